Source: an optimization exercise on an open RTL-to-GDS flow (aim: small area and a short achievable clock period). Production flows keep margins and buffers that such runs may drop. Where RTL was checked, it was by simulation tests only, not by an equivalence proof against the original. Runs are listed by start time; runs that overlapped did not see each other's results, and the first one shown may already differ from the original design. Some runs may be left out. An edit can pass the tests and still lose a function that they never use. Only the layout flow was run in runs 2 to 4; the RTL was not checked for function there.

--- flow/design.v ---
`timescale 1ns / 1ps
module ALU32Bit(ALUControl, A, B, ALUResult, Zero, Hi_in, Lo_in, Hi_out, Lo_out);
    input [5:0] ALUControl;
    input [31:0] A;
    input [31:0] B;
    input [31:0] Hi_in;
    input [31:0] Lo_in;
    output reg [31:0] ALUResult;
    output reg Zero;
    output reg [31:0] Hi_out;
    output reg [31:0] Lo_out;
    reg [63:0] Result64bit;
    always @(*) begin
        ALUResult = 32'h00000000;
        Hi_out = Hi_in;
        Lo_out = Lo_in;
        Result64bit = {Hi_in, Lo_in};
        case (ALUControl)
            6'b000000 : ALUResult = A + B;                  
            6'b000001 : ALUResult = A + B;                  
            6'b000010 : ALUResult = A + B;                  
            6'b000011 : ALUResult = A + B;                  
            6'b000100 : ALUResult = A - B;                  
            6'b000101 : ALUResult = A * B;                  
            6'b000110 : begin                               
                Result64bit = A * B;
                Hi_out = Result64bit[63:32];
                Lo_out = Result64bit[31:0];
            end
            6'b000111 : begin                               
                Result64bit = A * B;
                Hi_out = Result64bit[63:32];
                Lo_out = Result64bit[31:0];
            end
            6'b001000 : begin                               
                Result64bit = {Hi_in, Lo_in} + (A * B);
                Hi_out = Result64bit[63:32];
                Lo_out = Result64bit[31:0];
            end
            6'b001001 : begin                               
                Result64bit = {Hi_in, Lo_in} - (A * B);
                Hi_out = Result64bit[63:32];
                Lo_out = Result64bit[31:0];
            end
            6'b001010 : ALUResult = A & B;                  
            6'b001011 : ALUResult = A & B;                  
            6'b001100 : ALUResult = A | B;                  
            6'b001101 : ALUResult = ~(A | B);               
            6'b001110 : ALUResult = A ^ B;                  
            6'b001111 : ALUResult = A | {16'h0000, B[15:0]};  
            6'b010000 : ALUResult = A ^ B;                  
            6'b010001 : ALUResult = {{16{B[15]}}, B[15:0]};  
            6'b010010 : ALUResult = B << A;                 
            6'b010011 : ALUResult = B >> A;                 
            6'b010100 : ALUResult = B << A;                 
            6'b010101 : ALUResult = B >> A;                 
            6'b010110 : ALUResult = (A < B) ? 32'd1 : 32'd0;  
            6'b010111 : ALUResult = (A < B) ? 32'd1 : 32'd0;  
            6'b011000 : if (B != 0) ALUResult = A;          
            6'b011001 : if (B == 0) ALUResult = A;          
            6'b011010 : ALUResult = (B << (32 - A)) | (B >> A);  
            6'b011011 : ALUResult = (B << (32 - A)) | (B >> A);  
            6'b011100 : ALUResult = A >>> B;                
            6'b011101 : ALUResult = B >>> A;                
            6'b011110 : ALUResult = {{24{B[7]}}, B[7:0]};   
            6'b011111 : ALUResult = (A < B) ? 32'd1 : 32'd0;  
            6'b100000 : ALUResult = (A < B) ? 32'd1 : 32'd0;  
            6'b100001 : Hi_out = A;                         
            6'b100010 : Lo_out = A;                         
            6'b100011 : ALUResult = Hi_in;                  
            6'b100100 : ALUResult = Lo_in;                  
            6'b100101 : ALUResult = A + B;                  
            6'b100110 : ALUResult = {B[15:0], 16'h0000};    
            6'b100111 : ALUResult = ($signed(A) >= 0) ? 32'd0 : 32'd1;  
            6'b101000 : ALUResult = (A == B) ? 32'd0 : 32'd1;           
            6'b101001 : ALUResult = (A != B) ? 32'd0 : 32'd1;           
            6'b101010 : ALUResult = ($signed(A) > 0) ? 32'd0 : 32'd1;   
            6'b101011 : ALUResult = ($signed(A) <= 0) ? 32'd0 : 32'd1;  
            6'b101100 : ALUResult = ($signed(A) < 0) ? 32'd0 : 32'd1;   
            default   : ALUResult = 32'h00000000;           
        endcase
        Zero = (ALUResult == 32'h00000000);
    end
endmodule
`timescale 1ns / 1ps
module ALUTop(Clk, ALUControl, A, B, Hi_in, Lo_in, ALUResult, Zero, Hi_out, Lo_out);
    input Clk;
    input [5:0] ALUControl;
    input [31:0] A, B, Hi_in, Lo_in;
    output reg [31:0] ALUResult;
    output reg Zero;
    output reg [31:0] Hi_out, Lo_out;
    reg [5:0] ctl_q;
    reg [31:0] a_q, b_q, hi_q, lo_q;
    wire [31:0] res_d, hi_d, lo_d;
    wire zero_d;
    ALU32Bit alu(.ALUControl(ctl_q), .A(a_q), .B(b_q), .ALUResult(res_d), .Zero(zero_d),
                 .Hi_in(hi_q), .Lo_in(lo_q), .Hi_out(hi_d), .Lo_out(lo_d));
    always @(posedge Clk) begin
        ctl_q <= ALUControl;
        a_q <= A;
        b_q <= B;
        hi_q <= Hi_in;
        lo_q <= Lo_in;
        ALUResult <= res_d;
        Zero <= zero_d;
        Hi_out <= hi_d;
        Lo_out <= lo_d;
    end
endmodule
--- flow/run.sh ---
#!/bin/bash
# synth_recipe.tcl (not shown) runs the flow's synth.tcl, then flattens the netlist and writes it again
# the make line also repeats each setting of config.mk as NAME=value (left out here)
make -C /OpenROAD-flow-scripts/flow DESIGN_CONFIG=/design/flow/config.mk WORK_HOME=/design/flow/orfs CLKGATE_MAP_FILE= SYNTH_SCRIPT=/design/flow/synth_recipe.tcl finish
--- flow/config.mk ---
export PLATFORM = sky130hd
export DESIGN_NAME = ALUTop
export DESIGN_NICKNAME = ALUTop
export VERILOG_FILES = /design/flow/design.v
export SDC_FILE = /design/flow/constraint.sdc
export NUM_CORES = 4
export LEC_CHECK = 0
export CAP_MARGIN = 20
export CORE_MARGIN = 2
export CORE_UTILIZATION = 40
export SLEW_MARGIN = 20
--- flow/constraint.sdc ---
create_clock -name core_clock -period 14.0 [get_ports {Clk}]
set_input_delay 2.8000 -clock core_clock [delete_from_list [all_inputs] [get_ports {Clk}]]
set_output_delay 2.8000 -clock core_clock [all_outputs]
set_load 0.01 [all_outputs]
==> impl_metrics.toml, run 1 <==
[setup_path]
rr_startpoint = "b_q[14]"
path_common_cell = "fa_1"
cp.required_ns = 14.55
cp_slowest_stage_delay_ns = 0.86
arrival_ns = 13.22
cp-startpoint = "b_q[14]"
end_kind = "flop"
critical_path_class = "reg2reg"
crit_fanout = 23
cp_slowest_cell = "ha_1"
start_kind = "flop"

[sta]
fmax_ghz = 0.0789
finalSetupViolCount = 0
finalCriticalPeriod_ns = 12.68
min_period_over_period_pct = 90.5
hold_viol_final = 0
tightest_slew_ns = 1.37
setup_slack_ns = 1.32
rsz0062_at_grt = "false"
setup_tns_ns = 0
fin_skew_ns = 0.0277
slew_headroom_pct = 8.68
drv_slew = 0

[grt]
grt_pass1_vias = 59600
grt_pass1_wl_mm = 456
grt_max_degree = 61
antenna_found_initial = 35
overflow = 0
grtUsageTotal_pct = 42.4

[logic_synthesis]
ys_warn_count = 2
synth.cell_area_sq_um = 59600
yosys_register_bits = 231
synthCells = 7385
synth-async-reset-ratio_pct = 0
synth_top_flop_cell = "dfxtp_1"
syn_avg_cell_area_sq_um = 8.07
seq_area_frac_synth_pct = 7.76
synth_edf_count = 0
yosysUniqueCellTypes = 92

[clock_network]
cts_max_level = 2
ctsHoldBuffers = 0
cts_sinks = 231
clk_pin_slew_worst_paths_ns = 0.06
cts_buffer_depth = 3
cts_root_buf = "clkbuf_16"
cts_buffers = 35
cts_resized = 0
tritoncts = "built"
post_cts_buffers = 0
clk_latency_ns = 0.64

[floorplan]
core_area_sq_um = 148000
fp.dieH_um = 390
die-area_sq_um = 152000
ios = 232
start_util_pct = 40.3
rows = 141
die_w_um = 390

[placed_design]
place_inst = 9296
hpwl_mm = 254
portBuffers = 231
post-place-ws_ns = 1.66
dpl-instance-area_sq_um = 64600
globalplace.congestion = 1.06

[cells_and_area]
drive_gt1_share_pct = 7.54
fin_nets = 8934
syn_to_final_growth_pct = 10.6
final_cells = 9381
fin_area_sq_um = 65900

[routing]
wl_per_cell_um = 34.7
remaining_drc_errors = 0
vias = 59900
ant_nets = 0
viasPerCell = 6.38
wirelength_mm = 325
drt_pass1_iterations = 10
drt-initial-drc-count = 8212

[min_path]
worstHoldPathType = "reg2reg"
min_from = "lo_q[8]"

[run_status]
status = "timing/DRC/antenna clean"

[run]
cap_violations = 0
-- kinds of logic (layout without fill, tap and decap cells) --
kind of cell               after synthesis  count (layout)  share of synthesized area (%)
other                                    0              22                              0
and+or+nand+nor                       2269            2269                           16.6
adders and majority gates             1396            1396                           40.7
xor gates and xnor gates               106             106                           1.56
AOI/OAI and AO/OA                     1497            1497                           17.2
muxes                                  221             221                           5.72
buffers and inverters                 1665            1709                           10.6
DFF                                    231             231                           7.76
-- placed cells by master (no fill, tap or decap), drive strengths merged, types with 36 or more instances in the layout --
master	n
clkbuf	42
mux4	93
fa	900
a31oi	62
clkdlybuf4s50	231
buf	278
o221ai	40
inv	1125
a21o	74
mux2i	102
a21oi	368
a222oi	45
nand4	48
nor2b	37
nand3	104
a211oi	61
a221oi	67
ha	496
o21bai	71
o21ai	263
nand2b	53
nand2	797
dfxtp	231
a221o	47
o211ai	47
and3	36
a22oi	63
nor2	904
nor3	102
xnor2	71
nor4	50
-- worst max-delay path, delay by kind of cell (launching register included) --
kind | cells | cell delay, ns
compound gates | 13 | 3.63
xor+xnor | 1 | 0.71
fa+ha+maj | 11 | 5.56
buf+inv | 7 | 1.04
flops | 1 | 0.32
simple gates | 5 | 1.31
-- flip-flops by register name, indices dropped and copies added, names as in the netlist --
register   flops
lo_q          32
Hi_out        32
a_q           32
Lo_out        32
Zero           1
ALUResult     32
ctl_q          6
b_q           32
hi_q          32
-- synthesized netlist by cell type (61+ instances only) --
cell         n  share of area (%)
inv_1     1112                7.0
nor2_1     904                5.7
fa_1       900                 30
nand2_1    797                5.0
ha_1       496                 10
clkbuf_1   370                2.3
a21oi_1    368                3.1
o21ai_0    262                2.2
dfxtp_1    231                7.8
buf_1      124               0.78
nand3_1    104               0.87
mux2i_1    102                1.7
nor3_1     102               0.86
mux4_2      93                3.5
a21o_1      74               0.93
o21bai_1    71               0.89
xnor2_1     71                1.0
a221oi_1    67               0.98
a22oi_1     63               0.79
a31oi_1     62               0.65
a211oi_1    61               0.77
-- final timing paths --
path / to / slack, ns / cells after the start
max: Hi_out[28] / 1.32 / 37
min: Lo_out[8] / 0.58 / 2
max reg2reg: Hi_out[28] / 1.32 / 37
min reg2reg: Lo_out[8] / 0.58 / 2
-- metal layers --
metal  up-vias  track usage, %  routed length [um]  share of wire (%)
met5         -           0.191                 113              0.035
met4        12            26.1               24700                7.6
met3       917            11.3               36300                 11
met2      3994            63.5              140000                 43
met1     30300            54.3              124000                 38
li1      24700               -                   -                  -
-- metrics by stage --
stage	hold slack (ns)	utilization [%]
CTS	0.588	44.5
floorplan	0.471	-
finish	0.584	44.6
global placement	0.572	43.7
global route	0.590	44.5
detailed placement	0.576	43.7
-- area by class of cell --
cell class / instances / area [sq um]
Sequential cell: 231 / 4670
Inverter: 1137 / 4270
Tap cell: 1930 / 2410
Fill cell: 14900 / 82000
Multi-Input combinational cell: 5489 / 48900
Timing Repair Buffer: 509 / 4420
Clock buffer: 42 / 932
Antenna cell: 22 / 55.1
Clock inverter: 21 / 238
Power of run 1 is left out: the tool's default activity adds up to more than one toggle a clock period on the data nets, which glitch-free logic cannot reach.
==> run 2: changes to the inputs <==
==> flow/design.v (replaced) <==
`timescale 1ns / 1ps
module ALU32Bit(ALUControl, A, B, ALUResult, Zero, Hi_in, Lo_in, Hi_out, Lo_out);
    input [5:0] ALUControl;
    input [31:0] A;
    input [31:0] B;
    input [31:0] Hi_in;
    input [31:0] Lo_in;
    output reg [31:0] ALUResult;
    output Zero;
    output [31:0] Hi_out;
    output [31:0] Lo_out;
    wire op_mul  = (ALUControl == 6'h05);
    wire op_mult = (ALUControl == 6'h06) | (ALUControl == 6'h07);
    wire op_madd = (ALUControl == 6'h08);
    wire op_msub = (ALUControl == 6'h09);
    wire op_mthi = (ALUControl == 6'h21);
    wire op_mtlo = (ALUControl == 6'h22);
    wire op_hilo = op_mult | op_madd | op_msub;
    wire [33:0] bx = {1'b0, B, 1'b0};      
    wire [33:0] ax = {1'b0, A, 1'b0};      
    wire [15:0] neg, one, two;
    wire [32:0] pp0, pp1, pp2, pp3, pp4, pp5, pp6, pp7;
    wire [32:0] pp8, pp9, pp10, pp11, pp12, pp13, pp14, pp15;
    wire [31:0] pp16 = A & {32{B[31]}};
    wire [32:0] ppr [0:15];
    genvar j, i;
    generate
        for (j = 0; j < 16; j = j + 1) begin : benc
            wire b0 = bx[2*j];
            wire b1 = bx[2*j+1];
            wire b2 = bx[2*j+2];
            assign neg[j] = b2;
            assign one[j] = b1 ^ b0;
            assign two[j] = (b2 & ~b1 & ~b0) | (~b2 & b1 & b0);
            for (i = 0; i < 33; i = i + 1) begin : bsel
                assign ppr[j][i] = ((one[j] & ax[i+1]) | (two[j] & ax[i])) ^ neg[j];
            end
        end
    endgenerate
    assign pp0 = ppr[0];   assign pp1 = ppr[1];   assign pp2 = ppr[2];   assign pp3 = ppr[3];
    assign pp4 = ppr[4];   assign pp5 = ppr[5];   assign pp6 = ppr[6];   assign pp7 = ppr[7];
    assign pp8 = ppr[8];   assign pp9 = ppr[9];   assign pp10 = ppr[10]; assign pp11 = ppr[11];
    assign pp12 = ppr[12]; assign pp13 = ppr[13]; assign pp14 = ppr[14]; assign pp15 = ppr[15];
    wire [63:0] cadd = ({Hi_in, Lo_in} ^ {64{op_msub}}) & {64{op_madd | op_msub}};
    wire [63:0] px, py;
    wire hs0, hc0;
    HA uhs0 (.a(neg[11]), .b(cadd[22]), .s(hs0), .co(hc0));
    wire hs1, hc1;
    HA uhs1 (.a(cadd[23]), .b(pp0[23]), .s(hs1), .co(hc1));
    wire fs2, fc2;
    FA ufs2 (.a(neg[12]), .b(cadd[24]), .c(pp0[24]), .s(fs2), .co(fc2));
    wire hs3, hc3;
    HA uhs3 (.a(pp1[22]), .b(pp2[20]), .s(hs3), .co(hc3));
    wire fs4, fc4;
    FA ufs4 (.a(cadd[25]), .b(pp0[25]), .c(pp1[23]), .s(fs4), .co(fc4));
    wire hs5, hc5;
    HA uhs5 (.a(pp2[21]), .b(pp3[19]), .s(hs5), .co(hc5));
    wire fs6, fc6;
    FA ufs6 (.a(neg[13]), .b(cadd[26]), .c(pp0[26]), .s(fs6), .co(fc6));
    wire fs7, fc7;
    FA ufs7 (.a(pp1[24]), .b(pp2[22]), .c(pp3[20]), .s(fs7), .co(fc7));
    wire hs8, hc8;
    HA uhs8 (.a(pp4[18]), .b(pp5[16]), .s(hs8), .co(hc8));
    wire fs9, fc9;
    FA ufs9 (.a(cadd[27]), .b(pp0[27]), .c(pp1[25]), .s(fs9), .co(fc9));
    wire fs10, fc10;
    FA ufs10 (.a(pp2[23]), .b(pp3[21]), .c(pp4[19]), .s(fs10), .co(fc10));
    wire hs11, hc11;
    HA uhs11 (.a(pp5[17]), .b(pp6[15]), .s(hs11), .co(hc11));
    wire fs12, fc12;
    FA ufs12 (.a(neg[14]), .b(cadd[28]), .c(pp0[28]), .s(fs12), .co(fc12));
    wire fs13, fc13;
    FA ufs13 (.a(pp1[26]), .b(pp2[24]), .c(pp3[22]), .s(fs13), .co(fc13));
    wire fs14, fc14;
    FA ufs14 (.a(pp4[20]), .b(pp5[18]), .c(pp6[16]), .s(fs14), .co(fc14));
    wire hs15, hc15;
    HA uhs15 (.a(pp7[14]), .b(pp8[12]), .s(hs15), .co(hc15));
    wire fs16, fc16;
    FA ufs16 (.a(cadd[29]), .b(pp0[29]), .c(pp1[27]), .s(fs16), .co(fc16));
    wire fs17, fc17;
    FA ufs17 (.a(pp2[25]), .b(pp3[23]), .c(pp4[21]), .s(fs17), .co(fc17));
    wire fs18, fc18;
    FA ufs18 (.a(pp5[19]), .b(pp6[17]), .c(pp7[15]), .s(fs18), .co(fc18));
    wire hs19, hc19;
    HA uhs19 (.a(pp8[13]), .b(pp9[11]), .s(hs19), .co(hc19));
    wire fs20, fc20;
    FA ufs20 (.a(neg[15]), .b(cadd[30]), .c(pp0[30]), .s(fs20), .co(fc20));
    wire fs21, fc21;
    FA ufs21 (.a(pp1[28]), .b(pp2[26]), .c(pp3[24]), .s(fs21), .co(fc21));
    wire fs22, fc22;
    FA ufs22 (.a(pp4[22]), .b(pp5[20]), .c(pp6[18]), .s(fs22), .co(fc22));
    wire fs23, fc23;
    FA ufs23 (.a(pp7[16]), .b(pp8[14]), .c(pp9[12]), .s(fs23), .co(fc23));
    wire hs24, hc24;
    HA uhs24 (.a(pp10[10]), .b(pp11[8]), .s(hs24), .co(hc24));
    wire fs25, fc25;
    FA ufs25 (.a(cadd[31]), .b(pp0[31]), .c(pp1[29]), .s(fs25), .co(fc25));
    wire fs26, fc26;
    FA ufs26 (.a(pp2[27]), .b(pp3[25]), .c(pp4[23]), .s(fs26), .co(fc26));
    wire fs27, fc27;
    FA ufs27 (.a(pp5[21]), .b(pp6[19]), .c(pp7[17]), .s(fs27), .co(fc27));
    wire fs28, fc28;
    FA ufs28 (.a(pp8[15]), .b(pp9[13]), .c(pp10[11]), .s(fs28), .co(fc28));
    wire hs29, hc29;
    HA uhs29 (.a(pp11[9]), .b(pp12[7]), .s(hs29), .co(hc29));
    wire fs30, fc30;
    FA ufs30 (.a(cadd[32]), .b(pp16[0]), .c(pp0[32]), .s(fs30), .co(fc30));
    wire fs31, fc31;
    FA ufs31 (.a(pp1[30]), .b(pp2[28]), .c(pp3[26]), .s(fs31), .co(fc31));
    wire fs32, fc32;
    FA ufs32 (.a(pp4[24]), .b(pp5[22]), .c(pp6[20]), .s(fs32), .co(fc32));
    wire fs33, fc33;
    FA ufs33 (.a(pp7[18]), .b(pp8[16]), .c(pp9[14]), .s(fs33), .co(fc33));
    wire fs34, fc34;
    FA ufs34 (.a(pp10[12]), .b(pp11[10]), .c(pp12[8]), .s(fs34), .co(fc34));
    wire fs35, fc35;
    FA ufs35 (.a(1'b1), .b(~neg[0]), .c(cadd[33]), .s(fs35), .co(fc35));
    wire fs36, fc36;
    FA ufs36 (.a(pp16[1]), .b(pp1[31]), .c(pp2[29]), .s(fs36), .co(fc36));
    wire fs37, fc37;
    FA ufs37 (.a(pp3[27]), .b(pp4[25]), .c(pp5[23]), .s(fs37), .co(fc37));
    wire fs38, fc38;
    FA ufs38 (.a(pp6[21]), .b(pp7[19]), .c(pp8[17]), .s(fs38), .co(fc38));
    wire fs39, fc39;
    FA ufs39 (.a(pp9[15]), .b(pp10[13]), .c(pp11[11]), .s(fs39), .co(fc39));
    wire hs40, hc40;
    HA uhs40 (.a(pp12[9]), .b(pp13[7]), .s(hs40), .co(hc40));
    wire fs41, fc41;
    FA ufs41 (.a(1'b1), .b(cadd[34]), .c(pp16[2]), .s(fs41), .co(fc41));
    wire fs42, fc42;
    FA ufs42 (.a(pp1[32]), .b(pp2[30]), .c(pp3[28]), .s(fs42), .co(fc42));
    wire fs43, fc43;
    FA ufs43 (.a(pp4[26]), .b(pp5[24]), .c(pp6[22]), .s(fs43), .co(fc43));
    wire fs44, fc44;
    FA ufs44 (.a(pp7[20]), .b(pp8[18]), .c(pp9[16]), .s(fs44), .co(fc44));
    wire fs45, fc45;
    FA ufs45 (.a(pp10[14]), .b(pp11[12]), .c(pp12[10]), .s(fs45), .co(fc45));
    wire hs46, hc46;
    HA uhs46 (.a(pp13[8]), .b(pp14[6]), .s(hs46), .co(hc46));
    wire fs47, fc47;
    FA ufs47 (.a(~neg[1]), .b(cadd[35]), .c(pp16[3]), .s(fs47), .co(fc47));
    wire fs48, fc48;
    FA ufs48 (.a(pp2[31]), .b(pp3[29]), .c(pp4[27]), .s(fs48), .co(fc48));
    wire fs49, fc49;
    FA ufs49 (.a(pp5[25]), .b(pp6[23]), .c(pp7[21]), .s(fs49), .co(fc49));
    wire fs50, fc50;
    FA ufs50 (.a(pp8[19]), .b(pp9[17]), .c(pp10[15]), .s(fs50), .co(fc50));
    wire fs51, fc51;
    FA ufs51 (.a(pp11[13]), .b(pp12[11]), .c(pp13[9]), .s(fs51), .co(fc51));
    wire fs52, fc52;
    FA ufs52 (.a(1'b1), .b(cadd[36]), .c(pp16[4]), .s(fs52), .co(fc52));
    wire fs53, fc53;
    FA ufs53 (.a(pp2[32]), .b(pp3[30]), .c(pp4[28]), .s(fs53), .co(fc53));
    wire fs54, fc54;
    FA ufs54 (.a(pp5[26]), .b(pp6[24]), .c(pp7[22]), .s(fs54), .co(fc54));
    wire fs55, fc55;
    FA ufs55 (.a(pp8[20]), .b(pp9[18]), .c(pp10[16]), .s(fs55), .co(fc55));
    wire hs56, hc56;
    HA uhs56 (.a(pp11[14]), .b(pp12[12]), .s(hs56), .co(hc56));
    wire fs57, fc57;
    FA ufs57 (.a(~neg[2]), .b(cadd[37]), .c(pp16[5]), .s(fs57), .co(fc57));
    wire fs58, fc58;
    FA ufs58 (.a(pp3[31]), .b(pp4[29]), .c(pp5[27]), .s(fs58), .co(fc58));
    wire fs59, fc59;
    FA ufs59 (.a(pp6[25]), .b(pp7[23]), .c(pp8[21]), .s(fs59), .co(fc59));
    wire fs60, fc60;
    FA ufs60 (.a(pp9[19]), .b(pp10[17]), .c(pp11[15]), .s(fs60), .co(fc60));
    wire fs61, fc61;
    FA ufs61 (.a(1'b1), .b(cadd[38]), .c(pp16[6]), .s(fs61), .co(fc61));
    wire fs62, fc62;
    FA ufs62 (.a(pp3[32]), .b(pp4[30]), .c(pp5[28]), .s(fs62), .co(fc62));
    wire fs63, fc63;
    FA ufs63 (.a(pp6[26]), .b(pp7[24]), .c(pp8[22]), .s(fs63), .co(fc63));
    wire hs64, hc64;
    HA uhs64 (.a(pp9[20]), .b(pp10[18]), .s(hs64), .co(hc64));
    wire fs65, fc65;
    FA ufs65 (.a(~neg[3]), .b(cadd[39]), .c(pp16[7]), .s(fs65), .co(fc65));
    wire fs66, fc66;
    FA ufs66 (.a(pp4[31]), .b(pp5[29]), .c(pp6[27]), .s(fs66), .co(fc66));
    wire fs67, fc67;
    FA ufs67 (.a(pp7[25]), .b(pp8[23]), .c(pp9[21]), .s(fs67), .co(fc67));
    wire fs68, fc68;
    FA ufs68 (.a(1'b1), .b(cadd[40]), .c(pp16[8]), .s(fs68), .co(fc68));
    wire fs69, fc69;
    FA ufs69 (.a(pp4[32]), .b(pp5[30]), .c(pp6[28]), .s(fs69), .co(fc69));
    wire hs70, hc70;
    HA uhs70 (.a(pp7[26]), .b(pp8[24]), .s(hs70), .co(hc70));
    wire fs71, fc71;
    FA ufs71 (.a(~neg[4]), .b(cadd[41]), .c(pp16[9]), .s(fs71), .co(fc71));
    wire fs72, fc72;
    FA ufs72 (.a(pp5[31]), .b(pp6[29]), .c(pp7[27]), .s(fs72), .co(fc72));
    wire fs73, fc73;
    FA ufs73 (.a(1'b1), .b(cadd[42]), .c(pp16[10]), .s(fs73), .co(fc73));
    wire hs74, hc74;
    HA uhs74 (.a(pp5[32]), .b(pp6[30]), .s(hs74), .co(hc74));
    wire fs75, fc75;
    FA ufs75 (.a(~neg[5]), .b(cadd[43]), .c(pp16[11]), .s(fs75), .co(fc75));
    wire hs76, hc76;
    HA uhs76 (.a(1'b1), .b(cadd[44]), .s(hs76), .co(hc76));
    wire hs77, hc77;
    HA uhs77 (.a(neg[7]), .b(cadd[14]), .s(hs77), .co(hc77));
    wire hs78, hc78;
    HA uhs78 (.a(cadd[15]), .b(pp0[15]), .s(hs78), .co(hc78));
    wire fs79, fc79;
    FA ufs79 (.a(neg[8]), .b(cadd[16]), .c(pp0[16]), .s(fs79), .co(fc79));
    wire hs80, hc80;
    HA uhs80 (.a(pp1[14]), .b(pp2[12]), .s(hs80), .co(hc80));
    wire fs81, fc81;
    FA ufs81 (.a(cadd[17]), .b(pp0[17]), .c(pp1[15]), .s(fs81), .co(fc81));
    wire hs82, hc82;
    HA uhs82 (.a(pp2[13]), .b(pp3[11]), .s(hs82), .co(hc82));
    wire fs83, fc83;
    FA ufs83 (.a(neg[9]), .b(cadd[18]), .c(pp0[18]), .s(fs83), .co(fc83));
    wire fs84, fc84;
    FA ufs84 (.a(pp1[16]), .b(pp2[14]), .c(pp3[12]), .s(fs84), .co(fc84));
    wire hs85, hc85;
    HA uhs85 (.a(pp4[10]), .b(pp5[8]), .s(hs85), .co(hc85));
    wire fs86, fc86;
    FA ufs86 (.a(cadd[19]), .b(pp0[19]), .c(pp1[17]), .s(fs86), .co(fc86));
    wire fs87, fc87;
    FA ufs87 (.a(pp2[15]), .b(pp3[13]), .c(pp4[11]), .s(fs87), .co(fc87));
    wire hs88, hc88;
    HA uhs88 (.a(pp5[9]), .b(pp6[7]), .s(hs88), .co(hc88));
    wire fs89, fc89;
    FA ufs89 (.a(neg[10]), .b(cadd[20]), .c(pp0[20]), .s(fs89), .co(fc89));
    wire fs90, fc90;
    FA ufs90 (.a(pp1[18]), .b(pp2[16]), .c(pp3[14]), .s(fs90), .co(fc90));
    wire fs91, fc91;
    FA ufs91 (.a(pp4[12]), .b(pp5[10]), .c(pp6[8]), .s(fs91), .co(fc91));
    wire hs92, hc92;
    HA uhs92 (.a(pp7[6]), .b(pp8[4]), .s(hs92), .co(hc92));
    wire fs93, fc93;
    FA ufs93 (.a(cadd[21]), .b(pp0[21]), .c(pp1[19]), .s(fs93), .co(fc93));
    wire fs94, fc94;
    FA ufs94 (.a(pp2[17]), .b(pp3[15]), .c(pp4[13]), .s(fs94), .co(fc94));
    wire fs95, fc95;
    FA ufs95 (.a(pp5[11]), .b(pp6[9]), .c(pp7[7]), .s(fs95), .co(fc95));
    wire hs96, hc96;
    HA uhs96 (.a(pp8[5]), .b(pp9[3]), .s(hs96), .co(hc96));
    wire fs97, fc97;
    FA ufs97 (.a(hs0), .b(pp0[22]), .c(pp1[20]), .s(fs97), .co(fc97));
    wire fs98, fc98;
    FA ufs98 (.a(pp2[18]), .b(pp3[16]), .c(pp4[14]), .s(fs98), .co(fc98));
    wire fs99, fc99;
    FA ufs99 (.a(pp5[12]), .b(pp6[10]), .c(pp7[8]), .s(fs99), .co(fc99));
    wire fs100, fc100;
    FA ufs100 (.a(pp8[6]), .b(pp9[4]), .c(pp10[2]), .s(fs100), .co(fc100));
    wire fs101, fc101;
    FA ufs101 (.a(hc0), .b(pp1[21]), .c(pp2[19]), .s(fs101), .co(fc101));
    wire fs102, fc102;
    FA ufs102 (.a(pp3[17]), .b(pp4[15]), .c(pp5[13]), .s(fs102), .co(fc102));
    wire fs103, fc103;
    FA ufs103 (.a(pp6[11]), .b(pp7[9]), .c(pp8[7]), .s(fs103), .co(fc103));
    wire fs104, fc104;
    FA ufs104 (.a(pp9[5]), .b(pp10[3]), .c(pp11[1]), .s(fs104), .co(fc104));
    wire fs105, fc105;
    FA ufs105 (.a(pp3[18]), .b(pp4[16]), .c(pp5[14]), .s(fs105), .co(fc105));
    wire fs106, fc106;
    FA ufs106 (.a(pp6[12]), .b(pp7[10]), .c(pp8[8]), .s(fs106), .co(fc106));
    wire fs107, fc107;
    FA ufs107 (.a(pp9[6]), .b(pp10[4]), .c(pp11[2]), .s(fs107), .co(fc107));
    wire fs108, fc108;
    FA ufs108 (.a(pp12[0]), .b(hc1), .c(hs3), .s(fs108), .co(fc108));
    wire fs109, fc109;
    FA ufs109 (.a(pp4[17]), .b(pp5[15]), .c(pp6[13]), .s(fs109), .co(fc109));
    wire fs110, fc110;
    FA ufs110 (.a(pp7[11]), .b(pp8[9]), .c(pp9[7]), .s(fs110), .co(fc110));
    wire fs111, fc111;
    FA ufs111 (.a(pp10[5]), .b(pp11[3]), .c(pp12[1]), .s(fs111), .co(fc111));
    wire fs112, fc112;
    FA ufs112 (.a(hc3), .b(hs5), .c(fc2), .s(fs112), .co(fc112));
    wire fs113, fc113;
    FA ufs113 (.a(pp6[14]), .b(pp7[12]), .c(pp8[10]), .s(fs113), .co(fc113));
    wire fs114, fc114;
    FA ufs114 (.a(pp9[8]), .b(pp10[6]), .c(pp11[4]), .s(fs114), .co(fc114));
    wire fs115, fc115;
    FA ufs115 (.a(pp12[2]), .b(pp13[0]), .c(hc5), .s(fs115), .co(fc115));
    wire fs116, fc116;
    FA ufs116 (.a(hs8), .b(fc4), .c(fs6), .s(fs116), .co(fc116));
    wire fs117, fc117;
    FA ufs117 (.a(pp7[13]), .b(pp8[11]), .c(pp9[9]), .s(fs117), .co(fc117));
    wire fs118, fc118;
    FA ufs118 (.a(pp10[7]), .b(pp11[5]), .c(pp12[3]), .s(fs118), .co(fc118));
    wire fs119, fc119;
    FA ufs119 (.a(pp13[1]), .b(hc8), .c(hs11), .s(fs119), .co(fc119));
    wire fs120, fc120;
    FA ufs120 (.a(fc6), .b(fc7), .c(fs9), .s(fs120), .co(fc120));
    wire fs121, fc121;
    FA ufs121 (.a(pp9[10]), .b(pp10[8]), .c(pp11[6]), .s(fs121), .co(fc121));
    wire fs122, fc122;
    FA ufs122 (.a(pp12[4]), .b(pp13[2]), .c(pp14[0]), .s(fs122), .co(fc122));
    wire fs123, fc123;
    FA ufs123 (.a(hc11), .b(hs15), .c(fc9), .s(fs123), .co(fc123));
    wire fs124, fc124;
    FA ufs124 (.a(fc10), .b(fs12), .c(fs13), .s(fs124), .co(fc124));
    wire fs125, fc125;
    FA ufs125 (.a(pp10[9]), .b(pp11[7]), .c(pp12[5]), .s(fs125), .co(fc125));
    wire fs126, fc126;
    FA ufs126 (.a(pp13[3]), .b(pp14[1]), .c(hc15), .s(fs126), .co(fc126));
    wire fs127, fc127;
    FA ufs127 (.a(hs19), .b(fc12), .c(fc13), .s(fs127), .co(fc127));
    wire fs128, fc128;
    FA ufs128 (.a(fc14), .b(fs16), .c(fs17), .s(fs128), .co(fc128));
    wire fs129, fc129;
    FA ufs129 (.a(pp12[6]), .b(pp13[4]), .c(pp14[2]), .s(fs129), .co(fc129));
    wire fs130, fc130;
    FA ufs130 (.a(pp15[0]), .b(hc19), .c(hs24), .s(fs130), .co(fc130));
    wire fs131, fc131;
    FA ufs131 (.a(fc16), .b(fc17), .c(fc18), .s(fs131), .co(fc131));
    wire fs132, fc132;
    FA ufs132 (.a(fs20), .b(fs21), .c(fs22), .s(fs132), .co(fc132));
    wire fs133, fc133;
    FA ufs133 (.a(pp13[5]), .b(pp14[3]), .c(pp15[1]), .s(fs133), .co(fc133));
    wire fs134, fc134;
    FA ufs134 (.a(hc24), .b(hs29), .c(fc20), .s(fs134), .co(fc134));
    wire fs135, fc135;
    FA ufs135 (.a(fc21), .b(fc22), .c(fc23), .s(fs135), .co(fc135));
    wire fs136, fc136;
    FA ufs136 (.a(fs25), .b(fs26), .c(fs27), .s(fs136), .co(fc136));
    wire fs137, fc137;
    FA ufs137 (.a(pp13[6]), .b(pp14[4]), .c(pp15[2]), .s(fs137), .co(fc137));
    wire fs138, fc138;
    FA ufs138 (.a(hc29), .b(fc25), .c(fc26), .s(fs138), .co(fc138));
    wire fs139, fc139;
    FA ufs139 (.a(fc27), .b(fc28), .c(fs30), .s(fs139), .co(fc139));
    wire fs140, fc140;
    FA ufs140 (.a(fs31), .b(fs32), .c(fs33), .s(fs140), .co(fc140));
    wire fs141, fc141;
    FA ufs141 (.a(pp14[5]), .b(pp15[3]), .c(fs35), .s(fs141), .co(fc141));
    wire fs142, fc142;
    FA ufs142 (.a(hs40), .b(fc30), .c(fc31), .s(fs142), .co(fc142));
    wire fs143, fc143;
    FA ufs143 (.a(fc32), .b(fc33), .c(fc34), .s(fs143), .co(fc143));
    wire fs144, fc144;
    FA ufs144 (.a(fs36), .b(fs37), .c(fs38), .s(fs144), .co(fc144));
    wire fs145, fc145;
    FA ufs145 (.a(fc35), .b(pp15[4]), .c(hc40), .s(fs145), .co(fc145));
    wire fs146, fc146;
    FA ufs146 (.a(fs41), .b(hs46), .c(fc36), .s(fs146), .co(fc146));
    wire fs147, fc147;
    FA ufs147 (.a(fc37), .b(fc38), .c(fc39), .s(fs147), .co(fc147));
    wire fs148, fc148;
    FA ufs148 (.a(fs42), .b(fs43), .c(fs44), .s(fs148), .co(fc148));
    wire fs149, fc149;
    FA ufs149 (.a(pp14[7]), .b(pp15[5]), .c(fc41), .s(fs149), .co(fc149));
    wire fs150, fc150;
    FA ufs150 (.a(hc46), .b(fs47), .c(fc42), .s(fs150), .co(fc150));
    wire fs151, fc151;
    FA ufs151 (.a(fc43), .b(fc44), .c(fc45), .s(fs151), .co(fc151));
    wire fs152, fc152;
    FA ufs152 (.a(fs48), .b(fs49), .c(fs50), .s(fs152), .co(fc152));
    wire fs153, fc153;
    FA ufs153 (.a(pp13[10]), .b(pp14[8]), .c(pp15[6]), .s(fs153), .co(fc153));
    wire fs154, fc154;
    FA ufs154 (.a(fc47), .b(fs52), .c(hs56), .s(fs154), .co(fc154));
    wire fs155, fc155;
    FA ufs155 (.a(fc48), .b(fc49), .c(fc50), .s(fs155), .co(fc155));
    wire fs156, fc156;
    FA ufs156 (.a(fc51), .b(fs53), .c(fs54), .s(fs156), .co(fc156));
    wire fs157, fc157;
    FA ufs157 (.a(pp12[13]), .b(pp13[11]), .c(pp14[9]), .s(fs157), .co(fc157));
    wire fs158, fc158;
    FA ufs158 (.a(pp15[7]), .b(fc52), .c(hc56), .s(fs158), .co(fc158));
    wire fs159, fc159;
    FA ufs159 (.a(fs57), .b(fc53), .c(fc54), .s(fs159), .co(fc159));
    wire fs160, fc160;
    FA ufs160 (.a(fc55), .b(fs58), .c(fs59), .s(fs160), .co(fc160));
    wire fs161, fc161;
    FA ufs161 (.a(pp11[16]), .b(pp12[14]), .c(pp13[12]), .s(fs161), .co(fc161));
    wire fs162, fc162;
    FA ufs162 (.a(pp14[10]), .b(pp15[8]), .c(fc57), .s(fs162), .co(fc162));
    wire fs163, fc163;
    FA ufs163 (.a(fs61), .b(hs64), .c(fc58), .s(fs163), .co(fc163));
    wire fs164, fc164;
    FA ufs164 (.a(fc59), .b(fc60), .c(fs62), .s(fs164), .co(fc164));
    wire fs165, fc165;
    FA ufs165 (.a(pp10[19]), .b(pp11[17]), .c(pp12[15]), .s(fs165), .co(fc165));
    wire fs166, fc166;
    FA ufs166 (.a(pp13[13]), .b(pp14[11]), .c(pp15[9]), .s(fs166), .co(fc166));
    wire fs167, fc167;
    FA ufs167 (.a(fc61), .b(hc64), .c(fs65), .s(fs167), .co(fc167));
    wire fs168, fc168;
    FA ufs168 (.a(fc62), .b(fc63), .c(fs66), .s(fs168), .co(fc168));
    wire fs169, fc169;
    FA ufs169 (.a(pp9[22]), .b(pp10[20]), .c(pp11[18]), .s(fs169), .co(fc169));
    wire fs170, fc170;
    FA ufs170 (.a(pp12[16]), .b(pp13[14]), .c(pp14[12]), .s(fs170), .co(fc170));
    wire fs171, fc171;
    FA ufs171 (.a(pp15[10]), .b(fc65), .c(fs68), .s(fs171), .co(fc171));
    wire fs172, fc172;
    FA ufs172 (.a(hs70), .b(fc66), .c(fc67), .s(fs172), .co(fc172));
    wire fs173, fc173;
    FA ufs173 (.a(pp8[25]), .b(pp9[23]), .c(pp10[21]), .s(fs173), .co(fc173));
    wire fs174, fc174;
    FA ufs174 (.a(pp11[19]), .b(pp12[17]), .c(pp13[15]), .s(fs174), .co(fc174));
    wire fs175, fc175;
    FA ufs175 (.a(pp14[13]), .b(pp15[11]), .c(fc68), .s(fs175), .co(fc175));
    wire fs176, fc176;
    FA ufs176 (.a(hc70), .b(fs71), .c(fc69), .s(fs176), .co(fc176));
    wire fs177, fc177;
    FA ufs177 (.a(pp7[28]), .b(pp8[26]), .c(pp9[24]), .s(fs177), .co(fc177));
    wire fs178, fc178;
    FA ufs178 (.a(pp10[22]), .b(pp11[20]), .c(pp12[18]), .s(fs178), .co(fc178));
    wire fs179, fc179;
    FA ufs179 (.a(pp13[16]), .b(pp14[14]), .c(pp15[12]), .s(fs179), .co(fc179));
    wire fs180, fc180;
    FA ufs180 (.a(fc71), .b(fs73), .c(hs74), .s(fs180), .co(fc180));
    wire fs181, fc181;
    FA ufs181 (.a(pp6[31]), .b(pp7[29]), .c(pp8[27]), .s(fs181), .co(fc181));
    wire fs182, fc182;
    FA ufs182 (.a(pp9[25]), .b(pp10[23]), .c(pp11[21]), .s(fs182), .co(fc182));
    wire fs183, fc183;
    FA ufs183 (.a(pp12[19]), .b(pp13[17]), .c(pp14[15]), .s(fs183), .co(fc183));
    wire fs184, fc184;
    FA ufs184 (.a(pp15[13]), .b(fc73), .c(hc74), .s(fs184), .co(fc184));
    wire fs185, fc185;
    FA ufs185 (.a(pp16[12]), .b(hs76), .c(pp6[32]), .s(fs185), .co(fc185));
    wire fs186, fc186;
    FA ufs186 (.a(pp7[30]), .b(pp8[28]), .c(pp9[26]), .s(fs186), .co(fc186));
    wire fs187, fc187;
    FA ufs187 (.a(pp10[24]), .b(pp11[22]), .c(pp12[20]), .s(fs187), .co(fc187));
    wire fs188, fc188;
    FA ufs188 (.a(pp13[18]), .b(pp14[16]), .c(pp15[14]), .s(fs188), .co(fc188));
    wire fs189, fc189;
    FA ufs189 (.a(~neg[6]), .b(cadd[45]), .c(hc76), .s(fs189), .co(fc189));
    wire fs190, fc190;
    FA ufs190 (.a(pp16[13]), .b(pp7[31]), .c(pp8[29]), .s(fs190), .co(fc190));
    wire fs191, fc191;
    FA ufs191 (.a(pp9[27]), .b(pp10[25]), .c(pp11[23]), .s(fs191), .co(fc191));
    wire fs192, fc192;
    FA ufs192 (.a(pp12[21]), .b(pp13[19]), .c(pp14[17]), .s(fs192), .co(fc192));
    wire fs193, fc193;
    FA ufs193 (.a(1'b1), .b(cadd[46]), .c(pp16[14]), .s(fs193), .co(fc193));
    wire fs194, fc194;
    FA ufs194 (.a(pp7[32]), .b(pp8[30]), .c(pp9[28]), .s(fs194), .co(fc194));
    wire fs195, fc195;
    FA ufs195 (.a(pp10[26]), .b(pp11[24]), .c(pp12[22]), .s(fs195), .co(fc195));
    wire hs196, hc196;
    HA uhs196 (.a(pp13[20]), .b(pp14[18]), .s(hs196), .co(hc196));
    wire fs197, fc197;
    FA ufs197 (.a(~neg[7]), .b(cadd[47]), .c(pp16[15]), .s(fs197), .co(fc197));
    wire fs198, fc198;
    FA ufs198 (.a(pp8[31]), .b(pp9[29]), .c(pp10[27]), .s(fs198), .co(fc198));
    wire fs199, fc199;
    FA ufs199 (.a(pp11[25]), .b(pp12[23]), .c(pp13[21]), .s(fs199), .co(fc199));
    wire fs200, fc200;
    FA ufs200 (.a(1'b1), .b(cadd[48]), .c(pp16[16]), .s(fs200), .co(fc200));
    wire fs201, fc201;
    FA ufs201 (.a(pp8[32]), .b(pp9[30]), .c(pp10[28]), .s(fs201), .co(fc201));
    wire hs202, hc202;
    HA uhs202 (.a(pp11[26]), .b(pp12[24]), .s(hs202), .co(hc202));
    wire fs203, fc203;
    FA ufs203 (.a(~neg[8]), .b(cadd[49]), .c(pp16[17]), .s(fs203), .co(fc203));
    wire fs204, fc204;
    FA ufs204 (.a(pp9[31]), .b(pp10[29]), .c(pp11[27]), .s(fs204), .co(fc204));
    wire fs205, fc205;
    FA ufs205 (.a(1'b1), .b(cadd[50]), .c(pp16[18]), .s(fs205), .co(fc205));
    wire hs206, hc206;
    HA uhs206 (.a(pp9[32]), .b(pp10[30]), .s(hs206), .co(hc206));
    wire fs207, fc207;
    FA ufs207 (.a(~neg[9]), .b(cadd[51]), .c(pp16[19]), .s(fs207), .co(fc207));
    wire hs208, hc208;
    HA uhs208 (.a(1'b1), .b(cadd[52]), .s(hs208), .co(hc208));
    wire hs209, hc209;
    HA uhs209 (.a(neg[4]), .b(cadd[8]), .s(hs209), .co(hc209));
    wire hs210, hc210;
    HA uhs210 (.a(cadd[9]), .b(pp0[9]), .s(hs210), .co(hc210));
    wire fs211, fc211;
    FA ufs211 (.a(neg[5]), .b(cadd[10]), .c(pp0[10]), .s(fs211), .co(fc211));
    wire hs212, hc212;
    HA uhs212 (.a(pp1[8]), .b(pp2[6]), .s(hs212), .co(hc212));
    wire fs213, fc213;
    FA ufs213 (.a(cadd[11]), .b(pp0[11]), .c(pp1[9]), .s(fs213), .co(fc213));
    wire hs214, hc214;
    HA uhs214 (.a(pp2[7]), .b(pp3[5]), .s(hs214), .co(hc214));
    wire fs215, fc215;
    FA ufs215 (.a(neg[6]), .b(cadd[12]), .c(pp0[12]), .s(fs215), .co(fc215));
    wire fs216, fc216;
    FA ufs216 (.a(pp1[10]), .b(pp2[8]), .c(pp3[6]), .s(fs216), .co(fc216));
    wire hs217, hc217;
    HA uhs217 (.a(pp4[4]), .b(pp5[2]), .s(hs217), .co(hc217));
    wire fs218, fc218;
    FA ufs218 (.a(cadd[13]), .b(pp0[13]), .c(pp1[11]), .s(fs218), .co(fc218));
    wire fs219, fc219;
    FA ufs219 (.a(pp2[9]), .b(pp3[7]), .c(pp4[5]), .s(fs219), .co(fc219));
    wire hs220, hc220;
    HA uhs220 (.a(pp5[3]), .b(pp6[1]), .s(hs220), .co(hc220));
    wire fs221, fc221;
    FA ufs221 (.a(hs77), .b(pp0[14]), .c(pp1[12]), .s(fs221), .co(fc221));
    wire fs222, fc222;
    FA ufs222 (.a(pp2[10]), .b(pp3[8]), .c(pp4[6]), .s(fs222), .co(fc222));
    wire fs223, fc223;
    FA ufs223 (.a(pp5[4]), .b(pp6[2]), .c(pp7[0]), .s(fs223), .co(fc223));
    wire fs224, fc224;
    FA ufs224 (.a(hc77), .b(pp1[13]), .c(pp2[11]), .s(fs224), .co(fc224));
    wire fs225, fc225;
    FA ufs225 (.a(pp3[9]), .b(pp4[7]), .c(pp5[5]), .s(fs225), .co(fc225));
    wire fs226, fc226;
    FA ufs226 (.a(pp6[3]), .b(pp7[1]), .c(hs78), .s(fs226), .co(fc226));
    wire fs227, fc227;
    FA ufs227 (.a(pp3[10]), .b(pp4[8]), .c(pp5[6]), .s(fs227), .co(fc227));
    wire fs228, fc228;
    FA ufs228 (.a(pp6[4]), .b(pp7[2]), .c(pp8[0]), .s(fs228), .co(fc228));
    wire fs229, fc229;
    FA ufs229 (.a(hc78), .b(hs80), .c(fs79), .s(fs229), .co(fc229));
    wire fs230, fc230;
    FA ufs230 (.a(pp4[9]), .b(pp5[7]), .c(pp6[5]), .s(fs230), .co(fc230));
    wire fs231, fc231;
    FA ufs231 (.a(pp7[3]), .b(pp8[1]), .c(hc80), .s(fs231), .co(fc231));
    wire fs232, fc232;
    FA ufs232 (.a(hs82), .b(fc79), .c(fs81), .s(fs232), .co(fc232));
    wire fs233, fc233;
    FA ufs233 (.a(pp6[6]), .b(pp7[4]), .c(pp8[2]), .s(fs233), .co(fc233));
    wire fs234, fc234;
    FA ufs234 (.a(pp9[0]), .b(hc82), .c(hs85), .s(fs234), .co(fc234));
    wire fs235, fc235;
    FA ufs235 (.a(fc81), .b(fs83), .c(fs84), .s(fs235), .co(fc235));
    wire fs236, fc236;
    FA ufs236 (.a(pp7[5]), .b(pp8[3]), .c(pp9[1]), .s(fs236), .co(fc236));
    wire fs237, fc237;
    FA ufs237 (.a(hc85), .b(hs88), .c(fc83), .s(fs237), .co(fc237));
    wire fs238, fc238;
    FA ufs238 (.a(fc84), .b(fs86), .c(fs87), .s(fs238), .co(fc238));
    wire fs239, fc239;
    FA ufs239 (.a(pp9[2]), .b(pp10[0]), .c(hc88), .s(fs239), .co(fc239));
    wire fs240, fc240;
    FA ufs240 (.a(hs92), .b(fc86), .c(fc87), .s(fs240), .co(fc240));
    wire fs241, fc241;
    FA ufs241 (.a(fs89), .b(fs90), .c(fs91), .s(fs241), .co(fc241));
    wire fs242, fc242;
    FA ufs242 (.a(pp10[1]), .b(hc92), .c(hs96), .s(fs242), .co(fc242));
    wire fs243, fc243;
    FA ufs243 (.a(fc89), .b(fc90), .c(fc91), .s(fs243), .co(fc243));
    wire fs244, fc244;
    FA ufs244 (.a(fs93), .b(fs94), .c(fs95), .s(fs244), .co(fc244));
    wire fs245, fc245;
    FA ufs245 (.a(pp11[0]), .b(hc96), .c(fc93), .s(fs245), .co(fc245));
    wire fs246, fc246;
    FA ufs246 (.a(fc94), .b(fc95), .c(fs97), .s(fs246), .co(fc246));
    wire fs247, fc247;
    FA ufs247 (.a(fs98), .b(fs99), .c(fs100), .s(fs247), .co(fc247));
    wire fs248, fc248;
    FA ufs248 (.a(hs1), .b(fc97), .c(fc98), .s(fs248), .co(fc248));
    wire fs249, fc249;
    FA ufs249 (.a(fc99), .b(fc100), .c(fs101), .s(fs249), .co(fc249));
    wire fs250, fc250;
    FA ufs250 (.a(fs102), .b(fs103), .c(fs104), .s(fs250), .co(fc250));
    wire fs251, fc251;
    FA ufs251 (.a(fc101), .b(fc102), .c(fc103), .s(fs251), .co(fc251));
    wire fs252, fc252;
    FA ufs252 (.a(fc104), .b(fs105), .c(fs106), .s(fs252), .co(fc252));
    wire fs253, fc253;
    FA ufs253 (.a(fs107), .b(fs2), .c(fs108), .s(fs253), .co(fc253));
    wire fs254, fc254;
    FA ufs254 (.a(fc105), .b(fc106), .c(fc107), .s(fs254), .co(fc254));
    wire fs255, fc255;
    FA ufs255 (.a(fs109), .b(fs110), .c(fs111), .s(fs255), .co(fc255));
    wire fs256, fc256;
    FA ufs256 (.a(fs4), .b(fc108), .c(fs112), .s(fs256), .co(fc256));
    wire fs257, fc257;
    FA ufs257 (.a(fc109), .b(fc110), .c(fc111), .s(fs257), .co(fc257));
    wire fs258, fc258;
    FA ufs258 (.a(fs113), .b(fs114), .c(fs7), .s(fs258), .co(fc258));
    wire fs259, fc259;
    FA ufs259 (.a(fs115), .b(fc112), .c(fs116), .s(fs259), .co(fc259));
    wire fs260, fc260;
    FA ufs260 (.a(fc113), .b(fc114), .c(fs117), .s(fs260), .co(fc260));
    wire fs261, fc261;
    FA ufs261 (.a(fs118), .b(fs10), .c(fc115), .s(fs261), .co(fc261));
    wire fs262, fc262;
    FA ufs262 (.a(fs119), .b(fc116), .c(fs120), .s(fs262), .co(fc262));
    wire fs263, fc263;
    FA ufs263 (.a(fc117), .b(fc118), .c(fs121), .s(fs263), .co(fc263));
    wire fs264, fc264;
    FA ufs264 (.a(fs122), .b(fs14), .c(fc119), .s(fs264), .co(fc264));
    wire fs265, fc265;
    FA ufs265 (.a(fs123), .b(fc120), .c(fs124), .s(fs265), .co(fc265));
    wire fs266, fc266;
    FA ufs266 (.a(fc121), .b(fc122), .c(fs125), .s(fs266), .co(fc266));
    wire fs267, fc267;
    FA ufs267 (.a(fs18), .b(fs126), .c(fc123), .s(fs267), .co(fc267));
    wire fs268, fc268;
    FA ufs268 (.a(fs127), .b(fc124), .c(fs128), .s(fs268), .co(fc268));
    wire fs269, fc269;
    FA ufs269 (.a(fc125), .b(fs129), .c(fs23), .s(fs269), .co(fc269));
    wire fs270, fc270;
    FA ufs270 (.a(fc126), .b(fc127), .c(fs130), .s(fs270), .co(fc270));
    wire fs271, fc271;
    FA ufs271 (.a(fs131), .b(fc128), .c(fs132), .s(fs271), .co(fc271));
    wire fs272, fc272;
    FA ufs272 (.a(fc129), .b(fs133), .c(fs28), .s(fs272), .co(fc272));
    wire fs273, fc273;
    FA ufs273 (.a(fc130), .b(fc131), .c(fs134), .s(fs273), .co(fc273));
    wire fs274, fc274;
    FA ufs274 (.a(fs135), .b(fc132), .c(fs136), .s(fs274), .co(fc274));
    wire fs275, fc275;
    FA ufs275 (.a(fc133), .b(fs137), .c(fs34), .s(fs275), .co(fc275));
    wire fs276, fc276;
    FA ufs276 (.a(fc134), .b(fc135), .c(fs138), .s(fs276), .co(fc276));
    wire fs277, fc277;
    FA ufs277 (.a(fc136), .b(fs139), .c(fs140), .s(fs277), .co(fc277));
    wire fs278, fc278;
    FA ufs278 (.a(fc137), .b(fs39), .c(fs141), .s(fs278), .co(fc278));
    wire fs279, fc279;
    FA ufs279 (.a(fc138), .b(fs142), .c(fs143), .s(fs279), .co(fc279));
    wire fs280, fc280;
    FA ufs280 (.a(fc139), .b(fc140), .c(fs144), .s(fs280), .co(fc280));
    wire fs281, fc281;
    FA ufs281 (.a(fc141), .b(fs45), .c(fs145), .s(fs281), .co(fc281));
    wire fs282, fc282;
    FA ufs282 (.a(fc142), .b(fc143), .c(fs146), .s(fs282), .co(fc282));
    wire fs283, fc283;
    FA ufs283 (.a(fs147), .b(fc144), .c(fs148), .s(fs283), .co(fc283));
    wire fs284, fc284;
    FA ufs284 (.a(fs51), .b(fc145), .c(fs149), .s(fs284), .co(fc284));
    wire fs285, fc285;
    FA ufs285 (.a(fc146), .b(fc147), .c(fs150), .s(fs285), .co(fc285));
    wire fs286, fc286;
    FA ufs286 (.a(fs151), .b(fc148), .c(fs152), .s(fs286), .co(fc286));
    wire fs287, fc287;
    FA ufs287 (.a(fs153), .b(fs55), .c(fc149), .s(fs287), .co(fc287));
    wire fs288, fc288;
    FA ufs288 (.a(fc150), .b(fc151), .c(fs154), .s(fs288), .co(fc288));
    wire fs289, fc289;
    FA ufs289 (.a(fs155), .b(fc152), .c(fs156), .s(fs289), .co(fc289));
    wire fs290, fc290;
    FA ufs290 (.a(fc153), .b(fs157), .c(fs60), .s(fs290), .co(fc290));
    wire fs291, fc291;
    FA ufs291 (.a(fc154), .b(fs158), .c(fc155), .s(fs291), .co(fc291));
    wire fs292, fc292;
    FA ufs292 (.a(fs159), .b(fc156), .c(fs160), .s(fs292), .co(fc292));
    wire fs293, fc293;
    FA ufs293 (.a(fc157), .b(fs161), .c(fs63), .s(fs293), .co(fc293));
    wire fs294, fc294;
    FA ufs294 (.a(fc158), .b(fs162), .c(fc159), .s(fs294), .co(fc294));
    wire fs295, fc295;
    FA ufs295 (.a(fs163), .b(fc160), .c(fs164), .s(fs295), .co(fc295));
    wire fs296, fc296;
    FA ufs296 (.a(fc161), .b(fs165), .c(fs166), .s(fs296), .co(fc296));
    wire fs297, fc297;
    FA ufs297 (.a(fs67), .b(fc162), .c(fs167), .s(fs297), .co(fc297));
    wire fs298, fc298;
    FA ufs298 (.a(fc163), .b(fc164), .c(fs168), .s(fs298), .co(fc298));
    wire fs299, fc299;
    FA ufs299 (.a(fc165), .b(fc166), .c(fs169), .s(fs299), .co(fc299));
    wire fs300, fc300;
    FA ufs300 (.a(fs170), .b(fs69), .c(fc167), .s(fs300), .co(fc300));
    wire fs301, fc301;
    FA ufs301 (.a(fs171), .b(fs172), .c(fc168), .s(fs301), .co(fc301));
    wire fs302, fc302;
    FA ufs302 (.a(fc169), .b(fc170), .c(fs173), .s(fs302), .co(fc302));
    wire fs303, fc303;
    FA ufs303 (.a(fs174), .b(fs72), .c(fs175), .s(fs303), .co(fc303));
    wire fs304, fc304;
    FA ufs304 (.a(fc171), .b(fc172), .c(fs176), .s(fs304), .co(fc304));
    wire fs305, fc305;
    FA ufs305 (.a(fc173), .b(fc174), .c(fc72), .s(fs305), .co(fc305));
    wire fs306, fc306;
    FA ufs306 (.a(fs177), .b(fs178), .c(fs179), .s(fs306), .co(fc306));
    wire fs307, fc307;
    FA ufs307 (.a(fc175), .b(fc176), .c(fs180), .s(fs307), .co(fc307));
    wire fs308, fc308;
    FA ufs308 (.a(fs75), .b(fc177), .c(fc178), .s(fs308), .co(fc308));
    wire fs309, fc309;
    FA ufs309 (.a(fc179), .b(fs181), .c(fs182), .s(fs309), .co(fc309));
    wire fs310, fc310;
    FA ufs310 (.a(fs183), .b(fc180), .c(fs184), .s(fs310), .co(fc310));
    wire fs311, fc311;
    FA ufs311 (.a(fc75), .b(fc181), .c(fc182), .s(fs311), .co(fc311));
    wire fs312, fc312;
    FA ufs312 (.a(fc183), .b(fs185), .c(fs186), .s(fs312), .co(fc312));
    wire fs313, fc313;
    FA ufs313 (.a(fs187), .b(fs188), .c(fc184), .s(fs313), .co(fc313));
    wire fs314, fc314;
    FA ufs314 (.a(pp15[15]), .b(fs189), .c(fc185), .s(fs314), .co(fc314));
    wire fs315, fc315;
    FA ufs315 (.a(fc186), .b(fc187), .c(fc188), .s(fs315), .co(fc315));
    wire fs316, fc316;
    FA ufs316 (.a(fs190), .b(fs191), .c(fs192), .s(fs316), .co(fc316));
    wire fs317, fc317;
    FA ufs317 (.a(pp15[16]), .b(fc189), .c(fs193), .s(fs317), .co(fc317));
    wire fs318, fc318;
    FA ufs318 (.a(hs196), .b(fc190), .c(fc191), .s(fs318), .co(fc318));
    wire fs319, fc319;
    FA ufs319 (.a(fc192), .b(fs194), .c(fs195), .s(fs319), .co(fc319));
    wire fs320, fc320;
    FA ufs320 (.a(pp14[19]), .b(pp15[17]), .c(fc193), .s(fs320), .co(fc320));
    wire fs321, fc321;
    FA ufs321 (.a(hc196), .b(fs197), .c(fc194), .s(fs321), .co(fc321));
    wire fs322, fc322;
    FA ufs322 (.a(fc195), .b(fs198), .c(fs199), .s(fs322), .co(fc322));
    wire fs323, fc323;
    FA ufs323 (.a(pp13[22]), .b(pp14[20]), .c(pp15[18]), .s(fs323), .co(fc323));
    wire fs324, fc324;
    FA ufs324 (.a(fc197), .b(fs200), .c(hs202), .s(fs324), .co(fc324));
    wire fs325, fc325;
    FA ufs325 (.a(fc198), .b(fc199), .c(fs201), .s(fs325), .co(fc325));
    wire fs326, fc326;
    FA ufs326 (.a(pp12[25]), .b(pp13[23]), .c(pp14[21]), .s(fs326), .co(fc326));
    wire fs327, fc327;
    FA ufs327 (.a(pp15[19]), .b(fc200), .c(hc202), .s(fs327), .co(fc327));
    wire fs328, fc328;
    FA ufs328 (.a(fs203), .b(fc201), .c(fs204), .s(fs328), .co(fc328));
    wire fs329, fc329;
    FA ufs329 (.a(pp11[28]), .b(pp12[26]), .c(pp13[24]), .s(fs329), .co(fc329));
    wire fs330, fc330;
    FA ufs330 (.a(pp14[22]), .b(pp15[20]), .c(fc203), .s(fs330), .co(fc330));
    wire fs331, fc331;
    FA ufs331 (.a(fs205), .b(hs206), .c(fc204), .s(fs331), .co(fc331));
    wire fs332, fc332;
    FA ufs332 (.a(pp10[31]), .b(pp11[29]), .c(pp12[27]), .s(fs332), .co(fc332));
    wire fs333, fc333;
    FA ufs333 (.a(pp13[25]), .b(pp14[23]), .c(pp15[21]), .s(fs333), .co(fc333));
    wire fs334, fc334;
    FA ufs334 (.a(fc205), .b(hc206), .c(fs207), .s(fs334), .co(fc334));
    wire fs335, fc335;
    FA ufs335 (.a(pp16[20]), .b(hs208), .c(pp10[32]), .s(fs335), .co(fc335));
    wire fs336, fc336;
    FA ufs336 (.a(pp11[30]), .b(pp12[28]), .c(pp13[26]), .s(fs336), .co(fc336));
    wire fs337, fc337;
    FA ufs337 (.a(pp14[24]), .b(pp15[22]), .c(fc207), .s(fs337), .co(fc337));
    wire fs338, fc338;
    FA ufs338 (.a(~neg[10]), .b(cadd[53]), .c(hc208), .s(fs338), .co(fc338));
    wire fs339, fc339;
    FA ufs339 (.a(pp16[21]), .b(pp11[31]), .c(pp12[29]), .s(fs339), .co(fc339));
    wire fs340, fc340;
    FA ufs340 (.a(pp13[27]), .b(pp14[25]), .c(pp15[23]), .s(fs340), .co(fc340));
    wire fs341, fc341;
    FA ufs341 (.a(1'b1), .b(cadd[54]), .c(pp16[22]), .s(fs341), .co(fc341));
    wire fs342, fc342;
    FA ufs342 (.a(pp11[32]), .b(pp12[30]), .c(pp13[28]), .s(fs342), .co(fc342));
    wire hs343, hc343;
    HA uhs343 (.a(pp14[26]), .b(pp15[24]), .s(hs343), .co(hc343));
    wire fs344, fc344;
    FA ufs344 (.a(~neg[11]), .b(cadd[55]), .c(pp16[23]), .s(fs344), .co(fc344));
    wire fs345, fc345;
    FA ufs345 (.a(pp12[31]), .b(pp13[29]), .c(pp14[27]), .s(fs345), .co(fc345));
    wire fs346, fc346;
    FA ufs346 (.a(1'b1), .b(cadd[56]), .c(pp16[24]), .s(fs346), .co(fc346));
    wire hs347, hc347;
    HA uhs347 (.a(pp12[32]), .b(pp13[30]), .s(hs347), .co(hc347));
    wire fs348, fc348;
    FA ufs348 (.a(~neg[12]), .b(cadd[57]), .c(pp16[25]), .s(fs348), .co(fc348));
    wire hs349, hc349;
    HA uhs349 (.a(1'b1), .b(cadd[58]), .s(hs349), .co(hc349));
    wire hs350, hc350;
    HA uhs350 (.a(neg[2]), .b(cadd[4]), .s(hs350), .co(hc350));
    wire hs351, hc351;
    HA uhs351 (.a(cadd[5]), .b(pp0[5]), .s(hs351), .co(hc351));
    wire fs352, fc352;
    FA ufs352 (.a(neg[3]), .b(cadd[6]), .c(pp0[6]), .s(fs352), .co(fc352));
    wire hs353, hc353;
    HA uhs353 (.a(pp1[4]), .b(pp2[2]), .s(hs353), .co(hc353));
    wire fs354, fc354;
    FA ufs354 (.a(cadd[7]), .b(pp0[7]), .c(pp1[5]), .s(fs354), .co(fc354));
    wire hs355, hc355;
    HA uhs355 (.a(pp2[3]), .b(pp3[1]), .s(hs355), .co(hc355));
    wire fs356, fc356;
    FA ufs356 (.a(hs209), .b(pp0[8]), .c(pp1[6]), .s(fs356), .co(fc356));
    wire fs357, fc357;
    FA ufs357 (.a(pp2[4]), .b(pp3[2]), .c(pp4[0]), .s(fs357), .co(fc357));
    wire fs358, fc358;
    FA ufs358 (.a(hc209), .b(pp1[7]), .c(pp2[5]), .s(fs358), .co(fc358));
    wire fs359, fc359;
    FA ufs359 (.a(pp3[3]), .b(pp4[1]), .c(hs210), .s(fs359), .co(fc359));
    wire fs360, fc360;
    FA ufs360 (.a(pp3[4]), .b(pp4[2]), .c(pp5[0]), .s(fs360), .co(fc360));
    wire fs361, fc361;
    FA ufs361 (.a(hc210), .b(hs212), .c(fs211), .s(fs361), .co(fc361));
    wire fs362, fc362;
    FA ufs362 (.a(pp4[3]), .b(pp5[1]), .c(hc212), .s(fs362), .co(fc362));
    wire fs363, fc363;
    FA ufs363 (.a(hs214), .b(fc211), .c(fs213), .s(fs363), .co(fc363));
    wire fs364, fc364;
    FA ufs364 (.a(pp6[0]), .b(hc214), .c(hs217), .s(fs364), .co(fc364));
    wire fs365, fc365;
    FA ufs365 (.a(fc213), .b(fs215), .c(fs216), .s(fs365), .co(fc365));
    wire fs366, fc366;
    FA ufs366 (.a(hc217), .b(hs220), .c(fc215), .s(fs366), .co(fc366));
    wire fs367, fc367;
    FA ufs367 (.a(fc216), .b(fs218), .c(fs219), .s(fs367), .co(fc367));
    wire fs368, fc368;
    FA ufs368 (.a(hc220), .b(fc218), .c(fc219), .s(fs368), .co(fc368));
    wire fs369, fc369;
    FA ufs369 (.a(fs221), .b(fs222), .c(fs223), .s(fs369), .co(fc369));
    wire fs370, fc370;
    FA ufs370 (.a(fc221), .b(fc222), .c(fc223), .s(fs370), .co(fc370));
    wire fs371, fc371;
    FA ufs371 (.a(fs224), .b(fs225), .c(fs226), .s(fs371), .co(fc371));
    wire fs372, fc372;
    FA ufs372 (.a(fc224), .b(fc225), .c(fs227), .s(fs372), .co(fc372));
    wire fs373, fc373;
    FA ufs373 (.a(fs228), .b(fc226), .c(fs229), .s(fs373), .co(fc373));
    wire fs374, fc374;
    FA ufs374 (.a(fc227), .b(fc228), .c(fs230), .s(fs374), .co(fc374));
    wire fs375, fc375;
    FA ufs375 (.a(fs231), .b(fc229), .c(fs232), .s(fs375), .co(fc375));
    wire fs376, fc376;
    FA ufs376 (.a(fc230), .b(fs233), .c(fc231), .s(fs376), .co(fc376));
    wire fs377, fc377;
    FA ufs377 (.a(fs234), .b(fc232), .c(fs235), .s(fs377), .co(fc377));
    wire fs378, fc378;
    FA ufs378 (.a(fc233), .b(fs236), .c(fc234), .s(fs378), .co(fc378));
    wire fs379, fc379;
    FA ufs379 (.a(fs237), .b(fc235), .c(fs238), .s(fs379), .co(fc379));
    wire fs380, fc380;
    FA ufs380 (.a(fc236), .b(fs239), .c(fc237), .s(fs380), .co(fc380));
    wire fs381, fc381;
    FA ufs381 (.a(fs240), .b(fc238), .c(fs241), .s(fs381), .co(fc381));
    wire fs382, fc382;
    FA ufs382 (.a(fc239), .b(fc240), .c(fs242), .s(fs382), .co(fc382));
    wire fs383, fc383;
    FA ufs383 (.a(fs243), .b(fc241), .c(fs244), .s(fs383), .co(fc383));
    wire fs384, fc384;
    FA ufs384 (.a(fc242), .b(fc243), .c(fs245), .s(fs384), .co(fc384));
    wire fs385, fc385;
    FA ufs385 (.a(fc244), .b(fs246), .c(fs247), .s(fs385), .co(fc385));
    wire fs386, fc386;
    FA ufs386 (.a(fc245), .b(fs248), .c(fc246), .s(fs386), .co(fc386));
    wire fs387, fc387;
    FA ufs387 (.a(fc247), .b(fs249), .c(fs250), .s(fs387), .co(fc387));
    wire fs388, fc388;
    FA ufs388 (.a(fc248), .b(fs251), .c(fc249), .s(fs388), .co(fc388));
    wire fs389, fc389;
    FA ufs389 (.a(fc250), .b(fs252), .c(fs253), .s(fs389), .co(fc389));
    wire fs390, fc390;
    FA ufs390 (.a(fc251), .b(fs254), .c(fc252), .s(fs390), .co(fc390));
    wire fs391, fc391;
    FA ufs391 (.a(fs255), .b(fc253), .c(fs256), .s(fs391), .co(fc391));
    wire fs392, fc392;
    FA ufs392 (.a(fc254), .b(fs257), .c(fc255), .s(fs392), .co(fc392));
    wire fs393, fc393;
    FA ufs393 (.a(fs258), .b(fc256), .c(fs259), .s(fs393), .co(fc393));
    wire fs394, fc394;
    FA ufs394 (.a(fc257), .b(fc258), .c(fs260), .s(fs394), .co(fc394));
    wire fs395, fc395;
    FA ufs395 (.a(fs261), .b(fc259), .c(fs262), .s(fs395), .co(fc395));
    wire fs396, fc396;
    FA ufs396 (.a(fc260), .b(fs263), .c(fc261), .s(fs396), .co(fc396));
    wire fs397, fc397;
    FA ufs397 (.a(fs264), .b(fc262), .c(fs265), .s(fs397), .co(fc397));
    wire fs398, fc398;
    FA ufs398 (.a(fc263), .b(fs266), .c(fc264), .s(fs398), .co(fc398));
    wire fs399, fc399;
    FA ufs399 (.a(fs267), .b(fc265), .c(fs268), .s(fs399), .co(fc399));
    wire fs400, fc400;
    FA ufs400 (.a(fc266), .b(fs269), .c(fc267), .s(fs400), .co(fc400));
    wire fs401, fc401;
    FA ufs401 (.a(fs270), .b(fc268), .c(fs271), .s(fs401), .co(fc401));
    wire fs402, fc402;
    FA ufs402 (.a(fc269), .b(fs272), .c(fc270), .s(fs402), .co(fc402));
    wire fs403, fc403;
    FA ufs403 (.a(fc271), .b(fs273), .c(fs274), .s(fs403), .co(fc403));
    wire fs404, fc404;
    FA ufs404 (.a(fc272), .b(fs275), .c(fc273), .s(fs404), .co(fc404));
    wire fs405, fc405;
    FA ufs405 (.a(fc274), .b(fs276), .c(fs277), .s(fs405), .co(fc405));
    wire fs406, fc406;
    FA ufs406 (.a(fc275), .b(fs278), .c(fc276), .s(fs406), .co(fc406));
    wire fs407, fc407;
    FA ufs407 (.a(fc277), .b(fs279), .c(fs280), .s(fs407), .co(fc407));
    wire fs408, fc408;
    FA ufs408 (.a(fc278), .b(fs281), .c(fc279), .s(fs408), .co(fc408));
    wire fs409, fc409;
    FA ufs409 (.a(fc280), .b(fs282), .c(fs283), .s(fs409), .co(fc409));
    wire fs410, fc410;
    FA ufs410 (.a(fc281), .b(fs284), .c(fc282), .s(fs410), .co(fc410));
    wire fs411, fc411;
    FA ufs411 (.a(fc283), .b(fs285), .c(fs286), .s(fs411), .co(fc411));
    wire fs412, fc412;
    FA ufs412 (.a(fc284), .b(fs287), .c(fc285), .s(fs412), .co(fc412));
    wire fs413, fc413;
    FA ufs413 (.a(fs288), .b(fc286), .c(fs289), .s(fs413), .co(fc413));
    wire fs414, fc414;
    FA ufs414 (.a(fc287), .b(fs290), .c(fc288), .s(fs414), .co(fc414));
    wire fs415, fc415;
    FA ufs415 (.a(fs291), .b(fc289), .c(fs292), .s(fs415), .co(fc415));
    wire fs416, fc416;
    FA ufs416 (.a(fc290), .b(fs293), .c(fc291), .s(fs416), .co(fc416));
    wire fs417, fc417;
    FA ufs417 (.a(fs294), .b(fc292), .c(fs295), .s(fs417), .co(fc417));
    wire fs418, fc418;
    FA ufs418 (.a(fc293), .b(fs296), .c(fc294), .s(fs418), .co(fc418));
    wire fs419, fc419;
    FA ufs419 (.a(fs297), .b(fc295), .c(fs298), .s(fs419), .co(fc419));
    wire fs420, fc420;
    FA ufs420 (.a(fc296), .b(fs299), .c(fc297), .s(fs420), .co(fc420));
    wire fs421, fc421;
    FA ufs421 (.a(fs300), .b(fc298), .c(fs301), .s(fs421), .co(fc421));
    wire fs422, fc422;
    FA ufs422 (.a(fc299), .b(fs302), .c(fc300), .s(fs422), .co(fc422));
    wire fs423, fc423;
    FA ufs423 (.a(fs303), .b(fc301), .c(fs304), .s(fs423), .co(fc423));
    wire fs424, fc424;
    FA ufs424 (.a(fs305), .b(fc302), .c(fs306), .s(fs424), .co(fc424));
    wire fs425, fc425;
    FA ufs425 (.a(fc303), .b(fc304), .c(fs307), .s(fs425), .co(fc425));
    wire fs426, fc426;
    FA ufs426 (.a(fc305), .b(fs308), .c(fc306), .s(fs426), .co(fc426));
    wire fs427, fc427;
    FA ufs427 (.a(fs309), .b(fc307), .c(fs310), .s(fs427), .co(fc427));
    wire fs428, fc428;
    FA ufs428 (.a(fc308), .b(fs311), .c(fc309), .s(fs428), .co(fc428));
    wire fs429, fc429;
    FA ufs429 (.a(fs312), .b(fc310), .c(fs313), .s(fs429), .co(fc429));
    wire fs430, fc430;
    FA ufs430 (.a(fc311), .b(fs314), .c(fs315), .s(fs430), .co(fc430));
    wire fs431, fc431;
    FA ufs431 (.a(fc312), .b(fs316), .c(fc313), .s(fs431), .co(fc431));
    wire fs432, fc432;
    FA ufs432 (.a(fs317), .b(fc314), .c(fc315), .s(fs432), .co(fc432));
    wire fs433, fc433;
    FA ufs433 (.a(fs318), .b(fc316), .c(fs319), .s(fs433), .co(fc433));
    wire fs434, fc434;
    FA ufs434 (.a(fs320), .b(fc317), .c(fc318), .s(fs434), .co(fc434));
    wire fs435, fc435;
    FA ufs435 (.a(fs321), .b(fc319), .c(fs322), .s(fs435), .co(fc435));
    wire fs436, fc436;
    FA ufs436 (.a(fs323), .b(fc320), .c(fc321), .s(fs436), .co(fc436));
    wire fs437, fc437;
    FA ufs437 (.a(fs324), .b(fc322), .c(fs325), .s(fs437), .co(fc437));
    wire fs438, fc438;
    FA ufs438 (.a(fc323), .b(fs326), .c(fc324), .s(fs438), .co(fc438));
    wire fs439, fc439;
    FA ufs439 (.a(fs327), .b(fc325), .c(fs328), .s(fs439), .co(fc439));
    wire fs440, fc440;
    FA ufs440 (.a(fc326), .b(fs329), .c(fc327), .s(fs440), .co(fc440));
    wire fs441, fc441;
    FA ufs441 (.a(fs330), .b(fs331), .c(fc328), .s(fs441), .co(fc441));
    wire fs442, fc442;
    FA ufs442 (.a(fc329), .b(fs332), .c(fs333), .s(fs442), .co(fc442));
    wire fs443, fc443;
    FA ufs443 (.a(fc330), .b(fs334), .c(fc331), .s(fs443), .co(fc443));
    wire fs444, fc444;
    FA ufs444 (.a(fc332), .b(fc333), .c(fs335), .s(fs444), .co(fc444));
    wire fs445, fc445;
    FA ufs445 (.a(fs336), .b(fs337), .c(fc334), .s(fs445), .co(fc445));
    wire fs446, fc446;
    FA ufs446 (.a(fs338), .b(fc335), .c(fc336), .s(fs446), .co(fc446));
    wire fs447, fc447;
    FA ufs447 (.a(fs339), .b(fs340), .c(fc337), .s(fs447), .co(fc447));
    wire fs448, fc448;
    FA ufs448 (.a(fc338), .b(fs341), .c(hs343), .s(fs448), .co(fc448));
    wire fs449, fc449;
    FA ufs449 (.a(fc339), .b(fc340), .c(fs342), .s(fs449), .co(fc449));
    wire fs450, fc450;
    FA ufs450 (.a(pp15[25]), .b(fc341), .c(hc343), .s(fs450), .co(fc450));
    wire fs451, fc451;
    FA ufs451 (.a(fs344), .b(fc342), .c(fs345), .s(fs451), .co(fc451));
    wire fs452, fc452;
    FA ufs452 (.a(pp14[28]), .b(pp15[26]), .c(fc344), .s(fs452), .co(fc452));
    wire fs453, fc453;
    FA ufs453 (.a(fs346), .b(hs347), .c(fc345), .s(fs453), .co(fc453));
    wire fs454, fc454;
    FA ufs454 (.a(pp13[31]), .b(pp14[29]), .c(pp15[27]), .s(fs454), .co(fc454));
    wire fs455, fc455;
    FA ufs455 (.a(fc346), .b(hc347), .c(fs348), .s(fs455), .co(fc455));
    wire fs456, fc456;
    FA ufs456 (.a(pp16[26]), .b(hs349), .c(pp13[32]), .s(fs456), .co(fc456));
    wire fs457, fc457;
    FA ufs457 (.a(pp14[30]), .b(pp15[28]), .c(fc348), .s(fs457), .co(fc457));
    wire fs458, fc458;
    FA ufs458 (.a(~neg[13]), .b(cadd[59]), .c(hc349), .s(fs458), .co(fc458));
    wire fs459, fc459;
    FA ufs459 (.a(pp16[27]), .b(pp14[31]), .c(pp15[29]), .s(fs459), .co(fc459));
    wire fs460, fc460;
    FA ufs460 (.a(1'b1), .b(cadd[60]), .c(pp16[28]), .s(fs460), .co(fc460));
    wire hs461, hc461;
    HA uhs461 (.a(pp14[32]), .b(pp15[30]), .s(hs461), .co(hc461));
    wire fs462, fc462;
    FA ufs462 (.a(~neg[14]), .b(cadd[61]), .c(pp16[29]), .s(fs462), .co(fc462));
    wire hs463, hc463;
    HA uhs463 (.a(1'b1), .b(cadd[62]), .s(hs463), .co(hc463));
    wire hs464, hc464;
    HA uhs464 (.a(neg[1]), .b(cadd[2]), .s(hs464), .co(hc464));
    wire hs465, hc465;
    HA uhs465 (.a(cadd[3]), .b(pp0[3]), .s(hs465), .co(hc465));
    wire fs466, fc466;
    FA ufs466 (.a(hs350), .b(pp0[4]), .c(pp1[2]), .s(fs466), .co(fc466));
    wire fs467, fc467;
    FA ufs467 (.a(hc350), .b(pp1[3]), .c(pp2[1]), .s(fs467), .co(fc467));
    wire fs468, fc468;
    FA ufs468 (.a(pp3[0]), .b(hc351), .c(hs353), .s(fs468), .co(fc468));
    wire fs469, fc469;
    FA ufs469 (.a(hc353), .b(hs355), .c(fc352), .s(fs469), .co(fc469));
    wire fs470, fc470;
    FA ufs470 (.a(hc355), .b(fc354), .c(fs356), .s(fs470), .co(fc470));
    wire fs471, fc471;
    FA ufs471 (.a(fc356), .b(fc357), .c(fs358), .s(fs471), .co(fc471));
    wire fs472, fc472;
    FA ufs472 (.a(fc358), .b(fs360), .c(fc359), .s(fs472), .co(fc472));
    wire fs473, fc473;
    FA ufs473 (.a(fc360), .b(fs362), .c(fc361), .s(fs473), .co(fc473));
    wire fs474, fc474;
    FA ufs474 (.a(fc362), .b(fs364), .c(fc363), .s(fs474), .co(fc474));
    wire fs475, fc475;
    FA ufs475 (.a(fc364), .b(fs366), .c(fc365), .s(fs475), .co(fc475));
    wire fs476, fc476;
    FA ufs476 (.a(fc366), .b(fs368), .c(fc367), .s(fs476), .co(fc476));
    wire fs477, fc477;
    FA ufs477 (.a(fc368), .b(fs370), .c(fc369), .s(fs477), .co(fc477));
    wire fs478, fc478;
    FA ufs478 (.a(fc370), .b(fs372), .c(fc371), .s(fs478), .co(fc478));
    wire fs479, fc479;
    FA ufs479 (.a(fc372), .b(fs374), .c(fc373), .s(fs479), .co(fc479));
    wire fs480, fc480;
    FA ufs480 (.a(fc374), .b(fs376), .c(fc375), .s(fs480), .co(fc480));
    wire fs481, fc481;
    FA ufs481 (.a(fc376), .b(fs378), .c(fc377), .s(fs481), .co(fc481));
    wire fs482, fc482;
    FA ufs482 (.a(fc378), .b(fs380), .c(fc379), .s(fs482), .co(fc482));
    wire fs483, fc483;
    FA ufs483 (.a(fc380), .b(fs382), .c(fc381), .s(fs483), .co(fc483));
    wire fs484, fc484;
    FA ufs484 (.a(fc382), .b(fc383), .c(fs384), .s(fs484), .co(fc484));
    wire fs485, fc485;
    FA ufs485 (.a(fc384), .b(fc385), .c(fs386), .s(fs485), .co(fc485));
    wire fs486, fc486;
    FA ufs486 (.a(fc386), .b(fc387), .c(fs388), .s(fs486), .co(fc486));
    wire fs487, fc487;
    FA ufs487 (.a(fc388), .b(fs390), .c(fc389), .s(fs487), .co(fc487));
    wire fs488, fc488;
    FA ufs488 (.a(fc390), .b(fs392), .c(fc391), .s(fs488), .co(fc488));
    wire fs489, fc489;
    FA ufs489 (.a(fc392), .b(fs394), .c(fc393), .s(fs489), .co(fc489));
    wire fs490, fc490;
    FA ufs490 (.a(fc394), .b(fs396), .c(fc395), .s(fs490), .co(fc490));
    wire fs491, fc491;
    FA ufs491 (.a(fc396), .b(fs398), .c(fc397), .s(fs491), .co(fc491));
    wire fs492, fc492;
    FA ufs492 (.a(fc398), .b(fs400), .c(fc399), .s(fs492), .co(fc492));
    wire fs493, fc493;
    FA ufs493 (.a(fc400), .b(fs402), .c(fc401), .s(fs493), .co(fc493));
    wire fs494, fc494;
    FA ufs494 (.a(fc402), .b(fs404), .c(fc403), .s(fs494), .co(fc494));
    wire fs495, fc495;
    FA ufs495 (.a(fc404), .b(fs406), .c(fc405), .s(fs495), .co(fc495));
    wire fs496, fc496;
    FA ufs496 (.a(fc406), .b(fs408), .c(fc407), .s(fs496), .co(fc496));
    wire fs497, fc497;
    FA ufs497 (.a(fc408), .b(fs410), .c(fc409), .s(fs497), .co(fc497));
    wire fs498, fc498;
    FA ufs498 (.a(fc410), .b(fs412), .c(fc411), .s(fs498), .co(fc498));
    wire fs499, fc499;
    FA ufs499 (.a(fc412), .b(fs414), .c(fc413), .s(fs499), .co(fc499));
    wire fs500, fc500;
    FA ufs500 (.a(fc414), .b(fs416), .c(fc415), .s(fs500), .co(fc500));
    wire fs501, fc501;
    FA ufs501 (.a(fc416), .b(fs418), .c(fc417), .s(fs501), .co(fc501));
    wire fs502, fc502;
    FA ufs502 (.a(fc418), .b(fs420), .c(fc419), .s(fs502), .co(fc502));
    wire fs503, fc503;
    FA ufs503 (.a(fc420), .b(fs422), .c(fc421), .s(fs503), .co(fc503));
    wire fs504, fc504;
    FA ufs504 (.a(fc422), .b(fs424), .c(fc423), .s(fs504), .co(fc504));
    wire fs505, fc505;
    FA ufs505 (.a(fc424), .b(fs426), .c(fc425), .s(fs505), .co(fc505));
    wire fs506, fc506;
    FA ufs506 (.a(fc426), .b(fs428), .c(fc427), .s(fs506), .co(fc506));
    wire fs507, fc507;
    FA ufs507 (.a(fc428), .b(fs430), .c(fc429), .s(fs507), .co(fc507));
    wire fs508, fc508;
    FA ufs508 (.a(fc430), .b(fs432), .c(fc431), .s(fs508), .co(fc508));
    wire fs509, fc509;
    FA ufs509 (.a(fc432), .b(fs434), .c(fc433), .s(fs509), .co(fc509));
    wire fs510, fc510;
    FA ufs510 (.a(fc434), .b(fs436), .c(fc435), .s(fs510), .co(fc510));
    wire fs511, fc511;
    FA ufs511 (.a(fc436), .b(fs438), .c(fc437), .s(fs511), .co(fc511));
    wire fs512, fc512;
    FA ufs512 (.a(fc438), .b(fs440), .c(fc439), .s(fs512), .co(fc512));
    wire fs513, fc513;
    FA ufs513 (.a(fs442), .b(fc440), .c(fc441), .s(fs513), .co(fc513));
    wire fs514, fc514;
    FA ufs514 (.a(fc442), .b(fs444), .c(fs445), .s(fs514), .co(fc514));
    wire fs515, fc515;
    FA ufs515 (.a(fs446), .b(fc444), .c(fs447), .s(fs515), .co(fc515));
    wire fs516, fc516;
    FA ufs516 (.a(fc446), .b(fs448), .c(fc447), .s(fs516), .co(fc516));
    wire fs517, fc517;
    FA ufs517 (.a(fc448), .b(fs450), .c(fc449), .s(fs517), .co(fc517));
    wire fs518, fc518;
    FA ufs518 (.a(fc450), .b(fs452), .c(fs453), .s(fs518), .co(fc518));
    wire fs519, fc519;
    FA ufs519 (.a(fs454), .b(fc452), .c(fs455), .s(fs519), .co(fc519));
    wire fs520, fc520;
    FA ufs520 (.a(fc454), .b(fs456), .c(fs457), .s(fs520), .co(fc520));
    wire fs521, fc521;
    FA ufs521 (.a(fs458), .b(fc456), .c(fs459), .s(fs521), .co(fc521));
    wire fs522, fc522;
    FA ufs522 (.a(fc458), .b(fs460), .c(hs461), .s(fs522), .co(fc522));
    wire fs523, fc523;
    FA ufs523 (.a(pp15[31]), .b(fc460), .c(hc461), .s(fs523), .co(fc523));
    wire fs524, fc524;
    FA ufs524 (.a(pp16[30]), .b(hs463), .c(pp15[32]), .s(fs524), .co(fc524));
    wire fs525, fc525;
    FA ufs525 (.a(~neg[15]), .b(cadd[63]), .c(hc463), .s(fs525), .co(fc525));
    wire hs526, hc526;
    HA uhs526 (.a(neg[0]), .b(cadd[0]), .s(hs526), .co(hc526));
    wire hs527, hc527;
    HA uhs527 (.a(cadd[1]), .b(pp0[1]), .s(hs527), .co(hc527));
    wire fs528, fc528;
    FA ufs528 (.a(hs464), .b(pp0[2]), .c(pp1[0]), .s(fs528), .co(fc528));
    wire fs529, fc529;
    FA ufs529 (.a(hc464), .b(pp1[1]), .c(hs465), .s(fs529), .co(fc529));
    wire fs530, fc530;
    FA ufs530 (.a(pp2[0]), .b(hc465), .c(fs466), .s(fs530), .co(fc530));
    wire fs531, fc531;
    FA ufs531 (.a(hs351), .b(fc466), .c(fs467), .s(fs531), .co(fc531));
    wire fs532, fc532;
    FA ufs532 (.a(fc467), .b(fs352), .c(fs468), .s(fs532), .co(fc532));
    wire fs533, fc533;
    FA ufs533 (.a(fs354), .b(fc468), .c(fs469), .s(fs533), .co(fc533));
    wire fs534, fc534;
    FA ufs534 (.a(fs357), .b(fc469), .c(fs470), .s(fs534), .co(fc534));
    wire fs535, fc535;
    FA ufs535 (.a(fs359), .b(fc470), .c(fs471), .s(fs535), .co(fc535));
    wire fs536, fc536;
    FA ufs536 (.a(fc471), .b(fs361), .c(fs472), .s(fs536), .co(fc536));
    wire fs537, fc537;
    FA ufs537 (.a(fs363), .b(fc472), .c(fs473), .s(fs537), .co(fc537));
    wire fs538, fc538;
    FA ufs538 (.a(fs365), .b(fc473), .c(fs474), .s(fs538), .co(fc538));
    wire fs539, fc539;
    FA ufs539 (.a(fs367), .b(fc474), .c(fs475), .s(fs539), .co(fc539));
    wire fs540, fc540;
    FA ufs540 (.a(fs369), .b(fc475), .c(fs476), .s(fs540), .co(fc540));
    wire fs541, fc541;
    FA ufs541 (.a(fc476), .b(fs371), .c(fs477), .s(fs541), .co(fc541));
    wire fs542, fc542;
    FA ufs542 (.a(fc477), .b(fs373), .c(fs478), .s(fs542), .co(fc542));
    wire fs543, fc543;
    FA ufs543 (.a(fs375), .b(fc478), .c(fs479), .s(fs543), .co(fc543));
    wire fs544, fc544;
    FA ufs544 (.a(fs377), .b(fc479), .c(fs480), .s(fs544), .co(fc544));
    wire fs545, fc545;
    FA ufs545 (.a(fs379), .b(fc480), .c(fs481), .s(fs545), .co(fc545));
    wire fs546, fc546;
    FA ufs546 (.a(fs381), .b(fc481), .c(fs482), .s(fs546), .co(fc546));
    wire fs547, fc547;
    FA ufs547 (.a(fs383), .b(fc482), .c(fs483), .s(fs547), .co(fc547));
    wire fs548, fc548;
    FA ufs548 (.a(fs385), .b(fc483), .c(fs484), .s(fs548), .co(fc548));
    wire fs549, fc549;
    FA ufs549 (.a(fs387), .b(fc484), .c(fs485), .s(fs549), .co(fc549));
    wire fs550, fc550;
    FA ufs550 (.a(fc485), .b(fs389), .c(fs486), .s(fs550), .co(fc550));
    wire fs551, fc551;
    FA ufs551 (.a(fc486), .b(fs391), .c(fs487), .s(fs551), .co(fc551));
    wire fs552, fc552;
    FA ufs552 (.a(fs393), .b(fc487), .c(fs488), .s(fs552), .co(fc552));
    wire fs553, fc553;
    FA ufs553 (.a(fs395), .b(fc488), .c(fs489), .s(fs553), .co(fc553));
    wire fs554, fc554;
    FA ufs554 (.a(fs397), .b(fc489), .c(fs490), .s(fs554), .co(fc554));
    wire fs555, fc555;
    FA ufs555 (.a(fs399), .b(fc490), .c(fs491), .s(fs555), .co(fc555));
    wire fs556, fc556;
    FA ufs556 (.a(fs401), .b(fc491), .c(fs492), .s(fs556), .co(fc556));
    wire fs557, fc557;
    FA ufs557 (.a(fs403), .b(fc492), .c(fs493), .s(fs557), .co(fc557));
    wire fs558, fc558;
    FA ufs558 (.a(fs405), .b(fc493), .c(fs494), .s(fs558), .co(fc558));
    wire fs559, fc559;
    FA ufs559 (.a(fs407), .b(fc494), .c(fs495), .s(fs559), .co(fc559));
    wire fs560, fc560;
    FA ufs560 (.a(fs409), .b(fc495), .c(fs496), .s(fs560), .co(fc560));
    wire fs561, fc561;
    FA ufs561 (.a(fs411), .b(fc496), .c(fs497), .s(fs561), .co(fc561));
    wire fs562, fc562;
    FA ufs562 (.a(fs413), .b(fc497), .c(fs498), .s(fs562), .co(fc562));
    wire fs563, fc563;
    FA ufs563 (.a(fs415), .b(fc498), .c(fs499), .s(fs563), .co(fc563));
    wire fs564, fc564;
    FA ufs564 (.a(fs417), .b(fc499), .c(fs500), .s(fs564), .co(fc564));
    wire fs565, fc565;
    FA ufs565 (.a(fs419), .b(fc500), .c(fs501), .s(fs565), .co(fc565));
    wire fs566, fc566;
    FA ufs566 (.a(fs421), .b(fc501), .c(fs502), .s(fs566), .co(fc566));
    wire fs567, fc567;
    FA ufs567 (.a(fs423), .b(fc502), .c(fs503), .s(fs567), .co(fc567));
    wire fs568, fc568;
    FA ufs568 (.a(fs425), .b(fc503), .c(fs504), .s(fs568), .co(fc568));
    wire fs569, fc569;
    FA ufs569 (.a(fs427), .b(fc504), .c(fs505), .s(fs569), .co(fc569));
    wire fs570, fc570;
    FA ufs570 (.a(fs429), .b(fc505), .c(fs506), .s(fs570), .co(fc570));
    wire fs571, fc571;
    FA ufs571 (.a(fs431), .b(fc506), .c(fs507), .s(fs571), .co(fc571));
    wire fs572, fc572;
    FA ufs572 (.a(fs433), .b(fc507), .c(fs508), .s(fs572), .co(fc572));
    wire fs573, fc573;
    FA ufs573 (.a(fs435), .b(fc508), .c(fs509), .s(fs573), .co(fc573));
    wire fs574, fc574;
    FA ufs574 (.a(fs437), .b(fc509), .c(fs510), .s(fs574), .co(fc574));
    wire fs575, fc575;
    FA ufs575 (.a(fs439), .b(fc510), .c(fs511), .s(fs575), .co(fc575));
    wire fs576, fc576;
    FA ufs576 (.a(fs441), .b(fc511), .c(fs512), .s(fs576), .co(fc576));
    wire fs577, fc577;
    FA ufs577 (.a(fs443), .b(fc512), .c(fs513), .s(fs577), .co(fc577));
    wire fs578, fc578;
    FA ufs578 (.a(fc443), .b(fs514), .c(fc513), .s(fs578), .co(fc578));
    wire fs579, fc579;
    FA ufs579 (.a(fc445), .b(fc514), .c(fs515), .s(fs579), .co(fc579));
    wire fs580, fc580;
    FA ufs580 (.a(fs449), .b(fc515), .c(fs516), .s(fs580), .co(fc580));
    wire fs581, fc581;
    FA ufs581 (.a(fs451), .b(fc516), .c(fs517), .s(fs581), .co(fc581));
    wire fs582, fc582;
    FA ufs582 (.a(fc451), .b(fc517), .c(fs518), .s(fs582), .co(fc582));
    wire fs583, fc583;
    FA ufs583 (.a(fc453), .b(fc518), .c(fs519), .s(fs583), .co(fc583));
    wire fs584, fc584;
    FA ufs584 (.a(fc455), .b(fc519), .c(fs520), .s(fs584), .co(fc584));
    wire fs585, fc585;
    FA ufs585 (.a(fc457), .b(fs521), .c(fc520), .s(fs585), .co(fc585));
    wire fs586, fc586;
    FA ufs586 (.a(fc459), .b(fs522), .c(fc521), .s(fs586), .co(fc586));
    wire fs587, fc587;
    FA ufs587 (.a(fs462), .b(fc522), .c(fs523), .s(fs587), .co(fc587));
    wire fs588, fc588;
    FA ufs588 (.a(fc462), .b(fs524), .c(fc523), .s(fs588), .co(fc588));
    wire fs589, fc589;
    FA ufs589 (.a(pp16[31]), .b(fs525), .c(fc524), .s(fs589), .co(fc589));
    assign px = {fs589, fc587, fs587, fs586, fc584, fc583, fc582, fc581, fc580, fc579, fs579, fc577, fc576, fc575, fc574, fc573, fc572, fc571, fc570, fc569, fc568, fc567, fc566, fc565, fc564, fc563, fc562, fc561, fc560, fc559, fc558, fc557, fc556, fc555, fc554, fc553, fc552, fc551, fc550, fc549, fc548, fc547, fc546, fc545, fc544, fc543, fc542, fc541, fc540, fc539, fc538, fc537, fc536, fc535, fc534, fc533, fc532, fc531, fc530, fc529, fc528, hc527, hc526, hs526};
    assign py = {fc588, fs588, fc586, fc585, fs585, fs584, fs583, fs582, fs581, fs580, fc578, fs578, fs577, fs576, fs575, fs574, fs573, fs572, fs571, fs570, fs569, fs568, fs567, fs566, fs565, fs564, fs563, fs562, fs561, fs560, fs559, fs558, fs557, fs556, fs555, fs554, fs553, fs552, fs551, fs550, fs549, fs548, fs547, fs546, fs545, fs544, fs543, fs542, fs541, fs540, fs539, fs538, fs537, fs536, fs535, fs534, fs533, fs532, fs531, fs530, fs529, fs528, hs527, pp0[0]};
    wire [63:0] prod = px + py;
    wire [63:0] mres = prod ^ {64{op_msub}};
    assign Hi_out = op_hilo ? mres[63:32] : (op_mthi ? A : Hi_in);
    assign Lo_out = op_hilo ? mres[31:0]  : (op_mtlo ? A : Lo_in);
    wire is_sub = ~((ALUControl[5:2] == 4'b0000) | (ALUControl == 6'h25));
    wire [32:0] as = {1'b0, A} + {1'b0, B ^ {32{is_sub}}} + {32'b0, is_sub};
    wire ltu = ~as[32];
    wire eq = (A == B);
    wire a_nz = |A;
    wire sra_op = (ALUControl == 6'h1C);
    wire rot = (ALUControl == 6'h1A) | (ALUControl == 6'h1B);
    wire [31:0] shd = sra_op ? A : B;
    wire [31:0] sha = sra_op ? B : A;
    wire [63:0] fun = {rot ? B : 32'b0, shd} >> sha[4:0];
    wire sh_small = ~|sha[31:5];
    wire [31:0] srres = sh_small ? fun[31:0] : 32'b0;
    wire [31:0] rotres = sh_small ? fun[31:0] : ((A == 32'd32) ? B : 32'b0);
    wire [31:0] slres = (~|A[31:5]) ? (B << A[4:0]) : 32'b0;
    reg [31:0] r;
    always @(*) begin
        case (ALUControl)
            6'h00, 6'h01, 6'h02, 6'h03, 6'h25, 6'h04 : r = as[31:0];
            6'h0A, 6'h0B : r = A & B;
            6'h0C : r = A | B;
            6'h0D : r = ~(A | B);
            6'h0E, 6'h10 : r = A ^ B;
            6'h0F : r = A | {16'h0000, B[15:0]};
            6'h11 : r = {{16{B[15]}}, B[15:0]};
            6'h12, 6'h14 : r = slres;
            6'h13, 6'h15, 6'h1D, 6'h1C : r = srres;
            6'h16, 6'h17, 6'h1F, 6'h20 : r = {31'b0, ltu};
            6'h18 : r = (B != 0) ? A : 32'b0;
            6'h19 : r = (B == 0) ? A : 32'b0;
            6'h1A, 6'h1B : r = rotres;
            6'h1E : r = {{24{B[7]}}, B[7:0]};
            6'h23 : r = Hi_in;
            6'h24 : r = Lo_in;
            6'h26 : r = {B[15:0], 16'h0000};
            6'h27 : r = {31'b0, A[31]};
            6'h28 : r = {31'b0, ~eq};
            6'h29 : r = {31'b0, eq};
            6'h2A : r = {31'b0, A[31] | ~a_nz};
            6'h2B : r = {31'b0, ~A[31] & a_nz};
            6'h2C : r = {31'b0, ~A[31]};
            default : r = 32'b0;
        endcase
        ALUResult = op_mul ? prod[31:0] : r;
    end
    assign Zero = (ALUResult == 32'h00000000);
endmodule
module FA(input a, input b, input c, output s, output co);
    assign s = a ^ b ^ c;
    assign co = (a & b) | (a & c) | (b & c);
endmodule
module HA(input a, input b, output s, output co);
    assign s = a ^ b;
    assign co = a & b;
endmodule
`timescale 1ns / 1ps
module ALUTop(Clk, ALUControl, A, B, Hi_in, Lo_in, ALUResult, Zero, Hi_out, Lo_out);
    input Clk;
    input [5:0] ALUControl;
    input [31:0] A, B, Hi_in, Lo_in;
    output reg [31:0] ALUResult;
    output reg Zero;
    output reg [31:0] Hi_out, Lo_out;
    reg [5:0] ctl_q;
    reg [31:0] a_q, b_q, hi_q, lo_q;
    wire [31:0] res_d, hi_d, lo_d;
    wire zero_d;
    ALU32Bit alu(.ALUControl(ctl_q), .A(a_q), .B(b_q), .ALUResult(res_d), .Zero(zero_d),
                 .Hi_in(hi_q), .Lo_in(lo_q), .Hi_out(hi_d), .Lo_out(lo_d));
    always @(posedge Clk) begin
        ctl_q <= ALUControl;
        a_q <= A;
        b_q <= B;
        hi_q <= Hi_in;
        lo_q <= Lo_in;
        ALUResult <= res_d;
        Zero <= zero_d;
        Hi_out <= hi_d;
        Lo_out <= lo_d;
    end
endmodule
--- a/flow/config.mk
+++ b/flow/config.mk
@@ -6,6 +6,9 @@
 export NUM_CORES = 4
 export LEC_CHECK = 0
+export ABC_AREA = 1
 export CAP_MARGIN = 20
 export CORE_MARGIN = 2
 export CORE_UTILIZATION = 40
 export SLEW_MARGIN = 20
+export SYNTH_HIERARCHICAL = 1
+export SYNTH_MINIMUM_KEEP_SIZE = 0
==> impl_metrics.toml, run 2 <==
[logic_synthesis]
synth_area_leaders = "fa_1 25%, xor2_1 12%, nand2_1 11%"
synthAdderAreaFrac_pct = 30.4
synthCells = 6073
synthXorXnorAreaFrac_pct = 12.5
synth_top_area_share_pct = 24.5
synth_top_family_by_area = "adder cells"
ys_warn_count = 8
synth_compound_area_share_pct = 16.5
synth_edf_count = 0
synth_top_flop_cell = "dfxtp_1"
synth.cell_area_sq_um = 44400
ys_top_cells_by_count = "1275 x nand2_1, 616 x xor2_1, 545 x nand3_1"
yosys_register_bits = 231
synth_top_area_cell = "fa_1"
synth-async-reset-ratio_pct = 0
seq_area_frac_synth_pct = 10.4
syn_avg_cell_area_sq_um = 7.31
yosysMostFrequentCell = "nand2_1"
synth-simple-area-share_pct = 22.3
synthMuxAreaShare_pct = 0.270
yosysUniqueCellTypes = 56

[sta]
hold_viol_final = 0
min_period_over_period_pct = 63.1
tightest_slew_ns = 1.25
finalSetupViolCount = 0
slew_headroom_pct = 15.9
fin_skew_ns = 0.0421
fmax_ghz = 0.113
setup_tns_ns = 0
finalCriticalPeriod_ns = 8.83
rsz0062_at_grt = "false"
drv_slew = 0

[routing]
ant_nets = 0
wl_per_cell_um = 36.7
drt_pass1_iterations = 6
drt-initial-drc-count = 8176
vias = 49900
viasPerCell = 6.56
remaining_drc_errors = 0
wirelength_mm = 279

[placed_design]
globalplace.congestion = 1.09
portBuffers = 231
hpwl_mm = 208

[floorplan]
rows = 122
die_w_um = 337
die-area_sq_um = 114000
core_area_sq_um = 110000
fp.dieH_um = 337
start_util_pct = 40.2
ios = 232

[clock_network]
cts_max_level = 1
post_cts_buffers = 0
ctsHoldBuffers = 0
cts_sinks = 231
cts_buffers = 28
cts_resized = 0
cts_buffer_depth = 3
cts_root_buf = "clkbuf_16"
tritoncts = "built"
clk_latency_ns = 0.63
clk_pin_slew_worst_paths_ns = 0.07

[cells_and_area]
fin_nets = 6972
final_common_cell = "nand2_1"
syn_to_final_growth_pct = 11.2
final_cell_mix = "1273 x nand2_1, 616 x xor2_1, 544 x nand3_1, 544 x fa_1, 519 x o22ai_1"
drive_gt1_share_pct = 5.47
n_fill_cell = 11500

[run_status]
status = "timing/DRC/antenna clean"

[setup_path]
arrival_ns = 9.37
cp_slowest_cell = "a31oi_1"
cp.required_ns = 14.54
path_common_cell = "nand2_1"
critical_path_class = "reg2reg"
crit_family = "adder cells"
crit_fanout = 33
cp_num_buf_inv = 4
cp_slowest_stage_delay_ns = 0.65
end_kind = "flop"
crit_cells = 29
start_kind = "flop"
reg2regPathDepth = 29

[grt]
grt_max_degree = 74
antenna_found_initial = 28
grt_pass1_vias = 47400
grtUsageTotal_pct = 48.4
grt_pass1_wl_mm = 382
overflow = 0

[min_path]
worstHoldPathType = "reg2reg"
min_path_cells = 2

[run]
cap_violations = 0
-- run 2: changes by cell type after synthesis, sizes merged, moves of 93 or more --
cell	change
inv	-731
ha	-289
o22ai	+486
nand3	+444
mux4	-93
nand2	+483
a21oi	-123
fa	-356
xor2	+581
nor2	-532
-- run 2: Yosys stat by module, one instance, submodules excluded --
module / flops+latches / area, sq um
ALU32Bit: 0 / 28300
ALUTop: 231 / 4620
FA: 0 / 20.0
HA: 0 / 12.5
-- run 2: cell type report --
type | count | area (sq um) | share of cell area [%]
inverter | 428 | 1610 | 3.26
multi-input combinational | 4986 | 36600 | 74.1
clock inverter | 17 | 228 | 0.461
antenna | 13 | 32.5 | 0.0659
clock buffer | 34 | 764 | 1.55
timing repair buffer | 411 | 3660 | 7.42
tap | 1488 | 1860 | 3.77
sequential | 231 | 4650 | 9.42
-- run 2: tightest hold or removal path: stages, from the launching register on --
cell and delay (ns):
dfxtp_1 0.34, a21oi_1 0.14, a31oi_1 0.07
-- run 2: logic make-up after synthesis --
logic type | after synthesis
compound gates | 1231
xor+xnor | 632
fa+ha+maj | 751
buf+inv | 871
flops | 231
mux | 12
other cells | 1
simple gates | 2344
-- run 2: per-layer routing --
metal  share of wire [%]  track usage [%]  vias up
met5                0.11            0.851        -
met4                 7.6             28.1       30
met3                  14             17.0      983
met2                  40             67.8     4206
met1                  39             63.9    24300
li1                    -                -    20400
-- run 2: worst paths after layout --
kind	start	endpoint	slack [ns]
max	ctl_q[3]	Hi_out[17]	5.17
min	lo_q[7]	Lo_out[7]	0.63
max reg2reg	ctl_q[3]	Hi_out[17]	5.17
min reg2reg	lo_q[7]	Lo_out[7]	0.63
-- run 2: per-stage QoR --
stage          area, sq um  utilization (%)  setup WS [ns]  std cells  hold slack, ns
6_report             49400             44.7           5.17       7608           0.626
5_1_grt              49300             44.7           4.99       7595           0.655
4_1_cts              49300             44.7           5.49       7594           0.616
3_5_place_dp         48300             43.8           5.51       7543           0.586
3_3_place_gp         48300             43.8           5.48       7543           0.582
2_1_floorplan        44500                -           7.51       6088           0.448
Power of run 2 is left out for the same reason.
==> run 3: changes to the inputs <==
--- a/flow/design.v
+++ b/flow/design.v
@@ -1,10 +1,14 @@
 `timescale 1ns / 1ps
-module ALU32Bit(ALUControl, A, B, ALUResult, Zero, Hi_in, Lo_in, Hi_out, Lo_out);
+module ALU32Bit(ALUControl, op_ar, op_neg, op_hl, op_msub, A, B, ALUResult, Zero, Hi_in, Lo_in, Hi_out, Lo_out);
     input [5:0] ALUControl;
+    input op_ar;                        
+    input op_neg;                       
+    input op_hl;                        
+    input op_msub;                      
     input [31:0] A;
     input [31:0] B;
     input [31:0] Hi_in;
     input [31:0] Lo_in;
-    output reg [31:0] ALUResult;
+    output [31:0] ALUResult;
     output Zero;
     output [31:0] Hi_out;
@@ -13,8 +17,12 @@
     wire op_mult = (ALUControl == 6'h06) | (ALUControl == 6'h07);
     wire op_madd = (ALUControl == 6'h08);
-    wire op_msub = (ALUControl == 6'h09);
     wire op_mthi = (ALUControl == 6'h21);
     wire op_mtlo = (ALUControl == 6'h22);
+    wire op_add  = (ALUControl[5:2] == 4'b0000) | (ALUControl == 6'h25);
+    wire op_sub  = (ALUControl == 6'h04);
+    wire op_slt  = (ALUControl == 6'h16) | (ALUControl == 6'h17) |
+                   (ALUControl == 6'h1F) | (ALUControl == 6'h20);
     wire op_hilo = op_mult | op_madd | op_msub;
+    wire op_low  = op_mul | op_add | op_sub;  
     wire [33:0] bx = {1'b0, B, 1'b0};      
     wire [33:0] ax = {1'b0, A, 1'b0};      
@@ -22,5 +30,5 @@
     wire [32:0] pp0, pp1, pp2, pp3, pp4, pp5, pp6, pp7;
     wire [32:0] pp8, pp9, pp10, pp11, pp12, pp13, pp14, pp15;
-    wire [31:0] pp16 = A & {32{B[31]}};
+    wire [31:0] pp16 = A & {32{B[31] & ~op_ar}};
     wire [32:0] ppr [0:15];
     genvar j, i;
@@ -30,7 +38,13 @@
             wire b1 = bx[2*j+1];
             wire b2 = bx[2*j+2];
-            assign neg[j] = b2;
-            assign one[j] = b1 ^ b0;
-            assign two[j] = (b2 & ~b1 & ~b0) | (~b2 & b1 & b0);
+            if (j == 0) begin : r0
+                assign neg[j] = b2 & ~op_ar;
+                assign one[j] = (b1 ^ b0) | op_ar;
+                assign two[j] = ((b2 & ~b1 & ~b0) | (~b2 & b1 & b0)) & ~op_ar;
+            end else begin : rj
+                assign neg[j] = b2 & ~op_ar;
+                assign one[j] = (b1 ^ b0) & ~op_ar;
+                assign two[j] = ((b2 & ~b1 & ~b0) | (~b2 & b1 & b0)) & ~op_ar;
+            end
             for (i = 0; i < 33; i = i + 1) begin : bsel
                 assign ppr[j][i] = ((one[j] & ax[i+1]) | (two[j] & ax[i])) ^ neg[j];
@@ -42,5 +56,9 @@
     assign pp8 = ppr[8];   assign pp9 = ppr[9];   assign pp10 = ppr[10]; assign pp11 = ppr[11];
     assign pp12 = ppr[12]; assign pp13 = ppr[13]; assign pp14 = ppr[14]; assign pp15 = ppr[15];
-    wire [63:0] cadd = ({Hi_in, Lo_in} ^ {64{op_msub}}) & {64{op_madd | op_msub}};
+    wire [63:0] cadd;
+    assign cadd[31:0]  = ((Lo_in ^ {32{op_msub}}) & {32{op_hl}}) |
+                         ((B ^ {32{op_neg}}) & {32{op_ar}});
+    assign cadd[63:32] = ((Hi_in ^ {32{op_msub}}) & {32{op_hl}}) | {32{op_neg}};
+    wire cin = op_neg;
     wire [63:0] px, py;
     wire hs0, hc0;
@@ -239,11 +257,11 @@
     HA uhs96 (.a(pp8[5]), .b(pp9[3]), .s(hs96), .co(hc96));
     wire fs97, fc97;
-    FA ufs97 (.a(hs0), .b(pp0[22]), .c(pp1[20]), .s(fs97), .co(fc97));
+    FA ufs97 (.a(pp0[22]), .b(pp1[20]), .c(pp2[18]), .s(fs97), .co(fc97));
     wire fs98, fc98;
-    FA ufs98 (.a(pp2[18]), .b(pp3[16]), .c(pp4[14]), .s(fs98), .co(fc98));
+    FA ufs98 (.a(pp3[16]), .b(pp4[14]), .c(pp5[12]), .s(fs98), .co(fc98));
     wire fs99, fc99;
-    FA ufs99 (.a(pp5[12]), .b(pp6[10]), .c(pp7[8]), .s(fs99), .co(fc99));
+    FA ufs99 (.a(pp6[10]), .b(pp7[8]), .c(pp8[6]), .s(fs99), .co(fc99));
     wire fs100, fc100;
-    FA ufs100 (.a(pp8[6]), .b(pp9[4]), .c(pp10[2]), .s(fs100), .co(fc100));
+    FA ufs100 (.a(pp9[4]), .b(pp10[2]), .c(pp11[0]), .s(fs100), .co(fc100));
     wire fs101, fc101;
     FA ufs101 (.a(hc0), .b(pp1[21]), .c(pp2[19]), .s(fs101), .co(fc101));
@@ -335,5 +353,5 @@
     FA ufs144 (.a(fs36), .b(fs37), .c(fs38), .s(fs144), .co(fc144));
     wire fs145, fc145;
-    FA ufs145 (.a(fc35), .b(pp15[4]), .c(hc40), .s(fs145), .co(fc145));
+    FA ufs145 (.a(pp15[4]), .b(fc35), .c(hc40), .s(fs145), .co(fc145));
     wire fs146, fc146;
     FA ufs146 (.a(fs41), .b(hs46), .c(fc36), .s(fs146), .co(fc146));
@@ -415,15 +433,15 @@
     FA ufs184 (.a(pp15[13]), .b(fc73), .c(hc74), .s(fs184), .co(fc184));
     wire fs185, fc185;
-    FA ufs185 (.a(pp16[12]), .b(hs76), .c(pp6[32]), .s(fs185), .co(fc185));
+    FA ufs185 (.a(pp16[12]), .b(pp6[32]), .c(pp7[30]), .s(fs185), .co(fc185));
     wire fs186, fc186;
-    FA ufs186 (.a(pp7[30]), .b(pp8[28]), .c(pp9[26]), .s(fs186), .co(fc186));
+    FA ufs186 (.a(pp8[28]), .b(pp9[26]), .c(pp10[24]), .s(fs186), .co(fc186));
     wire fs187, fc187;
-    FA ufs187 (.a(pp10[24]), .b(pp11[22]), .c(pp12[20]), .s(fs187), .co(fc187));
+    FA ufs187 (.a(pp11[22]), .b(pp12[20]), .c(pp13[18]), .s(fs187), .co(fc187));
     wire fs188, fc188;
-    FA ufs188 (.a(pp13[18]), .b(pp14[16]), .c(pp15[14]), .s(fs188), .co(fc188));
+    FA ufs188 (.a(pp14[16]), .b(pp15[14]), .c(hs76), .s(fs188), .co(fc188));
     wire fs189, fc189;
-    FA ufs189 (.a(~neg[6]), .b(cadd[45]), .c(hc76), .s(fs189), .co(fc189));
+    FA ufs189 (.a(~neg[6]), .b(cadd[45]), .c(pp16[13]), .s(fs189), .co(fc189));
     wire fs190, fc190;
-    FA ufs190 (.a(pp16[13]), .b(pp7[31]), .c(pp8[29]), .s(fs190), .co(fc190));
+    FA ufs190 (.a(hc76), .b(pp7[31]), .c(pp8[29]), .s(fs190), .co(fc190));
     wire fs191, fc191;
     FA ufs191 (.a(pp9[27]), .b(pp10[25]), .c(pp11[23]), .s(fs191), .co(fc191));
@@ -487,9 +505,9 @@
     HA uhs220 (.a(pp5[3]), .b(pp6[1]), .s(hs220), .co(hc220));
     wire fs221, fc221;
-    FA ufs221 (.a(hs77), .b(pp0[14]), .c(pp1[12]), .s(fs221), .co(fc221));
+    FA ufs221 (.a(pp0[14]), .b(pp1[12]), .c(pp2[10]), .s(fs221), .co(fc221));
     wire fs222, fc222;
-    FA ufs222 (.a(pp2[10]), .b(pp3[8]), .c(pp4[6]), .s(fs222), .co(fc222));
+    FA ufs222 (.a(pp3[8]), .b(pp4[6]), .c(pp5[4]), .s(fs222), .co(fc222));
     wire fs223, fc223;
-    FA ufs223 (.a(pp5[4]), .b(pp6[2]), .c(pp7[0]), .s(fs223), .co(fc223));
+    FA ufs223 (.a(pp6[2]), .b(pp7[0]), .c(hs77), .s(fs223), .co(fc223));
     wire fs224, fc224;
     FA ufs224 (.a(hc77), .b(pp1[13]), .c(pp2[11]), .s(fs224), .co(fc224));
@@ -535,5 +553,5 @@
     FA ufs244 (.a(fs93), .b(fs94), .c(fs95), .s(fs244), .co(fc244));
     wire fs245, fc245;
-    FA ufs245 (.a(pp11[0]), .b(hc96), .c(fc93), .s(fs245), .co(fc245));
+    FA ufs245 (.a(hs0), .b(hc96), .c(fc93), .s(fs245), .co(fc245));
     wire fs246, fc246;
     FA ufs246 (.a(fc94), .b(fc95), .c(fs97), .s(fs246), .co(fc246));
@@ -575,5 +593,5 @@
     FA ufs264 (.a(fs122), .b(fs14), .c(fc119), .s(fs264), .co(fc264));
     wire fs265, fc265;
-    FA ufs265 (.a(fs123), .b(fc120), .c(fs124), .s(fs265), .co(fc265));
+    FA ufs265 (.a(fc120), .b(fs123), .c(fs124), .s(fs265), .co(fc265));
     wire fs266, fc266;
     FA ufs266 (.a(fc121), .b(fc122), .c(fs125), .s(fs266), .co(fc266));
@@ -581,5 +599,5 @@
     FA ufs267 (.a(fs18), .b(fs126), .c(fc123), .s(fs267), .co(fc267));
     wire fs268, fc268;
-    FA ufs268 (.a(fs127), .b(fc124), .c(fs128), .s(fs268), .co(fc268));
+    FA ufs268 (.a(fc124), .b(fs127), .c(fs128), .s(fs268), .co(fc268));
     wire fs269, fc269;
     FA ufs269 (.a(fc125), .b(fs129), .c(fs23), .s(fs269), .co(fc269));
@@ -587,35 +605,35 @@
     FA ufs270 (.a(fc126), .b(fc127), .c(fs130), .s(fs270), .co(fc270));
     wire fs271, fc271;
-    FA ufs271 (.a(fs131), .b(fc128), .c(fs132), .s(fs271), .co(fc271));
+    FA ufs271 (.a(fc128), .b(fs131), .c(fs132), .s(fs271), .co(fc271));
     wire fs272, fc272;
     FA ufs272 (.a(fc129), .b(fs133), .c(fs28), .s(fs272), .co(fc272));
     wire fs273, fc273;
-    FA ufs273 (.a(fc130), .b(fc131), .c(fs134), .s(fs273), .co(fc273));
+    FA ufs273 (.a(fc130), .b(fc131), .c(fc132), .s(fs273), .co(fc273));
     wire fs274, fc274;
-    FA ufs274 (.a(fs135), .b(fc132), .c(fs136), .s(fs274), .co(fc274));
+    FA ufs274 (.a(fs134), .b(fs135), .c(fs136), .s(fs274), .co(fc274));
     wire fs275, fc275;
     FA ufs275 (.a(fc133), .b(fs137), .c(fs34), .s(fs275), .co(fc275));
     wire fs276, fc276;
-    FA ufs276 (.a(fc134), .b(fc135), .c(fs138), .s(fs276), .co(fc276));
+    FA ufs276 (.a(fc134), .b(fc135), .c(fc136), .s(fs276), .co(fc276));
     wire fs277, fc277;
-    FA ufs277 (.a(fc136), .b(fs139), .c(fs140), .s(fs277), .co(fc277));
+    FA ufs277 (.a(fs138), .b(fs139), .c(fs140), .s(fs277), .co(fc277));
     wire fs278, fc278;
     FA ufs278 (.a(fc137), .b(fs39), .c(fs141), .s(fs278), .co(fc278));
     wire fs279, fc279;
-    FA ufs279 (.a(fc138), .b(fs142), .c(fs143), .s(fs279), .co(fc279));
+    FA ufs279 (.a(fc138), .b(fc139), .c(fc140), .s(fs279), .co(fc279));
     wire fs280, fc280;
-    FA ufs280 (.a(fc139), .b(fc140), .c(fs144), .s(fs280), .co(fc280));
+    FA ufs280 (.a(fs142), .b(fs143), .c(fs144), .s(fs280), .co(fc280));
     wire fs281, fc281;
-    FA ufs281 (.a(fc141), .b(fs45), .c(fs145), .s(fs281), .co(fc281));
+    FA ufs281 (.a(fs45), .b(fc141), .c(fs145), .s(fs281), .co(fc281));
     wire fs282, fc282;
-    FA ufs282 (.a(fc142), .b(fc143), .c(fs146), .s(fs282), .co(fc282));
+    FA ufs282 (.a(fc142), .b(fc143), .c(fc144), .s(fs282), .co(fc282));
     wire fs283, fc283;
-    FA ufs283 (.a(fs147), .b(fc144), .c(fs148), .s(fs283), .co(fc283));
+    FA ufs283 (.a(fs146), .b(fs147), .c(fs148), .s(fs283), .co(fc283));
     wire fs284, fc284;
     FA ufs284 (.a(fs51), .b(fc145), .c(fs149), .s(fs284), .co(fc284));
     wire fs285, fc285;
-    FA ufs285 (.a(fc146), .b(fc147), .c(fs150), .s(fs285), .co(fc285));
+    FA ufs285 (.a(fc146), .b(fc147), .c(fc148), .s(fs285), .co(fc285));
     wire fs286, fc286;
-    FA ufs286 (.a(fs151), .b(fc148), .c(fs152), .s(fs286), .co(fc286));
+    FA ufs286 (.a(fs150), .b(fs151), .c(fs152), .s(fs286), .co(fc286));
     wire fs287, fc287;
     FA ufs287 (.a(fs153), .b(fs55), .c(fc149), .s(fs287), .co(fc287));
@@ -623,5 +641,5 @@
     FA ufs288 (.a(fc150), .b(fc151), .c(fs154), .s(fs288), .co(fc288));
     wire fs289, fc289;
-    FA ufs289 (.a(fs155), .b(fc152), .c(fs156), .s(fs289), .co(fc289));
+    FA ufs289 (.a(fc152), .b(fs155), .c(fs156), .s(fs289), .co(fc289));
     wire fs290, fc290;
     FA ufs290 (.a(fc153), .b(fs157), .c(fs60), .s(fs290), .co(fc290));
@@ -629,5 +647,5 @@
     FA ufs291 (.a(fc154), .b(fs158), .c(fc155), .s(fs291), .co(fc291));
     wire fs292, fc292;
-    FA ufs292 (.a(fs159), .b(fc156), .c(fs160), .s(fs292), .co(fc292));
+    FA ufs292 (.a(fc156), .b(fs159), .c(fs160), .s(fs292), .co(fc292));
     wire fs293, fc293;
     FA ufs293 (.a(fc157), .b(fs161), .c(fs63), .s(fs293), .co(fc293));
@@ -635,5 +653,5 @@
     FA ufs294 (.a(fc158), .b(fs162), .c(fc159), .s(fs294), .co(fc294));
     wire fs295, fc295;
-    FA ufs295 (.a(fs163), .b(fc160), .c(fs164), .s(fs295), .co(fc295));
+    FA ufs295 (.a(fc160), .b(fs163), .c(fs164), .s(fs295), .co(fc295));
     wire fs296, fc296;
     FA ufs296 (.a(fc161), .b(fs165), .c(fs166), .s(fs296), .co(fc296));
@@ -647,5 +665,5 @@
     FA ufs300 (.a(fs170), .b(fs69), .c(fc167), .s(fs300), .co(fc300));
     wire fs301, fc301;
-    FA ufs301 (.a(fs171), .b(fs172), .c(fc168), .s(fs301), .co(fc301));
+    FA ufs301 (.a(fs171), .b(fc168), .c(fs172), .s(fs301), .co(fc301));
     wire fs302, fc302;
     FA ufs302 (.a(fc169), .b(fc170), .c(fs173), .s(fs302), .co(fc302));
@@ -671,5 +689,5 @@
     FA ufs312 (.a(fc183), .b(fs185), .c(fs186), .s(fs312), .co(fc312));
     wire fs313, fc313;
-    FA ufs313 (.a(fs187), .b(fs188), .c(fc184), .s(fs313), .co(fc313));
+    FA ufs313 (.a(fs187), .b(fc184), .c(fs188), .s(fs313), .co(fc313));
     wire fs314, fc314;
     FA ufs314 (.a(pp15[15]), .b(fs189), .c(fc185), .s(fs314), .co(fc314));
@@ -715,13 +733,13 @@
     FA ufs334 (.a(fc205), .b(hc206), .c(fs207), .s(fs334), .co(fc334));
     wire fs335, fc335;
-    FA ufs335 (.a(pp16[20]), .b(hs208), .c(pp10[32]), .s(fs335), .co(fc335));
+    FA ufs335 (.a(pp16[20]), .b(pp10[32]), .c(pp11[30]), .s(fs335), .co(fc335));
     wire fs336, fc336;
-    FA ufs336 (.a(pp11[30]), .b(pp12[28]), .c(pp13[26]), .s(fs336), .co(fc336));
+    FA ufs336 (.a(pp12[28]), .b(pp13[26]), .c(pp14[24]), .s(fs336), .co(fc336));
     wire fs337, fc337;
-    FA ufs337 (.a(pp14[24]), .b(pp15[22]), .c(fc207), .s(fs337), .co(fc337));
+    FA ufs337 (.a(pp15[22]), .b(hs208), .c(fc207), .s(fs337), .co(fc337));
     wire fs338, fc338;
-    FA ufs338 (.a(~neg[10]), .b(cadd[53]), .c(hc208), .s(fs338), .co(fc338));
+    FA ufs338 (.a(~neg[10]), .b(cadd[53]), .c(pp16[21]), .s(fs338), .co(fc338));
     wire fs339, fc339;
-    FA ufs339 (.a(pp16[21]), .b(pp11[31]), .c(pp12[29]), .s(fs339), .co(fc339));
+    FA ufs339 (.a(hc208), .b(pp11[31]), .c(pp12[29]), .s(fs339), .co(fc339));
     wire fs340, fc340;
     FA ufs340 (.a(pp13[27]), .b(pp14[25]), .c(pp15[23]), .s(fs340), .co(fc340));
@@ -757,7 +775,7 @@
     HA uhs355 (.a(pp2[3]), .b(pp3[1]), .s(hs355), .co(hc355));
     wire fs356, fc356;
-    FA ufs356 (.a(hs209), .b(pp0[8]), .c(pp1[6]), .s(fs356), .co(fc356));
+    FA ufs356 (.a(pp0[8]), .b(pp1[6]), .c(pp2[4]), .s(fs356), .co(fc356));
     wire fs357, fc357;
-    FA ufs357 (.a(pp2[4]), .b(pp3[2]), .c(pp4[0]), .s(fs357), .co(fc357));
+    FA ufs357 (.a(pp3[2]), .b(pp4[0]), .c(hs209), .s(fs357), .co(fc357));
     wire fs358, fc358;
     FA ufs358 (.a(hc209), .b(pp1[7]), .c(pp2[5]), .s(fs358), .co(fc358));
@@ -803,31 +821,31 @@
     FA ufs378 (.a(fc233), .b(fs236), .c(fc234), .s(fs378), .co(fc378));
     wire fs379, fc379;
-    FA ufs379 (.a(fs237), .b(fc235), .c(fs238), .s(fs379), .co(fc379));
+    FA ufs379 (.a(fc235), .b(fs237), .c(fs238), .s(fs379), .co(fc379));
     wire fs380, fc380;
     FA ufs380 (.a(fc236), .b(fs239), .c(fc237), .s(fs380), .co(fc380));
     wire fs381, fc381;
-    FA ufs381 (.a(fs240), .b(fc238), .c(fs241), .s(fs381), .co(fc381));
+    FA ufs381 (.a(fc238), .b(fs240), .c(fs241), .s(fs381), .co(fc381));
     wire fs382, fc382;
     FA ufs382 (.a(fc239), .b(fc240), .c(fs242), .s(fs382), .co(fc382));
     wire fs383, fc383;
-    FA ufs383 (.a(fs243), .b(fc241), .c(fs244), .s(fs383), .co(fc383));
+    FA ufs383 (.a(fc241), .b(fs243), .c(fs244), .s(fs383), .co(fc383));
     wire fs384, fc384;
-    FA ufs384 (.a(fc242), .b(fc243), .c(fs245), .s(fs384), .co(fc384));
+    FA ufs384 (.a(fc242), .b(fc243), .c(fc244), .s(fs384), .co(fc384));
     wire fs385, fc385;
-    FA ufs385 (.a(fc244), .b(fs246), .c(fs247), .s(fs385), .co(fc385));
+    FA ufs385 (.a(fs245), .b(fs246), .c(fs247), .s(fs385), .co(fc385));
     wire fs386, fc386;
-    FA ufs386 (.a(fc245), .b(fs248), .c(fc246), .s(fs386), .co(fc386));
+    FA ufs386 (.a(fc245), .b(fc246), .c(fc247), .s(fs386), .co(fc386));
     wire fs387, fc387;
-    FA ufs387 (.a(fc247), .b(fs249), .c(fs250), .s(fs387), .co(fc387));
+    FA ufs387 (.a(fs248), .b(fs249), .c(fs250), .s(fs387), .co(fc387));
     wire fs388, fc388;
-    FA ufs388 (.a(fc248), .b(fs251), .c(fc249), .s(fs388), .co(fc388));
+    FA ufs388 (.a(fc248), .b(fc249), .c(fc250), .s(fs388), .co(fc388));
     wire fs389, fc389;
-    FA ufs389 (.a(fc250), .b(fs252), .c(fs253), .s(fs389), .co(fc389));
+    FA ufs389 (.a(fs251), .b(fs252), .c(fs253), .s(fs389), .co(fc389));
     wire fs390, fc390;
-    FA ufs390 (.a(fc251), .b(fs254), .c(fc252), .s(fs390), .co(fc390));
+    FA ufs390 (.a(fc251), .b(fc252), .c(fs254), .s(fs390), .co(fc390));
     wire fs391, fc391;
     FA ufs391 (.a(fs255), .b(fc253), .c(fs256), .s(fs391), .co(fc391));
     wire fs392, fc392;
-    FA ufs392 (.a(fc254), .b(fs257), .c(fc255), .s(fs392), .co(fc392));
+    FA ufs392 (.a(fc254), .b(fc255), .c(fs257), .s(fs392), .co(fc392));
     wire fs393, fc393;
     FA ufs393 (.a(fs258), .b(fc256), .c(fs259), .s(fs393), .co(fc393));
@@ -837,5 +855,5 @@
     FA ufs395 (.a(fs261), .b(fc259), .c(fs262), .s(fs395), .co(fc395));
     wire fs396, fc396;
-    FA ufs396 (.a(fc260), .b(fs263), .c(fc261), .s(fs396), .co(fc396));
+    FA ufs396 (.a(fc260), .b(fc261), .c(fs263), .s(fs396), .co(fc396));
     wire fs397, fc397;
     FA ufs397 (.a(fs264), .b(fc262), .c(fs265), .s(fs397), .co(fc397));
@@ -857,5 +875,5 @@
     FA ufs405 (.a(fc274), .b(fs276), .c(fs277), .s(fs405), .co(fc405));
     wire fs406, fc406;
-    FA ufs406 (.a(fc275), .b(fs278), .c(fc276), .s(fs406), .co(fc406));
+    FA ufs406 (.a(fc275), .b(fc276), .c(fs278), .s(fs406), .co(fc406));
     wire fs407, fc407;
     FA ufs407 (.a(fc277), .b(fs279), .c(fs280), .s(fs407), .co(fc407));
@@ -893,27 +911,27 @@
     FA ufs423 (.a(fs303), .b(fc301), .c(fs304), .s(fs423), .co(fc423));
     wire fs424, fc424;
-    FA ufs424 (.a(fs305), .b(fc302), .c(fs306), .s(fs424), .co(fc424));
+    FA ufs424 (.a(fc302), .b(fs305), .c(fs306), .s(fs424), .co(fc424));
     wire fs425, fc425;
     FA ufs425 (.a(fc303), .b(fc304), .c(fs307), .s(fs425), .co(fc425));
     wire fs426, fc426;
-    FA ufs426 (.a(fc305), .b(fs308), .c(fc306), .s(fs426), .co(fc426));
+    FA ufs426 (.a(fc305), .b(fc306), .c(fs308), .s(fs426), .co(fc426));
     wire fs427, fc427;
     FA ufs427 (.a(fs309), .b(fc307), .c(fs310), .s(fs427), .co(fc427));
     wire fs428, fc428;
-    FA ufs428 (.a(fc308), .b(fs311), .c(fc309), .s(fs428), .co(fc428));
+    FA ufs428 (.a(fc308), .b(fc309), .c(fs311), .s(fs428), .co(fc428));
     wire fs429, fc429;
     FA ufs429 (.a(fs312), .b(fc310), .c(fs313), .s(fs429), .co(fc429));
     wire fs430, fc430;
-    FA ufs430 (.a(fc311), .b(fs314), .c(fs315), .s(fs430), .co(fc430));
+    FA ufs430 (.a(fc311), .b(fc312), .c(fs314), .s(fs430), .co(fc430));
     wire fs431, fc431;
-    FA ufs431 (.a(fc312), .b(fs316), .c(fc313), .s(fs431), .co(fc431));
+    FA ufs431 (.a(fs315), .b(fc313), .c(fs316), .s(fs431), .co(fc431));
     wire fs432, fc432;
     FA ufs432 (.a(fs317), .b(fc314), .c(fc315), .s(fs432), .co(fc432));
     wire fs433, fc433;
-    FA ufs433 (.a(fs318), .b(fc316), .c(fs319), .s(fs433), .co(fc433));
+    FA ufs433 (.a(fc316), .b(fs318), .c(fs319), .s(fs433), .co(fc433));
     wire fs434, fc434;
     FA ufs434 (.a(fs320), .b(fc317), .c(fc318), .s(fs434), .co(fc434));
     wire fs435, fc435;
-    FA ufs435 (.a(fs321), .b(fc319), .c(fs322), .s(fs435), .co(fc435));
+    FA ufs435 (.a(fc319), .b(fs321), .c(fs322), .s(fs435), .co(fc435));
     wire fs436, fc436;
     FA ufs436 (.a(fs323), .b(fc320), .c(fc321), .s(fs436), .co(fc436));
@@ -927,5 +945,5 @@
     FA ufs440 (.a(fc326), .b(fs329), .c(fc327), .s(fs440), .co(fc440));
     wire fs441, fc441;
-    FA ufs441 (.a(fs330), .b(fs331), .c(fc328), .s(fs441), .co(fc441));
+    FA ufs441 (.a(fs330), .b(fc328), .c(fs331), .s(fs441), .co(fc441));
     wire fs442, fc442;
     FA ufs442 (.a(fc329), .b(fs332), .c(fs333), .s(fs442), .co(fc442));
@@ -957,11 +975,11 @@
     FA ufs455 (.a(fc346), .b(hc347), .c(fs348), .s(fs455), .co(fc455));
     wire fs456, fc456;
-    FA ufs456 (.a(pp16[26]), .b(hs349), .c(pp13[32]), .s(fs456), .co(fc456));
+    FA ufs456 (.a(pp16[26]), .b(pp13[32]), .c(pp14[30]), .s(fs456), .co(fc456));
     wire fs457, fc457;
-    FA ufs457 (.a(pp14[30]), .b(pp15[28]), .c(fc348), .s(fs457), .co(fc457));
+    FA ufs457 (.a(pp15[28]), .b(hs349), .c(fc348), .s(fs457), .co(fc457));
     wire fs458, fc458;
-    FA ufs458 (.a(~neg[13]), .b(cadd[59]), .c(hc349), .s(fs458), .co(fc458));
+    FA ufs458 (.a(~neg[13]), .b(cadd[59]), .c(pp16[27]), .s(fs458), .co(fc458));
     wire fs459, fc459;
-    FA ufs459 (.a(pp16[27]), .b(pp14[31]), .c(pp15[29]), .s(fs459), .co(fc459));
+    FA ufs459 (.a(hc349), .b(pp14[31]), .c(pp15[29]), .s(fs459), .co(fc459));
     wire fs460, fc460;
     FA ufs460 (.a(1'b1), .b(cadd[60]), .c(pp16[28]), .s(fs460), .co(fc460));
@@ -973,279 +991,282 @@
     HA uhs463 (.a(1'b1), .b(cadd[62]), .s(hs463), .co(hc463));
     wire hs464, hc464;
-    HA uhs464 (.a(neg[1]), .b(cadd[2]), .s(hs464), .co(hc464));
+    HA uhs464 (.a(neg[0]), .b(cadd[0]), .s(hs464), .co(hc464));
     wire hs465, hc465;
-    HA uhs465 (.a(cadd[3]), .b(pp0[3]), .s(hs465), .co(hc465));
-    wire fs466, fc466;
-    FA ufs466 (.a(hs350), .b(pp0[4]), .c(pp1[2]), .s(fs466), .co(fc466));
+    HA uhs465 (.a(neg[1]), .b(cadd[2]), .s(hs465), .co(hc465));
+    wire hs466, hc466;
+    HA uhs466 (.a(cadd[3]), .b(pp0[3]), .s(hs466), .co(hc466));
     wire fs467, fc467;
-    FA ufs467 (.a(hc350), .b(pp1[3]), .c(pp2[1]), .s(fs467), .co(fc467));
+    FA ufs467 (.a(pp0[4]), .b(pp1[2]), .c(pp2[0]), .s(fs467), .co(fc467));
     wire fs468, fc468;
-    FA ufs468 (.a(pp3[0]), .b(hc351), .c(hs353), .s(fs468), .co(fc468));
+    FA ufs468 (.a(hc350), .b(pp1[3]), .c(pp2[1]), .s(fs468), .co(fc468));
     wire fs469, fc469;
-    FA ufs469 (.a(hc353), .b(hs355), .c(fc352), .s(fs469), .co(fc469));
+    FA ufs469 (.a(pp3[0]), .b(hc351), .c(hs353), .s(fs469), .co(fc469));
     wire fs470, fc470;
-    FA ufs470 (.a(hc355), .b(fc354), .c(fs356), .s(fs470), .co(fc470));
+    FA ufs470 (.a(hc353), .b(hs355), .c(fc352), .s(fs470), .co(fc470));
     wire fs471, fc471;
-    FA ufs471 (.a(fc356), .b(fc357), .c(fs358), .s(fs471), .co(fc471));
+    FA ufs471 (.a(hc355), .b(fc354), .c(fs356), .s(fs471), .co(fc471));
     wire fs472, fc472;
-    FA ufs472 (.a(fc358), .b(fs360), .c(fc359), .s(fs472), .co(fc472));
+    FA ufs472 (.a(fc356), .b(fc357), .c(fs358), .s(fs472), .co(fc472));
     wire fs473, fc473;
-    FA ufs473 (.a(fc360), .b(fs362), .c(fc361), .s(fs473), .co(fc473));
+    FA ufs473 (.a(fc358), .b(fs360), .c(fc359), .s(fs473), .co(fc473));
     wire fs474, fc474;
-    FA ufs474 (.a(fc362), .b(fs364), .c(fc363), .s(fs474), .co(fc474));
+    FA ufs474 (.a(fc360), .b(fs362), .c(fc361), .s(fs474), .co(fc474));
     wire fs475, fc475;
-    FA ufs475 (.a(fc364), .b(fs366), .c(fc365), .s(fs475), .co(fc475));
+    FA ufs475 (.a(fc362), .b(fs364), .c(fc363), .s(fs475), .co(fc475));
     wire fs476, fc476;
-    FA ufs476 (.a(fc366), .b(fs368), .c(fc367), .s(fs476), .co(fc476));
+    FA ufs476 (.a(fc364), .b(fc365), .c(fs366), .s(fs476), .co(fc476));
     wire fs477, fc477;
-    FA ufs477 (.a(fc368), .b(fs370), .c(fc369), .s(fs477), .co(fc477));
+    FA ufs477 (.a(fc366), .b(fc367), .c(fs368), .s(fs477), .co(fc477));
     wire fs478, fc478;
-    FA ufs478 (.a(fc370), .b(fs372), .c(fc371), .s(fs478), .co(fc478));
+    FA ufs478 (.a(fc368), .b(fs370), .c(fc369), .s(fs478), .co(fc478));
     wire fs479, fc479;
-    FA ufs479 (.a(fc372), .b(fs374), .c(fc373), .s(fs479), .co(fc479));
+    FA ufs479 (.a(fc370), .b(fs372), .c(fc371), .s(fs479), .co(fc479));
     wire fs480, fc480;
-    FA ufs480 (.a(fc374), .b(fs376), .c(fc375), .s(fs480), .co(fc480));
+    FA ufs480 (.a(fc372), .b(fs374), .c(fc373), .s(fs480), .co(fc480));
     wire fs481, fc481;
-    FA ufs481 (.a(fc376), .b(fs378), .c(fc377), .s(fs481), .co(fc481));
+    FA ufs481 (.a(fc374), .b(fs376), .c(fc375), .s(fs481), .co(fc481));
     wire fs482, fc482;
-    FA ufs482 (.a(fc378), .b(fs380), .c(fc379), .s(fs482), .co(fc482));
+    FA ufs482 (.a(fc376), .b(fs378), .c(fc377), .s(fs482), .co(fc482));
     wire fs483, fc483;
-    FA ufs483 (.a(fc380), .b(fs382), .c(fc381), .s(fs483), .co(fc483));
+    FA ufs483 (.a(fc378), .b(fs380), .c(fc379), .s(fs483), .co(fc483));
     wire fs484, fc484;
-    FA ufs484 (.a(fc382), .b(fc383), .c(fs384), .s(fs484), .co(fc484));
+    FA ufs484 (.a(fc380), .b(fs382), .c(fc381), .s(fs484), .co(fc484));
     wire fs485, fc485;
-    FA ufs485 (.a(fc384), .b(fc385), .c(fs386), .s(fs485), .co(fc485));
+    FA ufs485 (.a(fc382), .b(fc383), .c(fs384), .s(fs485), .co(fc485));
     wire fs486, fc486;
-    FA ufs486 (.a(fc386), .b(fc387), .c(fs388), .s(fs486), .co(fc486));
+    FA ufs486 (.a(fc384), .b(fc385), .c(fs386), .s(fs486), .co(fc486));
     wire fs487, fc487;
-    FA ufs487 (.a(fc388), .b(fs390), .c(fc389), .s(fs487), .co(fc487));
+    FA ufs487 (.a(fc386), .b(fc387), .c(fs388), .s(fs487), .co(fc487));
     wire fs488, fc488;
-    FA ufs488 (.a(fc390), .b(fs392), .c(fc391), .s(fs488), .co(fc488));
+    FA ufs488 (.a(fc388), .b(fs390), .c(fc389), .s(fs488), .co(fc488));
     wire fs489, fc489;
-    FA ufs489 (.a(fc392), .b(fs394), .c(fc393), .s(fs489), .co(fc489));
+    FA ufs489 (.a(fc390), .b(fs392), .c(fc391), .s(fs489), .co(fc489));
     wire fs490, fc490;
-    FA ufs490 (.a(fc394), .b(fs396), .c(fc395), .s(fs490), .co(fc490));
+    FA ufs490 (.a(fc392), .b(fs394), .c(fc393), .s(fs490), .co(fc490));
     wire fs491, fc491;
-    FA ufs491 (.a(fc396), .b(fs398), .c(fc397), .s(fs491), .co(fc491));
+    FA ufs491 (.a(fc394), .b(fs396), .c(fc395), .s(fs491), .co(fc491));
     wire fs492, fc492;
-    FA ufs492 (.a(fc398), .b(fs400), .c(fc399), .s(fs492), .co(fc492));
+    FA ufs492 (.a(fc396), .b(fs398), .c(fc397), .s(fs492), .co(fc492));
     wire fs493, fc493;
-    FA ufs493 (.a(fc400), .b(fs402), .c(fc401), .s(fs493), .co(fc493));
+    FA ufs493 (.a(fc398), .b(fs400), .c(fc399), .s(fs493), .co(fc493));
     wire fs494, fc494;
-    FA ufs494 (.a(fc402), .b(fs404), .c(fc403), .s(fs494), .co(fc494));
+    FA ufs494 (.a(fc400), .b(fs402), .c(fc401), .s(fs494), .co(fc494));
     wire fs495, fc495;
-    FA ufs495 (.a(fc404), .b(fs406), .c(fc405), .s(fs495), .co(fc495));
+    FA ufs495 (.a(fc402), .b(fs404), .c(fc403), .s(fs495), .co(fc495));
     wire fs496, fc496;
-    FA ufs496 (.a(fc406), .b(fs408), .c(fc407), .s(fs496), .co(fc496));
+    FA ufs496 (.a(fc404), .b(fs406), .c(fc405), .s(fs496), .co(fc496));
     wire fs497, fc497;
-    FA ufs497 (.a(fc408), .b(fs410), .c(fc409), .s(fs497), .co(fc497));
+    FA ufs497 (.a(fc406), .b(fs408), .c(fc407), .s(fs497), .co(fc497));
     wire fs498, fc498;
-    FA ufs498 (.a(fc410), .b(fs412), .c(fc411), .s(fs498), .co(fc498));
+    FA ufs498 (.a(fc408), .b(fs410), .c(fc409), .s(fs498), .co(fc498));
     wire fs499, fc499;
-    FA ufs499 (.a(fc412), .b(fs414), .c(fc413), .s(fs499), .co(fc499));
+    FA ufs499 (.a(fc410), .b(fs412), .c(fc411), .s(fs499), .co(fc499));
     wire fs500, fc500;
-    FA ufs500 (.a(fc414), .b(fs416), .c(fc415), .s(fs500), .co(fc500));
+    FA ufs500 (.a(fc412), .b(fs414), .c(fc413), .s(fs500), .co(fc500));
     wire fs501, fc501;
-    FA ufs501 (.a(fc416), .b(fs418), .c(fc417), .s(fs501), .co(fc501));
+    FA ufs501 (.a(fc414), .b(fs416), .c(fc415), .s(fs501), .co(fc501));
     wire fs502, fc502;
-    FA ufs502 (.a(fc418), .b(fs420), .c(fc419), .s(fs502), .co(fc502));
+    FA ufs502 (.a(fc416), .b(fs418), .c(fc417), .s(fs502), .co(fc502));
     wire fs503, fc503;
-    FA ufs503 (.a(fc420), .b(fs422), .c(fc421), .s(fs503), .co(fc503));
+    FA ufs503 (.a(fc418), .b(fs420), .c(fc419), .s(fs503), .co(fc503));
     wire fs504, fc504;
-    FA ufs504 (.a(fc422), .b(fs424), .c(fc423), .s(fs504), .co(fc504));
+    FA ufs504 (.a(fc420), .b(fs422), .c(fc421), .s(fs504), .co(fc504));
     wire fs505, fc505;
-    FA ufs505 (.a(fc424), .b(fs426), .c(fc425), .s(fs505), .co(fc505));
+    FA ufs505 (.a(fc422), .b(fs424), .c(fc423), .s(fs505), .co(fc505));
     wire fs506, fc506;
-    FA ufs506 (.a(fc426), .b(fs428), .c(fc427), .s(fs506), .co(fc506));
+    FA ufs506 (.a(fc424), .b(fs426), .c(fc425), .s(fs506), .co(fc506));
     wire fs507, fc507;
-    FA ufs507 (.a(fc428), .b(fs430), .c(fc429), .s(fs507), .co(fc507));
+    FA ufs507 (.a(fc426), .b(fs428), .c(fc427), .s(fs507), .co(fc507));
     wire fs508, fc508;
-    FA ufs508 (.a(fc430), .b(fs432), .c(fc431), .s(fs508), .co(fc508));
+    FA ufs508 (.a(fc428), .b(fs430), .c(fc429), .s(fs508), .co(fc508));
     wire fs509, fc509;
-    FA ufs509 (.a(fc432), .b(fs434), .c(fc433), .s(fs509), .co(fc509));
+    FA ufs509 (.a(fc430), .b(fc431), .c(fs432), .s(fs509), .co(fc509));
     wire fs510, fc510;
-    FA ufs510 (.a(fc434), .b(fs436), .c(fc435), .s(fs510), .co(fc510));
+    FA ufs510 (.a(fc432), .b(fs434), .c(fc433), .s(fs510), .co(fc510));
     wire fs511, fc511;
-    FA ufs511 (.a(fc436), .b(fs438), .c(fc437), .s(fs511), .co(fc511));
+    FA ufs511 (.a(fc434), .b(fs436), .c(fc435), .s(fs511), .co(fc511));
     wire fs512, fc512;
-    FA ufs512 (.a(fc438), .b(fs440), .c(fc439), .s(fs512), .co(fc512));
+    FA ufs512 (.a(fc436), .b(fs438), .c(fc437), .s(fs512), .co(fc512));
     wire fs513, fc513;
-    FA ufs513 (.a(fs442), .b(fc440), .c(fc441), .s(fs513), .co(fc513));
+    FA ufs513 (.a(fc438), .b(fs440), .c(fc439), .s(fs513), .co(fc513));
     wire fs514, fc514;
-    FA ufs514 (.a(fc442), .b(fs444), .c(fs445), .s(fs514), .co(fc514));
+    FA ufs514 (.a(fc440), .b(fs442), .c(fc441), .s(fs514), .co(fc514));
     wire fs515, fc515;
-    FA ufs515 (.a(fs446), .b(fc444), .c(fs447), .s(fs515), .co(fc515));
+    FA ufs515 (.a(fc442), .b(fs444), .c(fc443), .s(fs515), .co(fc515));
     wire fs516, fc516;
-    FA ufs516 (.a(fc446), .b(fs448), .c(fc447), .s(fs516), .co(fc516));
+    FA ufs516 (.a(fc444), .b(fs446), .c(fc445), .s(fs516), .co(fc516));
     wire fs517, fc517;
-    FA ufs517 (.a(fc448), .b(fs450), .c(fc449), .s(fs517), .co(fc517));
+    FA ufs517 (.a(fc446), .b(fs448), .c(fc447), .s(fs517), .co(fc517));
     wire fs518, fc518;
-    FA ufs518 (.a(fc450), .b(fs452), .c(fs453), .s(fs518), .co(fc518));
+    FA ufs518 (.a(fc448), .b(fs450), .c(fc449), .s(fs518), .co(fc518));
     wire fs519, fc519;
-    FA ufs519 (.a(fs454), .b(fc452), .c(fs455), .s(fs519), .co(fc519));
+    FA ufs519 (.a(fc450), .b(fs452), .c(fc451), .s(fs519), .co(fc519));
     wire fs520, fc520;
-    FA ufs520 (.a(fc454), .b(fs456), .c(fs457), .s(fs520), .co(fc520));
+    FA ufs520 (.a(fs454), .b(fc452), .c(fs455), .s(fs520), .co(fc520));
     wire fs521, fc521;
-    FA ufs521 (.a(fs458), .b(fc456), .c(fs459), .s(fs521), .co(fc521));
+    FA ufs521 (.a(fc454), .b(fs456), .c(fs457), .s(fs521), .co(fc521));
     wire fs522, fc522;
-    FA ufs522 (.a(fc458), .b(fs460), .c(hs461), .s(fs522), .co(fc522));
+    FA ufs522 (.a(fs458), .b(fc456), .c(fs459), .s(fs522), .co(fc522));
     wire fs523, fc523;
-    FA ufs523 (.a(pp15[31]), .b(fc460), .c(hc461), .s(fs523), .co(fc523));
+    FA ufs523 (.a(fc458), .b(fs460), .c(hs461), .s(fs523), .co(fc523));
     wire fs524, fc524;
-    FA ufs524 (.a(pp16[30]), .b(hs463), .c(pp15[32]), .s(fs524), .co(fc524));
+    FA ufs524 (.a(pp15[31]), .b(fc460), .c(hc461), .s(fs524), .co(fc524));
     wire fs525, fc525;
-    FA ufs525 (.a(~neg[15]), .b(cadd[63]), .c(hc463), .s(fs525), .co(fc525));
-    wire hs526, hc526;
-    HA uhs526 (.a(neg[0]), .b(cadd[0]), .s(hs526), .co(hc526));
+    FA ufs525 (.a(pp16[30]), .b(pp15[32]), .c(hs463), .s(fs525), .co(fc525));
+    wire fs526, fc526;
+    FA ufs526 (.a(~neg[15]), .b(cadd[63]), .c(pp16[31]), .s(fs526), .co(fc526));
     wire hs527, hc527;
-    HA uhs527 (.a(cadd[1]), .b(pp0[1]), .s(hs527), .co(hc527));
+    HA uhs527 (.a(cin), .b(pp0[0]), .s(hs527), .co(hc527));
     wire fs528, fc528;
-    FA ufs528 (.a(hs464), .b(pp0[2]), .c(pp1[0]), .s(fs528), .co(fc528));
+    FA ufs528 (.a(cadd[1]), .b(hc464), .c(pp0[1]), .s(fs528), .co(fc528));
     wire fs529, fc529;
-    FA ufs529 (.a(hc464), .b(pp1[1]), .c(hs465), .s(fs529), .co(fc529));
+    FA ufs529 (.a(pp0[2]), .b(pp1[0]), .c(hs465), .s(fs529), .co(fc529));
     wire fs530, fc530;
-    FA ufs530 (.a(pp2[0]), .b(hc465), .c(fs466), .s(fs530), .co(fc530));
+    FA ufs530 (.a(hc465), .b(pp1[1]), .c(hs466), .s(fs530), .co(fc530));
     wire fs531, fc531;
-    FA ufs531 (.a(hs351), .b(fc466), .c(fs467), .s(fs531), .co(fc531));
+    FA ufs531 (.a(hs350), .b(hc466), .c(fs467), .s(fs531), .co(fc531));
     wire fs532, fc532;
-    FA ufs532 (.a(fc467), .b(fs352), .c(fs468), .s(fs532), .co(fc532));
+    FA ufs532 (.a(hs351), .b(fc467), .c(fs468), .s(fs532), .co(fc532));
     wire fs533, fc533;
-    FA ufs533 (.a(fs354), .b(fc468), .c(fs469), .s(fs533), .co(fc533));
+    FA ufs533 (.a(fc468), .b(fs352), .c(fs469), .s(fs533), .co(fc533));
     wire fs534, fc534;
-    FA ufs534 (.a(fs357), .b(fc469), .c(fs470), .s(fs534), .co(fc534));
+    FA ufs534 (.a(fs354), .b(fc469), .c(fs470), .s(fs534), .co(fc534));
     wire fs535, fc535;
-    FA ufs535 (.a(fs359), .b(fc470), .c(fs471), .s(fs535), .co(fc535));
+    FA ufs535 (.a(fs357), .b(fc470), .c(fs471), .s(fs535), .co(fc535));
     wire fs536, fc536;
-    FA ufs536 (.a(fc471), .b(fs361), .c(fs472), .s(fs536), .co(fc536));
+    FA ufs536 (.a(fs359), .b(fc471), .c(fs472), .s(fs536), .co(fc536));
     wire fs537, fc537;
-    FA ufs537 (.a(fs363), .b(fc472), .c(fs473), .s(fs537), .co(fc537));
+    FA ufs537 (.a(fc472), .b(fs361), .c(fs473), .s(fs537), .co(fc537));
     wire fs538, fc538;
-    FA ufs538 (.a(fs365), .b(fc473), .c(fs474), .s(fs538), .co(fc538));
+    FA ufs538 (.a(fs363), .b(fc473), .c(fs474), .s(fs538), .co(fc538));
     wire fs539, fc539;
-    FA ufs539 (.a(fs367), .b(fc474), .c(fs475), .s(fs539), .co(fc539));
+    FA ufs539 (.a(fs365), .b(fc474), .c(fs475), .s(fs539), .co(fc539));
     wire fs540, fc540;
-    FA ufs540 (.a(fs369), .b(fc475), .c(fs476), .s(fs540), .co(fc540));
+    FA ufs540 (.a(fs367), .b(fc475), .c(fs476), .s(fs540), .co(fc540));
     wire fs541, fc541;
-    FA ufs541 (.a(fc476), .b(fs371), .c(fs477), .s(fs541), .co(fc541));
+    FA ufs541 (.a(fs369), .b(fc476), .c(fs477), .s(fs541), .co(fc541));
     wire fs542, fc542;
-    FA ufs542 (.a(fc477), .b(fs373), .c(fs478), .s(fs542), .co(fc542));
+    FA ufs542 (.a(fc477), .b(fs371), .c(fs478), .s(fs542), .co(fc542));
     wire fs543, fc543;
-    FA ufs543 (.a(fs375), .b(fc478), .c(fs479), .s(fs543), .co(fc543));
+    FA ufs543 (.a(fc478), .b(fs373), .c(fs479), .s(fs543), .co(fc543));
     wire fs544, fc544;
-    FA ufs544 (.a(fs377), .b(fc479), .c(fs480), .s(fs544), .co(fc544));
+    FA ufs544 (.a(fs375), .b(fc479), .c(fs480), .s(fs544), .co(fc544));
     wire fs545, fc545;
-    FA ufs545 (.a(fs379), .b(fc480), .c(fs481), .s(fs545), .co(fc545));
+    FA ufs545 (.a(fs377), .b(fc480), .c(fs481), .s(fs545), .co(fc545));
     wire fs546, fc546;
-    FA ufs546 (.a(fs381), .b(fc481), .c(fs482), .s(fs546), .co(fc546));
+    FA ufs546 (.a(fs379), .b(fc481), .c(fs482), .s(fs546), .co(fc546));
     wire fs547, fc547;
-    FA ufs547 (.a(fs383), .b(fc482), .c(fs483), .s(fs547), .co(fc547));
+    FA ufs547 (.a(fs381), .b(fc482), .c(fs483), .s(fs547), .co(fc547));
     wire fs548, fc548;
-    FA ufs548 (.a(fs385), .b(fc483), .c(fs484), .s(fs548), .co(fc548));
+    FA ufs548 (.a(fs383), .b(fc483), .c(fs484), .s(fs548), .co(fc548));
     wire fs549, fc549;
-    FA ufs549 (.a(fs387), .b(fc484), .c(fs485), .s(fs549), .co(fc549));
+    FA ufs549 (.a(fs385), .b(fc484), .c(fs485), .s(fs549), .co(fc549));
     wire fs550, fc550;
-    FA ufs550 (.a(fc485), .b(fs389), .c(fs486), .s(fs550), .co(fc550));
+    FA ufs550 (.a(fs387), .b(fc485), .c(fs486), .s(fs550), .co(fc550));
     wire fs551, fc551;
-    FA ufs551 (.a(fc486), .b(fs391), .c(fs487), .s(fs551), .co(fc551));
+    FA ufs551 (.a(fc486), .b(fs389), .c(fs487), .s(fs551), .co(fc551));
     wire fs552, fc552;
-    FA ufs552 (.a(fs393), .b(fc487), .c(fs488), .s(fs552), .co(fc552));
+    FA ufs552 (.a(fc487), .b(fs391), .c(fs488), .s(fs552), .co(fc552));
     wire fs553, fc553;
-    FA ufs553 (.a(fs395), .b(fc488), .c(fs489), .s(fs553), .co(fc553));
+    FA ufs553 (.a(fs393), .b(fc488), .c(fs489), .s(fs553), .co(fc553));
     wire fs554, fc554;
-    FA ufs554 (.a(fs397), .b(fc489), .c(fs490), .s(fs554), .co(fc554));
+    FA ufs554 (.a(fs395), .b(fc489), .c(fs490), .s(fs554), .co(fc554));
     wire fs555, fc555;
-    FA ufs555 (.a(fs399), .b(fc490), .c(fs491), .s(fs555), .co(fc555));
+    FA ufs555 (.a(fs397), .b(fc490), .c(fs491), .s(fs555), .co(fc555));
     wire fs556, fc556;
-    FA ufs556 (.a(fs401), .b(fc491), .c(fs492), .s(fs556), .co(fc556));
+    FA ufs556 (.a(fs399), .b(fc491), .c(fs492), .s(fs556), .co(fc556));
     wire fs557, fc557;
-    FA ufs557 (.a(fs403), .b(fc492), .c(fs493), .s(fs557), .co(fc557));
+    FA ufs557 (.a(fs401), .b(fc492), .c(fs493), .s(fs557), .co(fc557));
     wire fs558, fc558;
-    FA ufs558 (.a(fs405), .b(fc493), .c(fs494), .s(fs558), .co(fc558));
+    FA ufs558 (.a(fs403), .b(fc493), .c(fs494), .s(fs558), .co(fc558));
     wire fs559, fc559;
-    FA ufs559 (.a(fs407), .b(fc494), .c(fs495), .s(fs559), .co(fc559));
+    FA ufs559 (.a(fs405), .b(fc494), .c(fs495), .s(fs559), .co(fc559));
     wire fs560, fc560;
-    FA ufs560 (.a(fs409), .b(fc495), .c(fs496), .s(fs560), .co(fc560));
+    FA ufs560 (.a(fs407), .b(fc495), .c(fs496), .s(fs560), .co(fc560));
     wire fs561, fc561;
-    FA ufs561 (.a(fs411), .b(fc496), .c(fs497), .s(fs561), .co(fc561));
+    FA ufs561 (.a(fs409), .b(fc496), .c(fs497), .s(fs561), .co(fc561));
     wire fs562, fc562;
-    FA ufs562 (.a(fs413), .b(fc497), .c(fs498), .s(fs562), .co(fc562));
+    FA ufs562 (.a(fs411), .b(fc497), .c(fs498), .s(fs562), .co(fc562));
     wire fs563, fc563;
-    FA ufs563 (.a(fs415), .b(fc498), .c(fs499), .s(fs563), .co(fc563));
+    FA ufs563 (.a(fs413), .b(fc498), .c(fs499), .s(fs563), .co(fc563));
     wire fs564, fc564;
-    FA ufs564 (.a(fs417), .b(fc499), .c(fs500), .s(fs564), .co(fc564));
+    FA ufs564 (.a(fs415), .b(fc499), .c(fs500), .s(fs564), .co(fc564));
     wire fs565, fc565;
-    FA ufs565 (.a(fs419), .b(fc500), .c(fs501), .s(fs565), .co(fc565));
+    FA ufs565 (.a(fs417), .b(fc500), .c(fs501), .s(fs565), .co(fc565));
     wire fs566, fc566;
-    FA ufs566 (.a(fs421), .b(fc501), .c(fs502), .s(fs566), .co(fc566));
+    FA ufs566 (.a(fs419), .b(fc501), .c(fs502), .s(fs566), .co(fc566));
     wire fs567, fc567;
-    FA ufs567 (.a(fs423), .b(fc502), .c(fs503), .s(fs567), .co(fc567));
+    FA ufs567 (.a(fs421), .b(fc502), .c(fs503), .s(fs567), .co(fc567));
     wire fs568, fc568;
-    FA ufs568 (.a(fs425), .b(fc503), .c(fs504), .s(fs568), .co(fc568));
+    FA ufs568 (.a(fs423), .b(fc503), .c(fs504), .s(fs568), .co(fc568));
     wire fs569, fc569;
-    FA ufs569 (.a(fs427), .b(fc504), .c(fs505), .s(fs569), .co(fc569));
+    FA ufs569 (.a(fs425), .b(fc504), .c(fs505), .s(fs569), .co(fc569));
     wire fs570, fc570;
-    FA ufs570 (.a(fs429), .b(fc505), .c(fs506), .s(fs570), .co(fc570));
+    FA ufs570 (.a(fs427), .b(fc505), .c(fs506), .s(fs570), .co(fc570));
     wire fs571, fc571;
-    FA ufs571 (.a(fs431), .b(fc506), .c(fs507), .s(fs571), .co(fc571));
+    FA ufs571 (.a(fs429), .b(fc506), .c(fs507), .s(fs571), .co(fc571));
     wire fs572, fc572;
-    FA ufs572 (.a(fs433), .b(fc507), .c(fs508), .s(fs572), .co(fc572));
+    FA ufs572 (.a(fs431), .b(fc507), .c(fs508), .s(fs572), .co(fc572));
     wire fs573, fc573;
-    FA ufs573 (.a(fs435), .b(fc508), .c(fs509), .s(fs573), .co(fc573));
+    FA ufs573 (.a(fs433), .b(fc508), .c(fs509), .s(fs573), .co(fc573));
     wire fs574, fc574;
-    FA ufs574 (.a(fs437), .b(fc509), .c(fs510), .s(fs574), .co(fc574));
+    FA ufs574 (.a(fs435), .b(fc509), .c(fs510), .s(fs574), .co(fc574));
     wire fs575, fc575;
-    FA ufs575 (.a(fs439), .b(fc510), .c(fs511), .s(fs575), .co(fc575));
+    FA ufs575 (.a(fs437), .b(fc510), .c(fs511), .s(fs575), .co(fc575));
     wire fs576, fc576;
-    FA ufs576 (.a(fs441), .b(fc511), .c(fs512), .s(fs576), .co(fc576));
+    FA ufs576 (.a(fs439), .b(fc511), .c(fs512), .s(fs576), .co(fc576));
     wire fs577, fc577;
-    FA ufs577 (.a(fs443), .b(fc512), .c(fs513), .s(fs577), .co(fc577));
+    FA ufs577 (.a(fs441), .b(fc512), .c(fs513), .s(fs577), .co(fc577));
     wire fs578, fc578;
-    FA ufs578 (.a(fc443), .b(fs514), .c(fc513), .s(fs578), .co(fc578));
+    FA ufs578 (.a(fs443), .b(fc513), .c(fs514), .s(fs578), .co(fc578));
     wire fs579, fc579;
-    FA ufs579 (.a(fc445), .b(fc514), .c(fs515), .s(fs579), .co(fc579));
+    FA ufs579 (.a(fs445), .b(fc514), .c(fs515), .s(fs579), .co(fc579));
     wire fs580, fc580;
-    FA ufs580 (.a(fs449), .b(fc515), .c(fs516), .s(fs580), .co(fc580));
+    FA ufs580 (.a(fs447), .b(fc515), .c(fs516), .s(fs580), .co(fc580));
     wire fs581, fc581;
-    FA ufs581 (.a(fs451), .b(fc516), .c(fs517), .s(fs581), .co(fc581));
+    FA ufs581 (.a(fs449), .b(fc516), .c(fs517), .s(fs581), .co(fc581));
     wire fs582, fc582;
-    FA ufs582 (.a(fc451), .b(fc517), .c(fs518), .s(fs582), .co(fc582));
+    FA ufs582 (.a(fs451), .b(fc517), .c(fs518), .s(fs582), .co(fc582));
     wire fs583, fc583;
-    FA ufs583 (.a(fc453), .b(fc518), .c(fs519), .s(fs583), .co(fc583));
+    FA ufs583 (.a(fs453), .b(fc518), .c(fs519), .s(fs583), .co(fc583));
     wire fs584, fc584;
-    FA ufs584 (.a(fc455), .b(fc519), .c(fs520), .s(fs584), .co(fc584));
+    FA ufs584 (.a(fc453), .b(fc519), .c(fs520), .s(fs584), .co(fc584));
     wire fs585, fc585;
-    FA ufs585 (.a(fc457), .b(fs521), .c(fc520), .s(fs585), .co(fc585));
+    FA ufs585 (.a(fc455), .b(fc520), .c(fs521), .s(fs585), .co(fc585));
     wire fs586, fc586;
-    FA ufs586 (.a(fc459), .b(fs522), .c(fc521), .s(fs586), .co(fc586));
+    FA ufs586 (.a(fc457), .b(fs522), .c(fc521), .s(fs586), .co(fc586));
     wire fs587, fc587;
-    FA ufs587 (.a(fs462), .b(fc522), .c(fs523), .s(fs587), .co(fc587));
+    FA ufs587 (.a(fc459), .b(fs523), .c(fc522), .s(fs587), .co(fc587));
     wire fs588, fc588;
-    FA ufs588 (.a(fc462), .b(fs524), .c(fc523), .s(fs588), .co(fc588));
+    FA ufs588 (.a(fs462), .b(fc523), .c(fs524), .s(fs588), .co(fc588));
     wire fs589, fc589;
-    FA ufs589 (.a(pp16[31]), .b(fs525), .c(fc524), .s(fs589), .co(fc589));
-    assign px = {fs589, fc587, fs587, fs586, fc584, fc583, fc582, fc581, fc580, fc579, fs579, fc577, fc576, fc575, fc574, fc573, fc572, fc571, fc570, fc569, fc568, fc567, fc566, fc565, fc564, fc563, fc562, fc561, fc560, fc559, fc558, fc557, fc556, fc555, fc554, fc553, fc552, fc551, fc550, fc549, fc548, fc547, fc546, fc545, fc544, fc543, fc542, fc541, fc540, fc539, fc538, fc537, fc536, fc535, fc534, fc533, fc532, fc531, fc530, fc529, fc528, hc527, hc526, hs526};
-    assign py = {fc588, fs588, fc586, fc585, fs585, fs584, fs583, fs582, fs581, fs580, fc578, fs578, fs577, fs576, fs575, fs574, fs573, fs572, fs571, fs570, fs569, fs568, fs567, fs566, fs565, fs564, fs563, fs562, fs561, fs560, fs559, fs558, fs557, fs556, fs555, fs554, fs553, fs552, fs551, fs550, fs549, fs548, fs547, fs546, fs545, fs544, fs543, fs542, fs541, fs540, fs539, fs538, fs537, fs536, fs535, fs534, fs533, fs532, fs531, fs530, fs529, fs528, hs527, pp0[0]};
+    FA ufs589 (.a(fc462), .b(fc524), .c(fs525), .s(fs589), .co(fc589));
+    wire fs590, fc590;
+    FA ufs590 (.a(hc463), .b(fs526), .c(fc525), .s(fs590), .co(fc590));
+    assign px = {fs590, fc588, fs588, fs587, fc585, fc584, fc583, fc582, fc581, fc580, fc579, fc578, fc577, fc576, fc575, fc574, fc573, fc572, fc571, fc570, fc569, fc568, fc567, fc566, fc565, fc564, fc563, fc562, fc561, fc560, fc559, fc558, fc557, fc556, fc555, fc554, fc553, fc552, fc551, fc550, fc549, fc548, fc547, fc546, fc545, fc544, fc543, fc542, fc541, fc540, fc539, fc538, fc537, fc536, fc535, fc534, fc533, fc532, fc531, fc530, fc529, fc528, hc527, hs464};
+    assign py = {fc589, fs589, fc587, fc586, fs586, fs585, fs584, fs583, fs582, fs581, fs580, fs579, fs578, fs577, fs576, fs575, fs574, fs573, fs572, fs571, fs570, fs569, fs568, fs567, fs566, fs565, fs564, fs563, fs562, fs561, fs560, fs559, fs558, fs557, fs556, fs555, fs554, fs553, fs552, fs551, fs550, fs549, fs548, fs547, fs546, fs545, fs544, fs543, fs542, fs541, fs540, fs539, fs538, fs537, fs536, fs535, fs534, fs533, fs532, fs531, fs530, fs529, fs528, hs527};
     wire [63:0] prod = px + py;
     wire [63:0] mres = prod ^ {64{op_msub}};
+    wire [31:0] zc = {px[30:0] | py[30:0], 1'b0};
+    wire zsum = &(~(px[31:0] ^ py[31:0] ^ zc));
     assign Hi_out = op_hilo ? mres[63:32] : (op_mthi ? A : Hi_in);
     assign Lo_out = op_hilo ? mres[31:0]  : (op_mtlo ? A : Lo_in);
-    wire is_sub = ~((ALUControl[5:2] == 4'b0000) | (ALUControl == 6'h25));
-    wire [32:0] as = {1'b0, A} + {1'b0, B ^ {32{is_sub}}} + {32'b0, is_sub};
-    wire ltu = ~as[32];
+    wire op_sll = (ALUControl == 6'h12) | (ALUControl == 6'h14);
+    wire op_sra = (ALUControl == 6'h1C);
+    wire op_rot = (ALUControl == 6'h1A) | (ALUControl == 6'h1B);
+    wire [31:0] shd = op_sra ? A : B;
+    wire [31:0] sha = op_sra ? B : A;
+    wire [31:0] fx = op_rot ? B : (op_sll ? {1'b0, B[31:1]} : 32'b0);
+    wire [31:0] fy = op_sll ? {B[0], 31'b0} : shd;
+    wire [4:0] fk = sha[4:0] ^ {5{op_sll}};
+    wire [63:0] fun = {fx, fy} >> fk;
+    wire sh_small = ~|sha[31:5];
+    wire [31:0] shres = sh_small ? fun[31:0] : ((op_rot & (A == 32'd32)) ? B : 32'b0);
     wire eq = (A == B);
     wire a_nz = |A;
-    wire sra_op = (ALUControl == 6'h1C);
-    wire rot = (ALUControl == 6'h1A) | (ALUControl == 6'h1B);
-    wire [31:0] shd = sra_op ? A : B;
-    wire [31:0] sha = sra_op ? B : A;
-    wire [63:0] fun = {rot ? B : 32'b0, shd} >> sha[4:0];
-    wire sh_small = ~|sha[31:5];
-    wire [31:0] srres = sh_small ? fun[31:0] : 32'b0;
-    wire [31:0] rotres = sh_small ? fun[31:0] : ((A == 32'd32) ? B : 32'b0);
-    wire [31:0] slres = (~|A[31:5]) ? (B << A[4:0]) : 32'b0;
+    wire ltu = prod[32];
     reg [31:0] r;
     always @(*) begin
         case (ALUControl)
-            6'h00, 6'h01, 6'h02, 6'h03, 6'h25, 6'h04 : r = as[31:0];
             6'h0A, 6'h0B : r = A & B;
             6'h0C : r = A | B;
@@ -1254,10 +1275,7 @@
             6'h0F : r = A | {16'h0000, B[15:0]};
             6'h11 : r = {{16{B[15]}}, B[15:0]};
-            6'h12, 6'h14 : r = slres;
-            6'h13, 6'h15, 6'h1D, 6'h1C : r = srres;
-            6'h16, 6'h17, 6'h1F, 6'h20 : r = {31'b0, ltu};
+            6'h12, 6'h14, 6'h13, 6'h15, 6'h1D, 6'h1C, 6'h1A, 6'h1B : r = shres;
             6'h18 : r = (B != 0) ? A : 32'b0;
             6'h19 : r = (B == 0) ? A : 32'b0;
-            6'h1A, 6'h1B : r = rotres;
             6'h1E : r = {{24{B[7]}}, B[7:0]};
             6'h23 : r = Hi_in;
@@ -1272,7 +1290,7 @@
             default : r = 32'b0;
         endcase
-        ALUResult = op_mul ? prod[31:0] : r;
     end
-    assign Zero = (ALUResult == 32'h00000000);
+    assign ALUResult = op_low ? prod[31:0] : (op_slt ? {31'b0, ltu} : r);
+    assign Zero = op_low ? zsum : (op_slt ? ~ltu : ~|r);
 endmodule
 module FA(input a, input b, input c, output s, output co);
@@ -1293,11 +1311,21 @@
     output reg [31:0] Hi_out, Lo_out;
     reg [5:0] ctl_q;
+    reg ar_q;       
+    reg neg_q;      
+    reg hl_q;       
+    reg msub_q;     
     reg [31:0] a_q, b_q, hi_q, lo_q;
     wire [31:0] res_d, hi_d, lo_d;
     wire zero_d;
-    ALU32Bit alu(.ALUControl(ctl_q), .A(a_q), .B(b_q), .ALUResult(res_d), .Zero(zero_d),
+    ALU32Bit alu(.ALUControl(ctl_q), .op_ar(ar_q), .op_neg(neg_q), .op_hl(hl_q), .op_msub(msub_q), .A(a_q), .B(b_q), .ALUResult(res_d), .Zero(zero_d),
                  .Hi_in(hi_q), .Lo_in(lo_q), .Hi_out(hi_d), .Lo_out(lo_d));
     always @(posedge Clk) begin
         ctl_q <= ALUControl;
+        ar_q <= (ALUControl[5:2] == 4'b0000) | (ALUControl == 6'h25) | (ALUControl == 6'h04) |
+                (ALUControl == 6'h16) | (ALUControl == 6'h17) | (ALUControl == 6'h1F) | (ALUControl == 6'h20);
+        neg_q <= (ALUControl == 6'h04) | (ALUControl == 6'h16) | (ALUControl == 6'h17) |
+                 (ALUControl == 6'h1F) | (ALUControl == 6'h20);
+        hl_q <= (ALUControl == 6'h08) | (ALUControl == 6'h09);
+        msub_q <= (ALUControl == 6'h09);
         a_q <= A;
         b_q <= B;
==> flow/flow/run.sh (new file) <==
#!/bin/bash
set -euo pipefail
export SETUP_SLACK_MARGIN=${SETUP_MARGIN:-8}
bash standard.sh > standard.log 2>&1
==> flow/standard.sh (new file) <==
#!/bin/bash
# synth_recipe.tcl (not shown) runs the flow's synth.tcl, then flattens the netlist and writes it again
# the make line also repeats each setting of config.mk as NAME=value (left out here)
make -C /OpenROAD-flow-scripts/flow DESIGN_CONFIG=/design/flow/config.mk WORK_HOME=/design/flow/orfs CLKGATE_MAP_FILE= SYNTH_SCRIPT=/design/flow/synth_recipe.tcl "${@:-finish}"
removed: flow/run.sh
==> impl_metrics.toml, run 3 <==
[routing]
drt-met1-wl_mm = 83.0
wl_met2_mm = 95.5
top_layer = "met5"
vias = 48200
drt_pass1_iterations = 7
remaining_drc_errors = 0
ant_nets = 0
wirelength_mm = 239
met3_length_mm = 37.9
viasPerCell = 6.53
drt-initial-drc-count = 7988
wl_per_cell_um = 32.3

[setup_path]
crit_fanout = 9
critical_path_class = "reg2reg"
end_kind = "flop"
cp.required_ns = 14.50
arrival_ns = 7.43
start_kind = "flop"
reg2regPathDepth = 21

[cells_and_area]
drive_gt1_share_pct = 20.4
final_common_cell = "nand2_1"
syn_to_final_growth_pct = 30.1
fin_nets = 6844
final_cell_mix = "1061 x nand2_1, 517 x xor2_1, 461 x fa_1, 438 x o22ai_1, 428 x nand3_1"
n_fill_cell = 9950
multiInputGateArea_sq_um = 38800
fin_area_sq_um = 55700
regArea_sq_um = 4800

[logic_synthesis]
synth_compound_area_share_pct = 17.1
synth_area_leaders = "fa_1 25%, xor2_1 11%, dfxtp_1 11%"
synth-simple-area-share_pct = 19.7
yosysUniqueCellTypes = 59
synth-async-reset-ratio_pct = 0
synthMuxAreaShare_pct = 0
synth_edf_count = 0
ys_top_cells_by_count = "1128 x nand2_1, 556 x xor2_1, 544 x fa_1"
synth_top_flop_cell = "dfxtp_1"
synthCells = 5713
syn_avg_cell_area_sq_um = 7.50
yosysMostFrequentCell = "nand2_1"
yosys_register_bits = 235
synth_top_area_cell = "fa_1"
synthXorXnorAreaFrac_pct = 12.6
ys_warn_count = 8
synthAdderAreaFrac_pct = 31.5
synth_top_family_by_area = "adder cells"
seq_area_frac_synth_pct = 11.0
synth.cell_area_sq_um = 42800
synth_top_area_share_pct = 25.4

[clock_network]
cts_buffer_depth = 3
cts_buffers = 28
tritoncts = "built"
cts_max_level = 1
cts_root_buf = "clkbuf_16"
clk_pin_slew_worst_paths_ns = 0.06
clk_latency_ns = 0.66
cts_sinks = 235

[grt]
overflow = 0
grt_max_degree = 68
antenna_found_initial = 14
grtUsageTotal_pct = 42.1
grt_pass1_vias = 46000
grt_pass1_wl_mm = 331

[sta]
fmax_ghz = 0.144
min_period_over_period_pct = 49.5
rsz0062_at_grt = "true"
finalCriticalPeriod_ns = 6.93
setup_tns_ns = 0
finalSetupViolCount = 0
slew_headroom_pct = 14.8
drv_slew = 0
fin_skew_ns = 0.0187
hold_viol_final = 0
tightest_slew_ns = 1.27

[min_path]
worstHoldPathType = "reg2reg"
min_path_cells = 2

[run]
cap_violations = 0

[floorplan]
core_area_sq_um = 107000
die_w_um = 331
rows = 120
ios = 232
fp.dieH_um = 331
start_util_pct = 40.2
die-area_sq_um = 110000

[run_status]
status = "timing/DRC/antenna clean"

[placed_design]
dpl-instance-area_sq_um = 46400
portBuffers = 231
globalplace.congestion = 1.05
hpwl_mm = 160
## run 3: cell count changes in the layout (fill, tap and decap cells not counted), moves of 55 or more
| cell | change |
|---|---|
| nand2_1 | -212 |
| nor2_1 | -164 |
| nand3_1 | -116 |
| xor2_1 | -99 |
| fa_1 | -83 |
| fa_2 | +83 |
| buf_4 | +81 |
| o22ai_1 | -81 |
| buf_12 | +72 |
| o22ai_2 | +58 |
| a21oi_1 | -56 |
| o21ai_0 | -56 |
| buf_6 | +55 |
## run 3: timing repair
action | 4_1_cts | 5_1_grt
hold buffers | 0 | 0
cloned | 38 | 1
pin swaps | 178 | 130
buffers inserted | 206 | 65
setup endpoints to repair | 77 | 64
resized for setup | 890 | 244
## run 3: cells by family (layout without fill, tap and decap cells)
kind of cell | Yosys count | count (layout)
buffers and inverters | 899 | 1151
AND/OR/NAND/NOR | 1994 | 1994
AO/OA/AOI/OAI | 1217 | 1217
other | 1 | 20
XOR/XNOR | 617 | 617
adder cells (fa/ha/maj) | 750 | 750
flip-flops | 235 | 235
## run 3: per-module statistics from Yosys, one instance, submodules excluded
module	flops+latches	cell area [sq um]	cells	copies in the design
ALUTop	235	4810	258	1
FA	0	20.0	1	543
ALU32Bit	0	26500	4864	1
HA	0	12.5	1	48
## run 3: critical path, stage by stage, from the launching register on
cell and delay (ns):
dfxtp_1 0.31, buf_4 0.25, clkinv_1 0.64, a21oi_1 0.63
fa_1 0.52, fa_1 0.53, fa_1 0.45, fa_2 0.37
fa_1 0.47, fa_2 0.61, ha_4 0.25, a21oi_1 0.16
inv_1 0.10, a21oi_2 0.23, o21ai_1 0.13, inv_1 0.11
o21ai_0 0.13, a211oi_2 0.24, o21ai_2 0.16, or2_2 0.30
nand2_1 0.08, o211ai_1 0.10
## run 3: layout make-up
class	instances	share of cell area (%)
Clock inverter	16	0.436
Sequential cell	235	8.61
Clock buffer	35	1.38
Multi-Input combinational cell	4594	69.6
Tap cell	1403	3.15
Timing Repair Buffer	664	13.7
Inverter	436	3.11
Antenna cell	4	0.0180
## run 3: final timing paths
check             slack (ns)     start          to
hold reg to reg         0.64  lo_q[29]  Lo_out[29]
setup reg to reg        7.07    b_q[0]  Hi_out[24]
setup / recovery        7.07    b_q[0]  Hi_out[24]
hold / removal          0.64  lo_q[29]  Lo_out[29]
## run 3: layer usage
metal / up-vias / GRT usage [%]
met2: 4337 / 59.0
met4: 26 / 29.0
met3: 1263 / 17.3
met1: 23000 / 52.2
met5: - / 1.61
li1: 19600 / -
## run 3: through the flow
stage	instances	hold slack [ns]	util, %	setup slack, ns
floorplan	5728	0.518	-	7.98
global placement	7022	0.602	43.5	5.03
detailed placement	7022	0.616	43.5	4.93
CTS	7317	0.646	50.7	7.40
global route	7383	0.661	52.3	7.04
finish	7387	0.643	52.3	7.07
Power of run 3 is left out for the same reason.
==> run 4: changes to the inputs <==
==> flow/flow/run.sh (replaced) <==
#!/bin/bash
set -euo pipefail
export SETUP_SLACK_MARGIN=${SETUP_MARGIN:-10}
bash standard.sh > standard.log 2>&1
--- a/flow/config.mk
+++ b/flow/config.mk
@@ -9,5 +9,5 @@
 export CAP_MARGIN = 20
 export CORE_MARGIN = 2
-export CORE_UTILIZATION = 40
+export CORE_UTILIZATION = 60
 export SLEW_MARGIN = 20
 export SYNTH_HIERARCHICAL = 1
==> impl_metrics.toml, run 4 <==
[logic_synthesis]
yosysMostFrequentCell = "nand2_1"
synth_top_area_share_pct = 25.4
ys_top_cells_by_count = "1128 x nand2_1, 556 x xor2_1, 544 x fa_1"
ys_warn_count = 8
synth-async-reset-ratio_pct = 0
synthCells = 5713
synth.cell_area_sq_um = 42800
yosys_register_bits = 235
synth_area_leaders = "fa_1 25%, xor2_1 11%, dfxtp_1 11%"
synth_top_area_cell = "fa_1"
syn_avg_cell_area_sq_um = 7.50
seq_area_frac_synth_pct = 11.0
yosysUniqueCellTypes = 59
synth_edf_count = 0
synth_top_flop_cell = "dfxtp_1"

[clock_network]
cts_root_buf = "clkbuf_16"
cts_buffers = 28
cts_sinks = 235
cts_max_level = 1
cts_buffer_depth = 3

[grt]
grtUsageTotal_pct = 76.9
overflow = 14
grt_max_degree = 68

[placed_design]
globalplace.congestion = 1.14
hpwl_mm = 155
portBuffers = 231

[floorplan]
ios = 232
start_util_pct = 60.8
fp.dieH_um = 271
die_w_um = 271
rows = 97

[run_status]
status = "did not finish"
stop_stage = "global routing (5_1_grt)"
firstError = "[ERROR GRT-0232] Routing congestion too high. Check the congestion heatmap in the GUI."
-- run 4: cell counts after synthesis --
Identical to the previous run, type by type.
-- run 4: how the worst max path moves through the flow --
stage,to,slack (ns),cells after the start
after floorplan,Hi_out[27],8.02,28
after CTS,Hi_out[30],7.52,26
after detailed placement,ALUResult[0],5.65,24
after global placement,ALUResult[0],5.68,24
-- run 4: kinds of logic after synthesis --
| family | Yosys count | share of synthesized area [%] |
|---|---|---|
| adder cells (fa/ha/maj) | 750 | 31.5 |
| buffers and inverters | 899 | 8.17 |
| other | 1 | 0.00876 |
| AND/OR/NAND/NOR | 1994 | 19.7 |
| XOR/XNOR | 617 | 12.6 |
| AO/OA/AOI/OAI | 1217 | 17.1 |
| flip-flops | 235 | 11.0 |
-- run 4: per-module statistics from Yosys, one instance, submodules excluded --
module | area, sq um | copies in the design | cells | flip-flops and latches
ALU32Bit | 26500 | 1 | 4864 | 0
ALUTop | 4810 | 1 | 258 | 235
FA | 20.0 | 543 | 1 | 0
HA | 12.5 | 48 | 1 | 0
-- run 4: metrics by stage --
| stage | worst slack (ns) | cell area (sq um) | hold slack, ns | instances |
|---|---|---|---|---|
| floorplan | 8.02 | 44300 | 0.518 | 5728 |
| global placement | 5.68 | 46600 | 0.598 | 6562 |
| detailed placement | 5.65 | 46600 | 0.614 | 6562 |
| CTS | 7.52 | 53600 | 0.644 | 6843 |
-- run 4: metal layers --
layer	overflow	global-route usage (%)
met5	0	56.2
met4	4	65.4
met3	6	67.2
met2	1	87.2
met1	3	80.9
-- run 4: timing repair --
| action | CTS |
|---|---|
| endpoints found under the setup margin | 192 |
| buffers inserted | 192 |
| gates resized for setup | 992 |
| gates cloned | 37 |
| pin swaps | 135 |
| hold endpoints to repair | 0 |
| hold buffers | 0 |
==> run 5: changes to the inputs <==
--- a/flow/design.v
+++ b/flow/design.v
@@ -1246,6 +1246,19 @@
     assign px = {fs590, fc588, fs588, fs587, fc585, fc584, fc583, fc582, fc581, fc580, fc579, fc578, fc577, fc576, fc575, fc574, fc573, fc572, fc571, fc570, fc569, fc568, fc567, fc566, fc565, fc564, fc563, fc562, fc561, fc560, fc559, fc558, fc557, fc556, fc555, fc554, fc553, fc552, fc551, fc550, fc549, fc548, fc547, fc546, fc545, fc544, fc543, fc542, fc541, fc540, fc539, fc538, fc537, fc536, fc535, fc534, fc533, fc532, fc531, fc530, fc529, fc528, hc527, hs464};
     assign py = {fc589, fs589, fc587, fc586, fs586, fs585, fs584, fs583, fs582, fs581, fs580, fs579, fs578, fs577, fs576, fs575, fs574, fs573, fs572, fs571, fs570, fs569, fs568, fs567, fs566, fs565, fs564, fs563, fs562, fs561, fs560, fs559, fs558, fs557, fs556, fs555, fs554, fs553, fs552, fs551, fs550, fs549, fs548, fs547, fs546, fs545, fs544, fs543, fs542, fs541, fs540, fs539, fs538, fs537, fs536, fs535, fs534, fs533, fs532, fs531, fs530, fs529, fs528, hs527};
-    wire [63:0] prod = px + py;
-    wire [63:0] mres = prod ^ {64{op_msub}};
+    wire [63:0] hp = px ^ py;
+    wire [63:0] gk [0:6];
+    wire [63:0] pk [0:6];
+    assign gk[0] = px & py;
+    assign pk[0] = hp;
+    genvar k;
+    generate
+        for (k = 0; k < 6; k = k + 1) begin : ks
+            assign gk[k+1] = gk[k] | (pk[k] & {gk[k][63-(1<<k):0], {(1<<k){1'b0}}});
+            assign pk[k+1] = pk[k] & {pk[k][63-(1<<k):0], {(1<<k){1'b1}}};
+        end
+    endgenerate
+    wire [63:0] cy = {gk[6][62:0], 1'b0};
+    wire [63:0] prod = hp ^ cy;
+    wire [63:0] mres = (hp ^ {64{op_msub}}) ^ cy;
     wire [31:0] zc = {px[30:0] | py[30:0], 1'b0};
     wire zsum = &(~(px[31:0] ^ py[31:0] ^ zc));
==> flow/flow/run.sh (replaced) <==
#!/bin/bash
set -euo pipefail
export SETUP_SLACK_MARGIN=8
bash standard.sh > standard.log 2>&1
--- a/flow/config.mk
+++ b/flow/config.mk
@@ -9,5 +9,5 @@
 export CAP_MARGIN = 20
 export CORE_MARGIN = 2
-export CORE_UTILIZATION = 60
+export CORE_UTILIZATION = 40
 export SLEW_MARGIN = 20
 export SYNTH_HIERARCHICAL = 1
==> impl_metrics.toml, run 5 <==
[grt]
grt_max_degree = 65
antenna_found_initial = 23
grt_pass1_wl_mm = 354
grtUsageTotal_pct = 46.2
overflow = 0
grt_pass1_vias = 45600

[logic_synthesis]
syn_avg_cell_area_sq_um = 7.60
synth_top_flop_cell = "dfxtp_1"
seq_area_frac_synth_pct = 11.1
yosys_register_bits = 235
synth_top_area_cell = "fa_1"
synth_top_area_share_pct = 25.7
ys_warn_count = 8
yosysUniqueCellTypes = 64
ys_top_cells_by_count = "1085 x nand2_1, 559 x xor2_1, 544 x fa_1"
synth_edf_count = 0
synth-async-reset-ratio_pct = 0
yosysMostFrequentCell = "nand2_1"
synthCells = 5578
synth.cell_area_sq_um = 42400
synth_area_leaders = "fa_1 26%, xor2_1 12%, dfxtp_1 11%"

[sta]
finalSetupViolCount = 0
min_period_over_period_pct = 49.7
fin_skew_ns = 0.0325
tightest_slew_ns = 1.55
setup_tns_ns = 0
finalCriticalPeriod_ns = 6.96
slew_headroom_pct = -4.46
rsz0062_at_grt = "true"
hold_viol_final = 0
fmax_ghz = 0.144
drv_slew = 3

[routing]
remaining_drc_errors = 0
wl_met2_mm = 99.3
drt-initial-drc-count = 8461
wl_per_cell_um = 35.8
ant_nets = 0
wirelength_mm = 260
vias = 48700
viasPerCell = 6.71
top_layer = "met5"
met3_length_mm = 44.3
drt-met1-wl_mm = 92.7
drt_pass1_iterations = 14

[run_status]
status = "finished with violations"
violations = "capacitance limit, slew limit"

[placed_design]
portBuffers = 231
hpwl_mm = 174
globalplace.congestion = 1.10

[clock_network]
cts_sinks = 235
cts_buffer_depth = 3
cts_buffers = 26
clk_latency_ns = 0.62
tritoncts = "built"
cts_max_level = 1
cts_root_buf = "clkbuf_16"
clk_pin_slew_worst_paths_ns = 0.07

[setup_path]
start_kind = "flop"
endpoint = "Hi_out[27]"
cp_slowest_stage_delay_ns = 0.62
crit_fanout = 7
rrSetupSlack_ns = 7.04
cp.required_ns = 14.44
reg2reg_to = "Hi_out[27]"
arrival_ns = 7.40
cp_slowest_cell = "fa_1"
cp-startpoint = "b_q[10]"
end_kind = "flop"
rr_startpoint = "b_q[10]"
critical_path_class = "reg2reg"
reg2regPathDepth = 29

[floorplan]
fp.dieH_um = 330
die-area_sq_um = 109000
ios = 232
core_area_sq_um = 105000
die_w_um = 330
rows = 119
start_util_pct = 40.3

[cells_and_area]
n_fill_cell = 9912
syn_to_final_growth_pct = 29.5
final_cell_mix = "1042 x nand2_1, 511 x xor2_1, 470 x fa_1, 439 x o22ai_1, 356 x nand3_1"
final_common_cell = "nand2_1"
fin_nets = 6716
drive_gt1_share_pct = 20.4

[run]
cap_violations = 1

[min_path]
worstHoldPathType = "reg2reg"
run 5: cell count changes after synthesis, moves of 12 or more:
cell / before / now
a211oi_1: 47 / 13
a21oi_1: 262 / 232
buf_2: 42 / 59
clkbuf_1: 352 / 340
inv_1: 399 / 381
nand2_1: 1128 / 1085
nand3_1: 436 / 367
nand4_1: 41 / 25
nor2_1: 273 / 251
o211ai_1: 39 / 72
o21ai_0: 229 / 260
or2_2: 21 / 3
run 5: worst max-delay path, delay by kind of cell (launching register included):
| kind | cells | cell delay, ns |
|---|---|---|
| adder cells (fa/ha/maj) | 7 | 3.29 |
| AO/OA/AOI/OAI | 9 | 1.31 |
| buffers and inverters | 7 | 0.88 |
| AND/OR/NAND/NOR | 4 | 0.54 |
| XOR/XNOR | 2 | 0.39 |
| flip-flops | 1 | 0.34 |
run 5: layer usage:
layer,vias up,track usage [%]
li1,19200,-
met1,23400,57.9
met2,4774,62.5
met3,1354,22.9
met4,26,28.9
met5,-,1.52
run 5: modules after synthesis (local to each module, per instance):
module / cells / copies in the design
ALU32Bit: 4729 / 1
ALUTop: 258 / 1
FA: 1 / 543
HA: 1 / 48
run 5: cell type report:
cell class                 count  area (sq um)  area share, %
antenna                       20          50.0         0.0912
clock buffer                  30           717           1.31
clock inverter                18           189          0.344
inverter                     425          1740           3.16
multi-input combinational   4470         38200           69.6
sequential                   235          4760           8.68
tap                         1391          1740           3.17
timing repair buffer         672          7490           13.6
timing repair inverter         1          7.51         0.0137
run 5: worst min path at each step:
stage	start	endpoint	slack, ns	depth (start not counted)
3_5_place_dp	hi_q[31]	Hi_out[31]	0.68	2
2_1_floorplan	a_q[27]	ALUResult[27]	0.50	2
5_1_grt	hi_q[31]	Hi_out[31]	0.71	2
4_1_cts	hi_q[31]	Hi_out[31]	0.68	2
6_report	hi_q[31]	Hi_out[31]	0.70	2
3_3_place_gp	hi_q[31]	Hi_out[31]	0.66	2
run 5: cell families after synthesis:
logic type | count (synthesis) | synth area share, %
adder cells (fa/ha/maj) | 750 | 31.8
flip-flops | 235 | 11.1
AO/OA/AOI/OAI | 1243 | 17.7
XOR/XNOR | 630 | 13.1
other | 1 | 0.00885
AND/OR/NAND/NOR | 1831 | 18.1
buffers and inverters | 888 | 8.23
run 5: repair_timing:
action | CTS | global route
setup buffers | 193 | 75
hold buffers | 0 | 0
cloned | 30 | 3
resized for setup | 750 | 348
pin swaps | 134 | 131
setup endpoints to repair | 78 | 67
run 5: per-stage QoR:
stage	instance area, sq um	instances	hold WS [ns]	util [%]	setup slack (ns)
floorplan	42800	5593	0.496	-	7.98
global placement	46000	6893	0.664	43.7	5.23
detailed placement	46000	6893	0.683	43.7	5.32
CTS	52600	7164	0.681	49.9	7.21
global route	54800	7242	0.706	52.1	6.91
finish	54900	7262	0.697	52.1	7.04
Power of run 5 is left out for the same reason.
==> run 6: changes to the inputs <==
--- a/flow/design.v
+++ b/flow/design.v
@@ -1,4 +1,4 @@
 `timescale 1ns / 1ps
-module ALU32Bit(ALUControl, op_ar, op_neg, op_hl, op_msub, A, B, ALUResult, Zero, Hi_in, Lo_in, Hi_out, Lo_out);
+module ALU32Bit(ALUControl, op_ar, op_neg, op_hl, op_msub, bone, btwo, bneg, bhi, A, B, ALUResult, Zero, Hi_in, Lo_in, Hi_out, Lo_out);
     input [5:0] ALUControl;
     input op_ar;                        
@@ -6,4 +6,6 @@
     input op_hl;                        
     input op_msub;                      
+    input [15:0] bone, btwo, bneg;
+    input bhi;                          
     input [31:0] A;
     input [31:0] B;
@@ -25,28 +27,15 @@
     wire op_hilo = op_mult | op_madd | op_msub;
     wire op_low  = op_mul | op_add | op_sub;  
-    wire [33:0] bx = {1'b0, B, 1'b0};      
     wire [33:0] ax = {1'b0, A, 1'b0};      
-    wire [15:0] neg, one, two;
     wire [32:0] pp0, pp1, pp2, pp3, pp4, pp5, pp6, pp7;
     wire [32:0] pp8, pp9, pp10, pp11, pp12, pp13, pp14, pp15;
-    wire [31:0] pp16 = A & {32{B[31] & ~op_ar}};
+    wire [31:0] pp16 = A & {32{bhi}};
+    wire [15:0] neg = bneg;
     wire [32:0] ppr [0:15];
     genvar j, i;
     generate
-        for (j = 0; j < 16; j = j + 1) begin : benc
-            wire b0 = bx[2*j];
-            wire b1 = bx[2*j+1];
-            wire b2 = bx[2*j+2];
-            if (j == 0) begin : r0
-                assign neg[j] = b2 & ~op_ar;
-                assign one[j] = (b1 ^ b0) | op_ar;
-                assign two[j] = ((b2 & ~b1 & ~b0) | (~b2 & b1 & b0)) & ~op_ar;
-            end else begin : rj
-                assign neg[j] = b2 & ~op_ar;
-                assign one[j] = (b1 ^ b0) & ~op_ar;
-                assign two[j] = ((b2 & ~b1 & ~b0) | (~b2 & b1 & b0)) & ~op_ar;
-            end
-            for (i = 0; i < 33; i = i + 1) begin : bsel
-                assign ppr[j][i] = ((one[j] & ax[i+1]) | (two[j] & ax[i])) ^ neg[j];
+        for (j = 0; j < 16; j = j + 1) begin : bsel
+            for (i = 0; i < 33; i = i + 1) begin : bb
+                assign ppr[j][i] = ((bone[j] & ax[i+1]) | (btwo[j] & ax[i])) ^ bneg[j];
             end
         end
@@ -1246,23 +1235,9 @@
     assign px = {fs590, fc588, fs588, fs587, fc585, fc584, fc583, fc582, fc581, fc580, fc579, fc578, fc577, fc576, fc575, fc574, fc573, fc572, fc571, fc570, fc569, fc568, fc567, fc566, fc565, fc564, fc563, fc562, fc561, fc560, fc559, fc558, fc557, fc556, fc555, fc554, fc553, fc552, fc551, fc550, fc549, fc548, fc547, fc546, fc545, fc544, fc543, fc542, fc541, fc540, fc539, fc538, fc537, fc536, fc535, fc534, fc533, fc532, fc531, fc530, fc529, fc528, hc527, hs464};
     assign py = {fc589, fs589, fc587, fc586, fs586, fs585, fs584, fs583, fs582, fs581, fs580, fs579, fs578, fs577, fs576, fs575, fs574, fs573, fs572, fs571, fs570, fs569, fs568, fs567, fs566, fs565, fs564, fs563, fs562, fs561, fs560, fs559, fs558, fs557, fs556, fs555, fs554, fs553, fs552, fs551, fs550, fs549, fs548, fs547, fs546, fs545, fs544, fs543, fs542, fs541, fs540, fs539, fs538, fs537, fs536, fs535, fs534, fs533, fs532, fs531, fs530, fs529, fs528, hs527};
-    wire [63:0] hp = px ^ py;
-    wire [63:0] gk [0:6];
-    wire [63:0] pk [0:6];
-    assign gk[0] = px & py;
-    assign pk[0] = hp;
-    genvar k;
-    generate
-        for (k = 0; k < 6; k = k + 1) begin : ks
-            assign gk[k+1] = gk[k] | (pk[k] & {gk[k][63-(1<<k):0], {(1<<k){1'b0}}});
-            assign pk[k+1] = pk[k] & {pk[k][63-(1<<k):0], {(1<<k){1'b1}}};
-        end
-    endgenerate
-    wire [63:0] cy = {gk[6][62:0], 1'b0};
-    wire [63:0] prod = hp ^ cy;
-    wire [63:0] mres = (hp ^ {64{op_msub}}) ^ cy;
-    wire [31:0] zc = {px[30:0] | py[30:0], 1'b0};
-    wire zsum = &(~(px[31:0] ^ py[31:0] ^ zc));
-    assign Hi_out = op_hilo ? mres[63:32] : (op_mthi ? A : Hi_in);
-    assign Lo_out = op_hilo ? mres[31:0]  : (op_mtlo ? A : Lo_in);
+    wire ltu;
+    reg [31:0] r;                       
+    ALUOut fin(.px(px), .py(py), .op_msub(op_msub), .op_hilo(op_hilo), .op_low(op_low),
+               .op_slt(op_slt), .hi_o(op_mthi ? A : Hi_in), .lo_o(op_mtlo ? A : Lo_in), .r(r),
+               .ALUResult(ALUResult), .Zero(Zero), .Hi_out(Hi_out), .Lo_out(Lo_out), .ltu(ltu));
     wire op_sll = (ALUControl == 6'h12) | (ALUControl == 6'h14);
     wire op_sra = (ALUControl == 6'h1C);
@@ -1278,6 +1253,4 @@
     wire eq = (A == B);
     wire a_nz = |A;
-    wire ltu = prod[32];
-    reg [31:0] r;
     always @(*) begin
         case (ALUControl)
@@ -1304,4 +1277,40 @@
         endcase
     end
+endmodule
+module ALUOut(px, py, op_msub, op_hilo, op_low, op_slt, hi_o, lo_o, r, ALUResult, Zero, Hi_out, Lo_out, ltu);
+    input [63:0] px, py;
+    input op_msub, op_hilo, op_low, op_slt;
+    input [31:0] hi_o, lo_o, r;
+    output [31:0] ALUResult;
+    output Zero;
+    output [31:0] Hi_out, Lo_out;
+    output ltu;
+    wire [63:0] hp = px ^ py;
+    wire [63:0] gk [0:6];
+    wire [63:0] pk [0:6];
+    assign gk[0] = px & py;
+    assign pk[0] = hp;
+    genvar k, i;
+    generate
+        for (k = 0; k < 6; k = k + 1) begin : sk
+            for (i = 0; i < 64; i = i + 1) begin : b
+                if ((i >> k) & 1) begin : c
+                    assign gk[k+1][i] = gk[k][i] | (pk[k][i] & gk[k][((i >> k) << k) - 1]);
+                    assign pk[k+1][i] = pk[k][i] & pk[k][((i >> k) << k) - 1];
+                end else begin : p
+                    assign gk[k+1][i] = gk[k][i];
+                    assign pk[k+1][i] = pk[k][i];
+                end
+            end
+        end
+    endgenerate
+    wire [63:0] cy = {gk[6][62:0], 1'b0};
+    wire [63:0] prod = hp ^ cy;
+    wire [63:0] mres = (hp ^ {64{op_msub}}) ^ cy;
+    wire [31:0] zc = {px[30:0] | py[30:0], 1'b0};
+    wire zsum = &(~(px[31:0] ^ py[31:0] ^ zc));
+    assign Hi_out = op_hilo ? mres[63:32] : hi_o;
+    assign Lo_out = op_hilo ? mres[31:0]  : lo_o;
+    assign ltu = prod[32];
     assign ALUResult = op_low ? prod[31:0] : (op_slt ? {31'b0, ltu} : r);
     assign Zero = op_low ? zsum : (op_slt ? ~ltu : ~|r);
@@ -1328,17 +1337,42 @@
     reg hl_q;       
     reg msub_q;     
+    reg [15:0] bone_q, btwo_q, bneg_q;
+    reg bhi_q;
+    wire ar_d = (ALUControl[5:2] == 4'b0000) | (ALUControl == 6'h25) | (ALUControl == 6'h04) |
+                (ALUControl == 6'h16) | (ALUControl == 6'h17) | (ALUControl == 6'h1F) | (ALUControl == 6'h20);
+    wire [33:0] bx = {1'b0, B, 1'b0};     
+    wire [15:0] bone_d, btwo_d, bneg_d;
+    genvar j;
+    generate
+        for (j = 0; j < 16; j = j + 1) begin : benc
+            wire b0 = bx[2*j];
+            wire b1 = bx[2*j+1];
+            wire b2 = bx[2*j+2];
+            if (j == 0) begin : r0
+                assign bone_d[j] = (b1 ^ b0) | ar_d;
+            end else begin : rj
+                assign bone_d[j] = (b1 ^ b0) & ~ar_d;
+            end
+            assign btwo_d[j] = ((b2 & ~b1 & ~b0) | (~b2 & b1 & b0)) & ~ar_d;
+            assign bneg_d[j] = b2 & ~ar_d;
+        end
+    endgenerate
     reg [31:0] a_q, b_q, hi_q, lo_q;
     wire [31:0] res_d, hi_d, lo_d;
     wire zero_d;
-    ALU32Bit alu(.ALUControl(ctl_q), .op_ar(ar_q), .op_neg(neg_q), .op_hl(hl_q), .op_msub(msub_q), .A(a_q), .B(b_q), .ALUResult(res_d), .Zero(zero_d),
+    ALU32Bit alu(.ALUControl(ctl_q), .op_ar(ar_q), .op_neg(neg_q), .op_hl(hl_q), .op_msub(msub_q),
+                 .bone(bone_q), .btwo(btwo_q), .bneg(bneg_q), .bhi(bhi_q), .A(a_q), .B(b_q), .ALUResult(res_d), .Zero(zero_d),
                  .Hi_in(hi_q), .Lo_in(lo_q), .Hi_out(hi_d), .Lo_out(lo_d));
     always @(posedge Clk) begin
         ctl_q <= ALUControl;
-        ar_q <= (ALUControl[5:2] == 4'b0000) | (ALUControl == 6'h25) | (ALUControl == 6'h04) |
-                (ALUControl == 6'h16) | (ALUControl == 6'h17) | (ALUControl == 6'h1F) | (ALUControl == 6'h20);
+        ar_q <= ar_d;
         neg_q <= (ALUControl == 6'h04) | (ALUControl == 6'h16) | (ALUControl == 6'h17) |
                  (ALUControl == 6'h1F) | (ALUControl == 6'h20);
         hl_q <= (ALUControl == 6'h08) | (ALUControl == 6'h09);
         msub_q <= (ALUControl == 6'h09);
+        bone_q <= bone_d;
+        btwo_q <= btwo_d;
+        bneg_q <= bneg_d;
+        bhi_q <= B[31] & ~ar_d;
         a_q <= A;
         b_q <= B;
==> impl_metrics.toml, run 6 <==
[cells_and_area]
drive_gt1_share_pct = 12.1
n_fill_cell = 10600
final_cell_mix = "1115 x nand2_1, 591 x xor2_1, 528 x fa_1, 520 x nand3_1, 484 x o22ai_1"
multiInputGateArea_sq_um = 36000
syn_to_final_growth_pct = 17.5
final_util_pct = 47.5
fin_nets = 6605
final_common_cell = "nand2_1"
regArea_sq_um = 5820

[routing]
remaining_drc_errors = 0
wl_per_cell_um = 31.7
drt_pass1_iterations = 8
wirelength_mm = 227
vias = 45700
viasPerCell = 6.38
drt-initial-drc-count = 6606
ant_nets = 0

[sta]
slew_headroom_pct = 23.7
setup_tns_ns = 0
drv_slew = 0
hold_viol_final = 0
min_period_over_period_pct = 42.5
finalSetupViolCount = 0
fmax_ghz = 0.168
rsz0062_at_grt = "true"
fin_skew_ns = 0.0549
finalCriticalPeriod_ns = 5.95
tightest_slew_ns = 1.13

[clock_network]
clk_latency_ns = 0.65
cts_root_buf = "clkbuf_16"
ctsHoldBuffers = 0
cts_buffer_depth = 3
cts_buffers = 36
cts_sinks = 283
clk_pin_slew_worst_paths_ns = 0.06
tritoncts = "built"
cts_max_level = 2

[grt]
grt_pass1_vias = 44100
overflow = 0
grt_pass1_wl_mm = 315
grt_max_degree = 65
grtUsageTotal_pct = 38.8
antenna_found_initial = 11

[floorplan]
start_util_pct = 40.4
rows = 121
fp.dieH_um = 336
die_w_um = 336
die-area_sq_um = 113000
core_area_sq_um = 109000
ios = 232

[setup_path]
cp_num_buf_inv = 4
cp_slowest_stage_delay_ns = 0.61
arrival_ns = 6.47
cp_slowest_cell = "xor2_2"
critical_path_class = "reg2reg"
rrSetupSlack_ns = 8.05
path_common_cell = "fa_1"
crit_cells = 20
rr_startpoint = "bneg_q[10]"
cp.required_ns = 14.51
start_kind = "flop"
worstPathCellList = "buf_6 -> inv_1 -> xor2_2 -> fa_1 -> fa_1 -> fa_1 -> fa_1 -> inv_1 -> ha_2 -> nand2_1 -> nand2_1 -> a21oi_2 -> nand2_4 -> a21oi_4 -> nand2_8 -> clkinv_4 -> fa_2 -> and3_4 -> nor2_2 -> nand2_1"
end_kind = "flop"
reg2reg_to = "Zero"
reg2regPathDepth = 20
crit_fanout = 33
endpoint = "Zero"
crit_family = "adder cells"
cp-startpoint = "bneg_q[10]"

[logic_synthesis]
syn_avg_cell_area_sq_um = 7.79
synthCells = 5651
synth.cell_area_sq_um = 44000
ys_warn_count = 9

[run]
cap_violations = 0

[run_status]
status = "timing/DRC/antenna clean"

[min_path]
worstHoldPathType = "reg2reg"

[placed_design]
hpwl_mm = 157
portBuffers = 231
globalplace.congestion = 1.07
==> run 6: cell count changes in the layout (fill, tap and decap cells not counted), sizes merged, moves of 52 or more <==
cell / delta
buf: -211
xor2: +52
o211ai: -63
nor2: -55
nand3: +158
a21oi: -103
nand2: +104
==> run 6: cell type report <==
| class | count | area share (%) |
|---|---|---|
| Antenna cell | 3 | 0.0145 |
| Timing Repair Buffer | 464 | 10.1 |
| Clock inverter | 20 | 0.394 |
| Tap cell | 1414 | 3.42 |
| Clock buffer | 44 | 1.92 |
| Timing Repair inverter | 2 | 0.0193 |
| Multi-Input combinational cell | 4509 | 69.5 |
| Inverter | 420 | 3.38 |
| Sequential cell | 283 | 11.3 |
==> run 6: worst min-delay path by stage <==
stage              from         end  cells past startpoint
6_report        lo_q[4]   Lo_out[4]                      4
3_5_place_dp    lo_q[5]   Lo_out[5]                      4
5_1_grt         lo_q[4]   Lo_out[4]                      4
2_1_floorplan  lo_q[10]  Lo_out[10]                      4
4_1_cts         lo_q[5]   Lo_out[5]                      4
3_3_place_gp    lo_q[4]   Lo_out[4]                      4
==> run 6: metrics by stage <==
| stage | hold WS, ns | setup slack, ns | instances | instance area (sq um) |
|---|---|---|---|---|
| global route | 0.724 | 7.90 | 7156 | 51700 |
| global placement | 0.665 | 6.72 | 6981 | 47200 |
| finish | 0.691 | 8.05 | 7159 | 51700 |
| detailed placement | 0.666 | 6.65 | 6981 | 47200 |
| floorplan | 0.549 | 8.00 | 5666 | 44100 |
| CTS | 0.684 | 8.00 | 7097 | 50100 |
==> run 6: per-layer routing <==
layer  track usage, %  vias up  wire [um]
li1                 -    18900          -
met1             47.4    22100      81400
met2             55.7     3631      92200
met3             16.6     1084      34200
met4             25.1       18      18800
met5                0        -        355
==> run 6: what timing repair did <==
action,in CTS,in global routing
setup endpoints to repair,66,40
buffers inserted,39,48
pin swaps,10,70
gates resized for setup,276,245
cloned,13,11
==> run 6: worst reg2reg max path, delay by kind of cell, from the launching register on <==
family,cells,cell delay (ns)
flip-flops,1,0.32
XOR/XNOR,1,0.61
AND/OR/NAND/NOR,7,0.76
AO/OA/AOI/OAI,2,0.46
adder cells (fa/ha/maj),6,2.87
buffers and inverters,4,0.84
Power of run 6 is left out for the same reason.
==> run 7: changes to the inputs <==
==> flow/design.v (replaced) <==
`timescale 1ns / 1ps
module ALU32Bit(ALUControl, op_ar, op_neg, op_hl, bone, btwo, bneg, bhi, bn16, A, B, ALUResult, Zero, Hi_in, Lo_in, Hi_out, Lo_out);
    input [5:0] ALUControl;
    input op_ar;                        
    input op_neg;                       
    input op_hl;                        
    input [15:0] bone, btwo, bneg;
    input bhi;                          
    input bn16;                         
    input [31:0] A;
    input [31:0] B;
    input [31:0] Hi_in;
    input [31:0] Lo_in;
    output [31:0] ALUResult;
    output Zero;
    output [31:0] Hi_out;
    output [31:0] Lo_out;
    wire op_mul  = (ALUControl == 6'h05);
    wire op_mult = (ALUControl == 6'h06) | (ALUControl == 6'h07);
    wire op_mthi = (ALUControl == 6'h21);
    wire op_mtlo = (ALUControl == 6'h22);
    wire op_add  = (ALUControl[5:2] == 4'b0000) | (ALUControl == 6'h25);
    wire op_sub  = (ALUControl == 6'h04);
    wire op_slt  = (ALUControl == 6'h16) | (ALUControl == 6'h17) |
                   (ALUControl == 6'h1F) | (ALUControl == 6'h20);
    wire op_hilo = op_mult | op_hl;
    wire op_low  = op_mul | op_add | op_sub;  
    wire [33:0] ax = {1'b0, A, 1'b0};      
    wire [32:0] pp0, pp1, pp2, pp3, pp4, pp5, pp6, pp7;
    wire [32:0] pp8, pp9, pp10, pp11, pp12, pp13, pp14, pp15;
    wire [31:0] pp16 = (A & {32{bhi}}) ^ {32{bn16}};
    wire [15:0] neg = bneg;
    wire [32:0] ppr [0:15];
    genvar j, i;
    generate
        for (j = 0; j < 16; j = j + 1) begin : bsel
            for (i = 0; i < 33; i = i + 1) begin : bb
                assign ppr[j][i] = ((bone[j] & ax[i+1]) | (btwo[j] & ax[i])) ^ bneg[j];
            end
        end
    endgenerate
    assign pp0 = ppr[0];   assign pp1 = ppr[1];   assign pp2 = ppr[2];   assign pp3 = ppr[3];
    assign pp4 = ppr[4];   assign pp5 = ppr[5];   assign pp6 = ppr[6];   assign pp7 = ppr[7];
    assign pp8 = ppr[8];   assign pp9 = ppr[9];   assign pp10 = ppr[10]; assign pp11 = ppr[11];
    assign pp12 = ppr[12]; assign pp13 = ppr[13]; assign pp14 = ppr[14]; assign pp15 = ppr[15];
    wire [63:0] cadd;
    assign cadd[31:0]  = (Lo_in & {32{op_hl}}) |
                         ((B ^ {32{op_neg}}) & {32{op_ar}});
    assign cadd[63:32] = (Hi_in & {32{op_hl}}) | {32{op_neg}};
    wire cin = op_neg;
    wire [63:0] px, py;
    wire hs0, hc0;
    HA uhs0 (.a(neg[11]), .b(cadd[22]), .s(hs0), .co(hc0));
    wire hs1, hc1;
    HA uhs1 (.a(cadd[23]), .b(pp0[23]), .s(hs1), .co(hc1));
    wire fs2, fc2;
    FA ufs2 (.a(neg[12]), .b(cadd[24]), .c(pp0[24]), .s(fs2), .co(fc2));
    wire hs3, hc3;
    HA uhs3 (.a(pp1[22]), .b(pp2[20]), .s(hs3), .co(hc3));
    wire fs4, fc4;
    FA ufs4 (.a(cadd[25]), .b(pp0[25]), .c(pp1[23]), .s(fs4), .co(fc4));
    wire hs5, hc5;
    HA uhs5 (.a(pp2[21]), .b(pp3[19]), .s(hs5), .co(hc5));
    wire fs6, fc6;
    FA ufs6 (.a(neg[13]), .b(cadd[26]), .c(pp0[26]), .s(fs6), .co(fc6));
    wire fs7, fc7;
    FA ufs7 (.a(pp1[24]), .b(pp2[22]), .c(pp3[20]), .s(fs7), .co(fc7));
    wire hs8, hc8;
    HA uhs8 (.a(pp4[18]), .b(pp5[16]), .s(hs8), .co(hc8));
    wire fs9, fc9;
    FA ufs9 (.a(cadd[27]), .b(pp0[27]), .c(pp1[25]), .s(fs9), .co(fc9));
    wire fs10, fc10;
    FA ufs10 (.a(pp2[23]), .b(pp3[21]), .c(pp4[19]), .s(fs10), .co(fc10));
    wire hs11, hc11;
    HA uhs11 (.a(pp5[17]), .b(pp6[15]), .s(hs11), .co(hc11));
    wire fs12, fc12;
    FA ufs12 (.a(neg[14]), .b(cadd[28]), .c(pp0[28]), .s(fs12), .co(fc12));
    wire fs13, fc13;
    FA ufs13 (.a(pp1[26]), .b(pp2[24]), .c(pp3[22]), .s(fs13), .co(fc13));
    wire fs14, fc14;
    FA ufs14 (.a(pp4[20]), .b(pp5[18]), .c(pp6[16]), .s(fs14), .co(fc14));
    wire hs15, hc15;
    HA uhs15 (.a(pp7[14]), .b(pp8[12]), .s(hs15), .co(hc15));
    wire fs16, fc16;
    FA ufs16 (.a(cadd[29]), .b(pp0[29]), .c(pp1[27]), .s(fs16), .co(fc16));
    wire fs17, fc17;
    FA ufs17 (.a(pp2[25]), .b(pp3[23]), .c(pp4[21]), .s(fs17), .co(fc17));
    wire fs18, fc18;
    FA ufs18 (.a(pp5[19]), .b(pp6[17]), .c(pp7[15]), .s(fs18), .co(fc18));
    wire hs19, hc19;
    HA uhs19 (.a(pp8[13]), .b(pp9[11]), .s(hs19), .co(hc19));
    wire fs20, fc20;
    FA ufs20 (.a(neg[15]), .b(cadd[30]), .c(pp0[30]), .s(fs20), .co(fc20));
    wire fs21, fc21;
    FA ufs21 (.a(pp1[28]), .b(pp2[26]), .c(pp3[24]), .s(fs21), .co(fc21));
    wire fs22, fc22;
    FA ufs22 (.a(pp4[22]), .b(pp5[20]), .c(pp6[18]), .s(fs22), .co(fc22));
    wire fs23, fc23;
    FA ufs23 (.a(pp7[16]), .b(pp8[14]), .c(pp9[12]), .s(fs23), .co(fc23));
    wire hs24, hc24;
    HA uhs24 (.a(pp10[10]), .b(pp11[8]), .s(hs24), .co(hc24));
    wire fs25, fc25;
    FA ufs25 (.a(cadd[31]), .b(pp0[31]), .c(pp1[29]), .s(fs25), .co(fc25));
    wire fs26, fc26;
    FA ufs26 (.a(pp2[27]), .b(pp3[25]), .c(pp4[23]), .s(fs26), .co(fc26));
    wire fs27, fc27;
    FA ufs27 (.a(pp5[21]), .b(pp6[19]), .c(pp7[17]), .s(fs27), .co(fc27));
    wire fs28, fc28;
    FA ufs28 (.a(pp8[15]), .b(pp9[13]), .c(pp10[11]), .s(fs28), .co(fc28));
    wire hs29, hc29;
    HA uhs29 (.a(pp11[9]), .b(pp12[7]), .s(hs29), .co(hc29));
    wire fs30, fc30;
    FA ufs30 (.a(bn16), .b(cadd[32]), .c(pp16[0]), .s(fs30), .co(fc30));
    wire fs31, fc31;
    FA ufs31 (.a(pp0[32]), .b(pp1[30]), .c(pp2[28]), .s(fs31), .co(fc31));
    wire fs32, fc32;
    FA ufs32 (.a(pp3[26]), .b(pp4[24]), .c(pp5[22]), .s(fs32), .co(fc32));
    wire fs33, fc33;
    FA ufs33 (.a(pp6[20]), .b(pp7[18]), .c(pp8[16]), .s(fs33), .co(fc33));
    wire fs34, fc34;
    FA ufs34 (.a(pp9[14]), .b(pp10[12]), .c(pp11[10]), .s(fs34), .co(fc34));
    wire hs35, hc35;
    HA uhs35 (.a(pp12[8]), .b(pp13[6]), .s(hs35), .co(hc35));
    wire fs36, fc36;
    FA ufs36 (.a(1'b1), .b(~neg[0]), .c(cadd[33]), .s(fs36), .co(fc36));
    wire fs37, fc37;
    FA ufs37 (.a(pp16[1]), .b(pp1[31]), .c(pp2[29]), .s(fs37), .co(fc37));
    wire fs38, fc38;
    FA ufs38 (.a(pp3[27]), .b(pp4[25]), .c(pp5[23]), .s(fs38), .co(fc38));
    wire fs39, fc39;
    FA ufs39 (.a(pp6[21]), .b(pp7[19]), .c(pp8[17]), .s(fs39), .co(fc39));
    wire fs40, fc40;
    FA ufs40 (.a(pp9[15]), .b(pp10[13]), .c(pp11[11]), .s(fs40), .co(fc40));
    wire fs41, fc41;
    FA ufs41 (.a(pp12[9]), .b(pp13[7]), .c(pp14[5]), .s(fs41), .co(fc41));
    wire fs42, fc42;
    FA ufs42 (.a(1'b1), .b(cadd[34]), .c(pp16[2]), .s(fs42), .co(fc42));
    wire fs43, fc43;
    FA ufs43 (.a(pp1[32]), .b(pp2[30]), .c(pp3[28]), .s(fs43), .co(fc43));
    wire fs44, fc44;
    FA ufs44 (.a(pp4[26]), .b(pp5[24]), .c(pp6[22]), .s(fs44), .co(fc44));
    wire fs45, fc45;
    FA ufs45 (.a(pp7[20]), .b(pp8[18]), .c(pp9[16]), .s(fs45), .co(fc45));
    wire fs46, fc46;
    FA ufs46 (.a(pp10[14]), .b(pp11[12]), .c(pp12[10]), .s(fs46), .co(fc46));
    wire hs47, hc47;
    HA uhs47 (.a(pp13[8]), .b(pp14[6]), .s(hs47), .co(hc47));
    wire fs48, fc48;
    FA ufs48 (.a(~neg[1]), .b(cadd[35]), .c(pp16[3]), .s(fs48), .co(fc48));
    wire fs49, fc49;
    FA ufs49 (.a(pp2[31]), .b(pp3[29]), .c(pp4[27]), .s(fs49), .co(fc49));
    wire fs50, fc50;
    FA ufs50 (.a(pp5[25]), .b(pp6[23]), .c(pp7[21]), .s(fs50), .co(fc50));
    wire fs51, fc51;
    FA ufs51 (.a(pp8[19]), .b(pp9[17]), .c(pp10[15]), .s(fs51), .co(fc51));
    wire fs52, fc52;
    FA ufs52 (.a(pp11[13]), .b(pp12[11]), .c(pp13[9]), .s(fs52), .co(fc52));
    wire fs53, fc53;
    FA ufs53 (.a(1'b1), .b(cadd[36]), .c(pp16[4]), .s(fs53), .co(fc53));
    wire fs54, fc54;
    FA ufs54 (.a(pp2[32]), .b(pp3[30]), .c(pp4[28]), .s(fs54), .co(fc54));
    wire fs55, fc55;
    FA ufs55 (.a(pp5[26]), .b(pp6[24]), .c(pp7[22]), .s(fs55), .co(fc55));
    wire fs56, fc56;
    FA ufs56 (.a(pp8[20]), .b(pp9[18]), .c(pp10[16]), .s(fs56), .co(fc56));
    wire hs57, hc57;
    HA uhs57 (.a(pp11[14]), .b(pp12[12]), .s(hs57), .co(hc57));
    wire fs58, fc58;
    FA ufs58 (.a(~neg[2]), .b(cadd[37]), .c(pp16[5]), .s(fs58), .co(fc58));
    wire fs59, fc59;
    FA ufs59 (.a(pp3[31]), .b(pp4[29]), .c(pp5[27]), .s(fs59), .co(fc59));
    wire fs60, fc60;
    FA ufs60 (.a(pp6[25]), .b(pp7[23]), .c(pp8[21]), .s(fs60), .co(fc60));
    wire fs61, fc61;
    FA ufs61 (.a(pp9[19]), .b(pp10[17]), .c(pp11[15]), .s(fs61), .co(fc61));
    wire fs62, fc62;
    FA ufs62 (.a(1'b1), .b(cadd[38]), .c(pp16[6]), .s(fs62), .co(fc62));
    wire fs63, fc63;
    FA ufs63 (.a(pp3[32]), .b(pp4[30]), .c(pp5[28]), .s(fs63), .co(fc63));
    wire fs64, fc64;
    FA ufs64 (.a(pp6[26]), .b(pp7[24]), .c(pp8[22]), .s(fs64), .co(fc64));
    wire hs65, hc65;
    HA uhs65 (.a(pp9[20]), .b(pp10[18]), .s(hs65), .co(hc65));
    wire fs66, fc66;
    FA ufs66 (.a(~neg[3]), .b(cadd[39]), .c(pp16[7]), .s(fs66), .co(fc66));
    wire fs67, fc67;
    FA ufs67 (.a(pp4[31]), .b(pp5[29]), .c(pp6[27]), .s(fs67), .co(fc67));
    wire fs68, fc68;
    FA ufs68 (.a(pp7[25]), .b(pp8[23]), .c(pp9[21]), .s(fs68), .co(fc68));
    wire fs69, fc69;
    FA ufs69 (.a(1'b1), .b(cadd[40]), .c(pp16[8]), .s(fs69), .co(fc69));
    wire fs70, fc70;
    FA ufs70 (.a(pp4[32]), .b(pp5[30]), .c(pp6[28]), .s(fs70), .co(fc70));
    wire hs71, hc71;
    HA uhs71 (.a(pp7[26]), .b(pp8[24]), .s(hs71), .co(hc71));
    wire fs72, fc72;
    FA ufs72 (.a(~neg[4]), .b(cadd[41]), .c(pp16[9]), .s(fs72), .co(fc72));
    wire fs73, fc73;
    FA ufs73 (.a(pp5[31]), .b(pp6[29]), .c(pp7[27]), .s(fs73), .co(fc73));
    wire fs74, fc74;
    FA ufs74 (.a(1'b1), .b(cadd[42]), .c(pp16[10]), .s(fs74), .co(fc74));
    wire hs75, hc75;
    HA uhs75 (.a(pp5[32]), .b(pp6[30]), .s(hs75), .co(hc75));
    wire fs76, fc76;
    FA ufs76 (.a(~neg[5]), .b(cadd[43]), .c(pp16[11]), .s(fs76), .co(fc76));
    wire hs77, hc77;
    HA uhs77 (.a(1'b1), .b(cadd[44]), .s(hs77), .co(hc77));
    wire hs78, hc78;
    HA uhs78 (.a(neg[7]), .b(cadd[14]), .s(hs78), .co(hc78));
    wire hs79, hc79;
    HA uhs79 (.a(cadd[15]), .b(pp0[15]), .s(hs79), .co(hc79));
    wire fs80, fc80;
    FA ufs80 (.a(neg[8]), .b(cadd[16]), .c(pp0[16]), .s(fs80), .co(fc80));
    wire hs81, hc81;
    HA uhs81 (.a(pp1[14]), .b(pp2[12]), .s(hs81), .co(hc81));
    wire fs82, fc82;
    FA ufs82 (.a(cadd[17]), .b(pp0[17]), .c(pp1[15]), .s(fs82), .co(fc82));
    wire hs83, hc83;
    HA uhs83 (.a(pp2[13]), .b(pp3[11]), .s(hs83), .co(hc83));
    wire fs84, fc84;
    FA ufs84 (.a(neg[9]), .b(cadd[18]), .c(pp0[18]), .s(fs84), .co(fc84));
    wire fs85, fc85;
    FA ufs85 (.a(pp1[16]), .b(pp2[14]), .c(pp3[12]), .s(fs85), .co(fc85));
    wire hs86, hc86;
    HA uhs86 (.a(pp4[10]), .b(pp5[8]), .s(hs86), .co(hc86));
    wire fs87, fc87;
    FA ufs87 (.a(cadd[19]), .b(pp0[19]), .c(pp1[17]), .s(fs87), .co(fc87));
    wire fs88, fc88;
    FA ufs88 (.a(pp2[15]), .b(pp3[13]), .c(pp4[11]), .s(fs88), .co(fc88));
    wire hs89, hc89;
    HA uhs89 (.a(pp5[9]), .b(pp6[7]), .s(hs89), .co(hc89));
    wire fs90, fc90;
    FA ufs90 (.a(neg[10]), .b(cadd[20]), .c(pp0[20]), .s(fs90), .co(fc90));
    wire fs91, fc91;
    FA ufs91 (.a(pp1[18]), .b(pp2[16]), .c(pp3[14]), .s(fs91), .co(fc91));
    wire fs92, fc92;
    FA ufs92 (.a(pp4[12]), .b(pp5[10]), .c(pp6[8]), .s(fs92), .co(fc92));
    wire hs93, hc93;
    HA uhs93 (.a(pp7[6]), .b(pp8[4]), .s(hs93), .co(hc93));
    wire fs94, fc94;
    FA ufs94 (.a(cadd[21]), .b(pp0[21]), .c(pp1[19]), .s(fs94), .co(fc94));
    wire fs95, fc95;
    FA ufs95 (.a(pp2[17]), .b(pp3[15]), .c(pp4[13]), .s(fs95), .co(fc95));
    wire fs96, fc96;
    FA ufs96 (.a(pp5[11]), .b(pp6[9]), .c(pp7[7]), .s(fs96), .co(fc96));
    wire hs97, hc97;
    HA uhs97 (.a(pp8[5]), .b(pp9[3]), .s(hs97), .co(hc97));
    wire fs98, fc98;
    FA ufs98 (.a(pp0[22]), .b(pp1[20]), .c(pp2[18]), .s(fs98), .co(fc98));
    wire fs99, fc99;
    FA ufs99 (.a(pp3[16]), .b(pp4[14]), .c(pp5[12]), .s(fs99), .co(fc99));
    wire fs100, fc100;
    FA ufs100 (.a(pp6[10]), .b(pp7[8]), .c(pp8[6]), .s(fs100), .co(fc100));
    wire fs101, fc101;
    FA ufs101 (.a(pp9[4]), .b(pp10[2]), .c(pp11[0]), .s(fs101), .co(fc101));
    wire fs102, fc102;
    FA ufs102 (.a(hc0), .b(pp1[21]), .c(pp2[19]), .s(fs102), .co(fc102));
    wire fs103, fc103;
    FA ufs103 (.a(pp3[17]), .b(pp4[15]), .c(pp5[13]), .s(fs103), .co(fc103));
    wire fs104, fc104;
    FA ufs104 (.a(pp6[11]), .b(pp7[9]), .c(pp8[7]), .s(fs104), .co(fc104));
    wire fs105, fc105;
    FA ufs105 (.a(pp9[5]), .b(pp10[3]), .c(pp11[1]), .s(fs105), .co(fc105));
    wire fs106, fc106;
    FA ufs106 (.a(pp3[18]), .b(pp4[16]), .c(pp5[14]), .s(fs106), .co(fc106));
    wire fs107, fc107;
    FA ufs107 (.a(pp6[12]), .b(pp7[10]), .c(pp8[8]), .s(fs107), .co(fc107));
    wire fs108, fc108;
    FA ufs108 (.a(pp9[6]), .b(pp10[4]), .c(pp11[2]), .s(fs108), .co(fc108));
    wire fs109, fc109;
    FA ufs109 (.a(pp12[0]), .b(hc1), .c(hs3), .s(fs109), .co(fc109));
    wire fs110, fc110;
    FA ufs110 (.a(pp4[17]), .b(pp5[15]), .c(pp6[13]), .s(fs110), .co(fc110));
    wire fs111, fc111;
    FA ufs111 (.a(pp7[11]), .b(pp8[9]), .c(pp9[7]), .s(fs111), .co(fc111));
    wire fs112, fc112;
    FA ufs112 (.a(pp10[5]), .b(pp11[3]), .c(pp12[1]), .s(fs112), .co(fc112));
    wire fs113, fc113;
    FA ufs113 (.a(hc3), .b(hs5), .c(fc2), .s(fs113), .co(fc113));
    wire fs114, fc114;
    FA ufs114 (.a(pp6[14]), .b(pp7[12]), .c(pp8[10]), .s(fs114), .co(fc114));
    wire fs115, fc115;
    FA ufs115 (.a(pp9[8]), .b(pp10[6]), .c(pp11[4]), .s(fs115), .co(fc115));
    wire fs116, fc116;
    FA ufs116 (.a(pp12[2]), .b(pp13[0]), .c(hc5), .s(fs116), .co(fc116));
    wire fs117, fc117;
    FA ufs117 (.a(hs8), .b(fc4), .c(fs6), .s(fs117), .co(fc117));
    wire fs118, fc118;
    FA ufs118 (.a(pp7[13]), .b(pp8[11]), .c(pp9[9]), .s(fs118), .co(fc118));
    wire fs119, fc119;
    FA ufs119 (.a(pp10[7]), .b(pp11[5]), .c(pp12[3]), .s(fs119), .co(fc119));
    wire fs120, fc120;
    FA ufs120 (.a(pp13[1]), .b(hc8), .c(hs11), .s(fs120), .co(fc120));
    wire fs121, fc121;
    FA ufs121 (.a(fc6), .b(fc7), .c(fs9), .s(fs121), .co(fc121));
    wire fs122, fc122;
    FA ufs122 (.a(pp9[10]), .b(pp10[8]), .c(pp11[6]), .s(fs122), .co(fc122));
    wire fs123, fc123;
    FA ufs123 (.a(pp12[4]), .b(pp13[2]), .c(pp14[0]), .s(fs123), .co(fc123));
    wire fs124, fc124;
    FA ufs124 (.a(hc11), .b(hs15), .c(fc9), .s(fs124), .co(fc124));
    wire fs125, fc125;
    FA ufs125 (.a(fc10), .b(fs12), .c(fs13), .s(fs125), .co(fc125));
    wire fs126, fc126;
    FA ufs126 (.a(pp10[9]), .b(pp11[7]), .c(pp12[5]), .s(fs126), .co(fc126));
    wire fs127, fc127;
    FA ufs127 (.a(pp13[3]), .b(pp14[1]), .c(hc15), .s(fs127), .co(fc127));
    wire fs128, fc128;
    FA ufs128 (.a(hs19), .b(fc12), .c(fc13), .s(fs128), .co(fc128));
    wire fs129, fc129;
    FA ufs129 (.a(fc14), .b(fs16), .c(fs17), .s(fs129), .co(fc129));
    wire fs130, fc130;
    FA ufs130 (.a(pp12[6]), .b(pp13[4]), .c(pp14[2]), .s(fs130), .co(fc130));
    wire fs131, fc131;
    FA ufs131 (.a(pp15[0]), .b(hc19), .c(hs24), .s(fs131), .co(fc131));
    wire fs132, fc132;
    FA ufs132 (.a(fc16), .b(fc17), .c(fc18), .s(fs132), .co(fc132));
    wire fs133, fc133;
    FA ufs133 (.a(fs20), .b(fs21), .c(fs22), .s(fs133), .co(fc133));
    wire fs134, fc134;
    FA ufs134 (.a(pp13[5]), .b(pp14[3]), .c(pp15[1]), .s(fs134), .co(fc134));
    wire fs135, fc135;
    FA ufs135 (.a(hc24), .b(hs29), .c(fc20), .s(fs135), .co(fc135));
    wire fs136, fc136;
    FA ufs136 (.a(fc21), .b(fc22), .c(fc23), .s(fs136), .co(fc136));
    wire fs137, fc137;
    FA ufs137 (.a(fs25), .b(fs26), .c(fs27), .s(fs137), .co(fc137));
    wire fs138, fc138;
    FA ufs138 (.a(pp14[4]), .b(pp15[2]), .c(hc29), .s(fs138), .co(fc138));
    wire fs139, fc139;
    FA ufs139 (.a(fs30), .b(hs35), .c(fc25), .s(fs139), .co(fc139));
    wire fs140, fc140;
    FA ufs140 (.a(fc26), .b(fc27), .c(fc28), .s(fs140), .co(fc140));
    wire fs141, fc141;
    FA ufs141 (.a(fs31), .b(fs32), .c(fs33), .s(fs141), .co(fc141));
    wire fs142, fc142;
    FA ufs142 (.a(pp15[3]), .b(fc30), .c(hc35), .s(fs142), .co(fc142));
    wire fs143, fc143;
    FA ufs143 (.a(fs36), .b(fc31), .c(fc32), .s(fs143), .co(fc143));
    wire fs144, fc144;
    FA ufs144 (.a(fc33), .b(fc34), .c(fs37), .s(fs144), .co(fc144));
    wire fs145, fc145;
    FA ufs145 (.a(fs38), .b(fs39), .c(fs40), .s(fs145), .co(fc145));
    wire fs146, fc146;
    FA ufs146 (.a(pp15[4]), .b(fc36), .c(fs42), .s(fs146), .co(fc146));
    wire fs147, fc147;
    FA ufs147 (.a(hs47), .b(fc37), .c(fc38), .s(fs147), .co(fc147));
    wire fs148, fc148;
    FA ufs148 (.a(fc39), .b(fc40), .c(fc41), .s(fs148), .co(fc148));
    wire fs149, fc149;
    FA ufs149 (.a(fs43), .b(fs44), .c(fs45), .s(fs149), .co(fc149));
    wire fs150, fc150;
    FA ufs150 (.a(pp14[7]), .b(pp15[5]), .c(fc42), .s(fs150), .co(fc150));
    wire fs151, fc151;
    FA ufs151 (.a(hc47), .b(fs48), .c(fc43), .s(fs151), .co(fc151));
    wire fs152, fc152;
    FA ufs152 (.a(fc44), .b(fc45), .c(fc46), .s(fs152), .co(fc152));
    wire fs153, fc153;
    FA ufs153 (.a(fs49), .b(fs50), .c(fs51), .s(fs153), .co(fc153));
    wire fs154, fc154;
    FA ufs154 (.a(pp13[10]), .b(pp14[8]), .c(pp15[6]), .s(fs154), .co(fc154));
    wire fs155, fc155;
    FA ufs155 (.a(fc48), .b(fs53), .c(hs57), .s(fs155), .co(fc155));
    wire fs156, fc156;
    FA ufs156 (.a(fc49), .b(fc50), .c(fc51), .s(fs156), .co(fc156));
    wire fs157, fc157;
    FA ufs157 (.a(fc52), .b(fs54), .c(fs55), .s(fs157), .co(fc157));
    wire fs158, fc158;
    FA ufs158 (.a(pp12[13]), .b(pp13[11]), .c(pp14[9]), .s(fs158), .co(fc158));
    wire fs159, fc159;
    FA ufs159 (.a(pp15[7]), .b(fc53), .c(hc57), .s(fs159), .co(fc159));
    wire fs160, fc160;
    FA ufs160 (.a(fs58), .b(fc54), .c(fc55), .s(fs160), .co(fc160));
    wire fs161, fc161;
    FA ufs161 (.a(fc56), .b(fs59), .c(fs60), .s(fs161), .co(fc161));
    wire fs162, fc162;
    FA ufs162 (.a(pp11[16]), .b(pp12[14]), .c(pp13[12]), .s(fs162), .co(fc162));
    wire fs163, fc163;
    FA ufs163 (.a(pp14[10]), .b(pp15[8]), .c(fc58), .s(fs163), .co(fc163));
    wire fs164, fc164;
    FA ufs164 (.a(fs62), .b(hs65), .c(fc59), .s(fs164), .co(fc164));
    wire fs165, fc165;
    FA ufs165 (.a(fc60), .b(fc61), .c(fs63), .s(fs165), .co(fc165));
    wire fs166, fc166;
    FA ufs166 (.a(pp10[19]), .b(pp11[17]), .c(pp12[15]), .s(fs166), .co(fc166));
    wire fs167, fc167;
    FA ufs167 (.a(pp13[13]), .b(pp14[11]), .c(pp15[9]), .s(fs167), .co(fc167));
    wire fs168, fc168;
    FA ufs168 (.a(fc62), .b(hc65), .c(fs66), .s(fs168), .co(fc168));
    wire fs169, fc169;
    FA ufs169 (.a(fc63), .b(fc64), .c(fs67), .s(fs169), .co(fc169));
    wire fs170, fc170;
    FA ufs170 (.a(pp9[22]), .b(pp10[20]), .c(pp11[18]), .s(fs170), .co(fc170));
    wire fs171, fc171;
    FA ufs171 (.a(pp12[16]), .b(pp13[14]), .c(pp14[12]), .s(fs171), .co(fc171));
    wire fs172, fc172;
    FA ufs172 (.a(pp15[10]), .b(fc66), .c(fs69), .s(fs172), .co(fc172));
    wire fs173, fc173;
    FA ufs173 (.a(hs71), .b(fc67), .c(fc68), .s(fs173), .co(fc173));
    wire fs174, fc174;
    FA ufs174 (.a(pp8[25]), .b(pp9[23]), .c(pp10[21]), .s(fs174), .co(fc174));
    wire fs175, fc175;
    FA ufs175 (.a(pp11[19]), .b(pp12[17]), .c(pp13[15]), .s(fs175), .co(fc175));
    wire fs176, fc176;
    FA ufs176 (.a(pp14[13]), .b(pp15[11]), .c(fc69), .s(fs176), .co(fc176));
    wire fs177, fc177;
    FA ufs177 (.a(hc71), .b(fs72), .c(fc70), .s(fs177), .co(fc177));
    wire fs178, fc178;
    FA ufs178 (.a(pp7[28]), .b(pp8[26]), .c(pp9[24]), .s(fs178), .co(fc178));
    wire fs179, fc179;
    FA ufs179 (.a(pp10[22]), .b(pp11[20]), .c(pp12[18]), .s(fs179), .co(fc179));
    wire fs180, fc180;
    FA ufs180 (.a(pp13[16]), .b(pp14[14]), .c(pp15[12]), .s(fs180), .co(fc180));
    wire fs181, fc181;
    FA ufs181 (.a(fc72), .b(fs74), .c(hs75), .s(fs181), .co(fc181));
    wire fs182, fc182;
    FA ufs182 (.a(pp6[31]), .b(pp7[29]), .c(pp8[27]), .s(fs182), .co(fc182));
    wire fs183, fc183;
    FA ufs183 (.a(pp9[25]), .b(pp10[23]), .c(pp11[21]), .s(fs183), .co(fc183));
    wire fs184, fc184;
    FA ufs184 (.a(pp12[19]), .b(pp13[17]), .c(pp14[15]), .s(fs184), .co(fc184));
    wire fs185, fc185;
    FA ufs185 (.a(pp15[13]), .b(fc74), .c(hc75), .s(fs185), .co(fc185));
    wire fs186, fc186;
    FA ufs186 (.a(pp16[12]), .b(pp6[32]), .c(pp7[30]), .s(fs186), .co(fc186));
    wire fs187, fc187;
    FA ufs187 (.a(pp8[28]), .b(pp9[26]), .c(pp10[24]), .s(fs187), .co(fc187));
    wire fs188, fc188;
    FA ufs188 (.a(pp11[22]), .b(pp12[20]), .c(pp13[18]), .s(fs188), .co(fc188));
    wire fs189, fc189;
    FA ufs189 (.a(pp14[16]), .b(pp15[14]), .c(hs77), .s(fs189), .co(fc189));
    wire fs190, fc190;
    FA ufs190 (.a(~neg[6]), .b(cadd[45]), .c(pp16[13]), .s(fs190), .co(fc190));
    wire fs191, fc191;
    FA ufs191 (.a(hc77), .b(pp7[31]), .c(pp8[29]), .s(fs191), .co(fc191));
    wire fs192, fc192;
    FA ufs192 (.a(pp9[27]), .b(pp10[25]), .c(pp11[23]), .s(fs192), .co(fc192));
    wire fs193, fc193;
    FA ufs193 (.a(pp12[21]), .b(pp13[19]), .c(pp14[17]), .s(fs193), .co(fc193));
    wire fs194, fc194;
    FA ufs194 (.a(1'b1), .b(cadd[46]), .c(pp16[14]), .s(fs194), .co(fc194));
    wire fs195, fc195;
    FA ufs195 (.a(pp7[32]), .b(pp8[30]), .c(pp9[28]), .s(fs195), .co(fc195));
    wire fs196, fc196;
    FA ufs196 (.a(pp10[26]), .b(pp11[24]), .c(pp12[22]), .s(fs196), .co(fc196));
    wire hs197, hc197;
    HA uhs197 (.a(pp13[20]), .b(pp14[18]), .s(hs197), .co(hc197));
    wire fs198, fc198;
    FA ufs198 (.a(~neg[7]), .b(cadd[47]), .c(pp16[15]), .s(fs198), .co(fc198));
    wire fs199, fc199;
    FA ufs199 (.a(pp8[31]), .b(pp9[29]), .c(pp10[27]), .s(fs199), .co(fc199));
    wire fs200, fc200;
    FA ufs200 (.a(pp11[25]), .b(pp12[23]), .c(pp13[21]), .s(fs200), .co(fc200));
    wire fs201, fc201;
    FA ufs201 (.a(1'b1), .b(cadd[48]), .c(pp16[16]), .s(fs201), .co(fc201));
    wire fs202, fc202;
    FA ufs202 (.a(pp8[32]), .b(pp9[30]), .c(pp10[28]), .s(fs202), .co(fc202));
    wire hs203, hc203;
    HA uhs203 (.a(pp11[26]), .b(pp12[24]), .s(hs203), .co(hc203));
    wire fs204, fc204;
    FA ufs204 (.a(~neg[8]), .b(cadd[49]), .c(pp16[17]), .s(fs204), .co(fc204));
    wire fs205, fc205;
    FA ufs205 (.a(pp9[31]), .b(pp10[29]), .c(pp11[27]), .s(fs205), .co(fc205));
    wire fs206, fc206;
    FA ufs206 (.a(1'b1), .b(cadd[50]), .c(pp16[18]), .s(fs206), .co(fc206));
    wire hs207, hc207;
    HA uhs207 (.a(pp9[32]), .b(pp10[30]), .s(hs207), .co(hc207));
    wire fs208, fc208;
    FA ufs208 (.a(~neg[9]), .b(cadd[51]), .c(pp16[19]), .s(fs208), .co(fc208));
    wire hs209, hc209;
    HA uhs209 (.a(1'b1), .b(cadd[52]), .s(hs209), .co(hc209));
    wire hs210, hc210;
    HA uhs210 (.a(neg[4]), .b(cadd[8]), .s(hs210), .co(hc210));
    wire hs211, hc211;
    HA uhs211 (.a(cadd[9]), .b(pp0[9]), .s(hs211), .co(hc211));
    wire fs212, fc212;
    FA ufs212 (.a(neg[5]), .b(cadd[10]), .c(pp0[10]), .s(fs212), .co(fc212));
    wire hs213, hc213;
    HA uhs213 (.a(pp1[8]), .b(pp2[6]), .s(hs213), .co(hc213));
    wire fs214, fc214;
    FA ufs214 (.a(cadd[11]), .b(pp0[11]), .c(pp1[9]), .s(fs214), .co(fc214));
    wire hs215, hc215;
    HA uhs215 (.a(pp2[7]), .b(pp3[5]), .s(hs215), .co(hc215));
    wire fs216, fc216;
    FA ufs216 (.a(neg[6]), .b(cadd[12]), .c(pp0[12]), .s(fs216), .co(fc216));
    wire fs217, fc217;
    FA ufs217 (.a(pp1[10]), .b(pp2[8]), .c(pp3[6]), .s(fs217), .co(fc217));
    wire hs218, hc218;
    HA uhs218 (.a(pp4[4]), .b(pp5[2]), .s(hs218), .co(hc218));
    wire fs219, fc219;
    FA ufs219 (.a(cadd[13]), .b(pp0[13]), .c(pp1[11]), .s(fs219), .co(fc219));
    wire fs220, fc220;
    FA ufs220 (.a(pp2[9]), .b(pp3[7]), .c(pp4[5]), .s(fs220), .co(fc220));
    wire hs221, hc221;
    HA uhs221 (.a(pp5[3]), .b(pp6[1]), .s(hs221), .co(hc221));
    wire fs222, fc222;
    FA ufs222 (.a(pp0[14]), .b(pp1[12]), .c(pp2[10]), .s(fs222), .co(fc222));
    wire fs223, fc223;
    FA ufs223 (.a(pp3[8]), .b(pp4[6]), .c(pp5[4]), .s(fs223), .co(fc223));
    wire fs224, fc224;
    FA ufs224 (.a(pp6[2]), .b(pp7[0]), .c(hs78), .s(fs224), .co(fc224));
    wire fs225, fc225;
    FA ufs225 (.a(hc78), .b(pp1[13]), .c(pp2[11]), .s(fs225), .co(fc225));
    wire fs226, fc226;
    FA ufs226 (.a(pp3[9]), .b(pp4[7]), .c(pp5[5]), .s(fs226), .co(fc226));
    wire fs227, fc227;
    FA ufs227 (.a(pp6[3]), .b(pp7[1]), .c(hs79), .s(fs227), .co(fc227));
    wire fs228, fc228;
    FA ufs228 (.a(pp3[10]), .b(pp4[8]), .c(pp5[6]), .s(fs228), .co(fc228));
    wire fs229, fc229;
    FA ufs229 (.a(pp6[4]), .b(pp7[2]), .c(pp8[0]), .s(fs229), .co(fc229));
    wire fs230, fc230;
    FA ufs230 (.a(hc79), .b(hs81), .c(fs80), .s(fs230), .co(fc230));
    wire fs231, fc231;
    FA ufs231 (.a(pp4[9]), .b(pp5[7]), .c(pp6[5]), .s(fs231), .co(fc231));
    wire fs232, fc232;
    FA ufs232 (.a(pp7[3]), .b(pp8[1]), .c(hc81), .s(fs232), .co(fc232));
    wire fs233, fc233;
    FA ufs233 (.a(hs83), .b(fc80), .c(fs82), .s(fs233), .co(fc233));
    wire fs234, fc234;
    FA ufs234 (.a(pp6[6]), .b(pp7[4]), .c(pp8[2]), .s(fs234), .co(fc234));
    wire fs235, fc235;
    FA ufs235 (.a(pp9[0]), .b(hc83), .c(hs86), .s(fs235), .co(fc235));
    wire fs236, fc236;
    FA ufs236 (.a(fc82), .b(fs84), .c(fs85), .s(fs236), .co(fc236));
    wire fs237, fc237;
    FA ufs237 (.a(pp7[5]), .b(pp8[3]), .c(pp9[1]), .s(fs237), .co(fc237));
    wire fs238, fc238;
    FA ufs238 (.a(hc86), .b(hs89), .c(fc84), .s(fs238), .co(fc238));
    wire fs239, fc239;
    FA ufs239 (.a(fc85), .b(fs87), .c(fs88), .s(fs239), .co(fc239));
    wire fs240, fc240;
    FA ufs240 (.a(pp9[2]), .b(pp10[0]), .c(hc89), .s(fs240), .co(fc240));
    wire fs241, fc241;
    FA ufs241 (.a(hs93), .b(fc87), .c(fc88), .s(fs241), .co(fc241));
    wire fs242, fc242;
    FA ufs242 (.a(fs90), .b(fs91), .c(fs92), .s(fs242), .co(fc242));
    wire fs243, fc243;
    FA ufs243 (.a(pp10[1]), .b(hc93), .c(hs97), .s(fs243), .co(fc243));
    wire fs244, fc244;
    FA ufs244 (.a(fc90), .b(fc91), .c(fc92), .s(fs244), .co(fc244));
    wire fs245, fc245;
    FA ufs245 (.a(fs94), .b(fs95), .c(fs96), .s(fs245), .co(fc245));
    wire fs246, fc246;
    FA ufs246 (.a(hs0), .b(hc97), .c(fc94), .s(fs246), .co(fc246));
    wire fs247, fc247;
    FA ufs247 (.a(fc95), .b(fc96), .c(fs98), .s(fs247), .co(fc247));
    wire fs248, fc248;
    FA ufs248 (.a(fs99), .b(fs100), .c(fs101), .s(fs248), .co(fc248));
    wire fs249, fc249;
    FA ufs249 (.a(hs1), .b(fc98), .c(fc99), .s(fs249), .co(fc249));
    wire fs250, fc250;
    FA ufs250 (.a(fc100), .b(fc101), .c(fs102), .s(fs250), .co(fc250));
    wire fs251, fc251;
    FA ufs251 (.a(fs103), .b(fs104), .c(fs105), .s(fs251), .co(fc251));
    wire fs252, fc252;
    FA ufs252 (.a(fc102), .b(fc103), .c(fc104), .s(fs252), .co(fc252));
    wire fs253, fc253;
    FA ufs253 (.a(fc105), .b(fs106), .c(fs107), .s(fs253), .co(fc253));
    wire fs254, fc254;
    FA ufs254 (.a(fs108), .b(fs2), .c(fs109), .s(fs254), .co(fc254));
    wire fs255, fc255;
    FA ufs255 (.a(fc106), .b(fc107), .c(fc108), .s(fs255), .co(fc255));
    wire fs256, fc256;
    FA ufs256 (.a(fs110), .b(fs111), .c(fs112), .s(fs256), .co(fc256));
    wire fs257, fc257;
    FA ufs257 (.a(fs4), .b(fc109), .c(fs113), .s(fs257), .co(fc257));
    wire fs258, fc258;
    FA ufs258 (.a(fc110), .b(fc111), .c(fc112), .s(fs258), .co(fc258));
    wire fs259, fc259;
    FA ufs259 (.a(fs114), .b(fs115), .c(fs7), .s(fs259), .co(fc259));
    wire fs260, fc260;
    FA ufs260 (.a(fs116), .b(fc113), .c(fs117), .s(fs260), .co(fc260));
    wire fs261, fc261;
    FA ufs261 (.a(fc114), .b(fc115), .c(fs118), .s(fs261), .co(fc261));
    wire fs262, fc262;
    FA ufs262 (.a(fs119), .b(fs10), .c(fc116), .s(fs262), .co(fc262));
    wire fs263, fc263;
    FA ufs263 (.a(fs120), .b(fc117), .c(fs121), .s(fs263), .co(fc263));
    wire fs264, fc264;
    FA ufs264 (.a(fc118), .b(fc119), .c(fs122), .s(fs264), .co(fc264));
    wire fs265, fc265;
    FA ufs265 (.a(fs123), .b(fs14), .c(fc120), .s(fs265), .co(fc265));
    wire fs266, fc266;
    FA ufs266 (.a(fc121), .b(fs124), .c(fs125), .s(fs266), .co(fc266));
    wire fs267, fc267;
    FA ufs267 (.a(fc122), .b(fc123), .c(fs126), .s(fs267), .co(fc267));
    wire fs268, fc268;
    FA ufs268 (.a(fs18), .b(fs127), .c(fc124), .s(fs268), .co(fc268));
    wire fs269, fc269;
    FA ufs269 (.a(fc125), .b(fs128), .c(fs129), .s(fs269), .co(fc269));
    wire fs270, fc270;
    FA ufs270 (.a(fc126), .b(fs130), .c(fs23), .s(fs270), .co(fc270));
    wire fs271, fc271;
    FA ufs271 (.a(fc127), .b(fc128), .c(fs131), .s(fs271), .co(fc271));
    wire fs272, fc272;
    FA ufs272 (.a(fc129), .b(fs132), .c(fs133), .s(fs272), .co(fc272));
    wire fs273, fc273;
    FA ufs273 (.a(fc130), .b(fs134), .c(fs28), .s(fs273), .co(fc273));
    wire fs274, fc274;
    FA ufs274 (.a(fc131), .b(fc132), .c(fc133), .s(fs274), .co(fc274));
    wire fs275, fc275;
    FA ufs275 (.a(fs135), .b(fs136), .c(fs137), .s(fs275), .co(fc275));
    wire fs276, fc276;
    FA ufs276 (.a(fc134), .b(fs34), .c(fs138), .s(fs276), .co(fc276));
    wire fs277, fc277;
    FA ufs277 (.a(fc135), .b(fc136), .c(fc137), .s(fs277), .co(fc277));
    wire fs278, fc278;
    FA ufs278 (.a(fs139), .b(fs140), .c(fs141), .s(fs278), .co(fc278));
    wire fs279, fc279;
    FA ufs279 (.a(fs41), .b(fc138), .c(fs142), .s(fs279), .co(fc279));
    wire fs280, fc280;
    FA ufs280 (.a(fc139), .b(fc140), .c(fc141), .s(fs280), .co(fc280));
    wire fs281, fc281;
    FA ufs281 (.a(fs143), .b(fs144), .c(fs145), .s(fs281), .co(fc281));
    wire fs282, fc282;
    FA ufs282 (.a(fs46), .b(fc142), .c(fs146), .s(fs282), .co(fc282));
    wire fs283, fc283;
    FA ufs283 (.a(fc143), .b(fc144), .c(fc145), .s(fs283), .co(fc283));
    wire fs284, fc284;
    FA ufs284 (.a(fs147), .b(fs148), .c(fs149), .s(fs284), .co(fc284));
    wire fs285, fc285;
    FA ufs285 (.a(fs52), .b(fs150), .c(fc146), .s(fs285), .co(fc285));
    wire fs286, fc286;
    FA ufs286 (.a(fc147), .b(fc148), .c(fc149), .s(fs286), .co(fc286));
    wire fs287, fc287;
    FA ufs287 (.a(fs151), .b(fs152), .c(fs153), .s(fs287), .co(fc287));
    wire fs288, fc288;
    FA ufs288 (.a(fs154), .b(fs56), .c(fc150), .s(fs288), .co(fc288));
    wire fs289, fc289;
    FA ufs289 (.a(fc151), .b(fc152), .c(fs155), .s(fs289), .co(fc289));
    wire fs290, fc290;
    FA ufs290 (.a(fc153), .b(fs156), .c(fs157), .s(fs290), .co(fc290));
    wire fs291, fc291;
    FA ufs291 (.a(fc154), .b(fs158), .c(fs61), .s(fs291), .co(fc291));
    wire fs292, fc292;
    FA ufs292 (.a(fc155), .b(fs159), .c(fc156), .s(fs292), .co(fc292));
    wire fs293, fc293;
    FA ufs293 (.a(fc157), .b(fs160), .c(fs161), .s(fs293), .co(fc293));
    wire fs294, fc294;
    FA ufs294 (.a(fc158), .b(fs162), .c(fs64), .s(fs294), .co(fc294));
    wire fs295, fc295;
    FA ufs295 (.a(fc159), .b(fs163), .c(fc160), .s(fs295), .co(fc295));
    wire fs296, fc296;
    FA ufs296 (.a(fc161), .b(fs164), .c(fs165), .s(fs296), .co(fc296));
    wire fs297, fc297;
    FA ufs297 (.a(fc162), .b(fs166), .c(fs167), .s(fs297), .co(fc297));
    wire fs298, fc298;
    FA ufs298 (.a(fs68), .b(fc163), .c(fs168), .s(fs298), .co(fc298));
    wire fs299, fc299;
    FA ufs299 (.a(fc164), .b(fc165), .c(fs169), .s(fs299), .co(fc299));
    wire fs300, fc300;
    FA ufs300 (.a(fc166), .b(fc167), .c(fs170), .s(fs300), .co(fc300));
    wire fs301, fc301;
    FA ufs301 (.a(fs171), .b(fs70), .c(fc168), .s(fs301), .co(fc301));
    wire fs302, fc302;
    FA ufs302 (.a(fs172), .b(fc169), .c(fs173), .s(fs302), .co(fc302));
    wire fs303, fc303;
    FA ufs303 (.a(fc170), .b(fc171), .c(fs174), .s(fs303), .co(fc303));
    wire fs304, fc304;
    FA ufs304 (.a(fs175), .b(fs73), .c(fs176), .s(fs304), .co(fc304));
    wire fs305, fc305;
    FA ufs305 (.a(fc172), .b(fc173), .c(fs177), .s(fs305), .co(fc305));
    wire fs306, fc306;
    FA ufs306 (.a(fc174), .b(fc175), .c(fc73), .s(fs306), .co(fc306));
    wire fs307, fc307;
    FA ufs307 (.a(fs178), .b(fs179), .c(fs180), .s(fs307), .co(fc307));
    wire fs308, fc308;
    FA ufs308 (.a(fc176), .b(fc177), .c(fs181), .s(fs308), .co(fc308));
    wire fs309, fc309;
    FA ufs309 (.a(fs76), .b(fc178), .c(fc179), .s(fs309), .co(fc309));
    wire fs310, fc310;
    FA ufs310 (.a(fc180), .b(fs182), .c(fs183), .s(fs310), .co(fc310));
    wire fs311, fc311;
    FA ufs311 (.a(fs184), .b(fc181), .c(fs185), .s(fs311), .co(fc311));
    wire fs312, fc312;
    FA ufs312 (.a(fc76), .b(fc182), .c(fc183), .s(fs312), .co(fc312));
    wire fs313, fc313;
    FA ufs313 (.a(fc184), .b(fs186), .c(fs187), .s(fs313), .co(fc313));
    wire fs314, fc314;
    FA ufs314 (.a(fs188), .b(fc185), .c(fs189), .s(fs314), .co(fc314));
    wire fs315, fc315;
    FA ufs315 (.a(pp15[15]), .b(fs190), .c(fc186), .s(fs315), .co(fc315));
    wire fs316, fc316;
    FA ufs316 (.a(fc187), .b(fc188), .c(fc189), .s(fs316), .co(fc316));
    wire fs317, fc317;
    FA ufs317 (.a(fs191), .b(fs192), .c(fs193), .s(fs317), .co(fc317));
    wire fs318, fc318;
    FA ufs318 (.a(pp15[16]), .b(fc190), .c(fs194), .s(fs318), .co(fc318));
    wire fs319, fc319;
    FA ufs319 (.a(hs197), .b(fc191), .c(fc192), .s(fs319), .co(fc319));
    wire fs320, fc320;
    FA ufs320 (.a(fc193), .b(fs195), .c(fs196), .s(fs320), .co(fc320));
    wire fs321, fc321;
    FA ufs321 (.a(pp14[19]), .b(pp15[17]), .c(fc194), .s(fs321), .co(fc321));
    wire fs322, fc322;
    FA ufs322 (.a(hc197), .b(fs198), .c(fc195), .s(fs322), .co(fc322));
    wire fs323, fc323;
    FA ufs323 (.a(fc196), .b(fs199), .c(fs200), .s(fs323), .co(fc323));
    wire fs324, fc324;
    FA ufs324 (.a(pp13[22]), .b(pp14[20]), .c(pp15[18]), .s(fs324), .co(fc324));
    wire fs325, fc325;
    FA ufs325 (.a(fc198), .b(fs201), .c(hs203), .s(fs325), .co(fc325));
    wire fs326, fc326;
    FA ufs326 (.a(fc199), .b(fc200), .c(fs202), .s(fs326), .co(fc326));
    wire fs327, fc327;
    FA ufs327 (.a(pp12[25]), .b(pp13[23]), .c(pp14[21]), .s(fs327), .co(fc327));
    wire fs328, fc328;
    FA ufs328 (.a(pp15[19]), .b(fc201), .c(hc203), .s(fs328), .co(fc328));
    wire fs329, fc329;
    FA ufs329 (.a(fs204), .b(fc202), .c(fs205), .s(fs329), .co(fc329));
    wire fs330, fc330;
    FA ufs330 (.a(pp11[28]), .b(pp12[26]), .c(pp13[24]), .s(fs330), .co(fc330));
    wire fs331, fc331;
    FA ufs331 (.a(pp14[22]), .b(pp15[20]), .c(fc204), .s(fs331), .co(fc331));
    wire fs332, fc332;
    FA ufs332 (.a(fs206), .b(hs207), .c(fc205), .s(fs332), .co(fc332));
    wire fs333, fc333;
    FA ufs333 (.a(pp10[31]), .b(pp11[29]), .c(pp12[27]), .s(fs333), .co(fc333));
    wire fs334, fc334;
    FA ufs334 (.a(pp13[25]), .b(pp14[23]), .c(pp15[21]), .s(fs334), .co(fc334));
    wire fs335, fc335;
    FA ufs335 (.a(fc206), .b(hc207), .c(fs208), .s(fs335), .co(fc335));
    wire fs336, fc336;
    FA ufs336 (.a(pp16[20]), .b(pp10[32]), .c(pp11[30]), .s(fs336), .co(fc336));
    wire fs337, fc337;
    FA ufs337 (.a(pp12[28]), .b(pp13[26]), .c(pp14[24]), .s(fs337), .co(fc337));
    wire fs338, fc338;
    FA ufs338 (.a(pp15[22]), .b(hs209), .c(fc208), .s(fs338), .co(fc338));
    wire fs339, fc339;
    FA ufs339 (.a(~neg[10]), .b(cadd[53]), .c(pp16[21]), .s(fs339), .co(fc339));
    wire fs340, fc340;
    FA ufs340 (.a(hc209), .b(pp11[31]), .c(pp12[29]), .s(fs340), .co(fc340));
    wire fs341, fc341;
    FA ufs341 (.a(pp13[27]), .b(pp14[25]), .c(pp15[23]), .s(fs341), .co(fc341));
    wire fs342, fc342;
    FA ufs342 (.a(1'b1), .b(cadd[54]), .c(pp16[22]), .s(fs342), .co(fc342));
    wire fs343, fc343;
    FA ufs343 (.a(pp11[32]), .b(pp12[30]), .c(pp13[28]), .s(fs343), .co(fc343));
    wire hs344, hc344;
    HA uhs344 (.a(pp14[26]), .b(pp15[24]), .s(hs344), .co(hc344));
    wire fs345, fc345;
    FA ufs345 (.a(~neg[11]), .b(cadd[55]), .c(pp16[23]), .s(fs345), .co(fc345));
    wire fs346, fc346;
    FA ufs346 (.a(pp12[31]), .b(pp13[29]), .c(pp14[27]), .s(fs346), .co(fc346));
    wire fs347, fc347;
    FA ufs347 (.a(1'b1), .b(cadd[56]), .c(pp16[24]), .s(fs347), .co(fc347));
    wire hs348, hc348;
    HA uhs348 (.a(pp12[32]), .b(pp13[30]), .s(hs348), .co(hc348));
    wire fs349, fc349;
    FA ufs349 (.a(~neg[12]), .b(cadd[57]), .c(pp16[25]), .s(fs349), .co(fc349));
    wire hs350, hc350;
    HA uhs350 (.a(1'b1), .b(cadd[58]), .s(hs350), .co(hc350));
    wire hs351, hc351;
    HA uhs351 (.a(neg[2]), .b(cadd[4]), .s(hs351), .co(hc351));
    wire hs352, hc352;
    HA uhs352 (.a(cadd[5]), .b(pp0[5]), .s(hs352), .co(hc352));
    wire fs353, fc353;
    FA ufs353 (.a(neg[3]), .b(cadd[6]), .c(pp0[6]), .s(fs353), .co(fc353));
    wire hs354, hc354;
    HA uhs354 (.a(pp1[4]), .b(pp2[2]), .s(hs354), .co(hc354));
    wire fs355, fc355;
    FA ufs355 (.a(cadd[7]), .b(pp0[7]), .c(pp1[5]), .s(fs355), .co(fc355));
    wire hs356, hc356;
    HA uhs356 (.a(pp2[3]), .b(pp3[1]), .s(hs356), .co(hc356));
    wire fs357, fc357;
    FA ufs357 (.a(pp0[8]), .b(pp1[6]), .c(pp2[4]), .s(fs357), .co(fc357));
    wire fs358, fc358;
    FA ufs358 (.a(pp3[2]), .b(pp4[0]), .c(hs210), .s(fs358), .co(fc358));
    wire fs359, fc359;
    FA ufs359 (.a(hc210), .b(pp1[7]), .c(pp2[5]), .s(fs359), .co(fc359));
    wire fs360, fc360;
    FA ufs360 (.a(pp3[3]), .b(pp4[1]), .c(hs211), .s(fs360), .co(fc360));
    wire fs361, fc361;
    FA ufs361 (.a(pp3[4]), .b(pp4[2]), .c(pp5[0]), .s(fs361), .co(fc361));
    wire fs362, fc362;
    FA ufs362 (.a(hc211), .b(hs213), .c(fs212), .s(fs362), .co(fc362));
    wire fs363, fc363;
    FA ufs363 (.a(pp4[3]), .b(pp5[1]), .c(hc213), .s(fs363), .co(fc363));
    wire fs364, fc364;
    FA ufs364 (.a(hs215), .b(fc212), .c(fs214), .s(fs364), .co(fc364));
    wire fs365, fc365;
    FA ufs365 (.a(pp6[0]), .b(hc215), .c(hs218), .s(fs365), .co(fc365));
    wire fs366, fc366;
    FA ufs366 (.a(fc214), .b(fs216), .c(fs217), .s(fs366), .co(fc366));
    wire fs367, fc367;
    FA ufs367 (.a(hc218), .b(hs221), .c(fc216), .s(fs367), .co(fc367));
    wire fs368, fc368;
    FA ufs368 (.a(fc217), .b(fs219), .c(fs220), .s(fs368), .co(fc368));
    wire fs369, fc369;
    FA ufs369 (.a(hc221), .b(fc219), .c(fc220), .s(fs369), .co(fc369));
    wire fs370, fc370;
    FA ufs370 (.a(fs222), .b(fs223), .c(fs224), .s(fs370), .co(fc370));
    wire fs371, fc371;
    FA ufs371 (.a(fc222), .b(fc223), .c(fc224), .s(fs371), .co(fc371));
    wire fs372, fc372;
    FA ufs372 (.a(fs225), .b(fs226), .c(fs227), .s(fs372), .co(fc372));
    wire fs373, fc373;
    FA ufs373 (.a(fc225), .b(fc226), .c(fs228), .s(fs373), .co(fc373));
    wire fs374, fc374;
    FA ufs374 (.a(fs229), .b(fc227), .c(fs230), .s(fs374), .co(fc374));
    wire fs375, fc375;
    FA ufs375 (.a(fc228), .b(fc229), .c(fs231), .s(fs375), .co(fc375));
    wire fs376, fc376;
    FA ufs376 (.a(fs232), .b(fc230), .c(fs233), .s(fs376), .co(fc376));
    wire fs377, fc377;
    FA ufs377 (.a(fc231), .b(fs234), .c(fc232), .s(fs377), .co(fc377));
    wire fs378, fc378;
    FA ufs378 (.a(fs235), .b(fc233), .c(fs236), .s(fs378), .co(fc378));
    wire fs379, fc379;
    FA ufs379 (.a(fc234), .b(fs237), .c(fc235), .s(fs379), .co(fc379));
    wire fs380, fc380;
    FA ufs380 (.a(fc236), .b(fs238), .c(fs239), .s(fs380), .co(fc380));
    wire fs381, fc381;
    FA ufs381 (.a(fc237), .b(fs240), .c(fc238), .s(fs381), .co(fc381));
    wire fs382, fc382;
    FA ufs382 (.a(fc239), .b(fs241), .c(fs242), .s(fs382), .co(fc382));
    wire fs383, fc383;
    FA ufs383 (.a(fc240), .b(fc241), .c(fs243), .s(fs383), .co(fc383));
    wire fs384, fc384;
    FA ufs384 (.a(fc242), .b(fs244), .c(fs245), .s(fs384), .co(fc384));
    wire fs385, fc385;
    FA ufs385 (.a(fc243), .b(fc244), .c(fc245), .s(fs385), .co(fc385));
    wire fs386, fc386;
    FA ufs386 (.a(fs246), .b(fs247), .c(fs248), .s(fs386), .co(fc386));
    wire fs387, fc387;
    FA ufs387 (.a(fc246), .b(fc247), .c(fc248), .s(fs387), .co(fc387));
    wire fs388, fc388;
    FA ufs388 (.a(fs249), .b(fs250), .c(fs251), .s(fs388), .co(fc388));
    wire fs389, fc389;
    FA ufs389 (.a(fc249), .b(fc250), .c(fc251), .s(fs389), .co(fc389));
    wire fs390, fc390;
    FA ufs390 (.a(fs252), .b(fs253), .c(fs254), .s(fs390), .co(fc390));
    wire fs391, fc391;
    FA ufs391 (.a(fc252), .b(fc253), .c(fs255), .s(fs391), .co(fc391));
    wire fs392, fc392;
    FA ufs392 (.a(fs256), .b(fc254), .c(fs257), .s(fs392), .co(fc392));
    wire fs393, fc393;
    FA ufs393 (.a(fc255), .b(fc256), .c(fs258), .s(fs393), .co(fc393));
    wire fs394, fc394;
    FA ufs394 (.a(fs259), .b(fc257), .c(fs260), .s(fs394), .co(fc394));
    wire fs395, fc395;
    FA ufs395 (.a(fc258), .b(fc259), .c(fs261), .s(fs395), .co(fc395));
    wire fs396, fc396;
    FA ufs396 (.a(fs262), .b(fc260), .c(fs263), .s(fs396), .co(fc396));
    wire fs397, fc397;
    FA ufs397 (.a(fc261), .b(fc262), .c(fs264), .s(fs397), .co(fc397));
    wire fs398, fc398;
    FA ufs398 (.a(fs265), .b(fc263), .c(fs266), .s(fs398), .co(fc398));
    wire fs399, fc399;
    FA ufs399 (.a(fc264), .b(fs267), .c(fc265), .s(fs399), .co(fc399));
    wire fs400, fc400;
    FA ufs400 (.a(fs268), .b(fc266), .c(fs269), .s(fs400), .co(fc400));
    wire fs401, fc401;
    FA ufs401 (.a(fc267), .b(fs270), .c(fc268), .s(fs401), .co(fc401));
    wire fs402, fc402;
    FA ufs402 (.a(fs271), .b(fc269), .c(fs272), .s(fs402), .co(fc402));
    wire fs403, fc403;
    FA ufs403 (.a(fc270), .b(fs273), .c(fc271), .s(fs403), .co(fc403));
    wire fs404, fc404;
    FA ufs404 (.a(fc272), .b(fs274), .c(fs275), .s(fs404), .co(fc404));
    wire fs405, fc405;
    FA ufs405 (.a(fc273), .b(fs276), .c(fc274), .s(fs405), .co(fc405));
    wire fs406, fc406;
    FA ufs406 (.a(fc275), .b(fs277), .c(fs278), .s(fs406), .co(fc406));
    wire fs407, fc407;
    FA ufs407 (.a(fc276), .b(fs279), .c(fc277), .s(fs407), .co(fc407));
    wire fs408, fc408;
    FA ufs408 (.a(fc278), .b(fs280), .c(fs281), .s(fs408), .co(fc408));
    wire fs409, fc409;
    FA ufs409 (.a(fc279), .b(fc280), .c(fs282), .s(fs409), .co(fc409));
    wire fs410, fc410;
    FA ufs410 (.a(fc281), .b(fs283), .c(fs284), .s(fs410), .co(fc410));
    wire fs411, fc411;
    FA ufs411 (.a(fc282), .b(fs285), .c(fc283), .s(fs411), .co(fc411));
    wire fs412, fc412;
    FA ufs412 (.a(fc284), .b(fs286), .c(fs287), .s(fs412), .co(fc412));
    wire fs413, fc413;
    FA ufs413 (.a(fc285), .b(fs288), .c(fc286), .s(fs413), .co(fc413));
    wire fs414, fc414;
    FA ufs414 (.a(fs289), .b(fc287), .c(fs290), .s(fs414), .co(fc414));
    wire fs415, fc415;
    FA ufs415 (.a(fc288), .b(fs291), .c(fc289), .s(fs415), .co(fc415));
    wire fs416, fc416;
    FA ufs416 (.a(fs292), .b(fc290), .c(fs293), .s(fs416), .co(fc416));
    wire fs417, fc417;
    FA ufs417 (.a(fc291), .b(fs294), .c(fc292), .s(fs417), .co(fc417));
    wire fs418, fc418;
    FA ufs418 (.a(fs295), .b(fc293), .c(fs296), .s(fs418), .co(fc418));
    wire fs419, fc419;
    FA ufs419 (.a(fc294), .b(fs297), .c(fc295), .s(fs419), .co(fc419));
    wire fs420, fc420;
    FA ufs420 (.a(fs298), .b(fc296), .c(fs299), .s(fs420), .co(fc420));
    wire fs421, fc421;
    FA ufs421 (.a(fc297), .b(fs300), .c(fc298), .s(fs421), .co(fc421));
    wire fs422, fc422;
    FA ufs422 (.a(fs301), .b(fc299), .c(fs302), .s(fs422), .co(fc422));
    wire fs423, fc423;
    FA ufs423 (.a(fc300), .b(fs303), .c(fc301), .s(fs423), .co(fc423));
    wire fs424, fc424;
    FA ufs424 (.a(fs304), .b(fc302), .c(fs305), .s(fs424), .co(fc424));
    wire fs425, fc425;
    FA ufs425 (.a(fc303), .b(fs306), .c(fs307), .s(fs425), .co(fc425));
    wire fs426, fc426;
    FA ufs426 (.a(fc304), .b(fc305), .c(fs308), .s(fs426), .co(fc426));
    wire fs427, fc427;
    FA ufs427 (.a(fc306), .b(fc307), .c(fs309), .s(fs427), .co(fc427));
    wire fs428, fc428;
    FA ufs428 (.a(fs310), .b(fc308), .c(fs311), .s(fs428), .co(fc428));
    wire fs429, fc429;
    FA ufs429 (.a(fc309), .b(fc310), .c(fs312), .s(fs429), .co(fc429));
    wire fs430, fc430;
    FA ufs430 (.a(fs313), .b(fc311), .c(fs314), .s(fs430), .co(fc430));
    wire fs431, fc431;
    FA ufs431 (.a(fc312), .b(fc313), .c(fs315), .s(fs431), .co(fc431));
    wire fs432, fc432;
    FA ufs432 (.a(fs316), .b(fc314), .c(fs317), .s(fs432), .co(fc432));
    wire fs433, fc433;
    FA ufs433 (.a(fs318), .b(fc315), .c(fc316), .s(fs433), .co(fc433));
    wire fs434, fc434;
    FA ufs434 (.a(fc317), .b(fs319), .c(fs320), .s(fs434), .co(fc434));
    wire fs435, fc435;
    FA ufs435 (.a(fs321), .b(fc318), .c(fc319), .s(fs435), .co(fc435));
    wire fs436, fc436;
    FA ufs436 (.a(fc320), .b(fs322), .c(fs323), .s(fs436), .co(fc436));
    wire fs437, fc437;
    FA ufs437 (.a(fs324), .b(fc321), .c(fc322), .s(fs437), .co(fc437));
    wire fs438, fc438;
    FA ufs438 (.a(fs325), .b(fc323), .c(fs326), .s(fs438), .co(fc438));
    wire fs439, fc439;
    FA ufs439 (.a(fc324), .b(fs327), .c(fc325), .s(fs439), .co(fc439));
    wire fs440, fc440;
    FA ufs440 (.a(fs328), .b(fc326), .c(fs329), .s(fs440), .co(fc440));
    wire fs441, fc441;
    FA ufs441 (.a(fc327), .b(fs330), .c(fc328), .s(fs441), .co(fc441));
    wire fs442, fc442;
    FA ufs442 (.a(fs331), .b(fc329), .c(fs332), .s(fs442), .co(fc442));
    wire fs443, fc443;
    FA ufs443 (.a(fc330), .b(fs333), .c(fs334), .s(fs443), .co(fc443));
    wire fs444, fc444;
    FA ufs444 (.a(fc331), .b(fs335), .c(fc332), .s(fs444), .co(fc444));
    wire fs445, fc445;
    FA ufs445 (.a(fc333), .b(fc334), .c(fs336), .s(fs445), .co(fc445));
    wire fs446, fc446;
    FA ufs446 (.a(fs337), .b(fs338), .c(fc335), .s(fs446), .co(fc446));
    wire fs447, fc447;
    FA ufs447 (.a(fs339), .b(fc336), .c(fc337), .s(fs447), .co(fc447));
    wire fs448, fc448;
    FA ufs448 (.a(fs340), .b(fs341), .c(fc338), .s(fs448), .co(fc448));
    wire fs449, fc449;
    FA ufs449 (.a(fc339), .b(fs342), .c(hs344), .s(fs449), .co(fc449));
    wire fs450, fc450;
    FA ufs450 (.a(fc340), .b(fc341), .c(fs343), .s(fs450), .co(fc450));
    wire fs451, fc451;
    FA ufs451 (.a(pp15[25]), .b(fc342), .c(hc344), .s(fs451), .co(fc451));
    wire fs452, fc452;
    FA ufs452 (.a(fs345), .b(fc343), .c(fs346), .s(fs452), .co(fc452));
    wire fs453, fc453;
    FA ufs453 (.a(pp14[28]), .b(pp15[26]), .c(fc345), .s(fs453), .co(fc453));
    wire fs454, fc454;
    FA ufs454 (.a(fs347), .b(hs348), .c(fc346), .s(fs454), .co(fc454));
    wire fs455, fc455;
    FA ufs455 (.a(pp13[31]), .b(pp14[29]), .c(pp15[27]), .s(fs455), .co(fc455));
    wire fs456, fc456;
    FA ufs456 (.a(fc347), .b(hc348), .c(fs349), .s(fs456), .co(fc456));
    wire fs457, fc457;
    FA ufs457 (.a(pp16[26]), .b(pp13[32]), .c(pp14[30]), .s(fs457), .co(fc457));
    wire fs458, fc458;
    FA ufs458 (.a(pp15[28]), .b(hs350), .c(fc349), .s(fs458), .co(fc458));
    wire fs459, fc459;
    FA ufs459 (.a(~neg[13]), .b(cadd[59]), .c(pp16[27]), .s(fs459), .co(fc459));
    wire fs460, fc460;
    FA ufs460 (.a(hc350), .b(pp14[31]), .c(pp15[29]), .s(fs460), .co(fc460));
    wire fs461, fc461;
    FA ufs461 (.a(1'b1), .b(cadd[60]), .c(pp16[28]), .s(fs461), .co(fc461));
    wire hs462, hc462;
    HA uhs462 (.a(pp14[32]), .b(pp15[30]), .s(hs462), .co(hc462));
    wire fs463, fc463;
    FA ufs463 (.a(~neg[14]), .b(cadd[61]), .c(pp16[29]), .s(fs463), .co(fc463));
    wire hs464, hc464;
    HA uhs464 (.a(1'b1), .b(cadd[62]), .s(hs464), .co(hc464));
    wire hs465, hc465;
    HA uhs465 (.a(neg[0]), .b(cadd[0]), .s(hs465), .co(hc465));
    wire hs466, hc466;
    HA uhs466 (.a(neg[1]), .b(cadd[2]), .s(hs466), .co(hc466));
    wire hs467, hc467;
    HA uhs467 (.a(cadd[3]), .b(pp0[3]), .s(hs467), .co(hc467));
    wire fs468, fc468;
    FA ufs468 (.a(pp0[4]), .b(pp1[2]), .c(pp2[0]), .s(fs468), .co(fc468));
    wire fs469, fc469;
    FA ufs469 (.a(hc351), .b(pp1[3]), .c(pp2[1]), .s(fs469), .co(fc469));
    wire fs470, fc470;
    FA ufs470 (.a(pp3[0]), .b(hc352), .c(hs354), .s(fs470), .co(fc470));
    wire fs471, fc471;
    FA ufs471 (.a(hc354), .b(hs356), .c(fc353), .s(fs471), .co(fc471));
    wire fs472, fc472;
    FA ufs472 (.a(hc356), .b(fc355), .c(fs357), .s(fs472), .co(fc472));
    wire fs473, fc473;
    FA ufs473 (.a(fc357), .b(fc358), .c(fs359), .s(fs473), .co(fc473));
    wire fs474, fc474;
    FA ufs474 (.a(fc359), .b(fs361), .c(fc360), .s(fs474), .co(fc474));
    wire fs475, fc475;
    FA ufs475 (.a(fc361), .b(fs363), .c(fc362), .s(fs475), .co(fc475));
    wire fs476, fc476;
    FA ufs476 (.a(fc363), .b(fs365), .c(fc364), .s(fs476), .co(fc476));
    wire fs477, fc477;
    FA ufs477 (.a(fc365), .b(fc366), .c(fs367), .s(fs477), .co(fc477));
    wire fs478, fc478;
    FA ufs478 (.a(fc367), .b(fc368), .c(fs369), .s(fs478), .co(fc478));
    wire fs479, fc479;
    FA ufs479 (.a(fc369), .b(fs371), .c(fc370), .s(fs479), .co(fc479));
    wire fs480, fc480;
    FA ufs480 (.a(fc371), .b(fs373), .c(fc372), .s(fs480), .co(fc480));
    wire fs481, fc481;
    FA ufs481 (.a(fc373), .b(fs375), .c(fc374), .s(fs481), .co(fc481));
    wire fs482, fc482;
    FA ufs482 (.a(fc375), .b(fs377), .c(fc376), .s(fs482), .co(fc482));
    wire fs483, fc483;
    FA ufs483 (.a(fc377), .b(fs379), .c(fc378), .s(fs483), .co(fc483));
    wire fs484, fc484;
    FA ufs484 (.a(fc379), .b(fs381), .c(fc380), .s(fs484), .co(fc484));
    wire fs485, fc485;
    FA ufs485 (.a(fc381), .b(fs383), .c(fc382), .s(fs485), .co(fc485));
    wire fs486, fc486;
    FA ufs486 (.a(fc383), .b(fc384), .c(fs385), .s(fs486), .co(fc486));
    wire fs487, fc487;
    FA ufs487 (.a(fc385), .b(fc386), .c(fs387), .s(fs487), .co(fc487));
    wire fs488, fc488;
    FA ufs488 (.a(fc387), .b(fc388), .c(fs389), .s(fs488), .co(fc488));
    wire fs489, fc489;
    FA ufs489 (.a(fc389), .b(fs391), .c(fc390), .s(fs489), .co(fc489));
    wire fs490, fc490;
    FA ufs490 (.a(fc391), .b(fs393), .c(fc392), .s(fs490), .co(fc490));
    wire fs491, fc491;
    FA ufs491 (.a(fc393), .b(fs395), .c(fc394), .s(fs491), .co(fc491));
    wire fs492, fc492;
    FA ufs492 (.a(fc395), .b(fs397), .c(fc396), .s(fs492), .co(fc492));
    wire fs493, fc493;
    FA ufs493 (.a(fc397), .b(fs399), .c(fc398), .s(fs493), .co(fc493));
    wire fs494, fc494;
    FA ufs494 (.a(fc399), .b(fs401), .c(fc400), .s(fs494), .co(fc494));
    wire fs495, fc495;
    FA ufs495 (.a(fc401), .b(fs403), .c(fc402), .s(fs495), .co(fc495));
    wire fs496, fc496;
    FA ufs496 (.a(fc403), .b(fs405), .c(fc404), .s(fs496), .co(fc496));
    wire fs497, fc497;
    FA ufs497 (.a(fc405), .b(fs407), .c(fc406), .s(fs497), .co(fc497));
    wire fs498, fc498;
    FA ufs498 (.a(fc407), .b(fs409), .c(fc408), .s(fs498), .co(fc498));
    wire fs499, fc499;
    FA ufs499 (.a(fc409), .b(fs411), .c(fc410), .s(fs499), .co(fc499));
    wire fs500, fc500;
    FA ufs500 (.a(fc411), .b(fs413), .c(fc412), .s(fs500), .co(fc500));
    wire fs501, fc501;
    FA ufs501 (.a(fc413), .b(fs415), .c(fc414), .s(fs501), .co(fc501));
    wire fs502, fc502;
    FA ufs502 (.a(fc415), .b(fs417), .c(fc416), .s(fs502), .co(fc502));
    wire fs503, fc503;
    FA ufs503 (.a(fc417), .b(fs419), .c(fc418), .s(fs503), .co(fc503));
    wire fs504, fc504;
    FA ufs504 (.a(fc419), .b(fs421), .c(fc420), .s(fs504), .co(fc504));
    wire fs505, fc505;
    FA ufs505 (.a(fc421), .b(fs423), .c(fc422), .s(fs505), .co(fc505));
    wire fs506, fc506;
    FA ufs506 (.a(fc423), .b(fs425), .c(fc424), .s(fs506), .co(fc506));
    wire fs507, fc507;
    FA ufs507 (.a(fc425), .b(fs427), .c(fc426), .s(fs507), .co(fc507));
    wire fs508, fc508;
    FA ufs508 (.a(fc427), .b(fs429), .c(fc428), .s(fs508), .co(fc508));
    wire fs509, fc509;
    FA ufs509 (.a(fc429), .b(fs431), .c(fc430), .s(fs509), .co(fc509));
    wire fs510, fc510;
    FA ufs510 (.a(fc431), .b(fc432), .c(fs433), .s(fs510), .co(fc510));
    wire fs511, fc511;
    FA ufs511 (.a(fc433), .b(fs435), .c(fc434), .s(fs511), .co(fc511));
    wire fs512, fc512;
    FA ufs512 (.a(fc435), .b(fs437), .c(fc436), .s(fs512), .co(fc512));
    wire fs513, fc513;
    FA ufs513 (.a(fc437), .b(fs439), .c(fc438), .s(fs513), .co(fc513));
    wire fs514, fc514;
    FA ufs514 (.a(fc439), .b(fs441), .c(fc440), .s(fs514), .co(fc514));
    wire fs515, fc515;
    FA ufs515 (.a(fc441), .b(fs443), .c(fc442), .s(fs515), .co(fc515));
    wire fs516, fc516;
    FA ufs516 (.a(fc443), .b(fs445), .c(fc444), .s(fs516), .co(fc516));
    wire fs517, fc517;
    FA ufs517 (.a(fc445), .b(fs447), .c(fc446), .s(fs517), .co(fc517));
    wire fs518, fc518;
    FA ufs518 (.a(fc447), .b(fs449), .c(fc448), .s(fs518), .co(fc518));
    wire fs519, fc519;
    FA ufs519 (.a(fc449), .b(fs451), .c(fc450), .s(fs519), .co(fc519));
    wire fs520, fc520;
    FA ufs520 (.a(fc451), .b(fs453), .c(fc452), .s(fs520), .co(fc520));
    wire fs521, fc521;
    FA ufs521 (.a(fs455), .b(fc453), .c(fs456), .s(fs521), .co(fc521));
    wire fs522, fc522;
    FA ufs522 (.a(fc455), .b(fs457), .c(fs458), .s(fs522), .co(fc522));
    wire fs523, fc523;
    FA ufs523 (.a(fs459), .b(fc457), .c(fs460), .s(fs523), .co(fc523));
    wire fs524, fc524;
    FA ufs524 (.a(fc459), .b(fs461), .c(hs462), .s(fs524), .co(fc524));
    wire fs525, fc525;
    FA ufs525 (.a(pp15[31]), .b(fc461), .c(hc462), .s(fs525), .co(fc525));
    wire fs526, fc526;
    FA ufs526 (.a(pp16[30]), .b(pp15[32]), .c(hs464), .s(fs526), .co(fc526));
    wire fs527, fc527;
    FA ufs527 (.a(~neg[15]), .b(cadd[63]), .c(pp16[31]), .s(fs527), .co(fc527));
    wire hs528, hc528;
    HA uhs528 (.a(cin), .b(pp0[0]), .s(hs528), .co(hc528));
    wire fs529, fc529;
    FA ufs529 (.a(cadd[1]), .b(hc465), .c(pp0[1]), .s(fs529), .co(fc529));
    wire fs530, fc530;
    FA ufs530 (.a(pp0[2]), .b(pp1[0]), .c(hs466), .s(fs530), .co(fc530));
    wire fs531, fc531;
    FA ufs531 (.a(hc466), .b(pp1[1]), .c(hs467), .s(fs531), .co(fc531));
    wire fs532, fc532;
    FA ufs532 (.a(hs351), .b(hc467), .c(fs468), .s(fs532), .co(fc532));
    wire fs533, fc533;
    FA ufs533 (.a(hs352), .b(fc468), .c(fs469), .s(fs533), .co(fc533));
    wire fs534, fc534;
    FA ufs534 (.a(fc469), .b(fs353), .c(fs470), .s(fs534), .co(fc534));
    wire fs535, fc535;
    FA ufs535 (.a(fs355), .b(fc470), .c(fs471), .s(fs535), .co(fc535));
    wire fs536, fc536;
    FA ufs536 (.a(fs358), .b(fc471), .c(fs472), .s(fs536), .co(fc536));
    wire fs537, fc537;
    FA ufs537 (.a(fs360), .b(fc472), .c(fs473), .s(fs537), .co(fc537));
    wire fs538, fc538;
    FA ufs538 (.a(fc473), .b(fs362), .c(fs474), .s(fs538), .co(fc538));
    wire fs539, fc539;
    FA ufs539 (.a(fs364), .b(fc474), .c(fs475), .s(fs539), .co(fc539));
    wire fs540, fc540;
    FA ufs540 (.a(fs366), .b(fc475), .c(fs476), .s(fs540), .co(fc540));
    wire fs541, fc541;
    FA ufs541 (.a(fs368), .b(fc476), .c(fs477), .s(fs541), .co(fc541));
    wire fs542, fc542;
    FA ufs542 (.a(fs370), .b(fc477), .c(fs478), .s(fs542), .co(fc542));
    wire fs543, fc543;
    FA ufs543 (.a(fc478), .b(fs372), .c(fs479), .s(fs543), .co(fc543));
    wire fs544, fc544;
    FA ufs544 (.a(fc479), .b(fs374), .c(fs480), .s(fs544), .co(fc544));
    wire fs545, fc545;
    FA ufs545 (.a(fs376), .b(fc480), .c(fs481), .s(fs545), .co(fc545));
    wire fs546, fc546;
    FA ufs546 (.a(fs378), .b(fc481), .c(fs482), .s(fs546), .co(fc546));
    wire fs547, fc547;
    FA ufs547 (.a(fs380), .b(fc482), .c(fs483), .s(fs547), .co(fc547));
    wire fs548, fc548;
    FA ufs548 (.a(fs382), .b(fc483), .c(fs484), .s(fs548), .co(fc548));
    wire fs549, fc549;
    FA ufs549 (.a(fs384), .b(fc484), .c(fs485), .s(fs549), .co(fc549));
    wire fs550, fc550;
    FA ufs550 (.a(fs386), .b(fc485), .c(fs486), .s(fs550), .co(fc550));
    wire fs551, fc551;
    FA ufs551 (.a(fs388), .b(fc486), .c(fs487), .s(fs551), .co(fc551));
    wire fs552, fc552;
    FA ufs552 (.a(fc487), .b(fs390), .c(fs488), .s(fs552), .co(fc552));
    wire fs553, fc553;
    FA ufs553 (.a(fc488), .b(fs392), .c(fs489), .s(fs553), .co(fc553));
    wire fs554, fc554;
    FA ufs554 (.a(fs394), .b(fc489), .c(fs490), .s(fs554), .co(fc554));
    wire fs555, fc555;
    FA ufs555 (.a(fs396), .b(fc490), .c(fs491), .s(fs555), .co(fc555));
    wire fs556, fc556;
    FA ufs556 (.a(fs398), .b(fc491), .c(fs492), .s(fs556), .co(fc556));
    wire fs557, fc557;
    FA ufs557 (.a(fs400), .b(fc492), .c(fs493), .s(fs557), .co(fc557));
    wire fs558, fc558;
    FA ufs558 (.a(fs402), .b(fc493), .c(fs494), .s(fs558), .co(fc558));
    wire fs559, fc559;
    FA ufs559 (.a(fs404), .b(fc494), .c(fs495), .s(fs559), .co(fc559));
    wire fs560, fc560;
    FA ufs560 (.a(fs406), .b(fc495), .c(fs496), .s(fs560), .co(fc560));
    wire fs561, fc561;
    FA ufs561 (.a(fs408), .b(fc496), .c(fs497), .s(fs561), .co(fc561));
    wire fs562, fc562;
    FA ufs562 (.a(fs410), .b(fc497), .c(fs498), .s(fs562), .co(fc562));
    wire fs563, fc563;
    FA ufs563 (.a(fs412), .b(fc498), .c(fs499), .s(fs563), .co(fc563));
    wire fs564, fc564;
    FA ufs564 (.a(fs414), .b(fc499), .c(fs500), .s(fs564), .co(fc564));
    wire fs565, fc565;
    FA ufs565 (.a(fs416), .b(fc500), .c(fs501), .s(fs565), .co(fc565));
    wire fs566, fc566;
    FA ufs566 (.a(fs418), .b(fc501), .c(fs502), .s(fs566), .co(fc566));
    wire fs567, fc567;
    FA ufs567 (.a(fs420), .b(fc502), .c(fs503), .s(fs567), .co(fc567));
    wire fs568, fc568;
    FA ufs568 (.a(fs422), .b(fc503), .c(fs504), .s(fs568), .co(fc568));
    wire fs569, fc569;
    FA ufs569 (.a(fs424), .b(fc504), .c(fs505), .s(fs569), .co(fc569));
    wire fs570, fc570;
    FA ufs570 (.a(fs426), .b(fc505), .c(fs506), .s(fs570), .co(fc570));
    wire fs571, fc571;
    FA ufs571 (.a(fs428), .b(fc506), .c(fs507), .s(fs571), .co(fc571));
    wire fs572, fc572;
    FA ufs572 (.a(fs430), .b(fc507), .c(fs508), .s(fs572), .co(fc572));
    wire fs573, fc573;
    FA ufs573 (.a(fs432), .b(fc508), .c(fs509), .s(fs573), .co(fc573));
    wire fs574, fc574;
    FA ufs574 (.a(fs434), .b(fc509), .c(fs510), .s(fs574), .co(fc574));
    wire fs575, fc575;
    FA ufs575 (.a(fs436), .b(fc510), .c(fs511), .s(fs575), .co(fc575));
    wire fs576, fc576;
    FA ufs576 (.a(fs438), .b(fc511), .c(fs512), .s(fs576), .co(fc576));
    wire fs577, fc577;
    FA ufs577 (.a(fs440), .b(fc512), .c(fs513), .s(fs577), .co(fc577));
    wire fs578, fc578;
    FA ufs578 (.a(fs442), .b(fc513), .c(fs514), .s(fs578), .co(fc578));
    wire fs579, fc579;
    FA ufs579 (.a(fs444), .b(fc514), .c(fs515), .s(fs579), .co(fc579));
    wire fs580, fc580;
    FA ufs580 (.a(fs446), .b(fc515), .c(fs516), .s(fs580), .co(fc580));
    wire fs581, fc581;
    FA ufs581 (.a(fs448), .b(fc516), .c(fs517), .s(fs581), .co(fc581));
    wire fs582, fc582;
    FA ufs582 (.a(fs450), .b(fc517), .c(fs518), .s(fs582), .co(fc582));
    wire fs583, fc583;
    FA ufs583 (.a(fs452), .b(fc518), .c(fs519), .s(fs583), .co(fc583));
    wire fs584, fc584;
    FA ufs584 (.a(fs454), .b(fc519), .c(fs520), .s(fs584), .co(fc584));
    wire fs585, fc585;
    FA ufs585 (.a(fc454), .b(fc520), .c(fs521), .s(fs585), .co(fc585));
    wire fs586, fc586;
    FA ufs586 (.a(fc456), .b(fc521), .c(fs522), .s(fs586), .co(fc586));
    wire fs587, fc587;
    FA ufs587 (.a(fc458), .b(fs523), .c(fc522), .s(fs587), .co(fc587));
    wire fs588, fc588;
    FA ufs588 (.a(fc460), .b(fs524), .c(fc523), .s(fs588), .co(fc588));
    wire fs589, fc589;
    FA ufs589 (.a(fs463), .b(fc524), .c(fs525), .s(fs589), .co(fc589));
    wire fs590, fc590;
    FA ufs590 (.a(fc463), .b(fc525), .c(fs526), .s(fs590), .co(fc590));
    wire fs591, fc591;
    FA ufs591 (.a(hc464), .b(fs527), .c(fc526), .s(fs591), .co(fc591));
    assign px = {fs591, fc589, fs589, fs588, fc586, fc585, fc584, fc583, fc582, fc581, fc580, fc579, fc578, fc577, fc576, fc575, fc574, fc573, fc572, fc571, fc570, fc569, fc568, fc567, fc566, fc565, fc564, fc563, fc562, fc561, fc560, fc559, fc558, fc557, fc556, fc555, fc554, fc553, fc552, fc551, fc550, fc549, fc548, fc547, fc546, fc545, fc544, fc543, fc542, fc541, fc540, fc539, fc538, fc537, fc536, fc535, fc534, fc533, fc532, fc531, fc530, fc529, hc528, hs465};
    assign py = {fc590, fs590, fc588, fc587, fs587, fs586, fs585, fs584, fs583, fs582, fs581, fs580, fs579, fs578, fs577, fs576, fs575, fs574, fs573, fs572, fs571, fs570, fs569, fs568, fs567, fs566, fs565, fs564, fs563, fs562, fs561, fs560, fs559, fs558, fs557, fs556, fs555, fs554, fs553, fs552, fs551, fs550, fs549, fs548, fs547, fs546, fs545, fs544, fs543, fs542, fs541, fs540, fs539, fs538, fs537, fs536, fs535, fs534, fs533, fs532, fs531, fs530, fs529, hs528};
    wire ltu;
    reg [31:0] r;                       
    wire [63:0] hp = px ^ py;
    wire [63:0] hg = px & py;
    ALUOut fin(.hp(hp), .hg(hg), .op_hilo(op_hilo), .op_low(op_low),
               .op_slt(op_slt), .hi_o(op_mthi ? A : Hi_in), .lo_o(op_mtlo ? A : Lo_in), .r(r),
               .ALUResult(ALUResult), .Zero(Zero), .Hi_out(Hi_out), .Lo_out(Lo_out), .ltu(ltu));
    wire op_sll = (ALUControl == 6'h12) | (ALUControl == 6'h14);
    wire op_sra = (ALUControl == 6'h1C);
    wire op_rot = (ALUControl == 6'h1A) | (ALUControl == 6'h1B);
    wire [31:0] shd = op_sra ? A : B;
    wire [31:0] sha = op_sra ? B : A;
    wire [31:0] fx = op_rot ? B : (op_sll ? {1'b0, B[31:1]} : 32'b0);
    wire [31:0] fy = op_sll ? {B[0], 31'b0} : shd;
    wire [4:0] fk = sha[4:0] ^ {5{op_sll}};
    wire [63:0] fun = {fx, fy} >> fk;
    wire sh_small = ~|sha[31:5];
    wire [31:0] shres = sh_small ? fun[31:0] : ((op_rot & (A == 32'd32)) ? B : 32'b0);
    wire eq = (A == B);
    wire a_nz = |A;
    always @(*) begin
        case (ALUControl)
            6'h0A, 6'h0B : r = A & B;
            6'h0C : r = A | B;
            6'h0D : r = ~(A | B);
            6'h0E, 6'h10 : r = A ^ B;
            6'h0F : r = A | {16'h0000, B[15:0]};
            6'h11 : r = {{16{B[15]}}, B[15:0]};
            6'h12, 6'h14, 6'h13, 6'h15, 6'h1D, 6'h1C, 6'h1A, 6'h1B : r = shres;
            6'h18 : r = (B != 0) ? A : 32'b0;
            6'h19 : r = (B == 0) ? A : 32'b0;
            6'h1E : r = {{24{B[7]}}, B[7:0]};
            6'h23 : r = Hi_in;
            6'h24 : r = Lo_in;
            6'h26 : r = {B[15:0], 16'h0000};
            6'h27 : r = {31'b0, A[31]};
            6'h28 : r = {31'b0, ~eq};
            6'h29 : r = {31'b0, eq};
            6'h2A : r = {31'b0, A[31] | ~a_nz};
            6'h2B : r = {31'b0, ~A[31] & a_nz};
            6'h2C : r = {31'b0, ~A[31]};
            default : r = 32'b0;
        endcase
    end
endmodule
module ALUOut(hp, hg, op_hilo, op_low, op_slt, hi_o, lo_o, r, ALUResult, Zero, Hi_out, Lo_out, ltu);
    input [63:0] hp, hg;                  
    input op_hilo, op_low, op_slt;
    input [31:0] hi_o, lo_o, r;
    output [31:0] ALUResult;
    output Zero;
    output [31:0] Hi_out, Lo_out;
    output ltu;
    wire [63:0] gk [0:6];
    wire [63:0] pk [0:6];
    assign gk[0] = hg;
    assign pk[0] = hp;
    genvar k, i;
    generate
        for (k = 0; k < 6; k = k + 1) begin : sk
            for (i = 0; i < 64; i = i + 1) begin : b
                if ((i >> k) & 1) begin : c
                    assign gk[k+1][i] = gk[k][i] | (pk[k][i] & gk[k][((i >> k) << k) - 1]);
                    assign pk[k+1][i] = pk[k][i] & pk[k][((i >> k) << k) - 1];
                end else begin : p
                    assign gk[k+1][i] = gk[k][i];
                    assign pk[k+1][i] = pk[k][i];
                end
            end
        end
    endgenerate
    wire [63:0] cy = {gk[6][62:0], 1'b0};
    wire [63:0] prod = hp ^ cy;
    wire [31:0] zc = {hp[30:0] | hg[30:0], 1'b0};
    wire zsum = &(~(hp[31:0] ^ zc));
    assign Hi_out = op_hilo ? prod[63:32] : hi_o;
    assign Lo_out = op_hilo ? prod[31:0]  : lo_o;
    assign ltu = prod[32];
    assign ALUResult = op_low ? prod[31:0] : (op_slt ? {31'b0, ltu} : r);
    assign Zero = op_low ? zsum : (op_slt ? ~ltu : ~|r);
endmodule
module FA(input a, input b, input c, output s, output co);
    assign s = a ^ b ^ c;
    assign co = (a & b) | (a & c) | (b & c);
endmodule
module HA(input a, input b, output s, output co);
    assign s = a ^ b;
    assign co = a & b;
endmodule
`timescale 1ns / 1ps
module ALUTop(Clk, ALUControl, A, B, Hi_in, Lo_in, ALUResult, Zero, Hi_out, Lo_out);
    input Clk;
    input [5:0] ALUControl;
    input [31:0] A, B, Hi_in, Lo_in;
    output reg [31:0] ALUResult;
    output reg Zero;
    output reg [31:0] Hi_out, Lo_out;
    reg [5:0] ctl_q;
    reg ar_q;       
    reg neg_q;      
    reg hl_q;       
    reg [15:0] bone_q, btwo_q, bneg_q;
    reg bhi_q, bn16_q;
    wire ar_d = (ALUControl[5:2] == 4'b0000) | (ALUControl == 6'h25) | (ALUControl == 6'h04) |
                (ALUControl == 6'h16) | (ALUControl == 6'h17) | (ALUControl == 6'h1F) | (ALUControl == 6'h20);
    wire msub_d = (ALUControl == 6'h09);
    wire [33:0] bx = {1'b0, B, 1'b0};     
    wire [15:0] bone_d, btwo_d, bneg_d;
    genvar j;
    generate
        for (j = 0; j < 16; j = j + 1) begin : benc
            wire b0 = bx[2*j];
            wire b1 = bx[2*j+1];
            wire b2 = bx[2*j+2];
            if (j == 0) begin : r0
                assign bone_d[j] = (b1 ^ b0) | ar_d;
            end else begin : rj
                assign bone_d[j] = (b1 ^ b0) & ~ar_d;
            end
            assign btwo_d[j] = ((b2 & ~b1 & ~b0) | (~b2 & b1 & b0)) & ~ar_d;
            assign bneg_d[j] = (b2 & ~ar_d) ^ msub_d;
        end
    endgenerate
    reg [31:0] a_q, b_q, hi_q, lo_q;
    wire [31:0] res_d, hi_d, lo_d;
    wire zero_d;
    ALU32Bit alu(.ALUControl(ctl_q), .op_ar(ar_q), .op_neg(neg_q), .op_hl(hl_q),
                 .bone(bone_q), .btwo(btwo_q), .bneg(bneg_q), .bhi(bhi_q), .bn16(bn16_q), .A(a_q), .B(b_q), .ALUResult(res_d), .Zero(zero_d),
                 .Hi_in(hi_q), .Lo_in(lo_q), .Hi_out(hi_d), .Lo_out(lo_d));
    always @(posedge Clk) begin
        ctl_q <= ALUControl;
        ar_q <= ar_d;
        neg_q <= (ALUControl == 6'h04) | (ALUControl == 6'h16) | (ALUControl == 6'h17) |
                 (ALUControl == 6'h1F) | (ALUControl == 6'h20);
        hl_q <= (ALUControl == 6'h08) | (ALUControl == 6'h09);
        bone_q <= bone_d;
        btwo_q <= btwo_d;
        bneg_q <= bneg_d;
        bhi_q <= B[31] & ~ar_d;
        bn16_q <= B[31] & msub_d;
        a_q <= A;
        b_q <= B;
        hi_q <= Hi_in;
        lo_q <= Lo_in;
        ALUResult <= res_d;
        Zero <= zero_d;
        Hi_out <= hi_d;
        Lo_out <= lo_d;
    end
endmodule
==> impl_metrics.toml, run 7 <==
[setup_path]
worstPathCellList = "buf_12 -> clkinv_16 -> bufbuf_16 -> nand2_1 -> a32o_1 -> fa_1 -> fa_1 -> fa_1 -> fa_1 -> fa_1 -> ha_1 -> nand2_1 -> nor2_2 -> nand2_1 -> inv_1 -> nand3_1 -> nand3_1 -> nand2_1 -> o21ai_0"
cp_slowest_cell = "fa_1"
cp.required_ns = 14.48
end_kind = "flop"
crit_fanout = 18
path_common_cell = "fa_1"
arrival_ns = 6.41
start_kind = "flop"
critical_path_class = "reg2reg"
cp_slowest_stage_delay_ns = 0.54

[grt]
grt_pass1_vias = 42900
antenna_found_initial = 9
grt_max_degree = 71
grt_pass1_wl_mm = 310
grtUsageTotal_pct = 38.7
overflow = 0

[routing]
drt-initial-drc-count = 6464
wl_per_cell_um = 31.9
ant_nets = 0
vias = 44600
drt_pass1_iterations = 7
wirelength_mm = 223
viasPerCell = 6.38
remaining_drc_errors = 0

[clock_network]
cts_buffer_depth = 3
ctsHoldBuffers = 0
clk_latency_ns = 0.65
cts_buffers = 40
cts_root_buf = "clkbuf_16"
cts_max_level = 2
tritoncts = "built"
clk_pin_slew_worst_paths_ns = 0.06
cts_sinks = 284

[placed_design]
place_inst = 6840
hpwl_mm = 154
dpl-instance-area_sq_um = 46100
globalplace.congestion = 1.09
portBuffers = 231

[run]
cap_violations = 0

[logic_synthesis]
yosysMostFrequentCell = "nand2_1"
yosys_register_bits = 284
syn_avg_cell_area_sq_um = 7.78
synth_top_area_cell = "fa_1"
seq_area_frac_synth_pct = 13.2
ys_warn_count = 9
yosysUniqueCellTypes = 63
synth_top_area_share_pct = 25.4
synth-async-reset-ratio_pct = 0
synth_edf_count = 0
synth_area_leaders = "fa_1 25%, dfxtp_1 13%, xor2_1 12%"
ys_top_cells_by_count = "1174 x nand2_1, 591 x xor2_1, 544 x fa_1"
synth_top_flop_cell = "dfxtp_1"
synth.cell_area_sq_um = 42900
synthCells = 5516

[sta]
fin_skew_ns = 0.0317
tightest_slew_ns = 1.12
setup_tns_ns = 0
rsz0062_at_grt = "true"
min_period_over_period_pct = 42.4
finalCriticalPeriod_ns = 5.93
finalSetupViolCount = 0
slew_headroom_pct = 24.9
fmax_ghz = 0.169
drv_slew = 0
hold_viol_final = 0

[floorplan]
rows = 120
ios = 232
core_area_sq_um = 107000
start_util_pct = 40.2
die-area_sq_um = 110000
die_w_um = 332
fp.dieH_um = 332

[cells_and_area]
final_cells = 6991
final_common_cell = "nand2_1"
fin_nets = 6416
final_util_pct = 46.9
multiInputGateArea_sq_um = 34900
regArea_sq_um = 5800
fin_area_sq_um = 50100
syn_to_final_growth_pct = 16.6
final_cell_mix = "1167 x nand2_1, 577 x xor2_1, 520 x fa_1, 513 x nand3_1, 483 x o22ai_1"
drive_gt1_share_pct = 11.1
n_fill_cell = 10400

[run_status]
status = "timing/DRC/antenna clean"

[min_path]
worstHoldPathType = "reg2reg"
run 7: logic make-up after synthesis:
| family | count (synthesis) | share of synthesized area (%) |
|---|---|---|
| buffers and inverters | 822 | 7.84 |
| adder cells (fa/ha/maj) | 726 | 30.7 |
| AO/OA/AOI/OAI | 987 | 14.2 |
| AND/OR/NAND/NOR | 2100 | 21.8 |
| XOR/XNOR | 596 | 12.2 |
| flip-flops | 284 | 13.2 |
| other | 1 | 0.00873 |
run 7: per-layer routing:
metal  global-route usage, %  wire, um  vias up
met4                    20.8     15600       16
li1                        -         -    18500
met1                    48.0     82000    21800
met5                   0.825       220        -
met3                    16.5     32800      865
met2                    56.7     92400     3450
run 7: per-stage QoR:
stage	hold slack, ns	setup slack, ns
floorplan	0.520	8.27
finish	0.577	8.07
global route	0.603	7.94
CTS	0.577	8.00
detailed placement	0.559	6.81
global placement	0.565	6.76
run 7: critical path, delay by kind of cell, from the launching register on:
family,cells,cell delay [ns]
compound gates,2,0.79
fa+ha+maj,6,2.84
buf+inv,4,0.84
flops,1,0.40
simple gates,7,0.89
run 7: cell type report:
class,instances,share of cell area (%)
tap,1403,3.51
clock inverter,26,0.640
timing repair buffer,426,9.35
inverter,374,3.10
antenna,5,0.0250
multi-input combinational,4429,69.7
sequential,284,11.6
clock buffer,44,2.07
run 7: what timing repair did:
item,4_1_cts,5_1_grt
endpoints found under the setup margin,50,38
hold endpoints to repair,0,0
gates resized for setup,187,230
gates cloned,7,13
buffers inserted,18,37
pin swaps,4,29
run 7: final timing paths:
kind	slack [ns]	cells after the start	endpoint	startpoint
max	8.07	19	ALUResult[27]	neg_q
min	0.58	4	Hi_out[11]	hi_q[11]
max reg2reg	8.07	19	ALUResult[27]	neg_q
min reg2reg	0.58	4	Hi_out[11]	hi_q[11]
run 7: modules after synthesis, one instance, submodules excluded:
module    cells  cell area (sq um)
ALUOut     1003               4790
ALUTop      499               6760
ALU32Bit   3422              19900
FA            1               20.0
HA            1               12.5
Power of run 7 is left out for the same reason.
--- run 8: outline of the changes from run 7 ---
flow/design.v: 1387 -> 1417 lines; modules unchanged: 4
  ALU32Bit: edited, 1281 -> 1311 lines, shown in part
==> module ALU32Bit, changes in run 8, first 36 of 1867 lines <==
@@ -50,101 +50,101 @@
     wire [63:0] px, py;
     wire hs0, hc0;
-    HA uhs0 (.a(neg[11]), .b(cadd[22]), .s(hs0), .co(hc0));
+    HA uhs0 (.a(neg[11]), .b(pp0[22]), .s(hs0), .co(hc0));
     wire hs1, hc1;
-    HA uhs1 (.a(cadd[23]), .b(pp0[23]), .s(hs1), .co(hc1));
+    HA uhs1 (.a(pp0[23]), .b(pp1[21]), .s(hs1), .co(hc1));
     wire fs2, fc2;
-    FA ufs2 (.a(neg[12]), .b(cadd[24]), .c(pp0[24]), .s(fs2), .co(fc2));
+    FA ufs2 (.a(neg[12]), .b(pp0[24]), .c(pp1[22]), .s(fs2), .co(fc2));
     wire hs3, hc3;
-    HA uhs3 (.a(pp1[22]), .b(pp2[20]), .s(hs3), .co(hc3));
+    HA uhs3 (.a(pp2[20]), .b(pp3[18]), .s(hs3), .co(hc3));
     wire fs4, fc4;
-    FA ufs4 (.a(cadd[25]), .b(pp0[25]), .c(pp1[23]), .s(fs4), .co(fc4));
+    FA ufs4 (.a(pp0[25]), .b(pp1[23]), .c(pp2[21]), .s(fs4), .co(fc4));
     wire hs5, hc5;
-    HA uhs5 (.a(pp2[21]), .b(pp3[19]), .s(hs5), .co(hc5));
+    HA uhs5 (.a(pp3[19]), .b(pp4[17]), .s(hs5), .co(hc5));
     wire fs6, fc6;
-    FA ufs6 (.a(neg[13]), .b(cadd[26]), .c(pp0[26]), .s(fs6), .co(fc6));
+    FA ufs6 (.a(neg[13]), .b(pp0[26]), .c(pp1[24]), .s(fs6), .co(fc6));
     wire fs7, fc7;
-    FA ufs7 (.a(pp1[24]), .b(pp2[22]), .c(pp3[20]), .s(fs7), .co(fc7));
+    FA ufs7 (.a(pp2[22]), .b(pp3[20]), .c(pp4[18]), .s(fs7), .co(fc7));
     wire hs8, hc8;
-    HA uhs8 (.a(pp4[18]), .b(pp5[16]), .s(hs8), .co(hc8));
+    HA uhs8 (.a(pp5[16]), .b(pp6[14]), .s(hs8), .co(hc8));
     wire fs9, fc9;
-    FA ufs9 (.a(cadd[27]), .b(pp0[27]), .c(pp1[25]), .s(fs9), .co(fc9));
+    FA ufs9 (.a(pp0[27]), .b(pp1[25]), .c(pp2[23]), .s(fs9), .co(fc9));
     wire fs10, fc10;
-    FA ufs10 (.a(pp2[23]), .b(pp3[21]), .c(pp4[19]), .s(fs10), .co(fc10));
+    FA ufs10 (.a(pp3[21]), .b(pp4[19]), .c(pp5[17]), .s(fs10), .co(fc10));
     wire hs11, hc11;
==> flow/flow/run.sh (replaced) <==
#!/bin/bash
set -euo pipefail
export SETUP_SLACK_MARGIN=8.5
bash standard.sh > standard.log 2>&1
--- a/flow/config.mk
+++ b/flow/config.mk
@@ -7,8 +7,8 @@
 export LEC_CHECK = 0
 export ABC_AREA = 1
-export CAP_MARGIN = 20
+export CAP_MARGIN = 35
 export CORE_MARGIN = 2
 export CORE_UTILIZATION = 40
-export SLEW_MARGIN = 20
+export SLEW_MARGIN = 35
 export SYNTH_HIERARCHICAL = 1
 export SYNTH_MINIMUM_KEEP_SIZE = 0
==> impl_metrics.toml, run 8 <==
[clock_network]
clk_pin_slew_worst_paths_ns = 0.05
cts_max_level = 2
clk_latency_ns = 0.64
ctsHoldBuffers = 0
cts_sinks = 284
cts_root_buf = "clkbuf_16"
cts_buffer_depth = 3
cts_buffers = 38
tritoncts = "built"

[logic_synthesis]
synthXorXnorAreaFrac_pct = 12.2
synth-simple-area-share_pct = 21.8
syn_avg_cell_area_sq_um = 7.81
synthAdderAreaFrac_pct = 31.1
ys_warn_count = 9
synth_edf_count = 0
synthCells = 5496
synthMuxAreaShare_pct = 0
ys_top_cells_by_count = "1101 x nand2_1, 593 x xor2_1, 543 x fa_1"
synth_top_area_cell = "fa_1"
synth_area_leaders = "fa_1 25%, dfxtp_1 13%, xor2_1 12%"
synth.cell_area_sq_um = 42900
seq_area_frac_synth_pct = 13.2
synth-async-reset-ratio_pct = 0
yosys_register_bits = 284
synth_top_family_by_area = "adder cells"
yosysMostFrequentCell = "nand2_1"
synth_top_flop_cell = "dfxtp_1"
synth_compound_area_share_pct = 14.1
yosysUniqueCellTypes = 59
synth_top_area_share_pct = 25.3

[setup_path]
cp-startpoint = "a_q[31]"
cp.required_ns = 14.50
end_kind = "flop"
cp_num_buf_inv = 3
start_kind = "flop"
path_common_cell = "nand2_1"
crit_family = "adder cells"
arrival_ns = 6.32
crit_fanout = 4
cp_slowest_cell = "fa_2"
cp_slowest_stage_delay_ns = 0.59
critical_path_class = "reg2reg"
rr_startpoint = "a_q[31]"
worstPathCellList = "buf_12 -> clkinvlp_4 -> buf_12 -> o22ai_2 -> xor2_1 -> fa_2 -> fa_2 -> fa_1 -> fa_2 -> fa_1 -> fa_1 -> ha_4 -> nand2_4 -> nor2_4 -> nand2_4 -> nor3_4 -> nand2_4 -> nor3_2 -> nand2_1 -> nand2_1 -> nand2_1 -> nand3_1 -> nand2_1"

[routing]
vias = 45400
drt_pass1_iterations = 9
ant_nets = 0
wirelength_mm = 224
drt-initial-drc-count = 6977
remaining_drc_errors = 0
wl_per_cell_um = 31.9
viasPerCell = 6.47

[sta]
tightest_slew_ns = 0.973
slew_headroom_pct = 35.1
finalCriticalPeriod_ns = 5.82
setup_tns_ns = 0
fin_skew_ns = 0.0452
min_period_over_period_pct = 41.6
hold_viol_final = 0
rsz0062_at_grt = "true"
drv_slew = 0
fmax_ghz = 0.172
finalSetupViolCount = 0

[floorplan]
fp.dieH_um = 332
start_util_pct = 40.2
ios = 232
die_w_um = 332
rows = 120
core_area_sq_um = 107000
die-area_sq_um = 110000

[placed_design]
hpwl_mm = 153
globalplace.congestion = 1.11
portBuffers = 231

[cells_and_area]
n_fill_cell = 10200
drive_gt1_share_pct = 14.3
syn_to_final_growth_pct = 21.3
fin_nets = 6446
final_common_cell = "nand2_1"
final_cell_mix = "1055 x nand2_1, 561 x xor2_1, 516 x nand3_1, 492 x fa_1, 466 x o22ai_1"

[grt]
overflow = 0
grtUsageTotal_pct = 39.1
grt_max_degree = 79
grt_pass1_wl_mm = 314
antenna_found_initial = 16
grt_pass1_vias = 44100

[min_path]
worstHoldPathType = "reg2reg"
min_from = "hi_q[16]"

[run]
cap_violations = 0

[run_status]
status = "timing/DRC/antenna clean"
## run 8: cell count changes after synthesis, moves of 10 or more
cell,change
a21oi_1,+15
buf_1,+11
clkbuf_1,-23
ha_1,+16
inv_1,-15
nand2_1,-73
nand3_1,+10
nor2_1,+74
o211ai_1,-17
o21ai_0,-52
o21ai_1,+24
## run 8: area by class of cell
| class | instances | area (sq um) | area share (%) |
|---|---|---|---|
| multi-input combinational | 4415 | 36000 | 69.1 |
| sequential | 284 | 5810 | 11.2 |
| timing repair buffer | 467 | 5550 | 10.7 |
| tap | 1403 | 1760 | 3.37 |
| inverter | 363 | 1550 | 2.97 |
| clock buffer | 45 | 1030 | 1.98 |
| clock inverter | 23 | 344 | 0.661 |
| antenna | 9 | 22.5 | 0.0433 |
| timing repair inverter | 1 | 16.3 | 0.0312 |
## run 8: through the flow
| step | utilization (%) | setup WS [ns] | area [sq um] | hold slack, ns | std cells |
|---|---|---|---|---|---|
| after global placement | 43.2 | 7.19 | 46100 | 0.615 | 6808 |
| after CTS | 47.6 | 8.33 | 50800 | 0.627 | 6970 |
| after floorplan | - | 8.48 | 43000 | 0.520 | 5496 |
| after detailed placement | 43.2 | 7.10 | 46100 | 0.615 | 6808 |
| after global routing | 48.8 | 8.08 | 52000 | 0.660 | 7002 |
| final | 48.8 | 8.18 | 52100 | 0.618 | 7010 |
## run 8: what timing repair did
action                                  in CTS  in global routing
setup buffers                               66                 26
endpoints found under the setup margin      66                 57
gates resized for setup                    464                207
cloned                                      28                  4
pin swaps                                   86                 67
## run 8: layer usage
metal	wire [um]	global-route usage [%]	up-vias
li1	-	-	18600
met2	92800	57.0	3806
met1	79700	48.3	21900
met4	17500	24.5	22
met3	33100	15.2	1007
met5	320	0.738	-
## run 8: modules after synthesis, one instance, submodules excluded
module,copies in the design,flip-flops and latches
HA,64,0
ALUTop,1,284
ALU32Bit,1,0
ALUOut,1,0
FA,543,0
## run 8: logic make-up after synthesis
| kind of cell | after synthesis |
|---|---|
| buf+inv | 802 |
| fa+ha+maj | 741 |
| compound gates | 971 |
| flops | 284 |
| xor+xnor | 596 |
| simple gates | 2102 |
## run 8: final timing paths
path	end	slack, ns	depth (start not counted)
worst max register to register	Hi_out[19]	8.18	23
worst min register to register	Hi_out[16]	0.62	4
worst min-delay path	Hi_out[16]	0.62	4
worst max-delay path	Hi_out[19]	8.18	23
## run 8: worst reg2reg max path, delay by kind of cell (launching register included)
| kind | cells | cell delay, ns |
|---|---|---|
| AO/OA/AOI/OAI | 1 | 0.12 |
| XOR/XNOR | 1 | 0.22 |
| adder cells (fa/ha/maj) | 7 | 3.21 |
| buffers and inverters | 3 | 0.46 |
| flip-flops | 1 | 0.35 |
| AND/OR/NAND/NOR | 11 | 1.33 |
Power of run 8 is left out for the same reason.
==> run 9: changes to the inputs <==
--- a/flow/design.v
+++ b/flow/design.v
@@ -1,11 +1,5 @@
 `timescale 1ns / 1ps
-module ALU32Bit(ALUControl, op_ar, op_neg, op_hl, bone, btwo, bneg, bhi, bn16, A, B, ALUResult, Zero, Hi_in, Lo_in, Hi_out, Lo_out);
+module ALU32Bit(ALUControl, A, B, ALUResult, Zero, Hi_in, Lo_in, Hi_out, Lo_out);
     input [5:0] ALUControl;
-    input op_ar;                        
-    input op_neg;                       
-    input op_hl;                        
-    input [15:0] bone, btwo, bneg;
-    input bhi;                          
-    input bn16;                         
     input [31:0] A;
     input [31:0] B;
@@ -16,4 +10,8 @@
     output [31:0] Hi_out;
     output [31:0] Lo_out;
+    wire op_ar, op_neg, op_hl, bhi, bn16;
+    wire [15:0] bone, btwo, bneg;
+    BoothEnc benc(.ALUControl(ALUControl), .B(B), .op_ar(op_ar), .op_neg(op_neg), .op_hl(op_hl),
+                  .bone(bone), .btwo(btwo), .bneg(bneg), .bhi(bhi), .bn16(bn16));
     wire op_mul  = (ALUControl == 6'h05);
     wire op_mult = (ALUControl == 6'h06) | (ALUControl == 6'h07);
@@ -1311,4 +1309,34 @@
     end
 endmodule
+module BoothEnc(ALUControl, B, op_ar, op_neg, op_hl, bone, btwo, bneg, bhi, bn16);
+    input [5:0] ALUControl;
+    input [31:0] B;
+    output op_ar, op_neg, op_hl, bhi, bn16;
+    output [15:0] bone, btwo, bneg;
+    assign op_ar = (ALUControl[5:2] == 4'b0000) | (ALUControl == 6'h25) | (ALUControl == 6'h04) |
+                 (ALUControl == 6'h16) | (ALUControl == 6'h17) | (ALUControl == 6'h1F) | (ALUControl == 6'h20);
+    assign op_neg = (ALUControl == 6'h04) | (ALUControl == 6'h16) | (ALUControl == 6'h17) |
+                  (ALUControl == 6'h1F) | (ALUControl == 6'h20);
+    assign op_hl = (ALUControl == 6'h08) | (ALUControl == 6'h09);
+    wire op_msub = (ALUControl == 6'h09);
+    wire [33:0] bx = {1'b0, B, 1'b0};     
+    genvar jj;
+    generate
+        for (jj = 0; jj < 16; jj = jj + 1) begin : benc
+            wire b0 = bx[2*jj];
+            wire b1 = bx[2*jj+1];
+            wire b2 = bx[2*jj+2];
+            if (jj == 0) begin : r0
+                assign bone[jj] = (b1 ^ b0) | op_ar;
+            end else begin : rj
+                assign bone[jj] = (b1 ^ b0) & ~op_ar;
+            end
+            assign btwo[jj] = ((b2 & ~b1 & ~b0) | (~b2 & b1 & b0)) & ~op_ar;
+            assign bneg[jj] = (b2 & ~op_ar) ^ op_msub;
+        end
+    endgenerate
+    assign bhi = B[31] & ~op_ar;         
+    assign bn16 = B[31] & op_msub;       
+endmodule
 module ALUOut(hp, hg, op_hilo, op_low, op_slt, hi_o, lo_o, r, ALUResult, Zero, Hi_out, Lo_out, ltu);
     input [63:0] hp, hg;                  
@@ -1364,46 +1392,11 @@
     output reg [31:0] Hi_out, Lo_out;
     reg [5:0] ctl_q;
-    reg ar_q;       
-    reg neg_q;      
-    reg hl_q;       
-    reg [15:0] bone_q, btwo_q, bneg_q;
-    reg bhi_q, bn16_q;
-    wire ar_d = (ALUControl[5:2] == 4'b0000) | (ALUControl == 6'h25) | (ALUControl == 6'h04) |
-                (ALUControl == 6'h16) | (ALUControl == 6'h17) | (ALUControl == 6'h1F) | (ALUControl == 6'h20);
-    wire msub_d = (ALUControl == 6'h09);
-    wire [33:0] bx = {1'b0, B, 1'b0};     
-    wire [15:0] bone_d, btwo_d, bneg_d;
-    genvar j;
-    generate
-        for (j = 0; j < 16; j = j + 1) begin : benc
-            wire b0 = bx[2*j];
-            wire b1 = bx[2*j+1];
-            wire b2 = bx[2*j+2];
-            if (j == 0) begin : r0
-                assign bone_d[j] = (b1 ^ b0) | ar_d;
-            end else begin : rj
-                assign bone_d[j] = (b1 ^ b0) & ~ar_d;
-            end
-            assign btwo_d[j] = ((b2 & ~b1 & ~b0) | (~b2 & b1 & b0)) & ~ar_d;
-            assign bneg_d[j] = (b2 & ~ar_d) ^ msub_d;
-        end
-    endgenerate
     reg [31:0] a_q, b_q, hi_q, lo_q;
     wire [31:0] res_d, hi_d, lo_d;
     wire zero_d;
-    ALU32Bit alu(.ALUControl(ctl_q), .op_ar(ar_q), .op_neg(neg_q), .op_hl(hl_q),
-                 .bone(bone_q), .btwo(btwo_q), .bneg(bneg_q), .bhi(bhi_q), .bn16(bn16_q), .A(a_q), .B(b_q), .ALUResult(res_d), .Zero(zero_d),
+    ALU32Bit alu(.ALUControl(ctl_q), .A(a_q), .B(b_q), .ALUResult(res_d), .Zero(zero_d),
                  .Hi_in(hi_q), .Lo_in(lo_q), .Hi_out(hi_d), .Lo_out(lo_d));
     always @(posedge Clk) begin
         ctl_q <= ALUControl;
-        ar_q <= ar_d;
-        neg_q <= (ALUControl == 6'h04) | (ALUControl == 6'h16) | (ALUControl == 6'h17) |
-                 (ALUControl == 6'h1F) | (ALUControl == 6'h20);
-        hl_q <= (ALUControl == 6'h08) | (ALUControl == 6'h09);
-        bone_q <= bone_d;
-        btwo_q <= btwo_d;
-        bneg_q <= bneg_d;
-        bhi_q <= B[31] & ~ar_d;
-        bn16_q <= B[31] & msub_d;
         a_q <= A;
         b_q <= B;
==> flow/flow/run.sh (replaced) <==
#!/bin/bash
set -euo pipefail
export SETUP_SLACK_MARGIN=7.5
bash standard.sh > standard.log 2>&1
==> impl_metrics.toml, run 9 <==
[logic_synthesis]
synth.cell_area_sq_um = 41900
yosysMostFrequentCell = "nand2_1"
syn_avg_cell_area_sq_um = 7.69
synth_edf_count = 0
synth-async-reset-ratio_pct = 0
synth_area_leaders = "fa_1 26%, xor2_1 12%, dfxtp_1 11%"
yosysUniqueCellTypes = 59
synth_top_area_share_pct = 26.0
synthCells = 5443
yosys_register_bits = 231
ys_warn_count = 9
synth_top_flop_cell = "dfxtp_1"
seq_area_frac_synth_pct = 11.0
synth_top_area_cell = "fa_1"
ys_top_cells_by_count = "1101 x nand2_1, 593 x xor2_1, 543 x fa_1"

[placed_design]
globalplace.congestion = 1.03
portBuffers = 231
place_inst = 6748
post-place-ws_ns = 5.45
hpwl_mm = 144

[cells_and_area]
fin_nets = 6403
final_common_cell = "nand2_1"
final_cell_mix = "1060 x nand2_1, 563 x xor2_1, 520 x nand3_1, 488 x fa_1, 484 x o22ai_1"
final_cells = 6934
drive_gt1_share_pct = 13.5
syn_to_final_growth_pct = 19.9

[grt]
grt_max_degree = 65
overflow = 0
grtUsageTotal_pct = 38.1
antenna_found_initial = 11
grt_pass1_wl_mm = 300
grt_pass1_vias = 42900

[setup_path]
cp_num_buf_inv = 5
arrival_ns = 7.30
cp_slowest_cell = "fa_2"
crit_fanout = 9
reg2regPathDepth = 31
path_common_cell = "fa_2"
cp.required_ns = 14.47
rrSetupSlack_ns = 7.17
reg2reg_to = "Hi_out[26]"
start_kind = "flop"
cp_slowest_stage_delay_ns = 0.57
critical_path_class = "reg2reg"
crit_family = "adder cells"
end_kind = "flop"
rr_startpoint = "ctl_q[2]"

[sta]
rsz0062_at_grt = "true"
setup_slack_ns = 7.17
fmax_ghz = 0.146
fin_skew_ns = 0.0578
slew_headroom_pct = 19.8
hold_viol_final = 0
tightest_slew_ns = 1.19
finalCriticalPeriod_ns = 6.83
drv_slew = 0
finalSetupViolCount = 0
min_period_over_period_pct = 48.8
setup_tns_ns = 0

[routing]
vias = 44500
remaining_drc_errors = 0
ant_nets = 0
wirelength_mm = 211
viasPerCell = 6.42
drt_pass1_iterations = 8
wl_per_cell_um = 30.4
drt-initial-drc-count = 6920

[min_path]
worstHoldPathType = "reg2reg"
min_from = "hi_q[13]"
min_path_cells = 4
hold_end = "Hi_out[13]"

[clock_network]
cts_sinks = 231
cts_buffers = 27
cts_root_buf = "clkbuf_16"
cts_max_level = 1
tritoncts = "built"
cts_buffer_depth = 3
clk_pin_slew_worst_paths_ns = 0.06
clk_latency_ns = 0.64
ctsHoldBuffers = 0

[floorplan]
ios = 232
core_area_sq_um = 104000
rows = 118
fp.dieH_um = 328
start_util_pct = 40.4
die_w_um = 328
die-area_sq_um = 107000

[run]
cap_violations = 0

[run_status]
status = "timing/DRC/antenna clean"
==> run 9: what timing repair did <==
| item | CTS | global route |
|---|---|---|
| cloned | 39 | 3 |
| pin swaps | 75 | 56 |
| setup buffers | 79 | 9 |
| endpoints found under the setup margin | 74 | 53 |
| gates resized for setup | 416 | 92 |
==> run 9: metal layers <==
metal  vias to the layer above  global-route usage (%)  share of wire [%]
li1                      18500                       -                  -
met1                     21300                    47.6                 36
met2                      3629                    54.2                 40
met3                      1018                    15.4                 15
met4                        12                    24.6                8.5
met5                         -                       0              0.037
==> run 9: layout make-up <==
type	instances	area, sq um
diodes	9	22.5
inverters	363	1470
multi-input cells	4416	35800
repair buffers	482	5630
flip-flops and latches	231	4650
clock inverters	10	128
well taps	1380	1730
clock buffers	37	773
fillers	10200	53500
repair inverters	6	40.0
==> run 9: logic make-up after synthesis <==
group,after synthesis,share of synthesized area (%)
buf+inv,802,7.79
compound gates,971,14.5
simple gates,2102,22.3
flops,231,11.0
fa+ha+maj,741,31.9
xor+xnor,596,12.5
==> run 9: how the worst max path moves through the flow <==
stage,endpoint,cells past startpoint,slack (ns),from
2_1_floorplan,Hi_out[1],27,7.50,ctl_q[3]
3_3_place_gp,Zero,29,5.37,ctl_q[3]
3_5_place_dp,Zero,29,5.45,ctl_q[4]
4_1_cts,Hi_out[26],31,7.38,ctl_q[2]
5_1_grt,Hi_out[26],31,7.03,ctl_q[2]
6_report,Hi_out[26],31,7.17,ctl_q[2]
==> run 9: tightest hold or removal path, delay by kind of cell, from the launching register on <==
kind | cells | cell delay [ns]
AO/OA/AOI/OAI | 1 | 0.06
flip-flops | 1 | 0.32
AND/OR/NAND/NOR | 3 | 0.15
==> run 9: through the flow <==
| step | hold WS (ns) | area [sq um] | utilization, % |
|---|---|---|---|
| 2_1_floorplan | 0.520 | 41900 | - |
| 3_3_place_gp | 0.548 | 45100 | 43.5 |
| 3_5_place_dp | 0.550 | 45100 | 43.6 |
| 4_1_cts | 0.570 | 49600 | 47.8 |
| 5_1_grt | 0.608 | 50200 | 48.4 |
| 6_report | 0.562 | 50200 | 48.4 |
==> run 9: modules after synthesis, one instance, submodules excluded <==
module    cell area, sq um  copies in the design  cells  flip-flops and latches
ALU32Bit             19700                     1   3387                       0
ALUOut                4790                     1   1003                       0
ALUTop                4620                     1    231                     231
BoothEnc              1080                     1    215                       0
FA                    20.0                   543      1                       0
HA                    12.5                    64      1                       0
Power of run 9 is left out for the same reason.
==> run 10: changes to the inputs <==
==> flow/design.v: back to that of run 8 <==
==> flow/flow/run.sh (replaced) <==
#!/bin/bash
set -euo pipefail
export SETUP_SLACK_MARGIN=8
export BUFFER_PORTS_ARGS="-buffer_cell sky130_fd_sc_hd__buf_1"
bash standard.sh > standard.log 2>&1
--- a/flow/config.mk
+++ b/flow/config.mk
@@ -7,8 +7,8 @@
 export LEC_CHECK = 0
 export ABC_AREA = 1
-export CAP_MARGIN = 35
+export CAP_MARGIN = 30
 export CORE_MARGIN = 2
 export CORE_UTILIZATION = 40
-export SLEW_MARGIN = 35
+export SLEW_MARGIN = 30
 export SYNTH_HIERARCHICAL = 1
 export SYNTH_MINIMUM_KEEP_SIZE = 0
==> impl_metrics.toml, run 10 <==
[cells_and_area]
syn_to_final_growth_pct = 12.5
final_cell_mix = "1091 x nand2_1, 567 x xor2_1, 524 x nand3_1, 523 x fa_1, 491 x o22ai_1"
regArea_sq_um = 5810
n_fill_cell = 10500
final_common_cell = "nand2_1"
fin_nets = 6375
drive_gt1_share_pct = 10.2
multiInputGateArea_sq_um = 34900

[routing]
viasPerCell = 6.46
drt-initial-drc-count = 6629
drt_pass1_iterations = 9
wirelength_mm = 213
vias = 44800
wl_per_cell_um = 30.7
ant_nets = 0
remaining_drc_errors = 0

[clock_network]
clk_latency_ns = 0.63
cts_root_buf = "clkbuf_16"
ctsHoldBuffers = 0
tritoncts = "built"
clk_pin_slew_worst_paths_ns = 0.06
cts_buffers = 36
cts_max_level = 2
cts_buffer_depth = 3
cts_sinks = 284

[grt]
grt_max_degree = 65
overflow = 0
use_met3_pct = 15.2
busiest_layer = "met2"
grtUsageMet1_pct = 44.9
grt_pass1_wl_mm = 295
grt.met2_usage_pct = 52.3
grt_pass1_vias = 42600
antenna_found_initial = 19
grtUsageTotal_pct = 36.4

[logic_synthesis]
yosys_register_bits = 284
synth_top_area_share_pct = 25.3
seq_area_frac_synth_pct = 13.2
synth_area_leaders = "fa_1 25%, dfxtp_1 13%, xor2_1 12%"
synth_top_area_cell = "fa_1"
syn_avg_cell_area_sq_um = 7.81
synth-async-reset-ratio_pct = 0
synth_top_flop_cell = "dfxtp_1"
synthCells = 5496
ys_warn_count = 9
yosysMostFrequentCell = "nand2_1"
yosysUniqueCellTypes = 59
synth.cell_area_sq_um = 42900
synth_edf_count = 0
ys_top_cells_by_count = "1101 x nand2_1, 593 x xor2_1, 543 x fa_1"

[sta]
fmax_ghz = 0.166
rsz0062_at_grt = "true"
finalSetupViolCount = 0
min_period_over_period_pct = 43.1
finalCriticalPeriod_ns = 6.03
hold_viol_final = 0
slew_headroom_pct = 26.2
drv_slew = 0
fin_skew_ns = 0.0640
tightest_slew_ns = 1.09
setup_tns_ns = 0

[floorplan]
core_area_sq_um = 107000
rows = 120
fp.dieH_um = 332
die_w_um = 332
die-area_sq_um = 110000
ios = 232
start_util_pct = 40.2

[placed_design]
portBuffers = 231
hpwl_mm = 145
globalplace.congestion = 1.03

[setup_path]
critical_path_class = "reg2reg"
end_kind = "flop"
arrival_ns = 6.44
rrSetupSlack_ns = 7.97
crit_fanout = 36
cp.required_ns = 14.41
rr_startpoint = "a_q[1]"
start_kind = "flop"
cp-startpoint = "a_q[1]"

[min_path]
min_from = "hi_q[13]"
worstHoldPathType = "reg2reg"

[run]
cap_violations = 0

[run_status]
status = "timing/DRC/antenna clean"
==> run 10: path summary, 6_finish.rpt <==
kind,endpoint,cells past startpoint
hold reg to reg,Hi_out[13],4
hold / removal,Hi_out[13],4
setup / recovery,Lo_out[24],18
setup reg to reg,Lo_out[24],18
==> run 10: layer usage <==
metal	routed length, um	vias up
li1	-	18500
met1	75700	21600
met2	87300	3775
met3	33000	1001
met4	17000	24
met5	285	-
==> run 10: kinds of logic (layout without fill, tap and decap cells) <==
kind of cell / count (synthesis) / count (layout) / synth area share, %
compound gates: 971 / 971 / 14.1
fa+ha+maj: 741 / 741 / 31.1
xor+xnor: 596 / 596 / 12.2
flops: 284 / 284 / 13.2
other cells: 0 / 11 / 0
simple gates: 2102 / 2105 / 21.8
buf+inv: 802 / 829 / 7.60
==> run 10: layout make-up <==
class / count / share of cell area [%]
Sequential cell: 284 / 12.0
Inverter: 363 / 2.99
Clock inverter: 20 / 0.549
Tap cell: 1403 / 3.63
Timing Repair inverter: 1 / 0.0181
Antenna cell: 11 / 0.0570
Timing Repair Buffer: 400 / 6.40
Multi-Input combinational cell: 4413 / 72.3
Clock buffer: 45 / 2.06
==> run 10: timing repair <==
action | CTS | global route
pin swaps | 3 | 36
buffers inserted | 7 | 23
gates cloned | 2 | 21
endpoints found under the setup margin | 51 | 46
resized for setup | 133 | 255
==> run 10: stage by stage <==
step	utilization [%]	area, sq um	worst slack [ns]	hold slack [ns]	std cells
detailed placement	41.8	44600	6.99	0.565	6810
finish	45.2	48300	7.97	0.580	6940
CTS	43.6	46500	8.01	0.579	6884
global placement	41.8	44600	7.04	0.565	6809
global route	45.2	48300	7.92	0.614	6931
floorplan	-	42900	8.25	0.520	5496
==> run 10: worst max-delay path, stage by stage, from the launching register on <==
cell and delay [ns]:
dfxtp_2 0.41, inv_2 0.09, buf_4 0.51, o22ai_1 0.21, xor2_1 0.19, fa_1 0.61
fa_1 0.44, fa_1 0.41, fa_1 0.51, fa_1 0.43, ha_1 0.44, nand2_2 0.10
nor2_2 0.12, nand2_1 0.16, inv_1 0.23, nand2_1 0.11, nand3_1 0.09, nand2_1 0.18
o21ai_0 0.52
==> run 10: Yosys stat by module (local to each module, per instance) <==
module    flip-flops and latches  cells
FA                             0      1
HA                             0      1
ALUOut                         0   1003
ALUTop                       284    499
ALU32Bit                       0   3387
Power of run 10 is left out for the same reason.
==> run 11: changes to the inputs <==
==> flow/design.v: back to that of run 9 <==
==> flow/flow/run.sh (replaced) <==
#!/bin/bash
set -euo pipefail
export SETUP_SLACK_MARGIN=7.5
export BUFFER_PORTS_ARGS="-buffer_cell sky130_fd_sc_hd__buf_1"
bash standard.sh > standard.log 2>&1
==> impl_metrics.toml, run 11 <==
[sta]
rsz0062_at_grt = "true"
hold_viol_final = 0
tightest_slew_ns = 1.19
slew_headroom_pct = 19.9
finalSetupViolCount = 0
drv_slew = 0
fin_skew_ns = 0.0160
setup_slack_ns = 7.31
setup_tns_ns = 0
min_period_over_period_pct = 47.8
fmax_ghz = 0.150
finalCriticalPeriod_ns = 6.69

[clock_network]
cts_max_level = 1
clk_latency_ns = 0.64
cts_sinks = 231
cts_root_buf = "clkbuf_16"
cts_buffer_depth = 3
ctsHoldBuffers = 0
cts_buffers = 30
tritoncts = "built"
clk_pin_slew_worst_paths_ns = 0.06

[run]
cap_violations = 0

[floorplan]
core_area_sq_um = 104000
die-area_sq_um = 107000
ios = 232
fp.dieH_um = 328
rows = 118
start_util_pct = 40.4
die_w_um = 328

[grt]
grt_max_degree = 65
antenna_found_initial = 12
overflow = 0
grtUsageTotal_pct = 37.1
grt_pass1_vias = 41700
grt_pass1_wl_mm = 291

[routing]
wirelength_mm = 208
top_layer = "met5"
wl_per_cell_um = 29.9
remaining_drc_errors = 0
viasPerCell = 6.33
drt-met1-wl_mm = 74.9
drt-initial-drc-count = 6141
ant_nets = 0
wl_met2_mm = 84.7
drt_pass1_iterations = 13
vias = 43900
met3_length_mm = 30.7

[setup_path]
crit_fanout = 31
critical_path_class = "reg2reg"
rrSetupSlack_ns = 7.31
end_kind = "flop"
cp_slowest_stage_delay_ns = 0.55
cp_slowest_cell = "fa_2"
arrival_ns = 7.21
start_kind = "flop"
cp.required_ns = 14.53

[logic_synthesis]
synth.cell_area_sq_um = 41900
synthXorXnorAreaFrac_pct = 12.5
synthMuxAreaShare_pct = 0
synth-simple-area-share_pct = 22.3
synth_edf_count = 0
ys_warn_count = 9
synthAdderAreaFrac_pct = 31.9
synth_top_area_share_pct = 26.0
synth-async-reset-ratio_pct = 0
ys_top_cells_by_count = "1101 x nand2_1, 593 x xor2_1, 543 x fa_1"
yosys_register_bits = 231
synth_area_leaders = "fa_1 26%, xor2_1 12%, dfxtp_1 11%"
seq_area_frac_synth_pct = 11.0
synth_top_flop_cell = "dfxtp_1"
syn_avg_cell_area_sq_um = 7.69
synth_compound_area_share_pct = 14.5
yosysMostFrequentCell = "nand2_1"
yosysUniqueCellTypes = 59
synth_top_area_cell = "fa_1"
synthCells = 5443
synth_top_family_by_area = "adder cells"

[placed_design]
globalplace.congestion = 1.06
portBuffers = 231
hpwl_mm = 143
place_inst = 6741
post-place-ws_ns = 5.54

[cells_and_area]
syn_to_final_growth_pct = 17.1
drive_gt1_share_pct = 14.5
final_common_cell = "nand2_1"
final_cell_mix = "1048 x nand2_1, 556 x xor2_1, 515 x nand3_1, 484 x fa_1, 471 x o22ai_1"
final_cells = 6939
fin_nets = 6409
n_fill_cell = 10300

[run_status]
status = "timing/DRC/antenna clean"

[min_path]
worstHoldPathType = "reg2reg"
## run 11: cell count changes after synthesis, sizes merged
cell   previous run  this run
dfxtp           284       231
## run 11: routing by layer
layer	global-route usage, %	vias to the layer above
li1	-	18500
met1	46.7	21000
met2	53.5	3442
met3	13.6	922
met4	23.2	22
met5	0	-
## run 11: cell type report
class                   count  area [sq um]  share of cell area (%)
multi-input cells        4417         36000                    73.5
clock inverters            20           259                   0.528
well taps                1380          1730                    3.52
flip-flops and latches    231          4660                    9.50
diodes                      2          5.00                  0.0102
clock buffers              36           815                    1.66
repair inverters            4          27.5                  0.0561
inverters                 363          1480                    3.02
repair buffers            486          4040                    8.23
## run 11: worst max-delay path: cells and delay by family (launching register included)
kind | cells | cell delay (ns)
compound gates | 2 | 0.38
xor+xnor | 1 | 0.24
fa+ha+maj | 7 | 3.16
buf+inv | 6 | 0.93
flops | 1 | 0.37
simple gates | 15 | 1.43
## run 11: logic make-up (layout without fill, tap and decap cells)
family          count (synthesis)  after routing
flops                         231            231
other cells                     0              2
xor+xnor                      596            596
compound gates                971            971
fa+ha+maj                     741            741
buf+inv                       802            909
simple gates                 2102           2109
## run 11: stage by stage
stage / util (%) / hold slack [ns] / cell area (sq um)
5_1_grt: 47.3 / 0.613 / 49000
3_3_place_gp: 42.1 / 0.548 / 43600
4_1_cts: 45.5 / 0.570 / 47200
3_5_place_dp: 42.1 / 0.556 / 43600
6_report: 47.3 / 0.560 / 49000
2_1_floorplan: - / 0.520 / 41900
## run 11: per-module statistics from Yosys (local to each module, per instance)
module    flops+latches  copies in the design
ALU32Bit              0                     1
ALUOut                0                     1
ALUTop              231                     1
BoothEnc              0                     1
FA                    0                   543
HA                    0                    64
## run 11: path summary, 6_finish.rpt
kind                  from    endpoint  cells after the start
setup / recovery  ctl_q[2]  Hi_out[21]                     31
hold / removal    hi_q[10]  Hi_out[10]                      4
setup reg to reg  ctl_q[2]  Hi_out[21]                     31
hold reg to reg   hi_q[10]  Hi_out[10]                      4
## run 11: what timing repair did
item / 4_1_cts / 5_1_grt
resized for setup: 335 / 246
pin swaps: 68 / 105
setup buffers: 61 / 44
setup endpoints to repair: 74 / 61
cloned: 21 / 14
Power of run 11 is left out for the same reason.

what the ideal ports hide:
The results above use ideal ports. As a check the final layouts listed here were re-extracted and re-timed, cells and wires unchanged. Step 1, drivers: a clkbuf_16 drives Clk and a buf_2 each remaining input, both assumed. Step 2 adds t to the input delays and takes it off the output delays; t is the mean of the earliest and latest rising clock arrival at the registers after step 1. Input paths then give back, and output paths get back, about the clock's delay inside the block. a / b / c = ideal ports / drivers / drivers and shift; a / b = the first two.
| run | t, ns | slack for setup (ns) | worst setup path after step 2 | latest minus earliest clock arrival (ns) | worst register clock-pin slew, ns |
|---|---|---|---|---|---|
| run 1 | 0.704 | 1.324 / 1.324 / 1.324 | register to register | 0.028 / 0.029 | 0.07 / 0.07 |
| run 2 | 0.683 | 5.165 / 5.165 / 5.165 | register to register | 0.043 / 0.042 | 0.08 / 0.08 |
| run 3 | 0.730 | 7.070 / 7.070 / 7.070 | register to register | 0.019 / 0.019 | 0.08 / 0.08 |
| run 5 | 0.666 | 7.041 / 7.041 / 7.041 | register to register | 0.033 / 0.032 | 0.09 / 0.09 |
| run 6 | 0.698 | 8.046 / 8.046 / 8.046 | register to register | 0.057 / 0.058 | 0.07 / 0.07 |
| run 7 | 0.711 | 8.070 / 8.070 / 8.070 | register to register | 0.031 / 0.032 | 0.07 / 0.07 |
| run 8 | 0.697 | 8.183 / 8.183 / 8.183 | register to register | 0.046 / 0.046 | 0.07 / 0.07 |
| run 9 | 0.685 | 7.173 / 7.173 / 7.173 | register to register | 0.057 / 0.058 | 0.07 / 0.07 |
| run 10 | 0.668 | 7.967 / 7.967 / 7.967 | register to register | 0.064 / 0.064 | 0.08 / 0.08 |
| run 11 | 0.708 | 7.312 / 7.312 / 7.312 | register to register | 0.017 / 0.017 | 0.07 / 0.07 |
